What follows belongs to an exercise in optimizing a design on an open flow for small area and a short achievable clock period; a production flow would make more cautious choices. RTL that was checked went through simulation tests only; none was proved equivalent to the original. Runs are listed by start time; runs that overlapped did not see each other's results, and the first one shown may already differ from the original design. Some runs may be left out. An edit can pass the tests and still lose a function that they never use. The RTL of runs 4, 10 to 13, 18 to 20 and 32 was laid out without a check of its function.

<file path="flow/design.v">
module interrupt_controller (
    input  logic         PCLK,       
    input  logic         rstn,    
    input  logic         PSEL,       
    input  logic         PENABLE,    
    input  logic         PWRITE,     
    input  logic [4:0]   PADDR,      
    input  logic [31:0]  PWDATA,     
    output logic [31:0]  PRDATA,     
    output logic         PREADY,     
    output logic         PSLVERR,    
    input  logic [31:0]  IRQ,        
    input  logic [4:0]   index,      
    output logic [3:0]   INT,        
    output logic [4:0]   IRQ_VECTOR  
);
logic [31:0] irq_enable;     
logic [31:0] irq_disable;        
logic [4:0] irq_priority [31:0]; 
logic [31:0] irq_status;     
logic [31:0] irq_type;       
logic [3:0]  irq_map [31:0]; 
logic [31:0] irq_ack;         
logic [4:0] irq_vector_table [31:0]; 
logic [31:0] pending_irq; 
logic [4:0] highest_irq;  
logic [3:0] assigned_int; 
logic [31:0]irq_f;      
always_ff @(posedge PCLK or negedge rstn) begin
    if (!rstn) 
        irq_f <= 32'b0;
    else
          irq_f <= IRQ;
end
always_ff @(posedge PCLK or negedge rstn) begin
    if (!rstn) 
        irq_status <= 32'b0;
     else begin
        irq_status <= irq_status | (irq_f & ~irq_disable &irq_enable ) ; 
        for (int i = 0; i < 32; i++)
            if (irq_type[i] == 1'b0 && irq_ack[i])
                irq_status[i] <= 1'b0;
        if (PSEL && PENABLE && PWRITE && (PADDR == 5'h00))
            irq_status <= irq_status | PWDATA; 
    end
end
always_ff @(posedge PCLK or negedge rstn) begin
    if (!rstn) begin
        for (int i = 0; i < 32; i++) begin
            irq_priority[i] <= 0;
        end
    end
    else if(PSEL && PENABLE && PWRITE && (PADDR == 5'h0C)) begin
            irq_priority[index] <= PWDATA[4:0];
    end
end
always_ff @(posedge PCLK or negedge rstn) begin
    if (!rstn) begin
        for (int i = 0; i < 32; i++) begin
            irq_map[i] <= 0;
        end
    end
    else if(PSEL && PENABLE && PWRITE && (PADDR == 5'h1C)) begin
            irq_map[index] <= PWDATA[3:0];
    end
end
always_ff @(posedge PCLK or negedge rstn) begin
    if (!rstn) begin
        for (int i = 0; i < 32; i++) begin
            irq_vector_table[i] <= 0;
        end
    end
    else if(PSEL && PENABLE && PWRITE && (PADDR == 5'h18)) begin
            irq_vector_table[index] <= PWDATA;
    end
end
always_ff @(posedge PCLK or negedge rstn) begin
    if (!rstn) begin
        irq_enable  <= 32'b0;
        irq_disable <= 32'b0;
        irq_ack     <= 32'b0;
        irq_type    <= 32'b0;
    end else if (PSEL && PENABLE && PWRITE) begin
            case (PADDR)
                5'h04: irq_enable   <= irq_enable | PWDATA;   
                5'h08: irq_disable  <= irq_disable | PWDATA;  
                5'h10: irq_ack      <= irq_ack  | PWDATA;    
                5'h14: irq_type     <= PWDATA;              
            endcase
        end 
    end
always_ff @(posedge PCLK or negedge rstn) begin
    if (!rstn)
        PRDATA <= 32'b0;
        else if (PSEL && PENABLE && !PWRITE) begin
            case (PADDR)
                5'h00: PRDATA <= irq_status;
                5'h04: PRDATA <= irq_enable;
                5'h08: PRDATA <= irq_disable;
                5'h0C: PRDATA <= irq_priority[index];
                5'h10: PRDATA <= irq_ack;
                5'h14: PRDATA <= irq_type;
                5'h18: PRDATA <= irq_vector_table[index];
                5'h1C: PRDATA <= irq_map[index];
                default: PRDATA <= 'b0;
            endcase
        end
end
always_ff @(posedge PCLK or negedge rstn) begin
    if (!rstn) begin
        PREADY <= 1'b0;
         PSLVERR <= 1'b0;
    end
    else if (PSEL && PENABLE) begin
        PREADY <= 1'b1;
        PSLVERR <= 1'b0;
end
end
always_comb begin
    highest_irq = 5'b11111;
    assigned_int = 4'b0000;
    for (int i = 0; i < 32; i++) begin
        if (irq_status[i]) begin
            if (highest_irq == 5'b11111 || irq_priority[i] < irq_priority[highest_irq]) begin
                highest_irq = i;
                assigned_int = irq_map[i];
            end
        end
    end
end
always_ff @(posedge PCLK or negedge rstn) begin
    if (!rstn)
        INT <= 4'b0000;
    else begin
        if (assigned_int < 4'd4)
            INT[assigned_int[1:0]] <= (highest_irq != 5'b11111);
    end
end
always_ff @(posedge PCLK or negedge rstn) begin
    if (!rstn)
        IRQ_VECTOR <= 5'b11111;
    else
        IRQ_VECTOR <= irq_vector_table[highest_irq];
end
endmodule
</file>
<file path="flow/run.sh">
#!/bin/bash
# synth_recipe.tcl (not shown) runs the flow's synth.tcl, then flattens the netlist and writes it again
# the make line also repeats each setting of config.mk as NAME=value (left out here)
make -C /OpenROAD-flow-scripts/flow DESIGN_CONFIG=/design/flow/config.mk WORK_HOME=/design/flow/orfs CLKGATE_MAP_FILE= SYNTH_SCRIPT=/design/flow/synth_recipe.tcl finish
</file>
<file path="flow/config.mk">
export PLATFORM = sky130hd
export DESIGN_NAME = interrupt_controller
export DESIGN_NICKNAME = interrupt_controller
export VERILOG_FILES = /design/flow/design.v
export SDC_FILE = /design/flow/constraint.sdc
export NUM_CORES = 4
export LEC_CHECK = 0
export CAP_MARGIN = 20
export CORE_MARGIN = 2
export CORE_UTILIZATION = 20
export PLACE_DENSITY = 0.3
export SLEW_MARGIN = 20
</file>
<file path="flow/constraint.sdc">
create_clock -name core_clock -period 100.0 [get_ports {PCLK}]
set_input_delay 20.0000 -clock core_clock [delete_from_list [all_inputs] [get_ports {PCLK}]]
set_output_delay 20.0000 -clock core_clock [all_outputs]
set_load 0.01 [all_outputs]
</file>
==> results of run 1 <==
==> stage by stage <==
step	area, sq um	hold slack [ns]	utilization (%)	worst slack (ns)	std cells
detailed placement	62400	0.447	22.8	1.90	10200
finish	66100	0.459	24.1	4.88	10500
floorplan	55300	0.440	-	19.96	6542
CTS	65500	0.460	23.9	1.57	10400
global placement	62400	0.444	22.7	1.23	10200
global route	66000	0.476	24.0	0.0383	10400
==> state kept, by name (all words and copies together) (netlist names), 5 cells and up <==
name and cells:
irq_ack 32, irq_disable 32, IRQ_VECTOR 5, irq_map 128, irq_f 32, irq_status 32
irq_enable 32, irq_priority 160, PRDATA 32, irq_type 32, irq_vector_table 160
==> repair_timing <==
item,CTS,global route
gates resized for setup,0,57
endpoints found under the setup margin,0,9
setup buffers,0,19
==> final cells by class <==
cell class | instances | area, sq um
Antenna cell | 38 | 95.1
Fill cell | 30300 | 208000
Timing Repair Buffer | 583 | 4710
Clock buffer | 137 | 2730
Tap cell | 3686 | 4610
Clock inverter | 28 | 344
Inverter | 77 | 289
Sequential cell | 682 | 17100
Multi-Input combinational cell | 5224 | 36200
==> worst max path at each step <==
stage / startpoint / endpoint / slack, ns
finish: irq_priority[0][4]$_DFFE_PN0P_ / INT[2]$_DFFE_PN0N_ / 4.88
global route: irq_priority[0][4]$_DFFE_PN0P_ / INT[2]$_DFFE_PN0N_ / 0.04
CTS: irq_priority[0][2]$_DFFE_PN0P_ / INT[2]$_DFFE_PN0N_ / 1.57
detailed placement: irq_priority[0][2]$_DFFE_PN0P_ / INT[2]$_DFFE_PN0N_ / 1.90
global placement: irq_priority[0][2]$_DFFE_PN0P_ / INT[2]$_DFFE_PN0N_ / 1.23
floorplan: irq_priority[31][2]$_DFFE_PN0P_ / INT[2]$_DFFE_PN0N_ / 19.96
==> cell usage after synthesis, drive strengths merged (128+ instances only) <==
master / number
nand4: 161
ha: 128
nor3: 246
clkbuf: 467
mux2: 477
a21o: 166
a22oi: 342
o21ai: 351
a21oi: 358
nand2: 680
a221oi: 181
dfrtp: 677
nand3: 250
nor2: 487
==> per-layer routing <==
layer  GRT usage [%]  wire, um  vias up  part of all wire [%]
met1            41.6    190000    34500                    40
li1                -         -    26000                     -
met3            8.78     48800     1539                    10
met2            45.9    189000     5007                    40
met4            24.0     41800       30                   8.9
met5               0       207        -                 0.044
==> critical path, delay by kind of cell (launching register included) <==
| family | cells | cell delay [ns] |
|---|---|---|
| compound gates | 197 | 42.07 |
| simple gates | 174 | 37.15 |
| fa+ha+maj | 32 | 9.27 |
| buf+inv | 21 | 5.42 |
| mux | 2 | 0.59 |
| flops | 1 | 0.33 |
==> kinds of logic after synthesis <==
logic type	after synthesis
compound gates	2380
simple gates	2175
flops	682
buf+inv	638
mux	538
fa+ha+maj	128
other cells	1
==> out/results.ini, run 1 <==
[floorplanning]
core_area_sq_um = 274000
fp-row-count = 192
start_util_pct = 20.1
dieArea_sq_um = 281000
ios = 122
dieHeight_um = 530
die_w_um = 530

[worst_setup_path]
cpPeakStageDelay_ns = 0.65
r2r-start = irq_priority[0][4]$_DFFE_PN0P_
crit_path_top_delay_cell = a22oi_2
ff2ff_path_depth = 426
crit_type = reg2reg
critPathCaptureType = flop
start_kind = flop
critPathArrivalTime_ns = 95.81
required_ns = 100.69
regToRegSetupSlack_ns = 4.88
crit_fanout = 28
rr_endpoint = INT[2]$_DFFE_PN0N_
cp_common_cell = o21ai_0

[sta]
finalCritPeriodShare_pct = 95.1
tightestPinTransition_ns = 1.21
fin_skew_ns = 0.0236
max_freq_mhz = 10.5
drv_slew = 0
finalHoldViolCount = 0
slew_headroom_pct = 18.7
fin_crit_ns = 95.12
rsz0062_at_grt = false
fin_setup_tns_ns = 0
setup_viol_count_final = 0

[grt]
grt_pass1_vias = 64400
grt_pass1_wl_um = 621000
grt_overflow = 0
grt_max_degree = 82
grt_use_total_pct = 32.3
antenna_found_initial = 52

[finish]
nNetsFinal = 6864
final_common_cell = nand2_1
syn2layout_area_growth_pct = 19.5
drive_gt1_share_pct = 19.8
final_cell_mix = nand2_1, dfrtp_1, mux2_2

[synth]
yosysUniqueCellTypes = 135
seq_area_frac_synth_pct = 30.9
synthAdderAreaFrac_pct = 2.90
synth_top_cell_area_share_pct = 30.7
syn_area_per_cell_sq_um = 8.45
synth_mux_area_share_pct = 10.8
synthSimpleGateAreaFrac_pct = 19.0
yosys.area.top_type = dfrtp_1
synth_compound_area_share_pct = 31.8
synth-edff-count = 0
synthArstFlopShare_pct = 100
synth.cell_area_sq_um = 55300
synth-xor-area-share_pct = 0
yosys-top-cells-area = dfrtp_1, mux2_2, a22oi_1
synth_top_family_by_area = compound AO/OA/AOI/OAI gates
yosysWarnings = 4
ys_seq_elements = 682
syn_inst = 6542
synthFlopType = dfrtp_1

[place]
hpwl_um = 337000
io_buffers = 120
gp_congestion = 1.08

[clock_tree]
ctsHoldBuffers = 0
clockBufferDepth = 3
clockRootBuffer = clkbuf_16
cts.sinks = 682
htreeDepth = 3
clk_latency_ns = 0.76
cts_buffers = 89
path_clk_slew_ns = 0.06
cts_tree = built

[job]
cap_violations = 0

[routing]
wl_per_cell_um = 44.9
vias = 67100
routed_via_density = 6.41
drc = 0
first_pass_iters = 21
final_antenna_net_count = 0
routed_wl_um = 470000
drtIter0Drc = 10500

[min_path]
min_to = PREADY$_DFFE_PN0P_
worst_hold_path.num_cells = 1
min_from = PREADY$_DFFE_PN0P_
hold_path_class = reg2reg

[status]
status = finished clean

Power of run 1 is left out: the tool's default activity adds up to more than one toggle a clock period on the data nets, which glitch-free logic cannot reach.
==> run 2, diff against run 1 <==
==> flow/design.v (replaced) <==
module interrupt_controller (
    input  logic         PCLK,
    input  logic         rstn,
    input  logic         PSEL,
    input  logic         PENABLE,
    input  logic         PWRITE,
    input  logic [4:0]   PADDR,
    input  logic [31:0]  PWDATA,
    output logic [31:0]  PRDATA,
    output logic         PREADY,
    output logic         PSLVERR,
    input  logic [31:0]  IRQ,
    input  logic [4:0]   index,
    output logic [3:0]   INT,
    output logic [4:0]   IRQ_VECTOR
);
logic [31:0] irq_enable;
logic [31:0] irq_disable;
logic [31:0] irq_status;
logic [31:0] irq_type;
logic [31:0] irq_ack;
logic [31:0] irq_f;
logic [4:0]  irq_priority     [31:0];
logic [3:0]  irq_map          [31:0];
logic [4:0]  irq_vector_table [31:0];
wire acc = PSEL & PENABLE;
wire wr  = acc & PWRITE;
wire rd  = acc & ~PWRITE;
wire wr_status = wr & (PADDR == 5'h00);
wire wr_enable = wr & (PADDR == 5'h04);
wire wr_disable= wr & (PADDR == 5'h08);
wire wr_prio   = wr & (PADDR == 5'h0C);
wire wr_ack    = wr & (PADDR == 5'h10);
wire wr_type   = wr & (PADDR == 5'h14);
wire wr_vec    = wr & (PADDR == 5'h18);
wire wr_map    = wr & (PADDR == 5'h1C);
logic [31:0] idx_oh;
always_comb
    for (int i = 0; i < 32; i++)
        idx_oh[i] = (index == i[4:0]);
always_ff @(posedge PCLK or negedge rstn)
    if (!rstn) irq_f <= 32'b0;
    else       irq_f <= IRQ;
always_ff @(posedge PCLK or negedge rstn)
    if (!rstn)
        irq_status <= 32'b0;
    else if (wr_status)
        irq_status <= irq_status | PWDATA;
    else
        irq_status <= (irq_status | (irq_f & ~irq_disable & irq_enable)) & ~(~irq_type & irq_ack);
always_ff @(posedge PCLK or negedge rstn)
    if (!rstn) begin
        irq_enable  <= 32'b0;
        irq_disable <= 32'b0;
        irq_ack     <= 32'b0;
        irq_type    <= 32'b0;
    end else begin
        if (wr_enable)  irq_enable  <= irq_enable  | PWDATA;
        if (wr_disable) irq_disable <= irq_disable | PWDATA;
        if (wr_ack)     irq_ack     <= irq_ack     | PWDATA;
        if (wr_type)    irq_type    <= PWDATA;
    end
always_ff @(posedge PCLK or negedge rstn)
    if (!rstn) begin
        for (int i = 0; i < 32; i++) begin
            irq_priority[i]     <= 5'b0;
            irq_map[i]          <= 4'b0;
            irq_vector_table[i] <= 5'b0;
        end
    end else begin
        for (int i = 0; i < 32; i++) begin
            if (wr_prio & idx_oh[i]) irq_priority[i]     <= PWDATA[4:0];
            if (wr_map  & idx_oh[i]) irq_map[i]          <= PWDATA[3:0];
            if (wr_vec  & idx_oh[i]) irq_vector_table[i] <= PWDATA[4:0];
        end
    end
logic [4:0] rd_prio, rd_vec;
logic [3:0] rd_map;
always_comb begin
    rd_prio = 5'b0;
    rd_vec  = 5'b0;
    rd_map  = 4'b0;
    for (int i = 0; i < 32; i++) begin
        rd_prio = rd_prio | (irq_priority[i]     & {5{idx_oh[i]}});
        rd_vec  = rd_vec  | (irq_vector_table[i] & {5{idx_oh[i]}});
        rd_map  = rd_map  | (irq_map[i]          & {4{idx_oh[i]}});
    end
end
logic [31:0] rd_data;
always_comb
    case (PADDR)
        5'h00:   rd_data = irq_status;
        5'h04:   rd_data = irq_enable;
        5'h08:   rd_data = irq_disable;
        5'h0C:   rd_data = {27'b0, rd_prio};
        5'h10:   rd_data = irq_ack;
        5'h14:   rd_data = irq_type;
        5'h18:   rd_data = {27'b0, rd_vec};
        5'h1C:   rd_data = {28'b0, rd_map};
        default: rd_data = 32'b0;
    endcase
always_ff @(posedge PCLK or negedge rstn)
    if (!rstn)   PRDATA <= 32'b0;
    else if (rd) PRDATA <= rd_data;
always_ff @(posedge PCLK or negedge rstn)
    if (!rstn)    PREADY <= 1'b0;
    else if (acc) PREADY <= 1'b1;
assign PSLVERR = 1'b0;
logic [31:0] cand [0:5];
logic [31:0] zero_b;
always_comb begin
    cand[0] = irq_status;
    for (int b = 4; b >= 0; b--) begin
        for (int i = 0; i < 32; i++)
            zero_b[i] = cand[4-b][i] & ~irq_priority[i][b];
        cand[5-b] = (|zero_b) ? zero_b : cand[4-b];
    end
end
wire [31:0] c = cand[5];
logic [31:0] first;
logic        seen;
always_comb begin
    seen = 1'b0;
    for (int i = 0; i < 32; i++) begin
        first[i] = c[i] & ~seen;
        seen = seen | c[i];
    end
end
wire valid = |c[30:0];
wire [31:0] sel_oh = {~valid, first[30:0]};
logic [4:0] vec_sel;
logic [3:0] map_sel;
always_comb begin
    vec_sel = 5'b0;
    map_sel = 4'b0;
    for (int i = 0; i < 32; i++) begin
        vec_sel = vec_sel | (irq_vector_table[i] & {5{sel_oh[i]}});
        map_sel = map_sel | (irq_map[i]          & {4{first[i]}});
    end
end
always_ff @(posedge PCLK or negedge rstn)
    if (!rstn) INT <= 4'b0000;
    else if (map_sel[3:2] == 2'b00) INT[map_sel[1:0]] <= valid;
always_ff @(posedge PCLK or negedge rstn)
    if (!rstn) IRQ_VECTOR <= 5'b11111;
    else       IRQ_VECTOR <= vec_sel;
endmodule
==> run 2 against run 1 <==
- still clean
- cell count decreased by 47%
- synthesized cell count fell by 53%
- sequential share of layout area increased by 15 points
- routed wire length down 59%
- sequential cell count stayed put
- register-to-register slack gained 81 ns
- via count down 58%
- area after synthesis is 37% lower
- global-route usage down 11 points
- non-clock buffer count fell by 355
- critical path depth decreased by 415
- critical endpoint is now PRDATA[1]$_DFFE_PN0P_
==> out/results.ini, run 2 <==
[synth]
synth_mux_area_share_pct = 17.3  ; was 10.8%
synth_compound_area_share_pct = 19.4  ; was 31.8%
syn_inst = 3044  ; was 6542
yosysWarnings = 5  ; was 4
ys_seq_elements = 682  ; unchanged
synth_top_cell_area_share_pct = 48.9  ; was 30.7%
synthSimpleGateAreaFrac_pct = 10.7  ; was 19.0%
synth.most_common_cell = dfrtp_1
synth-edff-count = 0  ; unchanged
yosysUniqueCellTypes = 98  ; was 135
yosys.area.top_type = dfrtp_1  ; unchanged
synthFlopType = dfrtp_1  ; unchanged
seq_area_frac_synth_pct = 49.3  ; was 30.9%
synthAdderAreaFrac_pct = 0.181  ; was 2.90%
synthArstFlopShare_pct = 100  ; unchanged
synth_top_family_by_area = compound AO/OA/AOI/OAI gates  ; unchanged
yosys-top-cells-count = dfrtp_1, mux2_2, nand2_1  ; was dfrtp_1, nand2_1, nor2_1
yosys-top-cells-area = dfrtp_1, mux2_2, a22oi_1  ; unchanged
synth.cell_area_sq_um = 34600  ; was 55300 sq um
synth-xor-area-share_pct = 0  ; unchanged
syn_area_per_cell_sq_um = 11.4  ; was 8.45 sq um

[clock_tree]
postCtsSetupBuffers = 0  ; unchanged
htreeDepth = 3  ; unchanged
clk_latency_ns = 0.75  ; was 0.76 ns
ctsHoldBuffers = 0  ; unchanged
cts.repair.resized = 0  ; unchanged
cts_tree = built  ; unchanged
path_clk_slew_ns = 0.06  ; about the same
clockBufferDepth = 3  ; unchanged
clockRootBuffer = clkbuf_16  ; unchanged
cts.sinks = 682  ; unchanged
cts_buffers = 86  ; was 89

[routing]
routed_via_density = 5.11  ; was 6.41
final_antenna_net_count = 0  ; unchanged
drc = 0  ; unchanged
routed_wl_um = 192000  ; was 470000 um
vias = 28300  ; was 67100
drtIter0Drc = 2772  ; was 10500
wl_per_cell_um = 34.5  ; was 44.9 um
first_pass_iters = 6  ; was 21

[finish]
final_cell_mix = dfrtp_1, mux2_2, nand2_1  ; was nand2_1, dfrtp_1, mux2_2
syn2layout_area_growth_pct = 20.6  ; was 19.5%
post-route-util_pct = 24.3  ; was 24.1%
num-fill-cells = 18100  ; was 30300
final_common_cell = dfrtp_1  ; was nand2_1
nNetsFinal = 3250  ; was 6864
top_regs = irq_priority x160, irq_vector_table x160, irq_map x128  ; unchanged
ff_latch_area_sq_um = 17100  ; about the same
multiInputGateArea_sq_um = 16600  ; was 36200 sq um
drive_gt1_share_pct = 26.8  ; was 19.8%

[sta]
rsz0062_at_grt = false  ; unchanged
whs_ns = 0.475  ; was 0.459 ns
setup_viol_count_final = 0  ; unchanged
tightestPinTransition_ns = 1.25  ; was 1.21 ns
finalHoldViolCount = 0  ; unchanged
fin_crit_ns = 23.66  ; was 95.12 ns
max_freq_mhz = 42.3  ; was 10.5 MHz
slew_headroom_pct = 16.6  ; was 18.7%
drv_slew = 0  ; unchanged
fin_setup_tns_ns = 0  ; unchanged
finalCritPeriodShare_pct = 23.7  ; was 95.1%
layout_setup_ws_ns = 76.34  ; was 4.88 ns
fin_skew_ns = 0.0567  ; was 0.0236 ns

[worst_setup_path]
critPathArrivalTime_ns = 24.26  ; was 95.81 ns
ff2ff_path_depth = 34  ; was 426
required_ns = 100.60  ; was 100.69 ns
start_kind = input port  ; was flop
crit_type = in2reg  ; was reg2reg
critPathCaptureType = flop  ; unchanged
crit_fanout = 20  ; was 28

[floorplanning]
dieArea_sq_um = 176000  ; was 281000 sq um
start_util_pct = 20.2  ; was 20.1%
ios = 122  ; unchanged
core_area_sq_um = 172000  ; was 274000 sq um
fp-row-count = 152  ; was 192
dieHeight_um = 420  ; was 530 um
die_w_um = 420  ; was 530 um

[place]
hpwl_um = 143000  ; was 337000 um
dp_slack_ns = 75.39  ; was 1.90 ns
gp_congestion = 0.916  ; was 1.08
io_buffers = 120  ; unchanged

[grt]
grt_overflow = 0  ; unchanged
grt_use_total_pct = 21.5  ; was 32.3%
grt_pass1_vias = 28800  ; was 64400
grt_max_degree = 98  ; was 82
met2_usage_pct = 35.9  ; was 45.9%
grt_busiest_layer = met2  ; unchanged
antenna_found_initial = 13  ; was 52
grt_pass1_wl_um = 261000  ; was 621000 um
met1_usage_pct = 28.2  ; was 41.6%
use_met3_pct = 3.09  ; was 8.78%

[min_path]
worst_hold_path.num_cells = 1  ; unchanged
hold_path_class = reg2reg  ; unchanged

[job]
cap_violations = 0  ; unchanged

[status]
status = finished clean  ; unchanged

## run 2: cell count changes after synthesis, moves of 81 or more
cell	change
a221oi_1	-107
a222oi_1	-106
nor2_1	-381
a31oi_1	-81
ha_1	-123
clkbuf_1	-312
nand2_1	-440
nand3_1	-227
a22oi_1	-146
a21oi_1	-278
nand4_1	-109
nor3_1	-153
o21ai_0	-192
## run 2: cell families after synthesis
family | after synthesis
buf+inv | 264
mux | 499
other cells | 1
simple gates | 696
fa+ha+maj | 5
flops | 682
compound gates | 897
## run 2: final timing paths
path / to / slack [ns] / startpoint
min reg2reg: irq_ack[11]$_DFFE_PN0P_ / 0.47 / irq_ack[11]$_DFFE_PN0P_
min: irq_ack[11]$_DFFE_PN0P_ / 0.47 / irq_ack[11]$_DFFE_PN0P_
max: PRDATA[1]$_DFFE_PN0P_ / 76.34 / index[1]
min in group asynchronous: irq_vector_table[7][1]$_DFFE_PN0P_ / 19.26 / rstn
max reg2reg: INT[0]$_DFFE_PN0N_ / 86.24 / irq_priority[7][4]$_DFFE_PN0P_
max in group asynchronous: irq_priority[3][0]$_DFFE_PN0P_ / 77.63 / rstn
## run 2: layer usage
metal	share of wire [%]	vias to the layer above
met5	0.023	-
met3	4.6	286
met2	48	1082
met4	4.0	6
met1	44	15200
li1	-	11800
## run 2: per-stage QoR
| stage | std cells | area, sq um |
|---|---|---|
| global placement | 5386 | 38800 |
| global route | 5543 | 41800 |
| detailed placement | 5388 | 38800 |
| floorplan | 3044 | 34600 |
| finish | 5546 | 41800 |
| CTS | 5543 | 41700 |
## run 2: cell type report
| type | count | share of cell area (%) |
|---|---|---|
| flip-flops and latches | 682 | 40.9 |
| multi-input cells | 2098 | 39.7 |
| well taps | 2310 | 6.92 |
| clock buffers | 120 | 6.04 |
| repair buffers | 228 | 4.81 |
| clock inverters | 35 | 1.02 |
| inverters | 70 | 0.629 |
| diodes | 3 | 0.0180 |
## run 2: worst max-delay path: stages
cell and delay [ns]:
clkdlybuf4s50_1 0.55, nand2_1 0.74, nor2_1 0.47, buf_4 0.36, a22o_1 0.25, a221oi_1 0.31, nand4_1 0.15, nor3_1 0.70
o22ai_1 0.20, nor2_1 0.36, o21ai_0 0.14
Power of run 2 is not shown: the default activity estimate is doubtful for this run.
==> run 3, diff against run 2 <==
==> flow/flow/run.sh (new file) <==
#!/bin/bash
bash standard.sh > standard.log 2>&1
==> flow/standard.sh (new file) <==
#!/bin/bash
# synth_recipe.tcl (not shown) runs the flow's synth.tcl, then flattens the netlist and writes it again
# the make line also repeats each setting of config.mk as NAME=value (left out here)
make -C /OpenROAD-flow-scripts/flow DESIGN_CONFIG=/design/flow/config.mk WORK_HOME=/design/flow/orfs CLKGATE_MAP_FILE= SYNTH_SCRIPT=/design/flow/synth_recipe.tcl "${@:-finish}"
removed: flow/run.sh
==> run 3 against run 2 <==
- hold slack unchanged
- non-clock buffer count unchanged
- worst setup slack unchanged
- sequential share of layout area unchanged
- maximum frequency unchanged
- register-to-register slack about the same
- area after synthesis unchanged
- via count unchanged
- sequential cell count unchanged
- critical path type unchanged
==> out/results.ini, run 3 <==
[sta]
fin_setup_tns_ns = 0  ; unchanged
fin_skew_ns = 0.0567  ; unchanged
tightestPinTransition_ns = 1.25  ; unchanged
drv_slew = 0  ; unchanged
fin_crit_ns = 23.66  ; unchanged
setup_viol_count_final = 0  ; unchanged
finalCritPeriodShare_pct = 23.7  ; unchanged
max_freq_mhz = 42.3  ; unchanged
slew_headroom_pct = 16.6  ; unchanged
finalHoldViolCount = 0  ; unchanged
whs_ns = 0.475  ; unchanged
rsz0062_at_grt = false  ; unchanged

[routing]
final_antenna_net_count = 0  ; unchanged
drtIter0Drc = 2772  ; unchanged
routed_wl_um = 192000  ; unchanged
wl_per_cell_um = 34.5  ; unchanged
vias = 28300  ; unchanged
routed_via_density = 5.11  ; unchanged
first_pass_iters = 6  ; unchanged
drc = 0  ; unchanged

[finish]
syn2layout_area_growth_pct = 20.6  ; unchanged
num-fill-cells = 18100  ; unchanged
nNetsFinal = 3250  ; unchanged
top_regs = irq_priority x160, irq_vector_table x160, irq_map x128  ; unchanged
final_area_sq_um = 41800  ; unchanged
ff_latch_area_sq_um = 17100  ; unchanged
final_cell_mix = dfrtp_1, mux2_2, nand2_1  ; unchanged
multiInputGateArea_sq_um = 16600  ; unchanged
final_common_cell = dfrtp_1  ; unchanged
drive_gt1_share_pct = 26.8  ; unchanged

[min_path]
worst_hold_path.num_cells = 1  ; unchanged
min_to = irq_ack[11]$_DFFE_PN0P_  ; unchanged
hold_path_class = reg2reg  ; unchanged
min_from = irq_ack[11]$_DFFE_PN0P_  ; unchanged

[worst_setup_path]
start_kind = input port  ; unchanged
required_ns = 100.60  ; about the same
critPathCaptureType = flop  ; unchanged
ff2ff_path_depth = 34  ; unchanged
critPathArrivalTime_ns = 24.26  ; about the same
crit_fanout = 20  ; unchanged
regToRegSetupSlack_ns = 86.24  ; about the same
rr_endpoint = INT[0]$_DFFE_PN0N_  ; unchanged
crit_type = in2reg  ; unchanged
r2r-start = irq_priority[7][4]$_DFFE_PN0P_  ; unchanged

[clock_tree]
cts.sinks = 682  ; unchanged
cts.repair.resized = 0  ; unchanged
cts_tree = built  ; unchanged
ctsHoldBuffers = 0  ; unchanged
path_clk_slew_ns = 0.06  ; about the same
clockRootBuffer = clkbuf_16  ; unchanged
clk_latency_ns = 0.75  ; about the same
htreeDepth = 3  ; unchanged
postCtsSetupBuffers = 0  ; unchanged
clockBufferDepth = 3  ; unchanged
cts_buffers = 86  ; unchanged

[floorplanning]
die_w_um = 420  ; unchanged
dieArea_sq_um = 176000  ; unchanged
start_util_pct = 20.2  ; unchanged
ios = 122  ; unchanged
dieHeight_um = 420  ; unchanged
fp-row-count = 152  ; unchanged
core_area_sq_um = 172000  ; unchanged

[grt]
grt_overflow = 0  ; unchanged
antenna_found_initial = 13  ; unchanged
grt_pass1_vias = 28800  ; unchanged
grt_use_total_pct = 21.5  ; unchanged
grt_pass1_wl_um = 261000  ; unchanged
grt_max_degree = 98  ; unchanged

[synth]
ys_seq_elements = 682  ; unchanged
seq_area_frac_synth_pct = 49.3  ; unchanged
synth_top_cell_area_share_pct = 48.9  ; unchanged
synthArstFlopShare_pct = 100  ; unchanged
synth_mux_area_share_pct = 17.3  ; unchanged
yosysWarnings = 5  ; unchanged
synth_top_family_by_area = compound AO/OA/AOI/OAI gates  ; unchanged
synth.cell_area_sq_um = 34600  ; unchanged
yosysUniqueCellTypes = 98  ; unchanged
synthSimpleGateAreaFrac_pct = 10.7  ; unchanged
yosys-top-cells-count = dfrtp_1, mux2_2, nand2_1  ; unchanged
synth-edff-count = 0  ; unchanged
synth.most_common_cell = dfrtp_1  ; unchanged
synthAdderAreaFrac_pct = 0.181  ; unchanged
synth_compound_area_share_pct = 19.4  ; unchanged
yosys-top-cells-area = dfrtp_1, mux2_2, a22oi_1  ; unchanged
synthFlopType = dfrtp_1  ; unchanged
yosys.area.top_type = dfrtp_1  ; unchanged
syn_area_per_cell_sq_um = 11.4  ; unchanged
syn_inst = 3044  ; unchanged
synth-xor-area-share_pct = 0  ; unchanged

[status]
status = finished clean  ; unchanged

[place]
io_buffers = 120  ; unchanged
gp_congestion = 0.916  ; unchanged
dpl_cell_area_sq_um = 38800  ; unchanged
hpwl_um = 143000  ; unchanged

[job]
cap_violations = 0  ; unchanged

==> run 3: logic make-up after synthesis <==
| logic type | count (synthesis) |
|---|---|
| compound gates | 897 |
| fa+ha+maj | 5 |
| buf+inv | 264 |
| flops | 682 |
| mux | 499 |
| other cells | 1 |
| simple gates | 696 |
==> run 3: final cells by class <==
cell class / instances / share of cell area (%)
clock inverter: 35 / 1.02
tap: 2310 / 6.92
sequential: 682 / 40.9
multi-input combinational: 2098 / 39.7
inverter: 70 / 0.629
antenna: 3 / 0.0180
timing repair buffer: 228 / 4.81
clock buffer: 120 / 6.04
==> run 3: layer usage <==
layer / routed length, um / track usage, % / vias to the layer above / part of all wire [%]
met5: 44 / 0 / - / 0.023
met4: 7640 / 7.65 / 6 / 4.0
met3: 8860 / 3.09 / 286 / 4.6
met2: 91200 / 35.9 / 1082 / 48
met1: 83800 / 28.2 / 15200 / 44
li1: - / - / 11800 / -
==> run 3: metrics by stage <==
step / utilization, % / instances / setup WS [ns]
CTS: 24.3 / 5543 / 76.21
global placement: 22.6 / 5386 / 75.07
detailed placement: 22.6 / 5388 / 75.39
floorplan: - / 3044 / 77.89
finish: 24.3 / 5546 / 76.34
global route: 24.3 / 5543 / 76.31
==> run 3: worst max-delay path, stage by stage <==
cell	delay (ns)
clkdlybuf4s50_1	0.55
nand2_1	0.74
nor2_1	0.47
buf_4	0.36
a22o_1	0.25
a221oi_1	0.31
nand4_1	0.15
nor3_1	0.70
o22ai_1	0.20
nor2_1	0.36
o21ai_0	0.14
==> run 3: worst max path at each step <==
stage / end / slack, ns / start
2_1_floorplan: PRDATA[4]$_DFFE_PN0P_ / 77.89 / index[2]
3_3_place_gp: PRDATA[3]$_DFFE_PN0P_ / 75.07 / index[1]
3_5_place_dp: PRDATA[1]$_DFFE_PN0P_ / 75.39 / index[1]
4_1_cts: PRDATA[1]$_DFFE_PN0P_ / 76.21 / index[1]
5_1_grt: PRDATA[1]$_DFFE_PN0P_ / 76.31 / index[0]
6_report: PRDATA[1]$_DFFE_PN0P_ / 76.34 / index[1]
Power of run 3 is not shown: the default activity estimate is doubtful for this run.
==> run 4, diff against run 3 <==
--- a/flow/design.v
+++ b/flow/design.v
@@ -1 +1,35 @@
+module ic_elim (
+    input  logic [31:0] c_in,
+    input  logic [31:0] p,
+    input  logic        hold,
+    output logic [31:0] c_out
+);
+    wire [31:0] z   = c_in & ~p;
+    wire        any = (|z) & ~hold;
+    assign c_out = any ? z : c_in;
+endmodule
+module ic_first (
+    input  logic [31:0] c,
+    output logic [31:0] first
+);
+    logic seen;
+    always_comb begin
+        seen = 1'b0;
+        for (int i = 0; i < 32; i++) begin
+            first[i] = c[i] & ~seen;
+            seen = seen | c[i];
+        end
+    end
+endmodule
+module ic_ohmux #(parameter int W = 5) (
+    input  logic [31:0]     sel,
+    input  logic [32*W-1:0] d,
+    output logic [W-1:0]    q
+);
+    always_comb begin
+        q = '0;
+        for (int i = 0; i < 32; i++)
+            q = q | (d[W*i +: W] & {W{sel[i]}});
+    end
+endmodule
 module interrupt_controller (
@@ -22,2 +56,3 @@
 logic [31:0] irq_f;
+logic [31:0] tbl_valid;
 logic [4:0]  irq_priority     [31:0];
@@ -36,2 +71,3 @@
 wire wr_map    = wr & (PADDR == 5'h1C);
+wire wr_tbl    = wr_prio | wr_vec | wr_map;
 logic [31:0] idx_oh;
@@ -40,5 +76,4 @@
         idx_oh[i] = (index == i[4:0]);
-always_ff @(posedge PCLK or negedge rstn)
-    if (!rstn) irq_f <= 32'b0;
-    else       irq_f <= IRQ;
+always_ff @(posedge PCLK)
+    irq_f <= IRQ;
 always_ff @(posedge PCLK or negedge rstn)
@@ -63,14 +98,23 @@
 always_ff @(posedge PCLK or negedge rstn)
-    if (!rstn) begin
-        for (int i = 0; i < 32; i++) begin
-            irq_priority[i]     <= 5'b0;
-            irq_map[i]          <= 4'b0;
-            irq_vector_table[i] <= 5'b0;
-        end
-    end else begin
-        for (int i = 0; i < 32; i++) begin
-            if (wr_prio & idx_oh[i]) irq_priority[i]     <= PWDATA[4:0];
-            if (wr_map  & idx_oh[i]) irq_map[i]          <= PWDATA[3:0];
-            if (wr_vec  & idx_oh[i]) irq_vector_table[i] <= PWDATA[4:0];
-        end
+    if (!rstn)       tbl_valid <= 32'b0;
+    else if (wr_tbl) tbl_valid <= tbl_valid | idx_oh;
+wire [4:0] d_prio = PWDATA[4:0] & {5{wr_prio}};
+wire [4:0] d_vec  = PWDATA[4:0] & {5{wr_vec}};
+wire [3:0] d_map  = PWDATA[3:0] & {4{wr_map}};
+always_ff @(posedge PCLK)
+    for (int i = 0; i < 32; i++) begin
+        if (idx_oh[i] & (wr_prio | (wr_tbl & ~tbl_valid[i]))) irq_priority[i]     <= d_prio;
+        if (idx_oh[i] & (wr_map  | (wr_tbl & ~tbl_valid[i]))) irq_map[i]          <= d_map;
+        if (idx_oh[i] & (wr_vec  | (wr_tbl & ~tbl_valid[i]))) irq_vector_table[i] <= d_vec;
+    end
+logic [159:0] prio_flat, vec_flat;
+logic [127:0] map_flat;
+logic [31:0]  prio_bit [0:4];
+always_comb
+    for (int i = 0; i < 32; i++) begin
+        prio_flat[5*i +: 5] = irq_priority[i];
+        vec_flat[5*i +: 5]  = irq_vector_table[i];
+        map_flat[4*i +: 4]  = irq_map[i];
+        for (int b = 0; b < 5; b++)
+            prio_bit[b][i] = irq_priority[i][b];
     end
@@ -78,12 +122,7 @@
 logic [3:0] rd_map;
-always_comb begin
-    rd_prio = 5'b0;
-    rd_vec  = 5'b0;
-    rd_map  = 4'b0;
-    for (int i = 0; i < 32; i++) begin
-        rd_prio = rd_prio | (irq_priority[i]     & {5{idx_oh[i]}});
-        rd_vec  = rd_vec  | (irq_vector_table[i] & {5{idx_oh[i]}});
-        rd_map  = rd_map  | (irq_map[i]          & {4{idx_oh[i]}});
-    end
-end
+logic [0:0] rd_v;
+ic_ohmux #(.W(5)) u_rd_prio (.sel(idx_oh), .d(prio_flat), .q(rd_prio));
+ic_ohmux #(.W(5)) u_rd_vec  (.sel(idx_oh), .d(vec_flat),  .q(rd_vec));
+ic_ohmux #(.W(4)) u_rd_map  (.sel(idx_oh), .d(map_flat),  .q(rd_map));
+ic_ohmux #(.W(1)) u_rd_v    (.sel(idx_oh), .d(tbl_valid), .q(rd_v));
 logic [31:0] rd_data;
@@ -94,7 +133,7 @@
         5'h08:   rd_data = irq_disable;
-        5'h0C:   rd_data = {27'b0, rd_prio};
+        5'h0C:   rd_data = {27'b0, rd_prio & {5{rd_v[0]}}};
         5'h10:   rd_data = irq_ack;
         5'h14:   rd_data = irq_type;
-        5'h18:   rd_data = {27'b0, rd_vec};
-        5'h1C:   rd_data = {28'b0, rd_map};
+        5'h18:   rd_data = {27'b0, rd_vec & {5{rd_v[0]}}};
+        5'h1C:   rd_data = {28'b0, rd_map & {4{rd_v[0]}}};
         default: rd_data = 32'b0;
@@ -108,34 +147,24 @@
 assign PSLVERR = 1'b0;
+wire [31:0] pend_inv = irq_status & ~tbl_valid;
+wire        any_inv  = |pend_inv;
 logic [31:0] cand [0:5];
-logic [31:0] zero_b;
-always_comb begin
-    cand[0] = irq_status;
-    for (int b = 4; b >= 0; b--) begin
-        for (int i = 0; i < 32; i++)
-            zero_b[i] = cand[4-b][i] & ~irq_priority[i][b];
-        cand[5-b] = (|zero_b) ? zero_b : cand[4-b];
-    end
-end
-wire [31:0] c = cand[5];
+assign cand[0] = any_inv ? pend_inv : irq_status;
+ic_elim u_e4 (.c_in(cand[0]), .p(prio_bit[4]), .hold(any_inv), .c_out(cand[1]));
+ic_elim u_e3 (.c_in(cand[1]), .p(prio_bit[3]), .hold(any_inv), .c_out(cand[2]));
+ic_elim u_e2 (.c_in(cand[2]), .p(prio_bit[2]), .hold(any_inv), .c_out(cand[3]));
+ic_elim u_e1 (.c_in(cand[3]), .p(prio_bit[1]), .hold(any_inv), .c_out(cand[4]));
+ic_elim u_e0 (.c_in(cand[4]), .p(prio_bit[0]), .hold(any_inv), .c_out(cand[5]));
 logic [31:0] first;
-logic        seen;
-always_comb begin
-    seen = 1'b0;
-    for (int i = 0; i < 32; i++) begin
-        first[i] = c[i] & ~seen;
-        seen = seen | c[i];
-    end
-end
-wire valid = |c[30:0];
+ic_first u_first (.c(cand[5]), .first(first));
+wire valid = |cand[5][30:0];
 wire [31:0] sel_oh = {~valid, first[30:0]};
-logic [4:0] vec_sel;
-logic [3:0] map_sel;
-always_comb begin
-    vec_sel = 5'b0;
-    map_sel = 4'b0;
-    for (int i = 0; i < 32; i++) begin
-        vec_sel = vec_sel | (irq_vector_table[i] & {5{sel_oh[i]}});
-        map_sel = map_sel | (irq_map[i]          & {4{first[i]}});
-    end
-end
+logic [4:0] vec_raw;
+logic [3:0] map_raw;
+logic [0:0] vv, mv;
+ic_ohmux #(.W(5)) u_sel_vec (.sel(sel_oh), .d(vec_flat),  .q(vec_raw));
+ic_ohmux #(.W(4)) u_sel_map (.sel(first),  .d(map_flat),  .q(map_raw));
+ic_ohmux #(.W(1)) u_sel_vv  (.sel(sel_oh), .d(tbl_valid), .q(vv));
+ic_ohmux #(.W(1)) u_sel_mv  (.sel(first),  .d(tbl_valid), .q(mv));
+wire [4:0] vec_sel = vec_raw & {5{vv[0]}};
+wire [3:0] map_sel = map_raw & {4{mv[0]}};
 always_ff @(posedge PCLK or negedge rstn)
==> flow/run.sh (new file) <==
#!/bin/bash
# synth_recipe.tcl (not shown) runs the flow's synth.tcl, then flattens the netlist and writes it again
# the make line also repeats each setting of config.mk as NAME=value (left out here)
make -C /OpenROAD-flow-scripts/flow DESIGN_CONFIG=/design/flow/config.mk WORK_HOME=/design/flow/orfs CLKGATE_MAP_FILE= SYNTH_SCRIPT=/design/flow/synth_recipe.tcl finish
--- a/flow/config.mk
+++ b/flow/config.mk
@@ -9,4 +9,6 @@
 export CORE_MARGIN = 2
-export CORE_UTILIZATION = 20
-export PLACE_DENSITY = 0.3
+export CORE_UTILIZATION = 55
+export PLACE_DENSITY = 0.65
 export SLEW_MARGIN = 20
+export SYNTH_HIERARCHICAL = 1
+export SYNTH_MINIMUM_KEEP_SIZE = 0
removed: flow/flow/run.sh
removed: flow/standard.sh
==> run 4 against run 3 <==
- sequential share of layout area grew 12 points
- critical path depth shrank 1
- largest cell class unchanged
- global-route usage grew 23 points
==> out/results.ini, run 4 <==
[status]
status = finished clean  ; unchanged

[routing]
routed_via_density = 7.45  ; was 5.11
drc = 0  ; unchanged
wl_per_cell_um = 36.5  ; was 34.5 um
final_antenna_net_count = 0  ; unchanged
drtIter0Drc = 4415  ; was 2772
routed_wl_um = 135000  ; was 192000 um
vias = 27600  ; was 28300
first_pass_iters = 9  ; was 6

[synth]
yosys-top-cells-count = a22oi_1, edfxtp_1, dfrtp_1  ; was dfrtp_1, mux2_2, nand2_1
yosysUniqueCellTypes = 62  ; was 98
ys_seq_elements = 714  ; was 682
synthAdderAreaFrac_pct = 0.192  ; was 0.181%
yosys.area.top_type = edfxtp_1  ; was dfrtp_1
synth-edff-count = 448  ; was 0
synthArstFlopShare_pct = 32.8  ; was 100%
synthFlopType = edfxtp_1  ; was dfrtp_1
synth_top_family_by_area = compound AO/OA/AOI/OAI gates  ; unchanged
syn_inst = 2678  ; was 3044
yosys-top-cells-area = edfxtp_1, dfrtp_1, a22oi_1  ; was dfrtp_1, mux2_2, a22oi_1
synth_top_cell_area_share_pct = 41.3  ; was 48.9%
synth-xor-area-share_pct = 0  ; unchanged
seq_area_frac_synth_pct = 61.3  ; was 49.3%
syn_area_per_cell_sq_um = 12.2  ; was 11.4 sq um
synth.cell_area_sq_um = 32600  ; was 34600 sq um
synth_mux_area_share_pct = 2.35  ; was 17.3%
yosysWarnings = 21  ; was 5
synthSimpleGateAreaFrac_pct = 9.37  ; was 10.7%
synth_compound_area_share_pct = 23.1  ; was 19.4%

[finish]
nNetsFinal = 2941  ; was 3250
top_regs = irq_priority x160, irq_vector_table x160, irq_map x128  ; unchanged
layout.cells.non_filler = 3698  ; was 5546
syn2layout_area_growth_pct = 15.3  ; was 20.6%
drive_gt1_share_pct = 9.49  ; was 26.8%
final_cell_mix = a22oi_1, edfxtp_1, dfrtp_1  ; was dfrtp_1, mux2_2, nand2_1
multiInputGateArea_sq_um = 11600  ; was 16600 sq um
ff_latch_area_sq_um = 20000  ; was 17100 sq um
num-fill-cells = 4531  ; was 18100

[sta]
drv_slew = 0  ; unchanged
fin_setup_tns_ns = 0  ; unchanged
rsz0062_at_grt = false  ; unchanged
tightestPinTransition_ns = 1.27  ; was 1.25 ns
finalCritPeriodShare_pct = 24.1  ; was 23.7%
setup_viol_count_final = 0  ; unchanged
slew_headroom_pct = 15.5  ; was 16.6%
max_freq_mhz = 41.5  ; was 42.3 MHz
finalHoldViolCount = 0  ; unchanged
fin_skew_ns = 0.0196  ; was 0.0567 ns
fin_crit_ns = 24.09  ; was 23.66 ns
whs_ns = 0.467  ; was 0.475 ns

[clock_tree]
cts.repair.resized = 0  ; unchanged
postCtsSetupBuffers = 0  ; unchanged
cts.sinks = 714  ; was 682
path_clk_slew_ns = 0.06  ; about the same
clockRootBuffer = clkbuf_16  ; unchanged
clockBufferDepth = 3  ; unchanged
htreeDepth = 3  ; unchanged
cts_tree = built  ; unchanged
ctsHoldBuffers = 0  ; unchanged
cts_buffers = 76  ; was 86
clk_latency_ns = 0.63  ; was 0.75 ns

[worst_setup_path]
crit_type = in2reg  ; unchanged
critPathArrivalTime_ns = 24.56  ; was 24.26 ns
crit_fanout = 15  ; was 20
crit_chain = clkdlybuf4s50_1 -> nor2_1 -> nand2_1 -> clkinv_1 -> a22oi_1 -> nand4_1 -> or4_1 -> mux2_2 -> a22oi_1 -> o221ai_1  ; was clkdlybuf4s50_1 -> nand2_1 -> nor2_1 -> buf_4 -> a22o_1 -> a221oi_1 -> nand4_1 -> nor3_1 -> o22ai_1 -> nor2_1 -> o21ai_0
crit_path_top_delay_cell = clkinv_1  ; was nand2_1
cpLargestDelayFamily = buffers and inverters  ; was simple AND/OR/NAND/NOR gates
start_kind = input port  ; unchanged
cp_common_cell = a22oi_1  ; was nor2_1
crit_buf_inv = 2  ; unchanged
cpPeakStageDelay_ns = 1.00  ; was 0.74 ns
critPathCaptureType = flop  ; unchanged
required_ns = 100.47  ; was 100.60 ns

[floorplanning]
ios = 122  ; unchanged
dieArea_sq_um = 61200  ; was 176000 sq um
core_area_sq_um = 58800  ; was 172000 sq um
start_util_pct = 55.4  ; was 20.2%
fp-row-count = 89  ; was 152
die_w_um = 247  ; was 420 um
dieHeight_um = 247  ; was 420 um

[min_path]
hold_path_class = reg2reg  ; unchanged

[grt]
grt_pass1_wl_um = 189000  ; was 261000 um
grt_use_total_pct = 44.2  ; was 21.5%
grt_overflow = 0  ; unchanged
grt_max_degree = 103  ; was 98
antenna_found_initial = 7  ; was 13
grt_pass1_vias = 26100  ; was 28800

[place]
gp_congestion = 1.12  ; was 0.916
dp.cells = 3551  ; was 5388
hpwl_um = 95300  ; was 143000 um
io_buffers = 120  ; unchanged

[job]
cap_violations = 0  ; unchanged

run 4: changes by cell type after synthesis, moves of 58 or more:
| cell | previous run | this run |
|---|---|---|
| a21boi_0 | 15 | 120 |
| a21oi_1 | 74 | 200 |
| a221oi_1 | 72 | 0 |
| a22o_1 | 61 | 3 |
| a22oi_1 | 195 | 448 |
| clkbuf_1 | 155 | 57 |
| dfrtp_1 | 677 | 229 |
| edfxtp_1 | 0 | 448 |
| inv_1 | 68 | 206 |
| mux2_2 | 462 | 5 |
| nand2_1 | 237 | 139 |
| nor2_1 | 97 | 31 |
| o21ai_0 | 121 | 57 |
run 4: final timing paths:
kind                                                start                          to  slack, ns  depth (start not counted)
worst max-delay path                             index[4]       PRDATA[0]$_DFFE_PN0P_      75.91                         10
worst min-delay path                   PREADY$_DFFE_PN0N_          PREADY$_DFFE_PN0N_       0.47                          1
max in group asynchronous                            rstn     irq_status[5]$_DFF_PN0_      78.43                          4
min in group asynchronous                            rstn  irq_enable[20]$_DFFE_PN0P_      19.39                          1
worst min register to register         PREADY$_DFFE_PN0N_          PREADY$_DFFE_PN0N_       0.47                          1
worst max register to register  tbl_valid[22]$_DFFE_PN0P_          INT[2]$_DFFE_PN0N_      84.18                         46
run 4: cell type report:
class                   instances  area share [%]
diodes                          5          0.0333
clock buffers                 106            5.62
clock inverters                35           0.820
inverters                     206            2.06
multi-input cells            1665            30.9
flip-flops and latches        714            53.1
well taps                     773            2.58
repair buffers                194            4.82
run 4: metrics by stage:
step / utilization, % / worst slack [ns] / area (sq um)
final: 63.9 / 75.91 / 37600
after global routing: 63.9 / 76.01 / 37500
after CTS: 63.8 / 76.69 / 37500
after detailed placement: 59.7 / 76.05 / 35100
after global placement: 59.5 / 76.02 / 35000
after floorplan: - / 77.79 / 32600
run 4: layer usage:
metal	up-vias	GRT usage, %	wire (um)	share of wire, %
met2	2477	63.3	56600	42
met4	4	28.2	11200	8.3
met3	654	15.2	20000	15
met5	-	0	28	0.021
li1	11000	-	-	-
met1	13400	57.5	47200	35
run 4: kinds of logic after synthesis:
| family | after synthesis |
|---|---|
| AOI/OAI and AO/OA | 1086 |
| DFF | 714 |
| buffers and inverters | 299 |
| other | 1 |
| adders and majority gates | 5 |
| and+or+nand+nor | 536 |
| muxes | 37 |
run 4: Yosys stat by module, one instance, submodules excluded, excerpt:
| module | flops+latches | area, sq um |
|---|---|---|
| ic_first | 0 | 430 |
| interrupt_controller | 714 | 25700 |
| ic_elim | 0 | 493 |
run 4: worst register-to-register path: cells and delay by family, from the launching register on:
family                   cells  cell delay (ns)
AND/OR/NAND/NOR             17             6.24
adder cells (fa/ha/maj)      1             0.33
AO/OA/AOI/OAI               19             5.96
buffers and inverters        9             2.47
flip-flops                   1             0.76
Power of run 4 is not shown: the default activity estimate is doubtful for this run.
==> run 5, diff against run 4 <==
--- a/flow/design.v
+++ b/flow/design.v
@@ -3,7 +3,7 @@
     input  logic [31:0] p,
-    input  logic        hold,
+    input  logic [31:0] v,
     output logic [31:0] c_out
 );
-    wire [31:0] z   = c_in & ~p;
-    wire        any = (|z) & ~hold;
+    wire [31:0] z   = c_in & ~(p & v);
+    wire        any = |z;
     assign c_out = any ? z : c_in;
@@ -147,11 +147,9 @@
 assign PSLVERR = 1'b0;
-wire [31:0] pend_inv = irq_status & ~tbl_valid;
-wire        any_inv  = |pend_inv;
 logic [31:0] cand [0:5];
-assign cand[0] = any_inv ? pend_inv : irq_status;
-ic_elim u_e4 (.c_in(cand[0]), .p(prio_bit[4]), .hold(any_inv), .c_out(cand[1]));
-ic_elim u_e3 (.c_in(cand[1]), .p(prio_bit[3]), .hold(any_inv), .c_out(cand[2]));
-ic_elim u_e2 (.c_in(cand[2]), .p(prio_bit[2]), .hold(any_inv), .c_out(cand[3]));
-ic_elim u_e1 (.c_in(cand[3]), .p(prio_bit[1]), .hold(any_inv), .c_out(cand[4]));
-ic_elim u_e0 (.c_in(cand[4]), .p(prio_bit[0]), .hold(any_inv), .c_out(cand[5]));
+assign cand[0] = irq_status;
+ic_elim u_e4 (.c_in(cand[0]), .p(prio_bit[4]), .v(tbl_valid), .c_out(cand[1]));
+ic_elim u_e3 (.c_in(cand[1]), .p(prio_bit[3]), .v(tbl_valid), .c_out(cand[2]));
+ic_elim u_e2 (.c_in(cand[2]), .p(prio_bit[2]), .v(tbl_valid), .c_out(cand[3]));
+ic_elim u_e1 (.c_in(cand[3]), .p(prio_bit[1]), .v(tbl_valid), .c_out(cand[4]));
+ic_elim u_e0 (.c_in(cand[4]), .p(prio_bit[0]), .v(tbl_valid), .c_out(cand[5]));
 logic [31:0] first;
--- a/flow/config.mk
+++ b/flow/config.mk
@@ -9,4 +9,4 @@
 export CORE_MARGIN = 2
-export CORE_UTILIZATION = 55
-export PLACE_DENSITY = 0.65
+export CORE_UTILIZATION = 20
+export PLACE_DENSITY = 0.3
 export SLEW_MARGIN = 20
==> run 5 against run 4 <==
- first-iteration DRC count shrank 24%
- maximum frequency grew 1.3%
- area after synthesis grew 1.2%
- clock skew grew 0.014 ns
- count of clock-buffer cells in the layout grew 7
- die area grew to 2.7 times the previous value
- non-clock buffer count is the same
- cell area grew 6.8%
- sequential cell count is the same
- critical path depth grew 1
- utilization shrank 39 points
- synthesized cell count shrank 0.15%
==> out/results.ini, run 5 <==
[min_path]
hold_path_class = reg2reg  ; unchanged

[synth]
synth_top_cell_area_share_pct = 40.8  ; was 41.3%
yosys-top-cells-count = a22oi_1, edfxtp_1, nand2_1  ; was a22oi_1, edfxtp_1, dfrtp_1
yosysWarnings = 21  ; unchanged
syn_area_per_cell_sq_um = 12.3  ; was 12.2 sq um
yosys.area.top_type = edfxtp_1  ; unchanged
synth-edff-count = 448  ; unchanged
seq_area_frac_synth_pct = 60.6  ; was 61.3%
synthArstFlopShare_pct = 32.8  ; unchanged
synthFlopType = edfxtp_1  ; unchanged
synth.most_common_cell = a22oi_1
yosys-top-cells-area = edfxtp_1, dfrtp_1, a22oi_1  ; unchanged
ys_seq_elements = 714  ; unchanged
yosysUniqueCellTypes = 66  ; was 62
syn_inst = 2674  ; was 2678
synth.cell_area_sq_um = 32900  ; was 32600 sq um

[worst_setup_path]
rr_endpoint = INT[3]$_DFFE_PN0N_  ; was INT[2]$_DFFE_PN0N_
critPathArrivalTime_ns = 24.36  ; was 24.56 ns
cpPeakStageDelay_ns = 0.91  ; was 1.00 ns
crit_end = PRDATA[3]$_DFFE_PN0P_  ; was PRDATA[0]$_DFFE_PN0P_
crit_buf_inv = 2  ; unchanged
crit_fanout = 16  ; was 15
cpLargestDelayFamily = buffers and inverters  ; unchanged
start_kind = input port  ; unchanged
path_depth = 11  ; was 10
crit_path_top_delay_cell = clkinv_1  ; unchanged
crit_type = in2reg  ; unchanged
critPathCaptureType = flop  ; unchanged
cp-startpoint = index[1]  ; was index[4]
r2r-start = tbl_valid[6]$_DFFE_PN0P_  ; was tbl_valid[22]$_DFFE_PN0P_
regToRegSetupSlack_ns = 86.62  ; was 84.18 ns
crit_chain = clkdlybuf4s50_1 -> nor2b_1 -> nand2_1 -> clkinv_1 -> a22oi_1 -> nand4_1 -> or4_1 -> mux2_2 -> a22o_1 -> a221oi_1 -> o21ai_1  ; was clkdlybuf4s50_1 -> nor2_1 -> nand2_1 -> clkinv_1 -> a22oi_1 -> nand4_1 -> or4_1 -> mux2_2 -> a22oi_1 -> o221ai_1
required_ns = 100.56  ; was 100.47 ns
ff2ff_path_depth = 41  ; was 46

[clock_tree]
clockBufferDepth = 3  ; unchanged
cts_tree = built  ; unchanged
cts.sinks = 714  ; unchanged
cts.repair.resized = 0  ; unchanged
clockRootBuffer = clkbuf_16  ; unchanged
ctsHoldBuffers = 0  ; unchanged
cts_buffers = 89  ; was 76
clk_latency_ns = 0.72  ; was 0.63 ns
path_clk_slew_ns = 0.06  ; about the same
htreeDepth = 3  ; unchanged
postCtsSetupBuffers = 0  ; unchanged

[place]
dp_slack_ns = 75.79  ; was 76.05 ns
io_buffers = 120  ; unchanged
gp_congestion = 0.951  ; was 1.12
hpwl_um = 124000  ; was 95300 um

[floorplanning]
fp-row-count = 148  ; was 89
start_util_pct = 20.2  ; was 55.4%
dieArea_sq_um = 168000  ; was 61200 sq um
die_w_um = 410  ; was 247 um
ios = 122  ; unchanged
core_area_sq_um = 163000  ; was 58800 sq um
dieHeight_um = 410  ; was 247 um

[sta]
max_freq_mhz = 42.0  ; was 41.5 MHz
fin_skew_ns = 0.0332  ; was 0.0196 ns
fin_setup_tns_ns = 0  ; unchanged
slew_headroom_pct = 22.2  ; was 15.5%
finalCritPeriodShare_pct = 23.8  ; was 24.1%
rsz0062_at_grt = false  ; unchanged
finalHoldViolCount = 0  ; unchanged
tightestPinTransition_ns = 1.16  ; was 1.27 ns
fin_crit_ns = 23.80  ; was 24.09 ns
drv_slew = 0  ; unchanged
setup_viol_count_final = 0  ; unchanged
layout_setup_ws_ns = 76.20  ; was 75.91 ns

[finish]
syn2layout_area_growth_pct = 21.7  ; was 15.3%
final_cell_mix = a22oi_1, edfxtp_1, nand2_1  ; was a22oi_1, edfxtp_1, dfrtp_1
top_regs = irq_priority x160, irq_vector_table x160, irq_map x128  ; unchanged
num-fill-cells = 17100  ; was 4531
drive_gt1_share_pct = 10.3  ; was 9.49%
ff_latch_area_sq_um = 20000  ; unchanged
final_common_cell = a22oi_1
multiInputGateArea_sq_um = 12400  ; was 11600 sq um
post-route-util_pct = 24.6  ; was 63.9%
nNetsFinal = 2954  ; was 2941

[job]
cap_violations = 0  ; unchanged

[routing]
routed_wl_um = 167000  ; was 135000 um
drtIter0Drc = 3370  ; was 4415
wl_per_cell_um = 32.5  ; was 36.5 um
vias = 26500  ; was 27600
routed_via_density = 5.17  ; was 7.45
first_pass_iters = 6  ; was 9
final_antenna_net_count = 0  ; unchanged
drc = 0  ; unchanged

[grt]
grt_overflow = 0  ; unchanged
antenna_found_initial = 2  ; was 7
grt_use_total_pct = 19.3  ; was 44.2%
grt_max_degree = 140  ; was 103
grt_pass1_vias = 26300  ; was 26100
grt_pass1_wl_um = 226000  ; was 189000 um

[status]
status = finished clean  ; unchanged

[run 5: changes by cell type in the layout (fill, tap and decap cells not counted), sizes merged, moves of 62 or more]
cell and delta:
a21boi -105, o21a +160, a21oi -104, inv -161, nor3 +62, nand2 +134
a22oi +70
[run 5: per-module statistics from Yosys, one instance, submodules excluded, excerpt]
module                times used  flip-flops and latches  area (sq um)  cells
interrupt_controller           1                     714         25700   1620
ic_elim                        5                       0           576     90
ic_first                       1                       0           430     58
[run 5: area by class of cell]
| class | instances | share of cell area (%) |
|---|---|---|
| Timing Repair Buffer | 194 | 4.62 |
| Tap cell | 2175 | 6.79 |
| Inverter | 43 | 0.402 |
| Clock buffer | 113 | 6.14 |
| Clock inverter | 50 | 1.37 |
| Sequential cell | 714 | 49.8 |
| Antenna cell | 2 | 0.0125 |
| Multi-Input combinational cell | 1828 | 30.9 |
[run 5: worst min-delay path by stage]
stage,from,to,slack (ns),depth (start not counted)
floorplan,irq_ack[12]$_DFFE_PN0P_,irq_ack[12]$_DFFE_PN0P_,0.43,1
global placement,PREADY$_DFFE_PN0N_,PREADY$_DFFE_PN0N_,0.44,1
detailed placement,irq_ack[20]$_DFFE_PN0P_,irq_ack[20]$_DFFE_PN0P_,0.45,1
CTS,irq_ack[20]$_DFFE_PN0P_,irq_ack[20]$_DFFE_PN0P_,0.46,1
global route,irq_ack[20]$_DFFE_PN0P_,irq_ack[20]$_DFFE_PN0P_,0.48,1
finish,irq_ack[20]$_DFFE_PN0P_,irq_ack[20]$_DFFE_PN0P_,0.46,1
[run 5: kinds of logic after synthesis]
family / Yosys count / share of synthesized area (%)
compound gates: 987 / 21.8
fa+ha+maj: 5 / 0.190
buf+inv: 132 / 2.29
flops: 714 / 60.6
mux: 77 / 2.73
other cells: 1 / 0.0114
simple gates: 758 / 12.4
[run 5: layer usage]
metal  track usage, %  vias to the layer above  part of all wire, %
met2             32.0                     1266                   47
met1             25.4                    13800                   43
met4             7.37                        0                  4.1
li1                 -                    11100                    -
met5                0                        -                    0
met3             2.69                      278                  5.6
[run 5: through the flow]
stage | std cells | instance area (sq um) | hold WS, ns
CTS | 5115 | 40100 | 0.464
floorplan | 2674 | 32900 | 0.433
detailed placement | 4952 | 37000 | 0.451
global placement | 4947 | 36900 | 0.440
finish | 5119 | 40100 | 0.462
global route | 5117 | 40100 | 0.484
Power of run 5 is not shown: the default activity estimate is doubtful for this run.
==> run 6, diff against run 5 <==
--- a/flow/config.mk
+++ b/flow/config.mk
@@ -10,2 +10,3 @@
 export CORE_UTILIZATION = 20
+export CTS_BUF_LIST = sky130_fd_sc_hd__clkbuf_4
 export PLACE_DENSITY = 0.3
==> run 6 against run 5 <==
- non-clock buffer count grew 1
- critical path depth is the same
- register-to-register slack improved by 0.07 ns
- synthesized cell count unchanged
- largest cell class unchanged
==> out/results.ini, run 6 <==
[routing]
dr_wl_met3_um = 10300  ; was 9350 um
wl_per_cell_um = 31.4  ; was 32.5 um
route.met2.wl_um = 79300  ; was 79000 um
vias = 27100  ; was 26500
met1_length_um = 71700  ; was 71300 um
routed_via_density = 5.08  ; was 5.17
drc = 0  ; unchanged
first_pass_iters = 8  ; was 6
drtIter0Drc = 3057  ; was 3370
routed_wl_um = 168000  ; was 167000 um
highest_layer = met5  ; was met4
final_antenna_net_count = 0  ; unchanged

[worst_setup_path]
required_ns = 101.15  ; was 100.56 ns
regToRegSetupSlack_ns = 86.69  ; was 86.62 ns
crit_chain = clkdlybuf4s50_1 -> nor2b_1 -> nand2_1 -> clkinv_1 -> a22oi_1 -> nand4_1 -> or4_1 -> mux2_2 -> a22o_1 -> a221oi_1 -> o21ai_1  ; unchanged
crit_type = in2reg  ; unchanged
crit_path_top_delay_cell = clkinv_1  ; unchanged
ff2ff_path_depth = 41  ; unchanged
r2r-start = tbl_valid[6]$_DFFE_PN0P_  ; unchanged
critPathCaptureType = flop  ; unchanged
rr_endpoint = INT[3]$_DFFE_PN0N_  ; unchanged
critPathArrivalTime_ns = 24.34  ; was 24.36 ns
crit_fanout = 16  ; unchanged
start_kind = input port  ; unchanged
cpPeakStageDelay_ns = 0.94  ; was 0.91 ns

[clock_tree]
clk_latency_ns = 1.30  ; was 0.72 ns
ctsHoldBuffers = 0  ; unchanged
postCtsSetupBuffers = 0  ; unchanged
cts_tree = built  ; unchanged
cts_buffers = 207  ; was 89
path_clk_slew_ns = 0.07  ; was 0.06 ns
htreeDepth = 4  ; was 3
clockBufferDepth = 3  ; unchanged
clockRootBuffer = clkbuf_4  ; was clkbuf_16
cts.repair.resized = 0  ; unchanged
cts.sinks = 714  ; unchanged

[min_path]
min_from = irq_ack[20]$_DFFE_PN0P_  ; unchanged
worst_hold_path.num_cells = 1  ; unchanged
min_to = irq_ack[20]$_DFFE_PN0P_  ; unchanged
hold_path_class = reg2reg  ; unchanged

[synth]
yosys.area.top_type = edfxtp_1  ; unchanged
synth_top_cell_area_share_pct = 40.8  ; unchanged
yosys-top-cells-count = a22oi_1, edfxtp_1, nand2_1  ; unchanged
synthArstFlopShare_pct = 32.8  ; unchanged
yosys-top-cells-area = edfxtp_1, dfrtp_1, a22oi_1  ; unchanged
synth_compound_area_share_pct = 21.8  ; unchanged
seq_area_frac_synth_pct = 60.6  ; unchanged
synth-xor-area-share_pct = 0  ; unchanged
yosysUniqueCellTypes = 66  ; unchanged
synth.cell_area_sq_um = 32900  ; unchanged
synthFlopType = edfxtp_1  ; unchanged
synth.most_common_cell = a22oi_1  ; unchanged
synth_mux_area_share_pct = 2.73  ; unchanged
yosysWarnings = 21  ; unchanged
synthSimpleGateAreaFrac_pct = 12.4  ; unchanged
ys_seq_elements = 714  ; unchanged
synth-edff-count = 448  ; unchanged
synth_top_family_by_area = compound AO/OA/AOI/OAI gates  ; unchanged
synthAdderAreaFrac_pct = 0.190  ; unchanged
syn_area_per_cell_sq_um = 12.3  ; unchanged
syn_inst = 2674  ; unchanged

[sta]
finalHoldViolCount = 0  ; unchanged
max_freq_mhz = 43.1  ; was 42.0 MHz
fin_crit_ns = 23.19  ; was 23.80 ns
fin_skew_ns = 0.138  ; was 0.0332 ns
fin_setup_tns_ns = 0  ; unchanged
tightestPinTransition_ns = 1.22  ; was 1.16 ns
drv_slew = 0  ; unchanged
rsz0062_at_grt = false  ; unchanged
slew_headroom_pct = 18.9  ; was 22.2%
finalCritPeriodShare_pct = 23.2  ; was 23.8%
setup_viol_count_final = 0  ; unchanged

[floorplanning]
die_w_um = 410  ; unchanged
fp-row-count = 148  ; unchanged
dieArea_sq_um = 168000  ; unchanged
start_util_pct = 20.2  ; unchanged
ios = 122  ; unchanged
dieHeight_um = 410  ; unchanged
core_area_sq_um = 163000  ; unchanged

[grt]
grt_overflow = 0  ; unchanged
grt_pass1_vias = 27300  ; was 26300
grt_max_degree = 140  ; unchanged
antenna_found_initial = 5  ; was 2
grt_use_total_pct = 19.6  ; was 19.3%
grt_pass1_wl_um = 228000  ; was 226000 um

[finish]
syn2layout_area_growth_pct = 21.0  ; was 21.7%
final_cell_mix = a22oi_1, edfxtp_1, clkbuf_4  ; was a22oi_1, edfxtp_1, nand2_1
top_regs = irq_priority x160, irq_vector_table x160, irq_map x128  ; unchanged
drive_gt1_share_pct = 15.5  ; was 10.3%
final_common_cell = a22oi_1  ; unchanged
nNetsFinal = 3073  ; was 2954

[place]
gp_congestion = 0.951  ; unchanged
io_buffers = 120  ; unchanged
hpwl_um = 124000  ; unchanged

[status]
status = finished clean  ; unchanged

[job]
cap_violations = 0  ; unchanged

[run 6: cell counts after synthesis]
No cell type changed its count.
[run 6: logic make-up after synthesis]
logic type               count (synthesis)
AO/OA/AOI/OAI                          987
AND/OR/NAND/NOR                        758
flip-flops                             714
buffers and inverters                  132
multiplexers                            77
adder cells (fa/ha/maj)                  5
other                                    1
[run 6: worst max path at each step]
stage	endpoint	startpoint
floorplan	PRDATA[0]$_DFFE_PN0P_	index[1]
global placement	PRDATA[0]$_DFFE_PN0P_	index[1]
detailed placement	PRDATA[4]$_DFFE_PN0P_	index[0]
CTS	PRDATA[4]$_DFFE_PN0P_	index[0]
global route	PRDATA[3]$_DFFE_PN0P_	index[1]
finish	PRDATA[3]$_DFFE_PN0P_	index[0]
[run 6: per-module statistics from Yosys, one instance, submodules excluded, excerpt]
module                cells inside  area [sq um]  times used
ic_first                        58           430           1
interrupt_controller          1620         25700           1
ic_elim                         90           576           5
[run 6: per-stage QoR]
stage          std cells  setup WS [ns]  util (%)  instance area, sq um  hold slack, ns
2_1_floorplan       2674          77.74         -                 32900           0.433
3_3_place_gp        4947          75.77      22.6                 36900           0.440
3_5_place_dp        4952          75.79      22.7                 37000           0.451
4_1_cts             5329          77.24      24.4                 39800           0.466
5_1_grt             5340          76.86      24.4                 39900           0.487
6_report            5348          76.81      24.4                 39900           0.464
[run 6: per-layer routing]
metal / GRT usage (%) / up-vias
met3: 3.66 / 323
met1: 25.2 / 13900
met5: 0 / -
met2: 32.3 / 1350
li1: - / 11500
met4: 7.67 / 4
[run 6: worst max-delay path: cells and delay by family]
kind,cells,cell delay [ns]
buffers and inverters,2,1.60
muxes,1,0.30
AOI/OAI and AO/OA,4,1.05
and+or+nand+nor,4,1.37
[run 6: cell type report]
class / instances / area (sq um)
well taps: 2175 / 2720
clock inverters: 69 / 404
fillers: 17200 / 123000
clock buffers: 308 / 2310
multi-input cells: 1828 / 12400
repair buffers: 195 / 1880
diodes: 16 / 40.0
flip-flops and latches: 714 / 20000
inverters: 43 / 161
Power of run 6 is not shown: the default activity estimate is doubtful for this run.
==> run 7, diff against run 6 <==
==> flow/flow/run.sh (new file) <==
#!/bin/bash
# Standard ORFS flow, with smaller port buffers.
export BUFFER_PORTS_ARGS="-buffer_cell sky130_fd_sc_hd__buf_2"
bash standard.sh > standard.log 2>&1
==> flow/standard.sh (new file) <==
#!/bin/bash
# synth_recipe.tcl (not shown) runs the flow's synth.tcl, then flattens the netlist and writes it again
# the make line also repeats each setting of config.mk as NAME=value (left out here)
make -C /OpenROAD-flow-scripts/flow DESIGN_CONFIG=/design/flow/config.mk WORK_HOME=/design/flow/orfs CLKGATE_MAP_FILE= SYNTH_SCRIPT=/design/flow/synth_recipe.tcl "${@:-finish}"
removed: flow/run.sh
==> run 7 against run 6 <==
- largest cell class unchanged
- cell area down 1.9%
- global-route usage about the same
- cell count down 0.21%
- die area unchanged
- synthesized cell count unchanged
- first-iteration DRC count up 6.5%
- still clean
- hold slack about the same
- utilization down 0.45 points
- clock skew down 0.016 ns
- sequential cell count unchanged
- register-to-register slack worse by 1.9 ns
- sequential share of layout area up 0.95 points
==> out/results.ini, run 7 <==
[synth]
yosys.area.top_type = edfxtp_1  ; unchanged
yosys-top-cells-count = a22oi_1, edfxtp_1, nand2_1  ; unchanged
ys_seq_elements = 714  ; unchanged
yosysUniqueCellTypes = 66  ; unchanged
syn_area_per_cell_sq_um = 12.3  ; unchanged
synthArstFlopShare_pct = 32.8  ; unchanged
seq_area_frac_synth_pct = 60.6  ; unchanged
synthFlopType = edfxtp_1  ; unchanged
synth.most_common_cell = a22oi_1  ; unchanged
yosysWarnings = 21  ; unchanged
synth.cell_area_sq_um = 32900  ; unchanged
synth_top_cell_area_share_pct = 40.8  ; unchanged
synth-edff-count = 448  ; unchanged
yosys-top-cells-area = edfxtp_1, dfrtp_1, a22oi_1  ; unchanged
syn_inst = 2674  ; unchanged

[job]
cap_violations = 0  ; unchanged

[routing]
vias = 27100  ; about the same
drc = 0  ; unchanged
routed_via_density = 5.07  ; was 5.08
final_antenna_net_count = 0  ; unchanged
first_pass_iters = 6  ; was 8
routed_wl_um = 168000  ; about the same
drtIter0Drc = 3256  ; was 3057
wl_per_cell_um = 31.4  ; about the same

[place]
hpwl_um = 124000  ; about the same
gp_congestion = 0.952  ; was 0.951
io_buffers = 120  ; unchanged

[finish]
num-fill-cells = 17300  ; was 17200
syn2layout_area_growth_pct = 18.8  ; was 21.0%
post-route-util_pct = 24.0  ; was 24.4%
ff_latch_area_sq_um = 20000  ; unchanged
drive_gt1_share_pct = 18.9  ; was 15.5%
nNetsFinal = 3070  ; was 3073
top_regs = irq_priority x160, irq_vector_table x160, irq_map x128  ; unchanged
multiInputGateArea_sq_um = 12400  ; about the same
final_cell_mix = a22oi_1, edfxtp_1, clkbuf_4  ; unchanged
final_common_cell = a22oi_1  ; unchanged

[clock_tree]
cts.sinks = 714  ; unchanged
clockRootBuffer = clkbuf_4  ; unchanged
ctsHoldBuffers = 0  ; unchanged
cts.repair.resized = 0  ; unchanged
htreeDepth = 4  ; unchanged
postCtsSetupBuffers = 0  ; unchanged
clockBufferDepth = 3  ; unchanged
clk_latency_ns = 1.28  ; was 1.30 ns
cts_buffers = 209  ; was 207
path_clk_slew_ns = 0.06  ; was 0.07 ns
cts_tree = built  ; unchanged

[grt]
use_met3_pct = 3.61  ; was 3.66%
grt_overflow = 0  ; unchanged
met2_usage_pct = 31.7  ; was 32.3%
grt_use_total_pct = 19.6  ; about the same
grt_max_degree = 70  ; was 140
grt_busiest_layer = met2  ; unchanged
antenna_found_initial = 10  ; was 5
grt_pass1_vias = 27400  ; was 27300
grt_pass1_wl_um = 229000  ; was 228000 um
met1_usage_pct = 25.3  ; was 25.2%

[floorplanning]
core_area_sq_um = 163000  ; unchanged
dieArea_sq_um = 168000  ; unchanged
ios = 122  ; unchanged
dieHeight_um = 410  ; unchanged
fp-row-count = 148  ; unchanged
die_w_um = 410  ; unchanged
start_util_pct = 20.2  ; unchanged

[worst_setup_path]
regToRegSetupSlack_ns = 84.79  ; was 86.69 ns
crit_type = in2reg  ; unchanged
critPathCaptureType = flop  ; unchanged
crit_fanout = 16  ; unchanged
cp-startpoint = index[1]  ; was index[0]
required_ns = 101.13  ; was 101.15 ns
critPathArrivalTime_ns = 23.72  ; was 24.34 ns
start_kind = input port  ; unchanged
crit_end = PRDATA[3]$_DFFE_PN0P_  ; unchanged
rr_endpoint = INT[1]$_DFFE_PN0N_  ; was INT[3]$_DFFE_PN0N_
ff2ff_path_depth = 42  ; was 41
r2r-start = tbl_valid[28]$_DFFE_PN0P_  ; was tbl_valid[6]$_DFFE_PN0P_

[sta]
fin_crit_ns = 22.58  ; was 23.19 ns
fin_skew_ns = 0.122  ; was 0.138 ns
drv_slew = 0  ; unchanged
rsz0062_at_grt = false  ; unchanged
fin_setup_tns_ns = 0  ; unchanged
tightestPinTransition_ns = 1.21  ; was 1.22 ns
finalHoldViolCount = 0  ; unchanged
max_freq_mhz = 44.3  ; was 43.1 MHz
slew_headroom_pct = 19.1  ; was 18.9%
setup_viol_count_final = 0  ; unchanged
finalCritPeriodShare_pct = 22.6  ; was 23.2%

[status]
status = finished clean  ; unchanged

[min_path]
hold_path_class = reg2reg  ; unchanged

[run 7: cell counts after synthesis]
No cell type changed its count.
[run 7: through the flow]
stage	worst slack, ns	hold WS [ns]	cell area [sq um]	std cells
after detailed placement	76.27	0.447	36400	4948
after floorplan	77.74	0.433	32900	2674
final	77.42	0.464	39100	5337
after global placement	76.26	0.437	36300	4946
after CTS	77.65	0.462	39100	5328
after global routing	77.47	0.488	39100	5336
[run 7: cells by family after synthesis]
kind of cell,after synthesis,synth area share [%]
compound gates,987,21.8
fa+ha+maj,5,0.190
buf+inv,132,2.29
flops,714,60.6
mux,77,2.73
other cells,1,0.0114
simple gates,758,12.4
[run 7: how the worst min path moves through the flow]
stage / start / to / slack (ns) / cells after the start
floorplan: irq_ack[12]$_DFFE_PN0P_ / irq_ack[12]$_DFFE_PN0P_ / 0.43 / 1
global placement: PREADY$_DFFE_PN0N_ / PREADY$_DFFE_PN0N_ / 0.44 / 1
detailed placement: PREADY$_DFFE_PN0N_ / PREADY$_DFFE_PN0N_ / 0.45 / 1
CTS: PREADY$_DFFE_PN0N_ / PREADY$_DFFE_PN0N_ / 0.46 / 1
global route: PREADY$_DFFE_PN0N_ / PREADY$_DFFE_PN0N_ / 0.49 / 1
finish: PREADY$_DFFE_PN0N_ / PREADY$_DFFE_PN0N_ / 0.46 / 1
[run 7: cell type report]
cell class	count	area share, %
diodes	7	0.0448
clock buffers	298	5.72
clock inverters	82	1.12
inverters	43	0.412
multi-input cells	1828	31.7
flip-flops and latches	714	51.0
well taps	2175	6.95
repair buffers	190	3.03
[run 7: routing by layer]
metal / vias up / routed length, um
li1: 11500 / -
met1: 13900 / 71500
met2: 1338 / 78200
met3: 334 / 10200
met4: 0 / 7890
met5: - / 0
[run 7: critical path, stage by stage]
cell and delay [ns]:
buf_2 0.12, and2_1 0.25, nand2_1 0.34, inv_1 0.56
a22oi_1 0.46, nand4_1 0.34, or4_1 0.71, mux2_2 0.31
a22o_1 0.19, a221oi_1 0.31, o21ai_1 0.09
[run 7: per-module statistics from Yosys, one instance, submodules excluded, excerpt]
module                area [sq um]  times used  cells  flops+latches
interrupt_controller         25700           1   1620            714
ic_elim                        576           5     90              0
ic_first                       430           1     58              0
Power of run 7 is not shown: the default activity estimate is doubtful for this run.
==> run 8, diff against run 7 <==
==> flow/flow/run.sh (replaced) <==
#!/bin/bash
# Standard ORFS flow, with smaller port buffers, and timing repair asked to
# leave extra setup slack so that IO paths get optimised too.
export BUFFER_PORTS_ARGS="-buffer_cell sky130_fd_sc_hd__buf_2"
export SETUP_SLACK_MARGIN=78
bash standard.sh > standard.log 2>&1
==> run 8 against run 7 <==
- largest cell class unchanged
- routed wire length increased by 0.10%
- sequential share of layout area decreased by 0.87 points
- highest routed layer is now met5
- hold slack got worse by 0.0026 ns
- utilization increased by 0.42 points
- maximum frequency increased by 2.2%
- still clean on timing, DRC and antenna
- clock skew decreased by 0.021 ns
- register-to-register slack improved by 1.8 ns
- count of clock-buffer cells in the layout increased by 13
- sequential cell count unchanged
- critical path depth decreased by 1
- synthesized cell count unchanged
==> out/results.ini, run 8 <==
[status]
status = finished clean  ; unchanged

[worst_setup_path]
crit_chain = buf_2 -> and2_2 -> nand2_4 -> inv_6 -> a22oi_1 -> nand4_1 -> or4_4 -> a22o_1 -> a221oi_2 -> o21ai_0  ; was buf_2 -> and2_1 -> nand2_1 -> inv_1 -> a22oi_1 -> nand4_1 -> or4_1 -> mux2_2 -> a22o_1 -> a221oi_1 -> o21ai_1
crit_path_top_delay_cell = or4_4  ; was or4_1
cpPeakStageDelay_ns = 0.82  ; was 0.71 ns
crit_buf_inv = 2  ; unchanged
crit_type = in2reg  ; unchanged
critPathCaptureType = flop  ; unchanged
crit_fanout = 16  ; unchanged
required_ns = 101.09  ; was 101.13 ns
start_kind = input port  ; unchanged
cpLargestDelayFamily = simple AND/OR/NAND/NOR gates  ; unchanged
critPathArrivalTime_ns = 23.19  ; was 23.72 ns

[synth]
yosysUniqueCellTypes = 66  ; unchanged
synthArstFlopShare_pct = 32.8  ; unchanged
synth_top_cell_area_share_pct = 40.8  ; unchanged
syn_inst = 2674  ; unchanged
yosys-top-cells-area = edfxtp_1, dfrtp_1, a22oi_1  ; unchanged
yosys-top-cells-count = a22oi_1, edfxtp_1, nand2_1  ; unchanged
ys_seq_elements = 714  ; unchanged
synth-edff-count = 448  ; unchanged
synthFlopType = edfxtp_1  ; unchanged
yosysWarnings = 21  ; unchanged
synth.most_common_cell = a22oi_1  ; unchanged
yosys.area.top_type = edfxtp_1  ; unchanged
seq_area_frac_synth_pct = 60.6  ; unchanged
synth.cell_area_sq_um = 32900  ; unchanged
syn_area_per_cell_sq_um = 12.3  ; unchanged

[sta]
tightestPinTransition_ns = 1.08  ; was 1.21 ns
fin_crit_ns = 22.10  ; was 22.58 ns
finalHoldViolCount = 0  ; unchanged
rsz0062_at_grt = true  ; was false
drv_slew = 0  ; unchanged
slew_headroom_pct = 28.0  ; was 19.1%
finalCritPeriodShare_pct = 22.1  ; was 22.6%
max_freq_mhz = 45.2  ; was 44.3 MHz
setup_viol_count_final = 0  ; unchanged
fin_setup_tns_ns = 0  ; unchanged
fin_skew_ns = 0.101  ; was 0.122 ns

[routing]
routed_via_density = 5.09  ; was 5.07
drtIter0Drc = 2876  ; was 3256
routed_wl_um = 168000  ; about the same
final_antenna_net_count = 0  ; unchanged
first_pass_iters = 8  ; was 6
drc = 0  ; unchanged
wl_per_cell_um = 31.2  ; was 31.4 um
vias = 27300  ; was 27100

[job]
cap_violations = 0  ; unchanged

[floorplanning]
start_util_pct = 20.2  ; unchanged
core_area_sq_um = 163000  ; unchanged
ios = 122  ; unchanged
dieHeight_um = 410  ; unchanged
dieArea_sq_um = 168000  ; unchanged
fp-row-count = 148  ; unchanged
die_w_um = 410  ; unchanged

[finish]
post-route-util_pct = 24.4  ; was 24.0%
syn2layout_area_growth_pct = 20.8  ; was 18.8%
final_common_cell = a22oi_1  ; unchanged
num-fill-cells = 17300  ; about the same
multiInputGateArea_sq_um = 12700  ; was 12400 sq um
layout.cells.non_filler = 5376  ; was 5337
top_regs = irq_priority x160, irq_vector_table x160, irq_map x128  ; unchanged
ff_latch_area_sq_um = 20000  ; about the same
nNetsFinal = 3082  ; was 3070
final_cell_mix = a22oi_1, edfxtp_1, clkbuf_4  ; unchanged
drive_gt1_share_pct = 22.7  ; was 18.9%

[clock_tree]
cts_buffers = 211  ; was 209
ctsHoldBuffers = 0  ; unchanged
clockBufferDepth = 3  ; unchanged
htreeDepth = 4  ; unchanged
cts_tree = built  ; unchanged
path_clk_slew_ns = 0.06  ; about the same
clockRootBuffer = clkbuf_4  ; unchanged
clk_latency_ns = 1.27  ; was 1.28 ns
cts.sinks = 714  ; unchanged

[min_path]
hold_path_class = reg2reg  ; unchanged

[place]
io_buffers = 120  ; unchanged
dp.cells = 4947  ; was 4948
hpwl_um = 123000  ; was 124000 um
gp_congestion = 0.866  ; was 0.952

[grt]
grt_pass1_vias = 28000  ; was 27400
grt_use_total_pct = 19.6  ; about the same
grt_pass1_wl_um = 230000  ; was 229000 um
antenna_found_initial = 19  ; was 10
grt_overflow = 0  ; unchanged
grt_max_degree = 78  ; was 70

[run 8: cell counts after synthesis]
No cell type changed its count.
[run 8: worst reg2reg max path, delay by kind of cell, from the launching register on]
family	cells	cell delay (ns)
AND/OR/NAND/NOR	20	6.15
adder cells (fa/ha/maj)	1	0.36
AO/OA/AOI/OAI	16	3.90
flip-flops	1	0.89
buffers and inverters	6	2.00
[run 8: modules after synthesis (local to each module, per instance), excerpt]
module | cells | flops+latches | area (sq um)
ic_first | 58 | 0 | 430
interrupt_controller | 1620 | 714 | 25700
ic_elim | 90 | 0 | 576
[run 8: area by class of cell]
type	count	share of cell area, %
Sequential cell	714	50.1
Inverter	43	0.594
Timing Repair Buffer	200	3.37
Clock inverter	86	1.25
Clock buffer	311	5.86
Tap cell	2175	6.84
Antenna cell	19	0.119
Multi-Input combinational cell	1828	31.8
[run 8: metal layers]
metal  up-vias  track usage [%]  part of all wire (%)
li1      11600                -                     -
met1     14200             25.2                    43
met2      1220             32.0                    47
met3       296             4.15                   6.2
met4        14             7.63                   3.8
met5         -                0                 0.051
[run 8: worst paths after layout]
check                                               from                   endpoint  slack (ns)  cells after the start
worst max-delay path                            index[1]      PRDATA[0]$_DFFE_PN0P_       77.90                     10
worst min-delay path                  PREADY$_DFFE_PN0N_         PREADY$_DFFE_PN0N_        0.46                      1
worst max register to register  tbl_valid[6]$_DFFE_PN0P_         INT[3]$_DFFE_PN0N_       86.60                     43
worst min register to register        PREADY$_DFFE_PN0N_         PREADY$_DFFE_PN0N_        0.46                      1
max in group asynchronous                           rstn  tbl_valid[16]$_DFFE_PN0P_       79.06                      3
min in group asynchronous                           rstn  tbl_valid[13]$_DFFE_PN0P_       18.83                      1
[run 8: kinds of logic (layout without fill, tap and decap cells)]
| logic type | Yosys count | count (layout) | share of synthesized area, % |
|---|---|---|---|
| DFF | 714 | 714 | 60.6 |
| other | 1 | 20 | 0.0114 |
| and+or+nand+nor | 758 | 758 | 12.4 |
| AOI/OAI and AO/OA | 987 | 987 | 21.8 |
| muxes | 77 | 77 | 2.73 |
| buffers and inverters | 132 | 640 | 2.29 |
| adders and majority gates | 5 | 5 | 0.190 |
[run 8: metrics by stage]
stage / hold slack [ns] / setup WS [ns] / cell area [sq um]
floorplan: 0.433 / 77.80 / 33200
global placement: 0.440 / 75.99 / 36500
detailed placement: 0.444 / 76.06 / 36600
CTS: 0.459 / 77.96 / 39600
global route: 0.486 / 77.95 / 39800
finish: 0.461 / 77.90 / 39800
[run 8: repair_timing]
item / in CTS / in global routing
endpoints found under the hold margin: 0 / 0
pin swaps: 2 / 3
endpoints found under the setup margin: 350 / 113
buffers inserted: 8 / 5
gates resized for setup: 24 / 23
Power of run 8 is not shown: the default activity estimate is doubtful for this run.
==> run 9, diff against run 8 <==
==> flow/flow/run.sh (replaced) <==
#!/bin/bash
# Standard ORFS flow, with smaller port buffers, a clock tree of larger
# sink clusters without dummy loads, and timing repair asked to leave extra
# setup slack so that IO paths get optimised too.
export BUFFER_PORTS_ARGS="-buffer_cell sky130_fd_sc_hd__buf_2"
export SETUP_SLACK_MARGIN=78
export CTS_ARGS="-sink_clustering_enable -repair_clock_nets -dont_use_dummy_load -buf_list {sky130_fd_sc_hd__clkbuf_8 sky130_fd_sc_hd__clkbuf_16} -sink_clustering_size 20 -sink_clustering_max_diameter 80"
bash standard.sh > standard.log 2>&1
--- a/flow/config.mk
+++ b/flow/config.mk
@@ -10,3 +10,2 @@
 export CORE_UTILIZATION = 20
-export CTS_BUF_LIST = sky130_fd_sc_hd__clkbuf_4
 export PLACE_DENSITY = 0.3
==> run 9 against run 8 <==
- sequential cell count stayed put
- still clean
- routed wire length is 0.95% lower
- sequential share of layout area is 0.34 points higher
- cell count is 5.9% lower
- critical path type unchanged
- utilization is 0.17 points lower
- register-to-register slack better by 0.15 ns
==> out/results.ini, run 9 <==
[clock_tree]
path_clk_slew_ns = 0.06  ; about the same
clk_latency_ns = 0.72  ; was 1.27 ns
clockRootBuffer = clkbuf_16  ; was clkbuf_4
clockBufferDepth = 3  ; unchanged
cts_tree = built  ; unchanged
htreeDepth = 2  ; was 4
cts_buffers = 59  ; was 211
cts.sinks = 714  ; unchanged

[routing]
drtIter0Drc = 2952  ; was 2876
first_pass_iters = 6  ; was 8
drc = 0  ; unchanged
wl_per_cell_um = 32.9  ; was 31.2 um
final_antenna_net_count = 0  ; unchanged
routed_via_density = 5.23  ; was 5.09
vias = 26400  ; was 27300
routed_wl_um = 166000  ; was 168000 um

[finish]
num-fill-cells = 17200  ; was 17300
nNetsFinal = 2966  ; was 3082
layout.cells.non_filler = 5057  ; was 5376
top_regs = irq_priority x160, irq_vector_table x160, irq_map x128  ; unchanged
final_cell_mix = a22oi_1, edfxtp_1, nand2_1  ; was a22oi_1, edfxtp_1, clkbuf_4
final_common_cell = a22oi_1  ; unchanged
syn2layout_area_growth_pct = 20.0  ; was 20.8%
drive_gt1_share_pct = 20.0  ; was 22.7%

[synth]
synth-edff-count = 448  ; unchanged
yosys-top-cells-area = edfxtp_1, dfrtp_1, a22oi_1  ; unchanged
synth.cell_area_sq_um = 32900  ; unchanged
synth_top_cell_area_share_pct = 40.8  ; unchanged
yosys-top-cells-count = a22oi_1, edfxtp_1, nand2_1  ; unchanged
syn_area_per_cell_sq_um = 12.3  ; unchanged
yosysWarnings = 21  ; unchanged
yosysUniqueCellTypes = 66  ; unchanged
synthArstFlopShare_pct = 32.8  ; unchanged
syn_inst = 2674  ; unchanged
ys_seq_elements = 714  ; unchanged
seq_area_frac_synth_pct = 60.6  ; unchanged
synth.most_common_cell = a22oi_1  ; unchanged
yosys.area.top_type = edfxtp_1  ; unchanged
synthFlopType = edfxtp_1  ; unchanged

[sta]
layout_setup_ws_ns = 77.74  ; was 77.90 ns
rsz0062_at_grt = true  ; unchanged
setup_viol_count_final = 0  ; unchanged
finalCritPeriodShare_pct = 22.3  ; was 22.1%
fin_crit_ns = 22.26  ; was 22.10 ns
slew_headroom_pct = 27.3  ; was 28.0%
drv_slew = 0  ; unchanged
max_freq_mhz = 44.9  ; was 45.2 MHz
tightestPinTransition_ns = 1.09  ; was 1.08 ns
fin_skew_ns = 0.102  ; was 0.101 ns
fin_setup_tns_ns = 0  ; unchanged
finalHoldViolCount = 0  ; unchanged

[place]
io_buffers = 120  ; unchanged
dp_slack_ns = 76.06  ; unchanged
dp.cells = 4947  ; unchanged
hpwl_um = 123000  ; unchanged
gp_congestion = 0.866  ; unchanged

[grt]
grt_use_total_pct = 19.2  ; was 19.6%
grt_pass1_wl_um = 227000  ; was 230000 um
grt_pass1_vias = 26800  ; was 28000
grt_max_degree = 78  ; unchanged
grt_overflow = 0  ; unchanged
antenna_found_initial = 12  ; was 19

[worst_setup_path]
crit_chain = buf_12 -> nor3b_1 -> buf_4 -> nand2_4 -> clkinvlp_4 -> a22oi_2 -> nand4_1 -> or4_4 -> mux2_4 -> a22o_1 -> a221oi_2 -> o21ai_1  ; was buf_2 -> and2_2 -> nand2_4 -> inv_6 -> a22oi_1 -> nand4_1 -> or4_4 -> a22o_1 -> a221oi_2 -> o21ai_0
crit_type = in2reg  ; unchanged
cp-startpoint = index[3]  ; was index[1]
critPathArrivalTime_ns = 22.81  ; was 23.19 ns
path_depth = 12  ; was 10
ff2ff_path_depth = 42  ; was 43
cpPeakStageDelay_ns = 0.61  ; was 0.82 ns
regToRegSetupSlack_ns = 86.75  ; was 86.60 ns
required_ns = 100.55  ; was 101.09 ns
crit_end = PRDATA[0]$_DFFE_PN0P_  ; unchanged
rr_endpoint = INT[2]$_DFFE_PN0N_  ; was INT[3]$_DFFE_PN0N_
start_kind = input port  ; unchanged
crit_buf_inv = 3  ; was 2
cpLargestDelayFamily = simple AND/OR/NAND/NOR gates  ; unchanged
critPathCaptureType = flop  ; unchanged
crit_path_top_delay_cell = or4_4  ; unchanged
r2r-start = tbl_valid[6]$_DFFE_PN0P_  ; unchanged
crit_fanout = 8  ; was 16

[min_path]
hold_path_class = reg2reg  ; unchanged
min_from = PREADY$_DFFE_PN0N_  ; unchanged

[floorplanning]
die_w_um = 410  ; unchanged
dieHeight_um = 410  ; unchanged
dieArea_sq_um = 168000  ; unchanged
ios = 122  ; unchanged
core_area_sq_um = 163000  ; unchanged
start_util_pct = 20.2  ; unchanged
fp-row-count = 148  ; unchanged

[status]
status = finished clean  ; unchanged

[job]
cap_violations = 0  ; unchanged

==> run 9: metrics by stage <==
step	cell area, sq um	util [%]	hold slack, ns
2_1_floorplan	33200	-	0.433
3_3_place_gp	36500	22.4	0.440
3_5_place_dp	36600	22.5	0.444
4_1_cts	39300	24.1	0.460
5_1_grt	39500	24.2	0.492
6_report	39500	24.2	0.461
==> run 9: cell families after synthesis <==
| kind of cell | synth area share (%) |
|---|---|
| adder cells (fa/ha/maj) | 0.190 |
| flip-flops | 60.6 |
| AND/OR/NAND/NOR | 12.4 |
| multiplexers | 2.73 |
| AO/OA/AOI/OAI | 21.8 |
| other | 0.0114 |
| buffers and inverters | 2.29 |
==> run 9: worst min-delay path by stage <==
stage / end / slack (ns) / depth (start not counted)
global placement: PREADY$_DFFE_PN0N_ / 0.44 / 1
CTS: PREADY$_DFFE_PN0N_ / 0.46 / 1
global route: irq_ack[0]$_DFFE_PN0P_ / 0.49 / 1
floorplan: irq_ack[12]$_DFFE_PN0P_ / 0.43 / 1
finish: PREADY$_DFFE_PN0N_ / 0.46 / 1
detailed placement: PREADY$_DFFE_PN0N_ / 0.44 / 1
==> run 9: modules after synthesis, one instance, submodules excluded, a selection <==
module / cells inside / flops+latches / times used / area, sq um
ic_elim: 90 / 0 / 5 / 576
ic_first: 58 / 0 / 1 / 430
interrupt_controller: 1620 / 714 / 1 / 25700
==> run 9: worst reg2reg max path, delay by kind of cell, from the launching register on <==
family / cells / cell delay [ns]
AO/OA/AOI/OAI: 17 / 4.43
flip-flops: 1 / 0.88
buffers and inverters: 6 / 2.01
AND/OR/NAND/NOR: 19 / 5.82
==> run 9: what timing repair did <==
action | 4_1_cts | 5_1_grt
hold buffers | 0 | 0
setup endpoints to repair | 628 | 226
gates cloned | 1 | 0
buffers inserted | 44 | 4
pin swaps | 43 | 34
resized for setup | 195 | 48
==> run 9: cell type report <==
| type | instances | area (sq um) | area share [%] |
|---|---|---|---|
| timing repair buffer | 235 | 1720 | 4.36 |
| sequential | 714 | 20000 | 50.5 |
| clock buffer | 59 | 1480 | 3.73 |
| timing repair inverter | 1 | 11.3 | 0.0285 |
| multi-input combinational | 1828 | 13300 | 33.7 |
| inverter | 43 | 324 | 0.820 |
| tap | 2175 | 2720 | 6.88 |
| antenna | 2 | 5.00 | 0.0127 |
==> run 9: routing by layer <==
metal	track usage (%)	part of all wire [%]	up-vias
met4	6.50	3.8	8
met1	25.7	43	14000
met5	0	0.029	-
met2	32.0	47	1107
li1	-	-	11100
met3	2.55	5.6	239
Power of run 9 is not shown: the default activity estimate is doubtful for this run.
==> run 10, diff against run 9 <==
--- a/flow/design.v
+++ b/flow/design.v
@@ -120,9 +120,8 @@
     end
+wire [31:0] rd_sel = idx_oh & tbl_valid;
 logic [4:0] rd_prio, rd_vec;
 logic [3:0] rd_map;
-logic [0:0] rd_v;
-ic_ohmux #(.W(5)) u_rd_prio (.sel(idx_oh), .d(prio_flat), .q(rd_prio));
-ic_ohmux #(.W(5)) u_rd_vec  (.sel(idx_oh), .d(vec_flat),  .q(rd_vec));
-ic_ohmux #(.W(4)) u_rd_map  (.sel(idx_oh), .d(map_flat),  .q(rd_map));
-ic_ohmux #(.W(1)) u_rd_v    (.sel(idx_oh), .d(tbl_valid), .q(rd_v));
+ic_ohmux #(.W(5)) u_rd_prio (.sel(rd_sel), .d(prio_flat), .q(rd_prio));
+ic_ohmux #(.W(5)) u_rd_vec  (.sel(rd_sel), .d(vec_flat),  .q(rd_vec));
+ic_ohmux #(.W(4)) u_rd_map  (.sel(rd_sel), .d(map_flat),  .q(rd_map));
 logic [31:0] rd_data;
@@ -133,7 +132,7 @@
         5'h08:   rd_data = irq_disable;
-        5'h0C:   rd_data = {27'b0, rd_prio & {5{rd_v[0]}}};
+        5'h0C:   rd_data = {27'b0, rd_prio};
         5'h10:   rd_data = irq_ack;
         5'h14:   rd_data = irq_type;
-        5'h18:   rd_data = {27'b0, rd_vec & {5{rd_v[0]}}};
-        5'h1C:   rd_data = {28'b0, rd_map & {4{rd_v[0]}}};
+        5'h18:   rd_data = {27'b0, rd_vec};
+        5'h1C:   rd_data = {28'b0, rd_map};
         default: rd_data = 32'b0;
--- a/flow/flow/run.sh
+++ b/flow/flow/run.sh
@@ -6,3 +6,3 @@
 export SETUP_SLACK_MARGIN=78
-export CTS_ARGS="-sink_clustering_enable -repair_clock_nets -dont_use_dummy_load -buf_list {sky130_fd_sc_hd__clkbuf_8 sky130_fd_sc_hd__clkbuf_16} -sink_clustering_size 20 -sink_clustering_max_diameter 80"
+export CTS_ARGS="-sink_clustering_enable -repair_clock_nets -dont_use_dummy_load -buf_list {sky130_fd_sc_hd__clkbuf_8} -sink_clustering_size 16 -sink_clustering_max_diameter 60"
 bash standard.sh > standard.log 2>&1
==> run 10 against run 9 <==
- utilization down 0.89 points
- worst setup slack better by 0.034 ns
- maximum frequency up 0.15%
- sequential cell count unchanged
- routed wire length down 8.3%
- count of clock-buffer cells in the layout up 35
- critical path depth down 1
- synthesized cell count up 0.93%
- sequential share of layout area up 1.5 points
- die area up 0.13%
- global-route usage down 1.7 points
- area after synthesis up 0.13%
- critical path type unchanged
==> out/results.ini, run 10 <==
[sta]
fin_skew_ns = 0.121  ; was 0.102 ns
tightestPinTransition_ns = 1.11  ; was 1.09 ns
drv_slew = 0  ; unchanged
max_freq_mhz = 45.0  ; was 44.9 MHz
finalHoldViolCount = 0  ; unchanged
fin_crit_ns = 22.23  ; was 22.26 ns
finalCritPeriodShare_pct = 22.2  ; was 22.3%
slew_headroom_pct = 25.6  ; was 27.3%
setup_viol_count_final = 0  ; unchanged
fin_setup_tns_ns = 0  ; unchanged
rsz0062_at_grt = true  ; unchanged

[synth]
yosys-top-cells-area = edfxtp_1, dfrtp_1, a22oi_1  ; unchanged
synth_top_cell_area_share_pct = 40.8  ; about the same
yosys.area.top_type = edfxtp_1  ; unchanged
yosysUniqueCellTypes = 67  ; was 66
synthFlopType = edfxtp_1  ; unchanged
synth.cell_area_sq_um = 33000  ; was 32900 sq um
syn_area_per_cell_sq_um = 12.2  ; was 12.3 sq um
synth-edff-count = 448  ; unchanged
seq_area_frac_synth_pct = 60.5  ; was 60.6%
synth.most_common_cell = a22oi_1  ; unchanged
yosys-top-cells-count = a22oi_1, edfxtp_1, nand2_1  ; unchanged
syn_inst = 2699  ; was 2674
synthArstFlopShare_pct = 32.8  ; unchanged
ys_seq_elements = 714  ; unchanged
yosysWarnings = 21  ; unchanged

[finish]
nNetsFinal = 2978  ; was 2966
syn2layout_area_growth_pct = 16.3  ; was 20.0%
final_common_cell = a22oi_1  ; unchanged
layout.cells.non_filler = 5083  ; was 5057
num-fill-cells = 17400  ; was 17200
drive_gt1_share_pct = 17.3  ; was 20.0%
final_cell_mix = a22oi_1, edfxtp_1, nand2_1  ; unchanged
top_regs = irq_priority x160, irq_vector_table x160, irq_map x128  ; unchanged

[floorplanning]
core_area_sq_um = 164000  ; was 163000 sq um
fp-row-count = 149  ; was 148
start_util_pct = 20.1  ; was 20.2%
dieArea_sq_um = 168000  ; about the same
ios = 122  ; unchanged
dieHeight_um = 410  ; about the same
die_w_um = 410  ; about the same

[clock_tree]
cts_buffers = 94  ; was 59
cts.sinks = 714  ; unchanged
clockRootBuffer = clkbuf_8  ; was clkbuf_16
cts_tree = built  ; unchanged
clockBufferDepth = 3  ; unchanged
ctsHoldBuffers = 0  ; unchanged
clk_latency_ns = 0.82  ; was 0.72 ns
htreeDepth = 3  ; was 2
path_clk_slew_ns = 0.07  ; was 0.06 ns

[routing]
final_antenna_net_count = 0  ; unchanged
first_pass_iters = 8  ; was 6
routed_via_density = 5.10  ; was 5.23
wl_per_cell_um = 30.0  ; was 32.9 um
routed_wl_um = 153000  ; was 166000 um
drc = 0  ; unchanged
vias = 25900  ; was 26400
drtIter0Drc = 2769  ; was 2952

[worst_setup_path]
crit_fanout = 14  ; was 8
crit_type = in2reg  ; unchanged
cp-startpoint = index[4]  ; was index[3]
critPathCaptureType = flop  ; unchanged
start_kind = input port  ; unchanged
r2r-start = tbl_valid[4]$_DFFE_PN0N_  ; was tbl_valid[6]$_DFFE_PN0P_
critPathArrivalTime_ns = 22.91  ; was 22.81 ns
required_ns = 100.68  ; was 100.55 ns

[grt]
grt_pass1_wl_um = 209000  ; was 227000 um
antenna_found_initial = 9  ; was 12
grt_max_degree = 156  ; was 78
grt_use_total_pct = 17.5  ; was 19.2%
grt_overflow = 0  ; unchanged
grt_pass1_vias = 26200  ; was 26800

[place]
gp_congestion = 0.895  ; was 0.866
dp.cells = 4973  ; was 4947
io_buffers = 120  ; unchanged
hpwl_um = 113000  ; was 123000 um

[min_path]
hold_path_class = reg2reg  ; unchanged
min_from = PREADY$_DFFE_PN0N_  ; unchanged

[status]
status = finished clean  ; unchanged

[job]
cap_violations = 0  ; unchanged

-- run 10: worst max-delay path: stages --
cell,delay (ns)
buf_2,0.14
and3b_2,0.31
and3_4,0.21
buf_6,0.16
a22oi_2,0.16
nand4_1,0.28
or4_4,0.66
mux4_2,0.50
nor2b_1,0.15
a311oi_1,0.21
o21ai_0,0.10
-- run 10: per-module statistics from Yosys, one instance, submodules excluded, excerpt --
module | flip-flops and latches | cell area [sq um] | cells inside
ic_elim | 0 | 576 | 90
ic_first | 0 | 430 | 58
interrupt_controller | 714 | 25900 | 1666
-- run 10: layer usage --
metal	global-route usage (%)	part of all wire, %
met5	0	0.0085
met4	6.15	3.4
met3	2.18	5.1
met2	29.7	48
met1	22.9	43
-- run 10: cell families after synthesis --
family	Yosys count	share of synthesized area (%)
simple gates	800	13.4
fa+ha+maj	5	0.190
mux	50	1.72
other cells	1	0.0114
compound gates	1016	22.3
flops	714	60.5
buf+inv	113	1.95
-- run 10: cell type report --
type                            instances  area [sq um]  area share, %
Sequential cell                       714         20000           52.0
Multi-Input combinational cell       1879         13000           34.0
Tap cell                             2189          2740           7.14
Timing Repair Buffer                  195          1300           3.40
Clock buffer                           94          1290           3.37
Inverter                               10          37.5         0.0978
Antenna cell                            2          5.00         0.0130
-- run 10: final timing paths --
kind	cells past startpoint	slack [ns]	to
min in group asynchronous	1	19.15	PRDATA[10]$_DFFE_PN0P_
max reg2reg	43	86.77	INT[3]$_DFFE_PN0N_
max	11	77.77	PRDATA[4]$_DFFE_PN0P_
min	1	0.46	PREADY$_DFFE_PN0N_
min reg2reg	1	0.46	PREADY$_DFFE_PN0N_
max in group asynchronous	2	79.38	irq_ack[14]$_DFFE_PN0P_
-- run 10: what timing repair did --
item	CTS	global route
setup endpoints to repair	360	441
pin swaps	7	14
buffers inserted	7	0
cloned	2	5
gates resized for setup	53	63
hold endpoints to repair	0	0
-- run 10: metrics by stage --
stage	instance area [sq um]	util [%]	worst slack, ns	hold slack (ns)
finish	38400	23.3	77.77	0.462
global route	38400	23.3	77.76	0.485
CTS	38100	23.2	77.83	0.475
detailed placement	36500	22.2	76.29	0.458
global placement	36500	22.2	76.22	0.440
floorplan	33100	-	77.65	0.436
Power of run 10 is not shown: the default activity estimate is doubtful for this run.
==> run 11, diff against run 10 <==
==> flow/flow/run.sh (replaced) <==
#!/bin/bash
# Standard ORFS flow, with smaller port buffers, a clock tree of larger
# sink clusters without dummy loads, and timing repair asked to leave extra
# setup slack so that IO paths get optimised too.
export BUFFER_PORTS_ARGS="-buffer_cell sky130_fd_sc_hd__buf_2"
# no extra setup margin
export CTS_ARGS="-sink_clustering_enable -repair_clock_nets -dont_use_dummy_load -buf_list {sky130_fd_sc_hd__clkbuf_8 sky130_fd_sc_hd__clkbuf_16} -sink_clustering_size 20 -sink_clustering_max_diameter 80"
bash standard.sh > standard.log 2>&1
==> run 11 against run 10 <==
- non-clock buffer count grew 18
- routed wire length up 0.62%
- count of clock-buffer cells in the layout is 37 lower
- utilization decreased by 0.18 points
- cell area fell by 0.77%
- highest routed layer is now met4
- first-iteration DRC count increased by 11%
- register-to-register slack worse by 0.24 ns
- maximum frequency fell by 4.5%
- critical path depth shrank 1
- hold slack lost 0.0086 ns
- clock skew fell by 0.056 ns
==> out/results.ini, run 11 <==
[status]
status = finished clean  ; unchanged

[sta]
fin_setup_tns_ns = 0  ; unchanged
finalHoldViolCount = 0  ; unchanged
fin_skew_ns = 0.0653  ; was 0.121 ns
slew_headroom_pct = 19.2  ; was 25.6%
setup_viol_count_final = 0  ; unchanged
tightestPinTransition_ns = 1.21  ; was 1.11 ns
finalCritPeriodShare_pct = 23.3  ; was 22.2%
drv_slew = 0  ; unchanged
max_freq_mhz = 43.0  ; was 45.0 MHz
fin_crit_ns = 23.27  ; was 22.23 ns
whs_ns = 0.453  ; was 0.462 ns
rsz0062_at_grt = false  ; was true

[finish]
syn2layout_area_growth_pct = 15.4  ; was 16.3%
top_regs = irq_priority x160, irq_vector_table x160, irq_map x128  ; unchanged
num-fill-cells = 17500  ; was 17400
final_common_cell = a22oi_1  ; unchanged
drive_gt1_share_pct = 12.9  ; was 17.3%
nNetsFinal = 2952  ; was 2978
final_cell_mix = a22oi_1, edfxtp_1, nand2_1  ; unchanged

[floorplanning]
die_w_um = 410  ; unchanged
ios = 122  ; unchanged
dieArea_sq_um = 168000  ; unchanged
dieHeight_um = 410  ; unchanged
core_area_sq_um = 164000  ; unchanged
fp-row-count = 149  ; unchanged
start_util_pct = 20.1  ; unchanged

[clock_tree]
cts.sinks = 714  ; unchanged
clockRootBuffer = clkbuf_16  ; was clkbuf_8
ctsHoldBuffers = 0  ; unchanged
clk_latency_ns = 0.70  ; was 0.82 ns
htreeDepth = 2  ; was 3
cts.repair.resized = 0  ; was 53
clockBufferDepth = 3  ; unchanged
cts_buffers = 57  ; was 94
postCtsSetupBuffers = 0  ; was 7
path_clk_slew_ns = 0.08  ; was 0.07 ns
cts_tree = built  ; unchanged

[synth]
synth_top_cell_area_share_pct = 40.8  ; unchanged
syn_area_per_cell_sq_um = 12.2  ; unchanged
yosysWarnings = 21  ; unchanged
yosys-top-cells-area = edfxtp_1, dfrtp_1, a22oi_1  ; unchanged
seq_area_frac_synth_pct = 60.5  ; unchanged
synth-edff-count = 448  ; unchanged
yosysUniqueCellTypes = 67  ; unchanged
syn_inst = 2699  ; unchanged
synth.cell_area_sq_um = 33000  ; unchanged
ys_seq_elements = 714  ; unchanged
synth.most_common_cell = a22oi_1  ; unchanged
synthFlopType = edfxtp_1  ; unchanged
yosys.area.top_type = edfxtp_1  ; unchanged
synthArstFlopShare_pct = 32.8  ; unchanged
yosys-top-cells-count = a22oi_1, edfxtp_1, nand2_1  ; unchanged

[worst_setup_path]
crit_chain = buf_2 -> and2_0 -> and3_1 -> a22oi_1 -> nand4_1 -> or4_1 -> mux4_2 -> nor2b_1 -> a311oi_1 -> o21ai_0  ; was buf_2 -> and3b_2 -> and3_4 -> buf_6 -> a22oi_2 -> nand4_1 -> or4_4 -> mux4_2 -> nor2b_1 -> a311oi_1 -> o21ai_0
critPathArrivalTime_ns = 23.79  ; was 22.91 ns
crit_path_top_delay_cell = or4_1  ; was or4_4
crit_fanout = 16  ; was 14
critPathCaptureType = flop  ; unchanged
required_ns = 100.52  ; was 100.68 ns
crit_type = in2reg  ; unchanged
start_kind = input port  ; unchanged
cpPeakStageDelay_ns = 0.83  ; was 0.66 ns

[routing]
first_pass_iters = 7  ; was 8
routed_via_density = 5.08  ; was 5.10
routed_wl_um = 153000  ; about the same
drtIter0Drc = 3081  ; was 2769
wl_per_cell_um = 30.3  ; was 30.0 um
final_antenna_net_count = 0  ; unchanged
drc = 0  ; unchanged
vias = 25700  ; was 25900

[grt]
grt_pass1_vias = 26000  ; was 26200
grt_max_degree = 74  ; was 156
antenna_found_initial = 6  ; was 9
grt_overflow = 0  ; unchanged
grt_pass1_wl_um = 212000  ; was 209000 um
grt_use_total_pct = 17.8  ; was 17.5%

[min_path]
hold_path_class = reg2reg  ; unchanged

[place]
hpwl_um = 116000  ; was 113000 um
io_buffers = 120  ; unchanged
gp_congestion = 0.897  ; was 0.895

[job]
cap_violations = 0  ; unchanged

## run 11: cell counts after synthesis
No cell type changed its count.
## run 11: cell families (layout without fill, tap and decap cells)
group                      count (synthesis)  count (layout)  synth area share (%)
adders and majority gates                  5               5                 0.190
buffers and inverters                    113             280                  1.95
muxes                                     50              50                  1.72
and+or+nand+nor                          800             800                  13.4
DFF                                      714             714                  60.5
AOI/OAI and AO/OA                       1016            1016                  22.3
other                                      1               5                0.0114
## run 11: metrics by stage
| step | util [%] | worst slack [ns] | instance area (sq um) | std cells |
|---|---|---|---|---|
| floorplan | - | 77.51 | 33000 | 2699 |
| global placement | 22.2 | 75.96 | 36600 | 4994 |
| detailed placement | 22.3 | 76.09 | 36600 | 4998 |
| CTS | 23.1 | 76.85 | 38100 | 5055 |
| global route | 23.2 | 76.69 | 38100 | 5055 |
| finish | 23.2 | 76.73 | 38100 | 5059 |
## run 11: final timing paths
| check | to | startpoint | slack [ns] | cells after the start |
|---|---|---|---|---|
| worst max-delay path | PRDATA[4]$_DFFE_PN0P_ | index[1] | 76.73 | 10 |
| worst min-delay path | PREADY$_DFFE_PN0N_ | PREADY$_DFFE_PN0N_ | 0.45 | 1 |
| worst max register to register | INT[3]$_DFFE_PN0N_ | tbl_valid[12]$_DFFE_PN0N_ | 86.53 | 45 |
| worst min register to register | PREADY$_DFFE_PN0N_ | PREADY$_DFFE_PN0N_ | 0.45 | 1 |
| max in group asynchronous | irq_disable[24]$_DFFE_PN0P_ | rstn | 78.77 | 3 |
| min in group asynchronous | irq_enable[9]$_DFFE_PN0P_ | rstn | 19.20 | 1 |
## run 11: worst max-delay path: cells and delay by family
kind	cells	cell delay (ns)
simple gates	5	2.47
compound gates	3	0.63
mux	1	0.54
buf+inv	1	0.12
## run 11: final cells by class
| type | instances | area, sq um | share of cell area [%] |
|---|---|---|---|
| antenna | 4 | 10.0 | 0.0263 |
| clock buffer | 57 | 1430 | 3.75 |
| inverter | 10 | 37.5 | 0.0986 |
| multi-input combinational | 1872 | 12600 | 33.0 |
| sequential | 714 | 20000 | 52.4 |
| tap | 2189 | 2740 | 7.19 |
| timing repair buffer | 213 | 1330 | 3.50 |
## run 11: layer usage
layer	track usage [%]	vias to the layer above	share of wire (%)
met5	0	-	0
met3	2.28	217	4.8
met4	5.98	0	3.8
met1	23.5	13400	44
met2	29.8	962	47
li1	-	11100	-
## run 11: per-module statistics from Yosys, one instance, submodules excluded, excerpt
module,flops+latches,area [sq um],copies in the design,cells
ic_elim,0,576,5,90
ic_first,0,430,1,58
interrupt_controller,714,25900,1,1666
Power of run 11 is not shown: the default activity estimate is doubtful for this run.
==> run 12, diff against run 11 <==
--- a/flow/design.v
+++ b/flow/design.v
@@ -32,2 +32,13 @@
             q = q | (d[W*i +: W] & {W{sel[i]}});
+    end
+endmodule
+module ic_aomux #(parameter int N = 2, parameter int W = 32) (
+    input  logic [N-1:0]   sel,
+    input  logic [N*W-1:0] d,
+    output logic [W-1:0]   q
+);
+    always_comb begin
+        q = '0;
+        for (int k = 0; k < N; k++)
+            q = q | (d[W*k +: W] & {W{sel[k]}});
     end
@@ -126,18 +137,28 @@
 ic_ohmux #(.W(4)) u_rd_map  (.sel(rd_sel), .d(map_flat),  .q(rd_map));
-logic [31:0] rd_data;
-always_comb
-    case (PADDR)
-        5'h00:   rd_data = irq_status;
-        5'h04:   rd_data = irq_enable;
-        5'h08:   rd_data = irq_disable;
-        5'h0C:   rd_data = {27'b0, rd_prio};
-        5'h10:   rd_data = irq_ack;
-        5'h14:   rd_data = irq_type;
-        5'h18:   rd_data = {27'b0, rd_vec};
-        5'h1C:   rd_data = {28'b0, rd_map};
-        default: rd_data = 32'b0;
-    endcase
+logic [8:0] rd_word;
+always_comb begin
+    rd_word[0] = rd & (PADDR == 5'h00);
+    rd_word[1] = rd & (PADDR == 5'h04);
+    rd_word[2] = rd & (PADDR == 5'h08);
+    rd_word[3] = rd & (PADDR == 5'h0C);
+    rd_word[4] = rd & (PADDR == 5'h10);
+    rd_word[5] = rd & (PADDR == 5'h14);
+    rd_word[6] = rd & (PADDR == 5'h18);
+    rd_word[7] = rd & (PADDR == 5'h1C);
+    rd_word[8] = ~rd;
+end
+logic [31:0] prdata_d;
+ic_aomux #(.N(9), .W(5)) u_prdata_lo (
+    .sel(rd_word),
+    .d({PRDATA[4:0], {1'b0, rd_map}, rd_vec, irq_type[4:0], irq_ack[4:0],
+        rd_prio, irq_disable[4:0], irq_enable[4:0], irq_status[4:0]}),
+    .q(prdata_d[4:0]));
+ic_aomux #(.N(6), .W(27)) u_prdata_hi (
+    .sel({rd_word[8], rd_word[5:4], rd_word[2:0]}),
+    .d({PRDATA[31:5], irq_type[31:5], irq_ack[31:5],
+        irq_disable[31:5], irq_enable[31:5], irq_status[31:5]}),
+    .q(prdata_d[31:5]));
 always_ff @(posedge PCLK or negedge rstn)
-    if (!rstn)   PRDATA <= 32'b0;
-    else if (rd) PRDATA <= rd_data;
+    if (!rstn) PRDATA <= 32'b0;
+    else       PRDATA <= prdata_d;
 always_ff @(posedge PCLK or negedge rstn)
==> flow/flow/run.sh (replaced) <==
#!/bin/bash
# Standard ORFS flow, with smaller port buffers, a clock tree of larger
# sink clusters without dummy loads, and timing repair asked to leave extra
# setup slack so that IO paths get optimised too.
export BUFFER_PORTS_ARGS="-buffer_cell sky130_fd_sc_hd__buf_2"
export SETUP_SLACK_MARGIN=78
export CTS_ARGS="-sink_clustering_enable -repair_clock_nets -dont_use_dummy_load -buf_list {sky130_fd_sc_hd__clkbuf_8} -sink_clustering_size 16 -sink_clustering_max_diameter 60"
bash standard.sh > standard.log 2>&1
==> run 12 against run 11 <==
- still clean
- clock skew rose by 0.041 ns
- routed wire length rose by 2.0%
- global-route usage rose by 0.64 points
- count of clock-buffer cells in the layout rose by 40
- critical path depth fell by 6
- synthesized cell count fell by 3.8%
- hold slack got worse by 0.0068 ns
- non-clock buffer count fell by 40
- critical path type unchanged
- highest routed layer unchanged
==> out/results.ini, run 12 <==
[worst_setup_path]
cpLargestDelayFamily = simple AND/OR/NAND/NOR gates  ; unchanged
cpPeakStageDelay_ns = 0.89  ; was 0.83 ns
ff2ff_path_depth = 43  ; was 45
r2r-start = tbl_valid[8]$_DFFE_PN0N_  ; was tbl_valid[12]$_DFFE_PN0N_
rr_endpoint = INT[3]$_DFFE_PN0N_  ; unchanged
required_ns = 100.38  ; was 100.52 ns
regToRegSetupSlack_ns = 85.28  ; was 86.53 ns
critPathCaptureType = flop  ; unchanged
critPathArrivalTime_ns = 22.62  ; was 23.79 ns
crit_fanout = 32  ; was 16
start_kind = input port  ; unchanged
crit_buf_inv = 1  ; unchanged
crit_type = in2reg  ; unchanged
crit_chain = buf_2 -> nand4b_1 -> or2_2 -> a21oi_1  ; was buf_2 -> and2_0 -> and3_1 -> a22oi_1 -> nand4_1 -> or4_1 -> mux4_2 -> nor2b_1 -> a311oi_1 -> o21ai_0
crit_path_top_delay_cell = a21oi_1  ; was or4_1

[grt]
grt_use_total_pct = 18.4  ; was 17.8%
grt_pass1_vias = 25900  ; was 26000
grt_overflow = 0  ; unchanged
antenna_found_initial = 9  ; was 6
grt_max_degree = 137  ; was 74
grt_pass1_wl_um = 215000  ; was 212000 um

[finish]
multiInputGateArea_sq_um = 12200  ; was 12600 sq um
final_cell_mix = a22oi_1, edfxtp_1, nand2_1  ; unchanged
syn2layout_area_growth_pct = 14.4  ; was 15.4%
final_common_cell = a22oi_1  ; unchanged
nNetsFinal = 2869  ; was 2952
num-fill-cells = 17200  ; was 17500
top_regs = irq_priority x160, irq_vector_table x160, irq_map x128  ; unchanged
ff_latch_area_sq_um = 20000  ; unchanged
drive_gt1_share_pct = 16.9  ; was 12.9%

[synth]
synth-edff-count = 448  ; unchanged
yosys.area.top_type = edfxtp_1  ; unchanged
synth.cell_area_sq_um = 32600  ; was 33000 sq um
syn_area_per_cell_sq_um = 12.6  ; was 12.2 sq um
yosys-top-cells-area = edfxtp_1, dfrtp_1, a22oi_1  ; unchanged
seq_area_frac_synth_pct = 61.2  ; was 60.5%
yosysWarnings = 23  ; was 21
yosys-top-cells-count = a22oi_1, edfxtp_1, nand2_1  ; unchanged
synth_top_cell_area_share_pct = 41.2  ; was 40.8%
synthFlopType = edfxtp_1  ; unchanged
synth.most_common_cell = a22oi_1  ; unchanged
syn_inst = 2597  ; was 2699
synthArstFlopShare_pct = 32.8  ; unchanged
ys_seq_elements = 714  ; unchanged
yosysUniqueCellTypes = 60  ; was 67

[routing]
wl_per_cell_um = 31.5  ; was 30.3 um
highest_layer = met4  ; unchanged
drtIter0Drc = 2878  ; was 3081
vias = 25600  ; was 25700
route.met2.wl_um = 72300  ; was 72900 um
met1_length_um = 68700  ; was 67400 um
routed_wl_um = 157000  ; was 153000 um
routed_via_density = 5.17  ; was 5.08
dr_wl_met3_um = 8520  ; was 7330 um
first_pass_iters = 8  ; was 7
final_antenna_net_count = 0  ; unchanged
drc = 0  ; unchanged

[sta]
max_freq_mhz = 45.0  ; was 43.0 MHz
rsz0062_at_grt = true  ; was false
setup_viol_count_final = 0  ; unchanged
tightestPinTransition_ns = 1.02  ; was 1.21 ns
fin_skew_ns = 0.107  ; was 0.0653 ns
finalHoldViolCount = 0  ; unchanged
slew_headroom_pct = 31.9  ; was 19.2%
fin_setup_tns_ns = 0  ; unchanged
finalCritPeriodShare_pct = 22.2  ; was 23.3%
fin_crit_ns = 22.24  ; was 23.27 ns
drv_slew = 0  ; unchanged

[clock_tree]
postCtsSetupBuffers = 0  ; unchanged
ctsHoldBuffers = 0  ; unchanged
clockRootBuffer = clkbuf_8  ; was clkbuf_16
path_clk_slew_ns = 0.08  ; about the same
cts_tree = built  ; unchanged
cts_buffers = 97  ; was 57
clk_latency_ns = 0.81  ; was 0.70 ns
htreeDepth = 3  ; was 2
clockBufferDepth = 3  ; unchanged
cts.sinks = 714  ; unchanged

[floorplanning]
dieHeight_um = 408  ; was 410 um
die_w_um = 408  ; was 410 um
ios = 122  ; unchanged
core_area_sq_um = 162000  ; was 164000 sq um
start_util_pct = 20.1  ; about the same
fp-row-count = 148  ; was 149
dieArea_sq_um = 166000  ; was 168000 sq um

[place]
io_buffers = 120  ; unchanged
gp_congestion = 0.944  ; was 0.897
hpwl_um = 117000  ; was 116000 um

[min_path]
min_from = irq_type[26]$_DFFE_PN0P_  ; was PREADY$_DFFE_PN0N_
min_to = PRDATA[26]$_DFF_PN0_  ; was PREADY$_DFFE_PN0N_
hold_path_class = reg2reg  ; unchanged
worst_hold_path.num_cells = 2  ; was 1

[job]
cap_violations = 0  ; unchanged

[status]
status = finished clean  ; unchanged

## run 12: cell count changes after synthesis, sizes merged, moves of 15 or more
cell and delta:
o21ai -24, nand3b -26, a221oi -16, nand2b -32, a32o -17, nand2 -20
a21oi -32, a21o -15, buf -16, a22oi +82, or2 +33
## run 12: repair_timing
item | 4_1_cts | 5_1_grt
setup endpoints to repair | 6 | 95
pin swaps | 3 | 2
resized for setup | 10 | 21
## run 12: worst min-delay path: stages, from the launching register on
cell and delay [ns]:
dfrtp_1 0.35, a22oi_1 0.08, nand3_1 0.08
## run 12: final cells by class
class	instances	area share, %
multi-input combinational	1792	32.8
tap	2175	7.29
inverter	7	0.0704
clock buffer	97	3.58
antenna	6	0.0402
sequential	714	53.5
timing repair buffer	173	2.74
## run 12: logic make-up after synthesis
logic type	Yosys count	synth area share (%)
fa+ha+maj	5	0.192
flops	714	61.2
compound gates	982	22.2
simple gates	771	13.2
mux	32	1.10
buf+inv	92	2.04
other cells	1	0.0115
## run 12: worst max path at each step
stage / start / endpoint / slack (ns) / depth (start not counted)
final: PADDR[4] / irq_priority[19][3]$_DFFE_PP_ / 77.76 / 4
after CTS: index[3] / PRDATA[1]$_DFF_PN0_ / 77.95 / 9
after global routing: PADDR[4] / irq_priority[13][2]$_DFFE_PP_ / 77.84 / 4
after global placement: index[3] / PRDATA[0]$_DFF_PN0_ / 76.95 / 9
after detailed placement: index[3] / PRDATA[0]$_DFF_PN0_ / 76.94 / 9
after floorplan: index[0] / PRDATA[0]$_DFF_PN0_ / 78.00 / 10
## run 12: Yosys stat by module (local to each module, per instance), excerpt
module                cells  flip-flops and latches  cell area, sq um  copies in the design
ic_elim                  90                       0               576                     5
ic_first                 58                       0               430                     1
interrupt_controller   1413                     714             24200                     1
## run 12: layer usage
metal	track usage, %	vias up
met5	0	-
met4	7.31	0
met3	2.54	268
met2	29.6	1183
met1	24.8	13400
li1	-	10800
## run 12: metrics by stage
step / util, % / cells / setup slack, ns / instance area (sq um) / hold slack (ns)
6_report: 23.0 / 4964 / 77.76 / 37300 / 0.447
5_1_grt: 23.0 / 4962 / 77.84 / 37300 / 0.470
4_1_cts: 22.9 / 4958 / 77.95 / 37200 / 0.426
3_5_place_dp: 22.1 / 4861 / 76.94 / 35900 / 0.459
3_3_place_gp: 22.1 / 4861 / 76.95 / 35900 / 0.454
2_1_floorplan: - / 2598 / 78.00 / 32700 / 0.441
Power of run 12 is not shown: the default activity estimate is doubtful for this run.
==> run 13, diff against run 12 <==
==> flow/flow/run.sh (replaced) <==
#!/bin/bash
# Standard ORFS flow with these changes:
#  - synthesis maps with an area-oriented ABC script (registers are mapped
#    before ABC runs, so they are the standard synthesis's);
#  - smaller port buffers;
#  - a clock tree of larger sink clusters without dummy loads;
#  - timing repair asked to leave extra setup slack so that IO paths get
#    optimised too.
set -e
cp -r "$FLOW_HOME/scripts" scripts_area
cp flow/abc_area_map.script scripts_area/abc_speed.script
SCRIPTS_DIR=$PWD/scripts_area bash standard.sh synth > synth.log 2>&1
export BUFFER_PORTS_ARGS="-buffer_cell sky130_fd_sc_hd__buf_2"
export SETUP_SLACK_MARGIN=78
export CTS_ARGS="-sink_clustering_enable -repair_clock_nets -dont_use_dummy_load -buf_list {sky130_fd_sc_hd__clkbuf_8} -sink_clustering_size 16 -sink_clustering_max_diameter 60"
bash standard.sh > standard.log 2>&1
==> flow/flow/abc_area_map.script (new file) <==
strash
dc2
dch
map -a
topo
dnsize -c
==> run 13 against run 12 <==
- cell area increased by 4.1%
- synthesized cell count increased by 12%
- critical path depth increased by 9
- die area decreased by 2.5%
- first-iteration DRC count increased by 14%
- global-route usage increased by 2.3 points
- via count increased by 8.4%
- worst setup slack improved by 0.15 ns
- cell count increased by 7.2%
- still clean
- maximum frequency increased by 0.67%
- routed wire length increased by 10%
- hold slack improved by 0.037 ns
==> out/results.ini, run 13 <==
[status]
status = finished clean  ; unchanged

[synth]
synth-xor-area-share_pct = 0  ; unchanged
synthFlopType = edfxtp_1  ; unchanged
yosys.area.top_type = edfxtp_1  ; unchanged
synth.most_common_cell = edfxtp_1  ; was a22oi_1
synth.cell_area_sq_um = 31800  ; was 32600 sq um
seq_area_frac_synth_pct = 62.7  ; was 61.2%
synth_mux_area_share_pct = 0  ; was 1.10%
synthArstFlopShare_pct = 32.8  ; unchanged
synthAdderAreaFrac_pct = 0.197  ; was 0.192%
synth_top_cell_area_share_pct = 42.3  ; was 41.2%
synth_top_family_by_area = compound AO/OA/AOI/OAI gates  ; unchanged
syn_inst = 2910  ; was 2597
yosys-top-cells-area = edfxtp_1, dfrtp_1, a22oi_1  ; unchanged
yosys-top-cells-count = edfxtp_1, clkinv_1, a22oi_1  ; was a22oi_1, edfxtp_1, nand2_1
synthSimpleGateAreaFrac_pct = 10.1  ; was 13.2%
synth_compound_area_share_pct = 22.4  ; was 22.2%
yosysWarnings = 23  ; unchanged
synth-edff-count = 448  ; unchanged
syn_area_per_cell_sq_um = 10.9  ; was 12.6 sq um
yosysUniqueCellTypes = 30  ; was 60
ys_seq_elements = 714  ; unchanged

[grt]
antenna_found_initial = 11  ; was 9
grt_pass1_wl_um = 234000  ; was 215000 um
grt_max_degree = 120  ; was 137
grt_pass1_vias = 27000  ; was 25900
grt_overflow = 0  ; unchanged
grt_use_total_pct = 20.7  ; was 18.4%

[floorplanning]
die_w_um = 403  ; was 408 um
start_util_pct = 20.1  ; about the same
ios = 122  ; unchanged
fp-row-count = 146  ; was 148
dieArea_sq_um = 162000  ; was 166000 sq um
core_area_sq_um = 158000  ; was 162000 sq um
dieHeight_um = 403  ; was 408 um

[routing]
drtIter0Drc = 3272  ; was 2878
first_pass_iters = 6  ; was 8
routed_wl_um = 172000  ; was 157000 um
vias = 27800  ; was 25600
routed_via_density = 5.22  ; was 5.17
final_antenna_net_count = 0  ; unchanged
drc = 0  ; unchanged
wl_per_cell_um = 32.4  ; was 31.5 um

[clock_tree]
htreeDepth = 3  ; unchanged
cts_tree = built  ; unchanged
clockRootBuffer = clkbuf_8  ; unchanged
path_clk_slew_ns = 0.09  ; was 0.08 ns
cts_buffers = 91  ; was 97
clk_latency_ns = 0.80  ; was 0.81 ns
clockBufferDepth = 3  ; unchanged
cts.sinks = 714  ; unchanged
ctsHoldBuffers = 0  ; unchanged

[worst_setup_path]
critPathCaptureType = flop  ; unchanged
crit_fanout = 9  ; was 32
start_kind = input port  ; unchanged
crit_type = in2reg  ; unchanged
critPathArrivalTime_ns = 22.73  ; was 22.62 ns
required_ns = 100.64  ; was 100.38 ns

[finish]
layout.cells.non_filler = 5322  ; was 4964
drive_gt1_share_pct = 17.6  ; was 16.9%
final_cell_mix = edfxtp_1, clkinv_1, a22oi_1  ; was a22oi_1, edfxtp_1, nand2_1
top_regs = irq_priority x160, irq_vector_table x160, irq_map x128  ; unchanged
nNetsFinal = 3331  ; was 2869
final_common_cell = edfxtp_1  ; was a22oi_1
num-fill-cells = 16900  ; was 17200
syn2layout_area_growth_pct = 22.1  ; was 14.4%

[sta]
finalCritPeriodShare_pct = 22.1  ; was 22.2%
fin_skew_ns = 0.0818  ; was 0.107 ns
fin_setup_tns_ns = 0  ; unchanged
max_freq_mhz = 45.3  ; was 45.0 MHz
finalHoldViolCount = 0  ; unchanged
fin_crit_ns = 22.09  ; was 22.24 ns
whs_ns = 0.484  ; was 0.447 ns
setup_viol_count_final = 0  ; unchanged
rsz0062_at_grt = true  ; unchanged
tightestPinTransition_ns = 1.25  ; was 1.02 ns
slew_headroom_pct = 14.3  ; was 31.9%
drv_slew = 0  ; unchanged

[place]
io_buffers = 120  ; unchanged
dp.cells = 5202  ; was 4861
gp_congestion = 0.959  ; was 0.944
hpwl_um = 126000  ; was 117000 um

[min_path]
hold_path_class = reg2reg  ; unchanged

[job]
cap_violations = 0  ; unchanged

run 13: changes by cell type after synthesis, moves of 51 or more:
cell / change
a21o_1: -96
a21oi_1: +196
a22o_1: +51
a22oi_1: -217
a31oi_1: +160
clkinv_1: +381
nand3_1: +52
nor2_1: +67
o21a_1: -160
o21ai_0: +157
run 13: cell families (layout without fill, tap and decap cells):
group,after synthesis,in the layout
AO/OA/AOI/OAI,1112,1112
flip-flops,714,714
AND/OR/NAND/NOR,695,697
buffers and inverters,383,715
adder cells (fa/ha/maj),5,5
other,1,7
run 13: final cells by class:
| class | count | area (sq um) | area share [%] |
|---|---|---|---|
| well taps | 2072 | 2590 | 6.67 |
| clock buffers | 91 | 1250 | 3.22 |
| multi-input cells | 1816 | 11900 | 30.5 |
| diodes | 5 | 12.5 | 0.0322 |
| inverters | 381 | 1530 | 3.94 |
| repair buffers | 243 | 1650 | 4.25 |
| flip-flops and latches | 714 | 20000 | 51.4 |
run 13: metrics by stage:
step	util [%]	area [sq um]	worst slack, ns
floorplan	-	32200	77.92
global placement	22.9	36200	75.55
detailed placement	22.9	36300	75.98
CTS	24.1	38100	77.95
global route	24.5	38800	77.87
finish	24.6	38800	77.91
run 13: worst paths after layout:
kind                                                start                          to  slack [ns]  cells past startpoint
worst max-delay path                             index[1]         PRDATA[0]$_DFF_PN0_       77.91                     13
worst max register to register  tbl_valid[31]$_DFFE_PN0N_          INT[0]$_DFFE_PN0N_       82.97                     63
worst min-delay path             irq_type[11]$_DFFE_PN0P_        PRDATA[11]$_DFF_PN0_        0.48                      2
worst min register to register   irq_type[11]$_DFFE_PN0P_        PRDATA[11]$_DFF_PN0_        0.48                      2
min in group asynchronous                            rstn  irq_enable[25]$_DFFE_PN0P_       19.28                      1
max in group asynchronous                            rstn   tbl_valid[14]$_DFFE_PN0N_       78.47                      3
run 13: layer usage:
| metal | up-vias | GRT usage (%) | wire, um |
|---|---|---|---|
| met2 | 1223 | 31.9 | 76400 |
| met5 | - | 0 | 58 |
| li1 | 11900 | - | - |
| met4 | 10 | 5.59 | 4230 |
| met3 | 213 | 4.20 | 12700 |
| met1 | 14500 | 29.4 | 78900 |
run 13: per-module statistics from Yosys, one instance, submodules excluded, a selection:
module,cells,area [sq um],flops+latches,times used
ic_elim,107,553,0,5
interrupt_controller,1537,23700,714,1
ic_first,83,367,0,1
run 13: worst max-delay path, stage by stage:
cell	delay (ns)
buf_2	0.14
clkinv_1	0.06
nor2_1	0.04
buf_6	0.17
nand3_4	0.15
nor2_2	0.15
buf_4	0.25
a22oi_1	0.22
nand4_1	0.37
a2111oi_4	0.57
nand3_2	0.21
a22oi_2	0.25
nand4_1	0.12
run 13: what timing repair did:
item | in CTS | in global routing
cloned | 1 | 2
setup buffers | 6 | 15
resized for setup | 89 | 113
endpoints found under the setup margin | 822 | 580
pin swaps | 15 | 42
Power of run 13 is not shown: the default activity estimate is doubtful for this run.
==> run 14, diff against run 13 <==
--- a/flow/design.v
+++ b/flow/design.v
@@ -178,11 +178,8 @@
 wire [31:0] sel_oh = {~valid, first[30:0]};
-logic [4:0] vec_raw;
-logic [3:0] map_raw;
-logic [0:0] vv, mv;
-ic_ohmux #(.W(5)) u_sel_vec (.sel(sel_oh), .d(vec_flat),  .q(vec_raw));
-ic_ohmux #(.W(4)) u_sel_map (.sel(first),  .d(map_flat),  .q(map_raw));
-ic_ohmux #(.W(1)) u_sel_vv  (.sel(sel_oh), .d(tbl_valid), .q(vv));
-ic_ohmux #(.W(1)) u_sel_mv  (.sel(first),  .d(tbl_valid), .q(mv));
-wire [4:0] vec_sel = vec_raw & {5{vv[0]}};
-wire [3:0] map_sel = map_raw & {4{mv[0]}};
+wire [31:0] vec_pick = sel_oh & tbl_valid;
+wire [31:0] map_pick = {first[31] & tbl_valid[31], vec_pick[30:0]};
+logic [4:0] vec_sel;
+logic [3:0] map_sel;
+ic_ohmux #(.W(5)) u_sel_vec (.sel(vec_pick), .d(vec_flat), .q(vec_sel));
+ic_ohmux #(.W(4)) u_sel_map (.sel(map_pick), .d(map_flat), .q(map_sel));
 always_ff @(posedge PCLK or negedge rstn)
==> flow/flow/run.sh (replaced) <==
#!/bin/bash
# Standard ORFS flow, with smaller port buffers, a clock tree of larger
# sink clusters without dummy loads, and timing repair asked to leave extra
# setup slack so that IO paths get optimised too.
export BUFFER_PORTS_ARGS="-buffer_cell sky130_fd_sc_hd__buf_2"
export SETUP_SLACK_MARGIN=78
export CTS_ARGS="-sink_clustering_enable -repair_clock_nets -dont_use_dummy_load -buf_list {sky130_fd_sc_hd__clkbuf_8} -sink_clustering_size 16 -sink_clustering_max_diameter 60"
bash standard.sh > standard.log 2>&1
removed: flow/flow/abc_area_map.script
==> run 14 against run 13 <==
- non-clock buffer count shrank 76
- global-route usage shrank 3.5 points
- via count shrank 11%
- clock skew grew 0.052 ns
- critical path type unchanged
==> out/results.ini, run 14 <==
[status]
status = finished clean  ; unchanged

[clock_tree]
htreeDepth = 3  ; unchanged
clockRootBuffer = clkbuf_8  ; unchanged
path_clk_slew_ns = 0.05  ; was 0.09 ns
cts_tree = built  ; unchanged
cts_buffers = 95  ; was 91
clockBufferDepth = 3  ; unchanged
clk_latency_ns = 0.84  ; was 0.80 ns
cts.sinks = 714  ; unchanged

[synth]
yosys-top-cells-count = a22oi_1, edfxtp_1, nand2_1  ; was edfxtp_1, clkinv_1, a22oi_1
yosys-top-cells-area = edfxtp_1, dfrtp_1, a22oi_1  ; unchanged
seq_area_frac_synth_pct = 61.5  ; was 62.7%
synth_top_cell_area_share_pct = 41.4  ; was 42.3%
syn_area_per_cell_sq_um = 12.6  ; was 10.9 sq um
synth.most_common_cell = a22oi_1  ; was edfxtp_1
synthArstFlopShare_pct = 32.8  ; unchanged
yosysWarnings = 22  ; was 23
synth.cell_area_sq_um = 32500  ; was 31800 sq um
synthFlopType = edfxtp_1  ; unchanged
yosys.area.top_type = edfxtp_1  ; unchanged
ys_seq_elements = 714  ; unchanged
syn_inst = 2580  ; was 2910
yosysUniqueCellTypes = 62  ; was 30
synth-edff-count = 448  ; unchanged

[worst_setup_path]
crit_buf_inv = 1  ; was 4
crit_chain = buf_2 -> and3b_1 -> and3_2 -> a22oi_1 -> nand4_1 -> or4_4 -> a22o_1 -> a221oi_1 -> nand3_1  ; was buf_2 -> clkinv_1 -> nor2_1 -> buf_6 -> nand3_4 -> nor2_2 -> buf_4 -> a22oi_1 -> nand4_1 -> a2111oi_4 -> nand3_2 -> a22oi_2 -> nand4_1
crit_end = PRDATA[2]$_DFF_PN0_  ; was PRDATA[0]$_DFF_PN0_
cpPeakStageDelay_ns = 0.60  ; was 0.57 ns
start_kind = input port  ; unchanged
crit_fanout = 14  ; was 9
ff2ff_path_depth = 39  ; was 63
crit_path_top_delay_cell = or4_4  ; was a2111oi_4
critPathArrivalTime_ns = 22.72  ; was 22.73 ns
cp-startpoint = index[3]  ; was index[1]
rr_endpoint = INT[0]$_DFFE_PN0N_  ; unchanged
critPathCaptureType = flop  ; unchanged
required_ns = 100.66  ; was 100.64 ns
cpLargestDelayFamily = simple AND/OR/NAND/NOR gates  ; unchanged
regToRegSetupSlack_ns = 87.22  ; was 82.97 ns
r2r-start = irq_status[2]$_DFF_PN0_  ; was tbl_valid[31]$_DFFE_PN0N_
path_depth = 9  ; was 13
crit_type = in2reg  ; unchanged

[grt]
grt_pass1_wl_um = 200000  ; was 234000 um
grt_pass1_vias = 24200  ; was 27000
grt_max_degree = 151  ; was 120
antenna_found_initial = 15  ; was 11
grt_use_total_pct = 17.2  ; was 20.7%
grt_overflow = 0  ; unchanged

[place]
hpwl_um = 108000  ; was 126000 um
gp_congestion = 0.888  ; was 0.959
io_buffers = 120  ; unchanged

[floorplanning]
dieArea_sq_um = 166000  ; was 162000 sq um
core_area_sq_um = 161000  ; was 158000 sq um
ios = 122  ; unchanged
start_util_pct = 20.2  ; was 20.1%
die_w_um = 407  ; was 403 um
fp-row-count = 147  ; was 146
dieHeight_um = 407  ; was 403 um

[routing]
wl_per_cell_um = 29.5  ; was 32.4 um
first_pass_iters = 8  ; was 6
routed_wl_um = 145000  ; was 172000 um
routed_via_density = 5.02  ; was 5.22
vias = 24700  ; was 27800
drc = 0  ; unchanged
final_antenna_net_count = 0  ; unchanged
drtIter0Drc = 2623  ; was 3272

[finish]
num-fill-cells = 17000  ; was 16900
nNetsFinal = 2844  ; was 3331
drive_gt1_share_pct = 16.1  ; was 17.6%
ff_latch_area_sq_um = 20000  ; unchanged
top_regs = irq_priority x160, irq_vector_table x160, irq_map x128  ; unchanged
multiInputGateArea_sq_um = 12100  ; was 11900 sq um
final_cell_mix = a22oi_1, edfxtp_1, nand2_1  ; was edfxtp_1, clkinv_1, a22oi_1
final_common_cell = a22oi_1  ; was edfxtp_1
syn2layout_area_growth_pct = 14.2  ; was 22.1%

[sta]
finalCritPeriodShare_pct = 22.1  ; about the same
fin_crit_ns = 22.05  ; was 22.09 ns
tightestPinTransition_ns = 1.09  ; was 1.25 ns
finalHoldViolCount = 0  ; unchanged
fin_setup_tns_ns = 0  ; unchanged
rsz0062_at_grt = true  ; unchanged
slew_headroom_pct = 26.8  ; was 14.3%
drv_slew = 0  ; unchanged
setup_viol_count_final = 0  ; unchanged
max_freq_mhz = 45.3  ; about the same
fin_skew_ns = 0.134  ; was 0.0818 ns

[job]
cap_violations = 0  ; unchanged

[min_path]
hold_path_class = reg2reg  ; unchanged

-- run 14: cell count changes in the layout (fill, tap and decap cells not counted), sizes merged, moves of 96 or more --
cell / previous run / this run
a21o: 0 / 96
a21oi: 292 / 96
a22oi: 321 / 524
a31oi: 160 / 0
clkinv: 375 / 0
o21a: 0 / 160
o21ai: 161 / 1
-- run 14: worst min-delay path by stage --
stage,from,end,slack [ns],cells past startpoint
finish,PREADY$_DFFE_PN0N_,PREADY$_DFFE_PN0N_,0.46,1
global route,irq_ack[4]$_DFFE_PN0P_,irq_ack[4]$_DFFE_PN0P_,0.49,1
CTS,PREADY$_DFFE_PN0N_,PREADY$_DFFE_PN0N_,0.46,1
detailed placement,PREADY$_DFFE_PN0N_,PREADY$_DFFE_PN0N_,0.45,1
global placement,PREADY$_DFFE_PN0N_,PREADY$_DFFE_PN0N_,0.45,1
floorplan,irq_ack[1]$_DFFE_PN0P_,irq_ack[1]$_DFFE_PN0P_,0.44,1
-- run 14: per-stage QoR --
step	hold slack [ns]	cell area [sq um]	util (%)	worst slack, ns	instances
floorplan	0.441	32500	-	77.99	2581
global route	0.492	37100	23.0	78.00	4921
CTS	0.464	36900	22.9	78.01	4914
finish	0.456	37100	23.0	77.95	4923
detailed placement	0.447	35600	22.1	77.01	4819
global placement	0.450	35600	22.1	77.04	4819
-- run 14: routing by layer --
| metal | global-route usage (%) | up-vias | share of wire [%] |
|---|---|---|---|
| li1 | - | 10700 | - |
| met1 | 24.1 | 12800 | 46 |
| met2 | 27.7 | 1060 | 46 |
| met3 | 2.91 | 173 | 6.2 |
| met4 | 3.91 | 0 | 1.9 |
| met5 | 0 | - | 0 |
-- run 14: kinds of logic after synthesis --
family	share of synthesized area, %
fa+ha+maj	0.193
compound gates	21.6
buf+inv	2.04
flops	61.5
mux	1.11
simple gates	13.6
other cells	0.0116
-- run 14: per-module statistics from Yosys, one instance, submodules excluded, a selection --
module	cells inside	area, sq um	times used
ic_first	58	430	1
interrupt_controller	1438	24400	1
ic_elim	90	576	5
-- run 14: final cells by class --
type                       instances  area share (%)
sequential                       714            53.8
clock buffer                      95            3.53
timing repair buffer             167            2.67
tap                             2160            7.29
inverter                           7          0.0709
antenna                            5          0.0338
multi-input combinational       1775            32.6
-- run 14: repair_timing --
item | CTS | global route
setup buffers | 0 | 4
gates resized for setup | 5 | 25
setup endpoints to repair | 4 | 5
gates cloned | 0 | 0
pin swaps | 0 | 6
hold buffers | 0 | 0
Power of run 14 is not shown: the default activity estimate is doubtful for this run.
==> run 15, diff against run 14 <==
--- a/flow/flow/run.sh
+++ b/flow/flow/run.sh
@@ -6,3 +6,3 @@
 export SETUP_SLACK_MARGIN=78
-export CTS_ARGS="-sink_clustering_enable -repair_clock_nets -dont_use_dummy_load -buf_list {sky130_fd_sc_hd__clkbuf_8} -sink_clustering_size 16 -sink_clustering_max_diameter 60"
+export CTS_ARGS="-sink_clustering_enable -repair_clock_nets -dont_use_dummy_load -buf_list {sky130_fd_sc_hd__clkbuf_4} -sink_clustering_size 10 -sink_clustering_max_diameter 50"
 bash standard.sh > standard.log 2>&1
==> run 15 against run 14 <==
- still clean
- non-clock buffer count is 4 lower
- first-iteration DRC count is 0.42% lower
- register-to-register slack worse by 0.17 ns
- critical path type unchanged
==> out/results.ini, run 15 <==
[synth]
ys_seq_elements = 714  ; unchanged
synth.most_common_cell = a22oi_1  ; unchanged
syn_inst = 2580  ; unchanged
synth_top_cell_area_share_pct = 41.4  ; unchanged
yosys.area.top_type = edfxtp_1  ; unchanged
yosys-top-cells-count = a22oi_1, edfxtp_1, nand2_1  ; unchanged
yosysUniqueCellTypes = 62  ; unchanged
syn_area_per_cell_sq_um = 12.6  ; unchanged
synthArstFlopShare_pct = 32.8  ; unchanged
yosysWarnings = 22  ; unchanged
synthFlopType = edfxtp_1  ; unchanged
synth.cell_area_sq_um = 32500  ; unchanged
yosys-top-cells-area = edfxtp_1, dfrtp_1, a22oi_1  ; unchanged
synth-edff-count = 448  ; unchanged
seq_area_frac_synth_pct = 61.5  ; unchanged

[clock_tree]
clockRootBuffer = clkbuf_4  ; was clkbuf_8
cts_tree = built  ; unchanged
path_clk_slew_ns = 0.11  ; was 0.05 ns
cts_buffers = 118  ; was 95
cts.sinks = 714  ; unchanged
clk_latency_ns = 1.09  ; was 0.84 ns
clockBufferDepth = 3  ; unchanged
htreeDepth = 3  ; unchanged

[sta]
drv_slew = 0  ; unchanged
slew_headroom_pct = 25.9  ; was 26.8%
finalHoldViolCount = 0  ; unchanged
fin_setup_tns_ns = 0  ; unchanged
fin_skew_ns = 0.163  ; was 0.134 ns
rsz0062_at_grt = false  ; was true
fin_crit_ns = 21.97  ; was 22.05 ns
tightestPinTransition_ns = 1.10  ; was 1.09 ns
setup_viol_count_final = 0  ; unchanged
finalCritPeriodShare_pct = 22.0  ; was 22.1%
max_freq_mhz = 45.5  ; was 45.3 MHz

[worst_setup_path]
crit_buf_inv = 1  ; unchanged
critPathCaptureType = flop  ; unchanged
crit_path_top_delay_cell = or4_1  ; was or4_4
critPathArrivalTime_ns = 22.92  ; was 22.72 ns
cpPeakStageDelay_ns = 0.66  ; was 0.60 ns
start_kind = input port  ; unchanged
crit_chain = buf_2 -> and3b_1 -> and3_1 -> a22oi_1 -> nand4_1 -> or4_1 -> a221oi_1 -> nand3_1  ; was buf_2 -> and3b_1 -> and3_2 -> a22oi_1 -> nand4_1 -> or4_4 -> a22o_1 -> a221oi_1 -> nand3_1
crit_type = in2reg  ; unchanged
cpLargestDelayFamily = simple AND/OR/NAND/NOR gates  ; unchanged
crit_fanout = 14  ; unchanged
required_ns = 100.95  ; was 100.66 ns

[finish]
final_common_cell = a22oi_1  ; unchanged
nNetsFinal = 2863  ; was 2844
num-fill-cells = 17100  ; was 17000
top_regs = irq_priority x160, irq_vector_table x160, irq_map x128  ; unchanged
drive_gt1_share_pct = 16.0  ; was 16.1%
final_cell_mix = a22oi_1, edfxtp_1, nand2_1  ; unchanged
syn2layout_area_growth_pct = 12.5  ; was 14.2%

[routing]
routed_wl_um = 145000  ; about the same
wl_per_cell_um = 29.3  ; was 29.5 um
drc = 0  ; unchanged
first_pass_iters = 6  ; was 8
drtIter0Drc = 2612  ; was 2623
vias = 24900  ; was 24700
final_antenna_net_count = 0  ; unchanged
routed_via_density = 5.03  ; was 5.02

[grt]
grt_use_total_pct = 17.2  ; about the same
grt_pass1_wl_um = 200000  ; about the same
grt_max_degree = 151  ; unchanged
antenna_found_initial = 17  ; was 15
grt_overflow = 0  ; unchanged
grt_pass1_vias = 24400  ; was 24200

[floorplanning]
dieHeight_um = 407  ; unchanged
start_util_pct = 20.2  ; unchanged
ios = 122  ; unchanged
die_w_um = 407  ; unchanged
fp-row-count = 147  ; unchanged
core_area_sq_um = 161000  ; unchanged
dieArea_sq_um = 166000  ; unchanged

[place]
io_buffers = 120  ; unchanged
hpwl_um = 108000  ; unchanged
gp_congestion = 0.888  ; unchanged

[job]
cap_violations = 0  ; unchanged

[min_path]
hold_path_class = reg2reg  ; unchanged

[status]
status = finished clean  ; unchanged

## run 15: cell type report
cell class	instances	area (sq um)	share of cell area, %
Clock buffer	118	886	2.43
Sequential cell	714	20000	54.6
Tap cell	2160	2700	7.40
Timing Repair Buffer	163	946	2.59
Inverter	7	26.3	0.0719
Antenna cell	7	17.5	0.0480
Multi-Input combinational cell	1775	12000	32.8
## run 15: kinds of logic after synthesis
family,Yosys count,synth area share (%)
muxes,32,1.11
adders and majority gates,5,0.193
buffers and inverters,92,2.04
and+or+nand+nor,787,13.6
DFF,714,61.5
AOI/OAI and AO/OA,949,21.6
other,1,0.0116
## run 15: per-module statistics from Yosys, one instance, submodules excluded, a selection
module | cells | times used | area (sq um) | flops+latches
interrupt_controller | 1438 | 1 | 24400 | 714
ic_first | 58 | 1 | 430 | 0
ic_elim | 90 | 5 | 576 | 0
## run 15: through the flow
stage / instances / setup slack [ns] / hold slack [ns] / util [%] / instance area, sq um
3_5_place_dp: 4819 / 77.01 / 0.447 / 22.1 / 35600
2_1_floorplan: 2581 / 77.99 / 0.441 / - / 32500
6_report: 4944 / 78.03 / 0.404 / 22.7 / 36500
5_1_grt: 4941 / 78.01 / 0.420 / 22.7 / 36500
4_1_cts: 4937 / 78.02 / 0.373 / 22.7 / 36500
3_3_place_gp: 4819 / 77.04 / 0.450 / 22.1 / 35600
## run 15: final timing paths
path	end	slack [ns]	cells past startpoint	from
setup / recovery	PRDATA[2]$_DFF_PN0_	78.03	8	index[2]
hold / removal	PRDATA[10]$_DFF_PN0_	0.40	2	irq_type[10]$_DFFE_PN0P_
setup reg to reg	INT[0]$_DFFE_PN0N_	87.05	39	irq_status[2]$_DFF_PN0_
hold reg to reg	PRDATA[10]$_DFF_PN0_	0.40	2	irq_type[10]$_DFFE_PN0P_
max in group asynchronous	irq_ack[14]$_DFFE_PN0P_	79.36	2	rstn
min in group asynchronous	INT[0]$_DFFE_PN0N_	18.96	1	rstn
## run 15: tightest hold or removal path: stages (launching register included)
cell and delay, ns:
dfrtp_1 0.36, a22oi_1 0.08, nand3_1 0.09
## run 15: metal layers
metal	GRT usage [%]	vias to the layer above	wire [um]
met2	27.7	1081	67000
met5	0	-	19
met3	2.75	221	9010
met1	24.0	12800	65700
li1	-	10700	-
met4	4.44	2	3310
## run 15: timing repair
action                     4_1_cts  5_1_grt
setup endpoints to repair        1        0
resized for setup                1        0
setup buffers                    0        0
hold buffers                     0        0
Power of run 15 is not shown: the default activity estimate is doubtful for this run.
==> run 16, diff against run 15 <==
--- a/flow/flow/run.sh
+++ b/flow/flow/run.sh
@@ -5,3 +5,3 @@
 export BUFFER_PORTS_ARGS="-buffer_cell sky130_fd_sc_hd__buf_2"
-export SETUP_SLACK_MARGIN=78
+export SETUP_SLACK_MARGIN=79
 export CTS_ARGS="-sink_clustering_enable -repair_clock_nets -dont_use_dummy_load -buf_list {sky130_fd_sc_hd__clkbuf_4} -sink_clustering_size 10 -sink_clustering_max_diameter 50"
==> run 16 against run 15 <==
- still clean
- routed wire length rose by 5.3%
- first-iteration DRC count rose by 12%
- hold slack improved by 0.027 ns
- non-clock buffer count rose by 110
- maximum frequency rose by 0.86%
- utilization rose by 1.9 points
- cell count rose by 2.2%
==> out/results.ini, run 16 <==
[finish]
num-fill-cells = 16800  ; was 17100
top_regs = irq_priority x160, irq_vector_table x160, irq_map x128  ; unchanged
nNetsFinal = 2978  ; was 2863
drive_gt1_share_pct = 26.9  ; was 16.0%
final_cell_mix = a22oi_1, edfxtp_1, nand2_1  ; unchanged
syn2layout_area_growth_pct = 22.0  ; was 12.5%
final_common_cell = a22oi_1  ; unchanged
post-route-util_pct = 24.6  ; was 22.7%
final_area_sq_um = 39600  ; was 36500 sq um

[synth]
seq_area_frac_synth_pct = 61.5  ; unchanged
syn_area_per_cell_sq_um = 12.6  ; unchanged
synth.cell_area_sq_um = 32500  ; unchanged
yosysWarnings = 22  ; unchanged
synth-edff-count = 448  ; unchanged
synthArstFlopShare_pct = 32.8  ; unchanged
ys_seq_elements = 714  ; unchanged
syn_inst = 2580  ; unchanged
yosys-top-cells-count = a22oi_1, edfxtp_1, nand2_1  ; unchanged
yosysUniqueCellTypes = 62  ; unchanged
synth_top_cell_area_share_pct = 41.4  ; unchanged
yosys-top-cells-area = edfxtp_1, dfrtp_1, a22oi_1  ; unchanged
synth.most_common_cell = a22oi_1  ; unchanged
yosys.area.top_type = edfxtp_1  ; unchanged
synthFlopType = edfxtp_1  ; unchanged

[sta]
max_freq_mhz = 45.9  ; was 45.5 MHz
finalCritPeriodShare_pct = 21.8  ; was 22.0%
drv_slew = 0  ; unchanged
finalHoldViolCount = 0  ; unchanged
setup_viol_count_final = 0  ; unchanged
fin_crit_ns = 21.78  ; was 21.97 ns
fin_skew_ns = 0.202  ; was 0.163 ns
rsz0062_at_grt = true  ; was false
layout_setup_ws_ns = 78.22  ; was 78.03 ns
tightestPinTransition_ns = 1.10  ; about the same
slew_headroom_pct = 24.8  ; was 25.9%
fin_setup_tns_ns = 0  ; unchanged

[grt]
grt_pass1_vias = 25000  ; was 24400
grt_use_total_pct = 18.1  ; was 17.2%
grt_overflow = 0  ; unchanged
antenna_found_initial = 7  ; was 17
grt_max_degree = 161  ; was 151
grt_pass1_wl_um = 208000  ; was 200000 um

[worst_setup_path]
crit_fanout = 2  ; was 14
required_ns = 80.00  ; was 100.95 ns
critPathCaptureType = output pin  ; was flop
crit_path_top_delay_cell = dfrtp_2  ; was or4_1
path_depth = 1  ; was 8
cpPeakStageDelay_ns = 0.49  ; was 0.66 ns
crit_buf_inv = 1  ; unchanged
crit_type = reg2out  ; was in2reg
critPathArrivalTime_ns = 1.78  ; was 22.92 ns
ff2ff_path_depth = 39  ; unchanged
start_kind = flop  ; was input port
crit_chain = buf_6  ; was buf_2 -> and3b_1 -> and3_1 -> a22oi_1 -> nand4_1 -> or4_1 -> a221oi_1 -> nand3_1
cpLargestDelayFamily = flip-flops  ; was simple AND/OR/NAND/NOR gates

[status]
status = finished clean  ; unchanged

[job]
cap_violations = 0  ; unchanged

[routing]
routed_via_density = 5.05  ; was 5.03
first_pass_iters = 6  ; unchanged
drtIter0Drc = 2922  ; was 2612
routed_wl_um = 153000  ; was 145000 um
wl_per_cell_um = 30.2  ; was 29.3 um
vias = 25500  ; was 24900
drc = 0  ; unchanged
final_antenna_net_count = 0  ; unchanged

[place]
dp_slack_ns = 77.00  ; was 77.01 ns
gp_congestion = 0.932  ; was 0.888
dpl_cell_area_sq_um = 37100  ; was 35600 sq um
hpwl_um = 111000  ; was 108000 um
io_buffers = 120  ; unchanged

[floorplanning]
core_area_sq_um = 161000  ; unchanged
dieHeight_um = 407  ; unchanged
start_util_pct = 20.2  ; unchanged
ios = 122  ; unchanged
die_w_um = 407  ; unchanged
dieArea_sq_um = 166000  ; unchanged
fp-row-count = 147  ; unchanged

[clock_tree]
clockRootBuffer = clkbuf_4  ; unchanged
ctsHoldBuffers = 0  ; unchanged
cts_tree = built  ; unchanged
cts_buffers = 119  ; was 118
cts.sinks = 714  ; unchanged
htreeDepth = 3  ; unchanged
clockBufferDepth = 3  ; unchanged
clk_latency_ns = 1.14  ; was 1.09 ns
path_clk_slew_ns = 0.09  ; was 0.11 ns

[min_path]
hold_path_class = reg2reg  ; unchanged
worst_hold_path.num_cells = 2  ; unchanged

-- run 16: changes by cell type in the layout (fill, tap and decap cells not counted), moves of 28 or more --
cell     previous run  this run
buf_4              42       116
a21oi_4             0        96
a22oi_1           508       453
or2_4               1        35
or2_2              29         1
a21oi_1            95         0
buf_6               0        48
mux2_4              0        30
mux2_2             32         2
a22oi_2            16        71
-- run 16: cells by family (layout without fill, tap and decap cells) --
logic type	count (synthesis)	in the layout	share of synthesized area (%)
buf+inv	92	399	2.04
flops	714	714	61.5
mux	32	32	1.11
other cells	1	5	0.0116
fa+ha+maj	5	5	0.193
simple gates	787	791	13.6
compound gates	949	949	21.6
-- run 16: repair_timing --
action                                  4_1_cts  5_1_grt
buffers inserted                             86       24
pin swaps                                    44       29
hold endpoints to repair                      0        0
cloned                                        7        1
endpoints found under the setup margin      256      259
resized for setup                           135       31
-- run 16: final timing paths --
| check | from | slack (ns) | to |
|---|---|---|---|
| setup reg to reg | irq_status[12]$_DFF_PN0_ | 86.58 | INT[0]$_DFFE_PN0N_ |
| hold reg to reg | irq_enable[8]$_DFFE_PN0P_ | 0.43 | PRDATA[8]$_DFF_PN0_ |
| hold / removal | irq_enable[8]$_DFFE_PN0P_ | 0.43 | PRDATA[8]$_DFF_PN0_ |
| setup / recovery | PRDATA[2]$_DFF_PN0_ | 78.22 | PRDATA[2] |
| max in group asynchronous | rstn | 79.37 | irq_status[11]$_DFF_PN0_ |
| min in group asynchronous | rstn | 18.92 | irq_type[3]$_DFFE_PN0P_ |
-- run 16: per-module statistics from Yosys, one instance, submodules excluded, a selection --
module	cells inside	area [sq um]	flip-flops and latches	times used
interrupt_controller	1438	24400	714	1
ic_elim	90	576	0	5
ic_first	58	430	0	1
-- run 16: cell type report --
cell class | instances | area [sq um] | share of cell area (%)
inverter | 7 | 26.3 | 0.0664
sequential | 714 | 20000 | 50.4
timing repair buffer | 273 | 2150 | 5.42
clock buffer | 119 | 893 | 2.26
tap | 2160 | 2700 | 6.83
multi-input combinational | 1779 | 13900 | 35.0
antenna | 3 | 7.51 | 0.0190
-- run 16: per-stage QoR --
step                      instances  hold slack (ns)
after floorplan                2581            0.441
after global placement         4815            0.452
after detailed placement       4815            0.460
after CTS                      5027            0.416
after global routing           5054            0.446
final                          5055            0.431
-- run 16: tightest hold or removal path, stage by stage (launching register included) --
cell	delay (ns)
dfrtp_1	0.38
a22oi_2	0.06
nand3_1	0.08
-- run 16: per-layer routing --
metal	global-route usage, %	share of wire [%]	vias to the layer above
met5	0	0.018	-
met4	4.93	2.4	4
met3	3.31	6.6	191
met2	28.3	45	1101
met1	25.4	46	13300
li1	-	-	11000
Power of run 16 is not shown: the default activity estimate is doubtful for this run.
==> run 17, diff against run 16 <==
--- a/flow/flow/run.sh
+++ b/flow/flow/run.sh
@@ -5,3 +5,3 @@
 export BUFFER_PORTS_ARGS="-buffer_cell sky130_fd_sc_hd__buf_2"
-export SETUP_SLACK_MARGIN=79
+export SETUP_SLACK_MARGIN=78.5
 export CTS_ARGS="-sink_clustering_enable -repair_clock_nets -dont_use_dummy_load -buf_list {sky130_fd_sc_hd__clkbuf_4} -sink_clustering_size 10 -sink_clustering_max_diameter 50"
==> run 17 against run 16 <==
- synthesized cell count unchanged
- critical path type unchanged
- first-iteration DRC count decreased by 6.1%
- register-to-register slack improved by 1.0 ns
- area after synthesis unchanged
==> out/results.ini, run 17 <==
[routing]
final_antenna_net_count = 0  ; unchanged
vias = 25200  ; was 25500
routed_wl_um = 149000  ; was 153000 um
first_pass_iters = 6  ; unchanged
drc = 0  ; unchanged
drtIter0Drc = 2743  ; was 2922
routed_via_density = 5.05  ; about the same
wl_per_cell_um = 29.9  ; was 30.2 um

[synth]
syn_area_per_cell_sq_um = 12.6  ; unchanged
yosysUniqueCellTypes = 62  ; unchanged
synth.most_common_cell = a22oi_1  ; unchanged
yosysWarnings = 22  ; unchanged
synthArstFlopShare_pct = 32.8  ; unchanged
seq_area_frac_synth_pct = 61.5  ; unchanged
synth.cell_area_sq_um = 32500  ; unchanged
ys_seq_elements = 714  ; unchanged
syn_inst = 2580  ; unchanged
synthFlopType = edfxtp_1  ; unchanged
synth-edff-count = 448  ; unchanged
yosys.area.top_type = edfxtp_1  ; unchanged
synth_top_cell_area_share_pct = 41.4  ; unchanged
yosys-top-cells-area = edfxtp_1, dfrtp_1, a22oi_1  ; unchanged
yosys-top-cells-count = a22oi_1, edfxtp_1, nand2_1  ; unchanged

[clock_tree]
clockRootBuffer = clkbuf_4  ; unchanged
cts_tree = built  ; unchanged
clockBufferDepth = 3  ; unchanged
htreeDepth = 3  ; unchanged
path_clk_slew_ns = 0.11  ; was 0.09 ns
cts_buffers = 113  ; was 119
ctsHoldBuffers = 0  ; unchanged
clk_latency_ns = 1.07  ; was 1.14 ns
cts.sinks = 714  ; unchanged

[place]
gp_congestion = 0.883  ; was 0.932
io_buffers = 120  ; unchanged
dpl_cell_area_sq_um = 36700  ; was 37100 sq um
hpwl_um = 110000  ; was 111000 um
dp.cells = 4823  ; was 4815

[min_path]
hold_path_class = reg2reg  ; unchanged
min_from = irq_ack[2]$_DFFE_PN0P_  ; was irq_enable[8]$_DFFE_PN0P_

[sta]
fin_setup_tns_ns = 0  ; unchanged
fin_crit_ns = 21.73  ; was 21.78 ns
slew_headroom_pct = 23.7  ; was 24.8%
setup_viol_count_final = 0  ; unchanged
drv_slew = 0  ; unchanged
finalCritPeriodShare_pct = 21.7  ; was 21.8%
tightestPinTransition_ns = 1.14  ; was 1.10 ns
max_freq_mhz = 46.0  ; was 45.9 MHz
rsz0062_at_grt = true  ; unchanged
finalHoldViolCount = 0  ; unchanged
fin_skew_ns = 0.0784  ; was 0.202 ns

[finish]
drive_gt1_share_pct = 22.8  ; was 26.9%
layout.cells.non_filler = 4999  ; was 5055
final_cell_mix = a22oi_1, edfxtp_1, nand2_1  ; unchanged
final_common_cell = a22oi_1  ; unchanged
syn2layout_area_growth_pct = 18.3  ; was 22.0%
final_area_sq_um = 38400  ; was 39600 sq um
nNetsFinal = 2918  ; was 2978
top_regs = irq_priority x160, irq_vector_table x160, irq_map x128  ; unchanged

[worst_setup_path]
cpLargestDelayFamily = flip-flops  ; unchanged
crit_chain = buf_6  ; unchanged
crit_fanout = 2  ; unchanged
cp-startpoint = PRDATA[3]$_DFF_PN0_  ; was PRDATA[2]$_DFF_PN0_
r2r-start = tbl_valid[7]$_DFFE_PN0N_  ; was irq_status[12]$_DFF_PN0_
start_kind = flop  ; unchanged
critPathCaptureType = output pin  ; unchanged
crit_buf_inv = 1  ; unchanged
crit_path_top_delay_cell = dfrtp_2  ; unchanged
required_ns = 80.00  ; about the same
critPathArrivalTime_ns = 1.73  ; was 1.78 ns
crit_type = reg2out  ; unchanged
cpPeakStageDelay_ns = 0.52  ; was 0.49 ns

[status]
status = finished clean  ; unchanged

[grt]
grt_pass1_vias = 24700  ; was 25000
grt_use_total_pct = 17.5  ; was 18.1%
grt_pass1_wl_um = 203000  ; was 208000 um
grt_overflow = 0  ; unchanged
antenna_found_initial = 16  ; was 7
grt_max_degree = 67  ; was 161

[floorplanning]
core_area_sq_um = 161000  ; unchanged
dieArea_sq_um = 166000  ; unchanged
dieHeight_um = 407  ; unchanged
fp-row-count = 147  ; unchanged
start_util_pct = 20.2  ; unchanged
die_w_um = 407  ; unchanged
ios = 122  ; unchanged

[job]
cap_violations = 0  ; unchanged

[run 17: cell counts after synthesis]
No cell type changed its count.
[run 17: logic make-up (layout without fill, tap and decap cells)]
logic type / count (synthesis) / after routing / synth area share [%]
multiplexers: 32 / 32 / 1.11
buffers and inverters: 92 / 341 / 2.04
AO/OA/AOI/OAI: 949 / 949 / 21.6
flip-flops: 714 / 714 / 61.5
AND/OR/NAND/NOR: 787 / 789 / 13.6
other: 1 / 9 / 0.0116
adder cells (fa/ha/maj): 5 / 5 / 0.193
[run 17: metrics by stage]
stage	util (%)	hold WS [ns]	setup WS (ns)
after CTS	23.5	0.482	78.10
after floorplan	-	0.441	78.02
after global placement	22.8	0.446	77.00
after global routing	23.8	0.497	78.20
final	23.9	0.480	78.27
after detailed placement	22.8	0.462	76.96
[run 17: layer usage]
metal / vias up / part of all wire (%) / routed length [um] / track usage [%]
met5: - / 0.031 / 46 / 0
met4: 8 / 2.5 / 3760 / 4.37
met3: 266 / 6.0 / 8950 / 2.83
met2: 1048 / 45 / 67600 / 27.6
met1: 13100 / 46 / 69000 / 24.8
li1: 10800 / - / - / -
[run 17: repair_timing]
| item | CTS | global route |
|---|---|---|
| pin swaps | 1 | 29 |
| endpoints found under the setup margin | 47 | 54 |
| setup buffers | 20 | 33 |
| resized for setup | 40 | 62 |
| cloned | 0 | 3 |
[run 17: worst paths after layout]
path | to | slack, ns | depth (start not counted)
worst max-delay path | PRDATA[3] | 78.27 | 1
worst min register to register | irq_ack[2]$_DFFE_PN0P_ | 0.48 | 1
worst max register to register | INT[0]$_DFFE_PN0N_ | 87.58 | 38
max in group asynchronous | irq_enable[23]$_DFFE_PN0P_ | 78.83 | 3
worst min-delay path | irq_ack[2]$_DFFE_PN0P_ | 0.48 | 1
min in group asynchronous | INT[2]$_DFFE_PN0N_ | 18.86 | 1
[run 17: area by class of cell]
class                   instances  area, sq um
diodes                          7         17.5
inverters                       7         26.3
fillers                     17000       123000
flip-flops and latches        714        20000
well taps                    2160         2700
repair buffers                221         1580
clock buffers                 113          848
multi-input cells            1777        13300
[run 17: per-module statistics from Yosys, one instance, submodules excluded, a selection]
module	times used	area (sq um)	flops+latches
ic_first	1	430	0
interrupt_controller	1	24400	714
ic_elim	5	576	0
Power of run 17 is not shown: the default activity estimate is doubtful for this run.
==> run 18, diff against run 17 <==
--- a/flow/design.v
+++ b/flow/design.v
@@ -1,3 +1,47 @@
-module ic_elim (
-    input  logic [31:0] c_in,
+module ic_ao3n (
+    input  logic a1, b1, a2, b2, a3, b3,
+    output logic y
+);
+    assign y = ~((a1 & b1) | (a2 & b2) | (a3 & b3));
+endmodule
+module ic_oh32 (
+    input  logic [31:0] s,
+    input  logic [31:0] d,
+    output logic        q
+);
+    logic [10:0] y;
+    for (genvar k = 0; k < 10; k++) begin : g_ao
+        ic_ao3n u_ao (.a1(s[3*k]),   .b1(d[3*k]),
+                      .a2(s[3*k+1]), .b2(d[3*k+1]),
+                      .a3(s[3*k+2]), .b3(d[3*k+2]), .y(y[k]));
+    end
+    ic_ao3n u_ao10 (.a1(s[30]), .b1(d[30]), .a2(s[31]), .b2(d[31]),
+                    .a3(1'b0),  .b3(1'b0),  .y(y[10]));
+    assign q = ~&y;
+endmodule
+module ic_ohmux #(parameter int W = 5) (
+    input  logic [31:0]     sel,
+    input  logic [32*W-1:0] d,
+    output logic [W-1:0]    q
+);
+    for (genvar b = 0; b < W; b++) begin : g_bit
+        logic [31:0] col;
+        for (genvar i = 0; i < 32; i++) begin : g_col
+            assign col[i] = d[W*i + b];
+        end
+        ic_oh32 u_oh (.s(sel), .d(col), .q(q[b]));
+    end
+endmodule
+module ic_elim_p (
+    input  logic [31:0] c,
+    input  logic [31:0] p,
+    input  logic [31:0] v,
+    output logic [31:0] c_out_n
+);
+    wire [31:0] z   = c & ~(p & v);
+    wire        any = |z;
+    assign c_out_n = ~(z | (c & {32{~any}}));
+endmodule
+module ic_elim_n (
+    input  logic [31:0] c_n,
     input  logic [31:0] p,
@@ -6,8 +50,8 @@
 );
-    wire [31:0] z   = c_in & ~(p & v);
-    wire        any = |z;
-    assign c_out = any ? z : c_in;
+    wire [31:0] z_n = c_n | (p & v);
+    wire        any = ~&z_n;
+    assign c_out = ~(z_n & (c_n | {32{any}}));
 endmodule
 module ic_first (
-    input  logic [31:0] c,
+    input  logic [31:0] c_n,
     output logic [31:0] first
@@ -18,27 +62,5 @@
         for (int i = 0; i < 32; i++) begin
-            first[i] = c[i] & ~seen;
-            seen = seen | c[i];
+            first[i] = ~c_n[i] & ~seen;
+            seen = seen | ~c_n[i];
         end
-    end
-endmodule
-module ic_ohmux #(parameter int W = 5) (
-    input  logic [31:0]     sel,
-    input  logic [32*W-1:0] d,
-    output logic [W-1:0]    q
-);
-    always_comb begin
-        q = '0;
-        for (int i = 0; i < 32; i++)
-            q = q | (d[W*i +: W] & {W{sel[i]}});
-    end
-endmodule
-module ic_aomux #(parameter int N = 2, parameter int W = 32) (
-    input  logic [N-1:0]   sel,
-    input  logic [N*W-1:0] d,
-    output logic [W-1:0]   q
-);
-    always_comb begin
-        q = '0;
-        for (int k = 0; k < N; k++)
-            q = q | (d[W*k +: W] & {W{sel[k]}});
     end
@@ -150,12 +172,19 @@
 logic [31:0] prdata_d;
-ic_aomux #(.N(9), .W(5)) u_prdata_lo (
-    .sel(rd_word),
-    .d({PRDATA[4:0], {1'b0, rd_map}, rd_vec, irq_type[4:0], irq_ack[4:0],
-        rd_prio, irq_disable[4:0], irq_enable[4:0], irq_status[4:0]}),
-    .q(prdata_d[4:0]));
-ic_aomux #(.N(6), .W(27)) u_prdata_hi (
-    .sel({rd_word[8], rd_word[5:4], rd_word[2:0]}),
-    .d({PRDATA[31:5], irq_type[31:5], irq_ack[31:5],
-        irq_disable[31:5], irq_enable[31:5], irq_status[31:5]}),
-    .q(prdata_d[31:5]));
+for (genvar b = 0; b < 32; b++) begin : g_prdata
+    logic [2:0] y;
+    ic_ao3n u_ao0 (.a1(rd_word[0]), .b1(irq_status[b]),
+                   .a2(rd_word[1]), .b2(irq_enable[b]),
+                   .a3(rd_word[2]), .b3(irq_disable[b]), .y(y[0]));
+    ic_ao3n u_ao1 (.a1(rd_word[4]), .b1(irq_ack[b]),
+                   .a2(rd_word[5]), .b2(irq_type[b]),
+                   .a3(rd_word[8]), .b3(PRDATA[b]),      .y(y[1]));
+    if (b < 5) begin : g_tbl
+        ic_ao3n u_ao2 (.a1(rd_word[3]), .b1(rd_prio[b]),
+                       .a2(rd_word[6]), .b2(rd_vec[b]),
+                       .a3(rd_word[7]), .b3(b < 4 ? rd_map[b] : 1'b0), .y(y[2]));
+    end else begin : g_no_tbl
+        assign y[2] = 1'b1;
+    end
+    assign prdata_d[b] = ~&y;
+end
 always_ff @(posedge PCLK or negedge rstn)
@@ -167,12 +196,11 @@
 assign PSLVERR = 1'b0;
-logic [31:0] cand [0:5];
-assign cand[0] = irq_status;
-ic_elim u_e4 (.c_in(cand[0]), .p(prio_bit[4]), .v(tbl_valid), .c_out(cand[1]));
-ic_elim u_e3 (.c_in(cand[1]), .p(prio_bit[3]), .v(tbl_valid), .c_out(cand[2]));
-ic_elim u_e2 (.c_in(cand[2]), .p(prio_bit[2]), .v(tbl_valid), .c_out(cand[3]));
-ic_elim u_e1 (.c_in(cand[3]), .p(prio_bit[1]), .v(tbl_valid), .c_out(cand[4]));
-ic_elim u_e0 (.c_in(cand[4]), .p(prio_bit[0]), .v(tbl_valid), .c_out(cand[5]));
+logic [31:0] c1_n, c2, c3_n, c4, c5_n;
+ic_elim_p u_e4 (.c(irq_status), .p(prio_bit[4]), .v(tbl_valid), .c_out_n(c1_n));
+ic_elim_n u_e3 (.c_n(c1_n),     .p(prio_bit[3]), .v(tbl_valid), .c_out(c2));
+ic_elim_p u_e2 (.c(c2),         .p(prio_bit[2]), .v(tbl_valid), .c_out_n(c3_n));
+ic_elim_n u_e1 (.c_n(c3_n),     .p(prio_bit[1]), .v(tbl_valid), .c_out(c4));
+ic_elim_p u_e0 (.c(c4),         .p(prio_bit[0]), .v(tbl_valid), .c_out_n(c5_n));
 logic [31:0] first;
-ic_first u_first (.c(cand[5]), .first(first));
-wire valid = |cand[5][30:0];
+ic_first u_first (.c_n(c5_n), .first(first));
+wire valid = ~&c5_n[30:0];
 wire [31:0] sel_oh = {~valid, first[30:0]};
--- a/flow/flow/run.sh
+++ b/flow/flow/run.sh
@@ -5,3 +5,3 @@
 export BUFFER_PORTS_ARGS="-buffer_cell sky130_fd_sc_hd__buf_2"
-export SETUP_SLACK_MARGIN=78.5
+export SETUP_SLACK_MARGIN=78
 export CTS_ARGS="-sink_clustering_enable -repair_clock_nets -dont_use_dummy_load -buf_list {sky130_fd_sc_hd__clkbuf_4} -sink_clustering_size 10 -sink_clustering_max_diameter 50"
==> run 18 against run 17 <==
- utilization fell by 1.1 points
- cell count decreased by 6.0%
- synthesized cell count is 7.2% lower
- critical path depth grew 8
- count of clock-buffer cells in the layout down 2
- worst setup slack worse by 0.13 ns
- still clean on timing, DRC and antenna
- register-to-register slack got worse by 1.1 ns
- sequential cell count did not move
- die area is 3.3% lower
- largest cell class unchanged
- routed wire length down 7.2%
- sequential share of layout area is 4.1 points higher
- cell area decreased by 7.4%
==> out/results.ini, run 18 <==
[status]
status = finished clean  ; unchanged

[routing]
final_antenna_net_count = 0  ; unchanged
vias = 24700  ; was 25200
drc = 0  ; unchanged
first_pass_iters = 10  ; was 6
routed_via_density = 5.25  ; was 5.05
drtIter0Drc = 4132  ; was 2743
routed_wl_um = 138000  ; was 149000 um
wl_per_cell_um = 29.5  ; was 29.9 um

[sta]
fin_crit_ns = 21.86  ; was 21.73 ns
rsz0062_at_grt = false  ; was true
tightestPinTransition_ns = 1.11  ; was 1.14 ns
slew_headroom_pct = 26.2  ; was 23.7%
fin_skew_ns = 0.160  ; was 0.0784 ns
drv_slew = 0  ; unchanged
max_freq_mhz = 45.8  ; was 46.0 MHz
finalHoldViolCount = 0  ; unchanged
finalCritPeriodShare_pct = 21.9  ; was 21.7%
fin_setup_tns_ns = 0  ; unchanged
setup_viol_count_final = 0  ; unchanged

[job]
cap_violations = 0  ; unchanged

[worst_setup_path]
crit_type = in2reg  ; was reg2out
r2r-start = tbl_valid[8]$_DFFE_PN0N_  ; was tbl_valid[7]$_DFFE_PN0N_
crit_path_top_delay_cell = or3_1  ; was dfrtp_2
crit_buf_inv = 2  ; was 1
critPathArrivalTime_ns = 22.88  ; was 1.73 ns
ff2ff_path_depth = 42  ; was 38
required_ns = 101.02  ; was 80.00 ns
crit_fanout = 16  ; was 2
start_kind = input port  ; was flop
regToRegSetupSlack_ns = 86.50  ; was 87.58 ns
cpLargestDelayFamily = simple AND/OR/NAND/NOR gates  ; was flip-flops
rr_endpoint = INT[3]$_DFFE_PN0N_  ; was INT[0]$_DFFE_PN0N_
cp-startpoint = index[0]  ; was PRDATA[3]$_DFF_PN0_
cp_common_cell = a222oi_1
path_depth = 9  ; was 1
crit_chain = buf_2 -> nor2b_1 -> buf_4 -> and3_1 -> a222oi_1 -> nand4_1 -> or3_1 -> a222oi_1 -> nand3_1  ; was buf_6
cpPeakStageDelay_ns = 0.57  ; was 0.52 ns
critPathCaptureType = flop  ; was output pin
crit_end = PRDATA[0]$_DFF_PN0_  ; was PRDATA[3]

[grt]
grt_pass1_vias = 24600  ; was 24700
met1_usage_pct = 22.1  ; was 24.8%
antenna_found_initial = 16  ; unchanged
met2_usage_pct = 28.0  ; was 27.6%
grt_pass1_wl_um = 192000  ; was 203000 um
use_met3_pct = 3.47  ; was 2.83%
grt_busiest_layer = met2  ; unchanged
grt_use_total_pct = 17.0  ; was 17.5%
grt_overflow = 0  ; unchanged
grt_max_degree = 72  ; was 67

[place]
hpwl_um = 105000  ; was 110000 um
io_buffers = 120  ; unchanged
gp_congestion = 0.955  ; was 0.883

[finish]
final_common_cell = edfxtp_1  ; was a22oi_1
syn2layout_area_growth_pct = 13.4  ; was 18.3%
num-fill-cells = 16700  ; was 17000
top_regs = irq_priority x160, irq_vector_table x160, irq_map x128  ; unchanged
nNetsFinal = 2719  ; was 2918
final_cell_mix = edfxtp_1, a222oi_1, dfrtp_1  ; was a22oi_1, edfxtp_1, nand2_1
multiInputGateArea_sq_um = 11100  ; was 13300 sq um
ff_latch_area_sq_um = 20000  ; about the same
drive_gt1_share_pct = 17.2  ; was 22.8%

[clock_tree]
cts_tree = built  ; unchanged
ctsHoldBuffers = 0  ; unchanged
clk_latency_ns = 1.14  ; was 1.07 ns
path_clk_slew_ns = 0.11  ; about the same
clockBufferDepth = 3  ; unchanged
postCtsSetupBuffers = 0  ; was 20
clockRootBuffer = clkbuf_4  ; unchanged
cts.sinks = 714  ; unchanged
cts_buffers = 111  ; was 113
htreeDepth = 3  ; unchanged

[floorplanning]
dieArea_sq_um = 160000  ; was 166000 sq um
ios = 122  ; unchanged
fp-row-count = 145  ; was 147
core_area_sq_um = 156000  ; was 161000 sq um
die_w_um = 400  ; was 407 um
start_util_pct = 20.1  ; was 20.2%
dieHeight_um = 400  ; was 407 um

[synth]
synth.cell_area_sq_um = 31400  ; was 32500 sq um
seq_area_frac_synth_pct = 63.6  ; was 61.5%
syn_inst = 2395  ; was 2580
synth-edff-count = 448  ; unchanged
ys_seq_elements = 714  ; unchanged
yosysWarnings = 16  ; was 22
yosys.area.top_type = edfxtp_1  ; unchanged
synthArstFlopShare_pct = 32.8  ; unchanged
synth_top_cell_area_share_pct = 42.9  ; was 41.4%
yosys-top-cells-area = edfxtp_1, dfrtp_1, a222oi_1  ; was edfxtp_1, dfrtp_1, a22oi_1
synth.most_common_cell = edfxtp_1  ; was a22oi_1
yosysUniqueCellTypes = 61  ; was 62
yosys-top-cells-count = edfxtp_1, a222oi_1, dfrtp_1  ; was a22oi_1, edfxtp_1, nand2_1
synthFlopType = edfxtp_1  ; unchanged
syn_area_per_cell_sq_um = 13.1  ; was 12.6 sq um

[min_path]
min_from = irq_ack[14]$_DFFE_PN0P_  ; was irq_ack[2]$_DFFE_PN0P_
hold_path_class = reg2reg  ; unchanged

==> run 18: cell families (layout without fill, tap and decap cells) <==
kind of cell    Yosys count  count (layout)  synth area share [%]
flops                   714             714                  63.6
mux                      32              32                  1.15
simple gates            714             714                  12.8
fa+ha+maj                 5               5                 0.199
buf+inv                  76             290                  1.36
compound gates          830             830                  20.6
other cells              24              58                 0.287
==> run 18: area by class of cell <==
cell class	count	share of cell area (%)
Clock buffer	111	2.34
Antenna cell	10	0.0704
Timing Repair Buffer	172	2.83
Sequential cell	714	56.1
Inverter	7	0.0739
Tap cell	2058	7.24
Multi-Input combinational cell	1629	31.3
==> run 18: through the flow <==
step | utilization (%) | hold WS (ns) | cell area, sq um | cells | setup slack, ns
after detailed placement | 22.2 | 0.460 | 34700 | 4580 | 77.04
after global placement | 22.2 | 0.452 | 34700 | 4580 | 77.12
after CTS | 22.8 | 0.418 | 35500 | 4691 | 78.00
after global routing | 22.8 | 0.464 | 35600 | 4699 | 78.02
after floorplan | - | 0.440 | 31500 | 2419 | 78.00
final | 22.8 | 0.427 | 35600 | 4701 | 78.14
==> run 18: worst min path at each step <==
stage                                    to  cells after the start
finish                 PRDATA[14]$_DFF_PN0_                      2
global route           PRDATA[14]$_DFF_PN0_                      2
CTS                    PRDATA[14]$_DFF_PN0_                      2
detailed placement  irq_ack[12]$_DFFE_PN0P_                      1
global placement     irq_ack[7]$_DFFE_PN0P_                      1
floorplan            irq_ack[0]$_DFFE_PN0P_                      1
==> run 18: what timing repair did <==
item,4_1_cts,5_1_grt
hold endpoints to repair,0,0
gates resized for setup,1,1
setup endpoints to repair,1,6
==> run 18: modules after synthesis (local to each module, per instance), excerpt <==
module	cells inside	flops+latches	copies in the design
interrupt_controller	1468	714	1
ic_elim_p	90	0	3
ic_elim_n	79	0	2
ic_first	62	0	1
ic_oh32	5	0	23
ic_ao3n	1	0	322
==> run 18: worst reg2reg max path, delay by kind of cell (launching register included) <==
family | cells | cell delay [ns]
simple gates | 20 | 6.24
compound gates | 14 | 4.04
buf+inv | 7 | 2.42
flops | 1 | 0.34
fa+ha+maj | 1 | 0.29
==> run 18: routing by layer <==
layer,share of wire [%],wire length (um)
met5,0.063,87
met4,3.4,4730
met3,7.6,10500
met2,47,65100
met1,42,58000
Power of run 18 is not shown: the default activity estimate is doubtful for this run.
==> run 19, diff against run 18 <==
==> flow/flow/run.sh (replaced) <==
#!/bin/bash
# Standard ORFS flow, with smaller port buffers, a clock tree of larger
# sink clusters without dummy loads, and timing repair asked to leave extra
# setup slack so that IO paths get optimised too.
export BUFFER_PORTS_ARGS="-buffer_cell sky130_fd_sc_hd__buf_2"
export SETUP_SLACK_MARGIN=77.5
export CTS_ARGS="-sink_clustering_enable -repair_clock_nets -dont_use_dummy_load -buf_list {sky130_fd_sc_hd__clkbuf_4} -sink_clustering_size 8 -sink_clustering_max_diameter 40"
bash standard.sh > standard.log 2>&1
==> run 19 against run 18 <==
- still clean
- cell area increased by 0.95%
- critical path depth decreased by 1
- cell count is 1.0% higher
- clock skew is 0.064 ns lower
- area after synthesis unchanged
- count of clock-buffer cells in the layout rose by 44
- sequential share of layout area down 0.53 points
- die area stayed put
- largest cell class unchanged
==> out/results.ini, run 19 <==
[status]
status = finished clean  ; unchanged

[finish]
nNetsFinal = 2767  ; was 2719
multiInputGateArea_sq_um = 11100  ; about the same
syn2layout_area_growth_pct = 14.5  ; was 13.4%
top_regs = irq_priority x160, irq_vector_table x160, irq_map x128  ; unchanged
drive_gt1_share_pct = 18.3  ; was 17.2%
num-fill-cells = 16600  ; was 16700
final_cell_mix = edfxtp_1, a222oi_1, dfrtp_1  ; unchanged
final_common_cell = edfxtp_1  ; unchanged
ff_latch_area_sq_um = 20000  ; about the same

[synth]
yosysUniqueCellTypes = 61  ; unchanged
syn_inst = 2395  ; unchanged
seq_area_frac_synth_pct = 63.6  ; unchanged
ys_seq_elements = 714  ; unchanged
synthFlopType = edfxtp_1  ; unchanged
synth.cell_area_sq_um = 31400  ; unchanged
syn_area_per_cell_sq_um = 13.1  ; unchanged
synthArstFlopShare_pct = 32.8  ; unchanged
yosys.area.top_type = edfxtp_1  ; unchanged
yosys-top-cells-area = edfxtp_1, dfrtp_1, a222oi_1  ; unchanged
yosys-top-cells-count = edfxtp_1, a222oi_1, dfrtp_1  ; unchanged
synth_top_cell_area_share_pct = 42.9  ; unchanged
synth-edff-count = 448  ; unchanged
yosysWarnings = 16  ; unchanged
synth.most_common_cell = edfxtp_1  ; unchanged

[clock_tree]
clockRootBuffer = clkbuf_4  ; unchanged
path_clk_slew_ns = 0.06  ; was 0.11 ns
cts_tree = built  ; unchanged
ctsHoldBuffers = 0  ; unchanged
clk_latency_ns = 1.15  ; was 1.14 ns
cts_buffers = 155  ; was 111
cts.repair.resized = 0  ; was 1
postCtsSetupBuffers = 0  ; unchanged
htreeDepth = 4  ; was 3
cts.sinks = 714  ; unchanged
clockBufferDepth = 3  ; unchanged

[worst_setup_path]
cp_common_cell = a222oi_1  ; unchanged
cpLargestDelayFamily = simple AND/OR/NAND/NOR gates  ; unchanged
crit_path_top_delay_cell = a222oi_1  ; was or3_1
crit_end = PRDATA[2]$_DFF_PN0_  ; was PRDATA[0]$_DFF_PN0_
start_kind = input port  ; unchanged
crit_fanout = 14  ; was 16
crit_chain = buf_2 -> and3b_1 -> and3_1 -> a222oi_1 -> nand4_1 -> or3_1 -> a222oi_1 -> nand3_1  ; was buf_2 -> nor2b_1 -> buf_4 -> and3_1 -> a222oi_1 -> nand4_1 -> or3_1 -> a222oi_1 -> nand3_1
crit_type = in2reg  ; unchanged
critPathCaptureType = flop  ; unchanged
required_ns = 100.96  ; was 101.02 ns
ff2ff_path_depth = 42  ; unchanged
rr_endpoint = INT[0]$_DFFE_PN0N_  ; was INT[3]$_DFFE_PN0N_
cpPeakStageDelay_ns = 0.61  ; was 0.57 ns
critPathArrivalTime_ns = 22.89  ; was 22.88 ns
path_depth = 8  ; was 9
cp-startpoint = index[3]  ; was index[0]
crit_buf_inv = 1  ; was 2
regToRegSetupSlack_ns = 85.42  ; was 86.50 ns
r2r-start = tbl_valid[4]$_DFFE_PN0N_  ; was tbl_valid[8]$_DFFE_PN0N_

[routing]
wl_per_cell_um = 28.8  ; was 29.5 um
first_pass_iters = 13  ; was 10
routed_wl_um = 137000  ; was 138000 um
drc = 0  ; unchanged
vias = 24900  ; was 24700
final_antenna_net_count = 0  ; unchanged
drtIter0Drc = 4291  ; was 4132
routed_via_density = 5.25  ; about the same

[floorplanning]
die_w_um = 400  ; unchanged
core_area_sq_um = 156000  ; unchanged
fp-row-count = 145  ; unchanged
dieArea_sq_um = 160000  ; unchanged
ios = 122  ; unchanged
dieHeight_um = 400  ; unchanged
start_util_pct = 20.1  ; unchanged

[sta]
finalCritPeriodShare_pct = 21.9  ; about the same
tightestPinTransition_ns = 1.13  ; was 1.11 ns
fin_setup_tns_ns = 0  ; unchanged
drv_slew = 0  ; unchanged
fin_crit_ns = 21.93  ; was 21.86 ns
rsz0062_at_grt = false  ; unchanged
layout_setup_ws_ns = 78.07  ; was 78.14 ns
slew_headroom_pct = 24.7  ; was 26.2%
finalHoldViolCount = 0  ; unchanged
fin_skew_ns = 0.0956  ; was 0.160 ns
max_freq_mhz = 45.6  ; was 45.8 MHz
setup_viol_count_final = 0  ; unchanged

[grt]
antenna_found_initial = 9  ; was 16
grt_pass1_vias = 25400  ; was 24600
grt_overflow = 0  ; unchanged
grt_use_total_pct = 16.9  ; was 17.0%
grt_pass1_wl_um = 192000  ; about the same
grt_max_degree = 79  ; was 72

[place]
hpwl_um = 104000  ; was 105000 um
dp_slack_ns = 76.84  ; was 77.04 ns
io_buffers = 120  ; unchanged
gp_congestion = 0.916  ; was 0.955

[job]
cap_violations = 0  ; unchanged

[min_path]
hold_path_class = reg2reg  ; unchanged

run 19: metal layers:
metal  vias to the layer above  track usage, %  wire, um
met5                         -               0        54
met4                         8            6.92      5210
met3                       292            3.71     10600
met2                      1411            27.1     63400
met1                     12600            22.0     57600
li1                      10600               -         -
run 19: worst min-delay path by stage:
| stage | cells past startpoint | to | startpoint | slack [ns] |
|---|---|---|---|---|
| 3_3_place_gp | 1 | irq_ack[28]$_DFFE_PN0P_ | irq_ack[28]$_DFFE_PN0P_ | 0.45 |
| 6_report | 1 | PREADY$_DFFE_PN0N_ | PREADY$_DFFE_PN0N_ | 0.46 |
| 5_1_grt | 1 | PREADY$_DFFE_PN0N_ | PREADY$_DFFE_PN0N_ | 0.47 |
| 3_5_place_dp | 1 | PREADY$_DFFE_PN0N_ | PREADY$_DFFE_PN0N_ | 0.46 |
| 2_1_floorplan | 1 | irq_ack[0]$_DFFE_PN0P_ | irq_ack[0]$_DFFE_PN0P_ | 0.44 |
| 4_1_cts | 1 | PREADY$_DFFE_PN0N_ | PREADY$_DFFE_PN0N_ | 0.47 |
run 19: final cells by class:
cell class              count  share of cell area (%)
diodes                     11                  0.0767
well taps                2058                    7.17
inverters                   7                  0.0732
flip-flops and latches    714                    55.6
clock buffers             155                    3.24
multi-input cells        1629                    31.0
repair buffers            176                    2.88
run 19: Yosys stat by module (local to each module, per instance), a selection:
module	flip-flops and latches	cells inside	cell area (sq um)
ic_ao3n	0	1	10.0
ic_elim_n	0	79	448
ic_elim_p	0	90	556
ic_first	0	62	415
ic_oh32	0	5	27.5
interrupt_controller	714	1468	24500
run 19: metrics by stage:
step | instances | instance area, sq um | util, % | hold WS, ns
finish | 4750 | 35900 | 23.0 | 0.463
global route | 4748 | 35900 | 23.0 | 0.473
CTS | 4739 | 35900 | 23.0 | 0.468
detailed placement | 4584 | 34700 | 22.2 | 0.457
global placement | 4584 | 34700 | 22.2 | 0.450
floorplan | 2419 | 31500 | - | 0.440
run 19: worst register-to-register path, delay by kind of cell (launching register included):
family	cells	cell delay, ns
simple gates	20	7.06
compound gates	14	4.02
buf+inv	7	2.36
flops	1	0.74
fa+ha+maj	1	0.28
run 19: cell families after synthesis:
family | Yosys count | synth area share (%)
other cells | 24 | 0.287
mux | 32 | 1.15
flops | 714 | 63.6
fa+ha+maj | 5 | 0.199
compound gates | 830 | 20.6
simple gates | 714 | 12.8
buf+inv | 76 | 1.36
Power of run 19 is not shown: the default activity estimate is doubtful for this run.
==> run 20, diff against run 19 <==
==> flow/flow/run.sh (replaced) <==
#!/bin/bash
# Standard ORFS flow, with smaller port buffers, a clock tree of larger
# sink clusters without dummy loads, and timing repair asked to leave extra
# setup slack so that IO paths get optimised too.
export BUFFER_PORTS_ARGS="-buffer_cell sky130_fd_sc_hd__buf_2"
export SETUP_SLACK_MARGIN=78
export CTS_ARGS="-sink_clustering_enable -repair_clock_nets -dont_use_dummy_load -buf_list {sky130_fd_sc_hd__clkbuf_8} -sink_clustering_size 16 -sink_clustering_max_diameter 60"
bash standard.sh > standard.log 2>&1
==> run 20 against run 19 <==
- still clean
- count of clock-buffer cells in the layout decreased by 68
- cell area increased by 0.18%
- first-iteration DRC count is 15% lower
- critical path depth unchanged
- via count decreased by 1.9%
- die area unchanged
- cell count down 1.7%
- utilization about the same
- clock skew rose by 0.0054 ns
- routed wire length increased by 1.1%
- sequential share of layout area is 0.099 points lower
- critical path type unchanged
==> out/results.ini, run 20 <==
[grt]
grt_busiest_layer = met2  ; unchanged
met1_usage_pct = 22.3  ; was 22.0%
antenna_found_initial = 12  ; was 9
grt_overflow = 0  ; unchanged
use_met3_pct = 3.16  ; was 3.71%
grt_max_degree = 72  ; was 79
grt_pass1_vias = 24400  ; was 25400
met2_usage_pct = 28.1  ; was 27.1%
grt_pass1_wl_um = 192000  ; about the same
grt_use_total_pct = 16.9  ; about the same

[finish]
drive_gt1_share_pct = 17.3  ; was 18.3%
final_cell_mix = edfxtp_1, a222oi_1, dfrtp_1  ; unchanged
top_regs = irq_priority x160, irq_vector_table x160, irq_map x128  ; unchanged
final_common_cell = edfxtp_1  ; unchanged
nNetsFinal = 2695  ; was 2767
syn2layout_area_growth_pct = 14.7  ; was 14.5%

[synth]
yosysUniqueCellTypes = 61  ; unchanged
synthFlopType = edfxtp_1  ; unchanged
yosys-top-cells-count = edfxtp_1, a222oi_1, dfrtp_1  ; unchanged
yosysWarnings = 16  ; unchanged
synth_top_cell_area_share_pct = 42.9  ; unchanged
ys_seq_elements = 714  ; unchanged
yosys-top-cells-area = edfxtp_1, dfrtp_1, a222oi_1  ; unchanged
synthArstFlopShare_pct = 32.8  ; unchanged
seq_area_frac_synth_pct = 63.6  ; unchanged
syn_area_per_cell_sq_um = 13.1  ; unchanged
synth.cell_area_sq_um = 31400  ; unchanged
synth.most_common_cell = edfxtp_1  ; unchanged
syn_inst = 2395  ; unchanged
yosys.area.top_type = edfxtp_1  ; unchanged
synth-edff-count = 448  ; unchanged

[floorplanning]
start_util_pct = 20.1  ; unchanged
die_w_um = 400  ; unchanged
dieHeight_um = 400  ; unchanged
dieArea_sq_um = 160000  ; unchanged
ios = 122  ; unchanged
core_area_sq_um = 156000  ; unchanged
fp-row-count = 145  ; unchanged

[worst_setup_path]
start_kind = input port  ; unchanged
crit_type = in2reg  ; unchanged
crit_buf_inv = 1  ; unchanged
cp-startpoint = index[3]  ; unchanged
cpLargestDelayFamily = simple AND/OR/NAND/NOR gates  ; unchanged
cpPeakStageDelay_ns = 0.57  ; was 0.61 ns
critPathCaptureType = flop  ; unchanged
required_ns = 100.67  ; was 100.96 ns
r2r-start = tbl_valid[30]$_DFFE_PN0N_  ; was tbl_valid[4]$_DFFE_PN0N_
crit_fanout = 14  ; unchanged
cp_common_cell = a222oi_1  ; unchanged
crit_path_top_delay_cell = or3_1  ; was a222oi_1
critPathArrivalTime_ns = 22.70  ; was 22.89 ns
crit_chain = buf_2 -> and3b_1 -> and3_2 -> a222oi_1 -> nand4_1 -> or3_1 -> a222oi_1 -> nand3_1  ; was buf_2 -> and3b_1 -> and3_1 -> a222oi_1 -> nand4_1 -> or3_1 -> a222oi_1 -> nand3_1

[sta]
rsz0062_at_grt = true  ; was false
fin_setup_tns_ns = 0  ; unchanged
finalCritPeriodShare_pct = 22.0  ; was 21.9%
slew_headroom_pct = 28.8  ; was 24.7%
fin_skew_ns = 0.101  ; was 0.0956 ns
fin_crit_ns = 22.02  ; was 21.93 ns
finalHoldViolCount = 0  ; unchanged
max_freq_mhz = 45.4  ; was 45.6 MHz
tightestPinTransition_ns = 1.07  ; was 1.13 ns
drv_slew = 0  ; unchanged
setup_viol_count_final = 0  ; unchanged

[clock_tree]
cts_buffers = 87  ; was 155
clockRootBuffer = clkbuf_8  ; was clkbuf_4
path_clk_slew_ns = 0.08  ; was 0.06 ns
clockBufferDepth = 3  ; unchanged
cts_tree = built  ; unchanged
postCtsSetupBuffers = 0  ; unchanged
clk_latency_ns = 0.81  ; was 1.15 ns
cts.sinks = 714  ; unchanged
htreeDepth = 3  ; was 4

[routing]
first_pass_iters = 13  ; unchanged
drtIter0Drc = 3644  ; was 4291
vias = 24500  ; was 24900
routed_wl_um = 138000  ; was 137000 um
final_antenna_net_count = 0  ; unchanged
wl_per_cell_um = 29.6  ; was 28.8 um
drc = 0  ; unchanged
routed_via_density = 5.24  ; was 5.25

[place]
gp_congestion = 0.955  ; was 0.916
io_buffers = 120  ; unchanged
hpwl_um = 105000  ; was 104000 um

[min_path]
min_from = irq_ack[12]$_DFFE_PN0P_  ; was PREADY$_DFFE_PN0N_
hold_path_class = reg2reg  ; unchanged

[job]
cap_violations = 0  ; unchanged

[status]
status = finished clean  ; unchanged

run 20: final cells by class:
cell class              count  area, sq um
fillers                 16600       120000
flip-flops and latches    714        20000
multi-input cells        1629        11200
well taps                2058         2570
clock buffers              87         1200
repair buffers            172         1010
inverters                   7         26.3
diodes                      4         10.0
run 20: routing by layer:
metal	wire (um)	vias up
met4	4640	12
met3	9960	245
met1	58300	12600
li1	-	10400
met2	65500	1242
met5	74	-
run 20: timing repair:
item                       4_1_cts  5_1_grt
resized for setup                5       22
hold buffers                     0        0
setup endpoints to repair       47       49
pin swaps                        3        8
run 20: worst paths after layout:
| check | end | slack, ns | depth (start not counted) |
|---|---|---|---|
| min in group asynchronous | INT[0]$_DFFE_PN0N_ | 19.16 | 1 |
| max reg2reg | INT[3]$_DFFE_PN0N_ | 86.47 | 41 |
| max | PRDATA[0]$_DFF_PN0_ | 77.98 | 8 |
| min | irq_ack[12]$_DFFE_PN0P_ | 0.47 | 1 |
| max in group asynchronous | irq_disable[13]$_DFFE_PN0P_ | 78.45 | 4 |
| min reg2reg | irq_ack[12]$_DFFE_PN0P_ | 0.47 | 1 |
run 20: cells by family (layout without fill, tap and decap cells):
family,after synthesis,after routing,synth area share (%)
buffers and inverters,76,266,1.36
other,24,52,0.287
AND/OR/NAND/NOR,714,714,12.8
AO/OA/AOI/OAI,830,830,20.6
flip-flops,714,714,63.6
adder cells (fa/ha/maj),5,5,0.199
multiplexers,32,32,1.15
run 20: modules after synthesis (local to each module, per instance), a selection:
| module | times used | area [sq um] | cells |
|---|---|---|---|
| ic_first | 1 | 415 | 62 |
| ic_ao3n | 322 | 10.0 | 1 |
| ic_elim_n | 2 | 448 | 79 |
| interrupt_controller | 1 | 24500 | 1468 |
| ic_oh32 | 23 | 27.5 | 5 |
| ic_elim_p | 3 | 556 | 90 |
run 20: metrics by stage:
stage | instance area [sq um] | utilization (%) | instances | hold slack (ns) | setup WS, ns
2_1_floorplan | 31500 | - | 2419 | 0.440 | 78.00
3_3_place_gp | 34700 | 22.2 | 4580 | 0.452 | 77.12
3_5_place_dp | 34700 | 22.2 | 4580 | 0.460 | 77.04
4_1_cts | 35900 | 23.0 | 4667 | 0.474 | 78.01
5_1_grt | 36000 | 23.0 | 4669 | 0.494 | 77.99
6_report | 36000 | 23.0 | 4671 | 0.471 | 77.98
Power of run 20 is not shown: the default activity estimate is doubtful for this run.
==> run 21, diff against run 20 <==
--- a/flow/design.v
+++ b/flow/design.v
@@ -17,4 +17,3 @@
     end
-    ic_ao3n u_ao10 (.a1(s[30]), .b1(d[30]), .a2(s[31]), .b2(d[31]),
-                    .a3(1'b0),  .b3(1'b0),  .y(y[10]));
+    assign y[10] = ~((s[30] & d[30]) | (s[31] & d[31]));
     assign q = ~&y;
@@ -54,2 +53,11 @@
 endmodule
+module ic_first_stage (
+    input  logic c_n,
+    input  logic seen_in,
+    output logic first,
+    output logic seen_out
+);
+    assign first    = ~(c_n | seen_in);
+    assign seen_out = seen_in | ~c_n;
+endmodule
 module ic_first (
@@ -58,9 +66,9 @@
 );
-    logic seen;
-    always_comb begin
-        seen = 1'b0;
-        for (int i = 0; i < 32; i++) begin
-            first[i] = ~c_n[i] & ~seen;
-            seen = seen | ~c_n[i];
-        end
+    logic [32:0] seen;
+    assign seen[0] = 1'b0;
+    assign first[0] = ~c_n[0];
+    assign seen[1]  = ~c_n[0];
+    for (genvar i = 1; i < 32; i++) begin : g_st
+        ic_first_stage u_st (.c_n(c_n[i]), .seen_in(seen[i]),
+                             .first(first[i]), .seen_out(seen[i+1]));
     end
@@ -180,6 +188,8 @@
                    .a3(rd_word[8]), .b3(PRDATA[b]),      .y(y[1]));
-    if (b < 5) begin : g_tbl
+    if (b < 4) begin : g_tbl
         ic_ao3n u_ao2 (.a1(rd_word[3]), .b1(rd_prio[b]),
                        .a2(rd_word[6]), .b2(rd_vec[b]),
-                       .a3(rd_word[7]), .b3(b < 4 ? rd_map[b] : 1'b0), .y(y[2]));
+                       .a3(rd_word[7]), .b3(rd_map[b]),  .y(y[2]));
+    end else if (b == 4) begin : g_tbl4
+        assign y[2] = ~((rd_word[3] & rd_prio[b]) | (rd_word[6] & rd_vec[b]));
     end else begin : g_no_tbl
--- a/flow/flow/run.sh
+++ b/flow/flow/run.sh
@@ -6,3 +6,3 @@
 export SETUP_SLACK_MARGIN=78
-export CTS_ARGS="-sink_clustering_enable -repair_clock_nets -dont_use_dummy_load -buf_list {sky130_fd_sc_hd__clkbuf_8} -sink_clustering_size 16 -sink_clustering_max_diameter 60"
+export CTS_ARGS="-sink_clustering_enable -repair_clock_nets -dont_use_dummy_load -buf_list {sky130_fd_sc_hd__clkbuf_4} -sink_clustering_size 10 -sink_clustering_max_diameter 50"
 bash standard.sh > standard.log 2>&1
==> run 21 against run 20 <==
- non-clock buffer count decreased by 6
- hold slack got worse by 0.010 ns
- critical path depth increased by 1
==> out/results.ini, run 21 <==
[clock_tree]
cts_tree = built  ; unchanged
clockBufferDepth = 3  ; unchanged
clockRootBuffer = clkbuf_4  ; was clkbuf_8
cts.sinks = 714  ; unchanged
cts.repair.resized = 0  ; was 5
htreeDepth = 3  ; unchanged
cts_buffers = 112  ; was 87
ctsHoldBuffers = 0  ; unchanged
clk_latency_ns = 1.09  ; was 0.81 ns
postCtsSetupBuffers = 0  ; unchanged
path_clk_slew_ns = 0.07  ; was 0.08 ns

[sta]
rsz0062_at_grt = false  ; was true
fin_setup_tns_ns = 0  ; unchanged
max_freq_mhz = 45.6  ; was 45.4 MHz
setup_viol_count_final = 0  ; unchanged
finalCritPeriodShare_pct = 21.9  ; was 22.0%
tightestPinTransition_ns = 1.15  ; was 1.07 ns
drv_slew = 0  ; unchanged
finalHoldViolCount = 0  ; unchanged
fin_skew_ns = 0.115  ; was 0.101 ns
slew_headroom_pct = 23.7  ; was 28.8%
fin_crit_ns = 21.92  ; was 22.02 ns

[finish]
num-fill-cells = 16400  ; was 16600
ff_latch_area_sq_um = 20000  ; unchanged
final_area_sq_um = 35400  ; was 36000 sq um
final_cell_mix = edfxtp_1, a222oi_1, dfrtp_1  ; unchanged
drive_gt1_share_pct = 18.7  ; was 17.3%
multiInputGateArea_sq_um = 11100  ; was 11200 sq um
syn2layout_area_growth_pct = 13.5  ; was 14.7%
nNetsFinal = 2668  ; was 2695
top_regs = irq_priority x160, irq_vector_table x160, irq_map x128  ; unchanged
final_common_cell = edfxtp_1  ; unchanged

[routing]
routed_wl_um = 136000  ; was 138000 um
drc = 0  ; unchanged
vias = 24100  ; was 24500
wl_per_cell_um = 29.3  ; was 29.6 um
drtIter0Drc = 3998  ; was 3644
first_pass_iters = 12  ; was 13
final_antenna_net_count = 0  ; unchanged
routed_via_density = 5.19  ; was 5.24

[place]
dpl_cell_area_sq_um = 34600  ; was 34700 sq um
io_buffers = 120  ; unchanged
gp_congestion = 0.895  ; was 0.955
hpwl_um = 102000  ; was 105000 um

[worst_setup_path]
crit_fanout = 14  ; unchanged
start_kind = input port  ; unchanged
critPathArrivalTime_ns = 22.80  ; was 22.70 ns
required_ns = 100.88  ; was 100.67 ns
crit_type = in2reg  ; unchanged
critPathCaptureType = flop  ; unchanged

[job]
cap_violations = 0  ; unchanged

[floorplanning]
dieArea_sq_um = 159000  ; was 160000 sq um
dieHeight_um = 399  ; was 400 um
fp-row-count = 144  ; was 145
die_w_um = 399  ; was 400 um
start_util_pct = 20.2  ; was 20.1%
core_area_sq_um = 155000  ; was 156000 sq um
ios = 122  ; unchanged

[synth]
syn_area_per_cell_sq_um = 13.2  ; was 13.1 sq um
syn_inst = 2372  ; was 2395
synth.cell_area_sq_um = 31200  ; was 31400 sq um
yosysWarnings = 15  ; was 16

[grt]
grt_overflow = 0  ; unchanged
grt_pass1_wl_um = 191000  ; was 192000 um
antenna_found_initial = 7  ; was 12
grt_max_degree = 74  ; was 72
grt_use_total_pct = 16.8  ; was 16.9%
grt_pass1_vias = 24400  ; about the same

[status]
status = finished clean  ; unchanged

[min_path]
hold_path_class = reg2reg  ; unchanged

-- run 21: final timing paths --
check,end,slack [ns],cells past startpoint,startpoint
max,PRDATA[2]$_DFF_PN0_,78.08,9,index[2]
min,PREADY$_DFFE_PN0N_,0.46,1,PREADY$_DFFE_PN0N_
max reg2reg,INT[0]$_DFFE_PN0N_,83.77,66,tbl_valid[25]$_DFFE_PN0N_
min reg2reg,PREADY$_DFFE_PN0N_,0.46,1,PREADY$_DFFE_PN0N_
max in group asynchronous,irq_type[7]$_DFFE_PN0P_,78.96,3,rstn
min in group asynchronous,irq_disable[21]$_DFFE_PN0P_,18.85,1,rstn
-- run 21: worst max-delay path, cell delays in order --
cell and delay, ns:
buf_2 0.23, nor3_1 0.10, buf_4 0.19, and3_1 0.45
a222oi_1 0.51, nand2_1 0.24, or4_4 0.62, a222oi_1 0.32
nand3_1 0.12
-- run 21: per-stage QoR --
step / setup WS, ns / utilization, % / cells / hold slack, ns
after floorplan: 77.76 / - / 2372 / 0.439
final: 78.08 / 22.9 / 4632 / 0.460
after global placement: 77.09 / 22.3 / 4510 / 0.452
after global routing: 78.05 / 22.9 / 4628 / 0.446
after detailed placement: 77.05 / 22.4 / 4514 / 0.459
after CTS: 78.02 / 22.9 / 4626 / 0.412
-- run 21: per-layer routing --
| layer | routed length [um] | global-route usage (%) | part of all wire, % | vias up |
|---|---|---|---|---|
| met5 | 23 | 0 | 0.017 | - |
| met4 | 2500 | 4.18 | 1.8 | 4 |
| met3 | 8830 | 2.51 | 6.5 | 165 |
| met2 | 64500 | 27.8 | 47 | 1088 |
| met1 | 60000 | 22.9 | 44 | 12400 |
| li1 | - | - | - | 10400 |
-- run 21: layout make-up --
cell class / instances / area share, %
sequential: 714 / 56.3
multi-input combinational: 1579 / 31.2
tap: 2044 / 7.22
timing repair buffer: 166 / 2.68
clock buffer: 112 / 2.37
inverter: 11 / 0.117
antenna: 6 / 0.0424
Power of run 21 is not shown: the default activity estimate is doubtful for this run.
==> run 22, diff against run 21 <==
--- a/flow/config.mk
+++ b/flow/config.mk
@@ -9,4 +9,4 @@
 export CORE_MARGIN = 2
-export CORE_UTILIZATION = 20
-export PLACE_DENSITY = 0.3
+export CORE_UTILIZATION = 35
+export PLACE_DENSITY = 0.5
 export SLEW_MARGIN = 20
==> run 22 against run 21 <==
- still clean on timing, DRC and antenna
- cell area shrank 3.7%
- synthesized cell count is the same
- routed wire length shrank 14%
- clock skew shrank 0.021 ns
- sequential share of layout area grew 2.2 points
- global-route usage grew 8.4 points
- register-to-register slack lost 0.37 ns
- largest cell class unchanged
==> out/results.ini, run 22 <==
[status]
status = finished clean  ; unchanged

[grt]
grt_max_degree = 172  ; was 74
use_met3_pct = 3.62  ; was 2.51%
grt_use_total_pct = 25.2  ; was 16.8%
grt_pass1_wl_um = 168000  ; was 191000 um
met2_usage_pct = 40.3  ; was 27.8%
met1_usage_pct = 34.3  ; was 22.9%
grt_pass1_vias = 23800  ; was 24400
grt_overflow = 0  ; unchanged
antenna_found_initial = 5  ; was 7
grt_busiest_layer = met2  ; unchanged

[job]
cap_violations = 0  ; unchanged

[min_path]
hold_path_class = reg2reg  ; unchanged
worst_hold_path.num_cells = 2  ; was 1
min_to = PRDATA[23]$_DFF_PN0_  ; was PREADY$_DFFE_PN0N_
min_from = irq_type[23]$_DFFE_PN0P_  ; was PREADY$_DFFE_PN0N_

[place]
io_buffers = 120  ; unchanged
gp_congestion = 1.02  ; was 0.895
hpwl_um = 87200  ; was 102000 um

[worst_setup_path]
start_kind = input port  ; unchanged
required_ns = 100.75  ; was 100.88 ns
crit_fanout = 16  ; was 14
r2r-start = tbl_valid[25]$_DFFE_PN0N_  ; unchanged
crit_chain = buf_2 -> nor2b_1 -> buf_4 -> and3_1 -> a222oi_1 -> nand4_1 -> or4_4 -> a222oi_1 -> nand3_1  ; was buf_2 -> nor3_1 -> buf_4 -> and3_1 -> a222oi_1 -> nand2_1 -> or4_4 -> a222oi_1 -> nand3_1
crit_path_top_delay_cell = a222oi_1  ; was or4_4
crit_type = in2reg  ; unchanged
cpPeakStageDelay_ns = 0.63  ; was 0.62 ns
ff2ff_path_depth = 66  ; unchanged
cp_common_cell = a222oi_1  ; unchanged
critPathArrivalTime_ns = 22.70  ; was 22.80 ns
regToRegSetupSlack_ns = 83.40  ; was 83.77 ns
rr_endpoint = INT[0]$_DFFE_PN0N_  ; unchanged
critPathCaptureType = flop  ; unchanged

[clock_tree]
clk_latency_ns = 0.95  ; was 1.09 ns
cts.sinks = 714  ; unchanged
clockRootBuffer = clkbuf_4  ; unchanged
path_clk_slew_ns = 0.11  ; was 0.07 ns
postCtsSetupBuffers = 0  ; unchanged
clockBufferDepth = 3  ; unchanged
cts_buffers = 96  ; was 112
cts_tree = built  ; unchanged
htreeDepth = 3  ; unchanged

[routing]
first_pass_iters = 9  ; was 12
routed_wl_um = 117000  ; was 136000 um
drc = 0  ; unchanged
final_antenna_net_count = 0  ; unchanged
drtIter0Drc = 4501  ; was 3998
routed_via_density = 6.47  ; was 5.19
vias = 24100  ; about the same
wl_per_cell_um = 31.3  ; was 29.3 um

[finish]
final_common_cell = edfxtp_1  ; unchanged
syn2layout_area_growth_pct = 9.25  ; was 13.5%
multiInputGateArea_sq_um = 11000  ; was 11100 sq um
drive_gt1_share_pct = 18.0  ; was 18.7%
final_cell_mix = edfxtp_1, a222oi_1, dfrtp_1  ; unchanged
top_regs = irq_priority x160, irq_vector_table x160, irq_map x128  ; unchanged
num-fill-cells = 8430  ; was 16400
ff_latch_area_sq_um = 20000  ; unchanged
nNetsFinal = 2640  ; was 2668

[floorplanning]
dieArea_sq_um = 91600  ; was 159000 sq um
dieHeight_um = 303  ; was 399 um
ios = 122  ; unchanged
fp-row-count = 109  ; was 144
die_w_um = 303  ; was 399 um
start_util_pct = 35.3  ; was 20.2%
core_area_sq_um = 88400  ; was 155000 sq um

[sta]
drv_slew = 0  ; unchanged
tightestPinTransition_ns = 1.14  ; was 1.15 ns
fin_skew_ns = 0.0947  ; was 0.115 ns
fin_setup_tns_ns = 0  ; unchanged
fin_crit_ns = 21.95  ; was 21.92 ns
max_freq_mhz = 45.6  ; about the same
finalCritPeriodShare_pct = 21.9  ; about the same
slew_headroom_pct = 24.2  ; was 23.7%
rsz0062_at_grt = false  ; unchanged
setup_viol_count_final = 0  ; unchanged
finalHoldViolCount = 0  ; unchanged

[synth]
syn_area_per_cell_sq_um = 13.2  ; unchanged
syn_inst = 2372  ; unchanged
yosysWarnings = 15  ; unchanged
synth.cell_area_sq_um = 31200  ; unchanged

## run 22: repair_timing
item / CTS / global route
gates resized for setup: 0 / 4
hold buffers: 0 / 0
hold endpoints to repair: 0 / 0
endpoints found under the setup margin: 0 / 3
## run 22: per-layer routing
metal | vias to the layer above | wire length, um
met5 | - | 20
met4 | 2 | 5650
met3 | 270 | 8860
met2 | 1376 | 53800
met1 | 12200 | 48500
li1 | 10300 | -
## run 22: per-stage QoR
| stage | cell area (sq um) | utilization [%] | setup WS, ns | std cells | hold WS [ns] |
|---|---|---|---|---|---|
| finish | 34100 | 38.6 | 78.05 | 3726 | 0.470 |
| global route | 34100 | 38.6 | 78.04 | 3726 | 0.487 |
| CTS | 34100 | 38.5 | 78.00 | 3719 | 0.443 |
| detailed placement | 33300 | 37.7 | 77.02 | 3623 | 0.443 |
| global placement | 33300 | 37.7 | 77.08 | 3623 | 0.439 |
| floorplan | 31300 | - | 77.76 | 2372 | 0.439 |
## run 22: worst max path at each step
stage                                  endpoint      from  slack, ns  depth (start not counted)
2_1_floorplan  irq_vector_table[0][4]$_DFFE_PP_  PADDR[1]      77.76                          5
3_3_place_gp                PRDATA[3]$_DFF_PN0_  index[1]      77.08                          8
3_5_place_dp                PRDATA[3]$_DFF_PN0_  index[1]      77.02                          8
4_1_cts                     PRDATA[3]$_DFF_PN0_  index[1]      78.00                          8
5_1_grt                     PRDATA[0]$_DFF_PN0_  index[0]      78.04                          9
6_report                    PRDATA[2]$_DFF_PN0_  index[0]      78.05                          9
## run 22: worst max-delay path: cells and delay by family
kind	cells	cell delay [ns]
simple gates	5	1.51
buf+inv	2	0.32
compound gates	2	0.87
## run 22: area by class of cell
type | count | area share (%)
Multi-Input combinational cell | 1579 | 32.4
Tap cell | 1165 | 4.27
Antenna cell | 7 | 0.0514
Timing Repair Buffer | 154 | 2.58
Clock buffer | 96 | 2.11
Inverter | 11 | 0.121
Sequential cell | 714 | 58.5
Power of run 22 is not shown: the default activity estimate is doubtful for this run.
==> run 23, diff against run 22 <==
--- a/flow/design.v
+++ b/flow/design.v
@@ -94,3 +94,4 @@
 logic [31:0] irq_status;
-logic [31:0] irq_type;
+logic [31:0] irq_type;         
+logic        type_valid;       
 logic [31:0] irq_ack;
@@ -125,3 +126,3 @@
     else
-        irq_status <= (irq_status | (irq_f & ~irq_disable & irq_enable)) & ~(~irq_type & irq_ack);
+        irq_status <= (irq_status | (irq_f & ~irq_disable & irq_enable)) & ~(~(irq_type & {32{type_valid}}) & irq_ack);
 always_ff @(posedge PCLK or negedge rstn)
@@ -131,3 +132,2 @@
         irq_ack     <= 32'b0;
-        irq_type    <= 32'b0;
     end else begin
@@ -136,4 +136,8 @@
         if (wr_ack)     irq_ack     <= irq_ack     | PWDATA;
-        if (wr_type)    irq_type    <= PWDATA;
-    end
+    end
+always_ff @(posedge PCLK or negedge rstn)
+    if (!rstn)        type_valid <= 1'b0;
+    else if (wr_type) type_valid <= 1'b1;
+always_ff @(posedge PCLK)
+    if (wr_type) irq_type <= PWDATA;
 always_ff @(posedge PCLK or negedge rstn)
@@ -179,2 +183,3 @@
 end
+wire rd_type = rd_word[5] & type_valid;
 logic [31:0] prdata_d;
@@ -186,3 +191,3 @@
     ic_ao3n u_ao1 (.a1(rd_word[4]), .b1(irq_ack[b]),
-                   .a2(rd_word[5]), .b2(irq_type[b]),
+                   .a2(rd_type),    .b2(irq_type[b]),
                    .a3(rd_word[8]), .b3(PRDATA[b]),      .y(y[1]));
--- a/flow/flow/run.sh
+++ b/flow/flow/run.sh
@@ -4,3 +4,3 @@
 # setup slack so that IO paths get optimised too.
-export BUFFER_PORTS_ARGS="-buffer_cell sky130_fd_sc_hd__buf_2"
+export BUFFER_PORTS_ARGS="-buffer_cell sky130_fd_sc_hd__buf_1"
 export SETUP_SLACK_MARGIN=78
==> run 23 against run 22 <==
- routed wire length is 0.75% higher
- die area is 0.76% lower
- utilization is 0.23 points lower
- sequential share of layout area is 1.1 points higher
- global-route usage is 0.18 points higher
- still clean
- critical path type unchanged
- area after synthesis is 0.77% lower
- cell count is 0.78% lower
- cell area is 0.90% lower
==> out/results.ini, run 23 <==
[status]
status = finished clean  ; unchanged

[synth]
synth.cell_area_sq_um = 31000  ; was 31200 sq um
yosysWarnings = 15  ; unchanged
syn_area_per_cell_sq_um = 13.2  ; about the same
syn_inst = 2339  ; was 2372

[routing]
final_antenna_net_count = 0  ; unchanged
vias = 24100  ; about the same
wl_per_cell_um = 31.8  ; was 31.3 um
drc = 0  ; unchanged
drtIter0Drc = 4563  ; was 4501
routed_via_density = 6.53  ; was 6.47
first_pass_iters = 11  ; was 9
routed_wl_um = 118000  ; was 117000 um

[place]
dp_slack_ns = 77.01  ; was 77.02 ns
io_buffers = 120  ; unchanged
gp_congestion = 0.963  ; was 1.02
hpwl_um = 87700  ; was 87200 um
dpl_cell_area_sq_um = 33000  ; was 33300 sq um

[grt]
grt_max_degree = 76  ; was 172
grt_use_total_pct = 25.4  ; was 25.2%
antenna_found_initial = 1  ; was 5
grt_pass1_wl_um = 167000  ; was 168000 um
grt_overflow = 0  ; unchanged
grt_pass1_vias = 23700  ; was 23800

[floorplanning]
ios = 122  ; unchanged
fp-row-count = 109  ; unchanged
start_util_pct = 35.2  ; was 35.3%
dieHeight_um = 302  ; was 303 um
core_area_sq_um = 88100  ; was 88400 sq um
dieArea_sq_um = 90900  ; was 91600 sq um
die_w_um = 302  ; was 303 um

[sta]
finalHoldViolCount = 0  ; unchanged
slew_headroom_pct = 29.8  ; was 24.2%
fin_setup_tns_ns = 0  ; unchanged
max_freq_mhz = 45.4  ; was 45.6 MHz
fin_crit_ns = 22.02  ; was 21.95 ns
whs_ns = 0.459  ; was 0.470 ns
finalCritPeriodShare_pct = 22.0  ; was 21.9%
tightestPinTransition_ns = 1.05  ; was 1.14 ns
layout_setup_ws_ns = 77.98  ; was 78.05 ns
fin_skew_ns = 0.0717  ; was 0.0947 ns
rsz0062_at_grt = true  ; was false
drv_slew = 0  ; unchanged
setup_viol_count_final = 0  ; unchanged

[finish]
syn2layout_area_growth_pct = 9.10  ; was 9.25%
nNetsFinal = 2616  ; was 2640
final_common_cell = edfxtp_1  ; unchanged
final_area_sq_um = 33800  ; was 34100 sq um
final_cell_mix = edfxtp_1, a222oi_1, nand2_1  ; was edfxtp_1, a222oi_1, dfrtp_1
top_regs = irq_priority x160, irq_vector_table x160, irq_map x128  ; unchanged
drive_gt1_share_pct = 12.0  ; was 18.0%
num-fill-cells = 8418  ; was 8430

[clock_tree]
cts.sinks = 715  ; was 714
htreeDepth = 3  ; unchanged
clockBufferDepth = 3  ; unchanged
path_clk_slew_ns = 0.11  ; about the same
cts_tree = built  ; unchanged
ctsHoldBuffers = 0  ; unchanged
cts_buffers = 101  ; was 96
clockRootBuffer = clkbuf_4  ; unchanged
postCtsSetupBuffers = 0  ; unchanged
clk_latency_ns = 0.96  ; was 0.95 ns
cts.repair.resized = 0  ; unchanged

[worst_setup_path]
crit_type = in2reg  ; unchanged
critPathCaptureType = flop  ; unchanged
crit_fanout = 15  ; was 16
required_ns = 100.74  ; was 100.75 ns
critPathArrivalTime_ns = 22.77  ; was 22.70 ns
start_kind = input port  ; unchanged

[min_path]
hold_path_class = reg2reg  ; unchanged

[job]
cap_violations = 0  ; unchanged

[run 23: final timing paths]
check | start | end | slack, ns | depth (start not counted)
min reg2reg | irq_type[8]$_DFFE_PP_ | PRDATA[8]$_DFF_PN0_ | 0.46 | 2
max in group asynchronous | rstn | type_valid$_DFFE_PN0P_ | 78.97 | 3
min | irq_type[8]$_DFFE_PP_ | PRDATA[8]$_DFF_PN0_ | 0.46 | 2
max reg2reg | tbl_valid[4]$_DFFE_PN0N_ | INT[0]$_DFFE_PN0N_ | 83.10 | 68
min in group asynchronous | rstn | irq_ack[14]$_DFFE_PN0P_ | 19.04 | 1
max | index[1] | PRDATA[2]$_DFF_PN0_ | 77.98 | 8
[run 23: cell type report]
type	instances	area, sq um	area share [%]
repair buffers	155	724	2.14
inverters	43	161	0.478
multi-input cells	1516	10500	31.2
clock buffers	101	758	2.24
flip-flops and latches	715	20100	59.6
diodes	2	5.00	0.0148
well taps	1165	1460	4.31
[run 23: metal layers]
layer,routed length (um),share of wire (%),up-vias,global-route usage [%]
met4,7210,6.1,0,14.0
met3,9580,8.1,284,3.87
met2,53200,45,1474,39.6
met5,0,0,-,0
met1,47600,40,12200,33.8
li1,-,-,10200,-
[run 23: per-stage QoR]
step                utilization, %  std cells
detailed placement            37.4       3594
CTS                           38.3       3695
global route                  38.4       3696
floorplan                        -       2339
global placement              37.4       3593
finish                        38.4       3697
[run 23: worst max-delay path, cell delays in order]
cell and delay (ns):
buf_1 0.10, and2_1 0.41, and3_2 0.46, a222oi_1 0.44, nand4_1 0.30, or4_4 0.54, a222oi_1 0.37, nand3_1 0.13
Power of run 23 is not shown: the default activity estimate is doubtful for this run.
==> run 24, diff against run 23 <==
--- a/flow/flow/run.sh
+++ b/flow/flow/run.sh
@@ -6,3 +6,3 @@
 export SETUP_SLACK_MARGIN=78
-export CTS_ARGS="-sink_clustering_enable -repair_clock_nets -dont_use_dummy_load -buf_list {sky130_fd_sc_hd__clkbuf_4} -sink_clustering_size 10 -sink_clustering_max_diameter 50"
+export CTS_ARGS="-sink_clustering_enable -repair_clock_nets -dont_use_dummy_load -buf_list {sky130_fd_sc_hd__clkbuf_4} -sink_clustering_size 8 -sink_clustering_max_diameter 50"
 bash standard.sh > standard.log 2>&1
==> run 24 against run 23 <==
- area after synthesis is the same
- sequential cell count is the same
- hold slack gained 0.0018 ns
- via count grew 0.12%
- clock skew grew 0.0087 ns
- highest routed layer unchanged
==> out/results.ini, run 24 <==
[worst_setup_path]
regToRegSetupSlack_ns = 83.06  ; was 83.10 ns
critPathArrivalTime_ns = 22.87  ; was 22.77 ns
crit_chain = buf_1 -> nor2_1 -> and3_2 -> a222oi_1 -> nand4_1 -> or4_4 -> a222oi_1 -> nand3_1  ; was buf_1 -> and2_1 -> and3_2 -> a222oi_1 -> nand4_1 -> or4_4 -> a222oi_1 -> nand3_1
ff2ff_path_depth = 68  ; unchanged
crit_type = in2reg  ; unchanged
cp_common_cell = a222oi_1  ; unchanged
rr_endpoint = INT[0]$_DFFE_PN0N_  ; unchanged
cp-startpoint = index[4]  ; was index[1]
crit_buf_inv = 1  ; unchanged
crit_path_top_delay_cell = or4_4  ; unchanged
start_kind = input port  ; unchanged
critPathCaptureType = flop  ; unchanged
crit_fanout = 14  ; was 15
cpPeakStageDelay_ns = 0.54  ; about the same
r2r-start = tbl_valid[1]$_DFFE_PN0N_  ; was tbl_valid[4]$_DFFE_PN0N_
crit_end = PRDATA[2]$_DFF_PN0_  ; unchanged
required_ns = 100.79  ; was 100.74 ns
cpLargestDelayFamily = simple AND/OR/NAND/NOR gates  ; unchanged
path_depth = 8  ; unchanged

[synth]
syn_inst = 2339  ; unchanged
yosysWarnings = 15  ; unchanged
syn_area_per_cell_sq_um = 13.2  ; unchanged
synth.cell_area_sq_um = 31000  ; unchanged

[finish]
multiInputGateArea_sq_um = 10500  ; about the same
final_area_sq_um = 33800  ; about the same
ff_latch_area_sq_um = 20100  ; unchanged
final_common_cell = edfxtp_1  ; unchanged
nNetsFinal = 2623  ; was 2616
layout.cells.non_filler = 3705  ; was 3697
top_regs = irq_priority x160, irq_vector_table x160, irq_map x128  ; unchanged
drive_gt1_share_pct = 12.1  ; was 12.0%
num-fill-cells = 8427  ; was 8418
syn2layout_area_growth_pct = 9.25  ; was 9.10%
final_cell_mix = edfxtp_1, a222oi_1, nand2_1  ; unchanged

[sta]
fin_setup_tns_ns = 0  ; unchanged
finalCritPeriodShare_pct = 22.1  ; was 22.0%
setup_viol_count_final = 0  ; unchanged
fin_skew_ns = 0.0805  ; was 0.0717 ns
rsz0062_at_grt = true  ; unchanged
finalHoldViolCount = 0  ; unchanged
drv_slew = 0  ; unchanged
layout_setup_ws_ns = 77.92  ; was 77.98 ns
fin_crit_ns = 22.08  ; was 22.02 ns
slew_headroom_pct = 29.2  ; was 29.8%
tightestPinTransition_ns = 1.06  ; was 1.05 ns
max_freq_mhz = 45.3  ; was 45.4 MHz

[clock_tree]
postCtsSetupBuffers = 0  ; unchanged
path_clk_slew_ns = 0.09  ; was 0.11 ns
htreeDepth = 3  ; unchanged
ctsHoldBuffers = 0  ; unchanged
clk_latency_ns = 0.97  ; was 0.96 ns
cts_buffers = 108  ; was 101
cts.sinks = 715  ; unchanged
cts_tree = built  ; unchanged
clockBufferDepth = 3  ; unchanged
clockRootBuffer = clkbuf_4  ; unchanged

[floorplanning]
die_w_um = 302  ; unchanged
dieHeight_um = 302  ; unchanged
core_area_sq_um = 88100  ; unchanged
fp-row-count = 109  ; unchanged
start_util_pct = 35.2  ; unchanged
ios = 122  ; unchanged
dieArea_sq_um = 90900  ; unchanged

[routing]
first_pass_iters = 14  ; was 11
drtIter0Drc = 4602  ; was 4563
vias = 24200  ; was 24100
final_antenna_net_count = 0  ; unchanged
wl_per_cell_um = 31.8  ; about the same
routed_via_density = 6.52  ; was 6.53
drc = 0  ; unchanged
routed_wl_um = 118000  ; about the same

[place]
dp.cells = 3594  ; unchanged
dpl_cell_area_sq_um = 33000  ; unchanged
io_buffers = 120  ; unchanged
hpwl_um = 87700  ; unchanged
gp_congestion = 0.963  ; unchanged
dp_slack_ns = 77.01  ; unchanged

[grt]
grt_use_total_pct = 25.4  ; about the same
grt_pass1_vias = 23700  ; about the same
grt_overflow = 0  ; unchanged
antenna_found_initial = 1  ; unchanged
grt_pass1_wl_um = 167000  ; about the same
grt_max_degree = 76  ; unchanged

[job]
cap_violations = 0  ; unchanged

[min_path]
hold_path_class = reg2reg  ; unchanged

[status]
status = finished clean  ; unchanged

run 24: how the worst min path moves through the flow:
| stage | startpoint | to | slack, ns | cells after the start |
|---|---|---|---|---|
| final | PREADY$_DFFE_PN0N_ | PREADY$_DFFE_PN0N_ | 0.46 | 1 |
| after global routing | PREADY$_DFFE_PN0N_ | PREADY$_DFFE_PN0N_ | 0.47 | 1 |
| after CTS | irq_disable[16]$_DFFE_PN0P_ | PRDATA[16]$_DFF_PN0_ | 0.45 | 2 |
| after detailed placement | PREADY$_DFFE_PN0N_ | PREADY$_DFFE_PN0N_ | 0.45 | 1 |
| after global placement | PREADY$_DFFE_PN0N_ | PREADY$_DFFE_PN0N_ | 0.44 | 1 |
| after floorplan | irq_disable[0]$_DFFE_PN0P_ | irq_disable[0]$_DFFE_PN0P_ | 0.44 | 2 |
run 24: stage by stage:
| stage | hold WS, ns | util (%) |
|---|---|---|
| 2_1_floorplan | 0.439 | - |
| 3_3_place_gp | 0.442 | 37.4 |
| 3_5_place_dp | 0.445 | 37.4 |
| 4_1_cts | 0.451 | 38.4 |
| 5_1_grt | 0.474 | 38.4 |
| 6_report | 0.461 | 38.4 |
run 24: layout make-up:
cell class              count  share of cell area [%]
inverters                  43                   0.477
clock buffers             108                    2.40
multi-input cells        1516                    31.2
diodes                      3                  0.0222
flip-flops and latches    715                    59.5
well taps                1165                    4.31
repair buffers            155                    2.13
run 24: per-layer routing:
| layer | GRT usage, % | vias up | part of all wire (%) |
|---|---|---|---|
| met5 | 0 | - | 0 |
| met4 | 13.8 | 0 | 5.9 |
| met3 | 3.87 | 300 | 8.0 |
| met2 | 39.9 | 1444 | 46 |
| met1 | 33.9 | 12200 | 41 |
| li1 | - | 10200 | - |
run 24: timing repair:
action | 4_1_cts | 5_1_grt
resized for setup | 0 | 16
endpoints found under the setup margin | 0 | 14
hold endpoints to repair | 0 | 0
Power of run 24 is not shown: the default activity estimate is doubtful for this run.
==> run 25, diff against run 24 <==
--- a/flow/config.mk
+++ b/flow/config.mk
@@ -7,3 +7,3 @@
 export LEC_CHECK = 0
-export CAP_MARGIN = 20
+export CAP_MARGIN = 0
 export CORE_MARGIN = 2
@@ -11,3 +11,3 @@
 export PLACE_DENSITY = 0.5
-export SLEW_MARGIN = 20
+export SLEW_MARGIN = 0
 export SYNTH_HIERARCHICAL = 1
==> run 25 against run 24 <==
- sequential cell count is the same
- register-to-register slack lost 0.17 ns
- synthesized cell count is the same
- utilization shrank 0.060 points
- critical path type unchanged
- cell area shrank 0.16%
- sequential share of layout area grew 0.093 points
- maximum frequency is essentially flat
- worst setup slack gained 0.0074 ns
==> out/results.ini, run 25 <==
[worst_setup_path]
required_ns = 100.74  ; was 100.79 ns
start_kind = input port  ; unchanged
cp_common_cell = a222oi_1  ; unchanged
ff2ff_path_depth = 68  ; unchanged
rr_endpoint = INT[0]$_DFFE_PN0N_  ; unchanged
regToRegSetupSlack_ns = 82.89  ; was 83.06 ns
crit_chain = buf_1 -> and3b_1 -> and3_4 -> a222oi_1 -> nand4_1 -> or4_4 -> a222oi_1 -> nand3_1  ; was buf_1 -> nor2_1 -> and3_2 -> a222oi_1 -> nand4_1 -> or4_4 -> a222oi_1 -> nand3_1
cpPeakStageDelay_ns = 0.63  ; was 0.54 ns
critPathArrivalTime_ns = 22.81  ; was 22.87 ns
crit_type = in2reg  ; unchanged
r2r-start = tbl_valid[23]$_DFFE_PN0N_  ; was tbl_valid[1]$_DFFE_PN0N_
crit_path_top_delay_cell = a222oi_1  ; was or4_4
critPathCaptureType = flop  ; unchanged
crit_fanout = 14  ; unchanged

[routing]
wl_per_cell_um = 31.7  ; was 31.8 um
vias = 24100  ; was 24200
drtIter0Drc = 4574  ; was 4602
drc = 0  ; unchanged
routed_via_density = 6.51  ; was 6.52
routed_wl_um = 117000  ; was 118000 um
first_pass_iters = 14  ; unchanged
final_antenna_net_count = 0  ; unchanged

[floorplanning]
dieArea_sq_um = 90900  ; unchanged
start_util_pct = 35.2  ; unchanged
die_w_um = 302  ; unchanged
ios = 122  ; unchanged
dieHeight_um = 302  ; unchanged
core_area_sq_um = 88100  ; unchanged
fp-row-count = 109  ; unchanged

[clock_tree]
cts.sinks = 715  ; unchanged
clockBufferDepth = 3  ; unchanged
clockRootBuffer = clkbuf_4  ; unchanged
cts_tree = built  ; unchanged
cts_buffers = 107  ; was 108
path_clk_slew_ns = 0.10  ; was 0.09 ns
clk_latency_ns = 0.96  ; was 0.97 ns
ctsHoldBuffers = 0  ; unchanged
htreeDepth = 3  ; unchanged

[finish]
final_common_cell = edfxtp_1  ; unchanged
multiInputGateArea_sq_um = 10500  ; about the same
final_cell_mix = edfxtp_1, a222oi_1, nand2_1  ; unchanged
drive_gt1_share_pct = 11.6  ; was 12.1%
num-fill-cells = 8487  ; was 8427
top_regs = irq_priority x160, irq_vector_table x160, irq_map x128  ; unchanged
syn2layout_area_growth_pct = 9.08  ; was 9.25%
nNetsFinal = 2621  ; was 2623
ff_latch_area_sq_um = 20100  ; unchanged

[sta]
fin_skew_ns = 0.102  ; was 0.0805 ns
max_freq_mhz = 45.3  ; about the same
drv_slew = 0  ; unchanged
finalCritPeriodShare_pct = 22.1  ; about the same
finalHoldViolCount = 0  ; unchanged
fin_crit_ns = 22.07  ; was 22.08 ns
tightestPinTransition_ns = 1.21  ; was 1.06 ns
slew_headroom_pct = 19.2  ; was 29.2%
setup_viol_count_final = 0  ; unchanged
rsz0062_at_grt = true  ; unchanged
fin_setup_tns_ns = 0  ; unchanged

[min_path]
hold_path_class = reg2reg  ; unchanged
min_from = irq_type[26]$_DFFE_PP_  ; was PREADY$_DFFE_PN0N_
worst_hold_path.num_cells = 2  ; was 1
min_to = PRDATA[26]$_DFF_PN0_  ; was PREADY$_DFFE_PN0N_

[grt]
antenna_found_initial = 2  ; was 1
grt_overflow = 0  ; unchanged
grt_max_degree = 76  ; unchanged
grt_pass1_vias = 23500  ; was 23700
grt_use_total_pct = 25.2  ; was 25.4%
grt_pass1_wl_um = 166000  ; was 167000 um

[status]
status = finished clean  ; unchanged

[place]
gp_congestion = 0.963  ; unchanged
hpwl_um = 87700  ; about the same
io_buffers = 120  ; unchanged

[synth]
syn_area_per_cell_sq_um = 13.2  ; unchanged
syn_inst = 2339  ; unchanged
yosysWarnings = 15  ; unchanged
synth.cell_area_sq_um = 31000  ; unchanged

[job]
cap_violations = 0  ; unchanged

run 25: how the worst max path moves through the flow:
| stage | slack (ns) | cells past startpoint | from | to |
|---|---|---|---|---|
| after floorplan | 77.91 | 5 | PADDR[1] | irq_vector_table[0][0]$_DFFE_PP_ |
| after global placement | 76.84 | 8 | index[2] | PRDATA[3]$_DFF_PN0_ |
| after detailed placement | 76.96 | 8 | index[3] | PRDATA[4]$_DFF_PN0_ |
| after CTS | 78.05 | 8 | index[4] | PRDATA[3]$_DFF_PN0_ |
| after global routing | 77.99 | 8 | index[4] | PRDATA[1]$_DFF_PN0_ |
| final | 77.93 | 8 | index[2] | PRDATA[3]$_DFF_PN0_ |
run 25: what timing repair did:
item | 4_1_cts | 5_1_grt
endpoints found under the hold margin | 0 | 0
setup endpoints to repair | 3 | 6
gates resized for setup | 1 | 8
pin swaps | 0 | 1
setup buffers | 0 | 0
run 25: metrics by stage:
stage / cell area (sq um) / setup WS (ns) / hold slack (ns) / utilization [%] / std cells
floorplan: 31100 / 77.91 / 0.439 / - / 2339
CTS: 33800 / 78.05 / 0.452 / 38.3 / 3700
finish: 33800 / 77.93 / 0.456 / 38.4 / 3701
global placement: 33000 / 76.84 / 0.442 / 37.4 / 3593
global route: 33800 / 77.99 / 0.474 / 38.4 / 3701
detailed placement: 33000 / 76.96 / 0.445 / 37.4 / 3593
run 25: routing by layer:
metal / GRT usage, % / wire length [um] / vias to the layer above / part of all wire (%)
met5: 0 / 16 / - / 0.014
met4: 12.6 / 6470 / 2 / 5.5
met3: 3.19 / 9420 / 272 / 8.0
met2: 40.3 / 53800 / 1477 / 46
met1: 34.0 / 47700 / 12100 / 41
li1: - / - / 10200 / -
run 25: layout make-up:
cell class	instances	area share, %
Multi-Input combinational cell	1516	31.1
Inverter	43	0.478
Timing Repair Buffer	154	2.10
Sequential cell	715	59.6
Tap cell	1165	4.31
Antenna cell	1	0.00741
Clock buffer	107	2.38
run 25: critical path: cells and delay by family:
family	cells	cell delay, ns
buf+inv	1	0.28
simple gates	5	1.58
compound gates	2	0.93
Power of run 25 is not shown: the default activity estimate is doubtful for this run.
==> run 26, diff against run 25 <==
--- a/flow/config.mk
+++ b/flow/config.mk
@@ -7,7 +7,7 @@
 export LEC_CHECK = 0
-export CAP_MARGIN = 0
+export CAP_MARGIN = 20
 export CORE_MARGIN = 2
-export CORE_UTILIZATION = 35
-export PLACE_DENSITY = 0.5
-export SLEW_MARGIN = 0
+export CORE_UTILIZATION = 50
+export PLACE_DENSITY = 0.65
+export SLEW_MARGIN = 20
 export SYNTH_HIERARCHICAL = 1
==> run 26 against run 25 <==
- area after synthesis is the same
- die area decreased by 30%
- cell area down 1.3%
- register-to-register slack better by 1.2 ns
- non-clock buffer count is 2 lower
- hold slack better by 0.0050 ns
- clock skew up 0.0015 ns
- largest cell class unchanged
- critical path type unchanged
==> out/results.ini, run 26 <==
[synth]
synth.cell_area_sq_um = 31000  ; unchanged
syn_area_per_cell_sq_um = 13.2  ; unchanged
yosysWarnings = 15  ; unchanged
syn_inst = 2339  ; unchanged

[sta]
fin_skew_ns = 0.103  ; was 0.102 ns
max_freq_mhz = 45.4  ; was 45.3 MHz
setup_viol_count_final = 0  ; unchanged
tightestPinTransition_ns = 1.14  ; was 1.21 ns
finalHoldViolCount = 0  ; unchanged
drv_slew = 0  ; unchanged
fin_setup_tns_ns = 0  ; unchanged
layout_setup_ws_ns = 77.97  ; was 77.93 ns
finalCritPeriodShare_pct = 22.0  ; was 22.1%
rsz0062_at_grt = true  ; unchanged
slew_headroom_pct = 23.7  ; was 19.2%
fin_crit_ns = 22.03  ; was 22.07 ns

[finish]
final_common_cell = edfxtp_1  ; unchanged
top_regs = irq_priority x160, irq_vector_table x160, irq_map x128  ; unchanged
syn2layout_area_growth_pct = 7.65  ; was 9.08%
nNetsFinal = 2616  ; was 2621
drive_gt1_share_pct = 12.1  ; was 11.6%
final_cell_mix = edfxtp_1, a222oi_1, nand2_1  ; unchanged

[routing]
routed_wl_um = 110000  ; was 117000 um
wl_per_cell_um = 33.2  ; was 31.7 um
first_pass_iters = 14  ; unchanged
drtIter0Drc = 4644  ; was 4574
final_antenna_net_count = 0  ; unchanged
drc = 0  ; unchanged
vias = 24200  ; was 24100
routed_via_density = 7.29  ; was 6.51

[min_path]
min_from = PREADY$_DFFE_PN0N_  ; was irq_type[26]$_DFFE_PP_
min_to = PREADY$_DFFE_PN0N_  ; was PRDATA[26]$_DFF_PN0_
hold_path_class = reg2reg  ; unchanged
worst_hold_path.num_cells = 1  ; was 2

[worst_setup_path]
ff2ff_path_depth = 67  ; was 68
crit_fanout = 14  ; unchanged
regToRegSetupSlack_ns = 84.13  ; was 82.89 ns
crit_path_top_delay_cell = or4_4  ; was a222oi_1
start_kind = input port  ; unchanged
cp_common_cell = a222oi_1  ; unchanged
critPathCaptureType = flop  ; unchanged
required_ns = 100.75  ; was 100.74 ns
crit_chain = buf_2 -> and3b_1 -> and3_4 -> a222oi_1 -> nand4_1 -> or4_4 -> a222oi_1 -> nand3_1  ; was buf_1 -> and3b_1 -> and3_4 -> a222oi_1 -> nand4_1 -> or4_4 -> a222oi_1 -> nand3_1
rr_endpoint = INT[3]$_DFFE_PN0N_  ; was INT[0]$_DFFE_PN0N_
critPathArrivalTime_ns = 22.78  ; was 22.81 ns
crit_type = in2reg  ; unchanged
cpPeakStageDelay_ns = 0.56  ; was 0.63 ns
r2r-start = tbl_valid[23]$_DFFE_PN0N_  ; unchanged

[status]
status = finished clean  ; unchanged

[clock_tree]
path_clk_slew_ns = 0.09  ; was 0.10 ns
clockBufferDepth = 3  ; unchanged
cts.sinks = 715  ; unchanged
cts_tree = built  ; unchanged
clk_latency_ns = 0.95  ; was 0.96 ns
htreeDepth = 3  ; unchanged
cts_buffers = 104  ; was 107
ctsHoldBuffers = 0  ; unchanged
clockRootBuffer = clkbuf_4  ; unchanged

[place]
hpwl_um = 80500  ; was 87700 um
io_buffers = 120  ; unchanged
gp_congestion = 0.999  ; was 0.963
dp_slack_ns = 76.88  ; was 76.96 ns

[floorplanning]
ios = 122  ; unchanged
fp-row-count = 91  ; was 109
dieHeight_um = 253  ; was 302 um
die_w_um = 253  ; was 302 um
dieArea_sq_um = 64000  ; was 90900 sq um
start_util_pct = 50.4  ; was 35.2%
core_area_sq_um = 61500  ; was 88100 sq um

[grt]
antenna_found_initial = 1  ; was 2
grt_pass1_wl_um = 158000  ; was 166000 um
grt_overflow = 0  ; unchanged
grt_pass1_vias = 23300  ; was 23500
grt_max_degree = 79  ; was 76
grt_use_total_pct = 34.1  ; was 25.2%

[job]
cap_violations = 0  ; unchanged

==> run 26: through the flow <==
stage               util, %  hold slack, ns  std cells  area, sq um
floorplan                 -           0.439       2339        31100
CTS                    54.1           0.465       3320        33300
global placement       52.8           0.443       3216        32500
finish                 54.2           0.461       3321        33300
detailed placement     52.8           0.445       3216        32500
global route           54.2           0.477       3321        33300
==> run 26: area by class of cell <==
type	instances	area [sq um]
antenna	1	2.50
clock buffer	104	781
fill	5278	28100
inverter	43	161
multi-input combinational	1516	10600
sequential	715	20100
tap	790	988
timing repair buffer	152	702
==> run 26: critical path: cells and delay by family <==
kind	cells	cell delay (ns)
AO/OA/AOI/OAI	2	0.93
AND/OR/NAND/NOR	5	1.66
buffers and inverters	1	0.17
==> run 26: how the worst max path moves through the flow <==
| stage | from | endpoint | slack (ns) |
|---|---|---|---|
| 2_1_floorplan | PADDR[1] | irq_vector_table[0][0]$_DFFE_PP_ | 77.91 |
| 3_3_place_gp | index[4] | PRDATA[3]$_DFF_PN0_ | 76.96 |
| 3_5_place_dp | index[3] | PRDATA[2]$_DFF_PN0_ | 76.88 |
| 4_1_cts | index[4] | PRDATA[2]$_DFF_PN0_ | 78.04 |
| 5_1_grt | index[2] | PRDATA[2]$_DFF_PN0_ | 77.95 |
| 6_report | index[3] | PRDATA[2]$_DFF_PN0_ | 77.97 |
==> run 26: timing repair <==
item	in CTS	in global routing
pin swaps	8	3
endpoints found under the setup margin	3	27
gates resized for setup	16	14
buffers inserted	0	0
==> run 26: routing by layer <==
layer	wire (um)	global-route usage [%]	share of wire (%)	vias to the layer above
met5	0	0	0	-
met2	50000	52.1	45	1618
li1	-	-	-	10200
met4	7410	20.5	6.7	0
met3	9800	4.71	8.9	292
met1	43200	46.5	39	12100
Power of run 26 is not shown: the default activity estimate is doubtful for this run.
==> run 27, diff against run 26 <==
--- a/flow/flow/run.sh
+++ b/flow/flow/run.sh
@@ -5,3 +5,3 @@
 export BUFFER_PORTS_ARGS="-buffer_cell sky130_fd_sc_hd__buf_1"
-export SETUP_SLACK_MARGIN=78
+export SETUP_SLACK_MARGIN=78.25
 export CTS_ARGS="-sink_clustering_enable -repair_clock_nets -dont_use_dummy_load -buf_list {sky130_fd_sc_hd__clkbuf_4} -sink_clustering_size 8 -sink_clustering_max_diameter 50"
--- a/flow/config.mk
+++ b/flow/config.mk
@@ -9,4 +9,4 @@
 export CORE_MARGIN = 2
-export CORE_UTILIZATION = 50
-export PLACE_DENSITY = 0.65
+export CORE_UTILIZATION = 35
+export PLACE_DENSITY = 0.5
 export SLEW_MARGIN = 20
==> run 27 against run 26 <==
- still clean
- non-clock buffer count grew 33
- worst setup slack gained 0.013 ns
- hold slack gained 0.0069 ns
- die area grew 42%
- count of clock-buffer cells in the layout grew 6
- area after synthesis is the same
- utilization shrank 15 points
- critical path depth grew 1
- global-route usage shrank 8.4 points
- critical endpoint is now PRDATA[1]$_DFF_PN0_
- largest cell class unchanged
- highest routed layer unchanged
==> out/results.ini, run 27 <==
[status]
status = finished clean  ; unchanged

[grt]
antenna_found_initial = 3  ; was 1
grt_max_degree = 65  ; was 79
grt_pass1_wl_um = 169000  ; was 158000 um
grt_pass1_vias = 23600  ; was 23300
grt_overflow = 0  ; unchanged
grt_use_total_pct = 25.7  ; was 34.1%

[sta]
fin_crit_ns = 22.02  ; was 22.03 ns
finalHoldViolCount = 0  ; unchanged
setup_viol_count_final = 0  ; unchanged
finalCritPeriodShare_pct = 22.0  ; about the same
slew_headroom_pct = 10.2  ; was 23.7%
drv_slew = 0  ; unchanged
fin_setup_tns_ns = 0  ; unchanged
max_freq_mhz = 45.4  ; about the same
rsz0062_at_grt = true  ; unchanged
fin_skew_ns = 0.0925  ; was 0.103 ns
tightestPinTransition_ns = 1.35  ; was 1.14 ns

[floorplanning]
start_util_pct = 35.2  ; was 50.4%
dieArea_sq_um = 90900  ; was 64000 sq um
dieHeight_um = 302  ; was 253 um
die_w_um = 302  ; was 253 um
fp-row-count = 109  ; was 91
ios = 122  ; unchanged
core_area_sq_um = 88100  ; was 61500 sq um

[routing]
drc = 0  ; unchanged
first_pass_iters = 13  ; was 14
drtIter0Drc = 4091  ; was 4644
routed_wl_um = 122000  ; was 110000 um
routed_via_density = 6.52  ; was 7.29
final_antenna_net_count = 0  ; unchanged
vias = 24400  ; was 24200
wl_per_cell_um = 32.6  ; was 33.2 um

[synth]
syn_area_per_cell_sq_um = 13.2  ; unchanged
syn_inst = 2339  ; unchanged
synth.cell_area_sq_um = 31000  ; unchanged
yosysWarnings = 15  ; unchanged

[worst_setup_path]
crit_type = in2reg  ; unchanged
start_kind = input port  ; unchanged
critPathArrivalTime_ns = 22.79  ; was 22.78 ns
critPathCaptureType = flop  ; unchanged
crit_fanout = 6  ; was 14
required_ns = 100.77  ; was 100.75 ns

[finish]
final_common_cell = edfxtp_1  ; unchanged
syn2layout_area_growth_pct = 12.0  ; was 7.65%
top_regs = irq_priority x160, irq_vector_table x160, irq_map x128  ; unchanged
final_cell_mix = edfxtp_1, a222oi_1, nand2_1  ; unchanged
nNetsFinal = 2660  ; was 2616
final_area_sq_um = 34700  ; was 33300 sq um
drive_gt1_share_pct = 17.0  ; was 12.1%

[clock_tree]
cts.sinks = 715  ; unchanged
path_clk_slew_ns = 0.09  ; about the same
cts_tree = built  ; unchanged
clockBufferDepth = 3  ; unchanged
clk_latency_ns = 0.95  ; about the same
clockRootBuffer = clkbuf_4  ; unchanged
ctsHoldBuffers = 0  ; unchanged
cts_buffers = 110  ; was 104
htreeDepth = 3  ; unchanged

[place]
hpwl_um = 88400  ; was 80500 um
io_buffers = 120  ; unchanged
gp_congestion = 1.02  ; was 0.999
dpl_cell_area_sq_um = 33200  ; was 32500 sq um

[min_path]
hold_path_class = reg2reg  ; unchanged

[job]
cap_violations = 0  ; unchanged

run 27: final timing paths:
path	end	cells past startpoint	start	slack [ns]
hold reg to reg	PREADY$_DFFE_PN0N_	1	PREADY$_DFFE_PN0N_	0.47
max in group asynchronous	INT[2]$_DFFE_PN0N_	3	rstn	78.69
setup reg to reg	INT[0]$_DFFE_PN0N_	68	tbl_valid[19]$_DFFE_PN0N_	83.82
hold / removal	PREADY$_DFFE_PN0N_	1	PREADY$_DFFE_PN0N_	0.47
min in group asynchronous	irq_ack[13]$_DFFE_PN0P_	1	rstn	19.13
setup / recovery	PRDATA[1]$_DFF_PN0_	9	index[4]	77.98
run 27: layer usage:
layer / global-route usage (%) / share of wire [%] / up-vias
li1: - / - / 10300
met1: 34.5 / 40 / 12300
met2: 40.9 / 46 / 1476
met3: 3.54 / 8.3 / 276
met4: 12.7 / 5.8 / 0
met5: 0 / 0 / -
run 27: layout make-up:
cell class | count | area, sq um
Antenna cell | 5 | 12.5
Tap cell | 1165 | 1460
Fill cell | 8388 | 53400
Inverter | 43 | 161
Timing Repair Buffer | 185 | 1090
Clock buffer | 110 | 826
Sequential cell | 715 | 20100
Multi-Input combinational cell | 1521 | 11000
run 27: worst max-delay path, stage by stage:
cell      delay, ns
buf_8          0.11
and3b_2        0.24
and3_4         0.21
buf_6          0.13
a222oi_1       0.49
nand4_1        0.42
or4_4          0.58
a222oi_1       0.44
nand3_1        0.15
run 27: timing repair:
action	in CTS	in global routing
setup endpoints to repair	45	285
pin swaps	21	34
resized for setup	50	55
gates cloned	0	6
buffers inserted	22	5
run 27: stage by stage:
stage / worst slack, ns / utilization (%) / hold slack (ns) / std cells
global route: 78.08 / 39.4 / 0.480 / 3744
global placement: 77.08 / 37.7 / 0.441 / 3596
detailed placement: 76.93 / 37.7 / 0.447 / 3596
floorplan: 77.95 / - / 0.439 / 2339
CTS: 78.14 / 39.0 / 0.467 / 3728
finish: 77.98 / 39.4 / 0.468 / 3744
Power of run 27 is not shown: the default activity estimate is doubtful for this run.
==> run 28, diff against run 27 <==
--- a/flow/flow/run.sh
+++ b/flow/flow/run.sh
@@ -5,3 +5,3 @@
 export BUFFER_PORTS_ARGS="-buffer_cell sky130_fd_sc_hd__buf_1"
-export SETUP_SLACK_MARGIN=78.25
+export SETUP_SLACK_MARGIN=78.1
 export CTS_ARGS="-sink_clustering_enable -repair_clock_nets -dont_use_dummy_load -buf_list {sky130_fd_sc_hd__clkbuf_4} -sink_clustering_size 8 -sink_clustering_max_diameter 50"
==> run 28 against run 27 <==
- routed wire length fell by 2.6%
- cell area fell by 0.87%
- non-clock buffer count fell by 5
- cell count fell by 0.19%
- critical path depth rose by 1
- critical path type unchanged
- first-iteration DRC count rose by 5.6%
- hold slack improved by 0.013 ns
- worst setup slack got worse by 0.11 ns
==> out/results.ini, run 28 <==
[min_path]
worst_hold_path.num_cells = 2  ; was 1
hold_path_class = reg2reg  ; unchanged
min_to = irq_disable[30]$_DFFE_PN0P_  ; was PREADY$_DFFE_PN0N_
min_from = irq_disable[30]$_DFFE_PN0P_  ; was PREADY$_DFFE_PN0N_

[floorplanning]
core_area_sq_um = 88100  ; unchanged
ios = 122  ; unchanged
dieArea_sq_um = 90900  ; unchanged
die_w_um = 302  ; unchanged
start_util_pct = 35.2  ; unchanged
dieHeight_um = 302  ; unchanged
fp-row-count = 109  ; unchanged

[synth]
syn_inst = 2339  ; unchanged
syn_area_per_cell_sq_um = 13.2  ; unchanged
synth.cell_area_sq_um = 31000  ; unchanged
yosysWarnings = 15  ; unchanged

[grt]
grt_pass1_wl_um = 167000  ; was 169000 um
grt_pass1_vias = 23700  ; was 23600
grt_max_degree = 67  ; was 65
antenna_found_initial = 2  ; was 3
grt_use_total_pct = 25.4  ; was 25.7%
grt_overflow = 0  ; unchanged

[finish]
top_regs = irq_priority x160, irq_vector_table x160, irq_map x128  ; unchanged
multiInputGateArea_sq_um = 10800  ; was 11000 sq um
nNetsFinal = 2653  ; was 2660
final_cell_mix = edfxtp_1, a222oi_1, nand2_1  ; unchanged
num-fill-cells = 8464  ; was 8388
ff_latch_area_sq_um = 20100  ; unchanged
drive_gt1_share_pct = 15.5  ; was 17.0%
final_common_cell = edfxtp_1  ; unchanged
syn2layout_area_growth_pct = 11.0  ; was 12.0%

[routing]
drtIter0Drc = 4321  ; was 4091
routed_via_density = 6.49  ; was 6.52
final_antenna_net_count = 0  ; unchanged
wl_per_cell_um = 31.8  ; was 32.6 um
routed_wl_um = 119000  ; was 122000 um
vias = 24300  ; was 24400
drc = 0  ; unchanged
first_pass_iters = 13  ; unchanged

[clock_tree]
cts_tree = built  ; unchanged
cts_buffers = 111  ; was 110
path_clk_slew_ns = 0.10  ; was 0.09 ns
cts.sinks = 715  ; unchanged
clockRootBuffer = clkbuf_4  ; unchanged
clk_latency_ns = 0.97  ; was 0.95 ns
clockBufferDepth = 3  ; unchanged
ctsHoldBuffers = 0  ; unchanged
htreeDepth = 3  ; unchanged

[status]
status = finished clean  ; unchanged

[worst_setup_path]
critPathArrivalTime_ns = 22.91  ; was 22.79 ns
cp-startpoint = index[0]  ; was index[4]
ff2ff_path_depth = 68  ; unchanged
required_ns = 100.79  ; was 100.77 ns
r2r-start = tbl_valid[0]$_DFFE_PN0N_  ; was tbl_valid[19]$_DFFE_PN0N_
crit_type = in2reg  ; unchanged
rr_endpoint = INT[0]$_DFFE_PN0N_  ; unchanged
crit_chain = buf_8 -> nor2b_4 -> buf_6 -> and3_4 -> buf_4 -> a222oi_1 -> nand4_1 -> or4_4 -> a222oi_1 -> nand3_1  ; was buf_8 -> and3b_2 -> and3_4 -> buf_6 -> a222oi_1 -> nand4_1 -> or4_4 -> a222oi_1 -> nand3_1
crit_path_top_delay_cell = a222oi_1  ; was or4_4
cpPeakStageDelay_ns = 0.66  ; was 0.58 ns
crit_fanout = 8  ; was 6
critPathCaptureType = flop  ; unchanged
regToRegSetupSlack_ns = 84.03  ; was 83.82 ns
cp_common_cell = a222oi_1  ; unchanged
start_kind = input port  ; unchanged

[sta]
fin_crit_ns = 22.12  ; was 22.02 ns
slew_headroom_pct = 11.6  ; was 10.2%
setup_viol_count_final = 0  ; unchanged
drv_slew = 0  ; unchanged
rsz0062_at_grt = true  ; unchanged
max_freq_mhz = 45.2  ; was 45.4 MHz
tightestPinTransition_ns = 1.33  ; was 1.35 ns
fin_skew_ns = 0.101  ; was 0.0925 ns
fin_setup_tns_ns = 0  ; unchanged
finalHoldViolCount = 0  ; unchanged
finalCritPeriodShare_pct = 22.1  ; was 22.0%

[place]
gp_congestion = 0.991  ; was 1.02
io_buffers = 120  ; unchanged
hpwl_um = 86800  ; was 88400 um

[job]
cap_violations = 0  ; unchanged

[run 28: timing repair]
action	CTS	global route
buffers inserted	14	6
gates resized for setup	38	46
endpoints found under the hold margin	0	0
cloned	0	2
endpoints found under the setup margin	4	194
pin swaps	11	11
[run 28: metrics by stage]
| step | std cells | setup WS (ns) | hold WS, ns | instance area [sq um] | util, % |
|---|---|---|---|---|---|
| after floorplan | 2339 | 77.91 | 0.439 | 31200 | - |
| after global placement | 3598 | 76.84 | 0.446 | 33000 | 37.5 |
| after detailed placement | 3599 | 76.76 | 0.460 | 33100 | 37.5 |
| after CTS | 3724 | 78.10 | 0.483 | 34100 | 38.7 |
| after global routing | 3737 | 78.02 | 0.497 | 34400 | 39.0 |
| final | 3737 | 77.88 | 0.481 | 34400 | 39.0 |
[run 28: cell type report]
type,instances,area share (%)
Antenna cell,5,0.0364
Clock buffer,111,2.42
Inverter,43,0.469
Multi-Input combinational cell,1518,31.3
Sequential cell,715,58.6
Tap cell,1165,4.24
Timing Repair Buffer,180,2.97
[run 28: how the worst max path moves through the flow]
stage / cells after the start / endpoint
floorplan: 5 / irq_vector_table[0][0]$_DFFE_PP_
global placement: 8 / PRDATA[0]$_DFF_PN0_
detailed placement: 8 / PRDATA[3]$_DFF_PN0_
CTS: 8 / PRDATA[0]$_DFF_PN0_
global route: 10 / PRDATA[0]$_DFF_PN0_
finish: 10 / PRDATA[3]$_DFF_PN0_
[run 28: worst max-delay path: cells and delay by family]
kind | cells | cell delay, ns
AND/OR/NAND/NOR | 5 | 1.32
AO/OA/AOI/OAI | 2 | 1.18
buffers and inverters | 3 | 0.41
[run 28: routing by layer]
metal | share of wire, % | global-route usage [%] | up-vias | wire [um]
li1 | - | - | 10300 | -
met1 | 40 | 33.2 | 12200 | 47500
met2 | 47 | 41.2 | 1482 | 55300
met3 | 7.5 | 3.23 | 287 | 8940
met4 | 5.9 | 13.6 | 2 | 7050
met5 | 0.017 | 0 | - | 20
Power of run 28 is not shown: the default activity estimate is doubtful for this run.
==> run 29, diff against run 28 <==
--- a/flow/flow/run.sh
+++ b/flow/flow/run.sh
@@ -5,3 +5,3 @@
 export BUFFER_PORTS_ARGS="-buffer_cell sky130_fd_sc_hd__buf_1"
-export SETUP_SLACK_MARGIN=78.1
+export SETUP_SLACK_MARGIN=78
 export CTS_ARGS="-sink_clustering_enable -repair_clock_nets -dont_use_dummy_load -buf_list {sky130_fd_sc_hd__clkbuf_4} -sink_clustering_size 8 -sink_clustering_max_diameter 50"
--- a/flow/config.mk
+++ b/flow/config.mk
@@ -10,3 +10,3 @@
 export CORE_UTILIZATION = 35
-export PLACE_DENSITY = 0.5
+export PLACE_DENSITY = 0.7
 export SLEW_MARGIN = 20
==> run 29 against run 28 <==
- worst setup slack gained 0.0018 ns
- cell area down 1.8%
- sequential cell count is the same
- routed wire length shrank 13%
- critical endpoint is now PRDATA[0]$_DFF_PN0_
==> out/results.ini, run 29 <==
[grt]
grt_pass1_vias = 22800  ; was 23700
met1_usage_pct = 29.6  ; was 33.2%
grt_busiest_layer = met2  ; unchanged
grt_max_degree = 65  ; was 67
met2_usage_pct = 35.1  ; was 41.2%
use_met3_pct = 6.04  ; was 3.23%
antenna_found_initial = 12  ; was 2
grt_pass1_wl_um = 151000  ; was 167000 um
grt_use_total_pct = 22.3  ; was 25.4%
grt_overflow = 0  ; unchanged

[sta]
max_freq_mhz = 45.2  ; about the same
fin_crit_ns = 22.12  ; about the same
slew_headroom_pct = 28.2  ; was 11.6%
tightestPinTransition_ns = 1.08  ; was 1.33 ns
finalHoldViolCount = 0  ; unchanged
fin_skew_ns = 0.0651  ; was 0.101 ns
rsz0062_at_grt = true  ; unchanged
setup_viol_count_final = 0  ; unchanged
drv_slew = 0  ; unchanged
finalCritPeriodShare_pct = 22.1  ; about the same
fin_setup_tns_ns = 0  ; unchanged

[floorplanning]
die_w_um = 302  ; unchanged
start_util_pct = 35.2  ; unchanged
dieArea_sq_um = 90900  ; unchanged
ios = 122  ; unchanged
fp-row-count = 109  ; unchanged
core_area_sq_um = 88100  ; unchanged
dieHeight_um = 302  ; unchanged

[worst_setup_path]
crit_fanout = 14  ; was 8
ff2ff_path_depth = 67  ; was 68
start_kind = input port  ; unchanged
critPathArrivalTime_ns = 22.87  ; was 22.91 ns
crit_type = in2reg  ; unchanged
critPathCaptureType = flop  ; unchanged
required_ns = 100.75  ; was 100.79 ns

[synth]
yosysWarnings = 15  ; unchanged
syn_area_per_cell_sq_um = 13.2  ; unchanged
syn_inst = 2339  ; unchanged
synth.cell_area_sq_um = 31000  ; unchanged

[job]
cap_violations = 0  ; unchanged

[clock_tree]
cts_tree = built  ; unchanged
path_clk_slew_ns = 0.10  ; about the same
clk_latency_ns = 0.90  ; was 0.97 ns
clockBufferDepth = 3  ; unchanged
clockRootBuffer = clkbuf_4  ; unchanged
htreeDepth = 3  ; unchanged
cts.sinks = 715  ; unchanged
postCtsSetupBuffers = 0  ; was 14
cts_buffers = 103  ; was 111
ctsHoldBuffers = 0  ; unchanged

[routing]
drtIter0Drc = 4897  ; was 4321
wl_per_cell_um = 27.9  ; was 31.8 um
vias = 24000  ; was 24300
routed_via_density = 6.49  ; about the same
routed_wl_um = 103000  ; was 119000 um
drc = 0  ; unchanged
first_pass_iters = 13  ; unchanged
final_antenna_net_count = 0  ; unchanged

[status]
status = finished clean  ; unchanged

[finish]
top_regs = irq_priority x160, irq_vector_table x160, irq_map x128  ; unchanged
final_cell_mix = edfxtp_1, a222oi_1, nand2_1  ; unchanged
nNetsFinal = 2617  ; was 2653
drive_gt1_share_pct = 11.6  ; was 15.5%
final_common_cell = edfxtp_1  ; unchanged
syn2layout_area_growth_pct = 9.02  ; was 11.0%
num-fill-cells = 8462  ; was 8464

[place]
hpwl_um = 75600  ; was 86800 um
io_buffers = 120  ; unchanged
gp_congestion = 0.995  ; was 0.991

[min_path]
worst_hold_path.num_cells = 2  ; unchanged
hold_path_class = reg2reg  ; unchanged

==> run 29: final timing paths <==
check / from / endpoint / slack, ns
min in group asynchronous: rstn / irq_enable[18]$_DFFE_PN0P_ / 19.12
worst max register to register: tbl_valid[30]$_DFFE_PN0N_ / INT[3]$_DFFE_PN0N_ / 83.74
worst min-delay path: irq_type[9]$_DFFE_PP_ / PRDATA[9]$_DFF_PN0_ / 0.46
worst max-delay path: index[2] / PRDATA[0]$_DFF_PN0_ / 77.88
worst min register to register: irq_type[9]$_DFFE_PP_ / PRDATA[9]$_DFF_PN0_ / 0.46
max in group asynchronous: rstn / irq_enable[2]$_DFFE_PN0P_ / 78.85
==> run 29: critical path, stage by stage <==
cell	delay [ns]
clkbuf_2	0.20
and3b_1	0.31
and3_1	0.44
a222oi_1	0.47
nand4_1	0.22
or4_4	0.54
a222oi_1	0.55
nand3_1	0.14
==> run 29: what timing repair did <==
item | 4_1_cts | 5_1_grt
endpoints found under the setup margin | 1 | 10
gates cloned | 0 | 0
resized for setup | 3 | 11
hold endpoints to repair | 0 | 0
pin swaps | 3 | 6
==> run 29: layout make-up <==
type,instances,area [sq um],area share (%)
Sequential cell,715,20100,59.6
Antenna cell,6,15.0,0.0445
Inverter,43,161,0.478
Multi-Input combinational cell,1516,10500,31.1
Timing Repair Buffer,154,713,2.11
Tap cell,1165,1460,4.32
Clock buffer,103,773,2.29
==> run 29: metrics by stage <==
stage	cells	hold WS [ns]	worst slack (ns)	cell area, sq um	utilization, %
final	3702	0.461	77.88	33800	38.3
after global routing	3702	0.493	77.95	33800	38.3
after CTS	3696	0.463	78.01	33700	38.2
after detailed placement	3593	0.443	77.00	32900	37.4
after global placement	3593	0.437	77.04	32900	37.4
after floorplan	2339	0.439	77.91	31100	-
==> run 29: metal layers <==
| metal | vias to the layer above | share of wire, % |
|---|---|---|
| li1 | 10200 | - |
| met4 | 8 | 3.4 |
| met1 | 11900 | 39 |
| met2 | 1707 | 46 |
| met5 | - | 0.052 |
| met3 | 239 | 12 |
Power of run 29 is not shown: the default activity estimate is doubtful for this run.
==> run 30, diff against run 29 <==
--- a/flow/design.v
+++ b/flow/design.v
@@ -98,2 +98,3 @@
 logic [31:0] irq_f;
+logic [7:0]  grp_valid;        
 logic [31:0] tbl_valid;
@@ -142,13 +143,24 @@
     if (wr_type) irq_type <= PWDATA;
-always_ff @(posedge PCLK or negedge rstn)
-    if (!rstn)       tbl_valid <= 32'b0;
-    else if (wr_tbl) tbl_valid <= tbl_valid | idx_oh;
-wire [4:0] d_prio = PWDATA[4:0] & {5{wr_prio}};
-wire [4:0] d_vec  = PWDATA[4:0] & {5{wr_vec}};
-wire [3:0] d_map  = PWDATA[3:0] & {4{wr_map}};
+wire [7:0] grp_hit   = {8{wr_tbl}} & (8'b1 << index[4:2]);
+wire [7:0] grp_first = grp_hit & ~grp_valid;
+always_ff @(posedge PCLK or negedge rstn)
+    if (!rstn) grp_valid <= 8'b0;
+    else       grp_valid <= grp_valid | grp_hit;
+always_comb
+    for (int i = 0; i < 32; i++)
+        tbl_valid[i] = grp_valid[i/4];
+logic [4:0] d_prio [0:3];
+logic [4:0] d_vec  [0:3];
+logic [3:0] d_map  [0:3];
+always_comb
+    for (int k = 0; k < 4; k++) begin
+        d_prio[k] = PWDATA[4:0] & {5{wr_prio & (index[1:0] == k[1:0])}};
+        d_vec[k]  = PWDATA[4:0] & {5{wr_vec  & (index[1:0] == k[1:0])}};
+        d_map[k]  = PWDATA[3:0] & {4{wr_map  & (index[1:0] == k[1:0])}};
+    end
 always_ff @(posedge PCLK)
     for (int i = 0; i < 32; i++) begin
-        if (idx_oh[i] & (wr_prio | (wr_tbl & ~tbl_valid[i]))) irq_priority[i]     <= d_prio;
-        if (idx_oh[i] & (wr_map  | (wr_tbl & ~tbl_valid[i]))) irq_map[i]          <= d_map;
-        if (idx_oh[i] & (wr_vec  | (wr_tbl & ~tbl_valid[i]))) irq_vector_table[i] <= d_vec;
+        if ((idx_oh[i] & wr_prio) | grp_first[i/4]) irq_priority[i]     <= d_prio[i%4];
+        if ((idx_oh[i] & wr_map)  | grp_first[i/4]) irq_map[i]          <= d_map[i%4];
+        if ((idx_oh[i] & wr_vec)  | grp_first[i/4]) irq_vector_table[i] <= d_vec[i%4];
     end
--- a/flow/config.mk
+++ b/flow/config.mk
@@ -10,3 +10,3 @@
 export CORE_UTILIZATION = 35
-export PLACE_DENSITY = 0.7
+export PLACE_DENSITY = 0.5
 export SLEW_MARGIN = 20
==> run 30 against run 29 <==
- still clean on timing, DRC and antenna
- synthesized cell count up 0.30%
- non-clock buffer count up 49
- worst setup slack worse by 0.097 ns
==> out/results.ini, run 30 <==
[status]
status = finished clean  ; unchanged

[sta]
finalHoldViolCount = 0  ; unchanged
fin_skew_ns = 0.181  ; was 0.0651 ns
finalCritPeriodShare_pct = 22.2  ; was 22.1%
fin_crit_ns = 22.22  ; was 22.12 ns
slew_headroom_pct = 21.5  ; was 28.2%
setup_viol_count_final = 0  ; unchanged
max_freq_mhz = 45.0  ; was 45.2 MHz
rsz0062_at_grt = true  ; unchanged
fin_setup_tns_ns = 0  ; unchanged
tightestPinTransition_ns = 1.17  ; was 1.08 ns
drv_slew = 0  ; unchanged

[worst_setup_path]
required_ns = 100.84  ; was 100.75 ns
crit_type = in2reg  ; unchanged
crit_fanout = 14  ; unchanged
start_kind = input port  ; unchanged
critPathCaptureType = flop  ; unchanged
r2r-start = grp_valid[4]$_DFF_PN0_  ; was tbl_valid[30]$_DFFE_PN0N_
cp-startpoint = index[4]  ; was index[2]
critPathArrivalTime_ns = 23.06  ; was 22.87 ns

[floorplanning]
ios = 122  ; unchanged
core_area_sq_um = 85500  ; was 88100 sq um
start_util_pct = 35.5  ; was 35.2%
dieArea_sq_um = 89000  ; was 90900 sq um
fp-row-count = 107  ; was 109
dieHeight_um = 298  ; was 302 um
die_w_um = 298  ; was 302 um

[finish]
drive_gt1_share_pct = 12.5  ; was 11.6%
top_regs = irq_priority x160, irq_vector_table x160, irq_map x128  ; unchanged
final_area_sq_um = 33500  ; was 33800 sq um
final_cell_mix = edfxtp_1, a222oi_1, nand2_1  ; unchanged
nNetsFinal = 2657  ; was 2617
syn2layout_area_growth_pct = 10.3  ; was 9.02%
final_common_cell = edfxtp_1  ; unchanged

[clock_tree]
clockRootBuffer = clkbuf_4  ; unchanged
cts.sinks = 691  ; was 715
path_clk_slew_ns = 0.10  ; about the same
clockBufferDepth = 3  ; unchanged
ctsHoldBuffers = 0  ; unchanged
cts_tree = built  ; unchanged
clk_latency_ns = 1.08  ; was 0.90 ns
htreeDepth = 3  ; unchanged
cts_buffers = 105  ; was 103

[routing]
routed_via_density = 6.80  ; was 6.49
drc = 0  ; unchanged
vias = 25300  ; was 24000
final_antenna_net_count = 0  ; unchanged
routed_wl_um = 143000  ; was 103000 um
wl_per_cell_um = 38.5  ; was 27.9 um
drtIter0Drc = 4811  ; was 4897
first_pass_iters = 11  ; was 13

[grt]
grt_use_total_pct = 31.4  ; was 22.3%
grt_pass1_vias = 24600  ; was 22800
grt_pass1_wl_um = 195000  ; was 151000 um
grt_max_degree = 67  ; was 65
antenna_found_initial = 9  ; was 12
grt_overflow = 0  ; unchanged

[place]
gp_congestion = 0.996  ; was 0.995
hpwl_um = 101000  ; was 75600 um
io_buffers = 120  ; unchanged
dpl_cell_area_sq_um = 32500  ; was 32900 sq um

[synth]
yosysWarnings = 21  ; was 15
synth.cell_area_sq_um = 30300  ; was 31000 sq um
syn_area_per_cell_sq_um = 12.9  ; was 13.2 sq um
syn_inst = 2346  ; was 2339

[min_path]
hold_path_class = reg2reg  ; unchanged
min_from = irq_type[22]$_DFFE_PP_  ; was irq_type[9]$_DFFE_PP_

[job]
cap_violations = 0  ; unchanged

run 30: what timing repair did:
item                                   CTS  global route
pin swaps                                5            11
setup endpoints to repair              130           142
setup buffers                            8             2
endpoints found under the hold margin    0             0
gates resized for setup                  5            22
run 30: critical path: stages:
cell	delay, ns
buf_1	0.29
nor3_1	0.27
and3_2	0.47
a222oi_1	0.71
nand2_1	0.17
or4_4	0.64
a222oi_1	0.38
nand3_1	0.11
run 30: path summary, 6_finish.rpt:
path                       depth (start not counted)                   end  slack [ns]
setup / recovery                                   8   PRDATA[3]$_DFF_PN0_       77.78
hold / removal                                     2  PRDATA[22]$_DFF_PN0_        0.38
setup reg to reg                                  66    INT[2]$_DFFE_PN0N_       83.64
hold reg to reg                                    2  PRDATA[22]$_DFF_PN0_        0.38
max in group asynchronous                          3    INT[1]$_DFFE_PN0N_       78.39
min in group asynchronous                          1  PRDATA[22]$_DFF_PN0_       19.10
run 30: per-layer routing:
| layer | share of wire, % | global-route usage [%] | vias to the layer above | routed length, um |
|---|---|---|---|---|
| met5 | 0.020 | 0 | - | 28 |
| met4 | 5.7 | 17.0 | 4 | 8220 |
| met3 | 11 | 7.72 | 418 | 15400 |
| met2 | 46 | 49.9 | 1858 | 66200 |
| met1 | 37 | 39.7 | 12800 | 53400 |
| li1 | - | - | 10300 | - |
run 30: through the flow:
step                      utilization (%)  setup slack [ns]  hold WS, ns  instances
after detailed placement             38.0             76.72        0.445       3599
after CTS                            39.0             77.96        0.402       3712
after global placement               37.9             76.30        0.449       3595
final                                39.1             77.78        0.380       3724
after global routing                 39.1             77.90        0.447       3719
after floorplan                         -             77.77        0.439       2346
run 30: layout make-up:
cell class | count | area (sq um)
Timing Repair Buffer | 203 | 1110
Multi-Input combinational cell | 1535 | 10400
Sequential cell | 691 | 19500
Fill cell | 8169 | 52100
Antenna cell | 9 | 22.5
Tap cell | 1144 | 1430
Clock buffer | 105 | 788
Inverter | 37 | 139
Power of run 30 is not shown: the default activity estimate is doubtful for this run.
==> run 31, diff against run 30 <==
--- a/flow/design.v
+++ b/flow/design.v
@@ -144,3 +144,2 @@
 wire [7:0] grp_hit   = {8{wr_tbl}} & (8'b1 << index[4:2]);
-wire [7:0] grp_first = grp_hit & ~grp_valid;
 always_ff @(posedge PCLK or negedge rstn)
@@ -162,5 +161,5 @@
     for (int i = 0; i < 32; i++) begin
-        if ((idx_oh[i] & wr_prio) | grp_first[i/4]) irq_priority[i]     <= d_prio[i%4];
-        if ((idx_oh[i] & wr_map)  | grp_first[i/4]) irq_map[i]          <= d_map[i%4];
-        if ((idx_oh[i] & wr_vec)  | grp_first[i/4]) irq_vector_table[i] <= d_vec[i%4];
+        if ((idx_oh[i] & wr_prio) | ~grp_valid[i/4]) irq_priority[i]     <= d_prio[i%4];
+        if ((idx_oh[i] & wr_map)  | ~grp_valid[i/4]) irq_map[i]          <= d_map[i%4];
+        if ((idx_oh[i] & wr_vec)  | ~grp_valid[i/4]) irq_vector_table[i] <= d_vec[i%4];
     end
==> run 31 against run 30 <==
- area after synthesis about the same
- still clean on timing, DRC and antenna
- synthesized cell count is 0.26% lower
- maximum frequency up 0.17%
- critical path type unchanged
- largest cell class unchanged
==> out/results.ini, run 31 <==
[status]
status = finished clean  ; unchanged

[clock_tree]
path_clk_slew_ns = 0.10  ; about the same
clockBufferDepth = 3  ; unchanged
cts.sinks = 691  ; unchanged
cts_tree = built  ; unchanged
htreeDepth = 3  ; unchanged
cts_buffers = 113  ; was 105
clockRootBuffer = clkbuf_4  ; unchanged
clk_latency_ns = 0.94  ; was 1.08 ns

[finish]
final_cell_mix = edfxtp_1, a222oi_1, nand2_1  ; unchanged
top_regs = irq_priority x160, irq_vector_table x160, irq_map x128  ; unchanged
num-fill-cells = 8170  ; was 8169
multiInputGateArea_sq_um = 10300  ; was 10400 sq um
final_area_sq_um = 33100  ; was 33500 sq um
syn2layout_area_growth_pct = 9.22  ; was 10.3%
nNetsFinal = 2620  ; was 2657
ff_latch_area_sq_um = 19500  ; about the same
drive_gt1_share_pct = 11.6  ; was 12.5%
final_common_cell = edfxtp_1  ; unchanged
post-route-util_pct = 38.7  ; was 39.1%
layout.cells.non_filler = 3682  ; was 3724

[grt]
grt_use_total_pct = 27.7  ; was 31.4%
antenna_found_initial = 3  ; was 9
grt_pass1_vias = 24100  ; was 24600
grt_pass1_wl_um = 177000  ; was 195000 um
grt_max_degree = 66  ; was 67
grt_overflow = 0  ; unchanged

[place]
gp_congestion = 0.991  ; was 0.996
io_buffers = 120  ; unchanged
dpl_cell_area_sq_um = 32200  ; was 32500 sq um
hpwl_um = 94800  ; was 101000 um
dp.cells = 3563  ; was 3599

[sta]
finalCritPeriodShare_pct = 22.2  ; about the same
tightestPinTransition_ns = 1.21  ; was 1.17 ns
rsz0062_at_grt = true  ; unchanged
fin_crit_ns = 22.18  ; was 22.22 ns
fin_setup_tns_ns = 0  ; unchanged
fin_skew_ns = 0.0948  ; was 0.181 ns
slew_headroom_pct = 18.3  ; was 21.5%
max_freq_mhz = 45.1  ; was 45.0 MHz
drv_slew = 0  ; unchanged
setup_viol_count_final = 0  ; unchanged
finalHoldViolCount = 0  ; unchanged

[worst_setup_path]
crit_fanout = 20  ; was 14
required_ns = 100.79  ; was 100.84 ns
r2r-start = grp_valid[3]$_DFF_PN0_  ; was grp_valid[4]$_DFF_PN0_
regToRegSetupSlack_ns = 84.75  ; was 83.64 ns
start_kind = input port  ; unchanged
critPathCaptureType = flop  ; unchanged
critPathArrivalTime_ns = 22.98  ; was 23.06 ns
rr_endpoint = INT[3]$_DFFE_PN0N_  ; was INT[2]$_DFFE_PN0N_
ff2ff_path_depth = 68  ; was 66
crit_type = in2reg  ; unchanged

[min_path]
worst_hold_path.num_cells = 2  ; unchanged
min_from = irq_type[13]$_DFFE_PP_  ; was irq_type[22]$_DFFE_PP_
min_to = PRDATA[13]$_DFF_PN0_  ; was PRDATA[22]$_DFF_PN0_
hold_path_class = reg2reg  ; unchanged

[synth]
syn_inst = 2340  ; was 2346
yosysWarnings = 21  ; unchanged
synth.cell_area_sq_um = 30300  ; about the same
syn_area_per_cell_sq_um = 13.0  ; was 12.9 sq um

[floorplanning]
start_util_pct = 35.5  ; about the same
core_area_sq_um = 85500  ; unchanged
ios = 122  ; unchanged
dieHeight_um = 298  ; about the same
dieArea_sq_um = 89100  ; was 89000 sq um
fp-row-count = 107  ; unchanged
die_w_um = 298  ; about the same

[routing]
drtIter0Drc = 4736  ; was 4811
vias = 24500  ; was 25300
routed_wl_um = 127000  ; was 143000 um
final_antenna_net_count = 0  ; unchanged
first_pass_iters = 17  ; was 11
drc = 0  ; unchanged
routed_via_density = 6.66  ; was 6.80
wl_per_cell_um = 34.4  ; was 38.5 um

[job]
cap_violations = 0  ; unchanged

## run 31: repair_timing
item                                   4_1_cts  5_1_grt
buffers inserted                             1        1
endpoints found under the hold margin        0        0
pin swaps                                    4        9
gates resized for setup                     19       22
hold buffers                                 0        0
setup endpoints to repair                    5       12
## run 31: worst max-delay path by stage
stage             start             endpoint  slack, ns  depth (start not counted)
6_report       index[1]  PRDATA[1]$_DFF_PN0_      77.82                          9
5_1_grt        index[1]  PRDATA[1]$_DFF_PN0_      77.99                          9
4_1_cts        index[3]  PRDATA[1]$_DFF_PN0_      78.00                          9
3_5_place_dp   index[1]  PRDATA[1]$_DFF_PN0_      76.62                          8
3_3_place_gp   index[1]  PRDATA[0]$_DFF_PN0_      76.69                          8
2_1_floorplan  index[4]  PRDATA[0]$_DFF_PN0_      77.91                          9
## run 31: layout make-up
cell class | count | area share [%]
sequential | 691 | 59.0
multi-input combinational | 1526 | 31.2
tap | 1144 | 4.32
clock buffer | 113 | 2.56
timing repair buffer | 168 | 2.49
inverter | 36 | 0.408
antenna | 4 | 0.0302
## run 31: worst max-delay path, stage by stage
cell and delay (ns):
buf_2 0.16, nor2b_1 0.15, buf_4 0.21, and3_4 0.29, a222oi_1 0.44, nand4_1 0.29, or4_4 0.51, a222oi_1 0.72
nand3_1 0.18
## run 31: stage by stage
step	setup WS [ns]	hold WS, ns
floorplan	77.91	0.439
finish	77.82	0.467
global placement	76.69	0.437
detailed placement	76.62	0.458
global route	77.99	0.478
CTS	78.00	0.441
## run 31: routing by layer
layer	wire length (um)	share of wire [%]	vias to the layer above	global-route usage (%)
li1	-	-	10200	-
met1	48400	38	12400	34.9
met2	60300	48	1660	45.9
met3	10500	8.3	332	4.33
met4	7510	5.9	0	14.3
met5	0	0	-	0
Power of run 31 is not shown: the default activity estimate is doubtful for this run.
==> run 32, diff against run 31 <==
--- a/flow/design.v
+++ b/flow/design.v
@@ -176,3 +176,4 @@
     end
-wire [31:0] rd_sel = idx_oh & tbl_valid;
+wire [31:0] rd_sel = idx_oh;
+wire        rd_grp_valid = grp_valid[index[4:2]];
 logic [4:0] rd_prio, rd_vec;
@@ -195,2 +196,5 @@
 wire rd_type = rd_word[5] & type_valid;
+wire rd_prio_sel = rd_word[3] & rd_grp_valid;
+wire rd_vec_sel  = rd_word[6] & rd_grp_valid;
+wire rd_map_sel  = rd_word[7] & rd_grp_valid;
 logic [31:0] prdata_d;
@@ -205,7 +209,7 @@
     if (b < 4) begin : g_tbl
-        ic_ao3n u_ao2 (.a1(rd_word[3]), .b1(rd_prio[b]),
-                       .a2(rd_word[6]), .b2(rd_vec[b]),
-                       .a3(rd_word[7]), .b3(rd_map[b]),  .y(y[2]));
+        ic_ao3n u_ao2 (.a1(rd_prio_sel), .b1(rd_prio[b]),
+                       .a2(rd_vec_sel),  .b2(rd_vec[b]),
+                       .a3(rd_map_sel),  .b3(rd_map[b]),  .y(y[2]));
     end else if (b == 4) begin : g_tbl4
-        assign y[2] = ~((rd_word[3] & rd_prio[b]) | (rd_word[6] & rd_vec[b]));
+        assign y[2] = ~((rd_prio_sel & rd_prio[b]) | (rd_vec_sel & rd_vec[b]));
     end else begin : g_no_tbl
==> run 32 against run 31 <==
- worst setup slack worse by 0.013 ns
- utilization is 1.5 points higher
- count of clock-buffer cells in the layout is 6 lower
- via count is 6.3% higher
- area after synthesis is 0.34% lower
==> out/results.ini, run 32 <==
[status]
status = finished clean  ; unchanged

[worst_setup_path]
crit_type = in2reg  ; unchanged
start_kind = input port  ; unchanged
ff2ff_path_depth = 65  ; was 68
cp-startpoint = index[1]  ; unchanged
regToRegSetupSlack_ns = 84.48  ; was 84.75 ns
crit_fanout = 14  ; was 20
rr_endpoint = INT[2]$_DFFE_PN0N_  ; was INT[3]$_DFFE_PN0N_
critPathArrivalTime_ns = 23.06  ; was 22.98 ns
crit_end = PRDATA[0]$_DFF_PN0_  ; was PRDATA[1]$_DFF_PN0_
required_ns = 100.87  ; was 100.79 ns
r2r-start = grp_valid[4]$_DFF_PN0_  ; was grp_valid[3]$_DFF_PN0_
critPathCaptureType = flop  ; unchanged

[clock_tree]
clockBufferDepth = 3  ; unchanged
cts_buffers = 107  ; was 113
cts_tree = built  ; unchanged
path_clk_slew_ns = 0.10  ; about the same
clk_latency_ns = 1.01  ; was 0.94 ns
clockRootBuffer = clkbuf_4  ; unchanged
htreeDepth = 3  ; unchanged
cts.sinks = 691  ; unchanged

[sta]
drv_slew = 0  ; unchanged
slew_headroom_pct = 12.7  ; was 18.3%
max_freq_mhz = 45.1  ; about the same
fin_crit_ns = 22.20  ; was 22.18 ns
setup_viol_count_final = 0  ; unchanged
finalHoldViolCount = 0  ; unchanged
fin_skew_ns = 0.156  ; was 0.0948 ns
fin_setup_tns_ns = 0  ; unchanged
tightestPinTransition_ns = 1.30  ; was 1.21 ns
finalCritPeriodShare_pct = 22.2  ; about the same
rsz0062_at_grt = true  ; unchanged

[routing]
vias = 26100  ; was 24500
routed_via_density = 6.84  ; was 6.66
first_pass_iters = 15  ; was 17
drc = 0  ; unchanged
wl_per_cell_um = 38.2  ; was 34.4 um
final_antenna_net_count = 0  ; unchanged
routed_wl_um = 146000  ; was 127000 um
drtIter0Drc = 5618  ; was 4736

[grt]
grt_max_degree = 74  ; was 66
grt_pass1_vias = 25200  ; was 24100
grt_pass1_wl_um = 199000  ; was 177000 um
grt_overflow = 0  ; unchanged
antenna_found_initial = 6  ; was 3
grt_use_total_pct = 32.0  ; was 27.7%

[finish]
syn2layout_area_growth_pct = 13.7  ; was 9.22%
nNetsFinal = 2743  ; was 2620
top_regs = irq_priority x160, irq_vector_table x160, irq_map x128  ; unchanged
final_cell_mix = edfxtp_1, a222oi_1, nand2_1  ; unchanged
drive_gt1_share_pct = 16.7  ; was 11.6%
num-fill-cells = 8196  ; was 8170
final_common_cell = edfxtp_1  ; unchanged

[place]
hpwl_um = 101000  ; was 94800 um
gp_congestion = 1.03  ; was 0.991
io_buffers = 120  ; unchanged

[synth]
syn_inst = 2342  ; was 2340
yosysWarnings = 21  ; unchanged
synth.cell_area_sq_um = 30200  ; was 30300 sq um
syn_area_per_cell_sq_um = 12.9  ; was 13.0 sq um

[floorplanning]
dieArea_sq_um = 88800  ; was 89100 sq um
fp-row-count = 107  ; unchanged
dieHeight_um = 298  ; about the same
start_util_pct = 35.4  ; was 35.5%
ios = 122  ; unchanged
core_area_sq_um = 85400  ; was 85500 sq um
die_w_um = 298  ; about the same

[min_path]
hold_path_class = reg2reg  ; unchanged

[job]
cap_violations = 0  ; unchanged

run 32: changes by cell type in the layout (fill, tap and decap cells not counted), sizes merged, moves of 3 or more:
cell,change
and3,-31
buf,+112
clkbuf,-6
clkinvlp,+13
diode,+9
inv,+21
mux2i,+3
nand2,+3
nor2,+3
run 32: per-layer routing:
layer / GRT usage [%] / wire length (um)
met4: 21.0 / 11600
met3: 9.20 / 18300
met2: 48.4 / 63300
met1: 39.9 / 52700
met5: 0 / 0
run 32: worst min path at each step:
stage / from / to / cells after the start
floorplan: irq_disable[0]$_DFFE_PN0P_ / irq_disable[0]$_DFFE_PN0P_ / 2
CTS: irq_type[7]$_DFFE_PP_ / PRDATA[7]$_DFF_PN0_ / 2
global placement: irq_disable[25]$_DFFE_PN0P_ / irq_disable[25]$_DFFE_PN0P_ / 2
global route: irq_disable[30]$_DFFE_PN0P_ / PRDATA[30]$_DFF_PN0_ / 2
finish: PREADY$_DFFE_PN0N_ / PREADY$_DFFE_PN0N_ / 1
detailed placement: irq_disable[16]$_DFFE_PN0P_ / irq_disable[16]$_DFFE_PN0P_ / 2
run 32: cell type report:
class                   count  area (sq um)  share of cell area (%)
repair buffers            280          1890                    5.49
diodes                     13          32.5                  0.0946
flip-flops and latches    691         19500                    56.9
clock buffers             107           803                    2.34
multi-input cells        1509         10300                    30.0
well taps                1144          1430                    4.16
inverters                  70           374                    1.09
run 32: stage by stage:
step	util, %	setup WS [ns]	area (sq um)	hold WS, ns	std cells
after detailed placement	37.8	76.12	32300	0.458	3600
after CTS	39.7	78.00	33900	0.472	3774
final	40.2	77.80	34400	0.477	3814
after global routing	40.2	77.94	34400	0.489	3809
after global placement	37.8	76.13	32200	0.449	3595
after floorplan	-	78.00	30300	0.439	2342
run 32: timing repair:
| action | 4_1_cts | 5_1_grt |
|---|---|---|
| pin swaps | 20 | 32 |
| hold buffers | 0 | 0 |
| buffers inserted | 66 | 24 |
| endpoints found under the setup margin | 5 | 22 |
| resized for setup | 71 | 55 |
| cloned | 1 | 0 |
run 32: worst max-delay path, cell delays in order:
cell and delay [ns]:
buf_8 0.13, and2_4 0.20, buf_12 0.13, nand2_1 0.16, inv_4 0.16, a222oi_1 0.44, nand4_1 0.21, or4_4 0.60
a222oi_1 0.87, nand3_1 0.14
Power of run 32 is not shown: the default activity estimate is doubtful for this run.
==> run 33, diff against run 32 <==
--- a/flow/design.v
+++ b/flow/design.v
@@ -176,4 +176,3 @@
     end
-wire [31:0] rd_sel = idx_oh;
-wire        rd_grp_valid = grp_valid[index[4:2]];
+wire [31:0] rd_sel = idx_oh & tbl_valid;
 logic [4:0] rd_prio, rd_vec;
@@ -196,5 +195,2 @@
 wire rd_type = rd_word[5] & type_valid;
-wire rd_prio_sel = rd_word[3] & rd_grp_valid;
-wire rd_vec_sel  = rd_word[6] & rd_grp_valid;
-wire rd_map_sel  = rd_word[7] & rd_grp_valid;
 logic [31:0] prdata_d;
@@ -209,7 +205,7 @@
     if (b < 4) begin : g_tbl
-        ic_ao3n u_ao2 (.a1(rd_prio_sel), .b1(rd_prio[b]),
-                       .a2(rd_vec_sel),  .b2(rd_vec[b]),
-                       .a3(rd_map_sel),  .b3(rd_map[b]),  .y(y[2]));
+        ic_ao3n u_ao2 (.a1(rd_word[3]), .b1(rd_prio[b]),
+                       .a2(rd_word[6]), .b2(rd_vec[b]),
+                       .a3(rd_word[7]), .b3(rd_map[b]),  .y(y[2]));
     end else if (b == 4) begin : g_tbl4
-        assign y[2] = ~((rd_prio_sel & rd_prio[b]) | (rd_vec_sel & rd_vec[b]));
+        assign y[2] = ~((rd_word[3] & rd_prio[b]) | (rd_word[6] & rd_vec[b]));
     end else begin : g_no_tbl
==> flow/flow/run.sh (replaced) <==
#!/bin/bash
# Standard ORFS flow with these changes:
#  - port buffers: buf_2 on inputs, buf_1 on outputs (flow/ports.tcl, run
#    just before global placement in place of the standard buffer_ports);
#  - a clock tree of larger sink clusters without dummy loads;
#  - timing repair asked to leave extra setup slack so that IO paths get
#    optimised too.
export DONT_BUFFER_PORTS=1
export PRE_GLOBAL_PLACE_TCL=$PWD/flow/ports.tcl
export SETUP_SLACK_MARGIN=78
export CTS_ARGS="-sink_clustering_enable -repair_clock_nets -dont_use_dummy_load -buf_list {sky130_fd_sc_hd__clkbuf_4} -sink_clustering_size 8 -sink_clustering_max_diameter 50"
bash standard.sh > standard.log 2>&1
==> flow/flow/ports.tcl (new file) <==
# Port buffers: buf_2 on the inputs (they fan out inside the design),
# buf_1 on the outputs (each drives only its pin).
buffer_ports -inputs -buffer_cell sky130_fd_sc_hd__buf_2
buffer_ports -outputs -buffer_cell sky130_fd_sc_hd__buf_1
==> run 33 against run 32 <==
- hold slack got worse by 0.064 ns
- maximum frequency rose by 0.89%
- die area up 0.34%
- still clean
- largest cell class unchanged
- register-to-register slack worse by 0.57 ns
- cell area down 5.3%
- global-route usage down 5.7 points
- first-iteration DRC count shrank 19%
- critical path depth is 2 lower
- sequential cell count is the same
- cell count decreased by 6.8%
==> out/results.ini, run 33 <==
[finish]
final_common_cell = edfxtp_1  ; unchanged
nNetsFinal = 2491  ; was 2743
syn2layout_area_growth_pct = 7.25  ; was 13.7%
final_cell_mix = edfxtp_1, a222oi_1, nand2_1  ; unchanged
top_regs = irq_priority x160, irq_vector_table x160, irq_map x128  ; unchanged
drive_gt1_share_pct = 10.8  ; was 16.7%

[sta]
finalCritPeriodShare_pct = 22.0  ; was 22.2%
setup_viol_count_final = 0  ; unchanged
drv_slew = 0  ; unchanged
slew_headroom_pct = 19.3  ; was 12.7%
finalHoldViolCount = 0  ; unchanged
fin_crit_ns = 22.00  ; was 22.20 ns
rsz0062_at_grt = false  ; was true
fin_skew_ns = 0.133  ; was 0.156 ns
whs_ns = 0.413  ; was 0.477 ns
fin_setup_tns_ns = 0  ; unchanged
max_freq_mhz = 45.5  ; was 45.1 MHz
tightestPinTransition_ns = 1.20  ; was 1.30 ns

[worst_setup_path]
crit_fanout = 20  ; was 14
cp-startpoint = index[1]  ; unchanged
critPathCaptureType = flop  ; unchanged
start_kind = input port  ; unchanged
ff2ff_path_depth = 67  ; was 65
r2r-start = grp_valid[1]$_DFF_PN0_  ; was grp_valid[4]$_DFF_PN0_
critPathArrivalTime_ns = 22.80  ; was 23.06 ns
required_ns = 100.80  ; was 100.87 ns
crit_type = in2reg  ; unchanged

[clock_tree]
cts.sinks = 691  ; unchanged
htreeDepth = 3  ; unchanged
clk_latency_ns = 0.95  ; was 1.01 ns
ctsHoldBuffers = 0  ; unchanged
clockRootBuffer = clkbuf_4  ; unchanged
cts_tree = built  ; unchanged
cts_buffers = 109  ; was 107
path_clk_slew_ns = 0.09  ; was 0.10 ns
clockBufferDepth = 3  ; unchanged
postCtsSetupBuffers = 0  ; was 66

[routing]
routed_via_density = 6.67  ; was 6.84
vias = 23700  ; was 26100
drc = 0  ; unchanged
final_antenna_net_count = 0  ; unchanged
first_pass_iters = 10  ; was 15
drtIter0Drc = 4547  ; was 5618
wl_per_cell_um = 33.8  ; was 38.2 um
routed_wl_um = 120000  ; was 146000 um

[synth]
syn_inst = 2340  ; was 2342
syn_area_per_cell_sq_um = 13.0  ; was 12.9 sq um
synth.cell_area_sq_um = 30300  ; was 30200 sq um
yosysWarnings = 21  ; unchanged

[floorplanning]
dieHeight_um = 298  ; about the same
fp-row-count = 107  ; unchanged
core_area_sq_um = 85500  ; was 85400 sq um
start_util_pct = 35.5  ; was 35.4%
dieArea_sq_um = 89100  ; was 88800 sq um
die_w_um = 298  ; about the same
ios = 122  ; unchanged

[status]
status = finished clean  ; unchanged

[place]
hpwl_um = 89900  ; was 101000 um
io_buffers = 117  ; was 120
gp_congestion = 1.02  ; was 1.03

[grt]
grt_pass1_wl_um = 169000  ; was 199000 um
antenna_found_initial = 4  ; was 6
grt_pass1_vias = 23000  ; was 25200
grt_use_total_pct = 26.3  ; was 32.0%
grt_max_degree = 180  ; was 74
grt_overflow = 0  ; unchanged

[job]
cap_violations = 0  ; unchanged

[min_path]
worst_hold_path.num_cells = 2  ; was 1
min_from = irq_type[16]$_DFFE_PP_  ; was PREADY$_DFFE_PN0N_
hold_path_class = reg2reg  ; unchanged

## run 33: worst max-delay path, cell delays in order
cell and delay, ns:
nor2b_1 0.11, buf_4 0.20, and3_1 0.44, a222oi_1 0.51, nand4_1 0.28, or4_4 0.52, a222oi_1 0.57, nand3_1 0.13
## run 33: area by class of cell
cell class | count | area [sq um]
well taps | 1144 | 1430
fillers | 8093 | 53000
multi-input cells | 1526 | 10300
inverters | 36 | 135
flip-flops and latches | 691 | 19500
repair buffers | 43 | 320
clock buffers | 109 | 818
diodes | 5 | 12.5
## run 33: per-stage QoR
stage | worst slack [ns] | cell area [sq um] | instances | util, %
final | 78.00 | 32500 | 3554 | 38.0
after global routing | 78.07 | 32500 | 3553 | 38.0
after CTS | 78.11 | 32500 | 3547 | 38.0
after detailed placement | 77.05 | 31700 | 3438 | 37.0
after global placement | 77.16 | 31700 | 3438 | 37.0
after floorplan | 77.91 | 30400 | 2340 | -
## run 33: routing by layer
metal	up-vias	part of all wire [%]	GRT usage [%]
met1	11800	38	33.6
li1	9936	-	-
met3	292	9.4	4.84
met5	-	0.011	0
met4	2	5.2	12.3
met2	1645	47	43.2
## run 33: final timing paths
check,endpoint,slack (ns)
worst max register to register,INT[3]$_DFFE_PN0N_,83.91
worst min-delay path,PRDATA[16]$_DFF_PN0_,0.41
min in group asynchronous,irq_disable[15]$_DFFE_PN0P_,18.73
worst min register to register,PRDATA[16]$_DFF_PN0_,0.41
worst max-delay path,PRDATA[2]$_DFF_PN0_,78.00
max in group asynchronous,type_valid$_DFFE_PN0P_,80.68
## run 33: repair_timing
item / in CTS / in global routing
setup endpoints to repair: 0 / 3
resized for setup: 0 / 7
endpoints found under the hold margin: 0 / 0
Power of run 33 is not shown: the default activity estimate is doubtful for this run.
==> run 34, diff against run 33 <==
--- a/flow/flow/run.sh
+++ b/flow/flow/run.sh
@@ -2,3 +2,3 @@
 # Standard ORFS flow with these changes:
-#  - port buffers: buf_2 on inputs, buf_1 on outputs (flow/ports.tcl, run
+#  - port buffers: buf_4 on inputs, buf_1 on outputs (flow/ports.tcl, run
 #    just before global placement in place of the standard buffer_ports);
==> flow/flow/ports.tcl (replaced) <==
# Port buffers: buf_4 on the inputs (they fan out inside the design),
# buf_1 on the outputs (each drives only its pin).
buffer_ports -inputs -buffer_cell sky130_fd_sc_hd__buf_4
buffer_ports -outputs -buffer_cell sky130_fd_sc_hd__buf_1
==> run 34 against run 33 <==
- still clean on timing, DRC and antenna
- routed wire length unchanged
- global-route usage unchanged
- sequential share of layout area unchanged
- worst setup slack unchanged
- via count unchanged
- synthesized cell count unchanged
- critical path depth unchanged
- maximum frequency unchanged
- cell area unchanged
- first-iteration DRC count unchanged
- clock skew unchanged
- count of clock-buffer cells in the layout unchanged
- critical path type unchanged
- highest routed layer unchanged
==> out/results.ini, run 34 <==
[finish]
final_cell_mix = edfxtp_1, a222oi_1, nand2_1  ; unchanged
syn2layout_area_growth_pct = 7.25  ; unchanged
layout.cells.non_filler = 3554  ; unchanged
ff_latch_area_sq_um = 19500  ; unchanged
final_common_cell = edfxtp_1  ; unchanged
top_regs = irq_priority x160, irq_vector_table x160, irq_map x128  ; unchanged
drive_gt1_share_pct = 10.8  ; unchanged
nNetsFinal = 2491  ; unchanged
num-fill-cells = 8093  ; unchanged
multiInputGateArea_sq_um = 10300  ; unchanged

[routing]
routed_via_density = 6.67  ; unchanged
final_antenna_net_count = 0  ; unchanged
drtIter0Drc = 4547  ; unchanged
routed_wl_um = 120000  ; unchanged
first_pass_iters = 10  ; unchanged
drc = 0  ; unchanged
wl_per_cell_um = 33.8  ; unchanged
vias = 23700  ; unchanged

[floorplanning]
die_w_um = 298  ; unchanged
core_area_sq_um = 85500  ; unchanged
fp-row-count = 107  ; unchanged
start_util_pct = 35.5  ; unchanged
dieHeight_um = 298  ; unchanged
dieArea_sq_um = 89100  ; unchanged
ios = 122  ; unchanged

[clock_tree]
ctsHoldBuffers = 0  ; unchanged
cts.sinks = 691  ; unchanged
cts_tree = built  ; unchanged
postCtsSetupBuffers = 0  ; unchanged
cts_buffers = 109  ; unchanged
path_clk_slew_ns = 0.09  ; about the same
clockRootBuffer = clkbuf_4  ; unchanged
cts.repair.resized = 0  ; unchanged
htreeDepth = 3  ; unchanged
clk_latency_ns = 0.95  ; about the same
clockBufferDepth = 3  ; unchanged

[worst_setup_path]
crit_fanout = 20  ; unchanged
critPathCaptureType = flop  ; unchanged
critPathArrivalTime_ns = 22.80  ; about the same
start_kind = input port  ; unchanged
crit_type = in2reg  ; unchanged
required_ns = 100.80  ; about the same

[place]
gp_congestion = 1.02  ; unchanged
dp_slack_ns = 77.05  ; unchanged
dp.cells = 3438  ; unchanged
hpwl_um = 89900  ; unchanged
io_buffers = 117  ; unchanged

[sta]
fin_skew_ns = 0.133  ; unchanged
drv_slew = 0  ; unchanged
fin_setup_tns_ns = 0  ; unchanged
setup_viol_count_final = 0  ; unchanged
finalHoldViolCount = 0  ; unchanged
slew_headroom_pct = 19.3  ; unchanged
fin_crit_ns = 22.00  ; unchanged
whs_ns = 0.413  ; unchanged
max_freq_mhz = 45.5  ; unchanged
layout_setup_ws_ns = 78.00  ; unchanged
rsz0062_at_grt = false  ; unchanged
tightestPinTransition_ns = 1.20  ; unchanged
finalCritPeriodShare_pct = 22.0  ; unchanged

[grt]
antenna_found_initial = 4  ; unchanged
grt_use_total_pct = 26.3  ; unchanged
grt_overflow = 0  ; unchanged
grt_max_degree = 180  ; unchanged
grt_pass1_wl_um = 169000  ; unchanged
grt_pass1_vias = 23000  ; unchanged

[synth]
syn_area_per_cell_sq_um = 13.0  ; unchanged
synth.cell_area_sq_um = 30300  ; unchanged
yosysWarnings = 21  ; unchanged
syn_inst = 2340  ; unchanged

[min_path]
hold_path_class = reg2reg  ; unchanged

[job]
cap_violations = 0  ; unchanged

[status]
status = finished clean  ; unchanged

run 34: cell type report:
type / count / area share, %
diodes: 5 / 0.0385
clock buffers: 109 / 2.51
inverters: 36 / 0.415
multi-input cells: 1526 / 31.6
flip-flops and latches: 691 / 60.0
well taps: 1144 / 4.40
repair buffers: 43 / 0.984
run 34: final timing paths:
kind / startpoint / endpoint / slack (ns) / depth (start not counted)
worst max-delay path: index[1] / PRDATA[2]$_DFF_PN0_ / 78.00 / 8
worst min-delay path: irq_type[16]$_DFFE_PP_ / PRDATA[16]$_DFF_PN0_ / 0.41 / 2
worst max register to register: grp_valid[1]$_DFF_PN0_ / INT[3]$_DFFE_PN0N_ / 83.91 / 67
worst min register to register: irq_type[16]$_DFFE_PP_ / PRDATA[16]$_DFF_PN0_ / 0.41 / 2
max in group asynchronous: rstn / type_valid$_DFFE_PN0P_ / 80.68 / 0
min in group asynchronous: rstn / irq_disable[15]$_DFFE_PN0P_ / 18.73 / 0
run 34: worst max-delay path, cell delays in order:
cell and delay, ns:
nor2b_1 0.11, buf_4 0.20, and3_1 0.44, a222oi_1 0.51
nand4_1 0.28, or4_4 0.52, a222oi_1 0.57, nand3_1 0.13
run 34: stage by stage:
step	instance area, sq um	utilization [%]
after floorplan	30400	-
after global placement	31700	37.0
after detailed placement	31700	37.0
after CTS	32500	38.0
after global routing	32500	38.0
final	32500	38.0
run 34: metal layers:
metal,up-vias,track usage [%],wire [um]
met2,1645,43.2,56900
met5,-,0,13
li1,9936,-,-
met3,292,4.84,11300
met4,2,12.3,6230
met1,11800,33.6,45900
Power of run 34 is not shown: the default activity estimate is doubtful for this run.

[port drivers added, routing unchanged]
The results above use ideal ports. As a check the final layouts listed here were re-extracted and re-timed, cells and wires unchanged. Step 1 sets driving cells, clkbuf_16 on the clock port and buf_2 on the other inputs (assumed; they add their load-dependent delay and slew). Step 2, shift: input delay + t, output delay - t, t = (earliest + latest rising clock arrival at the registers) / 2. This alone moves slack from input paths to output paths. Slacks: no drivers / after step 1 / after step 2; pairs: no drivers / after step 1.
run | shift t [ns] | setup WS [ns] | latest minus earliest clock arrival (ns) | slew at the worst register clock pin (ns) | max-slew violations | max-capacitance violations
run 1 | 0.839 | 4.882 / 4.882 / 4.882 | 0.030 / 0.031 | 0.07 / 0.07 | 0 / 0 | 0 / 0
run 2 | 0.807 | 76.337 / 76.391 / 75.584 | 0.057 / 0.057 | 0.07 / 0.07 | 0 / 0 | 0 / 0
run 3 | 0.807 | 76.337 / 76.391 / 75.584 | 0.057 / 0.057 | 0.07 / 0.07 | 0 / 0 | 0 / 0
run 4 | 0.689 | 75.905 / 75.949 / 75.260 | 0.022 / 0.022 | 0.07 / 0.07 | 0 / 0 | 0 / 0
run 5 | 0.793 | 76.204 / 76.270 / 75.476 | 0.043 / 0.043 | 0.07 / 0.07 | 0 / 0 | 0 / 0
run 6 | 1.305 | 76.810 / 76.859 / 75.554 | 0.144 / 0.144 | 0.09 / 0.09 | 0 / 0 | 0 / 0
run 7 | 1.299 | 77.419 / 77.388 / 76.089 | 0.126 / 0.126 | 0.08 / 0.08 | 0 / 0 | 0 / 0
run 8 | 1.297 | 77.899 / 77.889 / 76.592 | 0.108 / 0.108 | 0.08 / 0.08 | 0 / 0 | 0 / 0
run 9 | 0.748 | 77.737 / 77.710 / 76.962 | 0.102 / 0.102 | 0.09 / 0.09 | 0 / 0 | 0 / 0
run 10 | 0.843 | 77.771 / 77.752 / 76.910 | 0.153 / 0.153 | 0.10 / 0.10 | 0 / 0 | 0 / 0
run 11 | 0.736 | 76.734 / 76.742 / 76.006 | 0.083 / 0.083 | 0.09 / 0.09 | 0 / 0 | 0 / 0
run 12 | 0.846 | 77.763 / 77.806 / 76.960 | 0.130 / 0.130 | 0.10 / 0.10 | 0 / 0 | 0 / 0
run 13 | 0.853 | 77.911 / 77.953 / 77.100 | 0.123 / 0.122 | 0.11 / 0.11 | 0 / 0 | 0 / 0
run 14 | 0.838 | 77.947 / 77.917 / 77.079 | 0.152 / 0.152 | 0.10 / 0.10 | 0 / 0 | 0 / 0
run 15 | 1.077 | 78.031 / 77.989 / 76.912 | 0.182 / 0.181 | 0.12 / 0.12 | 0 / 0 | 0 / 0
run 16 | 1.119 | 78.219 / 78.148 / 77.263 | 0.224 / 0.223 | 0.12 / 0.12 | 0 / 0 | 0 / 0
run 17 | 1.107 | 78.274 / 78.203 / 77.312 | 0.096 / 0.097 | 0.12 / 0.12 | 0 / 0 | 0 / 0
run 18 | 1.143 | 78.143 / 78.081 / 76.992 | 0.173 / 0.173 | 0.11 / 0.11 | 0 / 0 | 0 / 0
run 19 | 1.153 | 78.070 / 78.018 / 76.869 | 0.129 / 0.129 | 0.09 / 0.09 | 0 / 0 | 0 / 0
run 20 | 0.840 | 77.977 / 77.903 / 77.063 | 0.119 / 0.119 | 0.10 / 0.10 | 0 / 0 | 0 / 0
run 21 | 1.102 | 78.081 / 78.117 / 77.026 | 0.132 / 0.132 | 0.11 / 0.11 | 0 / 0 | 0 / 0
run 22 | 0.977 | 78.051 / 78.090 / 77.113 | 0.107 / 0.106 | 0.11 / 0.11 | 0 / 0 | 0 / 0
run 23 | 0.981 | 77.976 / 78.012 / 77.031 | 0.089 / 0.090 | 0.12 / 0.12 | 0 / 0 | 0 / 0
run 24 | 0.982 | 77.920 / 77.953 / 76.972 | 0.095 / 0.095 | 0.10 / 0.10 | 0 / 0 | 0 / 0
run 25 | 0.973 | 77.928 / 77.964 / 76.992 | 0.102 / 0.103 | 0.11 / 0.11 | 0 / 0 | 0 / 0
run 26 | 0.955 | 77.970 / 78.001 / 77.046 | 0.103 / 0.104 | 0.11 / 0.11 | 0 / 0 | 0 / 0
run 27 | 0.972 | 77.984 / 77.999 / 77.026 | 0.093 / 0.093 | 0.11 / 0.11 | 0 / 0 | 0 / 0
run 28 | 0.982 | 77.875 / 77.879 / 76.896 | 0.101 / 0.101 | 0.11 / 0.11 | 0 / 0 | 0 / 0
run 29 | 0.931 | 77.877 / 77.866 / 76.935 | 0.071 / 0.071 | 0.11 / 0.11 | 0 / 0 | 0 / 0
run 30 | 1.041 | 77.780 / 77.715 / 76.674 | 0.191 / 0.190 | 0.10 / 0.10 | 0 / 0 | 0 / 0
run 31 | 0.962 | 77.817 / 77.839 / 76.877 | 0.114 / 0.114 | 0.10 / 0.10 | 0 / 0 | 0 / 0
run 32 | 0.994 | 77.805 / 77.757 / 76.763 | 0.157 / 0.157 | 0.11 / 0.11 | 0 / 0 | 0 / 0
run 33 | 0.934 | 78.001 / 76.714 / 75.780 | 0.164 / 0.164 | 0.10 / 0.10 | 0 / 180 | 0 / 1
run 34 | 0.934 | 78.001 / 76.714 / 75.780 | 0.164 / 0.164 | 0.10 / 0.10 | 0 / 180 | 0 / 1
After both steps setup and hold are still met in every run listed. With drivers on, slew violations rise in run 33 and run 34. The drivers bring new capacitance violations in run 33 and run 34. Setup slack includes reset recovery checks.
